This design comes from an exercise in tuning for small area, a short achievable clock period and few clock cycles on the open sky130 flow, not from production work.
RTL that was checked went through simulation tests only; none was proved equivalent to the original.
The runs stand in the order in which they began. Some may have run side by side, so a run need not build on the results above it, and the first need not be the original design.
Not every run is shown, and edits may drop behaviour that the tests do not exercise.
The RTL of runs 5 to 10, 14 to 18, 23, 24, 35 and 36 was laid out without a check of its function.
The flow treats the clock pin as an ideal source. Dropping or thinning the clock tree relies on that and would not hold on a real chip.
Power is estimated from default activity; no workload was simulated.

===== config.mk =====
export PLATFORM = sky130hd
export DESIGN_NAME = cb_seg
export DESIGN_NICKNAME = cb_seg
export VERILOG_FILES = /design/flow/design.v
export SDC_FILE = /design/flow/constraint.sdc
export NUM_CORES = 4
export LEC_CHECK = 0
export CAP_MARGIN = 20
export CORE_MARGIN = 2
export CORE_UTILIZATION = 40
export SLEW_MARGIN = 20

===== constraint.sdc =====
create_clock -name core_clock -period 5.0 [get_ports {clk}]
set_input_delay 1.0000 -clock core_clock [delete_from_list [all_inputs] [get_ports {clk}]]
set_output_delay 1.0000 -clock core_clock [all_outputs]
set_load 0.01 [all_outputs]

===== design.v =====
module counter_10bits (
	input  wire       aclr,
	input  wire       clock,
	input  wire       cnt_en,
	input  wire [9:0] data,
	input  wire       sload,
	output reg  [9:0] q
);
always @(posedge clock or posedge aclr) begin
	if (aclr) q <= 10'd0;
	else if (sload) q <= data;
	else if (cnt_en) q <= q - 10'd1;
end
endmodule
module register_1bit (
	input  wire aclr,
	input  wire clock,
	input  wire data,
	input  wire enable,
	input  wire load,
	output reg  q
);
always @(posedge clock or posedge aclr) begin
	if (aclr) q <= 1'b0;
	else if (enable) q <= load ? data : 1'b0;
end
endmodule
module register_2bits (
	input  wire       aclr,
	input  wire       clock,
	input  wire [1:0] data,
	input  wire       enable,
	input  wire       load,
	output reg  [1:0] q
);
always @(posedge clock or posedge aclr) begin
	if (aclr) q <= 2'b00;
	else if (enable) q <= load ? data : {q[0], 1'b0};
end
endmodule
module register_8bits (
	input  wire       aclr,
	input  wire       clock,
	input  wire [7:0] data,
	input  wire       enable,
	input  wire       load,
	output reg  [7:0] q
);
always @(posedge clock or posedge aclr) begin
	if (aclr) q <= 8'd0;
	else if (enable) q <= load ? data : {1'b0, q[7:1]};
end
endmodule
module shiftreg (
	input  wire        aclr,
	input  wire        clock,
	input  wire [23:0] data,
	input  wire        enable,
	input  wire        load,
	input  wire        sset,
	output reg  [23:0] q
);
always @(posedge clock or posedge aclr) begin
	if (aclr) q <= 24'd0;
	else if (enable) begin
		if (sset) q <= 24'hffffff;
		else if (load) q <= data;
		else q <= {1'b0, q[23:1]};
	end
end
endmodule
module mux_ip (
	input  wire [7:0] data0x,
	input  wire [7:0] data1x,
	input  wire       sel,
	output wire [7:0] result
);
assign result = sel ? data1x : data0x;
endmodule
module crc_shift_mux (
	input  wire [7:0] data0x,
	input  wire [7:0] data1x,
	input  wire [7:0] data2x,
	input  wire [1:0] sel,
	output reg  [7:0] result
);
always @(*) begin
	case (sel)
		2'd0: result = data0x;
		2'd1: result = data1x;
		2'd2: result = data2x;
		default: result = 8'd0;
	endcase
end
endmodule
module fifo12 (
	input  wire        aclr,
	input  wire        clock,
	input  wire [11:0] data,
	input  wire        rdreq,
	input  wire        wrreq,
	output wire        empty,
	output wire        full,
	output reg  [11:0] q
);
reg [11:0] mem [0:31];
reg [4:0] rp, wp;
reg [5:0] cnt;
assign empty = (cnt == 6'd0);
assign full  = (cnt == 6'd32);
always @(posedge clock) begin
	if (wrreq) mem[wp] <= data;
end
always @(posedge clock or posedge aclr) begin
	if (aclr) begin
		rp <= 5'd0; wp <= 5'd0; cnt <= 6'd0; q <= 12'd0;
	end else begin
		if (wrreq) wp <= wp + 5'd1;
		if (rdreq) begin
			rp <= rp + 5'd1;
			q <= mem[rp];
		end
		cnt <= cnt + {5'd0, wrreq} - {5'd0, rdreq};
	end
end
endmodule
module fifo14 (
	input  wire        aclr,
	input  wire        clock,
	input  wire [13:0] data,
	input  wire        rdreq,
	input  wire        wrreq,
	output wire        empty,
	output wire        full,
	output reg  [13:0] q
);
reg [13:0] mem [0:31];
reg [4:0] rp, wp;
reg [5:0] cnt;
assign empty = (cnt == 6'd0);
assign full  = (cnt == 6'd32);
always @(posedge clock) begin
	if (wrreq) mem[wp] <= data;
end
always @(posedge clock or posedge aclr) begin
	if (aclr) begin
		rp <= 5'd0; wp <= 5'd0; cnt <= 6'd0; q <= 14'd0;
	end else begin
		if (wrreq) wp <= wp + 5'd1;
		if (rdreq) begin
			rp <= rp + 5'd1;
			q <= mem[rp];
		end
		cnt <= cnt + {5'd0, wrreq} - {5'd0, rdreq};
	end
end
endmodule
module crc24(
    input wire clk,
    input wire reset,
    input wire init,
    input wire en_com,
    input wire[7:0] d_in,
    output wire[23:0] crc_out
);
reg[23:0] state_next;
wire[23:0] state_reg;
shiftreg	shiftreg_inst (
	.aclr ( reset ),
	.clock ( clk ),
	.data ( state_next ),
	.enable (en_com ),
	.load (en_com),
	.sset (init),
	.q (state_reg)
	);
always@(state_reg, d_in)
begin
		state_next[  0] = state_reg[ 16] ^ state_reg[ 17] ^ state_reg[ 18] ^ state_reg[ 19] ^ state_reg[ 20] ^ state_reg[ 21] ^ state_reg[ 22] ^ state_reg[ 23] ^ d_in[  0] ^ d_in[  1] ^ d_in[  2] ^ d_in[  3] ^ d_in[  4] ^ d_in[  5] ^ d_in[  6] ^ d_in[  7];
		state_next[  1] = state_reg[ 16] ^ d_in[  7];
		state_next[  2] = state_reg[ 17] ^ d_in[  6];
		state_next[  3] = state_reg[ 18] ^ d_in[  5];
		state_next[  4] = state_reg[ 19] ^ d_in[  4];
		state_next[  5] = state_reg[ 16] ^ state_reg[ 17] ^ state_reg[ 18] ^ state_reg[ 19] ^ state_reg[ 21] ^ state_reg[ 22] ^ state_reg[ 23] ^ d_in[  0] ^ d_in[  1] ^ d_in[  2] ^ d_in[  4] ^ d_in[  5] ^ d_in[  6] ^ d_in[  7];
		state_next[  6] = state_reg[ 16] ^ state_reg[ 21] ^ d_in[  2] ^ d_in[  7];
		state_next[  7] = state_reg[ 17] ^ state_reg[ 22] ^ d_in[  1] ^ d_in[  6];
		state_next[  8] = state_reg[  0] ^ state_reg[ 18] ^ state_reg[ 23] ^ d_in[  0] ^ d_in[  5];
		state_next[  9] = state_reg[  1] ^ state_reg[ 19] ^ d_in[  4];
		state_next[ 10] = state_reg[  2] ^ state_reg[ 20] ^ d_in[  3];
		state_next[ 11] = state_reg[  3] ^ state_reg[ 21] ^ d_in[  2];
		state_next[ 12] = state_reg[  4] ^ state_reg[ 22] ^ d_in[  1];
		state_next[ 13] = state_reg[  5] ^ state_reg[ 23] ^ d_in[  0];
		state_next[ 14] = state_reg[  6];
		state_next[ 15] = state_reg[  7];
		state_next[ 16] = state_reg[  8];
		state_next[ 17] = state_reg[  9];
		state_next[ 18] = state_reg[ 10];
		state_next[ 19] = state_reg[ 11];
		state_next[ 20] = state_reg[ 12];
		state_next[ 21] = state_reg[ 13];
		state_next[ 22] = state_reg[ 14];
		state_next[ 23] = state_reg[ 15] ^ state_reg[ 16] ^ state_reg[ 17] ^ state_reg[ 18] ^ state_reg[ 19] ^ state_reg[ 20] ^ state_reg[ 21] ^ state_reg[ 22] ^ state_reg[ 23]
					^ d_in[  0] ^ d_in[  1] ^ d_in[  2] ^ d_in[  3] ^ d_in[  4] ^ d_in[  5] ^ d_in[  6] ^ d_in[  7];
end
assign crc_out = state_reg;
endmodule
module cal_size ( input logic [11:0] B,
						output logic [1:0] C_plus,
						output logic [1:0] C_minus,
						output logic [9:0] filler,
						output logic max_exceed_error);
	logic [2:0] branch;
	localparam max  = 12'h5FA;
	localparam high = 12'h37E;
	localparam mid  = 12'h300;
	localparam low  = 12'h084;
	assign max_exceed_error = (B > max) ? 1'b1: 1'b0;
	assign branch[2] = (B > high) ? 1'b1: 1'b0;   
	assign branch[1] = (B > mid) ? 1'b1: 1'b0;    
	assign branch[0] = (B > low) ? 1'b1: 1'b0;    
	always_comb
		case(branch)
			3'b111: begin
				C_plus = 2'b10;
				C_minus = 2'b00;
				filler = max - B;
				end
			3'b011: begin
				C_plus = 2'b01;
				C_minus = 2'b01;
				filler = high - B;
				end
			3'b001: begin
				C_plus = 2'b01;
				C_minus = 2'b00;
				filler = mid - B;
				end
			3'b000: begin
				C_plus = 2'b00;
				C_minus = 2'b01;
				filler = low - B;
				end
			default: begin
				C_plus = 2'b00;
				C_minus = 2'b00;
				filler = 10'h000;
				end
		endcase
endmodule
module CRC_size  (input logic aclr,
						input logic clk,
						input logic w,
						input logic [11:0] inputSize,
						input logic r_out,
						output logic empty_out,
						output logic [13:0] data_out);
	logic empty, full, r;
	logic [11:0] B;
	fifo12 fifo12_inst (.aclr(aclr), .clock(clk), .data(inputSize), .rdreq(r), 
							  .wrreq(w), .empty(empty), .full(full), .q(B));
	logic w_in, full_in;
	logic [13:0] data_in;	
	fifo14 fifo14_inst (.aclr(aclr), .clock(clk), .data(data_in), .rdreq(r_out), 
							  .wrreq(w_in), .empty(empty_out), .full(full_in), .q(data_out));
	logic max_exceed_error;
	logic [1:0] C_minus, C_plus;
	logic [9:0] filler;
	cal_size cal_size_inst (B, C_plus, C_minus, filler, max_exceed_error);
	logic stop, prev_stop;
	assign stop = (empty | full_in);
	always_ff @(posedge clk, posedge aclr)
		if (aclr) prev_stop <= 1;
		else 		 prev_stop <= stop;
	assign r = (~stop);
	assign w_in = (~prev_stop);
	assign data_in = {C_plus, C_minus, filler};
endmodule
module data_fsm(
    input wire clk,
    input wire reset,
	input wire empty_data_fifo,
	input wire empty_size_fifo,
	input wire[13:0] size,
	output wire[1:0] crc_shift_sel,
	output reg mux_fill,
	output reg mux_crc,
	output reg init_crc,
	output reg ena_crc,
	output reg read_data_fifo,
	output reg read_size_fifo,
	output reg wreq_itl_fifo,
	output reg wreq_enc_fifo,
	output wire block_size,
	output wire start,
	output reg filling,
	output reg crc
);
parameter IDLE			=	10'b0000000000,
			 READ_REQ	=	10'b0000000011,
			 READ_SIZE	=	10'b0000000101,
			 LOAD_SIZE	=	10'b0000001001,
			 SEND_SIZE	=  10'b0000010001,
			 FILLING		=	10'b0000100001,
			 READ_DATA	=	10'b0001000001,
			 OUT_CRC		=	10'b0010000001,
			 NEXT_BLOCK	=	10'b0100000001,
			 WAIT_NEXT = 	10'b1000000001;
reg[9:0] state_reg, next_state;
reg[9:0] cnt_fl_in, cnt_cb_in;
wire[9:0] cnt_fl_q, cnt_cb_q;
reg cnt_fl_en, cnt_fl_load, cnt_cb_en, cnt_cb_load;
reg req_crc_in, req_crc_load, req_crc_en;
wire req_crc_q;
reg[7:0] wc_in;
reg	 wc_load;
wire[7:0] wc_q;
reg cm_load, cm_en, cp_load, cp_en;
reg[1:0] cm_in, cp_in;
wire[1:0] cm_q, cp_q;
reg[7:0] wait_cyc;
reg blk_large, start_pend, start_req, send_size_large;
assign block_size = blk_large;
assign start = start_pend & wreq_itl_fifo;
always@(posedge clk or posedge reset) begin
	if (reset==1) begin
		blk_large <= 1'b0;
		start_pend <= 1'b0;
	end
	else begin
		if (state_reg == SEND_SIZE) blk_large <= send_size_large;
		if (start_req) start_pend <= 1'b1;
		else if (wreq_itl_fifo) start_pend <= 1'b0;
	end
end
assign crc_shift_sel = cnt_cb_q[1:0];
counter_10bits	cnt_fill (
	.aclr ( reset),
	.clock ( clk ),
	.cnt_en ( cnt_fl_en ),
	.data ( cnt_fl_in ),
	.sload ( cnt_fl_load ),
	.q ( cnt_fl_q )
	);
counter_10bits	cnt_cb (
	.aclr ( reset),
	.clock ( clk ),
	.cnt_en ( cnt_cb_en ),
	.data ( cnt_cb_in ),
	.sload ( cnt_cb_load ),
	.q ( cnt_cb_q )
	);
register_1bit	req_crc (
	.aclr (reset),
	.clock (clk),
	.data (req_crc_in),
	.enable (req_crc_en),
	.load ( req_crc_load),
	.q (req_crc_q)
	);
register_8bits	wait_cycles (
	.aclr (reset),
	.clock (clk),
	.data (wc_in),
	.enable (wc_load),
	.load (wc_load),
	.q (wc_q)
	);
register_2bits	cm (
	.aclr (reset),
	.clock (clk),
	.data (cm_in),
	.enable (cm_en),
	.load ( cm_load),
	.q (cm_q)
	);
register_2bits	cp (
	.aclr (reset),
	.clock (clk),
	.data (cp_in),
	.enable (cp_en),
	.load (cp_load),
	.q (cp_q)
	);
always@(posedge clk or posedge reset) begin
	if (reset==1) state_reg <= IDLE; 
	else state_reg <= next_state;
end
always@(*) begin
	case(state_reg)
		IDLE:			if(empty_size_fifo==0) next_state <= READ_REQ;
						else next_state <= IDLE;
		READ_REQ:	next_state <= READ_SIZE;
		READ_SIZE:	next_state <= LOAD_SIZE;
		LOAD_SIZE:	next_state <= SEND_SIZE;
		SEND_SIZE:	if(cnt_fl_q == 10'h0000) next_state <= READ_DATA;
						else next_state <= FILLING;
		FILLING:		if(cnt_fl_q == 10'h0000 && req_crc_q==0 && cnt_cb_q==10'h0001) next_state <= NEXT_BLOCK;	 
						else if(cnt_fl_q == 10'h0000) next_state <= READ_DATA;
						else next_state <= FILLING;
		READ_DATA:	if(req_crc_q==0 && cnt_cb_q==10'h0001) next_state <= NEXT_BLOCK;
						else if(req_crc_q==1 && cnt_cb_q == 10'h003)	next_state <= OUT_CRC;
						else next_state <= READ_DATA;
		OUT_CRC:		if(cnt_cb_q == 10'h0001) next_state <= NEXT_BLOCK;
						else next_state <= OUT_CRC;
		NEXT_BLOCK:	next_state <= WAIT_NEXT;
		WAIT_NEXT: begin
						if(wc_q == 8'd5) begin
							if(cm_q == 2'b00 && cp_q == 2'b00) next_state <= IDLE;
							else next_state <= LOAD_SIZE;
						end
						else next_state <= WAIT_NEXT;
				end
		default:		next_state <= IDLE;
	endcase
end
always@(*) begin
	mux_fill 	= 	1'b1;			 
	mux_crc 		=		1'b0;			 
	init_crc		=		1'b0;
	ena_crc		=		1'b0;
	read_data_fifo =	1'b0;
	read_size_fifo = 1'b0;
	send_size_large	=	1'b0;
	start_req		= 	1'b0;
	filling		= 	1'b0;
	crc			=		1'b0;
	cnt_fl_in	= 	10'h0000;
	cnt_cb_in	=		10'h0000;
	cnt_fl_en	=		1'b0;
	cnt_fl_load	=		1'b0;
	cnt_cb_en	=		1'b0;
	cnt_cb_load =		1'b0;
	req_crc_in	=		1'b0;
	req_crc_load=		1'b0;
	req_crc_en	=		1'b0;
	wreq_itl_fifo = 	1'b0;
	wreq_enc_fifo = 	1'b0;
	cm_in			=		2'b00;
	cm_load		=		1'b0;
	cm_en			=		1'b0;
	cp_in			=		2'b00;
	cp_load		=		1'b0;
	cp_en			=		1'b0;
	wc_in 		= 	8'b0;
	wc_load		= 	1'b0;
	case(state_reg)
		IDLE:	begin
						init_crc = 1'b1;
						ena_crc	= 1'b1;
						req_crc_in	=	1'b1;
						req_crc_load=	1'b1;
						req_crc_en	=	1'b1;
						wreq_itl_fifo = 	1'b0;
						wreq_enc_fifo = 	1'b0;
				end
		READ_REQ:	begin
						read_size_fifo = 1'b1;
						wreq_itl_fifo = 	1'b0;
						wreq_enc_fifo = 	1'b0;
				end
		READ_SIZE:begin
						cm_in		= size[11:10];
						cm_load 	=	1'b1;
						cm_en		=	1'b1;
						cp_in 	= size[13:12];
						cp_load 	=	1'b1;
						cp_en		=	1'b1;
						cnt_fl_in= size[9:0];
						cnt_fl_load=		1'b1;
						if ((size[13:12]==2'b00 && size[11:10]== 2'b01) ||
							(size[13:12]==2'b01 && size[11:10]== 2'b00)) begin
							req_crc_in = 1'b0;
							req_crc_en = 1'b1;
							req_crc_load = 1'b1;
						end
						wreq_itl_fifo = 	1'b0;
						wreq_enc_fifo = 	1'b0;
					end
		LOAD_SIZE:begin						
						if (cp_q == 2'b10 && cm_q == 2'b00) begin
							cp_in 	= 2'b01;
							cp_load 	=	1'b1;
							cp_en		=	1'b1;
							cnt_cb_in 	= 10'h300;	 
							cnt_cb_load	=	1'b1;
						end
						else if(cp_q == 2'b01 && cm_q == 2'b00) begin
							cp_in 	= 2'b00;
							cp_load 	=	1'b1;
							cp_en		=	1'b1;
							cnt_cb_in = 10'h300;	 
							cnt_cb_load	=	1'b1;
						end
						else if(cm_q == 2'b01) begin
							cm_in 	= 2'b00;
							cm_load 	=	1'b1;
							cm_en		=	1'b1;
							cnt_cb_in = 10'h084;	 
							cnt_cb_load	=	1'b1;
						end
						start_req 	= 1'b1;
					end
		SEND_SIZE: begin
						if(cnt_fl_q == 10'h000) begin 
							read_data_fifo =	1'b1;		 
						end
						else	begin 
							cnt_fl_en		= 1'b1;
						end
						if(cnt_cb_q == 10'h300)
							send_size_large = 1'b1;
						else
							send_size_large = 1'b0;
						cnt_cb_en= 1'b1;
					end
		FILLING:	begin
						mux_fill	=	1'b0;		 
						mux_crc	=	1'b0;
						filling 	=	1'b1;
						wreq_itl_fifo = 	1'b1;
						wreq_enc_fifo = 	1'b1;
						ena_crc 	= 1'b1;
						cnt_cb_en		= 1'b1;
						if(cnt_fl_q == 10'h000) 
						begin
							cnt_fl_en= 1'b0;		 
							read_data_fifo =	1'b1;		 
						end
						else cnt_fl_en= 1'b1;
					end
		READ_DATA:begin
						mux_fill = 1'b1;
						mux_crc	=	1'b0;
						init_crc = 1'b0;
						wreq_itl_fifo = 	1'b1;
						wreq_enc_fifo = 	1'b1;
						ena_crc 	= 1'b1;
						cnt_cb_en	=	1'b1;
						if((req_crc_q==0 && cnt_cb_q==10'h000) 
							|| (req_crc_q==1 && cnt_cb_q == 10'h003))
							read_data_fifo =	1'b0;	
						else
							read_data_fifo =	1'b1;
					end
		OUT_CRC:	begin
						mux_fill = 1'b1;
						mux_crc	=	1'b1;
						init_crc = 1'b0;
						wreq_itl_fifo = 	1'b1;
						wreq_enc_fifo = 	1'b1;
						ena_crc 	= 1'b0;
						cnt_cb_en	=	1'b1;
						crc		= 1'b1;
					end
		NEXT_BLOCK:	begin
				if(req_crc_q==1) begin 
					mux_crc = 1'b1;
					crc = 1'b1;  
				end
				init_crc = 1'b1;
				ena_crc 	= 1'b1;
				wreq_itl_fifo = 	1'b1;
				wreq_enc_fifo = 	1'b1;
				wc_in 	= 8'b0;
				wc_load 	=	1'b1;
				end
		WAIT_NEXT: begin
			wc_in 	= wc_q + 1'd1;
			wc_load 	=	1'b1;
			ena_crc 	= 1'b0;
		end
	endcase
end
endmodule
module cb_seg(
    input wire clk,
    input wire reset,
    input wire[11:0] tb_size_in,
    input wire wreq_size,
    output wire rreq_data,        
    input wire[7:0] tb_in,
    output wire cb_valid,
    output wire[7:0] cb_data,
    output wire cb_size,
    output wire cb_start
);
wire[7:0] data_fifo_out;
wire data_fifo_rd, size_fifo_rd, size_fifo_empty;
assign data_fifo_out = tb_in;
assign rreq_data = data_fifo_rd;
wire start;
wire wreq_itl_fifo, wreq_enc_fifo;
assign cb_valid = wreq_itl_fifo;
assign cb_start = start;
wire[1:0] crc_shift_mux_sel;
wire[13:0] size_fifo_data;
wire[7:0] padding_mux_out;
wire[23:0] crc_out;
wire[7:0] crc_shift_mux_out;
wire padding_mux_sel, crc_mux_sel, crc_init, crc_ena_com;
mux_ip	padding_mux (
	.data0x ( 8'h00 ),
	.data1x ( data_fifo_out ),
	.sel ( padding_mux_sel ),
	.result ( padding_mux_out )
	);
mux_ip	crc_mux (
	.data0x ( padding_mux_out ),
	.data1x ( crc_shift_mux_out ),
	.sel ( crc_mux_sel ),
	.result ( cb_data )
	);
crc_shift_mux	crc_shift_mux_inst (
	.data0x (crc_out[23:16]),
	.data1x (crc_out[15:8]),
	.data2x (crc_out[7:0]),
	.sel (crc_shift_mux_sel),
	.result (crc_shift_mux_out)
	);
crc24 crc_mod(
    .clk(clk),
    .reset(reset),
    .init(crc_init),
    .en_com(crc_ena_com),
    .d_in(padding_mux_out),
    .crc_out(crc_out)
);
data_fsm datapath_control_unit(
    .clk(clk),
    .reset(reset),
	.empty_data_fifo(1'b0),
	.empty_size_fifo(size_fifo_empty),
	.size(size_fifo_data),
	.crc_shift_sel(crc_shift_mux_sel),
	.mux_fill(padding_mux_sel),
	.mux_crc(crc_mux_sel),
    .init_crc(crc_init),
	.ena_crc(crc_ena_com),
	.read_data_fifo(data_fifo_rd),
	.read_size_fifo(size_fifo_rd),
	.block_size(cb_size),
	.wreq_itl_fifo(wreq_itl_fifo),
	.wreq_enc_fifo(wreq_enc_fifo),
	.start(start),
	.filling(),
	.crc()
);
CRC_size  cb_size_computation(
	.aclr(reset),
	.clk(clk),
	.w(wreq_size),
	.inputSize(tb_size_in),
	.r_out(size_fifo_rd),
	.empty_out(size_fifo_empty),
	.data_out(size_fifo_data)
);
endmodule

===== run.sh =====
#!/bin/bash
# synth_recipe.tcl (not shown) runs the flow's synth.tcl, then flattens the netlist and writes it again
# the make line also repeats each setting of config.mk as NAME=value (left out here)
make -C /OpenROAD-flow-scripts/flow DESIGN_CONFIG=/design/flow/config.mk WORK_HOME=/design/flow/orfs CLKGATE_MAP_FILE= SYNTH_SCRIPT=/design/flow/synth_recipe.tcl finish

==> impl_metrics.env, run 1 <==
export IMPL_status="finished clean"
export IMPL_p_leak_nw=14.21
export IMPL_seqCellArea_um2=27190
export IMPL_post_route_util=0.4608
export IMPL_finalPower_mw=25.87
export IMPL_cts_max_level=3
export IMPL_first_iter_violations=1775
export IMPL_dp_hpwl_um=47940
export IMPL_multiInputGateArea_um2=9938
export IMPL_synth_edf_count=800
export IMPL_routedWlPerCell_um=23.37
export IMPL_slowest_stage="xnor2_4"
export IMPL_syn_inst=1972
export IMPL_ant_nets=0
export IMPL_cts_resized_gates=0
export IMPL_grt_start_max_net_pins=104
export IMPL_antenna_found_initial=1
export IMPL_path_class="flop to flop"
export IMPL_regMostFlops="cb_size_computation.fifo14_inst.mem"
export IMPL_path_cells="nor4_1 -> a21oi_1 -> nor3_1 -> inv_1 -> ha_1 -> nor2b_1 -> o21ai_0 -> a21boi_0 -> o21ai_0 -> a21oi_1 -> a31oi_1 -> xnor2_4"
export IMPL_diodes=0
export IMPL_cts_root_buffer="clkbuf_16"
export IMPL_place_area_um2=39800
export IMPL_grt_overflow=0
export IMPL_cts_tree="done"
export IMPL_clock_sinks=926
export IMPL_ctsHoldBuffers=0
export IMPL_drcViolationCount=0
export IMPL_slew_violations=0
export IMPL_rows=112
export IMPL_ys_async_sr_fraction=0.1361
export IMPL_die_x_um=310.5
export IMPL_die_area_um2=96410
export IMPL_clock_fmax_mhz=221.7
export IMPL_io_buffers=34
export IMPL_viasPerCell=5.422
export IMPL_cp_start_kind="flop"
export IMPL_skew_ns=0.02368
export IMPL_via_count=18457
export IMPL_clkLatencyLatePin_ns=0.66
export IMPL_core_um2=93190
export IMPL_syn_avg_cell_area_um2=19.05
export IMPL_syn_area_um2=37580
export IMPL_grt_pass1_vias=19201
export IMPL_synth_yosys_seq_area_share=0.7233
export IMPL_relSlewSlack=0.2362
export IMPL_drive_gt1_frac=0.2553
export IMPL_dieHeight_um=310.5
export IMPL_drtPass1Iterations=7
export IMPL_largest_reg_flops=416
export IMPL_gp_routability_congestion=0.8232
export IMPL_clockBufferDepth=3
export IMPL_grt_pass1_wl_um=121900
export IMPL_setup_viol=0
export IMPL_hold_slack_ns=0.4900
export IMPL_reg_top3="cb_size_computation.fifo14_inst.mem x416, cb_size_computation.fifo12_inst.mem x384, crc_mod.shiftreg_inst.q x24"
export IMPL_synth_seq_cells=926
export IMPL_layout_commonest_cell="edfxtp_1"
export IMPL_p_per_area_nw_per_um2=602.5
export IMPL_cts_buffers=92
export IMPL_start_util=0.4032
export IMPL_grtUsageTotal=0.1708
export IMPL_tns_ns=0
export IMPL_cts_setup_buffers=0
export IMPL_worstPathRequired_ns=5.33
export IMPL_routed_wl_um=79560
export IMPL_synth_warnings=12
export IMPL_vdd_ir_drop_max_mv=0.5717
export IMPL_cp_end_kind="flop"
export IMPL_fin_crit_sh=0.9021
export IMPL_hold_path_class="flop to flop"
export IMPL_crit_fanout=32
export IMPL_final_cell_mix="edfxtp_1, mux4_2, dfrtp_1"
export IMPL_cap_violations=0
export IMPL_hold_violations=0
export IMPL_final_nets=2142
export IMPL_synth_main_ff_cell="edfxtp_1"
export IMPL_ys_types=72
export IMPL_rsz0062_at_grt="false"
export IMPL_stdcell_area_um2=42940
export IMPL_clk_pin_slew_ns=0.06
export IMPL_worst_pin_slew_ns=1.144
export IMPL_slowest_delay_ns=0.68
export IMPL_mappedNetlistNets=2041
export IMPL_synthToLayoutAreaGrowth_pct=14.28
export IMPL_n_fill_cell=7860
export IMPL_cp_data_arrival_time_ns=4.84
export IMPL_pin_count=35
export IMPL_min_period_ns=4.511
stage by stage:
step                instances  setup slack [ns]
global route             3404           0.06584
global placement         3228            0.5561
finish                   3404            0.4894
CTS                      3401            0.2158
detailed placement       3230            0.2763
floorplan                1972            0.1859
synthesized netlist by cell type (4+ instances only):
| cell type | number | share of area |
|---|---|---|
| clkbuf_1 | 57 | 0.0057 |
| nand4_1 | 10 | 0.0017 |
| nor2_1 | 132 | 0.013 |
| edfxtp_1 | 800 | 0.64 |
| dfrtp_1 | 125 | 0.083 |
| xor2_1 | 27 | 0.0063 |
| nand3_1 | 24 | 0.0032 |
| buf_2 | 28 | 0.0037 |
| buf_1 | 6 | 0.00060 |
| inv_1 | 55 | 0.0055 |
| buf_6 | 5 | 0.0015 |
| o22a_1 | 13 | 0.0030 |
| nand2_1 | 89 | 0.0089 |
| a21oi_1 | 45 | 0.0060 |
| mux4_2 | 250 | 0.15 |
| nor3_1 | 22 | 0.0029 |
| or3_1 | 5 | 0.00083 |
| nand3b_1 | 6 | 0.0012 |
| o21ai_0 | 57 | 0.0076 |
| xnor2_1 | 48 | 0.011 |
| nor4_1 | 5 | 0.00083 |
| and3_1 | 4 | 0.00067 |
| and2_1 | 5 | 0.00083 |
| a222oi_1 | 8 | 0.0021 |
| mux2i_1 | 25 | 0.0067 |
| a31oi_1 | 4 | 0.00067 |
| ha_1 | 43 | 0.014 |
kinds of logic after synthesis:
| family | share of synthesized area |
|---|---|
| AOI/OAI and AO/OA | 0.02601 |
| adders and majority gates | 0.01592 |
| DFF | 0.7233 |
| and+or+nand+nor | 0.04169 |
| buffers and inverters | 0.01791 |
| xor gates and xnor gates | 0.01811 |
| muxes | 0.1571 |
critical path: cells and delay by family (launching register included):
family                   cells  cell delay, ns
AND/OR/NAND/NOR              3            1.15
XOR/XNOR                     1            0.68
adder cells (fa/ha/maj)      1            0.35
AO/OA/AOI/OAI                6            1.27
flip-flops                   1            0.43
buffers and inverters        1            0.32
power breakdown:
group	switching [mW]	leakage (nW)	internal, mW	total (mW)
Clock	2.95	1.49	4.08	7.02
Sequential	0.625	8.73	11.4	12.0
Combinational	4.24	3.99	2.61	6.85
Total	7.81	14.2	18.1	25.9
final timing paths:
path | cells past startpoint | to | startpoint | slack, ns
max | 12 | cb_size_computation.fifo14_inst.mem[1][9] | cb_size_computation.fifo12_inst.q[6] | 0.49
min | 2 | datapath_control_unit.blk_large | datapath_control_unit.blk_large | 0.49
max reg2reg | 12 | cb_size_computation.fifo14_inst.mem[1][9] | cb_size_computation.fifo12_inst.q[6] | 0.49
min reg2reg | 2 | datapath_control_unit.blk_large | datapath_control_unit.blk_large | 0.49
max in group asynchronous | 4 | crc_mod.shiftreg_inst.q[1] | reset | 3.18
min in group asynchronous | 2 | datapath_control_unit.wait_cycles.q[3] | reset | 0.76
routing by layer:
metal,vias to the layer above,GRT usage,part of all wire
li1,8077,-,-
met1,9807,0.2394,0.44
met2,445,0.2751,0.49
met3,126,0.02697,0.046
met4,2,0.05561,0.027
met5,-,0,0.00014
area by class of cell:
| class | instances | area share |
|---|---|---|
| sequential | 926 | 0.6333 |
| multi-input combinational | 890 | 0.2314 |
| clock buffer | 113 | 0.05711 |
| tap | 1254 | 0.03654 |
| timing repair buffer | 107 | 0.02200 |
| clock inverter | 58 | 0.01454 |
| inverter | 56 | 0.005070 |
Testbench counts, summed over its fixed seeds: cycles 1,075,504.
==> run 2: changes to the inputs <==
==> design.v (replaced) <==
module cb_seg(
    input wire clk,
    input wire reset,
    input wire[11:0] tb_size_in,
    input wire wreq_size,
    output wire rreq_data,
    input wire[7:0] tb_in,
    output wire cb_valid,
    output wire[7:0] cb_data,
    output wire cb_size,
    output wire cb_start
);
reg [10:0] din_r;
reg        push_r;
always @(posedge clk) din_r <= tb_size_in[10:0];
always @(posedge clk or posedge reset)
    if (reset) push_r <= 1'b0;
    else       push_r <= wreq_size;
reg [10:0] wq [0:31];
integer i;
always @(posedge clk)
    if (push_r) begin
        wq[0] <= din_r;
        for (i = 1; i < 32; i = i + 1) wq[i] <= wq[i-1];
    end
reg [4:0] hidx;      
reg       qne;       
wire      pop;
wire [10:0] head = wq[hidx];
always @(posedge clk or posedge reset)
    if (reset) begin
        hidx <= 5'd0;
        qne  <= 1'b0;
    end else if (push_r & ~pop) begin
        if (qne) hidx <= hidx + 5'd1;
        qne <= 1'b1;
    end else if (pop & ~push_r) begin
        if (hidx == 5'd0) qne <= 1'b0;
        else hidx <= hidx - 5'd1;
    end
localparam IDLE = 2'd0, CLS = 2'd1, BODY = 2'd2, CRC = 2'd3;
reg [1:0]  ph;
reg [10:0] cur;      
reg [10:0] p;        
reg        fill;     
reg        twob;     
reg        big;      
reg        sob;      
reg        blk2;     
reg [1:0]  cc;       
assign pop = (ph == IDLE) & qne;
wire c_gt132 = cur > 11'd132;
wire c_gt768 = cur > 11'd768;
wire c_gt894 = cur > 11'd894;
wire [10:0] ktot_m1 = c_gt894 ? 11'd1529 : c_gt768 ? 11'd893 : c_gt132 ? 11'd767 : 11'd131;
wire body_last_nc = (p == 11'd0) | (twob & ~blk2 & (p == 11'd765));
always @(posedge clk or posedge reset)
    if (reset) ph <= IDLE;
    else case (ph)
        IDLE: if (qne) ph <= CLS;
        CLS:  ph <= BODY;
        BODY: if (body_last_nc) ph <= twob ? CRC : IDLE;
        CRC:  if (cc == 2'd2) ph <= blk2 ? IDLE : BODY;
    endcase
always @(posedge clk) begin
    case (ph)
        IDLE: cur <= head;
        CLS: begin
            p    <= ktot_m1;
            fill <= (cur != ktot_m1 + 11'd1);
            twob <= c_gt768;
            big  <= c_gt132 & ~(c_gt768 & ~c_gt894);
            sob  <= 1'b1;
            blk2 <= 1'b0;
        end
        BODY: begin
            p   <= p - 11'd1;
            sob <= 1'b0;
            if (p == cur) fill <= 1'b0;
            cc  <= 2'd0;
        end
        CRC: begin
            cc <= cc + 2'd1;
            if (cc == 2'd2) begin
                blk2 <= 1'b1;
                big  <= 1'b1;
                sob  <= 1'b1;
            end
        end
    endcase
end
wire is_v    = ph[1];                       
wire is_data = (ph == BODY) & ~fill;
wire is_crc  = (ph == CRC);
reg s1_v, s2_v, s1_d, s2_d, s1_c, s2_c;
reg [1:0] s1_cc, s2_cc;
reg s1_st, s2_st, s1_sz, s2_sz;
reg rreq_q;
assign rreq_data = rreq_q;
always @(posedge clk or posedge reset)
    if (reset) begin
        s1_v <= 1'b0; s2_v <= 1'b0; rreq_q <= 1'b0;
    end else begin
        s1_v <= is_v; s2_v <= s1_v; rreq_q <= is_data;
    end
always @(posedge clk) begin
    s1_d <= is_data; s1_c <= is_crc; s1_cc <= cc; s1_st <= sob; s1_sz <= big;
    s2_d <= s1_d;    s2_c <= s1_c;   s2_cc <= s1_cc; s2_st <= s1_st; s2_sz <= s1_sz;
end
reg [7:0]  ob;       
reg        ov, ost, osz, onc;
reg [23:0] crc;
assign cb_valid = ov;
assign cb_data  = ob;
assign cb_start = ost;
assign cb_size  = osz;
function [23:0] crc_next(input [23:0] s, input [7:0] d);
    reg [23:0] r;
    integer k;
    begin
        r = s;
        for (k = 0; k < 8; k = k + 1)
            r = {r[22:0], 1'b0} ^ ((r[23] ^ d[k]) ? 24'h800063 : 24'h0);
        crc_next = r;
    end
endfunction
wire [23:0] crc_n = crc_next(crc, ob);
always @(posedge clk or posedge reset)
    if (reset) ov <= 1'b0;
    else       ov <= s2_v;
always @(posedge clk) begin
    ost <= s2_st;
    osz <= s2_sz;
    onc <= ~s2_c;
    if (s2_c)
        ob <= (s2_cc == 2'd0) ? crc_n[7:0] : (s2_cc == 2'd1) ? crc[15:8] : crc[23:16];
    else
        ob <= s2_d ? tb_in : 8'h00;
    if (s2_v & s2_st) crc <= 24'hffffff;
    else if (ov & onc) crc <= crc_n;
end
endmodule
==> run 2 against run 1 <==
Against the previous run: largest power group unchanged; critical path type unchanged; still clean on timing, DRC and antenna; clock power is about 50% lower; flip-flop and latch count is 474 lower; count of clock-buffer cells in the layout fell by 54; global-route usage rose by 2.4 points; maximum frequency rose by 28%; final cell count shrank 45%.
==> impl_metrics.env, run 2 <==
export IMPL_status="finished clean"
export IMPL_rsz0062_at_grt="false"
export IMPL_clock_fmax_mhz=283.7
export IMPL_seqCellArea_um2=12930
export IMPL_min_period_ns=3.525
export IMPL_drive_gt1_frac=0.1149
export IMPL_yosys_top_cells_area="edfxtp_1, dfxtp_1, nand2_1, mux2i_1, dfrtp_1"
export IMPL_pin_count=35
export IMPL_vdd_ir_drop_max_mv=0.3492
export IMPL_cts_resized_gates=0
export IMPL_dieHeight_um=216.2
export IMPL_cts_buffers=46
export IMPL_final_cell_mix="edfxtp_1, nand2_1, dfxtp_1"
export IMPL_grt_overflow=0
export IMPL_clk_pin_slew_ns=0.06
export IMPL_routed_wl_um=46120
export IMPL_gp_routability_congestion=0.8389
export IMPL_relSlewSlack=0.2105
export IMPL_first_iter_violations=1771
export IMPL_fin_crit_sh=0.7049
export IMPL_stdcell_area_um2=20510
export IMPL_final_nets=1283
export IMPL_synth_edf_count=381
export IMPL_tns_ns=0
export IMPL_slowest_delay_ns=0.51
export IMPL_slew_violations=0
export IMPL_antenna_found_initial=0
export IMPL_syn_avg_cell_area_um2=14.97
export IMPL_viasPerCell=5.951
export IMPL_path_class="flop to flop"
export IMPL_cp_buffers_inverters=3
export IMPL_synthToLayoutAreaGrowth_pct=13.90
export IMPL_multiInputGateArea_um2=4651
export IMPL_slowest_stage="o2111ai_2"
export IMPL_crit_fanout=12
export IMPL_ctsHoldBuffers=0
export IMPL_die_area_um2=46730
export IMPL_cts_root_buffer="clkbuf_16"
export IMPL_worstPathRequired_ns=5.28
export IMPL_synth_yosys_seq_area_share=0.7179
export IMPL_via_count=11135
export IMPL_synth_warnings=2
export IMPL_grtUsageTotal=0.1952
export IMPL_skew_ns=0.02455
export IMPL_path_cells="inv_1 -> ha_1 -> buf_4 -> nor2b_1 -> o32a_1 -> nor3_1 -> o2111ai_2 -> buf_4 -> nor2_1 -> a41oi_1"
export IMPL_start_util=0.4063
export IMPL_place_area_um2=18950
export IMPL_reg_top3="wq x352, crc x24"
export IMPL_cts_max_level=2
export IMPL_grt_start_max_net_pins=151
export IMPL_p_per_area_nw_per_um2=640.0
export IMPL_power_switching_mw=4.683
export IMPL_hold_violations=0
export IMPL_seqPwrFrac=0.408
export IMPL_syn_inst=1203
export IMPL_clkLatencyLatePin_ns=0.59
export IMPL_synth_most_common_cell="edfxtp_1"
export IMPL_yosysTopAreaCellShare=0.6354
export IMPL_routedWlPerCell_um=24.65
export IMPL_mappedNetlistNets=1245
export IMPL_p_int_mw=8.443
export IMPL_p_leak_nw=7.087
export IMPL_ant_nets=0
export IMPL_regMostFlops="wq"
export IMPL_core_um2=44320
export IMPL_cts_setup_buffers=0
export IMPL_clockBufferDepth=3
export IMPL_io_buffers=33
export IMPL_grt_pass1_wl_um=68290
export IMPL_cp_start_kind="flop"
export IMPL_synth_main_ff_cell="edfxtp_1"
export IMPL_cts_tree="done"
export IMPL_cap_violations=0
export IMPL_ys_async_sr_fraction=0.02876
export IMPL_netlist_top_cells_count="edfxtp_1, nand2_1, dfxtp_1"
export IMPL_n_fill_cell=3879
export IMPL_rows=77
export IMPL_hold_path_class="flop to flop"
export IMPL_largest_reg_flops=352
export IMPL_synth_top_cell_by_area="edfxtp_1"
export IMPL_pwr_share_comb=0.324
export IMPL_setup_viol=0
export IMPL_diodes=0
export IMPL_ys_types=81
export IMPL_switching_share=0.3568
export IMPL_die_x_um=216.2
export IMPL_syn_area_um2=18010
export IMPL_synth_seq_cells=452
export IMPL_cp_end_kind="flop"
export IMPL_clockPowerShare=0.269
export IMPL_drtPass1Iterations=6
export IMPL_drcViolationCount=0
export IMPL_clock_sinks=452
export IMPL_cp_common_cell="buf_4"
export IMPL_cp_data_arrival_time_ns=3.80
export IMPL_grt_pass1_vias=10770
export IMPL_worst_pin_slew_ns=1.178
export IMPL_critical_path_top_delay_family="compound AO/OA/AOI/OAI gates"
export IMPL_layout_commonest_cell="edfxtp_1"
export IMPL_dp_hpwl_um=28920
[run 2: cell count changes in the layout (fill, tap and decap cells not counted), sizes merged, moves of 23 or more]
cell / delta
edfxtp: -419
mux4: -249
dfrtp: -112
nor2: -86
dfxtp: +58
buf: -57
clkbuf: -54
a22oi: +39
inv: -35
a32oi: +24
ha: -24
xnor2: -23
[run 2: path summary, 6_finish.rpt]
check / start / endpoint / cells after the start / slack (ns)
max: hidx[0] / cur[3] / 10 / 1.48
min: s1_d / s2_d / 0 / 0.33
max reg2reg: hidx[0] / cur[3] / 10 / 1.48
min reg2reg: s1_d / s2_d / 0 / 0.33
max in group asynchronous: reset / push_r / 2 / 3.82
min in group asynchronous: reset / rreq_q / 2 / 0.78
[run 2: cell type report]
type | count | area share
timing repair buffer | 57 | 0.02611
multi-input combinational | 659 | 0.2268
tap | 592 | 0.03612
inverter | 25 | 0.004575
clock inverter | 27 | 0.01379
clock buffer | 59 | 0.06198
sequential | 452 | 0.6307
[run 2: metal layers]
| metal | track usage | share of wire | vias up |
|---|---|---|---|
| met3 | 0.03593 | 0.098 | 109 |
| met4 | 0.07420 | 0.033 | 0 |
| li1 | - | - | 4811 |
| met5 | 0 | 0 | - |
| met2 | 0.3002 | 0.45 | 662 |
| met1 | 0.2765 | 0.41 | 5553 |
[run 2: cells by family (layout without fill, tap and decap cells)]
kind of cell | Yosys count | after routing | share of synthesized area
AOI/OAI and AO/OA | 259 | 259 | 0.1089
DFF | 452 | 452 | 0.7179
xor gates and xnor gates | 47 | 47 | 0.02529
and+or+nand+nor | 276 | 276 | 0.07539
buffers and inverters | 92 | 168 | 0.02487
adders and majority gates | 20 | 20 | 0.01376
muxes | 57 | 57 | 0.03391
[run 2: power groups by stage]
stage                     logic [mW]  registers [mW]  clock network [mW]
after floorplan                 3.03            5.16                   0
after global placement          4.13            5.41                   0
after detailed placement        4.18            5.42                   0
after CTS                       4.20            5.35                3.61
after global routing            4.59            5.43                3.74
final                           4.25            5.35                3.53
[run 2: per-stage QoR]
stage / instances / power [mW] / utilization / hold slack, ns / setup slack, ns
after floorplan: 1203 / 8.188 / - / 0.3096 / 0.7933
after global placement: 1785 / 9.540 / 0.4277 / 0.3123 / 1.668
after detailed placement: 1785 / 9.600 / 0.4277 / 0.3143 / 1.596
after CTS: 1871 / 13.16 / 0.4627 / 0.3285 / 1.570
after global routing: 1871 / 13.76 / 0.4628 / 0.3328 / 1.354
final: 1871 / 13.13 / 0.4628 / 0.3258 / 1.475
Testbench counts for the RTL of run 2, summed over its fixed seeds: cycles 1,062,360.
==> run 3: changes to the inputs <==
--- a/config.mk
+++ b/config.mk
@@ -9,3 +9,4 @@
 export CORE_MARGIN = 2
 export CORE_UTILIZATION = 40
+export SETUP_SLACK_MARGIN = 2.8
 export SLEW_MARGIN = 20
==> run 3 against run 2 <==
Against the previous run: maximum frequency is 35% higher; worst setup slack gained 0.92 ns; routed wire length up 9.1%; sequential power fell by 0.7%; non-clock buffer count up 101; clock skew increased by 0.012 ns; highest routed layer unchanged; design area is 8.2% higher; critical path depth did not move; final cell count up 5.6%; synthesized cell count is the same; largest cell class unchanged; synthesized area did not move; critical endpoint is now fill.
==> impl_metrics.env, run 3 <==
export IMPL_core_um2=44320
export IMPL_finalPower_mw=14.92
export IMPL_dieHeight_um=216.2
export IMPL_syn_avg_cell_area_um2=14.97
export IMPL_routedWlPerCell_um=25.49
export IMPL_path_class="flop to flop"
export IMPL_slew_violations=0
export IMPL_grt_pass1_vias=11484
export IMPL_dp_slack_ns=1.581
export IMPL_fin_crit_sh=0.5214
export IMPL_io_buffers=33
export IMPL_synth_seq_cells=452
export IMPL_min_period_ns=2.607
export IMPL_synth_main_ff_cell="edfxtp_1"
export IMPL_drcViolationCount=0
export IMPL_routed_wl_um=50340
export IMPL_skew_ns=0.03622
export IMPL_stdcell_area_um2=22200
export IMPL_crit_fanout=3
export IMPL_clk_pin_slew_ns=0.06
export IMPL_clockBufferDepth=3
export IMPL_critical_path_top_delay_family="compound AO/OA/AOI/OAI gates"
export IMPL_final_nets=1386
export IMPL_slowest_delay_ns=0.50
export IMPL_cts_tree="done"
export IMPL_ant_nets=0
export IMPL_die_x_um=216.2
export IMPL_regMostFlops="wq"
export IMPL_pin_count=35
export IMPL_cp_start_kind="flop"
export IMPL_syn_area_um2=18010
export IMPL_setup_slack_ns=2.393
export IMPL_grt_pass1_wl_um=73580
export IMPL_ys_types=81
export IMPL_final_cell_mix="edfxtp_1, nand2_1, buf_4"
export IMPL_via_count=11775
export IMPL_worst_pin_slew_ns=0.8724
export IMPL_status="finished clean"
export IMPL_path_cells="nor4_4 -> nand2_2 -> a2111oi_4 -> nor2_4 -> ha_4 -> xnor2_1 -> nor2_1 -> o21a_1 -> o211a_1 -> a31oi_1"
export IMPL_layout_commonest_cell="edfxtp_1"
export IMPL_grt_overflow=0
export IMPL_dp_hpwl_um=28950
export IMPL_cp_buffers_inverters=0
export IMPL_start_util=0.4063
export IMPL_p_leak_nw=7.804
export IMPL_synth_edf_count=381
export IMPL_rsz0062_at_grt="true"
export IMPL_netlist_top_cells_count="edfxtp_1, nand2_1, dfxtp_1"
export IMPL_cp_data_arrival_time_ns=2.93
export IMPL_ctsHoldBuffers=0
export IMPL_cts_max_level=2
export IMPL_yosysTopAreaCellShare=0.6354
export IMPL_synth_top_cell_by_area="edfxtp_1"
export IMPL_clkLatencyLatePin_ns=0.60
export IMPL_yosys_top_cells_area="edfxtp_1, dfxtp_1, nand2_1, mux2i_1, dfrtp_1"
export IMPL_gp_routability_congestion=0.8621
export IMPL_vdd_ir_drop_max_mv=0.4689
export IMPL_cts_buffers=48
export IMPL_hold_path_class="flop to flop"
export IMPL_synthToLayoutAreaGrowth_pct=23.29
export IMPL_first_iter_violations=1561
export IMPL_slowest_stage="edfxtp_1"
export IMPL_cap_violations=0
export IMPL_setup_viol=0
export IMPL_die_area_um2=46730
export IMPL_cts_root_buffer="clkbuf_16"
export IMPL_drive_gt1_frac=0.2496
export IMPL_grtUsageTotal=0.2110
export IMPL_antenna_found_initial=1
export IMPL_p_per_area_nw_per_um2=672.0
export IMPL_mappedNetlistNets=1245
export IMPL_clock_sinks=452
export IMPL_syn_inst=1203
export IMPL_viasPerCell=5.962
export IMPL_clock_fmax_mhz=383.6
export IMPL_synth_yosys_seq_area_share=0.7179
export IMPL_worstPathRequired_ns=5.33
export IMPL_relSlewSlack=0.4170
export IMPL_largest_reg_flops=352
export IMPL_place_area_um2=19000
export IMPL_hold_violations=0
export IMPL_ys_async_sr_fraction=0.02876
export IMPL_drtPass1Iterations=6
export IMPL_cp_end_kind="flop"
export IMPL_rows=77
export IMPL_grt_start_max_net_pins=132
export IMPL_tns_ns=0
export IMPL_reg_top3="wq x352, crc x24"
export IMPL_synth_most_common_cell="edfxtp_1"
export IMPL_synth_warnings=2
[run 3: cell count changes in the layout (fill, tap and decap cells not counted), moves of 11 or more]
cell / change
nor2_1: -16
clkdlybuf4s50_1: -12
buf_4: +68
nor2_4: +12
buf_6: +15
ha_1: -11
[run 3: logic make-up after synthesis]
group	Yosys count	synth area share
flops	452	0.7179
simple gates	276	0.07539
compound gates	259	0.1089
buf+inv	92	0.02487
mux	57	0.03391
xor+xnor	47	0.02529
fa+ha+maj	20	0.01376
[run 3: where the power goes]
| group | internal [mW] | total [mW] | switching [mW] |
|---|---|---|---|
| combinational | 2.67 | 6.07 | 3.40 |
| sequential | 4.78 | 5.31 | 0.530 |
| clock | 2.04 | 3.54 | 1.50 |
[run 3: repair_timing]
action / 4_1_cts / 5_1_grt
endpoints found under the setup margin: 285 / 103
cloned: 3 / 2
buffers inserted: 80 / 17
resized for setup: 154 / 41
pin swaps: 39 / 20
[run 3: area by class of cell]
type / count / area (um^2)
clock buffers: 70 / 1389
flip-flops and latches: 452 / 12950
clock inverters: 18 / 176.4
well taps: 592 / 740.7
diodes: 1 / 2.502
repair buffers: 158 / 1609
inverters: 25 / 111.4
multi-input cells: 659 / 5219
fillers: 3737 / 22120
[run 3: worst paths after layout]
kind / from / endpoint / slack, ns / cells after the start
hold reg to reg: s1_cc[1] / s2_cc[1] / 0.32 / 0
hold / removal: s1_cc[1] / s2_cc[1] / 0.32 / 0
setup / recovery: cur[6] / fill / 2.39 / 10
setup reg to reg: cur[6] / fill / 2.39 / 10
min in group asynchronous: reset / hidx[1] / 0.77 / 2
max in group asynchronous: reset / hidx[2] / 3.79 / 2
[run 3: per-layer routing]
layer,GRT usage,vias up,part of all wire
met3,0.04505,160,0.11
li1,-,5017,-
met2,0.3161,705,0.45
met5,0,-,0
met1,0.2954,5893,0.40
met4,0.09612,0,0.040
[run 3: through the flow]
| stage | cells | hold slack (ns) | util |
|---|---|---|---|
| 2_1_floorplan | 1203 | 0.3096 | - |
| 3_3_place_gp | 1784 | 0.3132 | 0.4288 |
| 3_5_place_dp | 1784 | 0.3132 | 0.4288 |
| 4_1_cts | 1955 | 0.3268 | 0.4918 |
| 5_1_grt | 1974 | 0.3330 | 0.5009 |
| 6_report | 1975 | 0.3239 | 0.5010 |
==> run 4: changes to the inputs <==
--- a/config.mk
+++ b/config.mk
@@ -6,4 +6,5 @@
 export NUM_CORES = 4
 export LEC_CHECK = 0
+export ABC_CLOCK_PERIOD_IN_PS = 2200
 export CAP_MARGIN = 20
 export CORE_MARGIN = 2
==> run 4 against run 3 <==
Against the previous run: clock skew did not move; sequential power barely moved; highest routed layer unchanged; first-iteration DRC count did not move; final cell count did not move; worst setup slack did not move; maximum frequency did not move; design area did not move; power did not move; die area did not move; critical path type unchanged; combinational power barely moved; routed wire length did not move; still clean; critical endpoint unchanged.
==> impl_metrics.env, run 4 <==
export IMPL_netlist_top_cells_count="edfxtp_1, nand2_1, dfxtp_1"
export IMPL_clkLatencyLatePin_ns=0.60
export IMPL_ctsHoldBuffers=0
export IMPL_cts_root_buffer="clkbuf_16"
export IMPL_synth_yosys_seq_area_share=0.7179
export IMPL_drcViolationCount=0
export IMPL_synth_seq_cells=452
export IMPL_synth_main_ff_cell="edfxtp_1"
export IMPL_mappedNetlistNets=1245
export IMPL_clk_pin_slew_ns=0.06
export IMPL_clock_fmax_mhz=383.6
export IMPL_yosysTopAreaCellShare=0.6354
export IMPL_status="finished clean"
export IMPL_clock_sinks=452
export IMPL_multiInputGateArea_um2=5219
export IMPL_path_cells="nor4_4 -> nand2_2 -> a2111oi_4 -> nor2_4 -> ha_4 -> xnor2_1 -> nor2_1 -> o21a_1 -> o211a_1 -> a31oi_1"
export IMPL_gp_routability_congestion=0.8621
export IMPL_start_util=0.4063
export IMPL_first_iter_violations=1561
export IMPL_regMostFlops="wq"
export IMPL_drtPass1Iterations=6
export IMPL_n_fill_cell=3737
export IMPL_cp_data_arrival_time_ns=2.93
export IMPL_worst_pin_slew_ns=0.8724
export IMPL_drive_gt1_frac=0.2496
export IMPL_synth_most_common_cell="edfxtp_1"
export IMPL_grtUsageTotal=0.2110
export IMPL_tns_ns=0
export IMPL_grt_pass1_wl_um=73580
export IMPL_cap_violations=0
export IMPL_ys_types=81
export IMPL_slew_violations=0
export IMPL_core_um2=44320
export IMPL_routed_wl_um=50340
export IMPL_routedWlPerCell_um=25.49
export IMPL_io_buffers=33
export IMPL_slowest_delay_ns=0.50
export IMPL_die_area_um2=46730
export IMPL_relSlewSlack=0.4170
export IMPL_hold_path_class="flop to flop"
export IMPL_seqCellArea_um2=12950
export IMPL_clockBufferDepth=3
export IMPL_p_leak_nw=7.804
export IMPL_cts_buffers=48
export IMPL_syn_avg_cell_area_um2=14.97
export IMPL_dp_hpwl_um=28950
export IMPL_finalPower_mw=14.92
export IMPL_cts_tree="done"
export IMPL_synth_warnings=2
export IMPL_setup_viol=0
export IMPL_rows=77
export IMPL_via_count=11775
export IMPL_dieHeight_um=216.2
export IMPL_syn_area_um2=18010
export IMPL_die_x_um=216.2
export IMPL_ant_nets=0
export IMPL_antenna_found_initial=1
export IMPL_fin_crit_sh=0.5214
export IMPL_yosys_top_cells_area="edfxtp_1, dfxtp_1, nand2_1, mux2i_1, dfrtp_1"
export IMPL_cp_end_kind="flop"
export IMPL_cts_max_level=2
export IMPL_syn_inst=1203
export IMPL_viasPerCell=5.962
export IMPL_final_nets=1386
export IMPL_layout_commonest_cell="edfxtp_1"
export IMPL_p_per_area_nw_per_um2=672.0
export IMPL_slowest_stage="edfxtp_1"
export IMPL_synthToLayoutAreaGrowth_pct=23.29
export IMPL_ys_async_sr_fraction=0.02876
export IMPL_worstPathRequired_ns=5.33
export IMPL_pin_count=35
export IMPL_min_period_ns=2.607
export IMPL_grt_pass1_vias=11484
export IMPL_skew_ns=0.03622
export IMPL_vdd_ir_drop_max_mv=0.4689
export IMPL_reg_top3="wq x352, crc x24"
export IMPL_rsz0062_at_grt="true"
export IMPL_synth_edf_count=381
export IMPL_crit_fanout=3
export IMPL_hold_violations=0
export IMPL_final_cell_mix="edfxtp_1, nand2_1, buf_4"
export IMPL_grt_start_max_net_pins=132
export IMPL_largest_reg_flops=352
export IMPL_path_class="flop to flop"
export IMPL_grt_overflow=0
export IMPL_cp_start_kind="flop"
export IMPL_synth_top_cell_by_area="edfxtp_1"
run 4: layer usage:
layer  vias up  track usage  routed length (um)  share of wire
met3       160      0.04505                5480           0.11
li1       5017            -                   -              -
met4         0      0.09612                2014          0.040
met1      5893       0.2954               20340           0.40
met5         -            0                   0              0
met2       705       0.3161               22500           0.45
run 4: kinds of logic (layout without fill, tap and decap cells):
group                    count (synthesis)  in the layout  share of synthesized area
AO/OA/AOI/OAI                          259            259                     0.1089
adder cells (fa/ha/maj)                 20             20                    0.01376
multiplexers                            57             57                    0.03391
AND/OR/NAND/NOR                        276            276                    0.07539
flip-flops                             452            452                     0.7179
XOR/XNOR                                47             47                    0.02529
other                                    0              1                          0
buffers and inverters                   92            271                    0.02487
run 4: power breakdown:
group / switching [mW] / internal (mW) / total (mW)
clock: 1.50 / 2.04 / 3.54
sequential: 0.530 / 4.78 / 5.31
combinational: 3.40 / 2.67 / 6.07
total: 5.43 / 9.49 / 14.9
run 4: layout make-up:
| cell class | count | share of cell area |
|---|---|---|
| tap | 592 | 0.03336 |
| multi-input combinational | 659 | 0.2351 |
| clock buffer | 70 | 0.06256 |
| timing repair buffer | 158 | 0.07248 |
| sequential | 452 | 0.5835 |
| antenna | 1 | 0.0001127 |
| clock inverter | 18 | 0.007946 |
| inverter | 25 | 0.005016 |
run 4: worst paths after layout:
kind | start | endpoint | slack [ns] | depth (start not counted)
worst max-delay path | cur[6] | fill | 2.39 | 10
worst min-delay path | s1_cc[1] | s2_cc[1] | 0.32 | 0
worst max register to register | cur[6] | fill | 2.39 | 10
worst min register to register | s1_cc[1] | s2_cc[1] | 0.32 | 0
max in group asynchronous | reset | hidx[2] | 3.79 | 2
min in group asynchronous | reset | hidx[1] | 0.77 | 2
run 4: timing repair:
action	CTS	global route
setup buffers	80	17
endpoints found under the setup margin	285	103
resized for setup	154	41
cloned	3	2
pin swaps	39	20
run 4: worst max-delay path, delay by kind of cell, from the launching register on:
family | cells | cell delay [ns]
AO/OA/AOI/OAI | 4 | 0.82
XOR/XNOR | 1 | 0.12
adder cells (fa/ha/maj) | 1 | 0.22
flip-flops | 1 | 0.50
AND/OR/NAND/NOR | 4 | 0.67
run 4: stage by stage:
stage                 util  setup slack, ns  instance area [um^2]  hold WS (ns)  cells
floorplan                -            1.068                 18130        0.3096   1203
global placement    0.4288            1.595                 19000        0.3132   1784
detailed placement  0.4288            1.581                 19000        0.3132   1784
CTS                 0.4918            2.379                 21800        0.3268   1955
global route        0.5009            2.254                 22200        0.3330   1974
finish              0.5010            2.393                 22200        0.3239   1975
==> run 5: changes to the inputs <==
--- a/design.v
+++ b/design.v
@@ -11,35 +11,29 @@
     output wire cb_start
 );
-reg [10:0] din_r;
-reg        push_r;
-always @(posedge clk) din_r <= tb_size_in[10:0];
+reg [10:0] wq [0:32];
+reg [32:0] v;
+wire       release_cur;
+wire [32:0] fa;      
+wire [31:0] mv;      
+assign fa[32] = 1'b1;
+genvar g;
+generate for (g = 0; g < 32; g = g + 1) begin : q
+    assign fa[g] = fa[g+1] & v[g+1];
+    assign mv[g] = v[g] & ~fa[g];
+    always @(posedge clk)
+        if (mv[g]) wq[g+1] <= wq[g];
+end endgenerate
+always @(posedge clk)
+    if (wreq_size) wq[0] <= tb_size_in[10:0];
 always @(posedge clk or posedge reset)
-    if (reset) push_r <= 1'b0;
-    else       push_r <= wreq_size;
-reg [10:0] wq [0:31];
-integer i;
-always @(posedge clk)
-    if (push_r) begin
-        wq[0] <= din_r;
-        for (i = 1; i < 32; i = i + 1) wq[i] <= wq[i-1];
+    if (reset) v <= 33'd0;
+    else begin
+        v[0] <= wreq_size | (v[0] & ~mv[0]);
+        v[32] <= mv[31] | (v[32] & ~release_cur);
+        v[31:1] <= mv[30:0] | (v[31:1] & ~mv[31:1]);
     end
-reg [4:0] hidx;      
-reg       qne;       
-wire      pop;
-wire [10:0] head = wq[hidx];
-always @(posedge clk or posedge reset)
-    if (reset) begin
-        hidx <= 5'd0;
-        qne  <= 1'b0;
-    end else if (push_r & ~pop) begin
-        if (qne) hidx <= hidx + 5'd1;
-        qne <= 1'b1;
-    end else if (pop & ~push_r) begin
-        if (hidx == 5'd0) qne <= 1'b0;
-        else hidx <= hidx - 5'd1;
-    end
+wire [10:0] cur = wq[32];
 localparam IDLE = 2'd0, CLS = 2'd1, BODY = 2'd2, CRC = 2'd3;
 reg [1:0]  ph;
-reg [10:0] cur;      
 reg [10:0] p;        
 reg        fill;     
@@ -49,5 +43,5 @@
 reg        blk2;     
 reg [1:0]  cc;       
-assign pop = (ph == IDLE) & qne;
+assign release_cur = (ph == BODY & body_last_nc & ~twob) | (ph == CRC & cc == 2'd2 & blk2);
 wire c_gt132 = cur > 11'd132;
 wire c_gt768 = cur > 11'd768;
@@ -58,5 +52,5 @@
     if (reset) ph <= IDLE;
     else case (ph)
-        IDLE: if (qne) ph <= CLS;
+        IDLE: if (v[32]) ph <= CLS;
         CLS:  ph <= BODY;
         BODY: if (body_last_nc) ph <= twob ? CRC : IDLE;
@@ -65,8 +59,7 @@
 always @(posedge clk) begin
     case (ph)
-        IDLE: cur <= head;
         CLS: begin
             p    <= ktot_m1;
-            fill <= (cur != ktot_m1 + 11'd1);
+            fill <= ~(cur == 11'd132 | cur == 11'd768 | cur == 11'd894 | cur == 11'd1530);
             twob <= c_gt768;
             big  <= c_gt132 & ~(c_gt768 & ~c_gt894);
--- a/config.mk
+++ b/config.mk
@@ -6,8 +6,7 @@
 export NUM_CORES = 4
 export LEC_CHECK = 0
-export ABC_CLOCK_PERIOD_IN_PS = 2200
 export CAP_MARGIN = 20
 export CORE_MARGIN = 2
 export CORE_UTILIZATION = 40
-export SETUP_SLACK_MARGIN = 2.8
+export SETUP_SLACK_MARGIN = 3.0
 export SLEW_MARGIN = 20
==> run 5 against run 4 <==
Against the previous run: routed wire length down 54%; critical endpoint is now ph[0]; sequential share of layout area up 12 points; synthesized area down 13%; still clean; highest routed layer unchanged.
==> impl_metrics.env, run 5 <==
export IMPL_p_leak_nw=6.827
export IMPL_drcViolationCount=0
export IMPL_clock_fmax_mhz=440.5
export IMPL_synth_top_cell_by_area="edfxtp_1"
export IMPL_synth_main_ff_cell="edfxtp_1"
export IMPL_reg2reg_from="p[4]"
export IMPL_reg2reg_slack_ns=2.73
export IMPL_first_iter_violations=407
export IMPL_cts_tree="done"
export IMPL_syn_inst=833
export IMPL_fin_crit_sh=0.4540
export IMPL_synth_most_common_cell="edfxtp_1"
export IMPL_final_nets=996
export IMPL_min_period_ns=2.270
export IMPL_cts_buffers=45
export IMPL_synth_warnings=2
export IMPL_ys_async_sr_fraction=0.08351
export IMPL_seqPwrFrac=0.515
export IMPL_grt_pass1_wl_um=35090
export IMPL_p_per_area_nw_per_um2=596.6
export IMPL_status="finished clean"
export IMPL_dieHeight_um=201.4
export IMPL_worst_pin_slew_ns=0.9086
export IMPL_drive_gt1_frac=0.2285
export IMPL_grt_pass1_vias=7061
export IMPL_pin_count=35
export IMPL_grt_overflow=0
export IMPL_synth_yosys_seq_area_share=0.8574
export IMPL_synthToLayoutAreaGrowth_pct=22.62
export IMPL_cts_root_buffer="clkbuf_16"
export IMPL_synth_top_family_by_area="simple AND/OR/NAND/NOR gates"
export IMPL_io_buffers=33
export IMPL_switching_share=0.2741
export IMPL_synth_area_mux_share=0.002650
export IMPL_path_class="flop to flop"
export IMPL_ys_types=48
export IMPL_routedWlPerCell_um=15.23
export IMPL_diodes=0
export IMPL_synth_compound_area_share=0.03751
export IMPL_crit_start="p[4]"
export IMPL_mappedNetlistNets=863
export IMPL_rsz0062_at_grt="true"
export IMPL_tns_ns=0
export IMPL_crit_fanout=3
export IMPL_start_util=0.4040
export IMPL_grtUsageTotal=0.1084
export IMPL_viasPerCell=4.647
export IMPL_yosys_top_cells_area="edfxtp_1, dfrtp_1, dfxtp_1, xnor2_1, nand2_1"
export IMPL_cp_start_kind="flop"
export IMPL_hold_path_class="flop to flop"
export IMPL_power_switching_mw=3.124
export IMPL_regMostFlops="wq"
export IMPL_yosys_area_share_simple=0.06385
export IMPL_die_area_um2=40540
export IMPL_synthAdderAreaFrac=0.005622
export IMPL_vdd_ir_drop_max_mv=0.2881
export IMPL_dpl_cell_count=1369
export IMPL_gp_routability_congestion=0.8072
export IMPL_syn_avg_cell_area_um2=18.70
export IMPL_final_cell_mix="edfxtp_1, nand2_1, clkbuf_16"
export IMPL_relSlewSlack=0.3931
export IMPL_clkLatencyLatePin_ns=0.54
export IMPL_via_count=7064
export IMPL_worstPathRequired_ns=5.42
export IMPL_synth_xor_area_frac=0.02450
export IMPL_antenna_found_initial=1
export IMPL_slew_violations=0
export IMPL_cts_max_level=2
export IMPL_cp_end_kind="flop"
export IMPL_layout_commonest_cell="edfxtp_1"
export IMPL_core_um2=38560
export IMPL_synth_seq_cells=467
export IMPL_netlist_top_cells_count="edfxtp_1, nand2_1, dfxtp_1"
export IMPL_cap_violations=0
export IMPL_r2r_end="ph[0]"
export IMPL_rows=72
export IMPL_critPathCapture="ph[0]"
export IMPL_die_x_um=201.4
export IMPL_ant_nets=0
export IMPL_layout_cells_non_filler=1520
export IMPL_grt_start_max_net_pins=40
export IMPL_reg_top3="wq x363, v x33, crc x24"
export IMPL_clk_pin_slew_ns=0.06
export IMPL_pwr_share_comb=0.206
export IMPL_setup_viol=0
export IMPL_routed_wl_um=23160
export IMPL_clock_sinks=467
export IMPL_largest_reg_flops=363
export IMPL_skew_ns=0.007943
export IMPL_hold_violations=0
export IMPL_cp_data_arrival_time_ns=2.69
export IMPL_reg2reg_depth=5
export IMPL_drtPass1Iterations=4
export IMPL_clockBufferDepth=3
export IMPL_syn_area_um2=15580
export IMPL_synth_edf_count=381
export IMPL_p_int_mw=8.274
export IMPL_dp_hpwl_um=13280
export IMPL_clockPowerShare=0.278
export IMPL_yosysTopAreaCellShare=0.7344
run 5: kinds of logic (layout without fill, tap and decap cells):
logic type / Yosys count / count (layout)
xor gates and xnor gates: 42 / 42
DFF: 467 / 467
muxes: 4 / 4
and+or+nand+nor: 195 / 203
adders and majority gates: 7 / 7
AOI/OAI and AO/OA: 85 / 86
buffers and inverters: 33 / 193
run 5: area by class of cell:
cell class	instances	area [um^2]
Fill cell	3179	19450
Sequential cell	467	13390
Multi-Input combinational cell	342	2584
Clock buffer	68	1305
Timing Repair Buffer	94	1017
Tap cell	518	648.1
Clock inverter	15	101.3
Inverter	16	60.06
run 5: what timing repair did:
action | CTS | global route
endpoints found under the hold margin | 0 | 0
buffers inserted | 31 | 24
setup endpoints to repair | 305 | 242
gates cloned | 2 | 11
resized for setup | 112 | 62
hold buffers | 0 | 0
pin swaps | 13 | 25
run 5: per-stage QoR:
step                      cell area (um^2)  utilization  worst slack [ns]  hold slack (ns)  power [mW]
after global routing                 19100       0.4955             2.668           0.3352       12.01
final                                19100       0.4955             2.730           0.3250       11.40
after floorplan                      15660            -             2.632           0.3096       7.273
after detailed placement             16580       0.4300             2.393           0.3136       7.920
after CTS                            18520       0.4802             2.735           0.3280       11.29
after global placement               16580       0.4300             2.487           0.3118       7.890
run 5: worst min path at each step:
stage,from,end,cells past startpoint
finish,s1_cc[1],s2_cc[1],0
floorplan,s2_sz,osz,0
global placement,s1_sz,s2_sz,0
detailed placement,s1_cc[0],s2_cc[0],0
CTS,s1_cc[0],s2_cc[0],0
global route,s2_sz,osz,0
run 5: power by group through the flow:
stage | logic (mW) | registers (mW) | clock network, mW
2_1_floorplan | 1.55 | 5.72 | 0
3_3_place_gp | 1.97 | 5.93 | 0
3_5_place_dp | 1.98 | 5.94 | 0
4_1_cts | 2.14 | 5.88 | 3.28
5_1_grt | 2.62 | 5.96 | 3.44
6_report | 2.35 | 5.87 | 3.17
run 5: critical path, cell delays in order (launching register included):
cell and delay [ns]:
edfxtp_1 0.40, or3_4 0.40, or4_4 0.42, or4_4 0.46, o21a_1 0.18, o32a_1 0.28
run 5: metal layers:
layer	vias up	routed length, um	global-route usage	part of all wire
met5	-	0	0	0
met4	0	539	0.04464	0.023
met3	45	1281	0.02770	0.055
met2	133	12290	0.1904	0.53
met1	3476	9045	0.1268	0.39
li1	3410	-	-	-
==> run 6: changes to the inputs <==
--- a/design.v
+++ b/design.v
@@ -34,5 +34,5 @@
     end
 wire [10:0] cur = wq[32];
-localparam IDLE = 2'd0, CLS = 2'd1, BODY = 2'd2, CRC = 2'd3;
+localparam IDLE = 2'd0, BODY = 2'd2, CRC = 2'd3;
 reg [1:0]  ph;
 reg [10:0] p;        
@@ -43,32 +43,35 @@
 reg        blk2;     
 reg [1:0]  cc;       
-assign release_cur = (ph == BODY & body_last_nc & ~twob) | (ph == CRC & cc == 2'd2 & blk2);
 wire c_gt132 = cur > 11'd132;
 wire c_gt768 = cur > 11'd768;
 wire c_gt894 = cur > 11'd894;
 wire [10:0] ktot_m1 = c_gt894 ? 11'd1529 : c_gt768 ? 11'd893 : c_gt132 ? 11'd767 : 11'd131;
+wire c_nofill = (cur == 11'd132) | (cur == 11'd768) | (cur == 11'd894) | (cur == 11'd1530);
 wire body_last_nc = (p == 11'd0) | (twob & ~blk2 & (p == 11'd765));
+wire tb_last = (ph == BODY & body_last_nc & ~twob) | (ph == CRC & cc == 2'd2 & blk2);
+wire start = v[32] & ((ph == IDLE) | tb_last);
+wire fill_end = (ph == BODY) & fill & (p == cur);
+assign release_cur = (start & c_nofill) | fill_end;
 always @(posedge clk or posedge reset)
     if (reset) ph <= IDLE;
+    else if (start) ph <= BODY;
     else case (ph)
-        IDLE: if (v[32]) ph <= CLS;
-        CLS:  ph <= BODY;
         BODY: if (body_last_nc) ph <= twob ? CRC : IDLE;
         CRC:  if (cc == 2'd2) ph <= blk2 ? IDLE : BODY;
+        default: ;
     endcase
 always @(posedge clk) begin
-    case (ph)
-        CLS: begin
-            p    <= ktot_m1;
-            fill <= ~(cur == 11'd132 | cur == 11'd768 | cur == 11'd894 | cur == 11'd1530);
-            twob <= c_gt768;
-            big  <= c_gt132 & ~(c_gt768 & ~c_gt894);
-            sob  <= 1'b1;
-            blk2 <= 1'b0;
-        end
+    if (start) begin
+        p    <= ktot_m1;
+        fill <= ~c_nofill;
+        twob <= c_gt768;
+        big  <= c_gt132 & ~(c_gt768 & ~c_gt894);
+        sob  <= 1'b1;
+        blk2 <= 1'b0;
+    end else case (ph)
         BODY: begin
             p   <= p - 11'd1;
             sob <= 1'b0;
-            if (p == cur) fill <= 1'b0;
+            if (fill_end) fill <= 1'b0;
             cc  <= 2'd0;
         end
@@ -81,4 +84,5 @@
             end
         end
+        default: ;
     endcase
 end
--- a/config.mk
+++ b/config.mk
@@ -9,4 +9,6 @@
 export CORE_MARGIN = 2
 export CORE_UTILIZATION = 40
+export CTS_CLUSTER_DIAMETER = 60
+export CTS_CLUSTER_SIZE = 30
 export SETUP_SLACK_MARGIN = 3.0
 export SLEW_MARGIN = 20
==> run 6 against run 5 <==
Against the previous run: combinational power decreased by 32%; clock skew increased by 0.0095 ns; worst setup slack improved by 0.16 ns; largest power group unchanged; sequential share of layout area increased by 2.3 points; critical path depth increased by 1; synthesized area decreased by 0.24%; die area decreased by 0.24%; final cell count decreased by 3.5%; global-route usage decreased by 0.15 points; via count decreased by 3.0%; synthesized cell count decreased by 0.48%; highest routed layer unchanged; design area decreased by 3.4%.
==> impl_metrics.env, run 6 <==
export IMPL_p_leak_nw=6.437
export IMPL_final_nets=953
export IMPL_cts_root_buffer="clkbuf_16"
export IMPL_hold_slack_ns=0.3324
export IMPL_dp_slack_ns=2.040
export IMPL_clock_sinks=467
export IMPL_cp_data_arrival_time_ns=2.44
export IMPL_routedWlPerCell_um=14.92
export IMPL_tns_ns=0
export IMPL_place_area_um2=16510
export IMPL_clkLatencyLatePin_ns=0.58
export IMPL_synth_top_cell_by_area="edfxtp_1"
export IMPL_grt_start_max_net_pins=40
export IMPL_dpl_cell_count=1367
export IMPL_rsz0062_at_grt="true"
export IMPL_ys_async_sr_fraction=0.08351
export IMPL_globalRoute_busiestLayer="met2"
export IMPL_drcViolationCount=0
export IMPL_stdcell_area_um2=18450
export IMPL_diodes=0
export IMPL_synth_warnings=2
export IMPL_worst_pin_slew_ns=0.9440
export IMPL_path_class="flop to flop"
export IMPL_rows=72
export IMPL_mappedNetlistNets=855
export IMPL_reg2reg_from="p[8]"
export IMPL_relSlewSlack=0.3694
export IMPL_yosys_top_cells_area="edfxtp_1, dfxtp_1, dfrtp_1, nand2_1, xor2_1"
export IMPL_grt_pass1_vias=6719
export IMPL_start_util=0.4040
export IMPL_layout_commonest_cell="edfxtp_1"
export IMPL_clk_pin_slew_ns=0.09
export IMPL_ctsHoldBuffers=0
export IMPL_synth_yosys_seq_area_share=0.8582
export IMPL_skew_ns=0.01748
export IMPL_netlist_top_cells_count="edfxtp_1, nand2_1, dfxtp_1"
export IMPL_cts_max_level=1
export IMPL_reg2reg_depth=6
export IMPL_syn_avg_cell_area_um2=18.75
export IMPL_clock_fmax_mhz=473.3
export IMPL_largest_reg_flops=363
export IMPL_cts_tree="done"
export IMPL_r2r_end="p[5]"
export IMPL_min_to="s2_sz"
export IMPL_routed_wl_um=21890
export IMPL_synth_main_ff_cell="edfxtp_1"
export IMPL_final_cell_mix="edfxtp_1, nand2_1, dfxtp_1"
export IMPL_ant_nets=0
export IMPL_synth_most_common_cell="edfxtp_1"
export IMPL_whs_path_depth=0
export IMPL_cts_buffers=29
export IMPL_regMostFlops="wq"
export IMPL_dp_hpwl_um=13080
export IMPL_min_period_ns=2.113
export IMPL_synthToLayoutAreaGrowth_pct=18.73
export IMPL_pin_count=35
export IMPL_synth_seq_cells=467
export IMPL_cp_end_kind="flop"
export IMPL_finalPower_mw=9.581
export IMPL_setup_slack_ns=2.887
export IMPL_reg_top3="wq x363, v x33, crc x24"
export IMPL_hold_path_class="flop to flop"
export IMPL_met2_usage=0.1865
export IMPL_dieHeight_um=201.1
export IMPL_hp_start="s1_sz"
export IMPL_hold_violations=0
export IMPL_viasPerCell=4.673
export IMPL_via_count=6855
export IMPL_slew_violations=0
export IMPL_met1_usage=0.1334
export IMPL_reg2reg_slack_ns=2.89
export IMPL_ys_types=48
export IMPL_worstPathRequired_ns=5.32
export IMPL_core_um2=38470
export IMPL_yosysTopAreaCellShare=0.7323
export IMPL_post_route_util=0.4797
export IMPL_syn_area_um2=15540
export IMPL_die_x_um=201.1
export IMPL_drtPass1Iterations=6
export IMPL_grt_overflow=0
export IMPL_gp_routability_congestion=0.7812
export IMPL_grtUsageTotal=0.1069
export IMPL_setup_viol=0
export IMPL_grt_pass1_wl_um=34640
export IMPL_p_per_area_nw_per_um2=519.2
export IMPL_crit_fanout=7
export IMPL_fin_crit_sh=0.4225
export IMPL_drive_gt1_frac=0.2150
export IMPL_first_iter_violations=274
export IMPL_vdd_ir_drop_max_mv=0.2727
export IMPL_io_buffers=33
export IMPL_clockBufferDepth=3
export IMPL_met3_usage=0.02187
export IMPL_synth_edf_count=379
export IMPL_layout_cells_non_filler=1467
export IMPL_antenna_found_initial=0
export IMPL_syn_inst=829
export IMPL_die_area_um2=40450
export IMPL_cp_start_kind="flop"
export IMPL_status="finished clean"
export IMPL_cap_violations=0
## run 6: cell count changes in the layout (fill, tap and decap cells not counted), sizes merged, moves of 6 or more
cell / before / now
xnor2: 29 / 17
nor2b: 13 / 7
nand2: 65 / 74
clkbuf: 70 / 30
inv: 17 / 28
xor2: 12 / 25
buf: 71 / 54
## run 6: metal layers
| metal | vias up | part of all wire |
|---|---|---|
| met3 | 44 | 0.047 |
| met5 | - | 0 |
| met2 | 126 | 0.52 |
| met1 | 3380 | 0.41 |
| met4 | 0 | 0.024 |
| li1 | 3305 | - |
## run 6: timing repair
action                                  CTS  global route
endpoints found under the setup margin  282           219
buffers inserted                         29            11
pin swaps                                14            14
gates cloned                              5             2
gates resized for setup                 120            44
## run 6: cell type report
type | count | area [um^2]
clock buffer | 30 | 729.5
clock inverter | 23 | 345.3
fill | 3188 | 20010
inverter | 17 | 63.81
multi-input combinational | 337 | 2633
sequential | 467 | 13350
tap | 518 | 648.1
timing repair buffer | 75 | 679.4
## run 6: how the worst max path moves through the flow
stage	from	endpoint	slack [ns]
2_1_floorplan	v[24]	wq[14][0]	3.00
3_3_place_gp	p[0]	p[3]	2.07
3_5_place_dp	p[0]	p[6]	2.04
4_1_cts	v[30]	wq[3][2]	2.81
5_1_grt	p[0]	p[6]	2.78
6_report	p[8]	p[5]	2.89
## run 6: power by group
group	internal, mW	switching [mW]
Clock	1.20	1.43
Sequential	4.99	0.380
Combinational	0.732	0.853
Total	6.92	2.66
## run 6: worst max-delay path, cell delays in order (launching register included)
cell,delay [ns]
edfxtp_1,0.51
nand4b_1,0.22
or3_4,0.41
nand3b_1,0.20
nand3_4,0.24
nor2_4,0.24
a21oi_2,0.04
## run 6: cells by family after synthesis
group,share of synthesized area
compound gates,0.03390
xor+xnor,0.02512
fa+ha+maj,0.002416
buf+inv,0.007729
flops,0.8582
mux,0.003220
simple gates,0.06940
==> run 7: changes to the inputs <==
--- a/config.mk
+++ b/config.mk
@@ -9,6 +9,5 @@
 export CORE_MARGIN = 2
 export CORE_UTILIZATION = 40
-export CTS_CLUSTER_DIAMETER = 60
-export CTS_CLUSTER_SIZE = 30
+export CTS_BUF_LIST = sky130_fd_sc_hd__clkbuf_4 sky130_fd_sc_hd__clkbuf_8
 export SETUP_SLACK_MARGIN = 3.0
 export SLEW_MARGIN = 20
==> run 7 against run 6 <==
Against the previous run: critical endpoint is now p[7]; routed wire length rose by 6.5%; worst setup slack got worse by 0.070 ns; sequential power barely moved; still clean on timing, DRC and antenna; critical path depth rose by 3; synthesized cell count did not move.
==> impl_metrics.env, run 7 <==
export IMPL_cp_data_arrival_time_ns=2.52
export IMPL_ys_types=48
export IMPL_core_um2=38470
export IMPL_setup_viol=0
export IMPL_clock_fmax_mhz=458.1
export IMPL_met2_usage=0.1886
export IMPL_pwr_share_comb=0.162
export IMPL_syn_avg_cell_area_um2=18.75
export IMPL_grt_pass1_vias=7117
export IMPL_start_util=0.4040
export IMPL_tns_ns=0
export IMPL_cp_end_kind="flop"
export IMPL_skew_ns=0.02899
export IMPL_rsz0062_at_grt="true"
export IMPL_final_nets=1019
export IMPL_cts_tree="done"
export IMPL_clk_pin_slew_ns=0.06
export IMPL_slew_violations=0
export IMPL_clockPowerShare=0.321
export IMPL_netlist_top_cells_count="edfxtp_1, nand2_1, dfxtp_1"
export IMPL_worst_pin_slew_ns=0.8958
export IMPL_clockBufferDepth=3
export IMPL_switching_share=0.2583
export IMPL_p_leak_nw=6.874
export IMPL_die_x_um=201.1
export IMPL_synth_most_common_cell="edfxtp_1"
export IMPL_synthToLayoutAreaGrowth_pct=23.17
export IMPL_synth_edf_count=379
export IMPL_min_period_ns=2.183
export IMPL_pin_count=35
export IMPL_syn_inst=829
export IMPL_synth_main_ff_cell="edfxtp_1"
export IMPL_io_buffers=33
export IMPL_grtUsageTotal=0.1124
export IMPL_yosys_top_cells_area="edfxtp_1, dfxtp_1, dfrtp_1, nand2_1, xor2_1"
export IMPL_synth_top_cell_by_area="edfxtp_1"
export IMPL_mappedNetlistNets=855
export IMPL_routed_wl_um=23320
export IMPL_status="finished clean"
export IMPL_grt_pass1_wl_um=35820
export IMPL_syn_area_um2=15540
export IMPL_clock_sinks=467
export IMPL_cts_root_buffer="clkbuf_8"
export IMPL_globalRoute_busiestLayer="met2"
export IMPL_layout_cells_non_filler=1573
export IMPL_first_iter_violations=320
export IMPL_setup_slack_ns=2.817
export IMPL_hold_path_class="flop to flop"
export IMPL_via_count=7230
export IMPL_ys_async_sr_fraction=0.08351
export IMPL_viasPerCell=4.596
export IMPL_clkLatencyLatePin_ns=0.61
export IMPL_cts_max_level=3
export IMPL_fin_crit_sh=0.4366
export IMPL_seqPwrFrac=0.517
export IMPL_synth_seq_cells=467
export IMPL_crit_fanout=7
export IMPL_dp_hpwl_um=13080
export IMPL_reg_top3="wq x363, v x33, crc x24"
export IMPL_path_class="flop to flop"
export IMPL_dpl_cell_count=1367
export IMPL_dieHeight_um=201.1
export IMPL_synth_yosys_seq_area_share=0.8582
export IMPL_routedWlPerCell_um=14.83
export IMPL_drive_gt1_frac=0.2900
export IMPL_vdd_ir_drop_max_mv=0.3022
export IMPL_cts_buffers=75
export IMPL_layout_commonest_cell="edfxtp_1"
export IMPL_diodes=0
export IMPL_drcViolationCount=0
export IMPL_yosysTopAreaCellShare=0.7323
export IMPL_ctsHoldBuffers=0
export IMPL_finalPower_mw=10.39
export IMPL_p_per_area_nw_per_um2=542.9
export IMPL_grt_start_max_net_pins=40
export IMPL_final_cell_mix="edfxtp_1, clkbuf_8, nand2_1"
export IMPL_gp_routability_congestion=0.7812
export IMPL_power_switching_mw=2.685
export IMPL_ant_nets=0
export IMPL_hold_violations=0
export IMPL_met1_usage=0.1327
export IMPL_cp_start_kind="flop"
export IMPL_die_area_um2=40450
export IMPL_drtPass1Iterations=4
export IMPL_largest_reg_flops=363
export IMPL_met3_usage=0.03418
export IMPL_dp_slack_ns=2.040
export IMPL_grt_overflow=0
export IMPL_rows=72
export IMPL_relSlewSlack=0.4028
export IMPL_p_int_mw=7.708
export IMPL_regMostFlops="wq"
export IMPL_antenna_found_initial=0
export IMPL_worstPathRequired_ns=5.34
export IMPL_cap_violations=0
export IMPL_synth_warnings=2
run 7: cell types whose count changed in the layout (fill, tap and decap cells not counted), sizes merged:
cell,previous run,this run
clkinv,9,13
buf,54,73
bufinv,0,3
clkbuf,30,115
nor2b,7,8
inv,28,22
run 7: layout make-up:
type,count,area (um^2)
inverter,17,63.81
clock buffer,115,1358
timing repair buffer,94,859.6
sequential,467,13360
fill,3157,19320
multi-input combinational,338,2628
clock inverter,24,224.0
tap,518,648.1
run 7: worst max-delay path: stages (launching register included):
cell and delay, ns:
edfxtp_1 0.41, inv_2 0.13, ha_4 0.14, nand4b_1 0.16, or3_4 0.39, nand3b_1 0.21, buf_6 0.14, nand3_4 0.16
nand2_1 0.12, o21ai_1 0.07
run 7: per-layer routing:
metal	part of all wire	wire length [um]
met5	0	0
met4	0.030	708
met3	0.056	1295
met2	0.51	11930
met1	0.40	9385
run 7: final timing paths:
path / from / to / slack (ns) / depth (start not counted)
worst max register to register: p[1] / p[7] / 2.82 / 9
min in group asynchronous: reset / v[0] / 0.90 / 2
worst min-delay path: s1_cc[1] / s2_cc[1] / 0.32 / 0
max in group asynchronous: reset / v[15] / 3.46 / 2
worst min register to register: s1_cc[1] / s2_cc[1] / 0.32 / 0
worst max-delay path: p[1] / p[7] / 2.82 / 9
run 7: cell families after synthesis:
kind of cell | after synthesis | share of synthesized area
XOR/XNOR | 43 | 0.02512
adder cells (fa/ha/maj) | 3 | 0.002416
AO/OA/AOI/OAI | 79 | 0.03390
flip-flops | 467 | 0.8582
AND/OR/NAND/NOR | 200 | 0.06940
buffers and inverters | 32 | 0.007729
multiplexers | 5 | 0.003220
run 7: timing repair:
item	4_1_cts	5_1_grt
pin swaps	9	19
endpoints found under the setup margin	291	229
resized for setup	110	57
setup buffers	18	41
gates cloned	4	4
run 7: per-stage QoR:
stage	util	instance area (um^2)	hold slack (ns)
after floorplan	-	15580	0.3096
after global placement	0.4293	16510	0.3130
after detailed placement	0.4293	16510	0.3121
after CTS	0.4799	18460	0.3232
after global routing	0.4976	19140	0.3332
final	0.4976	19140	0.3227
run 7: power by group through the flow:
stage	sequential, mW	combinational (mW)	clock (mW)
6_report	5.38	1.68	3.34
3_5_place_dp	5.42	1.29	0
5_1_grt	5.43	1.84	3.63
4_1_cts	5.38	1.38	3.45
3_3_place_gp	5.42	1.28	0
2_1_floorplan	5.27	1.03	0
==> run 8: changes to the inputs <==
--- a/design.v
+++ b/design.v
@@ -36,6 +36,8 @@
 localparam IDLE = 2'd0, BODY = 2'd2, CRC = 2'd3;
 reg [1:0]  ph;
-reg [10:0] p;        
+reg [10:0] p;
 reg        fill;     
+reg        fe;       
+reg        lastnc;   
 reg        twob;     
 reg        big;      
@@ -46,10 +48,11 @@
 wire c_gt768 = cur > 11'd768;
 wire c_gt894 = cur > 11'd894;
-wire [10:0] ktot_m1 = c_gt894 ? 11'd1529 : c_gt768 ? 11'd893 : c_gt132 ? 11'd767 : 11'd131;
 wire c_nofill = (cur == 11'd132) | (cur == 11'd768) | (cur == 11'd894) | (cur == 11'd1530);
-wire body_last_nc = (p == 11'd0) | (twob & ~blk2 & (p == 11'd765));
-wire tb_last = (ph == BODY & body_last_nc & ~twob) | (ph == CRC & cc == 2'd2 & blk2);
+wire c_fill1  = (cur == 11'd131) | (cur == 11'd767) | (cur == 11'd893) | (cur == 11'd1529);
+wire p_fe = twob ? (big ? (p == 11'd519) : (p == 11'd1155))
+                 : (big ? (p == 11'd1281) : (p == 11'd1917));
+wire tb_last = (ph == BODY & lastnc & ~twob) | (ph == CRC & cc == 2'd2 & blk2);
 wire start = v[32] & ((ph == IDLE) | tb_last);
-wire fill_end = (ph == BODY) & fill & (p == cur);
+wire fill_end = (ph == BODY) & fill & fe;
 assign release_cur = (start & c_nofill) | fill_end;
 always @(posedge clk or posedge reset)
@@ -57,5 +60,5 @@
     else if (start) ph <= BODY;
     else case (ph)
-        BODY: if (body_last_nc) ph <= twob ? CRC : IDLE;
+        BODY: if (lastnc) ph <= twob ? CRC : IDLE;
         CRC:  if (cc == 2'd2) ph <= blk2 ? IDLE : BODY;
         default: ;
@@ -63,16 +66,29 @@
 always @(posedge clk) begin
     if (start) begin
-        p    <= ktot_m1;
-        fill <= ~c_nofill;
-        twob <= c_gt768;
-        big  <= c_gt132 & ~(c_gt768 & ~c_gt894);
-        sob  <= 1'b1;
-        blk2 <= 1'b0;
+        p      <= c_nofill ? cur : ~cur;
+        fill   <= ~c_nofill;
+        fe     <= c_fill1;
+        lastnc <= 1'b0;
+        twob   <= c_gt768;
+        big    <= c_gt132 & ~(c_gt768 & ~c_gt894);
+        sob    <= 1'b1;
+        blk2   <= 1'b0;
     end else case (ph)
         BODY: begin
-            p   <= p - 11'd1;
             sob <= 1'b0;
-            if (fill_end) fill <= 1'b0;
             cc  <= 2'd0;
+            if (fill) begin
+                if (fe) begin
+                    p      <= cur;
+                    fill   <= 1'b0;
+                    lastnc <= (cur == 11'd1);
+                end else begin
+                    p      <= p - 11'd1;
+                    fe     <= p_fe;
+                end
+            end else begin
+                p      <= p - 11'd1;
+                lastnc <= (p == 11'd2) | (twob & ~blk2 & (p == 11'd767));
+            end
         end
         CRC: begin
--- a/config.mk
+++ b/config.mk
@@ -9,5 +9,6 @@
 export CORE_MARGIN = 2
 export CORE_UTILIZATION = 40
-export CTS_BUF_LIST = sky130_fd_sc_hd__clkbuf_4 sky130_fd_sc_hd__clkbuf_8
-export SETUP_SLACK_MARGIN = 3.0
+export CTS_CLUSTER_DIAMETER = 80
+export CTS_CLUSTER_SIZE = 35
+export SETUP_SLACK_MARGIN = 3.3
 export SLEW_MARGIN = 20
==> run 8 against run 7 <==
Against the previous run: sequential power increased by 13%; non-clock buffer count up 67; power grew 17%; count of clock-buffer cells in the layout down 89; critical path type unchanged.
==> impl_metrics.env, run 8 <==
export IMPL_drive_gt1_frac=0.2947
export IMPL_synth_seq_cells=469
export IMPL_synth_most_common_cell="edfxtp_1"
export IMPL_hold_violations=0
export IMPL_relSlewSlack=0.3190
export IMPL_dp_hpwl_um=14420
export IMPL_pwr_share_comb=0.346
export IMPL_final_cell_mix="edfxtp_1, nand2_1, buf_4"
export IMPL_slowest_stage="or4_4"
export IMPL_worst_pin_slew_ns=1.016
export IMPL_skew_ns=0.04055
export IMPL_ctsHoldBuffers=0
export IMPL_gp_routability_congestion=0.7967
export IMPL_synth_edf_count=380
export IMPL_place_area_um2=17040
export IMPL_cts_root_buffer="clkbuf_16"
export IMPL_clkLatencyLatePin_ns=0.56
export IMPL_p_per_area_nw_per_um2=614.5
export IMPL_cp_common_cell="or4_4"
export IMPL_route_met2_wl_um=13550
export IMPL_dieHeight_um=203.2
export IMPL_drt_met1_wl_um=10780
export IMPL_syn_avg_cell_area_um2=18.01
export IMPL_via_count=7691
export IMPL_path_cells="or4_4 -> or4_4 -> a21oi_4 -> nor2b_2 -> a221oi_2"
export IMPL_largest_reg_flops=363
export IMPL_synth_warnings=2
export IMPL_rows=72
export IMPL_viasPerCell=4.846
export IMPL_antenna_found_initial=3
export IMPL_synth_top_cell_by_area="edfxtp_1"
export IMPL_rsz0062_at_grt="true"
export IMPL_met3_wirelength_um=1098
export IMPL_slew_violations=0
export IMPL_p_int_mw=8.510
export IMPL_ant_nets=0
export IMPL_slowest_delay_ns=0.53
export IMPL_vdd_ir_drop_max_mv=0.4250
export IMPL_synthToLayoutAreaGrowth_pct=24.23
export IMPL_ys_types=56
export IMPL_syn_inst=881
export IMPL_clockPowerShare=0.152
export IMPL_grt_pass1_vias=7430
export IMPL_synth_main_ff_cell="edfxtp_1"
export IMPL_top_layer_used="met4"
export IMPL_grt_pass1_wl_um=38450
export IMPL_clock_sinks=469
export IMPL_status="finished clean"
export IMPL_reg_top3="wq x363, v x33, crc x24"
export IMPL_die_area_um2=41280
export IMPL_clk_pin_slew_ns=0.11
export IMPL_cp_data_arrival_time_ns=2.68
export IMPL_setup_viol=0
export IMPL_yosys_top_cells_area="edfxtp_1, dfxtp_1, dfrtp_1, nand2_1, xnor2_1"
export IMPL_seqPwrFrac=0.502
export IMPL_drtPass1Iterations=5
export IMPL_first_iter_violations=488
export IMPL_path_class="flop to flop"
export IMPL_synth_yosys_seq_area_share=0.8438
export IMPL_cap_violations=0
export IMPL_routedWlPerCell_um=16.37
export IMPL_netlist_top_cells_count="edfxtp_1, nand2_1, dfxtp_1"
export IMPL_tns_ns=0
export IMPL_cts_tree="done"
export IMPL_n_fill_cell=3139
export IMPL_post_route_util=0.5065
export IMPL_io_buffers=33
export IMPL_cp_buffers_inverters=0
export IMPL_cts_buffers=18
export IMPL_drcViolationCount=0
export IMPL_clock_fmax_mhz=428.9
export IMPL_worstPathRequired_ns=5.35
export IMPL_fin_crit_sh=0.4663
export IMPL_pin_count=35
export IMPL_cp_start_kind="flop"
export IMPL_stdcell_area_um2=19710
export IMPL_multiInputGateArea_um2=3298
export IMPL_crit_fanout=6
export IMPL_power_switching_mw=3.602
export IMPL_yosysTopAreaCellShare=0.7192
export IMPL_clockBufferDepth=3
export IMPL_cp_end_kind="flop"
export IMPL_grtUsageTotal=0.1172
export IMPL_core_um2=38920
export IMPL_mappedNetlistNets=911
export IMPL_die_x_um=203.2
export IMPL_grt_overflow=0
export IMPL_hold_path_class="flop to flop"
export IMPL_regMostFlops="wq"
export IMPL_critical_path_top_delay_family="simple AND/OR/NAND/NOR gates"
export IMPL_syn_area_um2=15870
export IMPL_cts_max_level=1
export IMPL_seqCellArea_um2=13420
export IMPL_grt_start_max_net_pins=40
export IMPL_p_leak_nw=7.108
export IMPL_start_util=0.4077
export IMPL_layout_commonest_cell="edfxtp_1"
export IMPL_final_nets=1087
export IMPL_routed_wl_um=25990
export IMPL_switching_share=0.2974
export IMPL_diodes=0
export IMPL_ys_async_sr_fraction=0.08316
export IMPL_min_period_ns=2.332
run 8: worst paths after layout:
check | from | to | slack (ns) | cells past startpoint
max in group asynchronous | reset | v[2] | 3.35 | 2
max | wq[32][5] | p[8] | 2.67 | 5
min | s2_sz | osz | 0.34 | 0
min in group asynchronous | reset | v[17] | 1.01 | 2
max reg2reg | wq[32][5] | p[8] | 2.67 | 5
min reg2reg | s2_sz | osz | 0.34 | 0
run 8: timing repair:
action	4_1_cts	5_1_grt
endpoints found under the hold margin	0	0
gates cloned	17	6
setup buffers	73	48
gates resized for setup	149	85
endpoints found under the setup margin	359	379
pin swaps	35	39
run 8: layout make-up:
cell class,instances,area share
inverter,14,0.002857
clock buffer,26,0.02438
tap,518,0.03288
sequential,469,0.6808
clock inverter,6,0.003999
timing repair inverter,1,0.0002539
multi-input combinational,392,0.1673
timing repair buffer,161,0.08754
run 8: power by group through the flow:
stage / Combinational, mW / Clock [mW] / Sequential (mW)
2_1_floorplan: 1.87 / 0 / 5.94
3_3_place_gp: 2.27 / 0 / 6.09
3_5_place_dp: 2.31 / 0 / 6.14
4_1_cts: 3.28 / 1.92 / 6.07
5_1_grt: 4.53 / 2.04 / 6.18
6_report: 4.19 / 1.84 / 6.08
run 8: stage by stage:
| stage | hold WS, ns | setup WS, ns | total power, mW | instances |
|---|---|---|---|---|
| 2_1_floorplan | 0.3096 | 2.736 | 7.814 | 881 |
| 3_3_place_gp | 0.3125 | 2.303 | 8.362 | 1411 |
| 3_5_place_dp | 0.3132 | 2.258 | 8.456 | 1411 |
| 4_1_cts | 0.3420 | 2.703 | 11.27 | 1533 |
| 5_1_grt | 0.3456 | 2.563 | 12.75 | 1587 |
| 6_report | 0.3359 | 2.668 | 12.11 | 1587 |
run 8: worst register-to-register path, cell delays in order, from the launching register on:
cell and delay, ns:
edfxtp_1 0.42, or4_4 0.53, or4_4 0.51, a21oi_4 0.27, nor2b_2 0.13, a221oi_2 0.29
run 8: logic make-up (layout without fill, tap and decap cells):
| family | Yosys count | after routing | share of synthesized area |
|---|---|---|---|
| multiplexers | 3 | 3 | 0.001893 |
| XOR/XNOR | 33 | 33 | 0.01908 |
| AND/OR/NAND/NOR | 232 | 242 | 0.07649 |
| adder cells (fa/ha/maj) | 7 | 7 | 0.005520 |
| flip-flops | 469 | 469 | 0.8438 |
| AO/OA/AOI/OAI | 102 | 107 | 0.04479 |
| buffers and inverters | 35 | 208 | 0.008438 |
run 8: layer usage:
| layer | track usage | up-vias |
|---|---|---|
| li1 | - | 3652 |
| met1 | 0.1472 | 3893 |
| met2 | 0.2099 | 116 |
| met3 | 0.02173 | 30 |
| met4 | 0.02842 | 0 |
| met5 | 0 | - |
==> run 9: changes to the inputs <==
--- a/config.mk
+++ b/config.mk
@@ -9,6 +9,6 @@
 export CORE_MARGIN = 2
 export CORE_UTILIZATION = 40
-export CTS_CLUSTER_DIAMETER = 80
-export CTS_CLUSTER_SIZE = 35
-export SETUP_SLACK_MARGIN = 3.3
+export CTS_CLUSTER_DIAMETER = 60
+export CTS_CLUSTER_SIZE = 30
+export SETUP_SLACK_MARGIN = 3.0
 export SLEW_MARGIN = 20
==> run 9 against run 8 <==
Against the previous run: still clean on timing, DRC and antenna; maximum frequency is essentially flat; non-clock buffer count is 71 lower; die area stayed put; final cell count is 3.6% lower; flip-flop and latch count unchanged; critical path type unchanged; highest routed layer unchanged.
==> impl_metrics.env, run 9 <==
export IMPL_status="finished clean"
export IMPL_cts_tree="done"
export IMPL_pin_count=35
export IMPL_drtPass1Iterations=4
export IMPL_clock_fmax_mhz=428.9
export IMPL_synth_yosys_seq_area_share=0.8438
export IMPL_path_class="flop to flop"
export IMPL_p_leak_nw=6.734
export IMPL_cp_end_kind="flop"
export IMPL_worst_pin_slew_ns=0.9612
export IMPL_yosysTopAreaCellShare=0.7192
export IMPL_die_area_um2=41280
export IMPL_rsz0062_at_grt="true"
export IMPL_grt_pass1_wl_um=36010
export IMPL_vdd_ir_drop_max_mv=0.2934
export IMPL_synthToLayoutAreaGrowth_pct=19.75
export IMPL_clock_sinks=469
export IMPL_die_x_um=203.2
export IMPL_regMostFlops="wq"
export IMPL_dp_slack_ns=2.414
export IMPL_final_nets=1019
export IMPL_syn_avg_cell_area_um2=18.01
export IMPL_ys_async_sr_fraction=0.08316
export IMPL_synth_most_common_cell="edfxtp_1"
export IMPL_netlist_top_cells_count="edfxtp_1, nand2_1, dfxtp_1"
export IMPL_clk_pin_slew_ns=0.09
export IMPL_final_cell_mix="edfxtp_1, nand2_1, dfxtp_1, buf_4, dfrtp_1"
export IMPL_start_util=0.4077
export IMPL_synth_seq_cells=469
export IMPL_synth_top_cell_by_area="edfxtp_1"
export IMPL_setup_slack_ns=2.668
export IMPL_dieHeight_um=203.2
export IMPL_relSlewSlack=0.3579
export IMPL_yosys_top_cells_area="edfxtp_1, dfxtp_1, dfrtp_1, nand2_1, xnor2_1"
export IMPL_p_per_area_nw_per_um2=611.2
export IMPL_cts_max_level=1
export IMPL_dp_hpwl_um=14030
export IMPL_clockBufferDepth=3
export IMPL_mappedNetlistNets=911
export IMPL_drcViolationCount=0
export IMPL_layout_commonest_cell="edfxtp_1"
export IMPL_core_um2=38920
export IMPL_cp_start_kind="flop"
export IMPL_cts_root_buffer="clkbuf_16"
export IMPL_cts_buffers=29
export IMPL_ys_types=56
export IMPL_n_fill_cell=3228
export IMPL_synth_warnings=2
export IMPL_routed_wl_um=23280
export IMPL_grt_pass1_vias=7106
export IMPL_reg_top3="wq x363, v x33, crc x24"
export IMPL_hold_violations=0
export IMPL_cap_violations=0
export IMPL_synth_edf_count=380
export IMPL_fin_crit_sh=0.4663
export IMPL_grt_start_max_net_pins=40
export IMPL_drive_gt1_frac=0.2332
export IMPL_gp_routability_congestion=0.7928
export IMPL_syn_area_um2=15870
export IMPL_via_count=7323
export IMPL_min_period_ns=2.332
export IMPL_antenna_found_initial=0
export IMPL_io_buffers=33
export IMPL_slew_violations=0
export IMPL_grtUsageTotal=0.1082
export IMPL_viasPerCell=4.786
export IMPL_ant_nets=0
export IMPL_synth_main_ff_cell="edfxtp_1"
export IMPL_first_iter_violations=464
export IMPL_diodes=0
export IMPL_largest_reg_flops=363
export IMPL_worstPathRequired_ns=5.29
export IMPL_crit_fanout=6
export IMPL_skew_ns=0.03164
export IMPL_grt_overflow=0
export IMPL_clkLatencyLatePin_ns=0.59
export IMPL_rows=72
export IMPL_setup_viol=0
export IMPL_hold_path_class="flop to flop"
export IMPL_cp_data_arrival_time_ns=2.63
export IMPL_syn_inst=881
export IMPL_tns_ns=0
export IMPL_routedWlPerCell_um=15.22
[run 9: cell counts after synthesis]
No cell type changed its count.
[run 9: power breakdown]
group | switching [mW] | internal (mW)
clock | 1.45 | 1.22
sequential | 0.490 | 5.57
combinational | 1.57 | 1.31
total | 3.51 | 8.10
[run 9: repair_timing]
action / CTS / global route
cloned: 3 / 7
setup buffers: 30 / 23
endpoints found under the setup margin: 313 / 262
pin swaps: 21 / 21
resized for setup: 122 / 50
hold buffers: 0 / 0
[run 9: final timing paths]
path	startpoint	to	slack (ns)	cells after the start
worst max-delay path	wq[32][3]	p[10]	2.67	6
min in group asynchronous	reset	v[1]	0.92	2
max in group asynchronous	reset	v[32]	3.44	2
worst min register to register	s1_sz	s2_sz	0.33	0
worst max register to register	wq[32][3]	p[10]	2.67	6
worst min-delay path	s1_sz	s2_sz	0.33	0
[run 9: cells by family after synthesis]
logic type	Yosys count	share of synthesized area
multiplexers	3	0.001893
buffers and inverters	35	0.008438
AO/OA/AOI/OAI	102	0.04479
flip-flops	469	0.8438
adder cells (fa/ha/maj)	7	0.005520
AND/OR/NAND/NOR	232	0.07649
XOR/XNOR	33	0.01908
[run 9: worst max-delay path, cell delays in order, from the launching register on]
cell and delay, ns:
edfxtp_1 0.40, or4_4 0.56, or4_4 0.52, a21oi_4 0.17, buf_12 0.14, or2_2 0.15, o221ai_1 0.12
[run 9: per-layer routing]
metal / vias to the layer above / share of wire / GRT usage
li1: 3528 / - / -
met1: 3652 / 0.43 / 0.1425
met2: 114 / 0.51 / 0.1872
met3: 29 / 0.040 / 0.01822
met4: 0 / 0.021 / 0.02763
met5: - / 0 / 0
[run 9: stage by stage]
step	util	std cells	total power, mW	hold WS (ns)	cell area, um^2
after global placement	0.4331	1413	8.319	0.3123	16860
after CTS	0.4754	1500	11.50	0.3267	18500
after detailed placement	0.4333	1413	8.409	0.3132	16860
after floorplan	-	881	7.736	0.3096	15960
final	0.4882	1530	11.61	0.3255	19000
after global routing	0.4882	1530	12.27	0.3262	19000
[run 9: area by class of cell]
cell class              instances  area, um^2  area share
clock buffers                  30       739.5     0.03892
clock inverters                24       370.4     0.01949
inverters                      14       52.55    0.002766
multi-input cells             385        2930      0.1542
flip-flops and latches        469       13400      0.7055
well taps                     518       648.1     0.03411
repair buffers                 90       854.6     0.04498
==> run 10: changes to the inputs <==
==> design.v: back to that of run 6 <==
--- a/config.mk
+++ b/config.mk
@@ -10,5 +10,5 @@
 export CORE_UTILIZATION = 40
 export CTS_CLUSTER_DIAMETER = 60
-export CTS_CLUSTER_SIZE = 30
+export CTS_CLUSTER_SIZE = 45
 export SETUP_SLACK_MARGIN = 3.0
 export SLEW_MARGIN = 20
==> run 10 against run 9 <==
Against the previous run: still clean on timing, DRC and antenna; synthesized area is 2.1% lower; flip-flop and latch count is 2 lower; worst setup slack better by 0.12 ns; core utilization is 0.96 points lower; power is 17% lower; non-clock buffer count is 16 lower; clock skew is 0.015 ns lower; critical path type unchanged; highest routed layer unchanged.
==> impl_metrics.env, run 10 <==
export IMPL_io_buffers=33
export IMPL_grtUsageTotal=0.1052
export IMPL_reg2reg_slack_ns=2.79
export IMPL_rows=72
export IMPL_relSlewSlack=0.3693
export IMPL_routedWlPerCell_um=14.95
export IMPL_final_nets=950
export IMPL_p_leak_nw=6.431
export IMPL_vdd_ir_drop_max_mv=0.2959
export IMPL_die_area_um2=40450
export IMPL_grt_start_max_net_pins=40
export IMPL_die_x_um=201.1
export IMPL_routed_wl_um=21890
export IMPL_path_class="flop to flop"
export IMPL_status="finished clean"
export IMPL_synth_most_common_cell="edfxtp_1"
export IMPL_ctsHoldBuffers=0
export IMPL_pwr_share_comb=0.160
export IMPL_tns_ns=0
export IMPL_yosys_top_cells_area="edfxtp_1, dfxtp_1, dfrtp_1, nand2_1, xor2_1"
export IMPL_switching_share=0.2782
export IMPL_min_period_ns=2.213
export IMPL_drtPass1Iterations=6
export IMPL_cts_max_level=1
export IMPL_hold_path_class="flop to flop"
export IMPL_synth_yosys_seq_area_share=0.8582
export IMPL_rsz0062_at_grt="true"
export IMPL_finalPower_mw=9.587
export IMPL_worst_pin_slew_ns=0.9441
export IMPL_cp_data_arrival_time_ns=2.53
export IMPL_synth_main_ff_cell="edfxtp_1"
export IMPL_crit_fanout=6
export IMPL_cp_start_kind="flop"
export IMPL_layout_cells_non_filler=1464
export IMPL_first_iter_violations=282
export IMPL_hold_violations=0
export IMPL_setup_viol=0
export IMPL_cts_buffers=29
export IMPL_netlist_top_cells_count="edfxtp_1, nand2_1, dfxtp_1"
export IMPL_grt_pass1_wl_um=34040
export IMPL_cts_tree="done"
export IMPL_p_per_area_nw_per_um2=520.7
export IMPL_synthToLayoutAreaGrowth_pct=18.47
export IMPL_core_um2=38470
export IMPL_slew_violations=0
export IMPL_cap_violations=0
export IMPL_final_cell_mix="edfxtp_1, nand2_1, dfxtp_1"
export IMPL_ys_types=48
export IMPL_ant_nets=0
export IMPL_start_util=0.4040
export IMPL_synth_warnings=2
export IMPL_diodes=0
export IMPL_clockPowerShare=0.279
export IMPL_p_int_mw=6.920
export IMPL_ys_async_sr_fraction=0.08351
export IMPL_place_area_um2=16510
export IMPL_grt_pass1_vias=6622
export IMPL_regMostFlops="wq"
export IMPL_synth_seq_cells=467
export IMPL_dpl_cell_count=1367
export IMPL_viasPerCell=4.639
export IMPL_clkLatencyLatePin_ns=0.58
export IMPL_drcViolationCount=0
export IMPL_gp_routability_congestion=0.7812
export IMPL_antenna_found_initial=0
export IMPL_pin_count=35
export IMPL_syn_inst=829
export IMPL_mappedNetlistNets=855
export IMPL_via_count=6792
export IMPL_hold_slack_ns=0.3336
export IMPL_dp_hpwl_um=13080
export IMPL_syn_avg_cell_area_um2=18.75
export IMPL_drive_gt1_frac=0.2061
export IMPL_clock_sinks=467
export IMPL_seqPwrFrac=0.561
export IMPL_fin_crit_sh=0.4427
export IMPL_worstPathRequired_ns=5.32
export IMPL_grt_overflow=0
export IMPL_layout_commonest_cell="edfxtp_1"
export IMPL_dieHeight_um=201.1
export IMPL_cp_end_kind="flop"
export IMPL_clk_pin_slew_ns=0.09
export IMPL_largest_reg_flops=363
export IMPL_power_switching_mw=2.667
export IMPL_clockBufferDepth=3
export IMPL_synth_top_cell_by_area="edfxtp_1"
export IMPL_syn_area_um2=15540
export IMPL_clock_fmax_mhz=451.8
export IMPL_stdcell_area_um2=18410
export IMPL_reg_top3="wq x363, v x33, crc x24"
export IMPL_skew_ns=0.01630
export IMPL_cts_root_buffer="clkbuf_16"
export IMPL_synth_edf_count=379
export IMPL_yosysTopAreaCellShare=0.7323
run 10: cell count changes after synthesis, sizes merged, moves of 5 or more:
cell and change:
or2 -9, nor2b -12, a221oi -5, xor2 +14, nor2 -14
run 10: cell type report:
type | count | area (um^2)
inverters | 17 | 63.81
well taps | 518 | 648.1
multi-input cells | 335 | 2566
repair buffers | 74 | 680.7
clock buffers | 30 | 739.5
fillers | 3202 | 20060
flip-flops and latches | 467 | 13350
clock inverters | 23 | 359.1
run 10: cell families (layout without fill, tap and decap cells):
family / after synthesis / count (layout) / share of synthesized area
DFF: 467 / 467 / 0.8582
xor gates and xnor gates: 43 / 43 / 0.02512
muxes: 5 / 5 / 0.003220
AOI/OAI and AO/OA: 79 / 79 / 0.03390
buffers and inverters: 32 / 144 / 0.007729
and+or+nand+nor: 200 / 205 / 0.06940
adders and majority gates: 3 / 3 / 0.002416
run 10: repair_timing:
| item | in CTS | in global routing |
|---|---|---|
| cloned | 3 | 2 |
| setup buffers | 22 | 17 |
| setup endpoints to repair | 286 | 213 |
| resized for setup | 109 | 41 |
| pin swaps | 9 | 15 |
run 10: final timing paths:
kind,startpoint,cells after the start,to
max,p[1],8,p[2]
min,s1_cc[1],0,s2_cc[1]
max reg2reg,p[1],8,p[2]
min reg2reg,s1_cc[1],0,s2_cc[1]
max in group asynchronous,reset,2,v[32]
min in group asynchronous,reset,2,v[1]
run 10: worst max-delay path, cell delays in order, from the launching register on:
cell and delay [ns]:
edfxtp_1 0.40, inv_1 0.17, ha_1 0.19, nand4b_1 0.15, or3_4 0.37, nand3b_1 0.21, nand3_4 0.22, a21oi_4 0.18
a21oi_1 0.07
run 10: power by group through the flow:
stage	combinational (mW)	clock, mW	sequential (mW)
2_1_floorplan	1.03	0	5.27
3_3_place_gp	1.28	0	5.42
3_5_place_dp	1.29	0	5.42
4_1_cts	1.41	2.77	5.36
5_1_grt	1.70	2.91	5.44
6_report	1.54	2.67	5.38
run 10: layer usage:
layer / track usage / part of all wire / vias up
met1: 0.1306 / 0.42 / 3344
met2: 0.1839 / 0.51 / 112
met4: 0.03571 / 0.025 / 0
met3: 0.02187 / 0.048 / 41
met5: 0 / 0 / -
li1: - / - / 3295
run 10: stage by stage:
| stage | util | worst slack [ns] |
|---|---|---|
| 6_report | 0.4786 | 2.787 |
| 5_1_grt | 0.4786 | 2.691 |
| 4_1_cts | 0.4680 | 2.747 |
| 3_5_place_dp | 0.4293 | 2.040 |
| 3_3_place_gp | 0.4293 | 2.074 |
| 2_1_floorplan | - | 3.001 |
==> run 11: changes to the inputs <==
--- a/design.v
+++ b/design.v
@@ -36,6 +36,8 @@
 localparam IDLE = 2'd0, BODY = 2'd2, CRC = 2'd3;
 reg [1:0]  ph;
-reg [10:0] p;        
+reg [10:0] p;
 reg        fill;     
+reg        fe;       
+reg        lastnc;   
 reg        twob;     
 reg        big;      
@@ -46,10 +48,11 @@
 wire c_gt768 = cur > 11'd768;
 wire c_gt894 = cur > 11'd894;
-wire [10:0] ktot_m1 = c_gt894 ? 11'd1529 : c_gt768 ? 11'd893 : c_gt132 ? 11'd767 : 11'd131;
 wire c_nofill = (cur == 11'd132) | (cur == 11'd768) | (cur == 11'd894) | (cur == 11'd1530);
-wire body_last_nc = (p == 11'd0) | (twob & ~blk2 & (p == 11'd765));
-wire tb_last = (ph == BODY & body_last_nc & ~twob) | (ph == CRC & cc == 2'd2 & blk2);
+wire c_fill1  = (cur == 11'd131) | (cur == 11'd767) | (cur == 11'd893) | (cur == 11'd1529);
+wire p_fe = twob ? (big ? (p == 11'd1528) : (p == 11'd892))
+                 : (big ? (p == 11'd766) : (p == 11'd130));
+wire tb_last = (ph == BODY & lastnc & ~twob) | (ph == CRC & cc == 2'd2 & blk2);
 wire start = v[32] & ((ph == IDLE) | tb_last);
-wire fill_end = (ph == BODY) & fill & (p == cur);
+wire fill_end = (ph == BODY) & fill & fe;
 assign release_cur = (start & c_nofill) | fill_end;
 always @(posedge clk or posedge reset)
@@ -57,5 +60,5 @@
     else if (start) ph <= BODY;
     else case (ph)
-        BODY: if (body_last_nc) ph <= twob ? CRC : IDLE;
+        BODY: if (lastnc) ph <= twob ? CRC : IDLE;
         CRC:  if (cc == 2'd2) ph <= blk2 ? IDLE : BODY;
         default: ;
@@ -63,16 +66,29 @@
 always @(posedge clk) begin
     if (start) begin
-        p    <= ktot_m1;
-        fill <= ~c_nofill;
-        twob <= c_gt768;
-        big  <= c_gt132 & ~(c_gt768 & ~c_gt894);
-        sob  <= 1'b1;
-        blk2 <= 1'b0;
+        p      <= cur;
+        fill   <= ~c_nofill;
+        fe     <= c_fill1;
+        lastnc <= 1'b0;
+        twob   <= c_gt768;
+        big    <= c_gt132 & ~(c_gt768 & ~c_gt894);
+        sob    <= 1'b1;
+        blk2   <= 1'b0;
     end else case (ph)
         BODY: begin
-            p   <= p - 11'd1;
             sob <= 1'b0;
-            if (fill_end) fill <= 1'b0;
             cc  <= 2'd0;
+            if (fill) begin
+                if (fe) begin
+                    p      <= cur;
+                    fill   <= 1'b0;
+                    lastnc <= (cur == 11'd1);
+                end else begin
+                    p      <= p + 11'd1;
+                    fe     <= p_fe;
+                end
+            end else begin
+                p      <= p - 11'd1;
+                lastnc <= (p == 11'd2) | (twob & ~blk2 & (p == 11'd767));
+            end
         end
         CRC: begin
--- a/config.mk
+++ b/config.mk
@@ -10,5 +10,5 @@
 export CORE_UTILIZATION = 40
 export CTS_CLUSTER_DIAMETER = 60
-export CTS_CLUSTER_SIZE = 45
+export CTS_CLUSTER_SIZE = 30
 export SETUP_SLACK_MARGIN = 3.0
 export SLEW_MARGIN = 20
==> run 11 against run 10 <==
Against the previous run: still clean on timing, DRC and antenna; maximum frequency up 6.0%; power up 17%; clock skew up 0.0024 ns; clock power down 2%; critical path depth down 7; register-to-register slack better by 0.17 ns; die area up 2.7%; combinational power up 81%; critical endpoint is now cb_valid.
==> impl_metrics.env, run 11 <==
export IMPL_cts_max_level=1
export IMPL_grtUsageTotal=0.1091
export IMPL_slew_violations=0
export IMPL_io_buffers=33
export IMPL_first_iter_violations=463
export IMPL_cp_buffers_inverters=1
export IMPL_pin_count=35
export IMPL_grt_pass1_wl_um=36260
export IMPL_ys_async_sr_fraction=0.08316
export IMPL_dp_hpwl_um=14510
export IMPL_largest_reg_flops=363
export IMPL_start_util=0.4039
export IMPL_synthToLayoutAreaGrowth_pct=17.97
export IMPL_grt_overflow=0
export IMPL_setup_viol=0
export IMPL_clock_fmax_mhz=479.1
export IMPL_yosysTopAreaCellShare=0.7143
export IMPL_dieHeight_um=203.8
export IMPL_fin_crit_sh=0.4174
export IMPL_finalPower_mw=11.23
export IMPL_reg2reg_from="ph[0]"
export IMPL_synth_top_cell_by_area="edfxtp_1"
export IMPL_tns_ns=0
export IMPL_cts_tree="done"
export IMPL_hp_start="s1_sz"
export IMPL_vdd_ir_drop_max_mv=0.3703
export IMPL_synth_seq_cells=469
export IMPL_antenna_found_initial=2
export IMPL_rsz0062_at_grt="true"
export IMPL_via_count=7482
export IMPL_final_cell_mix="edfxtp_1, nand2_1, buf_4"
export IMPL_clk_pin_slew_ns=0.08
export IMPL_path_class="flop to output pin"
export IMPL_r2r_end="p[0]"
export IMPL_mappedNetlistNets=937
export IMPL_ant_nets=0
export IMPL_hold_violations=0
export IMPL_clockBufferDepth=3
export IMPL_p_per_area_nw_per_um2=596.0
export IMPL_cts_root_buffer="clkbuf_16"
export IMPL_cp_data_arrival_time_ns=1.09
export IMPL_layout_commonest_cell="edfxtp_1"
export IMPL_regMostFlops="wq"
export IMPL_layout_cells_non_filler=1558
export IMPL_worst_pin_slew_ns=1.076
export IMPL_skew_ns=0.01868
export IMPL_syn_area_um2=15980
export IMPL_netlist_top_cells_count="edfxtp_1, nand2_1, dfxtp_1"
export IMPL_drive_gt1_frac=0.2101
export IMPL_path_cells="buf_2"
export IMPL_reg2reg_depth=6
export IMPL_ctsHoldBuffers=0
export IMPL_yosys_top_cells_area="edfxtp_1, dfxtp_1, dfrtp_1, nand2_1, xnor2_1"
export IMPL_grt_start_max_net_pins=40
export IMPL_cp_start_kind="flop"
export IMPL_synth_warnings=2
export IMPL_min_to="s2_sz"
export IMPL_drtPass1Iterations=5
export IMPL_cts_buffers=29
export IMPL_diodes=0
export IMPL_clock_sinks=469
export IMPL_syn_inst=907
export IMPL_synth_main_ff_cell="edfxtp_1"
export IMPL_reg_top3="wq x363, v x33, crc x24"
export IMPL_syn_avg_cell_area_um2=17.61
export IMPL_viasPerCell=4.802
export IMPL_hold_path_class="flop to flop"
export IMPL_ys_types=55
export IMPL_post_route_util=0.4765
export IMPL_gp_routability_congestion=0.8182
export IMPL_cap_violations=0
export IMPL_drcViolationCount=0
export IMPL_whs_path_depth=0
export IMPL_dpl_cell_count=1440
export IMPL_cp_end_kind="output pin"
export IMPL_min_period_ns=2.087
export IMPL_crit_fanout=2
export IMPL_critical_path_top_delay_family="flip-flops"
export IMPL_p_leak_nw=6.719
export IMPL_reg2reg_slack_ns=2.96
export IMPL_clkLatencyLatePin_ns=0.58
export IMPL_relSlewSlack=0.2815
export IMPL_final_nets=1042
export IMPL_grt_pass1_vias=7176
export IMPL_die_area_um2=41550
export IMPL_synth_yosys_seq_area_share=0.8380
export IMPL_synth_most_common_cell="edfxtp_1"
export IMPL_status="finished clean"
export IMPL_slowest_stage="dfrtp_1"
export IMPL_core_um2=39550
export IMPL_die_x_um=203.8
export IMPL_slowest_delay_ns=0.38
export IMPL_routedWlPerCell_um=15.12
export IMPL_synth_edf_count=380
export IMPL_worstPathRequired_ns=4.00
export IMPL_rows=73
export IMPL_routed_wl_um=23560
run 11: changes by cell type after synthesis, sizes merged, moves of 5 or more:
cell    delta
xor2      -10
nand3     +14
clkbuf     +9
nor2b      +7
o22ai     +11
nor2      +10
a31o       -5
a21oi      +6
xnor2      +8
run 11: power by group:
group	internal, mW	switching [mW]
combinational	1.23	1.56
sequential	5.38	0.452
clock	1.22	1.39
run 11: worst max-delay path by stage:
stage	end	depth (start not counted)	from
3_5_place_dp	p[0]	6	ph[0]
6_report	cb_valid	1	ov
3_3_place_gp	p[0]	6	ph[0]
4_1_cts	p[0]	6	ph[0]
5_1_grt	cb_valid	1	ov
2_1_floorplan	wq[9][0]	8	v[32]
run 11: area by class of cell:
cell class              instances  area, um^2
flip-flops and latches        469       13400
clock buffers                  29       725.7
well taps                     525       656.9
multi-input cells             393        2773
fillers                      3294       20700
clock inverters                23       301.5
repair buffers                 99       905.9
inverters                      20       81.33
run 11: cell families after synthesis:
group,synth area share
fa+ha+maj,0.005482
flops,0.8380
buf+inv,0.01159
mux,0.003211
compound gates,0.04707
xor+xnor,0.02334
simple gates,0.07127
run 11: timing repair:
item | 4_1_cts | 5_1_grt
setup buffers | 33 | 29
pin swaps | 10 | 8
setup endpoints to repair | 295 | 185
cloned | 1 | 2
resized for setup | 102 | 36
run 11: worst register-to-register path, delay by kind of cell, from the launching register on:
| kind | cells | cell delay [ns] |
|---|---|---|
| DFF | 1 | 0.48 |
| AOI/OAI and AO/OA | 3 | 0.61 |
| buffers and inverters | 1 | 0.09 |
| muxes | 1 | 0.37 |
| and+or+nand+nor | 1 | 0.26 |
run 11: stage by stage:
stage | hold WS (ns) | setup WS [ns] | area [um^2]
after global placement | 0.3108 | 2.279 | 16930
final | 0.3287 | 2.913 | 18850
after CTS | 0.3306 | 2.736 | 18420
after global routing | 0.3254 | 2.849 | 18850
after floorplan | 0.3096 | 2.904 | 16030
after detailed placement | 0.3121 | 2.214 | 16930
run 11: per-layer routing:
layer	up-vias	wire [um]	track usage
met2	143	11630	0.1884
met1	3688	10320	0.1403
li1	3609	-	-
met4	0	528	0.02894
met5	-	0	0
met3	42	1073	0.02264
Testbench counts for the RTL of run 11, summed over its fixed seeds: cycles 1,060,569.
==> run 12: changes to the inputs <==
--- a/config.mk
+++ b/config.mk
@@ -8,7 +8,7 @@
 export CAP_MARGIN = 20
 export CORE_MARGIN = 2
-export CORE_UTILIZATION = 40
+export CORE_UTILIZATION = 65
 export CTS_CLUSTER_DIAMETER = 60
-export CTS_CLUSTER_SIZE = 30
+export CTS_CLUSTER_SIZE = 40
 export SETUP_SLACK_MARGIN = 3.0
 export SLEW_MARGIN = 20
==> run 12 against run 11 <==
Against the previous run: largest cell class unchanged; largest power group unchanged; die area is 38% lower; worst setup slack got worse by 0.012 ns; flip-flop and latch count stayed put; non-clock buffer count up 19; final cell count is 12% lower; synthesized cell count unchanged; power rose by 1.8%; routed wire length rose by 17%.
==> impl_metrics.env, run 12 <==
export IMPL_clk_pin_slew_ns=0.11
export IMPL_r2r_end="wq[3][7]"
export IMPL_final_nets=1060
export IMPL_syn_inst=907
export IMPL_synth_main_ff_cell="edfxtp_1"
export IMPL_diodes=0
export IMPL_first_iter_violations=759
export IMPL_cts_root_buffer="clkbuf_16"
export IMPL_slowest_delay_ns=0.40
export IMPL_reg2reg_slack_ns=2.93
export IMPL_slew_violations=0
export IMPL_min_period_ns=2.099
export IMPL_io_buffers=33
export IMPL_syn_avg_cell_area_um2=17.61
export IMPL_synth_most_common_cell="edfxtp_1"
export IMPL_tns_ns=0
export IMPL_cp_end_kind="output pin"
export IMPL_gp_routability_congestion=0.8339
export IMPL_grt_pass1_vias=7840
export IMPL_grt_overflow=0
export IMPL_path_cells="buf_2"
export IMPL_cap_violations=0
export IMPL_ys_async_sr_fraction=0.08316
export IMPL_routed_wl_um=27550
export IMPL_setup_viol=0
export IMPL_via_count=7922
export IMPL_grtUsageTotal=0.2082
export IMPL_cts_tree="done"
export IMPL_yosysTopAreaCellShare=0.7143
export IMPL_synth_yosys_seq_area_share=0.8380
export IMPL_synth_edf_count=380
export IMPL_crit_cells=1
export IMPL_syn_area_um2=15980
export IMPL_drive_gt1_frac=0.2305
export IMPL_crit_start="ov"
export IMPL_fin_crit_sh=0.4198
export IMPL_routedWlPerCell_um=20.05
export IMPL_rows=57
export IMPL_crit_fanout=2
export IMPL_core_um2=24250
export IMPL_cts_buffers=27
export IMPL_clockBufferDepth=3
export IMPL_critPathCapture="cb_valid"
export IMPL_dp_hpwl_um=15500
export IMPL_largest_reg_flops=363
export IMPL_p_leak_nw=6.797
export IMPL_clock_sinks=469
export IMPL_die_x_um=160.8
export IMPL_synth_warnings=2
export IMPL_final_cell_mix="edfxtp_1, buf_4, nand2_1"
export IMPL_clkLatencyLatePin_ns=0.57
export IMPL_clock_fmax_mhz=476.5
export IMPL_reg2reg_depth=7
export IMPL_path_class="flop to output pin"
export IMPL_hp_start="s1_sz"
export IMPL_hold_path_class="flop to flop"
export IMPL_worstPathRequired_ns=4.00
export IMPL_skew_ns=0.02159
export IMPL_viasPerCell=5.766
export IMPL_regMostFlops="wq"
export IMPL_mappedNetlistNets=937
export IMPL_pin_count=35
export IMPL_worst_pin_slew_ns=1.020
export IMPL_vdd_ir_drop_max_mv=0.4864
export IMPL_cp_start_kind="flop"
export IMPL_layout_commonest_cell="edfxtp_1"
export IMPL_dieHeight_um=160.8
export IMPL_slowest_stage="dfrtp_1"
export IMPL_grt_start_max_net_pins=40
export IMPL_reg_top3="wq x363, v x33, crc x24"
export IMPL_status="finished clean"
export IMPL_reg2reg_from="v[11]"
export IMPL_ys_types=55
export IMPL_place_area_um2=16690
export IMPL_grt_pass1_wl_um=41800
export IMPL_hold_violations=0
export IMPL_cp_buffers_inverters=1
export IMPL_drtPass1Iterations=5
export IMPL_stdcell_area_um2=18770
export IMPL_ant_nets=0
export IMPL_die_area_um2=25850
export IMPL_critical_path_top_delay_family="flip-flops"
export IMPL_drcViolationCount=0
export IMPL_netlist_top_cells_count="edfxtp_1, nand2_1, dfxtp_1"
export IMPL_whs_path_depth=0
export IMPL_antenna_found_initial=0
export IMPL_p_per_area_nw_per_um2=609.0
export IMPL_synthToLayoutAreaGrowth_pct=17.49
export IMPL_relSlewSlack=0.3181
export IMPL_start_util=0.6588
export IMPL_yosys_top_cells_area="edfxtp_1, dfxtp_1, dfrtp_1, nand2_1, xnor2_1"
export IMPL_cts_max_level=1
export IMPL_cp_data_arrival_time_ns=1.10
export IMPL_synth_seq_cells=469
export IMPL_synth_top_cell_by_area="edfxtp_1"
export IMPL_rsz0062_at_grt="true"
[run 12: repair_timing]
item | CTS | global route
setup endpoints to repair | 317 | 241
cloned | 1 | 3
pin swaps | 9 | 8
gates resized for setup | 110 | 46
buffers inserted | 44 | 37
hold buffers | 0 | 0
hold endpoints to repair | 0 | 0
[run 12: cell type report]
| class | instances | area, um^2 |
|---|---|---|
| Clock buffer | 28 | 689.4 |
| Clock inverter | 21 | 316.6 |
| Fill cell | 1332 | 5479 |
| Inverter | 20 | 77.57 |
| Multi-Input combinational cell | 394 | 2850 |
| Sequential cell | 469 | 13400 |
| Tap cell | 324 | 405.4 |
| Timing Repair Buffer | 118 | 1027 |
[run 12: how the worst min path moves through the flow]
stage                     slack [ns]       end
after floorplan                 0.31       osz
after CTS                       0.34  s2_cc[0]
after detailed placement        0.31      s2_c
after global routing            0.34      s2_c
final                           0.33     s2_sz
after global placement          0.31     s2_sz
[run 12: kinds of logic (layout without fill, tap and decap cells)]
| logic type | count (synthesis) | after routing | synth area share |
|---|---|---|---|
| adders and majority gates | 7 | 7 | 0.005482 |
| muxes | 5 | 5 | 0.003211 |
| and+or+nand+nor | 225 | 227 | 0.07127 |
| xor gates and xnor gates | 41 | 41 | 0.02334 |
| AOI/OAI and AO/OA | 112 | 114 | 0.04707 |
| buffers and inverters | 48 | 187 | 0.01159 |
| DFF | 469 | 469 | 0.8380 |
[run 12: per-layer routing]
metal / wire, um / vias to the layer above / GRT usage
met2: 14340 / 223 / 0.3736
li1: - / 3638 / -
met4: 668 / 0 / 0.05073
met1: 11410 / 4001 / 0.2748
met3: 1128 / 60 / 0.02789
met5: 0 / - / 0
[run 12: stage by stage]
| stage | setup slack (ns) | cells | hold WS [ns] | total power [mW] | utilization |
|---|---|---|---|---|---|
| finish | 2.901 | 1374 | 0.3341 | 11.43 | 0.7740 |
| CTS | 2.850 | 1334 | 0.3396 | 11.09 | 0.7528 |
| floorplan | 2.904 | 907 | 0.3096 | 7.566 | - |
| detailed placement | 2.285 | 1240 | 0.3143 | 8.294 | 0.6882 |
| global route | 2.844 | 1374 | 0.3443 | 11.96 | 0.7740 |
| global placement | 2.372 | 1240 | 0.3139 | 8.159 | 0.6882 |
[run 12: worst reg2reg max path, cell delays in order (launching register included)]
cell,delay [ns]
dfrtp_1,0.44
nand3_2,0.13
nor4_2,0.30
and3_4,0.25
and3_4,0.25
and3_4,0.25
a21boi_4,0.09
buf_6,0.14
[run 12: report_power, final]
| part | internal [mW] | total, mW | leakage [nW] | switching [mW] |
|---|---|---|---|---|
| registers | 5.39 | 5.92 | 4.51 | 0.535 |
| logic | 1.30 | 2.95 | 1.80 | 1.65 |
| clock network | 1.17 | 2.56 | 0.483 | 1.39 |
==> run 13: changes to the inputs <==
--- a/design.v
+++ b/design.v
@@ -107,5 +107,4 @@
 wire is_crc  = (ph == CRC);
 reg s1_v, s2_v, s1_d, s2_d, s1_c, s2_c;
-reg [1:0] s1_cc, s2_cc;
 reg s1_st, s2_st, s1_sz, s2_sz;
 reg rreq_q;
@@ -118,9 +117,10 @@
     end
 always @(posedge clk) begin
-    s1_d <= is_data; s1_c <= is_crc; s1_cc <= cc; s1_st <= sob; s1_sz <= big;
-    s2_d <= s1_d;    s2_c <= s1_c;   s2_cc <= s1_cc; s2_st <= s1_st; s2_sz <= s1_sz;
+    s1_d <= is_data; s1_c <= is_crc; s1_st <= sob; s1_sz <= big;
+    s2_d <= s1_d;    s2_c <= s1_c;   s2_st <= s1_st; s2_sz <= s1_sz;
 end
 reg [7:0]  ob;       
-reg        ov, ost, osz, onc;
+reg        ov, ost, osz;
+reg        ocu;      
 reg [23:0] crc;
 assign cb_valid = ov;
@@ -145,11 +145,12 @@
     ost <= s2_st;
     osz <= s2_sz;
-    onc <= ~s2_c;
+    ocu <= s2_v & ~s2_c;
     if (s2_c)
-        ob <= (s2_cc == 2'd0) ? crc_n[7:0] : (s2_cc == 2'd1) ? crc[15:8] : crc[23:16];
+        ob <= ocu ? crc_n[7:0] : crc[15:8];
     else
         ob <= s2_d ? tb_in : 8'h00;
     if (s2_v & s2_st) crc <= 24'hffffff;
-    else if (ov & onc) crc <= crc_n;
+    else if (ocu) crc <= crc_n;
+    else if (s2_c) crc[15:0] <= crc[23:8];
 end
 endmodule
--- a/config.mk
+++ b/config.mk
@@ -8,7 +8,7 @@
 export CAP_MARGIN = 20
 export CORE_MARGIN = 2
-export CORE_UTILIZATION = 65
+export CORE_UTILIZATION = 40
 export CTS_CLUSTER_DIAMETER = 60
-export CTS_CLUSTER_SIZE = 40
+export CTS_CLUSTER_SIZE = 30
 export SETUP_SLACK_MARGIN = 3.0
 export SLEW_MARGIN = 20
==> run 13 against run 12 <==
Against the previous run: sequential share of layout area shrank 2.0 points; still clean on timing, DRC and antenna; critical path type unchanged; count of clock-buffer cells in the layout grew 3; design area grew 2.2%; global-route usage shrank 9.7 points; combinational power grew 3%; core utilization shrank 29 points; maximum frequency shrank 1.0%; register-to-register slack gained 0.04 ns; flip-flop and latch count shrank 4; final cell count grew 14%.
==> impl_metrics.env, run 13 <==
export IMPL_status="finished clean"
export IMPL_dpl_cell_count=1429
export IMPL_clockBufferDepth=3
export IMPL_cp_start_kind="flop"
export IMPL_r2r_end="wq[1][3]"
export IMPL_synth_main_ff_cell="edfxtp_1"
export IMPL_dieHeight_um=204.5
export IMPL_vdd_ir_drop_max_mv=0.4370
export IMPL_path_class="flop to output pin"
export IMPL_reg2reg_slack_ns=2.97
export IMPL_synth_yosys_seq_area_share=0.8277
export IMPL_io_buffers=33
export IMPL_antenna_found_initial=0
export IMPL_clk_pin_slew_ns=0.09
export IMPL_largest_reg_flops=363
export IMPL_ys_async_sr_fraction=0.08387
export IMPL_viasPerCell=4.860
export IMPL_clock_fmax_mhz=471.5
export IMPL_drive_gt1_frac=0.2375
export IMPL_layout_commonest_cell="edfxtp_1"
export IMPL_whs_path_depth=0
export IMPL_regMostFlops="wq"
export IMPL_die_x_um=204.5
export IMPL_diodes=0
export IMPL_gp_routability_congestion=0.7827
export IMPL_first_iter_violations=367
export IMPL_p_leak_nw=6.804
export IMPL_routedWlPerCell_um=15.30
export IMPL_critical_path_top_delay_family="flip-flops"
export IMPL_grt_start_max_net_pins=41
export IMPL_slowest_stage="dfrtp_1"
export IMPL_die_area_um2=41810
export IMPL_hold_violations=0
export IMPL_grt_pass1_vias=7213
export IMPL_final_cell_mix="edfxtp_1, buf_4, nand2_1"
export IMPL_grtUsageTotal=0.1116
export IMPL_p_per_area_nw_per_um2=603.2
export IMPL_setup_viol=0
export IMPL_worstPathRequired_ns=4.00
export IMPL_cts_buffers=30
export IMPL_reg2reg_from="v[15]"
export IMPL_dp_slack_ns=2.288
export IMPL_min_period_ns=2.121
export IMPL_mappedNetlistNets=925
export IMPL_clock_sinks=465
export IMPL_cts_tree="done"
export IMPL_dp_hpwl_um=14180
export IMPL_reg2reg_depth=6
export IMPL_core_um2=39730
export IMPL_netlist_top_cells_count="edfxtp_1, nand2_1, dfxtp_1"
export IMPL_hp_start="s1_c"
export IMPL_synth_most_common_cell="edfxtp_1"
export IMPL_synth_edf_count=380
export IMPL_reg_top3="wq x363, v x33, crc x24"
export IMPL_tns_ns=0
export IMPL_rsz0062_at_grt="true"
export IMPL_hold_path_class="flop to flop"
export IMPL_cp_end_kind="output pin"
export IMPL_ctsHoldBuffers=0
export IMPL_cts_max_level=1
export IMPL_fin_crit_sh=0.4242
export IMPL_grt_pass1_wl_um=37010
export IMPL_worst_pin_slew_ns=1.022
export IMPL_hold_slack_ns=0.3327
export IMPL_syn_area_um2=16080
export IMPL_start_util=0.4047
export IMPL_ys_types=72
export IMPL_ant_nets=0
export IMPL_pin_count=35
export IMPL_crit_fanout=1
export IMPL_synth_warnings=2
export IMPL_final_nets=1043
export IMPL_skew_ns=0.04549
export IMPL_syn_inst=895
export IMPL_synth_seq_cells=465
export IMPL_drcViolationCount=0
export IMPL_syn_avg_cell_area_um2=17.96
export IMPL_drtPass1Iterations=5
export IMPL_via_count=7587
export IMPL_slew_violations=0
export IMPL_min_to="s2_c"
export IMPL_yosysTopAreaCellShare=0.7097
export IMPL_synthToLayoutAreaGrowth_pct=19.34
export IMPL_cts_root_buffer="clkbuf_16"
export IMPL_path_cells="buf_6"
export IMPL_routed_wl_um=23890
export IMPL_clkLatencyLatePin_ns=0.62
export IMPL_relSlewSlack=0.3169
export IMPL_layout_cells_non_filler=1561
export IMPL_cp_data_arrival_time_ns=1.12
export IMPL_slowest_delay_ns=0.39
export IMPL_setup_slack_ns=2.879
export IMPL_cp_buffers_inverters=1
export IMPL_yosys_top_cells_area="edfxtp_1, dfrtp_1, dfxtp_1, xnor2_1, nand2_1"
export IMPL_grt_overflow=0
export IMPL_cap_violations=0
export IMPL_rows=73
export IMPL_synth_top_cell_by_area="edfxtp_1"
==> run 13: stage by stage <==
step           total power [mW]  area [um^2]    util
5_1_grt                   12.22        19190  0.4829
6_report                  11.57        19190  0.4829
4_1_cts                   11.49        18750  0.4719
2_1_floorplan             7.738        16120       -
3_5_place_dp              8.398        17030  0.4286
3_3_place_gp              8.311        17030  0.4286
==> run 13: layer usage <==
layer / vias up / track usage / wire length [um]
li1: 3636 / - / -
met1: 3773 / 0.1451 / 10100
met2: 137 / 0.1901 / 12150
met3: 41 / 0.02168 / 1018
met4: 0 / 0.03339 / 618
met5: - / 0 / 0
==> run 13: area by class of cell <==
type	instances	area [um^2]
fillers	3291	20540
clock inverters	24	337.8
repair buffers	106	924.6
clock buffers	31	754.5
multi-input cells	395	3128
inverters	15	58.81
well taps	525	656.9
flip-flops and latches	465	13330
==> run 13: logic make-up (layout without fill, tap and decap cells) <==
group                    after synthesis  count (layout)  share of synthesized area
AO/OA/AOI/OAI                        112             115                    0.04840
XOR/XNOR                              37              37                    0.02444
adder cells (fa/ha/maj)                7               7                   0.005447
buffers and inverters                 42             176                   0.009961
flip-flops                           465             465                     0.8277
multiplexers                          21              21                    0.01331
AND/OR/NAND/NOR                      211             215                    0.07074
==> run 13: timing repair <==
item,in CTS,in global routing
pin swaps,14,17
setup endpoints to repair,327,280
resized for setup,119,44
cloned,2,5
buffers inserted,43,27
==> run 13: how the worst max path moves through the flow <==
stage | from | end | depth (start not counted)
floorplan | v[32] | wq[19][0] | 6
global placement | cc[0] | p[0] | 8
detailed placement | cc[0] | p[0] | 8
CTS | ov | cb_valid | 1
global route | rreq_q | rreq_data | 1
finish | rreq_q | rreq_data | 1
==> run 13: report_power, final <==
| part | internal [mW] | leakage, nW | switching, mW | total [mW] |
|---|---|---|---|---|
| registers | 5.36 | 4.47 | 0.507 | 5.87 |
| clock network | 1.23 | 0.524 | 1.45 | 2.68 |
| logic | 1.48 | 1.81 | 1.55 | 3.03 |
| total | 8.07 | 6.80 | 3.51 | 11.6 |
Testbench counts for the RTL of run 13, summed over its fixed seeds: cycles 1,060,569.
==> run 14: changes to the inputs <==
--- a/design.v
+++ b/design.v
@@ -107,5 +107,5 @@
 wire is_crc  = (ph == CRC);
 reg s1_v, s2_v, s1_d, s2_d, s1_c, s2_c;
-reg s1_st, s2_st, s1_sz, s2_sz;
+reg s1_st, s2_st;
 reg rreq_q;
 assign rreq_data = rreq_q;
@@ -117,6 +117,6 @@
     end
 always @(posedge clk) begin
-    s1_d <= is_data; s1_c <= is_crc; s1_st <= sob; s1_sz <= big;
-    s2_d <= s1_d;    s2_c <= s1_c;   s2_st <= s1_st; s2_sz <= s1_sz;
+    s1_d <= is_data; s1_c <= is_crc; s1_st <= sob;
+    s2_d <= s1_d;    s2_c <= s1_c;   s2_st <= s1_st;
 end
 reg [7:0]  ob;       
@@ -144,5 +144,5 @@
 always @(posedge clk) begin
     ost <= s2_st;
-    osz <= s2_sz;
+    if (s2_st) osz <= big;
     ocu <= s2_v & ~s2_c;
     if (s2_c)
==> run 14 against run 13 <==
Against the previous run: clock skew shrank 0.029 ns; design area shrank 1.7%; count of clock-buffer cells in the layout shrank 1; power shrank 1.6%; first-iteration DRC count grew 8.2%; worst setup slack gained 0.035 ns; final cell count shrank 1.7%; critical path depth is the same; combinational power shrank 4%; synthesized cell count shrank 0.22%; register-to-register slack is essentially flat; highest routed layer unchanged.
==> impl_metrics.env, run 14 <==
export IMPL_setup_slack_ns=2.914
export IMPL_via_count=7410
export IMPL_antenna_found_initial=0
export IMPL_reg_top3="wq x363, v x33, crc x24"
export IMPL_place_area_um2=17000
export IMPL_dp_hpwl_um=14510
export IMPL_dieHeight_um=204.3
export IMPL_ant_nets=0
export IMPL_power_switching_mw=3.401
export IMPL_ctsHoldBuffers=0
export IMPL_io_buffers=33
export IMPL_cts_root_buffer="clkbuf_16"
export IMPL_final_cell_mix="edfxtp_1, nand2_1, buf_4"
export IMPL_largest_reg_flops=363
export IMPL_synth_edf_count=381
export IMPL_relSlewSlack=0.3364
export IMPL_ys_async_sr_fraction=0.08423
export IMPL_grt_start_max_net_pins=41
export IMPL_synth_warnings=2
export IMPL_syn_area_um2=16050
export IMPL_drtPass1Iterations=5
export IMPL_routed_wl_um=23240
export IMPL_worstPathRequired_ns=4.00
export IMPL_path_class="flop to output pin"
export IMPL_cts_max_level=1
export IMPL_synth_most_common_cell="edfxtp_1"
export IMPL_slowest_stage="edfxtp_1"
export IMPL_p_leak_nw=6.647
export IMPL_grt_pass1_wl_um=37430
export IMPL_drcViolationCount=0
export IMPL_critical_path_top_delay_family="flip-flops"
export IMPL_mappedNetlistNets=923
export IMPL_seqPwrFrac=0.514
export IMPL_diodes=0
export IMPL_clock_sinks=463
export IMPL_cts_tree="done"
export IMPL_multiInputGateArea_um2=3029
export IMPL_crit_fanout=1
export IMPL_synthToLayoutAreaGrowth_pct=17.52
export IMPL_final_nets=1016
export IMPL_rows=73
export IMPL_cts_buffers=30
export IMPL_synth_top_cell_by_area="edfxtp_1"
export IMPL_post_route_util=0.4758
export IMPL_skew_ns=0.01648
export IMPL_rsz0062_at_grt="true"
export IMPL_start_util=0.4048
export IMPL_clock_fmax_mhz=479.4
export IMPL_cp_end_kind="output pin"
export IMPL_setup_viol=0
export IMPL_clk_pin_slew_ns=0.08
export IMPL_clockBufferDepth=3
export IMPL_die_area_um2=41740
export IMPL_n_fill_cell=3355
export IMPL_syn_avg_cell_area_um2=17.97
export IMPL_grt_pass1_vias=7322
export IMPL_synth_seq_cells=463
export IMPL_hold_violations=0
export IMPL_synth_main_ff_cell="edfxtp_1"
export IMPL_p_int_mw=7.993
export IMPL_layout_commonest_cell="edfxtp_1"
export IMPL_cap_violations=0
export IMPL_worst_pin_slew_ns=0.9934
export IMPL_clockPowerShare=0.230
export IMPL_pin_count=35
export IMPL_die_x_um=204.3
export IMPL_cp_start_kind="flop"
export IMPL_syn_inst=893
export IMPL_hold_path_class="flop to flop"
export IMPL_gp_routability_congestion=0.7738
export IMPL_reg2reg_slack_ns=2.98
export IMPL_slowest_delay_ns=0.36
export IMPL_slew_violations=0
export IMPL_fin_crit_sh=0.4172
export IMPL_min_period_ns=2.086
export IMPL_tns_ns=0
export IMPL_core_um2=39640
export IMPL_cp_data_arrival_time_ns=1.09
export IMPL_first_iter_violations=397
export IMPL_stdcell_area_um2=18860
export IMPL_vdd_ir_drop_max_mv=0.5181
export IMPL_viasPerCell=4.827
export IMPL_dp_slack_ns=2.295
export IMPL_ys_types=72
export IMPL_status="finished clean"
export IMPL_yosys_top_cells_area="edfxtp_1, dfrtp_1, dfxtp_1, xnor2_1, nand2_1"
export IMPL_routedWlPerCell_um=15.14
export IMPL_pwr_share_comb=0.256
export IMPL_grtUsageTotal=0.1127
export IMPL_regMostFlops="wq"
export IMPL_cp_buffers_inverters=1
export IMPL_path_cells="buf_2"
export IMPL_netlist_top_cells_count="edfxtp_1, nand2_1, dfxtp_1"
export IMPL_grt_overflow=0
export IMPL_drive_gt1_frac=0.2158
export IMPL_seqCellArea_um2=13300
export IMPL_synth_yosys_seq_area_share=0.8274
export IMPL_switching_share=0.2985
export IMPL_yosysTopAreaCellShare=0.7129
export IMPL_clkLatencyLatePin_ns=0.59
export IMPL_p_per_area_nw_per_um2=604.1
-- run 14: path summary, 6_finish.rpt --
path / from / end / depth (start not counted)
hold reg to reg: s1_c / s2_c / 0
min in group asynchronous: reset / v[0] / 2
setup / recovery: osz / cb_size / 1
hold / removal: s1_c / s2_c / 0
max in group asynchronous: reset / v[32] / 2
setup reg to reg: v[30] / wq[1][9] / 6
-- run 14: final cells by class --
class	count	share of cell area
inverters	15	0.003118
repair buffers	85	0.04014
clock buffers	30	0.03981
well taps	525	0.03483
multi-input cells	391	0.1606
flip-flops and latches	463	0.7053
clock inverters	26	0.01619
-- run 14: metal layers --
metal,track usage,routed length [um],part of all wire
met1,0.1486,9976,0.43
met3,0.02136,970,0.042
met2,0.1901,11710,0.50
met4,0.03364,580,0.025
met5,0,0,0
-- run 14: metrics by stage --
stage	hold slack, ns	cells	power, mW
2_1_floorplan	0.3096	893	7.725
3_3_place_gp	0.3117	1427	8.292
3_5_place_dp	0.3144	1427	8.396
4_1_cts	0.3327	1519	11.35
5_1_grt	0.3385	1535	12.06
6_report	0.3300	1535	11.39
-- run 14: power groups by stage --
stage               registers, mW  clock network, mW  logic [mW]
CTS                          5.84               2.71        2.80
floorplan                    5.70                  0        2.02
global route                 5.96               2.87        3.23
global placement             5.89                  0        2.40
detailed placement           5.95                  0        2.45
finish                       5.85               2.62        2.92
-- run 14: kinds of logic (layout without fill, tap and decap cells) --
family	Yosys count	count (layout)	share of synthesized area
flops	463	463	0.8274
simple gates	211	212	0.07087
compound gates	112	114	0.04850
buf+inv	42	156	0.009980
xor+xnor	37	37	0.02448
mux	21	21	0.01333
fa+ha+maj	7	7	0.005457
-- run 14: what timing repair did --
action / CTS / global route
pin swaps: 16 / 15
endpoints found under the setup margin: 338 / 287
hold endpoints to repair: 0 / 0
gates resized for setup: 112 / 39
buffers inserted: 35 / 14
gates cloned: 1 / 2
==> run 15: changes to the inputs <==
==> flow/run.sh (new file) <==
#!/bin/bash
# The standard layout with two changes to how it is made: the clock tree gets
# no dummy loads, and the port buffers are the smallest buffer cell.
set -e
export CTS_ARGS="-sink_clustering_enable -repair_clock_nets -sink_clustering_size 30 -sink_clustering_max_diameter 60 -dont_use_dummy_load"
export BUFFER_PORTS_ARGS="-buffer_cell sky130_fd_sc_hd__buf_1"
cp standard.sh standard_sh_copy.txt
bash standard.sh > standard.log 2>&1
==> standard.sh (new file) <==
#!/bin/bash
# synth_recipe.tcl (not shown) runs the flow's synth.tcl, then flattens the netlist and writes it again
# the make line also repeats each setting of config.mk as NAME=value (left out here)
make -C /OpenROAD-flow-scripts/flow DESIGN_CONFIG=/design/flow/config.mk WORK_HOME=/design/flow/orfs CLKGATE_MAP_FILE= SYNTH_SCRIPT=/design/flow/synth_recipe.tcl "${@:-finish}"
removed: run.sh
==> run 15 against run 14 <==
Against the previous run: final cell count is 1.2% lower; routed wire length increased by 1.9%; largest cell class unchanged; critical endpoint unchanged; global-route usage decreased by 0.18 points.
==> impl_metrics.env, run 15 <==
export IMPL_reg_top3="wq x363, v x33, crc x24"
export IMPL_mappedNetlistNets=923
export IMPL_cp_start_kind="flop"
export IMPL_n_fill_cell=3355
export IMPL_drcViolationCount=0
export IMPL_p_per_area_nw_per_um2=596.7
export IMPL_slew_violations=0
export IMPL_crit_cells=1
export IMPL_drive_gt1_frac=0.1976
export IMPL_layout_cells_non_filler=1517
export IMPL_die_area_um2=41740
export IMPL_cts_tree="done"
export IMPL_synth_top_cell_by_area="edfxtp_1"
export IMPL_cp_end_kind="output pin"
export IMPL_setup_viol=0
export IMPL_dieHeight_um=204.3
export IMPL_grt_pass1_vias=7261
export IMPL_p_leak_nw=6.469
export IMPL_dp_hpwl_um=14500
export IMPL_clock_sinks=463
export IMPL_skew_ns=0.07130
export IMPL_dp_slack_ns=2.266
export IMPL_synth_warnings=2
export IMPL_path_class="flop to output pin"
export IMPL_clk_pin_slew_ns=0.08
export IMPL_final_cell_mix="edfxtp_1, nand2_1, buf_4"
export IMPL_cts_buffers=31
export IMPL_hold_slack_ns=0.3339
export IMPL_viasPerCell=4.906
export IMPL_crit_fanout=1
export IMPL_yosys_top_cells_area="edfxtp_1, dfrtp_1, dfxtp_1, xnor2_1, nand2_1"
export IMPL_vdd_ir_drop_max_mv=0.5129
export IMPL_largest_reg_flops=363
export IMPL_status="finished clean"
export IMPL_hold_violations=0
export IMPL_drtPass1Iterations=7
export IMPL_slowest_stage="edfxtp_1"
export IMPL_grt_start_max_net_pins=41
export IMPL_syn_inst=893
export IMPL_dpl_cell_count=1427
export IMPL_cts_max_level=1
export IMPL_worstPathRequired_ns=4.00
export IMPL_fin_crit_sh=0.4214
export IMPL_syn_avg_cell_area_um2=17.97
export IMPL_worst_pin_slew_ns=0.9885
export IMPL_layout_commonest_cell="edfxtp_1"
export IMPL_synth_edf_count=381
export IMPL_slowest_delay_ns=0.37
export IMPL_finalPower_mw=11.03
export IMPL_min_period_ns=2.107
export IMPL_grtUsageTotal=0.1109
export IMPL_final_nets=1024
export IMPL_pin_count=35
export IMPL_routedWlPerCell_um=15.60
export IMPL_hold_path_class="flop to flop"
export IMPL_clkLatencyLatePin_ns=0.58
export IMPL_antenna_found_initial=0
export IMPL_cap_violations=0
export IMPL_path_cells="clkbuf_2"
export IMPL_rows=73
export IMPL_routed_wl_um=23670
export IMPL_whs_path_depth=0
export IMPL_clock_fmax_mhz=474.6
export IMPL_synth_seq_cells=463
export IMPL_ys_types=72
export IMPL_netlist_top_cells_count="edfxtp_1, nand2_1, dfxtp_1"
export IMPL_ctsHoldBuffers=0
export IMPL_ant_nets=0
export IMPL_io_buffers=33
export IMPL_critical_path_top_delay_family="flip-flops"
export IMPL_gp_routability_congestion=0.7816
export IMPL_ys_async_sr_fraction=0.08423
export IMPL_cp_data_arrival_time_ns=1.11
export IMPL_diodes=0
export IMPL_reg2reg_depth=7
export IMPL_grt_pass1_wl_um=36740
export IMPL_via_count=7442
export IMPL_grt_overflow=0
export IMPL_yosysTopAreaCellShare=0.7129
export IMPL_clockBufferDepth=3
export IMPL_rsz0062_at_grt="true"
export IMPL_die_x_um=204.3
export IMPL_first_iter_violations=482
export IMPL_synth_most_common_cell="edfxtp_1"
export IMPL_tns_ns=0
export IMPL_regMostFlops="wq"
export IMPL_synth_yosys_seq_area_share=0.8274
export IMPL_core_um2=39640
export IMPL_relSlewSlack=0.3396
export IMPL_cts_root_buffer="clkbuf_16"
export IMPL_syn_area_um2=16050
export IMPL_cp_buffers_inverters=1
export IMPL_setup_slack_ns=2.893
export IMPL_synthToLayoutAreaGrowth_pct=15.22
export IMPL_start_util=0.4048
export IMPL_synth_main_ff_cell="edfxtp_1"
[run 15: cell counts after synthesis]
Identical to the previous run, type by type.
[run 15: path summary, 6_finish.rpt]
check	start	endpoint	slack [ns]
min in group asynchronous	reset	v[10]	0.58
worst max register to register	v[25]	wq[1][1]	2.95
worst max-delay path	osz	cb_size	2.89
worst min register to register	s1_st	s2_st	0.33
max in group asynchronous	reset	v[20]	3.76
worst min-delay path	s1_st	s2_st	0.33
[run 15: repair_timing]
| item | in CTS | in global routing |
|---|---|---|
| buffers inserted | 42 | 14 |
| setup endpoints to repair | 328 | 240 |
| resized for setup | 82 | 30 |
| hold endpoints to repair | 0 | 0 |
| cloned | 0 | 3 |
| pin swaps | 17 | 17 |
[run 15: through the flow]
| step | utilization | instance area [um^2] |
|---|---|---|
| after floorplan | - | 16090 |
| after global placement | 0.4236 | 16790 |
| after detailed placement | 0.4236 | 16790 |
| after CTS | 0.4593 | 18210 |
| after global routing | 0.4664 | 18490 |
| final | 0.4664 | 18490 |
[run 15: layer usage]
layer  share of wire  global-route usage  vias up
met2            0.50              0.1884      149
met1            0.43              0.1435     3695
met5               0                   0        -
met4           0.024             0.03442        0
met3           0.049             0.02248       35
li1                -                   -     3563
[run 15: power by group]
part | internal, mW | switching [mW] | total (mW)
clock | 1.09 | 1.12 | 2.21
sequential | 5.35 | 0.505 | 5.85
combinational | 1.41 | 1.56 | 2.97
total | 7.85 | 3.19 | 11.0
[run 15: kinds of logic after synthesis]
| logic type | Yosys count | share of synthesized area |
|---|---|---|
| adder cells (fa/ha/maj) | 7 | 0.005457 |
| XOR/XNOR | 37 | 0.02448 |
| AND/OR/NAND/NOR | 211 | 0.07087 |
| buffers and inverters | 42 | 0.009980 |
| multiplexers | 21 | 0.01333 |
| AO/OA/AOI/OAI | 112 | 0.04850 |
| flip-flops | 463 | 0.8274 |
[run 15: cell type report]
type,instances,area (um^2),share of cell area
Sequential cell,463,13300,0.7192
Clock buffer,31,775.7,0.04195
Multi-Input combinational cell,391,2997,0.1621
Inverter,15,61.31,0.003316
Timing Repair Buffer,92,701.9,0.03796
Tap cell,525,656.9,0.03553
==> run 16: changes to the inputs <==
--- a/config.mk
+++ b/config.mk
@@ -11,4 +11,4 @@
 export CTS_CLUSTER_DIAMETER = 60
 export CTS_CLUSTER_SIZE = 30
-export SETUP_SLACK_MARGIN = 3.0
+export SETUP_SLACK_MARGIN = 2.95
 export SLEW_MARGIN = 20
==> run 16 against run 15 <==
Against the previous run: sequential share of layout area increased by 0.14 points; critical endpoint unchanged; largest cell class unchanged; combinational power down 8.8%; clock power barely moved.
==> impl_metrics.env, run 16 <==
export IMPL_status="finished clean"
export IMPL_cts_tree="done"
export IMPL_start_util=0.4048
export IMPL_rows=73
export IMPL_rsz0062_at_grt="true"
export IMPL_synthToLayoutAreaGrowth_pct=14.98
export IMPL_yosysTopAreaCellShare=0.7129
export IMPL_first_iter_violations=437
export IMPL_n_fill_cell=3294
export IMPL_netlist_top_cells_count="edfxtp_1, nand2_1, dfxtp_1"
export IMPL_worst_pin_slew_ns=0.9498
export IMPL_dp_hpwl_um=14370
export IMPL_worstPathRequired_ns=4.00
export IMPL_synth_edf_count=381
export IMPL_crit_start="osz"
export IMPL_tns_ns=0
export IMPL_cp_start_kind="flop"
export IMPL_ys_async_sr_fraction=0.08423
export IMPL_dieHeight_um=204.3
export IMPL_slowest_stage="edfxtp_1"
export IMPL_syn_avg_cell_area_um2=17.97
export IMPL_vdd_ir_drop_max_mv=0.3954
export IMPL_drt_met1_wl_um=9949
export IMPL_synth_warnings=2
export IMPL_finalPower_mw=10.74
export IMPL_reg_top3="wq x363, v x33, crc x24"
export IMPL_hp_start="s1_c"
export IMPL_dp_slack_ns=2.294
export IMPL_layout_commonest_cell="edfxtp_1"
export IMPL_ys_types=72
export IMPL_grt_pass1_vias=7281
export IMPL_met3_wirelength_um=1080
export IMPL_route_met2_wl_um=11790
export IMPL_min_period_ns=2.080
export IMPL_slowest_delay_ns=0.36
export IMPL_mappedNetlistNets=923
export IMPL_synth_seq_cells=463
export IMPL_crit_fanout=1
export IMPL_dpl_cell_count=1427
export IMPL_p_leak_nw=6.454
export IMPL_cap_violations=0
export IMPL_hold_violations=0
export IMPL_skew_ns=0.06993
export IMPL_multiInputGateArea_um2=2963
export IMPL_path_cells="clkbuf_2"
export IMPL_hold_slack_ns=0.3308
export IMPL_via_count=7453
export IMPL_relSlewSlack=0.3655
export IMPL_grtUsageTotal=0.1101
export IMPL_regMostFlops="wq"
export IMPL_drcViolationCount=0
export IMPL_routed_wl_um=23460
export IMPL_diodes=0
export IMPL_gp_routability_congestion=0.7869
export IMPL_cts_max_level=1
export IMPL_ant_nets=0
export IMPL_yosys_top_cells_area="edfxtp_1, dfrtp_1, dfxtp_1, xnor2_1, nand2_1"
export IMPL_cp_data_arrival_time_ns=1.08
export IMPL_die_x_um=204.3
export IMPL_drive_gt1_frac=0.1903
export IMPL_critical_path_top_delay_family="flip-flops"
export IMPL_p_per_area_nw_per_um2=582.0
export IMPL_grt_pass1_wl_um=36730
export IMPL_die_area_um2=41740
export IMPL_reg2reg_from="v[13]"
export IMPL_largest_reg_flops=363
export IMPL_fin_crit_sh=0.4160
export IMPL_cts_root_buffer="clkbuf_16"
export IMPL_layout_cells_non_filler=1518
export IMPL_path_class="flop to output pin"
export IMPL_final_nets=1025
export IMPL_synth_yosys_seq_area_share=0.8274
export IMPL_viasPerCell=4.910
export IMPL_grt_start_max_net_pins=41
export IMPL_top_layer_used="met4"
export IMPL_clk_pin_slew_ns=0.08
export IMPL_synth_top_cell_by_area="edfxtp_1"
export IMPL_routedWlPerCell_um=15.45
export IMPL_final_cell_mix="edfxtp_1, nand2_1, buf_4"
export IMPL_clock_fmax_mhz=480.8
export IMPL_seqCellArea_um2=13300
export IMPL_antenna_found_initial=1
export IMPL_pin_count=35
export IMPL_cp_buffers_inverters=1
export IMPL_setup_slack_ns=2.920
export IMPL_drtPass1Iterations=5
export IMPL_core_um2=39640
export IMPL_cts_buffers=31
export IMPL_ctsHoldBuffers=0
export IMPL_clock_sinks=463
export IMPL_synth_most_common_cell="edfxtp_1"
export IMPL_clkLatencyLatePin_ns=0.59
export IMPL_setup_viol=0
export IMPL_clockBufferDepth=3
export IMPL_hold_path_class="flop to flop"
export IMPL_slew_violations=0
export IMPL_synth_main_ff_cell="edfxtp_1"
export IMPL_syn_inst=893
export IMPL_cp_end_kind="output pin"
export IMPL_syn_area_um2=16050
export IMPL_grt_overflow=0
export IMPL_io_buffers=33
-- run 16: cell counts after synthesis --
No cell type changed its count.
-- run 16: cells by family after synthesis --
logic type,synth area share
simple gates,0.07087
compound gates,0.04850
flops,0.8274
fa+ha+maj,0.005457
buf+inv,0.009980
mux,0.01333
xor+xnor,0.02448
-- run 16: worst reg2reg max path, cell delays in order, from the launching register on --
cell,delay (ns)
dfrtp_1,0.42
nand2_2,0.09
or3_4,0.38
nor4_4,0.22
buf_6,0.18
buf_6,0.11
and2_4,0.15
a21boi_4,0.08
buf_12,0.15
-- run 16: final cells by class --
cell class                 count  share of cell area
multi-input combinational    393              0.1606
clock buffer                  31             0.04204
tap                          525             0.03560
inverter                      15            0.003187
sequential                   463              0.7206
timing repair buffer          91             0.03804
-- run 16: report_power, final --
part | total, mW | leakage (nW) | internal, mW | switching [mW]
Sequential | 5.83 | 4.45 | 5.35 | 0.486
Combinational | 2.71 | 1.62 | 1.25 | 1.46
Clock | 2.19 | 0.382 | 1.09 | 1.10
-- run 16: through the flow --
step,instance area [um^2],util
2_1_floorplan,16070,-
3_3_place_gp,16770,0.4230
3_5_place_dp,16770,0.4230
4_1_cts,18110,0.4568
5_1_grt,18450,0.4655
6_report,18450,0.4655
-- run 16: routing by layer --
metal  up-vias  global-route usage
met5         -                   0
met4         0             0.03546
met3        38             0.01929
met2       149              0.1915
met1      3699              0.1401
li1       3567                   -
-- run 16: timing repair --
item                                    4_1_cts  5_1_grt
buffers inserted                             31       23
endpoints found under the setup margin      308      223
gates resized for setup                      72       32
hold endpoints to repair                      0        0
pin swaps                                    13       13
cloned                                        5        1
-- run 16: path summary, 6_finish.rpt --
| path | endpoint | slack, ns | cells after the start |
|---|---|---|---|
| min | s2_c | 0.33 | 0 |
| max | cb_size | 2.92 | 1 |
| max reg2reg | wq[7][3] | 2.95 | 8 |
| max in group asynchronous | v[32] | 3.76 | 2 |
| min in group asynchronous | v[10] | 0.59 | 2 |
| min reg2reg | s2_c | 0.33 | 0 |
==> run 17: changes to the inputs <==
--- a/config.mk
+++ b/config.mk
@@ -11,4 +11,4 @@
 export CTS_CLUSTER_DIAMETER = 60
 export CTS_CLUSTER_SIZE = 30
-export SETUP_SLACK_MARGIN = 2.95
+export SETUP_SLACK_MARGIN = 2.85
 export SLEW_MARGIN = 20
==> run 17 against run 16 <==
Against the previous run: via count is 3.0% lower; final cell count is 1.9% lower; largest power group unchanged; hold slack worse by 0.011 ns; worst setup slack worse by 0.015 ns; routed wire length is 2.1% lower; critical path depth stayed put; core utilization is 1.3 points lower; register-to-register slack worse by 0.04 ns.
==> impl_metrics.env, run 17 <==
export IMPL_status="finished clean"
export IMPL_tns_ns=0
export IMPL_synth_seq_cells=463
export IMPL_final_cell_mix="edfxtp_1, nand2_1, dfxtp_1"
export IMPL_reg2reg_from="wq[32][5]"
export IMPL_regMostFlops="wq"
export IMPL_seqPwrFrac=0.554
export IMPL_cp_end_kind="output pin"
export IMPL_syn_area_um2=16050
export IMPL_dp_hpwl_um=14590
export IMPL_grtUsageTotal=0.1091
export IMPL_skew_ns=0.05769
export IMPL_clkLatencyLatePin_ns=0.57
export IMPL_synth_area_mux_share=0.01333
export IMPL_critical_path_top_delay_family="flip-flops"
export IMPL_antenna_found_initial=0
export IMPL_ys_types=72
export IMPL_slowest_stage="edfxtp_1"
export IMPL_clockBufferDepth=3
export IMPL_cp_start_kind="flop"
export IMPL_first_iter_violations=449
export IMPL_io_buffers=33
export IMPL_crit_fanout=1
export IMPL_min_to="s2_c"
export IMPL_die_x_um=204.3
export IMPL_drive_gt1_frac=0.1359
export IMPL_yosysTopAreaCellShare=0.7129
export IMPL_die_area_um2=41740
export IMPL_grt_overflow=0
export IMPL_r2r_end="fill"
export IMPL_drcViolationCount=0
export IMPL_start_util=0.4048
export IMPL_p_per_area_nw_per_um2=584.7
export IMPL_stdcell_area_um2=17930
export IMPL_synth_warnings=2
export IMPL_core_um2=39640
export IMPL_synth_top_family_by_area="simple AND/OR/NAND/NOR gates"
export IMPL_layout_cells_non_filler=1489
export IMPL_post_route_util=0.4524
export IMPL_clock_fmax_mhz=477.3
export IMPL_power_switching_mw=2.991
export IMPL_final_nets=996
export IMPL_mappedNetlistNets=923
export IMPL_min_period_ns=2.095
export IMPL_pwr_share_comb=0.244
export IMPL_syn_inst=893
export IMPL_hold_violations=0
export IMPL_layout_commonest_cell="edfxtp_1"
export IMPL_fin_crit_sh=0.4190
export IMPL_cts_tree="done"
export IMPL_gp_routability_congestion=0.7727
export IMPL_synthToLayoutAreaGrowth_pct=11.74
export IMPL_p_int_mw=7.494
export IMPL_slew_violations=0
export IMPL_yosys_area_share_simple=0.07087
export IMPL_vdd_ir_drop_max_mv=0.4007
export IMPL_worstPathRequired_ns=4.00
export IMPL_synth_main_ff_cell="edfxtp_1"
export IMPL_slowest_delay_ns=0.37
export IMPL_yosys_top_cells_area="edfxtp_1, dfrtp_1, dfxtp_1, xnor2_1, nand2_1"
export IMPL_synth_edf_count=381
export IMPL_synthAdderAreaFrac=0.005458
export IMPL_reg_top3="wq x363, v x33, crc x24"
export IMPL_hold_path_class="flop to flop"
export IMPL_cts_root_buffer="clkbuf_16"
export IMPL_synth_yosys_seq_area_share=0.8274
export IMPL_cts_max_level=1
export IMPL_diodes=0
export IMPL_clk_pin_slew_ns=0.08
export IMPL_synth_top_cell_by_area="edfxtp_1"
export IMPL_rsz0062_at_grt="false"
export IMPL_setup_slack_ns=2.905
export IMPL_ant_nets=0
export IMPL_drtPass1Iterations=4
export IMPL_hp_start="s1_c"
export IMPL_grt_pass1_vias=7092
export IMPL_routed_wl_um=22980
export IMPL_cts_buffers=29
export IMPL_dieHeight_um=204.3
export IMPL_path_cells="buf_1"
export IMPL_syn_avg_cell_area_um2=17.97
export IMPL_pin_count=35
export IMPL_dpl_cell_count=1427
export IMPL_path_class="flop to output pin"
export IMPL_viasPerCell=4.854
export IMPL_grt_pass1_wl_um=36000
export IMPL_cap_violations=0
export IMPL_routedWlPerCell_um=15.43
export IMPL_synth_compound_area_share=0.04850
export IMPL_whs_path_depth=0
export IMPL_clock_sinks=463
export IMPL_largest_reg_flops=363
export IMPL_rows=73
export IMPL_synth_xor_area_frac=0.02448
export IMPL_via_count=7228
export IMPL_ctsHoldBuffers=0
export IMPL_ys_async_sr_fraction=0.08423
export IMPL_worst_pin_slew_ns=0.9647
export IMPL_reg2reg_slack_ns=2.91
export IMPL_netlist_top_cells_count="edfxtp_1, nand2_1, dfxtp_1"
export IMPL_clockPowerShare=0.201
export IMPL_place_area_um2=16760
export IMPL_cp_buffers_inverters=1
export IMPL_synth_most_common_cell="edfxtp_1"
export IMPL_setup_viol=0
export IMPL_reg2reg_depth=4
export IMPL_hold_slack_ns=0.3201
export IMPL_finalPower_mw=10.48
export IMPL_grt_start_max_net_pins=41
export IMPL_relSlewSlack=0.3555
export IMPL_cp_data_arrival_time_ns=1.10
export IMPL_p_leak_nw=6.191
export IMPL_switching_share=0.2853
export IMPL_dp_slack_ns=2.264
==> run 17: cell types whose count changed in the layout (fill, tap and decap cells not counted), sizes merged <==
| cell | change |
|---|---|
| and2 | -1 |
| nor2b | -1 |
| clkbuf | -5 |
| buf | -20 |
| o21a | -2 |
==> run 17: layout make-up <==
cell class | instances | area [um^2]
flip-flops and latches | 463 | 13290
clock buffers | 29 | 725.7
well taps | 525 | 656.9
repair buffers | 68 | 396.6
inverters | 15 | 56.30
fillers | 3418 | 21710
multi-input cells | 389 | 2811
==> run 17: power by group through the flow <==
stage               clock [mW]  sequential (mW)  combinational (mW)
floorplan                    0             5.70                2.02
global placement             0             5.89                2.33
detailed placement           0             5.94                2.39
CTS                       2.21             5.83                2.52
global route              2.34             5.91                2.84
finish                    2.11             5.81                2.56
==> run 17: per-layer routing <==
layer / vias up / global-route usage / wire [um]
met2: 108 / 0.1861 / 11410
met5: - / 0 / 0
met4: 0 / 0.03701 / 601
li1: 3498 / - / -
met1: 3579 / 0.1404 / 10010
met3: 43 / 0.02025 / 954
==> run 17: logic make-up after synthesis <==
logic type,after synthesis
adder cells (fa/ha/maj),7
AND/OR/NAND/NOR,211
multiplexers,21
XOR/XNOR,37
buffers and inverters,42
flip-flops,463
AO/OA/AOI/OAI,112
==> run 17: worst max path at each step <==
stage | from | endpoint | slack [ns] | depth (start not counted)
after global routing | v[20] | wq[1][6] | 2.83 | 7
after CTS | v[30] | wq[12][5] | 2.84 | 5
final | osz | cb_size | 2.90 | 1
after global placement | cc[0] | p[0] | 2.31 | 8
after floorplan | v[32] | wq[1][0] | 2.88 | 6
after detailed placement | twob | p[0] | 2.26 | 6
==> run 17: what timing repair did <==
item	CTS	global route
gates resized for setup	35	18
buffers inserted	23	9
cloned	1	0
pin swaps	9	4
endpoints found under the setup margin	286	131
==> run 18: changes to the inputs <==
==> flow/run.sh (replaced) <==
#!/bin/bash
# The standard layout with three changes to how it is made: the clock tree
# gets no dummy loads, its middle level of buffers is removed after CTS
# (collapse_clock.tcl) so it has two levels, and the port buffers are the
# smallest buffer cell.
set -e
export CTS_ARGS="-sink_clustering_enable -repair_clock_nets -sink_clustering_size 50 -sink_clustering_max_diameter 55 -dont_use_dummy_load"
export BUFFER_PORTS_ARGS="-buffer_cell sky130_fd_sc_hd__buf_1"
export POST_CTS_TCL="$PWD/flow/collapse_clock.tcl"
bash standard.sh > standard.log 2>&1
==> flow/collapse_clock.tcl (new file) <==
# Collapse the clock tree to two buffer levels: every clock buffer that only
# drives other clock buffers is removed and its loads are moved onto the net
# that drives it, so the root buffer drives the leaf buffers directly.
set block [ord::get_db_block]
proc clkbuf_out {inst} {
  foreach it [$inst getITerms] {
    if {[$it isOutputSignal]} { return [$it getNet] }
  }
  return "NULL"
}
proc is_clkbuf {inst} {
  return [string match "sky130_fd_sc_hd__clkbuf_*" [[$inst getMaster] getName]]
}
set port_net [$block findNet clk]
set root ""
foreach it [$port_net getITerms] { set root [$it getInst] }
set root_net [clkbuf_out $root]
set changed 1
while {$changed} {
  set changed 0
  foreach it [$root_net getITerms] {
    set inst [$it getInst]
    if {$inst == $root || ![$it isInputSignal] || ![is_clkbuf $inst]} { continue }
    set onet [clkbuf_out $inst]
    set all_bufs 1
    foreach lit [$onet getITerms] {
      set li [$lit getInst]
      if {$li == $inst} { continue }
      if {![is_clkbuf $li]} { set all_bufs 0 }
    }
    if {!$all_bufs} { continue }
    set loads {}
    foreach lit [$onet getITerms] {
      if {[$lit getInst] != $inst} { lappend loads $lit }
    }
    foreach lit $loads {
      $lit disconnect
      $lit connect $root_net
    }
    puts "collapse_clock: removed [$inst getName], moved [llength $loads] loads to [$root_net getName]"
    odb::dbInst_destroy $inst
    odb::dbNet_destroy $onet
    set changed 1
    break
  }
}
estimate_parasitics -placement
report_clock_latency
--- a/config.mk
+++ b/config.mk
@@ -11,4 +11,4 @@
 export CTS_CLUSTER_DIAMETER = 60
 export CTS_CLUSTER_SIZE = 30
-export SETUP_SLACK_MARGIN = 2.85
+export SETUP_SLACK_MARGIN = 3.0
 export SLEW_MARGIN = 20
==> run 18 against run 17 <==
Against the previous run: still clean; synthesized area unchanged; register-to-register slack better by 0.03 ns; flip-flop and latch count unchanged; clock skew down 0.011 ns; sequential share of layout area fell by 1.8 points; critical path depth unchanged; worst setup slack lost 0.025 ns; count of clock-buffer cells in the layout increased by 1; first-iteration DRC count is 16% higher; core utilization rose by 1.2 points; via count is 2.2% higher; largest power group unchanged.
==> impl_metrics.env, run 18 <==
export IMPL_status="finished clean"
export IMPL_cap_violations=0
export IMPL_reg2reg_from="v[24]"
export IMPL_path_cells="clkbuf_2"
export IMPL_grt_start_max_net_pins=41
export IMPL_setup_viol=0
export IMPL_worstPathRequired_ns=4.00
export IMPL_gp_routability_congestion=0.7816
export IMPL_final_cell_mix="edfxtp_1, nand2_1, buf_4"
export IMPL_cp_buffers_inverters=1
export IMPL_cp_data_arrival_time_ns=1.12
export IMPL_relSlewSlack=0.3515
export IMPL_drtPass1Iterations=5
export IMPL_slowest_delay_ns=0.37
export IMPL_synth_most_common_cell="edfxtp_1"
export IMPL_setup_slack_ns=2.880
export IMPL_routed_wl_um=23280
export IMPL_final_nets=1012
export IMPL_slew_violations=0
export IMPL_diodes=0
export IMPL_first_iter_violations=519
export IMPL_synth_main_ff_cell="edfxtp_1"
export IMPL_routedWlPerCell_um=15.47
export IMPL_pin_count=35
export IMPL_synth_warnings=2
export IMPL_netlist_top_cells_count="edfxtp_1, nand2_1, dfxtp_1"
export IMPL_syn_area_um2=16050
export IMPL_rows=73
export IMPL_clock_sinks=463
export IMPL_grt_overflow=0
export IMPL_via_count=7385
export IMPL_synth_yosys_seq_area_share=0.8274
export IMPL_yosys_top_cells_area="edfxtp_1, dfrtp_1, dfxtp_1, xnor2_1, nand2_1"
export IMPL_drcViolationCount=0
export IMPL_clock_fmax_mhz=471.7
export IMPL_grt_pass1_vias=7153
export IMPL_vdd_ir_drop_max_mv=0.4654
export IMPL_finalPower_mw=10.79
export IMPL_pwr_share_comb=0.259
export IMPL_layout_commonest_cell="edfxtp_1"
export IMPL_crit_fanout=1
export IMPL_p_leak_nw=6.393
export IMPL_grtUsageTotal=0.1183
export IMPL_syn_inst=893
export IMPL_drive_gt1_frac=0.1908
export IMPL_dp_slack_ns=2.266
export IMPL_fin_crit_sh=0.4240
export IMPL_reg_top3="wq x363, v x33, crc x24"
export IMPL_met3_usage=0.03890
export IMPL_skew_ns=0.04679
export IMPL_ys_types=72
export IMPL_start_util=0.4048
export IMPL_dp_hpwl_um=14500
export IMPL_path_class="flop to output pin"
export IMPL_min_period_ns=2.120
export IMPL_antenna_found_initial=0
export IMPL_viasPerCell=4.907
export IMPL_die_area_um2=41740
export IMPL_cp_start_kind="flop"
export IMPL_clockPowerShare=0.197
export IMPL_crit_start="osz"
export IMPL_p_per_area_nw_per_um2=586.8
export IMPL_seqPwrFrac=0.544
export IMPL_regMostFlops="wq"
export IMPL_mappedNetlistNets=923
export IMPL_met1_usage=0.1427
export IMPL_synthToLayoutAreaGrowth_pct=14.63
export IMPL_grt_pass1_wl_um=36470
export IMPL_critical_path_top_delay_family="flip-flops"
export IMPL_rsz0062_at_grt="true"
export IMPL_power_switching_mw=3.107
export IMPL_hold_path_class="flop to flop"
export IMPL_die_x_um=204.3
export IMPL_hp_start="s1_st"
export IMPL_place_area_um2=16790
export IMPL_worst_pin_slew_ns=0.9708
export IMPL_globalRoute_busiestLayer="met2"
export IMPL_hold_violations=0
export IMPL_clk_pin_slew_ns=0.08
export IMPL_ant_nets=0
export IMPL_ys_async_sr_fraction=0.08423
export IMPL_io_buffers=33
export IMPL_synth_top_cell_by_area="edfxtp_1"
export IMPL_tns_ns=0
export IMPL_cp_end_kind="output pin"
export IMPL_met2_usage=0.1878
export IMPL_slowest_stage="edfxtp_1"
export IMPL_yosysTopAreaCellShare=0.7129
export IMPL_dieHeight_um=204.3
export IMPL_clkLatencyLatePin_ns=0.61
export IMPL_core_um2=39640
export IMPL_largest_reg_flops=363
export IMPL_stdcell_area_um2=18400
export IMPL_synth_edf_count=381
export IMPL_synth_seq_cells=463
export IMPL_switching_share=0.2878
export IMPL_syn_avg_cell_area_um2=17.97
export IMPL_p_int_mw=7.688
-- run 18: cells by family (layout without fill, tap and decap cells) --
| family | count (synthesis) | count (layout) | share of synthesized area |
|---|---|---|---|
| AOI/OAI and AO/OA | 112 | 115 | 0.04850 |
| xor gates and xnor gates | 37 | 37 | 0.02448 |
| adders and majority gates | 7 | 7 | 0.005457 |
| buffers and inverters | 42 | 125 | 0.009980 |
| DFF | 463 | 463 | 0.8274 |
| muxes | 21 | 21 | 0.01333 |
| and+or+nand+nor | 211 | 212 | 0.07087 |
-- run 18: layer usage --
metal	up-vias	routed length, um
li1	3541	-
met1	3677	10170
met2	132	11580
met3	35	981
met4	0	556
met5	-	0
-- run 18: worst paths after layout --
check / to / cells after the start / slack (ns)
max in group asynchronous: v[32] / 2 / 3.79
min: s2_st / 0 / 0.33
max reg2reg: wq[1][10] / 7 / 2.94
max: cb_size / 1 / 2.88
min reg2reg: s2_st / 0 / 0.33
min in group asynchronous: v[0] / 2 / 0.55
-- run 18: through the flow --
step | cells | utilization | hold slack (ns)
after detailed placement | 1427 | 0.4236 | 0.3172
final | 1505 | 0.4641 | 0.3327
after floorplan | 893 | - | 0.3096
after global routing | 1505 | 0.4641 | 0.3389
after global placement | 1427 | 0.4236 | 0.3111
-- run 18: power groups by stage --
stage               clock network [mW]  logic (mW)  registers (mW)
floorplan                            0        2.02            5.70
global placement                     0        2.34            5.89
finish                            2.13        2.79            5.87
global route                      2.35        3.09            5.97
detailed placement                   0        2.39            5.95
-- run 18: layout make-up --
cell class	count	area [um^2]
clock buffer	30	750.7
fill	3371	21240
inverter	15	61.31
multi-input combinational	392	3033
sequential	463	13300
tap	525	656.9
timing repair buffer	80	593.1
==> run 19: changes to the inputs <==
--- a/design.v
+++ b/design.v
@@ -107,5 +107,5 @@
 wire is_crc  = (ph == CRC);
 reg s1_v, s2_v, s1_d, s2_d, s1_c, s2_c;
-reg s1_st, s2_st;
+reg s1_st, s2_st, s1_sz, s2_sz;
 reg rreq_q;
 assign rreq_data = rreq_q;
@@ -117,6 +117,6 @@
     end
 always @(posedge clk) begin
-    s1_d <= is_data; s1_c <= is_crc; s1_st <= sob;
-    s2_d <= s1_d;    s2_c <= s1_c;   s2_st <= s1_st;
+    s1_d <= is_data; s1_c <= is_crc; s1_st <= sob; s1_sz <= big;
+    s2_d <= s1_d;    s2_c <= s1_c;   s2_st <= s1_st; s2_sz <= s1_sz;
 end
 reg [7:0]  ob;       
@@ -144,5 +144,5 @@
 always @(posedge clk) begin
     ost <= s2_st;
-    if (s2_st) osz <= big;
+    osz <= s2_sz;
     ocu <= s2_v & ~s2_c;
     if (s2_c)
==> flow/run.sh (replaced) <==
#!/bin/bash
# The standard layout with two changes to how it is made: the clock tree gets
# no dummy loads, and the port buffers are the smallest buffer cell.
set -e
export CTS_ARGS="-sink_clustering_enable -repair_clock_nets -sink_clustering_size 30 -sink_clustering_max_diameter 60 -dont_use_dummy_load"
export BUFFER_PORTS_ARGS="-buffer_cell sky130_fd_sc_hd__buf_1"
cp standard.sh standard_sh_copy.txt
bash standard.sh > standard.log 2>&1
--- a/config.mk
+++ b/config.mk
@@ -11,4 +11,4 @@
 export CTS_CLUSTER_DIAMETER = 60
 export CTS_CLUSTER_SIZE = 30
-export SETUP_SLACK_MARGIN = 3.0
+export SETUP_SLACK_MARGIN = 2.75
 export SLEW_MARGIN = 20
removed: flow/collapse_clock.tcl
==> run 19 against run 18 <==
Against the previous run: still clean; clock power rose by 2%; combinational power is 11% lower; sequential share of layout area is 2.6 points higher; synthesized cell count grew 0.22%; register-to-register slack worse by 0.10 ns; design area fell by 3.4%; critical path depth unchanged; die area increased by 0.18%; global-route usage is 0.97 points lower; flip-flop and latch count is 2 higher; largest cell class unchanged.
==> impl_metrics.env, run 19 <==
export IMPL_netlist_top_cells_count="edfxtp_1, nand2_1, dfxtp_1"
export IMPL_crit_fanout=2
export IMPL_stdcell_area_um2=17770
export IMPL_min_to="s2_d"
export IMPL_vdd_ir_drop_max_mv=0.4224
export IMPL_worst_pin_slew_ns=0.9904
export IMPL_dp_slack_ns=2.287
export IMPL_first_iter_violations=408
export IMPL_io_buffers=33
export IMPL_synth_seq_cells=465
export IMPL_rsz0062_at_grt="true"
export IMPL_ys_types=72
export IMPL_slew_violations=0
export IMPL_grt_pass1_wl_um=36190
export IMPL_yosysTopAreaCellShare=0.7097
export IMPL_regMostFlops="wq"
export IMPL_ant_nets=0
export IMPL_path_class="flop to output pin"
export IMPL_p_leak_nw=6.103
export IMPL_drive_gt1_frac=0.1036
export IMPL_clkLatencyLatePin_ns=0.60
export IMPL_routedWlPerCell_um=15.28
export IMPL_synth_warnings=2
export IMPL_ctsHoldBuffers=0
export IMPL_routed_wl_um=22470
export IMPL_synth_yosys_seq_area_share=0.8277
export IMPL_via_count=7127
export IMPL_tns_ns=0
export IMPL_drtPass1Iterations=4
export IMPL_die_x_um=204.5
export IMPL_ys_async_sr_fraction=0.08387
export IMPL_clockBufferDepth=3
export IMPL_min_period_ns=2.176
export IMPL_seqCellArea_um2=13310
export IMPL_synthToLayoutAreaGrowth_pct=10.55
export IMPL_largest_reg_flops=363
export IMPL_cp_data_arrival_time_ns=1.18
export IMPL_whs_path_depth=0
export IMPL_syn_avg_cell_area_um2=17.96
export IMPL_dp_hpwl_um=14390
export IMPL_cap_violations=0
export IMPL_setup_slack_ns=2.824
export IMPL_setup_viol=0
export IMPL_final_cell_mix="edfxtp_1, nand2_1, dfxtp_1"
export IMPL_diodes=0
export IMPL_place_area_um2=16780
export IMPL_cp_end_kind="output pin"
export IMPL_critical_path_top_delay_family="flip-flops"
export IMPL_cts_max_level=1
export IMPL_syn_area_um2=16080
export IMPL_p_per_area_nw_per_um2=590.5
export IMPL_multiInputGateArea_um2=2764
export IMPL_synth_edf_count=380
export IMPL_synth_most_common_cell="edfxtp_1"
export IMPL_cp_start_kind="flop"
export IMPL_die_area_um2=41810
export IMPL_final_nets=978
export IMPL_gp_routability_congestion=0.7525
export IMPL_syn_inst=895
export IMPL_antenna_found_initial=0
export IMPL_grtUsageTotal=0.1087
export IMPL_hp_start="s1_d"
export IMPL_cts_root_buffer="clkbuf_16"
export IMPL_cts_buffers=30
export IMPL_rows=73
export IMPL_slowest_delay_ns=0.42
export IMPL_viasPerCell=4.845
export IMPL_grt_overflow=0
export IMPL_mappedNetlistNets=925
export IMPL_reg2reg_depth=5
export IMPL_grt_start_max_net_pins=41
export IMPL_grt_pass1_vias=7093
export IMPL_reg2reg_from="v[31]"
export IMPL_fin_crit_sh=0.4351
export IMPL_slowest_stage="dfxtp_1"
export IMPL_status="finished clean"
export IMPL_relSlewSlack=0.3383
export IMPL_core_um2=39730
export IMPL_synth_main_ff_cell="edfxtp_1"
export IMPL_n_fill_cell=3461
export IMPL_pin_count=35
export IMPL_drcViolationCount=0
export IMPL_skew_ns=0.09661
export IMPL_clock_fmax_mhz=459.6
export IMPL_start_util=0.4047
export IMPL_clock_sinks=465
export IMPL_path_cells="buf_1"
export IMPL_hold_violations=0
export IMPL_reg_top3="wq x363, v x33, crc x24"
export IMPL_yosys_top_cells_area="edfxtp_1, dfrtp_1, dfxtp_1, xnor2_1, nand2_1"
export IMPL_reg2reg_slack_ns=2.84
export IMPL_worstPathRequired_ns=4.00
export IMPL_cp_buffers_inverters=1
export IMPL_synth_top_cell_by_area="edfxtp_1"
export IMPL_r2r_end="wq[18][8]"
export IMPL_hold_path_class="flop to flop"
export IMPL_layout_commonest_cell="edfxtp_1"
export IMPL_dieHeight_um=204.5
export IMPL_cts_tree="done"
export IMPL_clk_pin_slew_ns=0.07
export IMPL_finalPower_mw=10.50
-- run 19: changes by cell type in the layout (fill, tap and decap cells not counted), moves of 5 or more --
cell     previous run  this run
and2_4              6         1
buf_4              42        15
and2_1              6        12
dfxtp_1            34        46
buf_1              21        33
buf_6              11         0
dfxtp_2             7         0
-- run 19: area by class of cell --
class                           instances  share of cell area
Tap cell                              525             0.03696
Multi-Input combinational cell        388              0.1555
Timing Repair Buffer                   48             0.01330
Inverter                               15            0.003168
Sequential cell                       465              0.7488
Clock buffer                           30             0.04224
-- run 19: per-stage QoR --
| stage | utilization | hold WS, ns | cells |
|---|---|---|---|
| global route | 0.4474 | 0.3318 | 1471 |
| floorplan | - | 0.3096 | 895 |
| CTS | 0.4450 | 0.3285 | 1468 |
| detailed placement | 0.4225 | 0.3128 | 1430 |
| global placement | 0.4225 | 0.3118 | 1430 |
| finish | 0.4474 | 0.3277 | 1471 |
-- run 19: worst max-delay path by stage --
| stage | from | slack (ns) | cells after the start | to |
|---|---|---|---|---|
| after floorplan | v[32] | 2.78 | 5 | wq[22][0] |
| after global placement | cc[0] | 2.32 | 8 | p[0] |
| after detailed placement | twob | 2.29 | 6 | p[0] |
| after CTS | v[31] | 2.62 | 5 | wq[19][7] |
| after global routing | v[31] | 2.71 | 5 | wq[18][7] |
| final | ob[2] | 2.82 | 1 | cb_data[2] |
-- run 19: routing by layer --
layer	vias up	part of all wire	track usage
li1	3467	-	-
met1	3509	0.45	0.1431
met2	105	0.49	0.1822
met3	46	0.041	0.02152
met4	0	0.025	0.03364
met5	-	0	0
-- run 19: kinds of logic after synthesis --
family | share of synthesized area
DFF | 0.8277
muxes | 0.01331
buffers and inverters | 0.009961
xor gates and xnor gates | 0.02444
adders and majority gates | 0.005447
and+or+nand+nor | 0.07074
AOI/OAI and AO/OA | 0.04840
-- run 19: timing repair --
item | 4_1_cts | 5_1_grt
resized for setup | 22 | 14
setup buffers | 8 | 3
setup endpoints to repair | 246 | 180
pin swaps | 4 | 3
-- run 19: power by group --
part           total, mW  internal, mW  leakage (nW)  switching [mW]
Combinational       2.49          1.09          1.26            1.39
Clock               2.17          1.05         0.370            1.11
Sequential          5.84          5.35          4.47           0.490
Testbench counts for the RTL of run 19, summed over its fixed seeds: cycles 1,060,569.
==> run 20: changes to the inputs <==
--- a/config.mk
+++ b/config.mk
@@ -11,4 +11,4 @@
 export CTS_CLUSTER_DIAMETER = 60
 export CTS_CLUSTER_SIZE = 30
-export SETUP_SLACK_MARGIN = 2.75
+export SETUP_SLACK_MARGIN = 2.85
 export SLEW_MARGIN = 20
==> run 20 against run 19 <==
Against the previous run: still clean; synthesized area unchanged; synthesized cell count stayed put; sequential power about the same; non-clock buffer count rose by 16; first-iteration DRC count rose by 13%; die area unchanged; clock power decreased by 4%; routed wire length up 0.37%; global-route usage fell by 0.058 points; design area up 0.73%; core utilization up 0.33 points; flip-flop and latch count is the same; highest routed layer unchanged.
==> impl_metrics.env, run 20 <==
export IMPL_whs_path_depth=0
export IMPL_synth_edf_count=380
export IMPL_first_iter_violations=459
export IMPL_grt_overflow=0
export IMPL_hold_path_class="flop to flop"
export IMPL_cts_buffers=28
export IMPL_path_cells="buf_1"
export IMPL_largest_reg_flops=363
export IMPL_synth_most_common_cell="edfxtp_1"
export IMPL_critical_path_top_delay_family="flip-flops"
export IMPL_cp_end_kind="output pin"
export IMPL_drive_gt1_frac=0.1332
export IMPL_clock_sinks=465
export IMPL_die_x_um=204.5
export IMPL_clkLatencyLatePin_ns=0.57
export IMPL_rows=73
export IMPL_layout_commonest_cell="edfxtp_1"
export IMPL_synth_warnings=2
export IMPL_grtUsageTotal=0.1081
export IMPL_status="finished clean"
export IMPL_antenna_found_initial=1
export IMPL_reg_top3="wq x363, v x33, crc x24"
export IMPL_fin_crit_sh=0.4184
export IMPL_syn_avg_cell_area_um2=17.96
export IMPL_grt_pass1_wl_um=35980
export IMPL_ant_nets=0
export IMPL_path_class="flop to output pin"
export IMPL_clockBufferDepth=3
export IMPL_synth_seq_cells=465
export IMPL_dp_slack_ns=2.275
export IMPL_netlist_top_cells_count="edfxtp_1, nand2_1, dfxtp_1"
export IMPL_ctsHoldBuffers=0
export IMPL_pin_count=35
export IMPL_reg2reg_from="wq[32][4]"
export IMPL_skew_ns=0.04970
export IMPL_reg2reg_depth=4
export IMPL_p_per_area_nw_per_um2=582.6
export IMPL_regMostFlops="wq"
export IMPL_globalRoute_busiestLayer="met2"
export IMPL_hold_violations=0
export IMPL_slew_violations=0
export IMPL_yosys_top_cells_area="edfxtp_1, dfrtp_1, dfxtp_1, xnor2_1, nand2_1"
export IMPL_final_cell_mix="edfxtp_1, nand2_1, dfxtp_1"
export IMPL_min_period_ns=2.092
export IMPL_tns_ns=0
export IMPL_cts_max_level=1
export IMPL_clock_fmax_mhz=478.1
export IMPL_relSlewSlack=0.3596
export IMPL_worstPathRequired_ns=4.00
export IMPL_crit_cells=1
export IMPL_vdd_ir_drop_max_mv=0.3823
export IMPL_final_nets=993
export IMPL_worst_pin_slew_ns=0.9586
export IMPL_met2_usage=0.1864
export IMPL_synth_yosys_seq_area_share=0.8277
export IMPL_setup_slack_ns=2.908
export IMPL_grt_pass1_vias=7136
export IMPL_start_util=0.4047
export IMPL_core_um2=39730
export IMPL_synth_top_cell_by_area="edfxtp_1"
export IMPL_die_area_um2=41810
export IMPL_synth_main_ff_cell="edfxtp_1"
export IMPL_slowest_delay_ns=0.37
export IMPL_cp_start_kind="flop"
export IMPL_syn_inst=895
export IMPL_met1_usage=0.1384
export IMPL_met3_usage=0.02057
export IMPL_syn_area_um2=16080
export IMPL_cap_violations=0
export IMPL_via_count=7202
export IMPL_diodes=0
export IMPL_min_to="s2_v"
export IMPL_drcViolationCount=0
export IMPL_cts_tree="done"
export IMPL_dp_hpwl_um=14470
export IMPL_cts_root_buffer="clkbuf_16"
export IMPL_reg2reg_slack_ns=2.92
export IMPL_gp_routability_congestion=0.7662
export IMPL_dieHeight_um=204.5
export IMPL_crit_fanout=2
export IMPL_ys_types=72
export IMPL_clk_pin_slew_ns=0.09
export IMPL_grt_start_max_net_pins=41
export IMPL_cp_data_arrival_time_ns=1.09
export IMPL_mappedNetlistNets=925
export IMPL_hp_start="s1_v"
export IMPL_routedWlPerCell_um=15.18
export IMPL_cp_buffers_inverters=1
export IMPL_setup_viol=0
export IMPL_finalPower_mw=10.43
export IMPL_io_buffers=33
export IMPL_r2r_end="twob"
export IMPL_slowest_stage="dfxtp_1"
export IMPL_synthToLayoutAreaGrowth_pct=11.36
export IMPL_viasPerCell=4.847
export IMPL_ys_async_sr_fraction=0.08387
export IMPL_yosysTopAreaCellShare=0.7097
export IMPL_drtPass1Iterations=4
export IMPL_rsz0062_at_grt="false"
export IMPL_p_leak_nw=6.166
export IMPL_routed_wl_um=22560
run 20: cell counts after synthesis:
Identical to the previous run, type by type.
run 20: final cells by class:
cell class,count,area (um^2)
Clock buffer,28,700.7
Fill cell,3428,21830
Inverter,15,56.30
Multi-Input combinational cell,389,2810
Sequential cell,465,13320
Tap cell,525,656.9
Timing Repair Buffer,64,362.8
run 20: worst max path at each step:
| stage | slack, ns | endpoint | start |
|---|---|---|---|
| after floorplan | 2.88 | wq[1][0] | v[32] |
| after global placement | 2.32 | p[0] | cc[0] |
| after detailed placement | 2.27 | p[0] | cc[0] |
| after CTS | 2.66 | wq[21][9] | v[31] |
| after global routing | 2.84 | fill | wq[32][9] |
| final | 2.91 | cb_data[1] | ob[1] |
run 20: power by group:
part / switching, mW / internal [mW]
registers: 0.482 / 5.36
logic: 1.40 / 1.12
clock network: 1.09 / 0.988
total: 2.97 / 7.46
run 20: routing by layer:
layer | wire [um] | up-vias
li1 | - | 3501
met1 | 9807 | 3562
met2 | 11260 | 101
met3 | 954 | 38
met4 | 530 | 0
met5 | 0 | -
run 20: per-stage QoR:
step	util	cell area (um^2)	hold slack, ns	std cells
2_1_floorplan	-	16090	0.3096	895
3_3_place_gp	0.4225	16790	0.3122	1429
3_5_place_dp	0.4225	16790	0.3143	1429
4_1_cts	0.4439	17640	0.3339	1468
5_1_grt	0.4506	17900	0.3332	1486
6_report	0.4506	17900	0.3310	1486
run 20: logic make-up (layout without fill, tap and decap cells):
kind of cell	after synthesis	count (layout)	synth area share
flip-flops	465	465	0.8277
adder cells (fa/ha/maj)	7	7	0.005447
buffers and inverters	42	107	0.009961
AND/OR/NAND/NOR	211	211	0.07074
multiplexers	21	21	0.01331
AO/OA/AOI/OAI	112	113	0.04840
XOR/XNOR	37	37	0.02444
run 20: repair_timing:
item | in CTS | in global routing
buffers inserted | 11 | 17
endpoints found under the setup margin | 287 | 184
cloned | 0 | 1
pin swaps | 4 | 7
resized for setup | 23 | 30
==> run 21: changes to the inputs <==
==> flow/run.sh (replaced) <==
#!/bin/bash
# The standard layout with two changes to how it is made: the clock tree gets
# no dummy loads, and the port buffers are the smallest buffer cell.
set -e
export CTS_ARGS="-sink_clustering_enable -repair_clock_nets -sink_clustering_size 20 -sink_clustering_max_diameter 45 -dont_use_dummy_load -sink_clustering_buffer sky130_fd_sc_hd__clkbuf_8"
export BUFFER_PORTS_ARGS="-buffer_cell sky130_fd_sc_hd__buf_1"
cp standard.sh standard_sh_copy.txt
bash standard.sh > standard.log 2>&1
==> run 21 against run 20 <==
Against the previous run: die area did not move; hold slack barely moved; non-clock buffer count fell by 7; count of clock-buffer cells in the layout rose by 14; routed wire length rose by 2.8%; final cell count rose by 0.74%; via count rose by 2.2%; sequential share of layout area rose by 0.26 points; global-route usage rose by 0.17 points; flip-flop and latch count did not move; synthesized cell count did not move; sequential power barely moved; largest cell class unchanged; critical endpoint is now fill.
==> impl_metrics.env, run 21 <==
export IMPL_syn_avg_cell_area_um2=17.96
export IMPL_gp_routability_congestion=0.7662
export IMPL_routed_wl_um=23190
export IMPL_synth_warnings=2
export IMPL_yosys_top_cells_area="edfxtp_1, dfrtp_1, dfxtp_1, xnor2_1, nand2_1"
export IMPL_cts_tree="done"
export IMPL_synth_edf_count=380
export IMPL_cts_root_buffer="clkbuf_16"
export IMPL_synthToLayoutAreaGrowth_pct=10.98
export IMPL_worst_pin_slew_ns=0.9649
export IMPL_ctsHoldBuffers=0
export IMPL_clockBufferDepth=3
export IMPL_rows=73
export IMPL_yosysTopAreaCellShare=0.7097
export IMPL_tns_ns=0
export IMPL_dp_hpwl_um=14470
export IMPL_grtUsageTotal=0.1098
export IMPL_min_period_ns=2.102
export IMPL_status="finished clean"
export IMPL_grt_pass1_vias=7257
export IMPL_p_per_area_nw_per_um2=578.1
export IMPL_first_iter_violations=421
export IMPL_clock_fmax_mhz=475.7
export IMPL_grt_overflow=0
export IMPL_start_util=0.4047
export IMPL_path_class="flop to flop"
export IMPL_regMostFlops="wq"
export IMPL_mappedNetlistNets=925
export IMPL_cts_max_level=2
export IMPL_finalPower_mw=10.31
export IMPL_relSlewSlack=0.3554
export IMPL_fin_crit_sh=0.4204
export IMPL_syn_area_um2=16080
export IMPL_synth_top_cell_by_area="edfxtp_1"
export IMPL_cp_data_arrival_time_ns=2.38
export IMPL_grt_pass1_wl_um=36210
export IMPL_ant_nets=0
export IMPL_slew_violations=0
export IMPL_hold_violations=0
export IMPL_drtPass1Iterations=7
export IMPL_synth_most_common_cell="edfxtp_1"
export IMPL_pin_count=35
export IMPL_netlist_top_cells_count="edfxtp_1, nand2_1, dfxtp_1"
export IMPL_drive_gt1_frac=0.1409
export IMPL_diodes=0
export IMPL_n_fill_cell=3426
export IMPL_p_leak_nw=6.141
export IMPL_via_count=7359
export IMPL_hold_path_class="flop to flop"
export IMPL_setup_viol=0
export IMPL_worstPathRequired_ns=5.28
export IMPL_largest_reg_flops=363
export IMPL_layout_commonest_cell="edfxtp_1"
export IMPL_io_buffers=33
export IMPL_cts_buffers=42
export IMPL_final_nets=1004
export IMPL_clock_sinks=465
export IMPL_synth_main_ff_cell="edfxtp_1"
export IMPL_final_cell_mix="edfxtp_1, nand2_1, dfxtp_1"
export IMPL_drcViolationCount=0
export IMPL_cp_start_kind="flop"
export IMPL_grt_start_max_net_pins=41
export IMPL_ys_async_sr_fraction=0.08387
export IMPL_synth_yosys_seq_area_share=0.8277
export IMPL_dpl_cell_count=1429
export IMPL_layout_cells_non_filler=1497
export IMPL_clk_pin_slew_ns=0.10
export IMPL_crit_fanout=10
export IMPL_syn_inst=895
export IMPL_viasPerCell=4.916
export IMPL_rsz0062_at_grt="true"
export IMPL_ys_types=72
export IMPL_die_x_um=204.5
export IMPL_cp_end_kind="flop"
export IMPL_clkLatencyLatePin_ns=0.53
export IMPL_routedWlPerCell_um=15.49
export IMPL_vdd_ir_drop_max_mv=0.3898
export IMPL_die_area_um2=41810
export IMPL_cap_violations=0
export IMPL_dieHeight_um=204.5
export IMPL_skew_ns=0.06358
export IMPL_synth_seq_cells=465
export IMPL_reg_top3="wq x363, v x33, crc x24"
export IMPL_antenna_found_initial=1
export IMPL_core_um2=39730
[run 21: cell counts after synthesis]
No cell type changed its count.
[run 21: cells by family after synthesis]
kind of cell | after synthesis | synth area share
compound gates | 112 | 0.04840
xor+xnor | 37 | 0.02444
fa+ha+maj | 7 | 0.005447
buf+inv | 42 | 0.009961
flops | 465 | 0.8277
mux | 21 | 0.01331
simple gates | 211 | 0.07074
[run 21: worst max-delay path, stage by stage, from the launching register on]
cell	delay [ns]
edfxtp_1	0.56
nor4bb_1	0.35
a31oi_1	0.07
or4_4	0.53
a211oi_4	0.33
a21oi_2	0.06
[run 21: metrics by stage]
| stage | util | cell area, um^2 | setup WS, ns | hold WS [ns] |
|---|---|---|---|---|
| final | 0.4491 | 17840 | 2.898 | 0.3307 |
| after global routing | 0.4491 | 17840 | 2.796 | 0.3270 |
| after detailed placement | 0.4225 | 16790 | 2.275 | 0.3143 |
| after CTS | 0.4417 | 17550 | 2.694 | 0.3301 |
| after floorplan | - | 16090 | 2.885 | 0.3096 |
| after global placement | 0.4225 | 16790 | 2.318 | 0.3122 |
[run 21: path summary, 6_finish.rpt]
| path | from | end | slack, ns | depth (start not counted) |
|---|---|---|---|---|
| setup reg to reg | wq[32][7] | fill | 2.90 | 5 |
| hold reg to reg | s1_v | s2_v | 0.33 | 0 |
| hold / removal | s1_v | s2_v | 0.33 | 0 |
| min in group asynchronous | reset | v[4] | 0.63 | 2 |
| max in group asynchronous | reset | v[20] | 3.70 | 2 |
| setup / recovery | wq[32][7] | fill | 2.90 | 5 |
[run 21: power by group]
group          switching (mW)  internal [mW]  leakage (nW)
logic                    1.40           1.12          1.35
clock network            1.10          0.843         0.328
registers               0.490           5.36          4.47
[run 21: per-layer routing]
metal	global-route usage	share of wire	up-vias
met3	0.02535	0.047	57
met4	0.04322	0.028	0
li1	-	-	3524
met2	0.1847	0.50	157
met5	0	0	-
met1	0.1377	0.43	3621
[run 21: layout make-up]
| class | instances | area [um^2] | share of cell area |
|---|---|---|---|
| clock buffers | 42 | 634.4 | 0.03555 |
| inverters | 15 | 56.30 | 0.003155 |
| multi-input cells | 393 | 2869 | 0.1608 |
| flip-flops and latches | 465 | 13320 | 0.7464 |
| well taps | 525 | 656.9 | 0.03681 |
| repair buffers | 57 | 309.0 | 0.01732 |
[run 21: repair_timing]
action,4_1_cts,5_1_grt
resized for setup,22,34
endpoints found under the setup margin,294,232
cloned,0,5
setup buffers,7,14
hold endpoints to repair,0,0
pin swaps,3,12
==> run 22: changes to the inputs <==
==> flow/run.sh (replaced) <==
#!/bin/bash
# The standard layout with two changes to how it is made: the clock tree gets
# no dummy loads, and the port buffers are the smallest buffer cell.
set -e
export CTS_ARGS="-sink_clustering_enable -repair_clock_nets -sink_clustering_size 30 -sink_clustering_max_diameter 60 -dont_use_dummy_load"
export BUFFER_PORTS_ARGS="-buffer_cell sky130_fd_sc_hd__buf_1"
cp standard.sh standard_sh_copy.txt
export POST_CTS_TCL="$PWD/flow/drop_root.tcl"
bash standard.sh > standard.log 2>&1
==> flow/drop_root.tcl (new file) <==
set block [ord::get_db_block]
set port_net [$block findNet clk]
set iterms [$port_net getITerms]
if {[llength $iterms] == 1} {
  set root [[lindex $iterms 0] getInst]
  set onet ""
  foreach it [$root getITerms] {
    if {[$it isOutputSignal]} { set onet [$it getNet] }
  }
  set loads {}
  foreach it [$onet getITerms] {
    if {[$it getInst] != $root} { lappend loads $it }
  }
  if {[llength $loads] <= 4 && [llength [$onet getBTerms]] == 0} {
    foreach it $loads {
      $it disconnect
      $it connect $port_net
    }
    puts "drop_root: removed [$root getName], [llength $loads] loads moved to the clock port"
    odb::dbInst_destroy $root
    odb::dbNet_destroy $onet
  } else {
    puts "drop_root: root drives [llength $loads] pins, left unchanged"
  }
}
estimate_parasitics -placement
report_clock_latency
==> run 22 against run 21 <==
Against the previous run: power grew 0.57%; maximum frequency is 1.2% higher; critical path type unchanged; die area unchanged; count of clock-buffer cells in the layout shrank 15; clock skew decreased by 0.014 ns; global-route usage down 0.27 points; final cell count down 0.80%; synthesized area unchanged; critical endpoint is now twob; synthesized cell count unchanged; flip-flop and latch count did not move; design area up 0.19%; register-to-register slack improved by 0.02 ns.
==> impl_metrics.env, run 22 <==
export IMPL_gp_routability_congestion=0.7662
export IMPL_routedWlPerCell_um=15.14
export IMPL_syn_inst=895
export IMPL_cp_data_arrival_time_ns=2.20
export IMPL_final_cell_mix="edfxtp_1, nand2_1, dfxtp_1"
export IMPL_viasPerCell=4.859
export IMPL_first_iter_violations=428
export IMPL_dp_hpwl_um=14470
export IMPL_finalPower_mw=10.37
export IMPL_rsz0062_at_grt="false"
export IMPL_pwr_share_comb=0.243
export IMPL_ant_nets=0
export IMPL_ys_async_sr_fraction=0.08387
export IMPL_grt_start_max_net_pins=41
export IMPL_status="finished clean"
export IMPL_synth_main_ff_cell="edfxtp_1"
export IMPL_slowest_delay_ns=0.53
export IMPL_clockPowerShare=0.195
export IMPL_worstPathRequired_ns=5.12
export IMPL_ys_types=72
export IMPL_largest_reg_flops=363
export IMPL_netlist_top_cells_count="edfxtp_1, nand2_1, dfxtp_1"
export IMPL_yosys_top_cells_area="edfxtp_1, dfrtp_1, dfxtp_1, xnor2_1, nand2_1"
export IMPL_grtUsageTotal=0.1070
export IMPL_synth_warnings=2
export IMPL_seqCellArea_um2=13320
export IMPL_worst_pin_slew_ns=0.9586
export IMPL_hold_slack_ns=0.3315
export IMPL_grt_pass1_vias=7127
export IMPL_power_switching_mw=2.947
export IMPL_yosysTopAreaCellShare=0.7097
export IMPL_min_period_ns=2.077
export IMPL_path_class="flop to flop"
export IMPL_clk_pin_slew_ns=0.10
export IMPL_pin_count=35
export IMPL_fin_crit_sh=0.4155
export IMPL_switching_share=0.2841
export IMPL_dieHeight_um=204.5
export IMPL_vdd_ir_drop_max_mv=0.3824
export IMPL_drive_gt1_frac=0.1302
export IMPL_clock_sinks=465
export IMPL_layout_commonest_cell="edfxtp_1"
export IMPL_hold_path_class="flop to flop"
export IMPL_cap_violations=0
export IMPL_antenna_found_initial=1
export IMPL_synth_top_cell_by_area="edfxtp_1"
export IMPL_p_leak_nw=6.154
export IMPL_io_buffers=33
export IMPL_syn_area_um2=16080
export IMPL_die_x_um=204.5
export IMPL_syn_avg_cell_area_um2=17.96
export IMPL_p_per_area_nw_per_um2=580.3
export IMPL_cp_start_kind="flop"
export IMPL_drcViolationCount=0
export IMPL_relSlewSlack=0.3596
export IMPL_stdcell_area_um2=17880
export IMPL_routed_wl_um=22480
export IMPL_final_nets=992
export IMPL_setup_viol=0
export IMPL_synth_most_common_cell="edfxtp_1"
export IMPL_clkLatencyLatePin_ns=0.43
export IMPL_place_area_um2=16790
export IMPL_post_route_util=0.4499
export IMPL_clock_fmax_mhz=481.4
export IMPL_start_util=0.4047
export IMPL_seqPwrFrac=0.562
export IMPL_synth_yosys_seq_area_share=0.8277
export IMPL_via_count=7215
export IMPL_hold_violations=0
export IMPL_slew_violations=0
export IMPL_cp_end_kind="flop"
export IMPL_skew_ns=0.04930
export IMPL_die_area_um2=41810
export IMPL_crit_fanout=3
export IMPL_n_fill_cell=3430
export IMPL_mappedNetlistNets=925
export IMPL_drtPass1Iterations=4
export IMPL_tns_ns=0
export IMPL_rows=73
export IMPL_core_um2=39730
export IMPL_synth_edf_count=380
export IMPL_synth_seq_cells=465
export IMPL_diodes=0
export IMPL_synthToLayoutAreaGrowth_pct=11.19
export IMPL_p_int_mw=7.426
export IMPL_path_cells="or4_4 -> buf_4 -> o311a_1 -> or2_2"
export IMPL_slowest_stage="or4_4"
export IMPL_multiInputGateArea_um2=2810
export IMPL_reg_top3="wq x363, v x33, crc x24"
export IMPL_regMostFlops="wq"
export IMPL_grt_pass1_wl_um=35900
export IMPL_grt_overflow=0
-- run 22: cell types whose count changed in the layout (fill, tap and decap cells not counted), moves of 2 or more --
cell and change:
o21a_2 -2, dfrtp_2 -2, nor2b_4 -2, clkbuf_8 -37, buf_2 +2, buf_4 +7
and2_4 -2, dfrtp_1 +2, clkbuf_16 +22, nor2b_2 +2
-- run 22: kinds of logic after synthesis --
family                   count (synthesis)  share of synthesized area
buffers and inverters                   42                   0.009961
AND/OR/NAND/NOR                        211                    0.07074
XOR/XNOR                                37                    0.02444
AO/OA/AOI/OAI                          112                    0.04840
adder cells (fa/ha/maj)                  7                   0.005447
multiplexers                            21                    0.01331
flip-flops                             465                     0.8277
-- run 22: final cells by class --
| type | count | area share |
|---|---|---|
| well taps | 525 | 0.03674 |
| multi-input cells | 389 | 0.1572 |
| inverters | 15 | 0.003150 |
| repair buffers | 64 | 0.02030 |
| clock buffers | 27 | 0.03779 |
| flip-flops and latches | 465 | 0.7448 |
-- run 22: worst max-delay path: cells and delay by family, from the launching register on --
family                 cells  cell delay (ns)
buffers and inverters      1             0.16
flip-flops                 1             0.40
AND/OR/NAND/NOR            2             0.84
AO/OA/AOI/OAI              1             0.36
-- run 22: path summary, 6_finish.rpt --
kind	to	cells after the start	slack, ns	from
worst max-delay path	twob	4	2.92	wq[32][4]
worst min-delay path	s2_v	0	0.33	s1_v
worst max register to register	twob	4	2.92	wq[32][4]
worst min register to register	s2_v	0	0.33	s1_v
max in group asynchronous	v[31]	2	3.60	reset
min in group asynchronous	v[5]	2	0.72	reset
-- run 22: power by group through the flow --
| stage | Sequential (mW) | Clock, mW | Combinational [mW] |
|---|---|---|---|
| after floorplan | 5.72 | 0 | 2.02 |
| after global placement | 5.90 | 0 | 2.33 |
| after detailed placement | 5.95 | 0 | 2.38 |
| after global routing | 5.94 | 2.24 | 2.81 |
| final | 5.83 | 2.02 | 2.52 |
-- run 22: routing by layer --
layer,GRT usage,wire length (um),vias to the layer above
met5,0,0,-
met4,0.03028,516,0
met3,0.01770,870,35
met2,0.1864,11240,98
met1,0.1384,9853,3582
li1,-,-,3500
-- run 22: per-stage QoR --
| stage | setup slack (ns) | cells |
|---|---|---|
| detailed placement | 2.275 | 1429 |
| global placement | 2.318 | 1429 |
| global route | 2.839 | 1485 |
| floorplan | 2.885 | 895 |
| finish | 2.923 | 1485 |
==> run 23: changes to the inputs <==
--- a/design.v
+++ b/design.v
@@ -34,4 +34,14 @@
     end
 wire [10:0] cur = wq[32];
+wire [10:0] w31 = wq[31];
+reg c_gt768, c_big, c_nofill, c_fill1, c_is1;
+always @(posedge clk)
+    if (mv[31]) begin
+        c_gt768  <= w31 > 11'd768;
+        c_big    <= (w31 > 11'd132) & ~((w31 > 11'd768) & ~(w31 > 11'd894));
+        c_nofill <= (w31 == 11'd132) | (w31 == 11'd768) | (w31 == 11'd894) | (w31 == 11'd1530);
+        c_fill1  <= (w31 == 11'd131) | (w31 == 11'd767) | (w31 == 11'd893) | (w31 == 11'd1529);
+        c_is1    <= (w31 == 11'd1);
+    end
 localparam IDLE = 2'd0, BODY = 2'd2, CRC = 2'd3;
 reg [1:0]  ph;
@@ -45,9 +55,4 @@
 reg        blk2;     
 reg [1:0]  cc;       
-wire c_gt132 = cur > 11'd132;
-wire c_gt768 = cur > 11'd768;
-wire c_gt894 = cur > 11'd894;
-wire c_nofill = (cur == 11'd132) | (cur == 11'd768) | (cur == 11'd894) | (cur == 11'd1530);
-wire c_fill1  = (cur == 11'd131) | (cur == 11'd767) | (cur == 11'd893) | (cur == 11'd1529);
 wire p_fe = twob ? (big ? (p == 11'd1528) : (p == 11'd892))
                  : (big ? (p == 11'd766) : (p == 11'd130));
@@ -71,5 +76,5 @@
         lastnc <= 1'b0;
         twob   <= c_gt768;
-        big    <= c_gt132 & ~(c_gt768 & ~c_gt894);
+        big    <= c_big;
         sob    <= 1'b1;
         blk2   <= 1'b0;
@@ -82,5 +87,5 @@
                     p      <= cur;
                     fill   <= 1'b0;
-                    lastnc <= (cur == 11'd1);
+                    lastnc <= c_is1;
                 end else begin
                     p      <= p + 11'd1;
--- a/config.mk
+++ b/config.mk
@@ -11,4 +11,4 @@
 export CTS_CLUSTER_DIAMETER = 60
 export CTS_CLUSTER_SIZE = 30
-export SETUP_SLACK_MARGIN = 2.85
+export SETUP_SLACK_MARGIN = 3.0
 export SLEW_MARGIN = 20
==> run 23 against run 22 <==
Against the previous run: largest cell class unchanged; maximum frequency down 9.1%; sequential power up 2%; critical endpoint is now wq[3][6]; combinational power up 14%; global-route usage up 0.12 points; core utilization up 1.7 points; clock skew up 0.0081 ns; count of clock-buffer cells in the layout up 2.
==> impl_metrics.env, run 23 <==
export IMPL_status="finished clean"
export IMPL_dp_hpwl_um=14720
export IMPL_setup_viol=0
export IMPL_worst_pin_slew_ns=0.8620
export IMPL_post_route_util=0.4672
export IMPL_dieHeight_um=205.2
export IMPL_grt_overflow=0
export IMPL_rows=73
export IMPL_synthToLayoutAreaGrowth_pct=14.92
export IMPL_synth_warnings=2
export IMPL_start_util=0.4065
export IMPL_dp_slack_ns=2.403
export IMPL_finalPower_mw=10.96
export IMPL_antenna_found_initial=0
export IMPL_pin_count=35
export IMPL_die_x_um=205.2
export IMPL_rsz0062_at_grt="true"
export IMPL_slowest_delay_ns=0.58
export IMPL_cp_start_kind="flop"
export IMPL_p_per_area_nw_per_um2=589.0
export IMPL_synth_edf_count=385
export IMPL_ys_async_sr_fraction=0.08298
export IMPL_reg_top3="wq x363, v x33, crc x24"
export IMPL_grt_pass1_wl_um=36680
export IMPL_clock_fmax_mhz=437.5
export IMPL_yosysTopAreaCellShare=0.7141
export IMPL_drive_gt1_frac=0.1915
export IMPL_cp_end_kind="flop"
export IMPL_cp_data_arrival_time_ns=2.41
export IMPL_clkLatencyLatePin_ns=0.44
export IMPL_crit_fanout=6
export IMPL_ant_nets=0
export IMPL_cap_violations=0
export IMPL_slew_violations=0
export IMPL_yosys_top_cells_area="edfxtp_1, dfrtp_1, dfxtp_1, xnor2_1, nand2_1"
export IMPL_path_cells="nand2_1 -> or3_4 -> or4_4 -> nor3_4 -> buf_6 -> a31oi_4"
export IMPL_syn_area_um2=16190
export IMPL_final_cell_mix="edfxtp_1, nand2_1, dfxtp_1, dfrtp_1, nor2_1"
export IMPL_layout_cells_non_filler=1512
export IMPL_cp_buffers_inverters=1
export IMPL_hold_violations=0
export IMPL_routed_wl_um=23640
export IMPL_hold_path_class="flop to flop"
export IMPL_grt_start_max_net_pins=41
export IMPL_vdd_ir_drop_max_mv=0.3903
export IMPL_hold_slack_ns=0.3266
export IMPL_gp_routability_congestion=0.7728
export IMPL_mappedNetlistNets=933
export IMPL_min_period_ns=2.286
export IMPL_worstPathRequired_ns=5.12
export IMPL_clock_sinks=470
export IMPL_critical_path_top_delay_family="simple AND/OR/NAND/NOR gates"
export IMPL_regMostFlops="wq"
export IMPL_diodes=0
export IMPL_first_iter_violations=431
export IMPL_synth_seq_cells=470
export IMPL_viasPerCell=4.829
export IMPL_synth_main_ff_cell="edfxtp_1"
export IMPL_synth_top_cell_by_area="edfxtp_1"
export IMPL_grtUsageTotal=0.1083
export IMPL_synth_yosys_seq_area_share=0.8313
export IMPL_slowest_stage="or4_4"
export IMPL_drtPass1Iterations=5
export IMPL_grt_pass1_vias=7091
export IMPL_place_area_um2=17000
export IMPL_stdcell_area_um2=18600
export IMPL_netlist_top_cells_count="edfxtp_1, nand2_1, dfxtp_1"
export IMPL_drcViolationCount=0
export IMPL_syn_avg_cell_area_um2=17.93
export IMPL_layout_commonest_cell="edfxtp_1"
export IMPL_path_class="flop to flop"
export IMPL_via_count=7301
export IMPL_p_leak_nw=6.530
export IMPL_io_buffers=33
export IMPL_syn_inst=903
export IMPL_synth_most_common_cell="edfxtp_1"
export IMPL_dpl_cell_count=1438
export IMPL_routedWlPerCell_um=15.64
export IMPL_skew_ns=0.05739
export IMPL_die_area_um2=42100
export IMPL_setup_slack_ns=2.714
export IMPL_largest_reg_flops=363
export IMPL_fin_crit_sh=0.4572
export IMPL_core_um2=39820
export IMPL_final_nets=1019
export IMPL_clk_pin_slew_ns=0.07
export IMPL_relSlewSlack=0.4239
export IMPL_tns_ns=0
export IMPL_ys_types=64
run 23: report_power, final:
part,total (mW),switching (mW),leakage (nW),internal [mW]
combinational,2.88,1.52,1.62,1.36
sequential,5.96,0.540,4.55,5.42
clock,2.12,1.10,0.357,1.02
total,11.0,3.16,6.53,7.80
run 23: cell type report:
class / instances / area [um^2]
fill: 3353 / 21220
multi-input combinational: 394 / 3083
clock buffer: 29 / 725.7
tap: 525 / 656.9
timing repair buffer: 75 / 589.3
inverter: 19 / 75.07
sequential: 470 / 13470
run 23: cell families after synthesis:
group,count (synthesis),share of synthesized area
buf+inv,46,0.01167
mux,22,0.01383
simple gates,207,0.06732
compound gates,110,0.04575
fa+ha+maj,7,0.005410
xor+xnor,41,0.02473
flops,470,0.8313
run 23: routing by layer:
metal	track usage	share of wire	wire length, um
met1	0.1278	0.41	9671
met2	0.2034	0.54	12660
met3	0.01901	0.031	724
met4	0.02724	0.025	584
met5	0	0	0
run 23: final timing paths:
kind,start,end,slack [ns],cells past startpoint
min reg2reg,s1_st,s2_st,0.33,0
min in group asynchronous,reset,v[26],0.67,3
max reg2reg,v[22],wq[3][6],2.71,6
max in group asynchronous,reset,v[9],3.91,3
min,s1_st,s2_st,0.33,0
max,v[22],wq[3][6],2.71,6
==> run 24: changes to the inputs <==
--- a/config.mk
+++ b/config.mk
@@ -11,4 +11,4 @@
 export CTS_CLUSTER_DIAMETER = 60
 export CTS_CLUSTER_SIZE = 30
-export SETUP_SLACK_MARGIN = 3.0
+export SETUP_SLACK_MARGIN = 3.1
 export SLEW_MARGIN = 20
==> run 24 against run 23 <==
Against the previous run: clock skew shrank 0.020 ns; count of clock-buffer cells in the layout shrank 1; register-to-register slack gained 0.06 ns; core utilization grew 0.18 points; maximum frequency grew 2.5%; global-route usage grew 0.29 points; first-iteration DRC count grew 7.7%; power grew 1.1%; critical path depth grew 1.
==> impl_metrics.env, run 24 <==
export IMPL_die_area_um2=42100
export IMPL_drcViolationCount=0
export IMPL_syn_avg_cell_area_um2=17.93
export IMPL_layout_commonest_cell="edfxtp_1"
export IMPL_viasPerCell=4.838
export IMPL_reg2reg_depth=7
export IMPL_layout_cells_non_filler=1525
export IMPL_routed_wl_um=23540
export IMPL_r2r_end="wq[7][6]"
export IMPL_netlist_top_cells_count="edfxtp_1, nand2_1, dfxtp_1"
export IMPL_die_x_um=205.2
export IMPL_drtPass1Iterations=4
export IMPL_slew_violations=0
export IMPL_largest_reg_flops=363
export IMPL_clkLatencyLatePin_ns=0.45
export IMPL_synth_warnings=2
export IMPL_cp_common_cell="buf_6"
export IMPL_reg2reg_slack_ns=2.77
export IMPL_reg_top3="wq x363, v x33, crc x24"
export IMPL_setup_viol=0
export IMPL_pin_count=35
export IMPL_syn_inst=903
export IMPL_n_fill_cell=3375
export IMPL_p_leak_nw=6.603
export IMPL_synth_top_cell_by_area="edfxtp_1"
export IMPL_dp_hpwl_um=14760
export IMPL_routedWlPerCell_um=15.43
export IMPL_io_buffers=33
export IMPL_worstPathRequired_ns=5.16
export IMPL_syn_area_um2=16190
export IMPL_clock_sinks=470
export IMPL_synth_seq_cells=470
export IMPL_seqCellArea_um2=13480
export IMPL_first_iter_violations=464
export IMPL_dpl_cell_count=1437
export IMPL_synth_most_common_cell="edfxtp_1"
export IMPL_path_cells="nand2_1 -> or3_4 -> or4_4 -> buf_6 -> nor2_4 -> buf_6 -> a21boi_2"
export IMPL_ant_nets=0
export IMPL_grt_pass1_wl_um=37310
export IMPL_rows=73
export IMPL_tns_ns=0
export IMPL_rsz0062_at_grt="true"
export IMPL_ys_types=64
export IMPL_synth_yosys_seq_area_share=0.8313
export IMPL_p_per_area_nw_per_um2=593.5
export IMPL_path_class="flop to flop"
export IMPL_fin_crit_sh=0.4461
export IMPL_min_period_ns=2.230
export IMPL_reg2reg_from="v[22]"
export IMPL_yosysTopAreaCellShare=0.7141
export IMPL_final_cell_mix="edfxtp_1, nand2_1, buf_4"
export IMPL_synth_main_ff_cell="edfxtp_1"
export IMPL_min_to="s2_c"
export IMPL_clk_pin_slew_ns=0.10
export IMPL_whs_path_depth=0
export IMPL_cp_end_kind="flop"
export IMPL_start_util=0.4065
export IMPL_multiInputGateArea_um2=3075
export IMPL_cp_start_kind="flop"
export IMPL_gp_routability_congestion=0.7869
export IMPL_grtUsageTotal=0.1112
export IMPL_diodes=0
export IMPL_ys_async_sr_fraction=0.08298
export IMPL_skew_ns=0.03765
export IMPL_vdd_ir_drop_max_mv=0.3520
export IMPL_final_nets=1032
export IMPL_relSlewSlack=0.3999
export IMPL_mappedNetlistNets=933
export IMPL_synthToLayoutAreaGrowth_pct=15.36
export IMPL_yosys_top_cells_area="edfxtp_1, dfrtp_1, dfxtp_1, xnor2_1, nand2_1"
export IMPL_antenna_found_initial=0
export IMPL_hp_start="s1_c"
export IMPL_grt_pass1_vias=7274
export IMPL_dieHeight_um=205.2
export IMPL_via_count=7378
export IMPL_slowest_delay_ns=0.57
export IMPL_core_um2=39820
export IMPL_regMostFlops="wq"
export IMPL_slowest_stage="or4_4"
export IMPL_hold_violations=0
export IMPL_synth_edf_count=385
export IMPL_cp_data_arrival_time_ns=2.39
export IMPL_clock_fmax_mhz=448.4
export IMPL_worst_pin_slew_ns=0.8989
export IMPL_hold_path_class="flop to flop"
export IMPL_grt_start_max_net_pins=41
export IMPL_crit_fanout=5
export IMPL_grt_overflow=0
export IMPL_cap_violations=0
export IMPL_drive_gt1_frac=0.2100
export IMPL_status="finished clean"
==> run 24: stage by stage <==
stage                     setup WS [ns]  total power, mW  hold WS (ns)  utilization  instance area [um^2]
after floorplan                   2.802            7.776        0.3096            -                 16380
after global placement            2.501            8.307        0.3107       0.4282                 17050
after detailed placement          2.434            8.398        0.3128       0.4282                 17050
after global routing              2.686            11.72        0.3311       0.4690                 18680
final                             2.770            11.08        0.3249       0.4690                 18680
==> run 24: worst max-delay path: cells and delay by family, from the launching register on <==
family,cells,cell delay (ns)
buf+inv,2,0.31
simple gates,4,1.22
compound gates,1,0.09
flops,1,0.35
==> run 24: layout make-up <==
class                      instances  share of cell area
tap                              525             0.03517
sequential                       470              0.7216
timing repair buffer              91             0.03685
clock buffer                      28             0.03752
multi-input combinational        392              0.1647
inverter                          19            0.004221
==> run 24: power by group <==
group,internal [mW],switching [mW]
registers,5.42,0.522
clock network,0.988,1.08
logic,1.48,1.59
total,7.89,3.19
==> run 24: cells by family (layout without fill, tap and decap cells) <==
group / after synthesis / count (layout) / synth area share
flops: 470 / 470 / 0.8313
simple gates: 207 / 207 / 0.06732
compound gates: 110 / 115 / 0.04575
buf+inv: 46 / 138 / 0.01167
xor+xnor: 41 / 41 / 0.02473
mux: 22 / 22 / 0.01383
fa+ha+maj: 7 / 7 / 0.005410
==> run 24: per-layer routing <==
layer / up-vias / track usage / wire length (um)
met3: 34 / 0.01774 / 821
met4: 0 / 0.02390 / 399
met2: 95 / 0.1984 / 12050
met1: 3687 / 0.1435 / 10260
met5: - / 0 / 0
li1: 3562 / - / -
==> run 24: worst max-delay path by stage <==
stage	start	cells past startpoint	slack [ns]	endpoint
5_1_grt	v[23]	7	2.69	wq[7][8]
6_report	v[22]	7	2.77	wq[7][6]
3_3_place_gp	v[32]	5	2.50	wq[1][10]
3_5_place_dp	v[32]	5	2.43	wq[1][10]
2_1_floorplan	v[22]	6	2.80	wq[1][0]
==> run 25: changes to the inputs <==
--- a/design.v
+++ b/design.v
@@ -12,24 +12,40 @@
 );
 reg [10:0] wq [0:32];
-reg [32:0] v;
+reg [32:0] v;        
 wire       release_cur;
 wire [32:0] fa;      
 wire [31:0] mv;      
-assign fa[32] = 1'b1;
+reg  [7:1] fb;
+wire [8:1] fbx = {v[32], fb};
+wire [32:0] vn;      
 genvar g;
 generate for (g = 0; g < 32; g = g + 1) begin : q
-    assign fa[g] = fa[g+1] & v[g+1];
+    localparam integer M = ((g + 4) / 4) * 4;
+    if (g + 1 == M) begin : top
+        assign fa[g] = fbx[M/4];
+    end else begin : loc
+        assign fa[g] = (&v[M-1:g+1]) & fbx[M/4];
+    end
     assign mv[g] = v[g] & ~fa[g];
     always @(posedge clk)
         if (mv[g]) wq[g+1] <= wq[g];
 end endgenerate
+assign fa[32] = 1'b1;
 always @(posedge clk)
     if (wreq_size) wq[0] <= tb_size_in[10:0];
+assign vn[0]    = wreq_size | (v[0] & ~mv[0]);
+assign vn[32]   = mv[31] | (v[32] & ~release_cur);
+assign vn[31:1] = mv[30:0] | (v[31:1] & ~mv[31:1]);
+integer j;
+reg [7:1] fbn;
+always @(*)
+    for (j = 1; j < 8; j = j + 1) fbn[j] = &(vn | ((33'd1 << (4 * j)) - 33'd1));
 always @(posedge clk or posedge reset)
-    if (reset) v <= 33'd0;
-    else begin
-        v[0] <= wreq_size | (v[0] & ~mv[0]);
-        v[32] <= mv[31] | (v[32] & ~release_cur);
-        v[31:1] <= mv[30:0] | (v[31:1] & ~mv[31:1]);
+    if (reset) begin
+        v  <= 33'd0;
+        fb <= 7'd0;
+    end else begin
+        v  <= vn;
+        fb <= fbn;
     end
 wire [10:0] cur = wq[32];
--- a/config.mk
+++ b/config.mk
@@ -11,4 +11,4 @@
 export CTS_CLUSTER_DIAMETER = 60
 export CTS_CLUSTER_SIZE = 30
-export SETUP_SLACK_MARGIN = 3.1
+export SETUP_SLACK_MARGIN = 2.95
 export SLEW_MARGIN = 20
==> run 25 against run 24 <==
Against the previous run: global-route usage fell by 0.35 points; hold slack improved by 0.0022 ns; highest routed layer unchanged; final cell count rose by 0.66%; sequential power rose by 2%; first-iteration DRC count rose by 2.4%; register-to-register slack improved by 0.28 ns; synthesized cell count rose by 4.0%; still clean; critical path type unchanged; critical path depth fell by 1; design area fell by 2.7%.
==> impl_metrics.env, run 25 <==
export IMPL_status="finished clean"
export IMPL_syn_avg_cell_area_um2=17.51
export IMPL_core_um2=40740
export IMPL_synth_top_cell_by_area="edfxtp_1"
export IMPL_setup_viol=0
export IMPL_clk_pin_slew_ns=0.08
export IMPL_fin_crit_sh=0.3910
export IMPL_routedWlPerCell_um=15.10
export IMPL_clock_sinks=477
export IMPL_cap_violations=0
export IMPL_first_iter_violations=475
export IMPL_syn_inst=939
export IMPL_regMostFlops="wq"
export IMPL_ant_nets=0
export IMPL_relSlewSlack=0.4115
export IMPL_dieHeight_um=206.7
export IMPL_crit_start="ph[0]"
export IMPL_cp_start_kind="flop"
export IMPL_cp_end_kind="flop"
export IMPL_hp_start="s1_st"
export IMPL_drive_gt1_frac=0.1057
export IMPL_vdd_ir_drop_max_mv=0.4100
export IMPL_final_nets=1035
export IMPL_synth_most_common_cell="edfxtp_1"
export IMPL_drtPass1Iterations=4
export IMPL_synth_warnings=2
export IMPL_synthToLayoutAreaGrowth_pct=10.48
export IMPL_synth_seq_cells=477
export IMPL_die_area_um2=42740
export IMPL_yosysTopAreaCellShare=0.7032
export IMPL_reg_top3="wq x363, v x33, crc x24"
export IMPL_setup_slack_ns=3.045
export IMPL_netlist_top_cells_count="edfxtp_1, nand2_1, dfrtp_1, dfxtp_1, o21ai_0"
export IMPL_clkLatencyLatePin_ns=0.43
export IMPL_diodes=0
export IMPL_grt_overflow=0
export IMPL_synth_yosys_seq_area_share=0.8292
export IMPL_grt_pass1_vias=7261
export IMPL_yosys_top_cells_area="edfxtp_1, dfrtp_1, dfxtp_1, nand2_1, xnor2_1"
export IMPL_slew_violations=0
export IMPL_grtUsageTotal=0.1076
export IMPL_tns_ns=0
export IMPL_layout_commonest_cell="edfxtp_1"
export IMPL_grt_start_max_net_pins=47
export IMPL_dp_slack_ns=2.695
export IMPL_synth_edf_count=385
export IMPL_ys_async_sr_fraction=0.09644
export IMPL_worstPathRequired_ns=5.17
export IMPL_skew_ns=0.05404
export IMPL_via_count=7443
export IMPL_hold_violations=0
export IMPL_routed_wl_um=23190
export IMPL_rows=74
export IMPL_final_cell_mix="edfxtp_1, nand2_1, dfrtp_1"
export IMPL_antenna_found_initial=0
export IMPL_die_x_um=206.7
export IMPL_rsz0062_at_grt="true"
export IMPL_p_per_area_nw_per_um2=576.5
export IMPL_path_class="flop to flop"
export IMPL_clock_fmax_mhz=511.5
export IMPL_crit_fanout=10
export IMPL_grt_pass1_wl_um=36690
export IMPL_dp_hpwl_um=15010
export IMPL_io_buffers=33
export IMPL_hold_path_class="flop to flop"
export IMPL_drcViolationCount=0
export IMPL_viasPerCell=4.849
export IMPL_largest_reg_flops=363
export IMPL_min_period_ns=1.955
export IMPL_cp_data_arrival_time_ns=2.12
export IMPL_n_fill_cell=3498
export IMPL_syn_area_um2=16440
export IMPL_synth_main_ff_cell="edfxtp_1"
export IMPL_start_util=0.4036
export IMPL_pin_count=35
export IMPL_worst_pin_slew_ns=0.8809
export IMPL_ys_types=60
export IMPL_mappedNetlistNets=969
export IMPL_gp_routability_congestion=0.7950
export IMPL_p_leak_nw=6.382
export IMPL_reg2reg_from="ph[0]"
run 25: changes by cell type in the layout (fill, tap and decap cells not counted), sizes merged, moves of 7 or more:
cell,before,now
and2,9,25
nand2,55,77
nor3,15,7
buf,89,58
o21ai,15,28
a21boi,13,6
nor2,40,27
o22ai,4,11
nand2b,12,21
dfrtp,39,46
run 25: final timing paths:
| check | endpoint | slack (ns) | depth (start not counted) |
|---|---|---|---|
| max | p[0] | 3.04 | 6 |
| min | s2_st | 0.33 | 0 |
| max reg2reg | p[0] | 3.04 | 6 |
| min reg2reg | s2_st | 0.33 | 0 |
| max in group asynchronous | v[32] | 3.76 | 3 |
| min in group asynchronous | v[0] | 0.72 | 3 |
run 25: final cells by class:
| cell class | instances | area (um^2) | share of cell area |
|---|---|---|---|
| inverter | 24 | 100.1 | 0.005511 |
| sequential | 477 | 13640 | 0.7512 |
| multi-input combinational | 416 | 2696 | 0.1484 |
| timing repair buffer | 58 | 356.6 | 0.01963 |
| tap | 532 | 665.6 | 0.03665 |
| clock buffer | 28 | 700.7 | 0.03858 |
run 25: cell families after synthesis:
family / after synthesis / share of synthesized area
xor+xnor: 43 / 0.02382
simple gates: 222 / 0.06880
flops: 477 / 0.8292
buf+inv: 46 / 0.01119
fa+ha+maj: 10 / 0.007154
compound gates: 122 / 0.04810
mux: 19 / 0.01172
run 25: metrics by stage:
stage          cell area (um^2)  utilization  cells  power (mW)  hold slack (ns)
3_3_place_gp              17200       0.4223   1490       8.197           0.3147
2_1_floorplan             16450            -    939       7.678           0.3096
3_5_place_dp              17200       0.4223   1490       8.281           0.3136
5_1_grt                   18160       0.4459   1535       11.10           0.3305
6_report                  18160       0.4459   1535       10.47           0.3271
run 25: worst max-delay path, stage by stage (launching register included):
cell and delay, ns:
dfrtp_1 0.46, and2b_2 0.33, nand2_1 0.11, nand3_4 0.13, inv_4 0.09, a21oi_2 0.20, mux2_2 0.35
run 25: power by group:
group	internal, mW	switching [mW]
Sequential	5.51	0.515
Clock	0.987	1.09
Combinational	0.989	1.37
Total	7.49	2.98
run 25: metal layers:
metal | GRT usage | share of wire | vias to the layer above | routed length (um)
met2 | 0.1810 | 0.48 | 110 | 11230
met5 | 0 | 0 | - | 0
met3 | 0.01711 | 0.033 | 36 | 768
li1 | - | - | 3598 | -
met4 | 0.02888 | 0.022 | 0 | 502
met1 | 0.1465 | 0.46 | 3699 | 10680
Testbench counts for the RTL of run 25, summed over its fixed seeds: cycles 1,060,569.
==> run 26: changes to the inputs <==
--- a/config.mk
+++ b/config.mk
@@ -11,4 +11,4 @@
 export CTS_CLUSTER_DIAMETER = 60
 export CTS_CLUSTER_SIZE = 30
-export SETUP_SLACK_MARGIN = 2.95
+export SETUP_SLACK_MARGIN = 3.05
 export SLEW_MARGIN = 20
==> run 26 against run 25 <==
Against the previous run: still clean on timing, DRC and antenna; via count is 0.40% higher; sequential power is essentially flat; non-clock buffer count rose by 16; sequential share of layout area shrank 0.98 points; count of clock-buffer cells in the layout unchanged; clock power barely moved; worst setup slack better by 0.0033 ns; global-route usage increased by 0.083 points; routed wire length up 1.2%; largest cell class unchanged; largest power group unchanged.
==> impl_metrics.env, run 26 <==
export IMPL_critical_path_top_delay_family="flip-flops"
export IMPL_ant_nets=0
export IMPL_rsz0062_at_grt="true"
export IMPL_dp_slack_ns=2.704
export IMPL_slowest_delay_ns=0.40
export IMPL_slowest_stage="dfrtp_1"
export IMPL_grt_start_max_net_pins=47
export IMPL_grtUsageTotal=0.1085
export IMPL_clkLatencyLatePin_ns=0.43
export IMPL_dpl_cell_count=1489
export IMPL_drcViolationCount=0
export IMPL_start_util=0.4036
export IMPL_min_period_ns=1.952
export IMPL_first_iter_violations=489
export IMPL_clock_fmax_mhz=512.3
export IMPL_viasPerCell=4.818
export IMPL_crit_start="rreq_q"
export IMPL_grt_pass1_vias=7102
export IMPL_reg_top3="wq x363, v x33, crc x24"
export IMPL_syn_inst=939
export IMPL_clock_sinks=477
export IMPL_core_um2=40740
export IMPL_synthToLayoutAreaGrowth_pct=11.97
export IMPL_yosysTopAreaCellShare=0.7032
export IMPL_slew_violations=0
export IMPL_dieHeight_um=206.7
export IMPL_gp_routability_congestion=0.7896
export IMPL_p_leak_nw=6.499
export IMPL_syn_area_um2=16440
export IMPL_crit_fanout=1
export IMPL_n_fill_cell=3481
export IMPL_vdd_ir_drop_max_mv=0.3596
export IMPL_yosys_area_share_simple=0.06880
export IMPL_layout_cells_non_filler=1551
export IMPL_synth_edf_count=385
export IMPL_fin_crit_sh=0.3904
export IMPL_routedWlPerCell_um=15.13
export IMPL_ys_types=60
export IMPL_critPathCapture="rreq_data"
export IMPL_cp_buffers_inverters=1
export IMPL_die_x_um=206.7
export IMPL_synth_yosys_seq_area_share=0.8292
export IMPL_drive_gt1_frac=0.1364
export IMPL_io_buffers=33
export IMPL_reg2reg_from="ph[0]"
export IMPL_syn_avg_cell_area_um2=17.51
export IMPL_skew_ns=0.06232
export IMPL_grt_pass1_wl_um=36660
export IMPL_synth_most_common_cell="edfxtp_1"
export IMPL_largest_reg_flops=363
export IMPL_worstPathRequired_ns=4.00
export IMPL_synth_area_mux_share=0.01172
export IMPL_relSlewSlack=0.4272
export IMPL_hold_violations=0
export IMPL_p_per_area_nw_per_um2=580.8
export IMPL_path_class="flop to output pin"
export IMPL_synth_top_family_by_area="simple AND/OR/NAND/NOR gates"
export IMPL_synthAdderAreaFrac=0.007154
export IMPL_crit_cells=1
export IMPL_rows=74
export IMPL_final_cell_mix="edfxtp_1, nand2_1, dfrtp_1"
export IMPL_final_nets=1051
export IMPL_drtPass1Iterations=5
export IMPL_synth_main_ff_cell="edfxtp_1"
export IMPL_setup_viol=0
export IMPL_mappedNetlistNets=969
export IMPL_synth_xor_area_frac=0.02382
export IMPL_r2r_end="p[0]"
export IMPL_stdcell_area_um2=18410
export IMPL_antenna_found_initial=0
export IMPL_synth_seq_cells=477
export IMPL_via_count=7473
export IMPL_grt_overflow=0
export IMPL_cp_end_kind="output pin"
export IMPL_yosys_top_cells_area="edfxtp_1, dfrtp_1, dfxtp_1, nand2_1, xnor2_1"
export IMPL_regMostFlops="wq"
export IMPL_status="finished clean"
export IMPL_netlist_top_cells_count="edfxtp_1, nand2_1, dfrtp_1, dfxtp_1, o21ai_0"
export IMPL_ys_async_sr_fraction=0.09644
export IMPL_place_area_um2=17200
export IMPL_layout_commonest_cell="edfxtp_1"
export IMPL_worst_pin_slew_ns=0.8571
export IMPL_synth_compound_area_share=0.04810
export IMPL_hold_path_class="flop to flop"
export IMPL_cp_data_arrival_time_ns=0.95
export IMPL_pin_count=35
export IMPL_reg2reg_depth=6
export IMPL_tns_ns=0
export IMPL_dp_hpwl_um=15120
export IMPL_reg2reg_slack_ns=3.13
export IMPL_diodes=0
export IMPL_cp_start_kind="flop"
export IMPL_synth_warnings=2
export IMPL_clk_pin_slew_ns=0.06
export IMPL_cap_violations=0
export IMPL_path_cells="clkbuf_2"
export IMPL_synth_top_cell_by_area="edfxtp_1"
export IMPL_die_area_um2=42740
export IMPL_setup_slack_ns=3.048
export IMPL_routed_wl_um=23460
run 26: changes by cell type in the layout (fill, tap and decap cells not counted), moves of 2 or more:
cell,delta
xnor2_2,+3
buf_4,+16
buf_2,-6
buf_6,+6
dfxtp_1,-2
xnor2_1,-4
dfxtp_2,+2
run 26: stage by stage:
stage               power, mW  hold slack [ns]    util
floorplan               7.678           0.3096       -
global placement        8.197           0.3147  0.4221
detailed placement      8.292           0.3143  0.4221
global route            11.33           0.3304  0.4519
finish                  10.69           0.3273  0.4519
run 26: cell families (layout without fill, tap and decap cells):
group           count (synthesis)  after routing
flops                         477            477
fa+ha+maj                      10             10
simple gates                  222            222
mux                            19             19
compound gates                122            122
buf+inv                        46            126
xor+xnor                       43             43
run 26: power breakdown:
part           internal, mW  total [mW]  switching (mW)
logic                  1.13        2.58            1.45
registers              5.52        6.03           0.509
clock network         0.987        2.09            1.10
run 26: worst min path at each step:
| stage | startpoint | end | slack, ns | cells past startpoint |
|---|---|---|---|---|
| floorplan | s2_sz | osz | 0.31 | 0 |
| global placement | s2_sz | osz | 0.31 | 0 |
| detailed placement | s2_sz | osz | 0.31 | 0 |
| global route | s2_sz | osz | 0.33 | 0 |
| finish | s1_st | s2_st | 0.33 | 0 |
run 26: per-layer routing:
layer  GRT usage  vias to the layer above  wire [um]
met5           0                        -          0
met4     0.02457                        0        515
met3     0.01947                       35        913
met2      0.1828                       92      11350
met1      0.1477                     3706      10680
li1            -                     3640          -
run 26: cell type report:
| class | instances | area (um^2) | share of cell area |
|---|---|---|---|
| multi-input cells | 416 | 2775 | 0.1508 |
| clock buffers | 28 | 700.7 | 0.03806 |
| well taps | 532 | 665.6 | 0.03616 |
| inverters | 24 | 103.9 | 0.005641 |
| repair buffers | 74 | 515.5 | 0.02800 |
| flip-flops and latches | 477 | 13650 | 0.7414 |
==> run 27: changes to the inputs <==
==> flow/drop_root.tcl (replaced) <==
set block [ord::get_db_block]
set port_net [$block findNet clk]

proc out_net {inst} {
  foreach it [$inst getITerms] {
    if {[$it isOutputSignal]} { return [$it getNet] }
  }
  return ""
}
proc in_iterm {inst} {
  foreach it [$inst getITerms] {
    if {[$it isInputSignal]} { return $it }
  }
  return ""
}
proc loads_of {net drv} {
  set l {}
  foreach it [$net getITerms] {
    if {[$it getInst] != $drv && [$it isInputSignal]} { lappend l $it }
  }
  return $l
}

set iterms [$port_net getITerms]
if {[llength $iterms] == 1} {
  set root [[lindex $iterms 0] getInst]
  set onet [out_net $root]
  set loads [loads_of $onet $root]
  if {[llength $loads] <= 2} {
    foreach it $loads {
      $it disconnect
      $it connect $port_net
    }
    puts "drop_root: removed [$root getName], [llength $loads] loads moved to the clock port"
    odb::dbInst_destroy $root
    odb::dbNet_destroy $onet
    # split each first-level buffer in two
    set n 0
    foreach it $loads {
      set mid [$it getInst]
      set mnet [out_net $mid]
      set leaves [loads_of $mnet $mid]
      if {[llength $leaves] < 4} { continue }
      # sort the leaves along the wider spread of their locations
      set pts {}
      set xs {}
      set ys {}
      foreach l $leaves {
        set loc [[$l getInst] getLocation]
        lappend pts [list $l [lindex $loc 0] [lindex $loc 1]]
        lappend xs [lindex $loc 0]
        lappend ys [lindex $loc 1]
      }
      set xs [lsort -integer $xs]
      set ys [lsort -integer $ys]
      set dx [expr {[lindex $xs end] - [lindex $xs 0]}]
      set dy [expr {[lindex $ys end] - [lindex $ys 0]}]
      set key [expr {$dx >= $dy ? 1 : 2}]
      set pts [lsort -integer -index $key $pts]
      set half [expr {[llength $pts] / 2}]
      set g1 [lrange $pts 0 [expr {$half - 1}]]
      set g2 [lrange $pts $half end]
      set master [$mid getMaster]
      set nb [odb::dbInst_create $block $master "clkbuf_split_$n"]
      set nn [odb::dbNet_create $block "clknet_split_$n"]
      $nn setSigType CLOCK
      [in_iterm $nb] connect $port_net
      foreach itx [$nb getITerms] {
        if {[$itx isOutputSignal]} { $itx connect $nn }
      }
      set sx 0; set sy 0
      foreach p $g2 {
        set l [lindex $p 0]
        $l disconnect
        $l connect $nn
        set sx [expr {$sx + [lindex $p 1]}]
        set sy [expr {$sy + [lindex $p 2]}]
      }
      $nb setLocation [expr {$sx / [llength $g2]}] [expr {$sy / [llength $g2]}]
      $nb setPlacementStatus PLACED
      set sx 0; set sy 0
      foreach p $g1 {
        set sx [expr {$sx + [lindex $p 1]}]
        set sy [expr {$sy + [lindex $p 2]}]
      }
      $mid setLocation [expr {$sx / [llength $g1]}] [expr {$sy / [llength $g1]}]
      puts "drop_root: split [$mid getName]: [llength $g1] + [llength $g2] leaves"
      incr n
    }
    detailed_placement
    check_placement -verbose
  } else {
    puts "drop_root: root drives [llength $loads] pins, left unchanged"
  }
}
estimate_parasitics -placement
report_clock_latency
==> run 27 against run 26 <==
Against the previous run: largest cell class unchanged; synthesized cell count unchanged; clock power increased by 3%; global-route usage increased by 0.16 points; first-iteration DRC count increased by 3.9%; sequential power about the same; largest power group unchanged; power increased by 0.72%; hold slack about the same; synthesized area unchanged; flip-flop and latch count unchanged; critical path depth increased by 5.
==> impl_metrics.env, run 27 <==
export IMPL_layout_commonest_cell="edfxtp_1"
export IMPL_grtUsageTotal=0.1101
export IMPL_worst_pin_slew_ns=0.8516
export IMPL_r2r_end="p[0]"
export IMPL_drtPass1Iterations=5
export IMPL_yosys_top_cells_area="edfxtp_1, dfrtp_1, dfxtp_1, nand2_1, xnor2_1"
export IMPL_pin_count=35
export IMPL_io_buffers=33
export IMPL_p_per_area_nw_per_um2=583.3
export IMPL_clock_sinks=477
export IMPL_hold_violations=0
export IMPL_cp_end_kind="flop"
export IMPL_switching_share=0.2831
export IMPL_crit_fanout=10
export IMPL_ant_nets=0
export IMPL_synth_most_common_cell="edfxtp_1"
export IMPL_final_nets=1053
export IMPL_synth_compound_area_share=0.04810
export IMPL_hp_start="s1_st"
export IMPL_synthToLayoutAreaGrowth_pct=12.30
export IMPL_grt_start_max_net_pins=47
export IMPL_slew_violations=0
export IMPL_first_iter_violations=508
export IMPL_clock_fmax_mhz=538.9
export IMPL_synth_area_mux_share=0.01172
export IMPL_diodes=0
export IMPL_grt_pass1_wl_um=36720
export IMPL_tns_ns=0
export IMPL_reg2reg_depth=6
export IMPL_synth_top_family_by_area="simple AND/OR/NAND/NOR gates"
export IMPL_synth_warnings=2
export IMPL_mappedNetlistNets=969
export IMPL_reg2reg_slack_ns=3.14
export IMPL_status="finished clean"
export IMPL_crit_start="ph[0]"
export IMPL_yosys_area_share_simple=0.06880
export IMPL_synth_yosys_seq_area_share=0.8292
export IMPL_antenna_found_initial=0
export IMPL_rsz0062_at_grt="true"
export IMPL_rows=74
export IMPL_worstPathRequired_ns=5.07
export IMPL_drcViolationCount=0
export IMPL_synth_main_ff_cell="edfxtp_1"
export IMPL_pwr_share_comb=0.240
export IMPL_cp_start_kind="flop"
export IMPL_slowest_stage="dfrtp_2"
export IMPL_clk_pin_slew_ns=0.08
export IMPL_netlist_top_cells_count="edfxtp_1, nand2_1, dfrtp_1, dfxtp_1, o21ai_0"
export IMPL_p_int_mw=7.720
export IMPL_reg_top3="wq x363, v x33, crc x24"
export IMPL_path_cells="and2b_2 -> nand2_1 -> nand3_4 -> inv_8 -> a21oi_4 -> mux2_2"
export IMPL_power_switching_mw=3.049
export IMPL_synth_seq_cells=477
export IMPL_die_area_um2=42740
export IMPL_min_period_ns=1.856
export IMPL_clockPowerShare=0.200
export IMPL_syn_avg_cell_area_um2=17.51
export IMPL_reg2reg_from="ph[0]"
export IMPL_grt_overflow=0
export IMPL_gp_routability_congestion=0.7896
export IMPL_dp_hpwl_um=15120
export IMPL_syn_area_um2=16440
export IMPL_fin_crit_sh=0.3711
export IMPL_synth_top_cell_by_area="edfxtp_1"
export IMPL_dieHeight_um=206.7
export IMPL_yosysTopAreaCellShare=0.7032
export IMPL_largest_reg_flops=363
export IMPL_slowest_delay_ns=0.46
export IMPL_viasPerCell=4.831
export IMPL_start_util=0.4036
export IMPL_hold_path_class="flop to flop"
export IMPL_synthAdderAreaFrac=0.007154
export IMPL_routedWlPerCell_um=15.12
export IMPL_setup_viol=0
export IMPL_seqPwrFrac=0.560
export IMPL_finalPower_mw=10.77
export IMPL_clkLatencyLatePin_ns=0.35
export IMPL_via_count=7503
export IMPL_relSlewSlack=0.4309
export IMPL_min_to="s2_st"
export IMPL_whs_path_depth=0
export IMPL_synth_xor_area_frac=0.02382
export IMPL_vdd_ir_drop_max_mv=0.3607
export IMPL_die_x_um=206.7
export IMPL_cap_violations=0
export IMPL_grt_pass1_vias=7122
export IMPL_drive_gt1_frac=0.1371
export IMPL_core_um2=40740
export IMPL_ys_async_sr_fraction=0.09644
export IMPL_final_cell_mix="edfxtp_1, nand2_1, dfrtp_1"
export IMPL_routed_wl_um=23490
export IMPL_regMostFlops="wq"
export IMPL_skew_ns=0.06366
export IMPL_ys_types=60
export IMPL_cp_data_arrival_time_ns=1.93
export IMPL_synth_edf_count=385
export IMPL_path_class="flop to flop"
export IMPL_p_leak_nw=6.522
export IMPL_syn_inst=939
run 27: cell families (layout without fill, tap and decap cells):
| logic type | Yosys count | count (layout) |
|---|---|---|
| xor+xnor | 43 | 43 |
| flops | 477 | 477 |
| mux | 19 | 19 |
| compound gates | 122 | 122 |
| fa+ha+maj | 10 | 10 |
| simple gates | 222 | 222 |
| buf+inv | 46 | 128 |
run 27: critical path, delay by kind of cell, from the launching register on:
| family | cells | cell delay [ns] |
|---|---|---|
| AND/OR/NAND/NOR | 3 | 0.56 |
| flip-flops | 1 | 0.46 |
| multiplexers | 1 | 0.34 |
| AO/OA/AOI/OAI | 1 | 0.15 |
| buffers and inverters | 1 | 0.07 |
run 27: area by class of cell, clock buffers not listed:
class	count	area [um^2]
flip-flops and latches	477	13650
fillers	3476	22280
well taps	532	665.6
multi-input cells	416	2775
repair buffers	74	514.2
plain buffers	2	50.05
inverters	24	108.9
run 27: metal layers:
metal / global-route usage / routed length [um] / vias to the layer above
met5: 0 / 0 / -
met2: 0.1824 / 11450 / 104
met4: 0.02761 / 460 / 0
li1: - / - / 3649
met1: 0.1480 / 10670 / 3715
met3: 0.02480 / 910 / 35
run 27: how the worst max path moves through the flow:
stage | end | slack (ns) | depth (start not counted)
finish | p[0] | 3.14 | 6
floorplan | fb[1] | 3.06 | 6
global route | p[9] | 3.01 | 5
detailed placement | p[0] | 2.70 | 8
global placement | fb[1] | 2.76 | 6
run 27: stage by stage:
step / instances / hold slack (ns) / area, um^2 / utilization / setup WS [ns]
after floorplan: 939 / 0.3096 / 16450 / - / 3.059
after global placement: 1489 / 0.3147 / 17200 / 0.4221 / 2.755
after detailed placement: 1489 / 0.3143 / 17200 / 0.4221 / 2.704
after global routing: 1553 / 0.3302 / 18460 / 0.4532 / 3.011
final: 1553 / 0.3271 / 18460 / 0.4532 / 3.144
run 27: power by group through the flow:
stage / registers, mW / logic, mW / clock network, mW
finish: 6.03 / 2.59 / 2.16
global route: 6.14 / 2.89 / 2.39
detailed placement: 6.14 / 2.15 / 0
global placement: 6.09 / 2.10 / 0
floorplan: 5.90 / 1.78 / 0
==> run 28: changes to the inputs <==
==> flow/run.sh (replaced) <==
#!/bin/bash
set -e
export CTS_ARGS="-sink_clustering_enable -repair_clock_nets -sink_clustering_size 30 -sink_clustering_max_diameter 60 -dont_use_dummy_load"
export BUFFER_PORTS_ARGS="-buffer_cell sky130_fd_sc_hd__buf_1"
export POST_CTS_TCL="$PWD/flow/drop_root.tcl"
bash standard.sh > standard.log 2>&1
==> run 28 against run 27 <==
Against the previous run: still clean on timing, DRC and antenna; flip-flop and latch count unchanged; routed wire length is the same; combinational power barely moved; register-to-register slack about the same; synthesized cell count unchanged.
==> impl_metrics.env, run 28 <==
export IMPL_power_switching_mw=3.049
export IMPL_yosys_top_cells_area="edfxtp_1, dfrtp_1, dfxtp_1, nand2_1, xnor2_1"
export IMPL_viasPerCell=4.831
export IMPL_core_um2=40740
export IMPL_synth_main_ff_cell="edfxtp_1"
export IMPL_start_util=0.4036
export IMPL_hold_slack_ns=0.3271
export IMPL_drtPass1Iterations=5
export IMPL_drt_met1_wl_um=10670
export IMPL_pwr_share_comb=0.240
export IMPL_whs_path_depth=0
export IMPL_rows=74
export IMPL_drive_gt1_frac=0.1371
export IMPL_cp_data_arrival_time_ns=1.93
export IMPL_status="finished clean"
export IMPL_syn_inst=939
export IMPL_synth_most_common_cell="edfxtp_1"
export IMPL_dieHeight_um=206.7
export IMPL_die_area_um2=42740
export IMPL_worst_pin_slew_ns=0.8516
export IMPL_clock_fmax_mhz=538.9
export IMPL_antenna_found_initial=0
export IMPL_place_area_um2=17200
export IMPL_clock_sinks=477
export IMPL_r2r_end="p[0]"
export IMPL_via_count=7503
export IMPL_synth_area_mux_share=0.01172
export IMPL_diodes=0
export IMPL_hp_start="s1_st"
export IMPL_switching_share=0.2831
export IMPL_grtUsageTotal=0.1101
export IMPL_synth_seq_cells=477
export IMPL_setup_slack_ns=3.144
export IMPL_yosys_area_share_simple=0.06880
export IMPL_synthToLayoutAreaGrowth_pct=12.30
export IMPL_cp_start_kind="flop"
export IMPL_reg2reg_slack_ns=3.14
export IMPL_clk_pin_slew_ns=0.08
export IMPL_hold_path_class="flop to flop"
export IMPL_hold_violations=0
export IMPL_grt_start_max_net_pins=47
export IMPL_clockPowerShare=0.200
export IMPL_p_leak_nw=6.522
export IMPL_ys_async_sr_fraction=0.09644
export IMPL_vdd_ir_drop_max_mv=0.3607
export IMPL_reg_top3="wq x363, v x33, crc x24"
export IMPL_routedWlPerCell_um=15.12
export IMPL_worstPathRequired_ns=5.07
export IMPL_reg2reg_from="ph[0]"
export IMPL_n_fill_cell=3476
export IMPL_crit_fanout=10
export IMPL_cap_violations=0
export IMPL_grt_pass1_wl_um=36720
export IMPL_reg2reg_depth=6
export IMPL_tns_ns=0
export IMPL_dp_hpwl_um=15120
export IMPL_path_cells="and2b_2 -> nand2_1 -> nand3_4 -> inv_8 -> a21oi_4 -> mux2_2"
export IMPL_rsz0062_at_grt="true"
export IMPL_min_period_ns=1.856
export IMPL_route_met2_wl_um=11450
export IMPL_synth_edf_count=385
export IMPL_yosysTopAreaCellShare=0.7032
export IMPL_gp_routability_congestion=0.7896
export IMPL_first_iter_violations=508
export IMPL_critical_path_top_delay_family="simple AND/OR/NAND/NOR gates"
export IMPL_synthAdderAreaFrac=0.007154
export IMPL_mappedNetlistNets=969
export IMPL_setup_viol=0
export IMPL_post_route_util=0.4532
export IMPL_stdcell_area_um2=18460
export IMPL_ys_types=60
export IMPL_ant_nets=0
export IMPL_cp_end_kind="flop"
export IMPL_io_buffers=33
export IMPL_syn_avg_cell_area_um2=17.51
export IMPL_synth_yosys_seq_area_share=0.8292
export IMPL_syn_area_um2=16440
export IMPL_synth_top_cell_by_area="edfxtp_1"
export IMPL_dp_slack_ns=2.704
export IMPL_met3_wirelength_um=910
export IMPL_drcViolationCount=0
export IMPL_relSlewSlack=0.4309
export IMPL_fin_crit_sh=0.3711
export IMPL_grt_overflow=0
export IMPL_grt_pass1_vias=7122
export IMPL_p_int_mw=7.720
export IMPL_synth_xor_area_frac=0.02382
export IMPL_slew_violations=0
export IMPL_min_to="s2_st"
export IMPL_slowest_delay_ns=0.46
export IMPL_final_nets=1053
export IMPL_largest_reg_flops=363
export IMPL_cp_buffers_inverters=1
export IMPL_synth_top_family_by_area="simple AND/OR/NAND/NOR gates"
export IMPL_die_x_um=206.7
export IMPL_seqPwrFrac=0.560
export IMPL_skew_ns=0.06366
export IMPL_synth_warnings=2
export IMPL_final_cell_mix="edfxtp_1, nand2_1, dfrtp_1"
export IMPL_top_layer_used="met4"
export IMPL_path_class="flop to flop"
export IMPL_regMostFlops="wq"
export IMPL_netlist_top_cells_count="edfxtp_1, nand2_1, dfrtp_1, dfxtp_1, o21ai_0"
export IMPL_p_per_area_nw_per_um2=583.3
export IMPL_synth_compound_area_share=0.04810
export IMPL_pin_count=35
export IMPL_routed_wl_um=23490
export IMPL_slowest_stage="dfrtp_2"
export IMPL_clkLatencyLatePin_ns=0.35
export IMPL_layout_commonest_cell="edfxtp_1"
==> run 28: cell counts in the layout (fill, tap and decap cells not counted) <==
No cell type changed its count.
==> run 28: logic make-up after synthesis <==
logic type,count (synthesis)
and+or+nand+nor,222
muxes,19
adders and majority gates,10
xor gates and xnor gates,43
buffers and inverters,46
DFF,477
AOI/OAI and AO/OA,122
==> run 28: routing by layer <==
| layer | vias up | GRT usage |
|---|---|---|
| met4 | 0 | 0.02761 |
| met5 | - | 0 |
| met2 | 104 | 0.1824 |
| li1 | 3649 | - |
| met1 | 3715 | 0.1480 |
| met3 | 35 | 0.02480 |
==> run 28: layout make-up, clock buffers not listed <==
| type | instances | area (um^2) | area share |
|---|---|---|---|
| plain buffers | 2 | 50.05 | 0.002711 |
| well taps | 532 | 665.6 | 0.03605 |
| repair buffers | 74 | 514.2 | 0.02785 |
| flip-flops and latches | 477 | 13650 | 0.7392 |
| multi-input cells | 416 | 2775 | 0.1503 |
| inverters | 24 | 108.9 | 0.005896 |
==> run 28: power by group through the flow <==
stage               clock (mW)  combinational (mW)  sequential, mW
finish                    2.16                2.59            6.03
global route              2.39                2.89            6.14
detailed placement           0                2.15            6.14
global placement             0                2.10            6.09
floorplan                    0                1.78            5.90
==> run 28: how the worst max path moves through the flow <==
| stage | slack [ns] | depth (start not counted) | from | to |
|---|---|---|---|---|
| final | 3.14 | 6 | ph[0] | p[0] |
| after global routing | 3.01 | 5 | p[2] | p[9] |
| after floorplan | 3.06 | 6 | fb[5] | fb[1] |
| after global placement | 2.76 | 6 | fb[5] | fb[1] |
| after detailed placement | 2.70 | 8 | cc[0] | p[0] |
==> run 28: through the flow <==
stage	power, mW	std cells
after global routing	11.41	1553
after floorplan	7.678	939
final	10.77	1553
after global placement	8.197	1489
after detailed placement	8.292	1489
==> run 29: changes to the inputs <==
--- a/config.mk
+++ b/config.mk
@@ -11,4 +11,4 @@
 export CTS_CLUSTER_DIAMETER = 60
 export CTS_CLUSTER_SIZE = 30
-export SETUP_SLACK_MARGIN = 3.05
+export SETUP_SLACK_MARGIN = 3.2
 export SLEW_MARGIN = 20
==> run 29 against run 28 <==
Against the previous run: maximum frequency fell by 1.4%; synthesized cell count unchanged; design area up 2.2%; synthesized area stayed put; power rose by 3.5%; flip-flop and latch count unchanged; sequential power hardly changed; still clean; register-to-register slack gained 0.07 ns; clock skew is 0.0034 ns lower.
==> impl_metrics.env, run 29 <==
export IMPL_grtUsageTotal=0.1112
export IMPL_final_cell_mix="edfxtp_1, nand2_1, buf_4"
export IMPL_fin_crit_sh=0.3763
export IMPL_vdd_ir_drop_max_mv=0.3424
export IMPL_drtPass1Iterations=6
export IMPL_relSlewSlack=0.4530
export IMPL_switching_share=0.2872
export IMPL_drcViolationCount=0
export IMPL_syn_avg_cell_area_um2=17.51
export IMPL_clock_sinks=477
export IMPL_cp_buffers_inverters=1
export IMPL_synth_main_ff_cell="edfxtp_1"
export IMPL_slowest_stage="dfrtp_1"
export IMPL_core_um2=40740
export IMPL_grt_overflow=0
export IMPL_worst_pin_slew_ns=0.8185
export IMPL_drive_gt1_frac=0.1871
export IMPL_viasPerCell=4.825
export IMPL_hold_violations=0
export IMPL_gp_routability_congestion=0.7864
export IMPL_cap_violations=0
export IMPL_synthToLayoutAreaGrowth_pct=14.78
export IMPL_post_route_util=0.4632
export IMPL_largest_reg_flops=363
export IMPL_cp_start_kind="flop"
export IMPL_p_per_area_nw_per_um2=590.9
export IMPL_routedWlPerCell_um=15.35
export IMPL_p_int_mw=7.947
export IMPL_grt_pass1_wl_um=37330
export IMPL_critical_path_top_delay_family="flip-flops"
export IMPL_reg2reg_from="p[4]"
export IMPL_clk_pin_slew_ns=0.07
export IMPL_synth_top_cell_by_area="edfxtp_1"
export IMPL_setup_viol=0
export IMPL_slowest_delay_ns=0.40
export IMPL_clockPowerShare=0.190
export IMPL_synth_warnings=2
export IMPL_slew_violations=0
export IMPL_worstPathRequired_ns=4.00
export IMPL_ys_types=60
export IMPL_reg2reg_depth=7
export IMPL_stdcell_area_um2=18870
export IMPL_clock_fmax_mhz=531.5
export IMPL_syn_inst=939
export IMPL_reg_top3="wq x363, v x33, crc x24"
export IMPL_pin_count=35
export IMPL_die_x_um=206.7
export IMPL_tns_ns=0
export IMPL_cp_end_kind="output pin"
export IMPL_min_period_ns=1.882
export IMPL_start_util=0.4036
export IMPL_routed_wl_um=24090
export IMPL_dieHeight_um=206.7
export IMPL_whs_path_depth=0
export IMPL_dp_slack_ns=2.684
export IMPL_reg2reg_slack_ns=3.21
export IMPL_yosys_top_cells_area="edfxtp_1, dfrtp_1, dfxtp_1, nand2_1, xnor2_1"
export IMPL_grt_start_max_net_pins=47
export IMPL_first_iter_violations=490
export IMPL_grt_pass1_vias=7227
export IMPL_rsz0062_at_grt="true"
export IMPL_layout_commonest_cell="edfxtp_1"
export IMPL_final_nets=1069
export IMPL_place_area_um2=17200
export IMPL_crit_fanout=1
export IMPL_clkLatencyLatePin_ns=0.34
export IMPL_yosysTopAreaCellShare=0.7032
export IMPL_synth_yosys_seq_area_share=0.8292
export IMPL_ant_nets=0
export IMPL_path_cells="clkbuf_2"
export IMPL_seqPwrFrac=0.541
export IMPL_setup_slack_ns=3.118
export IMPL_netlist_top_cells_count="edfxtp_1, nand2_1, dfrtp_1, dfxtp_1, o21ai_0"
export IMPL_synth_most_common_cell="edfxtp_1"
export IMPL_pwr_share_comb=0.269
export IMPL_finalPower_mw=11.15
export IMPL_via_count=7571
export IMPL_synth_seq_cells=477
export IMPL_hold_path_class="flop to flop"
export IMPL_min_to="osz"
export IMPL_io_buffers=33
export IMPL_hp_start="s2_sz"
export IMPL_diodes=0
export IMPL_die_area_um2=42740
export IMPL_regMostFlops="wq"
export IMPL_synth_edf_count=385
export IMPL_dp_hpwl_um=15130
export IMPL_r2r_end="p[10]"
export IMPL_path_class="flop to output pin"
export IMPL_skew_ns=0.06030
export IMPL_rows=74
export IMPL_cp_data_arrival_time_ns=0.88
export IMPL_power_switching_mw=3.203
export IMPL_syn_area_um2=16440
export IMPL_status="finished clean"
export IMPL_mappedNetlistNets=969
export IMPL_antenna_found_initial=0
export IMPL_p_leak_nw=6.705
export IMPL_ys_async_sr_fraction=0.09644
-- run 29: cells by family (layout without fill, tap and decap cells) --
kind of cell | count (synthesis) | count (layout) | synth area share
simple gates | 222 | 222 | 0.06880
fa+ha+maj | 10 | 10 | 0.007154
buf+inv | 46 | 144 | 0.01119
flops | 477 | 477 | 0.8292
compound gates | 122 | 122 | 0.04810
mux | 19 | 19 | 0.01172
xor+xnor | 43 | 43 | 0.02382
-- run 29: worst max-delay path by stage --
stage | slack [ns] | startpoint | endpoint | depth (start not counted)
global placement | 2.74 | fb[5] | fb[1] | 6
global route | 3.07 | p[4] | lastnc | 6
detailed placement | 2.68 | fb[5] | fb[1] | 6
floorplan | 3.06 | fb[5] | fb[1] | 6
finish | 3.12 | rreq_q | rreq_data | 1
-- run 29: power by group through the flow --
stage | Sequential [mW] | Clock (mW) | Combinational (mW)
finish | 6.03 | 2.12 | 3.00
global route | 6.13 | 2.35 | 3.32
global placement | 6.09 | 0 | 2.11
floorplan | 5.90 | 0 | 1.79
detailed placement | 6.14 | 0 | 2.16
-- run 29: metal layers --
metal,up-vias,global-route usage,wire [um]
met5,-,0,0
li1,3675,-,-
met2,113,0.1856,11740
met1,3747,0.1491,10940
met4,0,0.03571,546
met3,36,0.01931,866
-- run 29: area by class of cell, clock buffers not listed --
type | instances | area (um^2)
multi-input combinational | 416 | 3020
buffer | 2 | 50.05
sequential | 477 | 13660
inverter | 24 | 106.4
timing repair buffer | 91 | 696.9
fill | 3436 | 21870
tap | 532 | 665.6
-- run 29: stage by stage --
step,cells,hold slack [ns]
finish,1569,0.3274
global route,1569,0.3307
detailed placement,1489,0.3121
global placement,1489,0.3150
floorplan,939,0.3096
==> run 30: changes to the inputs <==
--- a/config.mk
+++ b/config.mk
@@ -8,7 +8,7 @@
 export CAP_MARGIN = 20
 export CORE_MARGIN = 2
-export CORE_UTILIZATION = 40
+export CORE_UTILIZATION = 55
 export CTS_CLUSTER_DIAMETER = 60
 export CTS_CLUSTER_SIZE = 30
-export SETUP_SLACK_MARGIN = 3.2
+export SETUP_SLACK_MARGIN = 3.05
 export SLEW_MARGIN = 20
==> run 30 against run 29 <==
Against the previous run: still clean; clock power is 5% higher; maximum frequency is 0.50% higher; hold slack worse by 0.011 ns; highest routed layer unchanged.
==> impl_metrics.env, run 30 <==
export IMPL_yosys_top_cells_area="edfxtp_1, dfrtp_1, dfxtp_1, nand2_1, xnor2_1"
export IMPL_dpl_cell_count=1347
export IMPL_place_area_um2=17020
export IMPL_io_buffers=33
export IMPL_clockPowerShare=0.206
export IMPL_finalPower_mw=10.86
export IMPL_ys_async_sr_fraction=0.09644
export IMPL_crit_start="fb[7]"
export IMPL_syn_area_um2=16440
export IMPL_synth_most_common_cell="edfxtp_1"
export IMPL_clkLatencyLatePin_ns=0.35
export IMPL_grtUsageTotal=0.1488
export IMPL_final_nets=1058
export IMPL_hold_path_class="flop to flop"
export IMPL_dp_slack_ns=2.630
export IMPL_reg2reg_from="fb[7]"
export IMPL_cp_buffers_inverters=0
export IMPL_yosysTopAreaCellShare=0.7032
export IMPL_cp_data_arrival_time_ns=2.16
export IMPL_stdcell_area_um2=18370
export IMPL_ys_types=60
export IMPL_clock_sinks=477
export IMPL_critPathCapture="fb[1]"
export IMPL_status="finished clean"
export IMPL_rsz0062_at_grt="true"
export IMPL_drcViolationCount=0
export IMPL_vdd_ir_drop_max_mv=0.3983
export IMPL_p_int_mw=7.787
export IMPL_synthToLayoutAreaGrowth_pct=11.72
export IMPL_min_period_ns=1.872
export IMPL_rows=63
export IMPL_seqCellArea_um2=13650
export IMPL_synth_main_ff_cell="edfxtp_1"
export IMPL_reg_top3="wq x363, v x33, crc x24"
export IMPL_netlist_top_cells_count="edfxtp_1, nand2_1, dfrtp_1, dfxtp_1, o21ai_0"
export IMPL_drive_gt1_frac=0.1384
export IMPL_first_iter_violations=435
export IMPL_antenna_found_initial=0
export IMPL_gp_routability_congestion=0.7447
export IMPL_dieHeight_um=176.9
export IMPL_synth_warnings=2
export IMPL_p_per_area_nw_per_um2=591.0
export IMPL_syn_inst=939
export IMPL_r2r_end="fb[1]"
export IMPL_start_util=0.5562
export IMPL_fin_crit_sh=0.3744
export IMPL_slew_violations=0
export IMPL_layout_commonest_cell="edfxtp_1"
export IMPL_worst_pin_slew_ns=0.8584
export IMPL_grt_pass1_wl_um=36160
export IMPL_path_cells="nand2b_4 -> maj3_1 -> o21ai_2 -> nand3_2 -> and4b_2 -> o2111a_1"
export IMPL_slowest_stage="dfrtp_1"
export IMPL_grt_start_max_net_pins=47
export IMPL_setup_slack_ns=3.128
export IMPL_die_x_um=176.9
export IMPL_ant_nets=0
export IMPL_clk_pin_slew_ns=0.08
export IMPL_routedWlPerCell_um=16.26
export IMPL_syn_avg_cell_area_um2=17.51
export IMPL_multiInputGateArea_um2=2770
export IMPL_cp_start_kind="flop"
export IMPL_slowest_delay_ns=0.39
export IMPL_core_um2=29560
export IMPL_tns_ns=0
export IMPL_largest_reg_flops=363
export IMPL_cap_violations=0
export IMPL_crit_cells=6
export IMPL_clock_fmax_mhz=534.2
export IMPL_drtPass1Iterations=4
export IMPL_skew_ns=0.04420
export IMPL_seqPwrFrac=0.556
export IMPL_power_switching_mw=3.069
export IMPL_p_leak_nw=6.569
export IMPL_switching_share=0.2827
export IMPL_synth_seq_cells=477
export IMPL_viasPerCell=5.243
export IMPL_cp_end_kind="flop"
export IMPL_relSlewSlack=0.4264
export IMPL_reg2reg_depth=6
export IMPL_via_count=7424
export IMPL_hold_violations=0
export IMPL_synth_top_cell_by_area="edfxtp_1"
export IMPL_grt_overflow=0
export IMPL_pin_count=35
export IMPL_setup_viol=0
export IMPL_pwr_share_comb=0.238
export IMPL_reg2reg_slack_ns=3.13
export IMPL_path_class="flop to flop"
export IMPL_diodes=0
export IMPL_critical_path_top_delay_family="simple AND/OR/NAND/NOR gates"
export IMPL_regMostFlops="wq"
export IMPL_grt_pass1_vias=7002
export IMPL_synth_edf_count=385
export IMPL_layout_cells_non_filler=1416
export IMPL_routed_wl_um=23030
export IMPL_n_fill_cell=2159
export IMPL_dp_hpwl_um=14510
export IMPL_mappedNetlistNets=969
export IMPL_worstPathRequired_ns=5.29
export IMPL_die_area_um2=31290
export IMPL_crit_fanout=4
export IMPL_final_cell_mix="edfxtp_1, nand2_1, dfrtp_1"
export IMPL_synth_yosys_seq_area_share=0.8292
[run 30: power groups by stage]
stage | sequential, mW | combinational [mW] | clock [mW]
final | 6.03 | 2.59 | 2.23
after detailed placement | 6.13 | 2.14 | 0
after global routing | 6.14 | 2.89 | 2.46
after global placement | 6.10 | 2.10 | 0
after floorplan | 5.90 | 1.78 | 0
[run 30: cells by family (layout without fill, tap and decap cells)]
logic type,Yosys count,count (layout),synth area share
AOI/OAI and AO/OA,122,122,0.04810
xor gates and xnor gates,43,43,0.02382
adders and majority gates,10,10,0.007154
buffers and inverters,46,133,0.01119
DFF,477,477,0.8292
muxes,19,19,0.01172
and+or+nand+nor,222,222,0.06880
[run 30: routing by layer]
metal	track usage	routed length, um	share of wire	up-vias
met5	0	0	0	-
met3	0.03565	992	0.043	28
met1	0.2097	10580	0.46	3636
li1	-	-	-	3650
met2	0.2368	10990	0.48	110
met4	0.03822	464	0.020	0
[run 30: worst min path at each step]
stage / from / end / slack [ns] / depth (start not counted)
global route: s1_c / s2_c / 0.33 / 0
detailed placement: s2_sz / osz / 0.31 / 0
global placement: s2_sz / osz / 0.31 / 0
finish: s1_c / s2_c / 0.32 / 0
floorplan: s2_sz / osz / 0.31 / 0
[run 30: layout make-up, clock buffers not listed]
class	count	share of cell area
tap	390	0.02657
timing repair buffer	77	0.03025
multi-input combinational	416	0.1508
inverter	24	0.005790
sequential	477	0.7430
buffer	2	0.002725
[run 30: metrics by stage]
step,util,hold slack (ns)
6_report,0.6214,0.3161
5_1_grt,0.6214,0.3253
3_5_place_dp,0.5757,0.3121
3_3_place_gp,0.5757,0.3107
2_1_floorplan,-,0.3096
[run 30: worst reg2reg max path: stages, from the launching register on]
cell,delay (ns)
dfrtp_1,0.39
nand2b_4,0.16
maj3_1,0.37
o21ai_2,0.21
nand3_2,0.14
and4b_2,0.37
o2111a_1,0.20
==> run 31: changes to the inputs <==
--- a/config.mk
+++ b/config.mk
@@ -6,7 +6,8 @@
 export NUM_CORES = 4
 export LEC_CHECK = 0
+export ABC_AREA = 1
 export CAP_MARGIN = 20
 export CORE_MARGIN = 2
-export CORE_UTILIZATION = 55
+export CORE_UTILIZATION = 40
 export CTS_CLUSTER_DIAMETER = 60
 export CTS_CLUSTER_SIZE = 30
==> run 31 against run 30 <==
Against the previous run: sequential share of layout area is 0.45 points lower; routed wire length is 6.4% higher; hold slack better by 0.0091 ns; clock skew is 0.020 ns higher; via count is 7.8% higher; maximum frequency is 2.4% lower; synthesized area is 0.30% higher; largest cell class unchanged; worst setup slack worse by 0.046 ns; core utilization is 17 points lower; synthesized cell count is 15% higher; sequential power hardly changed.
==> impl_metrics.env, run 31 <==
export IMPL_clock_sinks=477
export IMPL_clk_pin_slew_ns=0.06
export IMPL_final_nets=1197
export IMPL_synth_xor_area_frac=0.009561
export IMPL_reg_top3="wq x363, v x33, crc x24"
export IMPL_slowest_stage="edfxtp_1"
export IMPL_rsz0062_at_grt="true"
export IMPL_synth_warnings=2
export IMPL_layout_commonest_cell="edfxtp_1"
export IMPL_slowest_delay_ns=0.45
export IMPL_gp_routability_congestion=0.8787
export IMPL_skew_ns=0.06467
export IMPL_status="finished clean"
export IMPL_syn_area_um2=16490
export IMPL_mappedNetlistNets=1114
export IMPL_p_per_area_nw_per_um2=574.4
export IMPL_routedWlPerCell_um=14.43
export IMPL_first_iter_violations=558
export IMPL_synth_yosys_seq_area_share=0.8268
export IMPL_drive_gt1_frac=0.1245
export IMPL_ys_async_sr_fraction=0.09644
export IMPL_routed_wl_um=24500
export IMPL_relSlewSlack=0.3613
export IMPL_core_um2=40740
export IMPL_antenna_found_initial=1
export IMPL_cp_start_kind="flop"
export IMPL_yosysTopAreaCellShare=0.7011
export IMPL_via_count=8003
export IMPL_netlist_top_cells_count="edfxtp_1, nand2_1, inv_1"
export IMPL_syn_inst=1084
export IMPL_dieHeight_um=207.0
export IMPL_worstPathRequired_ns=5.07
export IMPL_start_util=0.4048
export IMPL_fin_crit_sh=0.3837
export IMPL_grt_start_max_net_pins=47
export IMPL_synth_edf_count=385
export IMPL_worst_pin_slew_ns=0.9580
export IMPL_clkLatencyLatePin_ns=0.36
export IMPL_p_leak_nw=7.013
export IMPL_yosys_area_share_simple=0.08726
export IMPL_grtUsageTotal=0.1116
export IMPL_synth_seq_cells=477
export IMPL_yosys_top_cells_area="edfxtp_1, dfrtp_1, dfxtp_1, nand2_1, inv_1"
export IMPL_synthAdderAreaFrac=0.005311
export IMPL_synth_most_common_cell="edfxtp_1"
export IMPL_hold_slack_ns=0.3252
export IMPL_io_buffers=33
export IMPL_ys_types=46
export IMPL_synth_main_ff_cell="edfxtp_1"
export IMPL_hold_path_class="flop to flop"
export IMPL_ant_nets=0
export IMPL_crit_fanout=4
export IMPL_vdd_ir_drop_max_mv=0.2471
export IMPL_die_x_um=207.0
export IMPL_pin_count=35
export IMPL_grt_overflow=0
export IMPL_finalPower_mw=10.61
export IMPL_min_period_ns=1.919
export IMPL_clock_fmax_mhz=521.2
export IMPL_tns_ns=0
export IMPL_dp_hpwl_um=16050
export IMPL_final_cell_mix="edfxtp_1, nand2_1, inv_1"
export IMPL_largest_reg_flops=363
export IMPL_path_class="flop to flop"
export IMPL_synth_area_mux_share=0
export IMPL_setup_viol=0
export IMPL_viasPerCell=4.713
export IMPL_grt_pass1_wl_um=38900
export IMPL_cp_end_kind="flop"
export IMPL_synth_top_cell_by_area="edfxtp_1"
export IMPL_slew_violations=0
export IMPL_synth_top_family_by_area="simple AND/OR/NAND/NOR gates"
export IMPL_cap_violations=0
export IMPL_rows=74
export IMPL_die_area_um2=42860
export IMPL_post_route_util=0.4535
export IMPL_synth_compound_area_share=0.03991
export IMPL_path_cells="ha_2 -> nand3_4 -> nor2_4 -> nand3_4 -> nor2_4 -> nand2_1 -> xor2_1 -> nand2_1 -> o21ai_0 -> nand2_1 -> nand2_1"
export IMPL_cp_data_arrival_time_ns=1.98
export IMPL_synthToLayoutAreaGrowth_pct=12.04
export IMPL_drtPass1Iterations=5
export IMPL_cp_common_cell="nand2_1"
export IMPL_syn_avg_cell_area_um2=15.21
export IMPL_hold_violations=0
export IMPL_drcViolationCount=0
export IMPL_regMostFlops="wq"
export IMPL_grt_pass1_vias=7865
-- run 31: worst paths after layout --
kind	startpoint	slack [ns]	cells after the start	to
setup / recovery	p[0]	3.08	11	p[10]
hold / removal	s1_sz	0.33	0	s2_sz
setup reg to reg	p[0]	3.08	11	p[10]
hold reg to reg	s1_sz	0.33	0	s2_sz
max in group asynchronous	reset	3.77	3	v[9]
min in group asynchronous	reset	0.66	2	v[24]
-- run 31: where the power goes --
| group | switching [mW] | internal (mW) | leakage, nW |
|---|---|---|---|
| registers | 0.489 | 5.54 | 4.68 |
| clock network | 1.10 | 1.10 | 0.382 |
| logic | 1.55 | 0.821 | 1.96 |
-- run 31: cell type report, clock buffers not listed --
cell class / instances / area (um^2)
fill: 3527 / 22260
sequential: 477 / 13640
multi-input combinational: 471 / 2487
tap: 532 / 665.6
inverter: 125 / 475.5
timing repair buffer: 61 / 424.2
buffer: 2 / 50.05
antenna: 1 / 2.502
-- run 31: through the flow --
step	area, um^2	instances	setup WS [ns]
after global routing	18470	1697	3.000
final	18480	1698	3.081
after floorplan	16490	1084	3.227
after global placement	17250	1639	2.732
after detailed placement	17250	1639	2.693
-- run 31: kinds of logic after synthesis --
family / count (synthesis)
AO/OA/AOI/OAI: 114
XOR/XNOR: 18
adder cells (fa/ha/maj): 7
buffers and inverters: 136
flip-flops: 477
AND/OR/NAND/NOR: 332
-- run 31: worst max-delay path, delay by kind of cell, from the launching register on --
kind | cells | cell delay [ns]
compound gates | 1 | 0.07
simple gates | 8 | 0.73
fa+ha+maj | 1 | 0.26
xor+xnor | 1 | 0.14
flops | 1 | 0.45
-- run 31: metal layers --
metal	vias to the layer above	global-route usage	routed length (um)
met3	46	0.02335	1133
met5	-	0	0
met4	0	0.03670	614
met1	3897	0.1448	10780
met2	134	0.1879	11980
li1	3926	-	-
==> run 32: changes to the inputs <==
--- a/config.mk
+++ b/config.mk
@@ -6,5 +6,4 @@
 export NUM_CORES = 4
 export LEC_CHECK = 0
-export ABC_AREA = 1
 export CAP_MARGIN = 20
 export CORE_MARGIN = 2
@@ -12,4 +11,4 @@
 export CTS_CLUSTER_DIAMETER = 60
 export CTS_CLUSTER_SIZE = 30
-export SETUP_SLACK_MARGIN = 3.05
+export SETUP_SLACK_MARGIN = 3.1
 export SLEW_MARGIN = 20
==> run 32 against run 31 <==
Against the previous run: still clean on timing, DRC and antenna; core utilization rose by 0.35 points; synthesized cell count fell by 13%; routed wire length fell by 2.9%; combinational power rose by 16%; die area fell by 0.29%; flip-flop and latch count did not move; worst setup slack improved by 0.051 ns; clock power fell by 2%; highest routed layer unchanged.
==> impl_metrics.env, run 32 <==
export IMPL_status="finished clean"
export IMPL_clkLatencyLatePin_ns=0.35
export IMPL_cap_violations=0
export IMPL_via_count=7563
export IMPL_grt_overflow=0
export IMPL_viasPerCell=4.851
export IMPL_slowest_stage="dfrtp_1"
export IMPL_hp_start="s1_st"
export IMPL_gp_routability_congestion=0.7896
export IMPL_dieHeight_um=206.7
export IMPL_first_iter_violations=556
export IMPL_synth_yosys_seq_area_share=0.8292
export IMPL_dp_hpwl_um=15120
export IMPL_crit_start="rreq_q"
export IMPL_hold_violations=0
export IMPL_n_fill_cell=3443
export IMPL_stdcell_area_um2=18620
export IMPL_relSlewSlack=0.4325
export IMPL_ant_nets=0
export IMPL_mappedNetlistNets=969
export IMPL_vdd_ir_drop_max_mv=0.3608
export IMPL_drcViolationCount=0
export IMPL_diodes=0
export IMPL_routed_wl_um=23790
export IMPL_cp_start_kind="flop"
export IMPL_final_nets=1059
export IMPL_worstPathRequired_ns=4.00
export IMPL_largest_reg_flops=363
export IMPL_reg2reg_from="twob"
export IMPL_clk_pin_slew_ns=0.06
export IMPL_rows=74
export IMPL_synth_main_ff_cell="edfxtp_1"
export IMPL_fin_crit_sh=0.3735
export IMPL_die_x_um=206.7
export IMPL_syn_avg_cell_area_um2=17.51
export IMPL_antenna_found_initial=0
export IMPL_p_leak_nw=6.590
export IMPL_syn_inst=939
export IMPL_reg_top3="wq x363, v x33, crc x24"
export IMPL_setup_viol=0
export IMPL_grt_start_max_net_pins=47
export IMPL_hold_slack_ns=0.3270
export IMPL_grt_pass1_wl_um=37050
export IMPL_hold_path_class="flop to flop"
export IMPL_ys_types=60
export IMPL_ys_async_sr_fraction=0.09644
export IMPL_layout_commonest_cell="edfxtp_1"
export IMPL_worst_pin_slew_ns=0.8495
export IMPL_grtUsageTotal=0.1111
export IMPL_slowest_delay_ns=0.37
export IMPL_yosysTopAreaCellShare=0.7032
export IMPL_min_period_ns=1.868
export IMPL_cp_data_arrival_time_ns=0.87
export IMPL_clock_sinks=477
export IMPL_synth_warnings=2
export IMPL_clock_fmax_mhz=535.4
export IMPL_netlist_top_cells_count="edfxtp_1, nand2_1, dfrtp_1, dfxtp_1, o21ai_0"
export IMPL_skew_ns=0.06353
export IMPL_synth_edf_count=385
export IMPL_tns_ns=0
export IMPL_cp_end_kind="output pin"
export IMPL_rsz0062_at_grt="true"
export IMPL_yosys_top_cells_area="edfxtp_1, dfrtp_1, dfxtp_1, nand2_1, xnor2_1"
export IMPL_path_class="flop to output pin"
export IMPL_critical_path_top_delay_family="flip-flops"
export IMPL_synthToLayoutAreaGrowth_pct=13.24
export IMPL_syn_area_um2=16440
export IMPL_routedWlPerCell_um=15.26
export IMPL_final_cell_mix="edfxtp_1, nand2_1, buf_4"
export IMPL_drive_gt1_frac=0.1529
export IMPL_cp_buffers_inverters=1
export IMPL_die_area_um2=42740
export IMPL_path_cells="buf_1"
export IMPL_core_um2=40740
export IMPL_synth_seq_cells=477
export IMPL_synth_top_cell_by_area="edfxtp_1"
export IMPL_io_buffers=33
export IMPL_start_util=0.4036
export IMPL_crit_fanout=1
export IMPL_synth_most_common_cell="edfxtp_1"
export IMPL_grt_pass1_vias=7185
export IMPL_drtPass1Iterations=5
export IMPL_setup_slack_ns=3.132
export IMPL_place_area_um2=17200
export IMPL_slew_violations=0
export IMPL_regMostFlops="wq"
export IMPL_dp_slack_ns=2.704
export IMPL_p_per_area_nw_per_um2=586.6
export IMPL_pin_count=35
export IMPL_post_route_util=0.4570
## run 32: cell types whose count changed after synthesis, sizes merged, moves of 8 or more
cell    previous run  this run
inv              124        22
and2               2        25
nor2              84        27
o21ai             40        28
nor2b              0        11
a21oi             42        26
xnor2              2        26
mux2i              0        17
nand2            183        77
nand3             36        27
nand2b             1        21
a21o               0         8
## run 32: final cells by class, clock buffers not listed
class	instances	area (um^2)	share of cell area
Buffer	2	50.05	0.002688
Sequential cell	477	13650	0.7331
Inverter	24	108.9	0.005847
Multi-Input combinational cell	416	2872	0.1542
Tap cell	532	665.6	0.03575
Timing Repair Buffer	80	571.8	0.03071
## run 32: layer usage
layer  global-route usage  part of all wire  up-vias
li1                     -                 -     3650
met1               0.1492              0.45     3757
met2               0.1845              0.49      121
met3              0.02480             0.042       35
met4              0.02761             0.019        0
met5                    0                 0        -
## run 32: path summary, 6_finish.rpt
kind	end	slack (ns)	cells past startpoint
max in group asynchronous	ph[1]	3.66	3
max reg2reg	p[10]	3.16	8
min	s2_st	0.33	0
min reg2reg	s2_st	0.33	0
min in group asynchronous	v[0]	0.81	3
max	rreq_data	3.13	1
## run 32: power breakdown
group / switching (mW) / total, mW / internal [mW] / leakage (nW)
Combinational: 1.51 / 2.74 / 1.22 / 1.56
Clock: 1.09 / 2.16 / 1.07 / 0.370
Sequential: 0.507 / 6.02 / 5.52 / 4.66
Total: 3.11 / 10.9 / 7.81 / 6.59
## run 32: logic make-up after synthesis
family | synth area share
xor+xnor | 0.02382
flops | 0.8292
buf+inv | 0.01119
simple gates | 0.06880
compound gates | 0.04810
mux | 0.01172
fa+ha+maj | 0.007154
## run 32: metrics by stage
step | instances | power [mW]
global placement | 1489 | 8.197
global route | 1559 | 11.56
floorplan | 939 | 7.678
finish | 1559 | 10.92
detailed placement | 1489 | 8.292
==> run 33: changes to the inputs <==
==> flow/run.sh (replaced) <==
#!/bin/bash
set -e
export CTS_ARGS="-sink_clustering_enable -repair_clock_nets -sink_clustering_size 30 -sink_clustering_max_diameter 50 -dont_use_dummy_load"
export BUFFER_PORTS_ARGS="-buffer_cell sky130_fd_sc_hd__buf_1"
export POST_CTS_TCL="$PWD/flow/drop_root.tcl"
bash standard.sh > standard.log 2>&1
--- a/config.mk
+++ b/config.mk
@@ -11,4 +11,4 @@
 export CTS_CLUSTER_DIAMETER = 60
 export CTS_CLUSTER_SIZE = 30
-export SETUP_SLACK_MARGIN = 3.1
+export SETUP_SLACK_MARGIN = 3.05
 export SLEW_MARGIN = 20
==> run 33 against run 32 <==
Against the previous run: still clean on timing, DRC and antenna; sequential power barely moved; combinational power is 8.0% lower; die area unchanged; hold slack worse by 0.0017 ns; clock skew is 0.022 ns lower; design area down 0.19%; largest power group unchanged; highest routed layer unchanged.
==> impl_metrics.env, run 33 <==
export IMPL_viasPerCell=4.817
export IMPL_clock_sinks=477
export IMPL_gp_routability_congestion=0.7896
export IMPL_min_period_ns=2.035
export IMPL_skew_ns=0.04141
export IMPL_antenna_found_initial=0
export IMPL_yosysTopAreaCellShare=0.7032
export IMPL_grt_start_max_net_pins=47
export IMPL_syn_area_um2=16440
export IMPL_regMostFlops="wq"
export IMPL_crit_fanout=1
export IMPL_hold_slack_ns=0.3253
export IMPL_synth_edf_count=385
export IMPL_die_area_um2=42740
export IMPL_clk_pin_slew_ns=0.06
export IMPL_tns_ns=0
export IMPL_ant_nets=0
export IMPL_relSlewSlack=0.4157
export IMPL_final_nets=1051
export IMPL_finalPower_mw=11.08
export IMPL_cts_tree="done"
export IMPL_grtUsageTotal=0.1117
export IMPL_slew_violations=0
export IMPL_routedWlPerCell_um=15.27
export IMPL_synth_top_family_by_area="simple AND/OR/NAND/NOR gates"
export IMPL_grt_overflow=0
export IMPL_n_fill_cell=3452
export IMPL_yosys_top_cells_area="edfxtp_1, dfrtp_1, dfxtp_1, nand2_1, xnor2_1"
export IMPL_synthToLayoutAreaGrowth_pct=13.02
export IMPL_reg2reg_slack_ns=3.13
export IMPL_vdd_ir_drop_max_mv=0.3464
export IMPL_syn_avg_cell_area_um2=17.51
export IMPL_largest_reg_flops=363
export IMPL_layout_cells_non_filler=1551
export IMPL_hold_path_class="flop to flop"
export IMPL_synth_top_cell_by_area="edfxtp_1"
export IMPL_netlist_top_cells_count="edfxtp_1, nand2_1, dfrtp_1, dfxtp_1, o21ai_0"
export IMPL_drive_gt1_frac=0.1335
export IMPL_slowest_delay_ns=0.39
export IMPL_rsz0062_at_grt="true"
export IMPL_synth_compound_area_share=0.04810
export IMPL_status="finished clean"
export IMPL_path_cells="clkbuf_2"
export IMPL_drtPass1Iterations=4
export IMPL_layout_commonest_cell="edfxtp_1"
export IMPL_p_leak_nw=6.569
export IMPL_stdcell_area_um2=18580
export IMPL_cp_end_kind="output pin"
export IMPL_clock_fmax_mhz=491.5
export IMPL_path_class="flop to output pin"
export IMPL_core_um2=40740
export IMPL_syn_inst=939
export IMPL_synth_xor_area_frac=0.02382
export IMPL_synth_seq_cells=477
export IMPL_ys_async_sr_fraction=0.09644
export IMPL_rows=74
export IMPL_diodes=0
export IMPL_setup_slack_ns=2.965
export IMPL_synth_area_mux_share=0.01172
export IMPL_hold_violations=0
export IMPL_cp_start_kind="flop"
export IMPL_cp_data_arrival_time_ns=1.03
export IMPL_ys_types=60
export IMPL_dpl_cell_count=1489
export IMPL_dp_hpwl_um=15120
export IMPL_cap_violations=0
export IMPL_io_buffers=33
export IMPL_die_x_um=206.7
export IMPL_reg_top3="wq x363, v x33, crc x24"
export IMPL_worst_pin_slew_ns=0.8743
export IMPL_mappedNetlistNets=969
export IMPL_synthAdderAreaFrac=0.007154
export IMPL_clkLatencyLatePin_ns=0.53
export IMPL_dp_slack_ns=2.704
export IMPL_cp_buffers_inverters=1
export IMPL_synth_main_ff_cell="edfxtp_1"
export IMPL_synth_most_common_cell="edfxtp_1"
export IMPL_place_area_um2=17200
export IMPL_synth_warnings=2
export IMPL_fin_crit_sh=0.4069
export IMPL_drcViolationCount=0
export IMPL_dieHeight_um=206.7
export IMPL_p_per_area_nw_per_um2=596.3
export IMPL_start_util=0.4036
export IMPL_slowest_stage="dfrtp_1"
export IMPL_setup_viol=0
export IMPL_yosys_area_share_simple=0.06880
export IMPL_routed_wl_um=23690
export IMPL_final_cell_mix="edfxtp_1, nand2_1, dfrtp_1"
export IMPL_synth_yosys_seq_area_share=0.8292
export IMPL_worstPathRequired_ns=4.00
export IMPL_first_iter_violations=480
export IMPL_grt_pass1_wl_um=37290
export IMPL_grt_pass1_vias=7233
export IMPL_pin_count=35
export IMPL_critical_path_top_delay_family="flip-flops"
export IMPL_via_count=7471
export IMPL_post_route_util=0.4561
-- run 33: cell count changes in the layout (fill, tap and decap cells not counted), sizes merged --
cell | before | now
buf | 80 | 63
clkbuf | 30 | 39
-- run 33: cells by family (layout without fill, tap and decap cells) --
logic type / count (synthesis) / count (layout)
fa+ha+maj: 10 / 10
simple gates: 222 / 222
mux: 19 / 19
buf+inv: 46 / 126
compound gates: 122 / 122
xor+xnor: 43 / 43
flops: 477 / 477
-- run 33: path summary, 6_finish.rpt --
path                            depth (start not counted)         to    from
worst max-delay path                                    1  rreq_data  rreq_q
worst min-delay path                                    0        osz   s2_sz
worst max register to register                          6       p[0]   ph[0]
worst min register to register                          0        osz   s2_sz
max in group asynchronous                               3      v[32]   reset
min in group asynchronous                               3       v[3]   reset
-- run 33: report_power, final --
group          leakage [nW]  switching [mW]  internal [mW]  total, mW
clock                 0.468            1.19           1.34       2.53
combinational          1.44            1.43           1.09       2.52
sequential             4.66           0.513           5.52       6.03
total                  6.57            3.13           7.95       11.1
-- run 33: layout make-up, clock buffers not listed --
class,count,area (um^2),share of cell area
inverters,24,103.9,0.005589
multi-input cells,416,2759,0.1485
flip-flops and latches,477,13650,0.7346
well taps,532,665.6,0.03582
repair buffers,64,452.9,0.02438
-- run 33: per-layer routing --
layer	global-route usage	up-vias	wire length [um]
met5	0	-	0
met4	0.03369	0	550
met3	0.02527	44	1205
met2	0.1848	146	11410
met1	0.1482	3648	10520
li1	-	3633	-
==> run 34: changes to the inputs <==
==> flow/run.sh (replaced) <==
#!/bin/bash
set -e
export CTS_ARGS="-sink_clustering_enable -repair_clock_nets -sink_clustering_size 30 -sink_clustering_max_diameter 75 -dont_use_dummy_load"
export BUFFER_PORTS_ARGS="-buffer_cell sky130_fd_sc_hd__buf_1"
export POST_CTS_TCL="$PWD/flow/drop_root.tcl"
bash standard.sh > standard.log 2>&1
==> run 34 against run 33 <==
Against the previous run: still clean on timing, DRC and antenna; power is 5.6% lower; sequential share of layout area rose by 1.3 points; maximum frequency grew 8.2%; clock power is 26% lower; design area is 1.8% lower; first-iteration DRC count rose by 26%; largest power group unchanged.
==> impl_metrics.env, run 34 <==
export IMPL_regMostFlops="wq"
export IMPL_yosys_top_cells_area="edfxtp_1, dfrtp_1, dfxtp_1, nand2_1, xnor2_1"
export IMPL_ys_async_sr_fraction=0.09644
export IMPL_multiInputGateArea_um2=2760
export IMPL_cp_end_kind="flop"
export IMPL_drtPass1Iterations=5
export IMPL_crit_fanout=10
export IMPL_reg2reg_slack_ns=3.12
export IMPL_synth_main_ff_cell="edfxtp_1"
export IMPL_syn_avg_cell_area_um2=17.51
export IMPL_cap_violations=0
export IMPL_pin_count=35
export IMPL_synth_yosys_seq_area_share=0.8292
export IMPL_p_per_area_nw_per_um2=573.2
export IMPL_hold_slack_ns=0.2974
export IMPL_gp_routability_congestion=0.7896
export IMPL_slew_violations=0
export IMPL_first_iter_violations=604
export IMPL_start_util=0.4036
export IMPL_synth_top_family_by_area="simple AND/OR/NAND/NOR gates"
export IMPL_synth_xor_area_frac=0.02382
export IMPL_r2r_end="p[0]"
export IMPL_synth_top_cell_by_area="edfxtp_1"
export IMPL_viasPerCell=4.823
export IMPL_layout_cells_non_filler=1543
export IMPL_dieHeight_um=206.7
export IMPL_grt_pass1_wl_um=36800
export IMPL_slowest_delay_ns=0.34
export IMPL_reg_top3="wq x363, v x33, crc x24"
export IMPL_skew_ns=0.04186
export IMPL_status="finished clean"
export IMPL_hp_start="s1_c"
export IMPL_grt_pass1_vias=7067
export IMPL_syn_inst=939
export IMPL_rows=74
export IMPL_grt_start_max_net_pins=47
export IMPL_min_period_ns=1.881
export IMPL_routed_wl_um=23460
export IMPL_routedWlPerCell_um=15.21
export IMPL_synth_seq_cells=477
export IMPL_layout_commonest_cell="edfxtp_1"
export IMPL_reg2reg_depth=8
export IMPL_clkLatencyLatePin_ns=0.33
export IMPL_whs_path_depth=0
export IMPL_n_fill_cell=3492
export IMPL_dp_hpwl_um=15120
export IMPL_drcViolationCount=0
export IMPL_yosys_area_share_simple=0.06880
export IMPL_clock_sinks=477
export IMPL_synth_edf_count=385
export IMPL_worstPathRequired_ns=5.07
export IMPL_vdd_ir_drop_max_mv=0.4450
export IMPL_worst_pin_slew_ns=0.8690
export IMPL_via_count=7442
export IMPL_setup_slack_ns=3.119
export IMPL_path_cells="inv_1 -> ha_1 -> nand3_1 -> nand2_1 -> nand3_4 -> inv_4 -> a21oi_4 -> mux2_2"
export IMPL_relSlewSlack=0.4195
export IMPL_cp_start_kind="flop"
export IMPL_largest_reg_flops=363
export IMPL_syn_area_um2=16440
export IMPL_synthToLayoutAreaGrowth_pct=10.97
export IMPL_diodes=0
export IMPL_netlist_top_cells_count="edfxtp_1, nand2_1, dfrtp_1, dfxtp_1, o21ai_0"
export IMPL_mappedNetlistNets=969
export IMPL_die_x_um=206.7
export IMPL_die_area_um2=42740
export IMPL_tns_ns=0
export IMPL_dpl_cell_count=1489
export IMPL_hold_path_class="flop to flop"
export IMPL_seqCellArea_um2=13650
export IMPL_io_buffers=33
export IMPL_setup_viol=0
export IMPL_grt_overflow=0
export IMPL_drive_gt1_frac=0.1246
export IMPL_cp_data_arrival_time_ns=1.95
export IMPL_synth_most_common_cell="edfxtp_1"
export IMPL_fin_crit_sh=0.3762
export IMPL_ys_types=60
export IMPL_reg2reg_from="cc[0]"
export IMPL_slowest_stage="edfxtp_1"
export IMPL_synth_area_mux_share=0.01172
export IMPL_ant_nets=0
export IMPL_p_leak_nw=6.424
export IMPL_synth_compound_area_share=0.04810
export IMPL_grtUsageTotal=0.1102
export IMPL_place_area_um2=17200
export IMPL_antenna_found_initial=0
export IMPL_rsz0062_at_grt="true"
export IMPL_hold_violations=0
export IMPL_clock_fmax_mhz=531.6
export IMPL_clk_pin_slew_ns=0.10
export IMPL_synth_warnings=2
export IMPL_synthAdderAreaFrac=0.007154
export IMPL_path_class="flop to flop"
export IMPL_yosysTopAreaCellShare=0.7032
export IMPL_dp_slack_ns=2.704
export IMPL_core_um2=40740
export IMPL_final_cell_mix="edfxtp_1, nand2_1, dfrtp_1"
export IMPL_stdcell_area_um2=18250
export IMPL_min_to="s2_c"
export IMPL_final_nets=1043
[run 34: cell types whose count changed in the layout (fill, tap and decap cells not counted), sizes merged]
cell    before  now
clkbuf      39   23
buf         63   71
[run 34: where the power goes]
part	leakage [nW]	internal [mW]	switching [mW]
clock	0.283	0.831	1.04
sequential	4.66	5.51	0.520
combinational	1.48	1.11	1.44
total	6.42	7.46	3.00
[run 34: critical path: cells and delay by family, from the launching register on]
family | cells | cell delay, ns
compound gates | 1 | 0.16
fa+ha+maj | 1 | 0.24
buf+inv | 2 | 0.15
flops | 1 | 0.34
mux | 1 | 0.34
simple gates | 3 | 0.41
[run 34: cell families after synthesis]
kind of cell	Yosys count
flip-flops	477
AND/OR/NAND/NOR	222
AO/OA/AOI/OAI	122
buffers and inverters	46
XOR/XNOR	43
multiplexers	19
adder cells (fa/ha/maj)	10
[run 34: worst max path at each step]
| stage | from | to | slack [ns] | cells after the start |
|---|---|---|---|---|
| finish | cc[0] | p[0] | 3.12 | 8 |
| global route | p[5] | lastnc | 2.98 | 6 |
| detailed placement | cc[0] | p[0] | 2.70 | 8 |
| global placement | fb[5] | fb[1] | 2.76 | 6 |
| floorplan | fb[5] | fb[1] | 3.06 | 6 |
[run 34: layout make-up, clock buffers not listed]
| type | instances | share of cell area |
|---|---|---|
| plain buffers | 2 | 0.002743 |
| inverters | 24 | 0.005692 |
| multi-input cells | 416 | 0.1513 |
| flip-flops and latches | 477 | 0.7480 |
| well taps | 532 | 0.03648 |
| repair buffers | 71 | 0.02695 |
[run 34: per-stage QoR]
step | utilization | power [mW]
2_1_floorplan | - | 7.678
3_5_place_dp | 0.4221 | 8.292
5_1_grt | 0.4479 | 11.10
6_report | 0.4479 | 10.46
3_3_place_gp | 0.4221 | 8.197
[run 34: layer usage]
metal / track usage / part of all wire / wire length (um) / up-vias
met5: 0 / 0 / 0 / -
met4: 0.02330 / 0.014 / 338 / 0
met3: 0.02433 / 0.037 / 878 / 23
met2: 0.1830 / 0.49 / 11490 / 90
met1: 0.1499 / 0.46 / 10750 / 3714
li1: - / - / - / 3615
==> run 35: changes to the inputs <==
--- a/design.v
+++ b/design.v
@@ -16,14 +16,14 @@
 wire [32:0] fa;      
 wire [31:0] mv;      
-reg  [7:1] fb;
-wire [8:1] fbx = {v[32], fb};
+reg  [3:1] fb;
+wire [4:1] fbx = {v[32], fb};
 wire [32:0] vn;      
 genvar g;
 generate for (g = 0; g < 32; g = g + 1) begin : q
-    localparam integer M = ((g + 4) / 4) * 4;
+    localparam integer M = ((g + 8) / 8) * 8;
     if (g + 1 == M) begin : top
-        assign fa[g] = fbx[M/4];
+        assign fa[g] = fbx[M/8];
     end else begin : loc
-        assign fa[g] = (&v[M-1:g+1]) & fbx[M/4];
+        assign fa[g] = (&v[M-1:g+1]) & fbx[M/8];
     end
     assign mv[g] = v[g] & ~fa[g];
@@ -38,11 +38,11 @@
 assign vn[31:1] = mv[30:0] | (v[31:1] & ~mv[31:1]);
 integer j;
-reg [7:1] fbn;
+reg [3:1] fbn;
 always @(*)
-    for (j = 1; j < 8; j = j + 1) fbn[j] = &(vn | ((33'd1 << (4 * j)) - 33'd1));
+    for (j = 1; j < 4; j = j + 1) fbn[j] = &(vn | ((33'd1 << (8 * j)) - 33'd1));
 always @(posedge clk or posedge reset)
     if (reset) begin
         v  <= 33'd0;
-        fb <= 7'd0;
+        fb <= 3'd0;
     end else begin
         v  <= vn;
==> flow/run.sh (replaced) <==
#!/bin/bash
set -e
export CTS_ARGS="-sink_clustering_enable -repair_clock_nets -sink_clustering_size 30 -sink_clustering_max_diameter 60 -dont_use_dummy_load"
export BUFFER_PORTS_ARGS="-buffer_cell sky130_fd_sc_hd__buf_1"
export POST_CTS_TCL="$PWD/flow/drop_root.tcl"
bash standard.sh > standard.log 2>&1
--- a/flow/drop_root.tcl
+++ b/flow/drop_root.tcl
@@ -27,5 +27,5 @@
   set onet [out_net $root]
   set loads [loads_of $onet $root]
-  if {[llength $loads] <= 2} {
+  if {[llength $loads] <= 4} {
     foreach it $loads {
       $it disconnect
@@ -37,5 +37,7 @@
     # split each first-level buffer in two
     set n 0
+    set npins [llength $loads]
     foreach it $loads {
+      if {$npins >= 4} { break }
       set mid [$it getInst]
       set mnet [out_net $mid]
@@ -87,4 +89,5 @@
       puts "drop_root: split [$mid getName]: [llength $g1] + [llength $g2] leaves"
       incr n
+      incr npins
     }
     detailed_placement
==> run 35 against run 34 <==
Against the previous run: first-iteration DRC count is 19% lower; sequential power is 2% lower; flip-flop and latch count is 4 lower; core utilization is 0.29 points higher; critical endpoint is now rreq_data; highest routed layer unchanged; synthesized cell count is 0.53% lower; register-to-register slack hardly changed; power is 2.5% higher; still clean on timing, DRC and antenna.
==> impl_metrics.env, run 35 <==
export IMPL_die_x_um=206.5
export IMPL_first_iter_violations=490
export IMPL_dieHeight_um=206.5
export IMPL_core_um2=40650
export IMPL_routedWlPerCell_um=15.32
export IMPL_min_period_ns=1.901
export IMPL_slew_violations=0
export IMPL_drive_gt1_frac=0.1351
export IMPL_syn_inst=934
export IMPL_mappedNetlistNets=964
export IMPL_cp_start_kind="flop"
export IMPL_relSlewSlack=0.4676
export IMPL_dp_slack_ns=2.334
export IMPL_worst_pin_slew_ns=0.7966
export IMPL_ys_types=60
export IMPL_p_per_area_nw_per_um2=585.2
export IMPL_reg_top3="wq x363, v x33, crc x24"
export IMPL_synth_top_family_by_area="simple AND/OR/NAND/NOR gates"
export IMPL_reg2reg_depth=7
export IMPL_synth_warnings=2
export IMPL_clk_pin_slew_ns=0.07
export IMPL_grt_pass1_vias=7246
export IMPL_synth_compound_area_share=0.04660
export IMPL_synthAdderAreaFrac=0.008390
export IMPL_synth_main_ff_cell="edfxtp_1"
export IMPL_synth_most_common_cell="edfxtp_1"
export IMPL_synth_area_mux_share=0.01167
export IMPL_yosys_area_share_simple=0.07322
export IMPL_via_count=7480
export IMPL_whs_path_depth=0
export IMPL_ys_async_sr_fraction=0.08879
export IMPL_syn_area_um2=16400
export IMPL_gp_routability_congestion=0.8059
export IMPL_status="finished clean"
export IMPL_cp_end_kind="output pin"
export IMPL_seqCellArea_um2=13550
export IMPL_regMostFlops="wq"
export IMPL_layout_commonest_cell="edfxtp_1"
export IMPL_crit_fanout=1
export IMPL_critical_path_top_delay_family="flip-flops"
export IMPL_synth_edf_count=385
export IMPL_dp_hpwl_um=14970
export IMPL_yosysTopAreaCellShare=0.7048
export IMPL_final_cell_mix="edfxtp_1, nand2_1, dfrtp_1"
export IMPL_drtPass1Iterations=5
export IMPL_tns_ns=0
export IMPL_cp_buffers_inverters=1
export IMPL_clock_fmax_mhz=526.0
export IMPL_largest_reg_flops=363
export IMPL_synthToLayoutAreaGrowth_pct=11.69
export IMPL_post_route_util=0.4508
export IMPL_viasPerCell=4.886
export IMPL_cap_violations=0
export IMPL_setup_slack_ns=3.099
export IMPL_stdcell_area_um2=18320
export IMPL_slowest_stage="dfrtp_1"
export IMPL_n_fill_cell=3467
export IMPL_grt_start_max_net_pins=43
export IMPL_synth_xor_area_frac=0.02395
export IMPL_die_area_um2=42650
export IMPL_fin_crit_sh=0.3802
export IMPL_netlist_top_cells_count="edfxtp_1, nand2_1, dfxtp_1"
export IMPL_start_util=0.4036
export IMPL_hold_violations=0
export IMPL_multiInputGateArea_um2=2840
export IMPL_p_leak_nw=6.385
export IMPL_pin_count=35
export IMPL_setup_viol=0
export IMPL_synth_seq_cells=473
export IMPL_rows=74
export IMPL_io_buffers=33
export IMPL_place_area_um2=17120
export IMPL_vdd_ir_drop_max_mv=0.4112
export IMPL_finalPower_mw=10.72
export IMPL_synth_top_cell_by_area="edfxtp_1"
export IMPL_grt_pass1_wl_um=37030
export IMPL_crit_cells=1
export IMPL_worstPathRequired_ns=4.00
export IMPL_clkLatencyLatePin_ns=0.35
export IMPL_hold_path_class="flop to flop"
export IMPL_clock_sinks=473
export IMPL_rsz0062_at_grt="true"
export IMPL_synth_yosys_seq_area_share=0.8250
export IMPL_path_cells="buf_1"
export IMPL_yosys_top_cells_area="edfxtp_1, dfrtp_1, dfxtp_1, nand2_1, mux2i_1"
export IMPL_ant_nets=0
export IMPL_antenna_found_initial=0
export IMPL_routed_wl_um=23460
export IMPL_path_class="flop to output pin"
export IMPL_grtUsageTotal=0.1098
export IMPL_slowest_delay_ns=0.38
export IMPL_cp_data_arrival_time_ns=0.90
export IMPL_diodes=0
export IMPL_grt_overflow=0
export IMPL_final_nets=1031
export IMPL_skew_ns=0.05610
export IMPL_dpl_cell_count=1474
export IMPL_hold_slack_ns=0.3267
export IMPL_layout_cells_non_filler=1531
export IMPL_syn_avg_cell_area_um2=17.56
export IMPL_drcViolationCount=0
## run 35: changes by cell type in the layout (fill, tap and decap cells not counted), moves of 7 or more
cell       previous run  this run
nand2_1              75        65
buf_4                38        30
and2_1               25        18
clkbuf_16            23        30
xor2_1               17        10
## run 35: area by class of cell, clock buffers not listed
cell class / instances / share of cell area
tap: 532 / 0.03633
buffer: 2 / 0.002731
sequential: 473 / 0.7395
multi-input combinational: 416 / 0.1550
timing repair buffer: 64 / 0.02424
inverter: 16 / 0.003961
## run 35: report_power, final
group	switching, mW	internal, mW
clock network	1.09	1.07
registers	0.520	5.37
logic	1.52	1.15
## run 35: final timing paths
kind / start / slack [ns] / endpoint
max in group asynchronous: reset / 3.90 / fb[3]
setup / recovery: rreq_q / 3.10 / rreq_data
hold / removal: s1_c / 0.33 / s2_c
min in group asynchronous: reset / 0.61 / v[0]
setup reg to reg: p[0] / 3.12 / lastnc
hold reg to reg: s1_c / 0.33 / s2_c
## run 35: kinds of logic after synthesis
family                     Yosys count
adders and majority gates           12
muxes                               19
DFF                                473
and+or+nand+nor                    229
buffers and inverters               46
xor gates and xnor gates            38
AOI/OAI and AO/OA                  117
## run 35: routing by layer
metal | vias to the layer above | track usage | part of all wire | routed length (um)
met5 | - | 0 | 0 | 0
met4 | 0 | 0.02653 | 0.016 | 365
li1 | 3623 | - | - | -
met3 | 36 | 0.02318 | 0.041 | 965
met2 | 120 | 0.1863 | 0.50 | 11650
met1 | 3701 | 0.1447 | 0.45 | 10470
## run 35: worst register-to-register path: cells and delay by family (launching register included)
family / cells / cell delay (ns)
AOI/OAI and AO/OA: 2 / 0.58
and+or+nand+nor: 4 / 0.51
DFF: 1 / 0.45
adders and majority gates: 1 / 0.25
==> run 36: changes to the inputs <==
==> flow/run.sh (replaced) <==
#!/bin/bash
set -e
export CTS_ARGS="-sink_clustering_enable -repair_clock_nets -sink_clustering_size 30 -sink_clustering_max_diameter 50 -dont_use_dummy_load"
export BUFFER_PORTS_ARGS="-buffer_cell sky130_fd_sc_hd__buf_1"
export POST_CTS_TCL="$PWD/flow/drop_root.tcl"
bash standard.sh > standard.log 2>&1
==> run 36 against run 35 <==
Against the previous run: sequential share of layout area fell by 0.60 points; critical endpoint is now lastnc; flip-flop and latch count is the same; final cell count grew 0.59%; global-route usage hardly changed; core utilization rose by 0.37 points; first-iteration DRC count grew 9.4%.
==> impl_metrics.env, run 36 <==
export IMPL_io_buffers=33
export IMPL_synth_top_cell_by_area="edfxtp_1"
export IMPL_routed_wl_um=23910
export IMPL_syn_avg_cell_area_um2=17.56
export IMPL_synth_yosys_seq_area_share=0.8250
export IMPL_min_period_ns=1.904
export IMPL_seqCellArea_um2=13550
export IMPL_dpl_cell_count=1474
export IMPL_p_leak_nw=6.461
export IMPL_largest_reg_flops=363
export IMPL_synth_seq_cells=473
export IMPL_core_um2=40650
export IMPL_diodes=0
export IMPL_worst_pin_slew_ns=0.8026
export IMPL_clock_sinks=473
export IMPL_stdcell_area_um2=18470
export IMPL_drt_met1_wl_um=10470
export IMPL_synth_edf_count=385
export IMPL_drcViolationCount=0
export IMPL_met3_wirelength_um=1196
export IMPL_first_iter_violations=536
export IMPL_top_layer_used="met4"
export IMPL_rows=74
export IMPL_yosysTopAreaCellShare=0.7048
export IMPL_grtUsageTotal=0.1097
export IMPL_gp_routability_congestion=0.8059
export IMPL_route_met2_wl_um=11760
export IMPL_mappedNetlistNets=964
export IMPL_path_cells="nand3_2 -> nor2_2 -> and3_2 -> nand3_1 -> a211o_1 -> a311oi_2"
export IMPL_pin_count=35
export IMPL_die_x_um=206.5
export IMPL_routedWlPerCell_um=15.52
export IMPL_reg_top3="wq x363, v x33, crc x24"
export IMPL_multiInputGateArea_um2=2841
export IMPL_cp_end_kind="flop"
export IMPL_slowest_delay_ns=0.55
export IMPL_n_fill_cell=3453
export IMPL_synth_main_ff_cell="edfxtp_1"
export IMPL_crit_fanout=8
export IMPL_tns_ns=0
export IMPL_dp_hpwl_um=14970
export IMPL_rsz0062_at_grt="true"
export IMPL_via_count=7532
export IMPL_ys_async_sr_fraction=0.08879
export IMPL_setup_viol=0
export IMPL_netlist_top_cells_count="edfxtp_1, nand2_1, dfxtp_1"
export IMPL_die_area_um2=42650
export IMPL_cp_data_arrival_time_ns=2.15
export IMPL_final_nets=1040
export IMPL_layout_commonest_cell="edfxtp_1"
export IMPL_ant_nets=0
export IMPL_drive_gt1_frac=0.1458
export IMPL_clock_fmax_mhz=525.3
export IMPL_p_per_area_nw_per_um2=593.3
export IMPL_ys_types=60
export IMPL_final_cell_mix="edfxtp_1, nand2_1, dfrtp_1"
export IMPL_grt_pass1_wl_um=37200
export IMPL_viasPerCell=4.891
export IMPL_cap_violations=0
export IMPL_layout_cells_non_filler=1540
export IMPL_clkLatencyLatePin_ns=0.36
export IMPL_grt_pass1_vias=7299
export IMPL_synth_warnings=2
export IMPL_slowest_stage="edfxtp_1"
export IMPL_grt_overflow=0
export IMPL_cp_start_kind="flop"
export IMPL_fin_crit_sh=0.3807
export IMPL_yosys_top_cells_area="edfxtp_1, dfrtp_1, dfxtp_1, nand2_1, mux2i_1"
export IMPL_worstPathRequired_ns=5.25
export IMPL_antenna_found_initial=0
export IMPL_clk_pin_slew_ns=0.06
export IMPL_relSlewSlack=0.4636
export IMPL_drtPass1Iterations=5
export IMPL_dieHeight_um=206.5
export IMPL_place_area_um2=17120
export IMPL_grt_start_max_net_pins=43
export IMPL_syn_area_um2=16400
export IMPL_hold_violations=0
export IMPL_slew_violations=0
export IMPL_hold_path_class="flop to flop"
export IMPL_regMostFlops="wq"
export IMPL_path_class="flop to flop"
export IMPL_vdd_ir_drop_max_mv=0.3562
export IMPL_syn_inst=934
export IMPL_synthToLayoutAreaGrowth_pct=12.60
export IMPL_status="finished clean"
export IMPL_skew_ns=0.04359
export IMPL_synth_most_common_cell="edfxtp_1"
export IMPL_start_util=0.4036
==> run 36: final timing paths <==
kind | endpoint | slack, ns | depth (start not counted) | startpoint
worst min-delay path | s2_c | 0.33 | 0 | s1_c
worst max-delay path | lastnc | 3.10 | 6 | p[3]
worst min register to register | s2_c | 0.33 | 0 | s1_c
worst max register to register | lastnc | 3.10 | 6 | p[3]
max in group asynchronous | v[25] | 3.91 | 3 | reset
min in group asynchronous | v[6] | 0.58 | 2 | reset
==> run 36: metal layers <==
| layer | track usage | vias to the layer above |
|---|---|---|
| met5 | 0 | - |
| met4 | 0.03036 | 0 |
| met3 | 0.02271 | 45 |
| met2 | 0.1865 | 141 |
| met1 | 0.1431 | 3701 |
| li1 | - | 3645 |
==> run 36: worst max-delay path, delay by kind of cell (launching register included) <==
kind | cells | cell delay, ns
and+or+nand+nor | 4 | 0.70
AOI/OAI and AO/OA | 2 | 0.58
DFF | 1 | 0.55
==> run 36: power by group <==
group          switching, mW  leakage [nW]  internal, mW  total, mW
Clock                   1.13         0.431          1.24       2.36
Sequential             0.514          4.60          5.37       5.89
Combinational           1.55          1.43          1.16       2.71
Total                   3.19          6.46          7.77       11.0
==> run 36: stage by stage <==
| step | total power, mW | setup slack (ns) | hold slack [ns] | utilization |
|---|---|---|---|---|
| floorplan | 7.731 | 3.047 | 0.3096 | - |
| global placement | 8.240 | 2.437 | 0.3136 | 0.4212 |
| detailed placement | 8.324 | 2.334 | 0.3150 | 0.4213 |
| global route | 11.58 | 2.994 | 0.3386 | 0.4544 |
| finish | 10.96 | 3.096 | 0.3280 | 0.4544 |
==> run 36: cells by family (layout without fill, tap and decap cells) <==
logic type / count (synthesis) / after routing / share of synthesized area
xor gates and xnor gates: 38 / 38 / 0.02395
adders and majority gates: 12 / 12 / 0.008390
buffers and inverters: 46 / 118 / 0.01121
AOI/OAI and AO/OA: 117 / 117 / 0.04660
muxes: 19 / 19 / 0.01167
DFF: 473 / 473 / 0.8250
and+or+nand+nor: 229 / 231 / 0.07322
==> run 36: cell type report, clock buffers not listed <==
class,count,share of cell area
Sequential cell,473,0.7335
Multi-Input combinational cell,417,0.1538
Tap cell,532,0.03604
Timing Repair Buffer,67,0.02527
Inverter,16,0.003929

==> what the ideal ports hide <==
The results above use ideal ports. As a check the final layouts listed here were re-extracted and re-timed, cells and wires unchanged.
Step 1, drivers: a clkbuf_16 drives clk and a buf_2 each remaining input, both assumed.
Step 2 moves the port delays by t, midway between the first and last clock arrival at a register: inputs arrive t later, outputs are due t later. That takes back most of the time a late clock gives input paths.
Three values: ideal, step 1, step 2; two values: the first two.
run | t, ns | slack for setup (ns) | slew at the worst register clock pin (ns) | pins driven straight from the clock port
run 1 | 0.715 | 0.489 / 0.480 / 0.489 | 0.07 / 0.07 | 1
run 2 | 0.629 | 1.475 / 1.475 / 1.475 | 0.07 / 0.07 | 1
run 3 | 0.637 | 2.393 / 2.393 / 2.393 | 0.07 / 0.07 | 1
run 4 | 0.637 | 2.393 / 2.393 / 2.393 | 0.07 / 0.07 | 1
run 5 | 0.587 | 2.730 / 2.730 / 2.730 | 0.06 / 0.06 | 1
run 6 | 0.617 | 2.887 / 2.868 / 2.848 | 0.10 / 0.10 | 1
run 7 | 0.637 | 2.817 / 2.817 / 2.817 | 0.07 / 0.07 | 1
run 8 | 0.593 | 2.668 / 2.668 / 2.668 | 0.12 / 0.12 | 1
run 9 | 0.623 | 2.668 / 2.668 / 2.668 | 0.10 / 0.10 | 1
run 10 | 0.619 | 2.787 / 2.787 / 2.787 | 0.10 / 0.10 | 1
run 11 | 0.615 | 2.913 / 2.863 / 2.855 | 0.10 / 0.10 | 1
run 12 | 0.604 | 2.901 / 2.854 / 2.804 | 0.11 / 0.11 | 1
run 13 | 0.645 | 2.879 / 2.829 / 2.843 | 0.10 / 0.10 | 1
run 14 | 0.633 | 2.914 / 2.862 / 2.859 | 0.10 / 0.10 | 1
run 15 | 0.605 | 2.893 / 2.841 / 2.948 | 0.09 / 0.09 | 1
run 16 | 0.617 | 2.920 / 2.868 / 2.951 | 0.10 / 0.10 | 1
run 17 | 0.607 | 2.905 / 2.853 / 2.905 | 0.10 / 0.10 | 1
run 18 | 0.642 | 2.880 / 2.828 / 2.940 | 0.10 / 0.10 | 1
run 19 | 0.605 | 2.824 / 2.772 / 2.835 | 0.10 / 0.10 | 1
run 20 | 0.601 | 2.908 / 2.855 / 2.922 | 0.10 / 0.10 | 1
run 21 | 0.549 | 2.898 / 2.878 / 2.898 | 0.11 / 0.11 | 1
run 22 | 0.481 | 2.923 / 2.923 / 2.923 | 0.10 / 0.10 | 2
run 23 | 0.482 | 2.714 / 2.714 / 2.714 | 0.10 / 0.10 | 2
run 24 | 0.487 | 2.770 / 2.770 / 2.770 | 0.10 / 0.10 | 2
run 25 | 0.479 | 3.045 / 2.988 / 3.045 | 0.10 / 0.10 | 2
run 26 | 0.478 | 3.048 / 2.981 / 3.128 | 0.11 / 0.11 | 2
run 27 | 0.424 | 3.144 / 3.043 / 3.144 | 0.11 / 0.11 | 4
run 28 | 0.424 | 3.144 / 3.043 / 3.144 | 0.11 / 0.11 | 4
run 29 | 0.419 | 3.118 / 3.017 / 3.197 | 0.10 / 0.10 | 4
run 30 | 0.428 | 3.128 / 3.047 / 3.128 | 0.10 / 0.10 | 4
run 31 | 0.436 | 3.081 / 3.069 / 3.081 | 0.10 / 0.10 | 4
run 32 | 0.424 | 3.132 / 3.030 / 3.161 | 0.11 / 0.11 | 4
run 33 | 0.560 | 2.965 / 2.917 / 3.132 | 0.09 / 0.09 | 1
run 34 | 0.414 | 3.119 / 3.032 / 3.119 | 0.11 / 0.11 | 4
run 35 | 0.420 | 3.099 / 3.003 / 3.115 | 0.10 / 0.10 | 4
run 36 | 0.426 | 3.096 / 3.025 / 3.096 | 0.08 / 0.08 | 4
After both steps every run listed still meets setup and hold. The setup slack of run 12, which loses most, moves by -0.047 ns with the drivers and by -0.097 ns with both steps. Setup slack includes reset recovery checks.
